Background: an optimization exercise with open tools, aiming at small area, a short achievable clock period and few clock cycles per item. Do not read the settings as production practice.
RTL that was checked went through simulation tests only; none was proved equivalent to the original.
Runs are listed by start time; runs that overlapped did not see each other's results, and the first one shown may already differ from the original design.
Some runs may be left out. An edit can pass the tests and still lose a function that they never use.
Function not checked in runs 2, 5, 7, 8 and 11 to 14: the RTL went through the layout flow alone.
Power and IR drop assume default switching activity.

==> flow/design.v <==
`timescale 1ns / 1ps
module PE_v2 #(
    parameter DATA_WIDTH = 16,
    parameter FRAC_WIDTH = 8
)(
    input wire clk,
    input wire rst_n,
    input wire enable,
    input wire clear,
    input wire signed [DATA_WIDTH-1:0] a_in,
    input wire signed [DATA_WIDTH-1:0] b_in,
    output reg signed [DATA_WIDTH-1:0] a_out,
    output reg signed [DATA_WIDTH-1:0] b_out,
    output wire signed [DATA_WIDTH-1:0] c_out
);
    reg signed [2*DATA_WIDTH-1:0] accumulator;
    wire signed [2*DATA_WIDTH-1:0] product;
    assign product = a_in * b_in;
    assign c_out = accumulator[DATA_WIDTH+FRAC_WIDTH-1:FRAC_WIDTH];
    always @(posedge clk or negedge rst_n) begin
        if (!rst_n) begin
            a_out <= 0;
            b_out <= 0;
            accumulator <= 0;
        end else begin
            if (clear) begin
                accumulator <= 0;
            end 
            if (enable) begin
                a_out <= a_in;
                b_out <= b_in;
                accumulator <= accumulator + product;
            end
        end
    end
endmodule
module systolic_matrix_mult #(
    parameter DATA_WIDTH = 16,
    parameter FRAC_WIDTH = 8,
    parameter M = 4,
    parameter N = 4,
    parameter K = 4
)(
    input wire clk,
    input wire rst_n,
    input wire start,
    input wire signed [DATA_WIDTH-1:0] a_data,
    input wire [$clog2(M)-1:0] a_row,
    input wire [$clog2(K)-1:0] a_col,
    input wire a_valid,
    input wire signed [DATA_WIDTH-1:0] b_data,
    input wire [$clog2(K)-1:0] b_row,
    input wire [$clog2(N)-1:0] b_col,
    input wire b_valid,
    output reg signed [DATA_WIDTH-1:0] c_data,
    output reg [$clog2(M)-1:0] c_row,
    output reg [$clog2(N)-1:0] c_col,
    output reg c_valid,
    output reg done
);
    reg signed [DATA_WIDTH-1:0] mat_a [0:M-1][0:K-1];
    reg signed [DATA_WIDTH-1:0] mat_b [0:K-1][0:N-1];
    wire signed [DATA_WIDTH-1:0] a_h [0:M-1][0:N];
    wire signed [DATA_WIDTH-1:0] b_v [0:M][0:N-1];
    wire signed [DATA_WIDTH-1:0] c_results [0:M-1][0:N-1];
    reg compute_enable;
    reg clear_accumulators;
    reg [7:0] cycle_count;
    genvar i, j;
    generate
        for (i = 0; i < M; i = i + 1) begin : row
            for (j = 0; j < N; j = j + 1) begin : col
                PE_v2 #(.DATA_WIDTH(DATA_WIDTH), .FRAC_WIDTH(FRAC_WIDTH)) pe (
                    .clk(clk),
                    .rst_n(rst_n),
                    .enable(compute_enable),
                    .clear(clear_accumulators),
                    .a_in(a_h[i][j]),
                    .a_out(a_h[i][j+1]),
                    .b_in(b_v[i][j]),
                    .b_out(b_v[i+1][j]),
                    .c_out(c_results[i][j])
                );
            end
        end
    endgenerate
    reg signed [DATA_WIDTH-1:0] a_feed [0:M-1];
    reg signed [DATA_WIDTH-1:0] b_feed [0:N-1];
    integer idx;
    always @(*) begin
        for (idx = 0; idx < M; idx = idx + 1) begin
            if (compute_enable && cycle_count >= idx && cycle_count - idx < K) begin
                a_feed[idx] = mat_a[idx][cycle_count - idx];
            end else begin
                a_feed[idx] = 0;
            end
        end
        for (idx = 0; idx < N; idx = idx + 1) begin
            if (compute_enable && cycle_count >= idx && cycle_count - idx < K) begin
                b_feed[idx] = mat_b[cycle_count - idx][idx];
            end else begin
                b_feed[idx] = 0;
            end
        end
    end
    generate
        for (i = 0; i < M; i = i + 1) begin : a_connect
            assign a_h[i][0] = a_feed[i];
        end
        for (j = 0; j < N; j = j + 1) begin : b_connect
            assign b_v[0][j] = b_feed[j];
        end
    endgenerate
    localparam IDLE = 2'b00;
    localparam LOAD = 2'b01;
    localparam COMPUTE = 2'b10;
    localparam OUTPUT = 2'b11;
    reg [1:0] state, next_state;
    reg [$clog2(M*K):0] a_load_count;
    reg [$clog2(K*N):0] b_load_count;
    always @(posedge clk or negedge rst_n) begin
        if (!rst_n) begin
            state <= IDLE;
        end else begin
            state <= next_state;
        end
    end
    always @(*) begin
        next_state = state;
        case (state)
            IDLE: if (start) next_state = LOAD;
            LOAD: if (a_load_count == M*K && b_load_count == K*N) next_state = COMPUTE;
            COMPUTE: if (cycle_count == M + N + K - 1) next_state = OUTPUT;
            OUTPUT: if (out_row == M-1 && out_col == N-1) next_state = IDLE;
        endcase
    end
    always @(posedge clk or negedge rst_n) begin
        if (!rst_n) begin
            a_load_count <= 0;
            b_load_count <= 0;
        end else if (state == IDLE) begin
            a_load_count <= 0;
            b_load_count <= 0;
        end else if (state == LOAD) begin
            if (a_valid && a_load_count < M*K) begin
                mat_a[a_row][a_col] <= a_data;
                a_load_count <= a_load_count + 1;
            end
            if (b_valid && b_load_count < K*N) begin
                mat_b[b_row][b_col] <= b_data;
                b_load_count <= b_load_count + 1;
            end
        end
    end
    always @(posedge clk or negedge rst_n) begin
        if (!rst_n) begin
            cycle_count <= 0;
            compute_enable <= 0;
            clear_accumulators <= 0;
        end else begin
            clear_accumulators <= 0;
            case (state)
                IDLE, LOAD: begin
                    cycle_count <= 0;
                    compute_enable <= 0;
                    if (state == LOAD && next_state == COMPUTE) begin
                        clear_accumulators <= 1;
                    end
                end
                COMPUTE: begin
                    compute_enable <= 1;
                    if (cycle_count < M + N + K - 1 && compute_enable) begin
                        cycle_count <= cycle_count + 1;
                    end
                end
                default: begin
                    compute_enable <= 0;
                end
            endcase
        end
    end
    reg [$clog2(M)-1:0] out_row;
    reg [$clog2(N)-1:0] out_col;
    always @(posedge clk or negedge rst_n) begin
        if (!rst_n) begin
            out_row <= 0;
            out_col <= 0;
            c_data <= 0;
            c_row <= 0;
            c_col <= 0;
            c_valid <= 0;
            done <= 0;
        end else begin
            c_valid <= 0;
            done <= 0;
            if (state == OUTPUT) begin
                c_data <= c_results[out_row][out_col];
                c_row <= out_row;
                c_col <= out_col;
                c_valid <= 1;
                if (out_col == N-1) begin
                    out_col <= 0;
                    if (out_row == M-1) begin
                        out_row <= 0;
                        done <= 1;
                    end else begin
                        out_row <= out_row + 1;
                    end
                end else begin
                    out_col <= out_col + 1;
                end
            end else if (state == IDLE) begin
                out_row <= 0;
                out_col <= 0;
            end
        end
    end
endmodule
==> flow/run.sh <==
#!/bin/bash
# synth_recipe.tcl (not shown) runs the flow's synth.tcl, then flattens the netlist and writes it again
# the make line also repeats each setting of config.mk as NAME=value (left out here)
make -C /OpenROAD-flow-scripts/flow DESIGN_CONFIG=/design/flow/config.mk WORK_HOME=/design/flow/orfs CLKGATE_MAP_FILE= SYNTH_SCRIPT=/design/flow/synth_recipe.tcl finish
==> flow/config.mk <==
export PLATFORM = sky130hd
export DESIGN_NAME = systolic_matrix_mult
export DESIGN_NICKNAME = systolic_matrix_mult
export VERILOG_FILES = /design/flow/design.v
export SDC_FILE = /design/flow/constraint.sdc
export NUM_CORES = 4
export LEC_CHECK = 0
export CAP_MARGIN = 20
export CORE_MARGIN = 2
export CORE_UTILIZATION = 30
export SLEW_MARGIN = 20
==> flow/constraint.sdc <==
create_clock -name core_clock -period 10.0 [get_ports {clk}]
set_input_delay 2.0000 -clock core_clock [delete_from_list [all_inputs] [get_ports {clk}]]
set_output_delay 2.0000 -clock core_clock [all_outputs]
set_load 0.01 [all_outputs]
==> reports/metrics.cfg, run 1 <==
[sta]
drv_slew = 0
timing.final.crit_share_pct = 95.83
worstMarginPinSlew_ps = 1216
max_slew_margin_pct = 18.92
setup_viol = 0
hold_viol_final = 0
setup_tns_ps = 0
rsz0062_at_grt = no
fmaxAchievable_ghz = 0.1043
finClkSkew_ps = 87.30
period_minus_slack_ps = 9583

[detailed_routing]
ant_nets = 0
drc = 0
wirelength_um = 624400
via_per_inst = 4.972
wl_per_cell_um = 22.94
first_pass_iters = 10
drt_iter0_drc = 12670
num_vias = 135300

[setup_path]
endpoint_kind = flop
worst_ep_required_time_ps = 10800
arrival_ps = 10390
startpoint_type = flop
slowest_stage = fa_1
max_stage_delay_ps = 550
startpoint = cycle_count[1]$_DFFE_PN0P_
r2r-start = cycle_count[1]$_DFFE_PN0P_
cp_max_fo = 17
criticalPathCategory = flop to flop

[clock_tree]
cts_root_buf = clkbuf_16
ctsHtreeMaxLevel = 4
clock_sinks = 1328
cts_tree = done
numCtsBuffers = 170
postCtsHoldBufs = 0
clock_path_buffers = 4
clock_latency_ps = 930
clk_pin_slew_ps = 60

[synthesis]
synth.net_count = 23720
syn_area_sq_um = 186400
yosysWarnings = 10
synth_most_common_cell = inv_1
avgSynthCellArea_sq_um = 9.806
ys_top_cells_by_area = fa_1, dfrtp_1, ha_1
synth_top_cell_by_area = fa_1
synth-edff-count = 512
ys_types = 104
async_reset_ff_share_pct = 61.45
synthTopCellsByCount = inv_1, fa_1, nand2_1, and2_1, ha_1
seq_area_frac_synth_pct = 19.20
syn-instance-count = 19010
synth_flop_cell = dfrtp_1
synth_seq_cells = 1328
synth_top_area_share_pct = 35.91

[flow_run]
max_cap_viol_count = 0

[final_layout]
fill_cells = 63410
areaGrowthSynthToFinish_pct = 9.256
fin_cells = 27220
nets = 23500
multi_input_area_sq_um = 132500
post_route_cells_drive_above_1_share_pct = 6.344
register_area_sq_um = 35810

[global_route]
grt_first_pass_wirelength_um = 945500
gr-total-overflow = 0
grt_use_total_pct = 19.93
grt_pass1_vias = 143200
antenna_found_initial = 53
grt_max_degree = 140

[min_path]
hp-class = flop to flop
holdCritStartpoint = row[1].col[0].pe.a_out[10]$_DFFE_PN0P_

[floorplan]
placementRows = 289
die_w_um = 792.3
start_util_pct = 30.11
die_y_um = 792.3
dieArea_sq_um = 627700
core_sq_um = 619100
ios = 67

[place]
portBuffers = 66
dp_cells = 26900
dp.final_hpwl_um = 496100
gp_congestion = 0.9816

[outcome]
status = timing/DRC/antenna clean

layer usage:
metal | vias up | GRT usage (%) | share of wire [%]
li1 | 58340 | - | -
met1 | 70070 | 26.77 | 42
met2 | 5698 | 30.66 | 44
met3 | 1219 | 4.376 | 8.9
met4 | 20 | 9.347 | 5.8
met5 | - | 0 | 0.020
flip-flops by register name, summed over array words and instances, names as in the netlist, 5 cells and up:
register / count
a_load_count: 5
b_load_count: 5
c_data: 16
cycle_count: 8
mat_a: 256
mat_b: 256
row.col.pe.a_out: 192
row.col.pe.accumulator: 384
row.col.pe.b_out: 192
cell families after synthesis:
| family | count (synthesis) | share of synthesized area (%) |
|---|---|---|
| adders and majority gates | 4669 | 44.81 |
| DFF | 1328 | 19.20 |
| muxes | 352 | 2.149 |
| and+or+nand+nor | 4986 | 12.72 |
| xor gates and xnor gates | 706 | 3.382 |
| AOI/OAI and AO/OA | 2065 | 7.758 |
| buffers and inverters | 4903 | 9.985 |
cell usage in the layout, fill, tap and decap left out, drive strengths merged, types with 20 or more instances in the layout:
| cell | count |
|---|---|
| nor2b | 41 |
| a221oi | 55 |
| nand3 | 143 |
| nand2b | 117 |
| a222oi | 79 |
| a31oi | 89 |
| a211oi | 34 |
| buf | 451 |
| clkinv | 57 |
| dfrtp | 816 |
| o22ai | 55 |
| and3 | 63 |
| o21a | 31 |
| or2 | 23 |
| a22oi | 333 |
| a21oi | 344 |
| o211ai | 20 |
| nor2 | 428 |
| o21ai | 385 |
| ha | 1325 |
| xnor2 | 488 |
| nand4 | 47 |
| mux2i | 56 |
| bufinv | 20 |
| nor3 | 97 |
| xor2 | 213 |
| edfxtp | 512 |
| clkdlybuf4s50 | 62 |
| and2 | 1450 |
| clkbuf | 194 |
| a22o | 181 |
| o21bai | 40 |
| a21o | 235 |
| nand2 | 2501 |
| fa | 3344 |
| inv | 4011 |
| mux2 | 286 |
what timing repair did:
item                       CTS  global route
buffers inserted             0             0
setup endpoints to repair    0             1
gates resized for setup      0             1
metrics by stage:
step / utilization, % / hold slack (ps) / worst slack [ps] / instance area [sq um]
floorplan: - / 456.3 / 870.6 / 186400
global placement: 31.97 / 463.6 / 472.3 / 197900
detailed placement: 31.97 / 470.2 / 505.5 / 197900
CTS: 32.89 / 483.1 / 449.5 / 203600
global route: 32.89 / 490.5 / 1.925 / 203600
finish: 32.90 / 482.1 / 416.5 / 203700
path summary, 6_finish.rpt:
check	slack, ps	end	cells past startpoint
max in group asynchronous	6170	row[0].col[3].pe.accumulator[7]$_DFFE_PN0P_	5
worst max-delay path	420	row[1].col[0].pe.accumulator[23]$_DFFE_PN0P_	33
worst min-delay path	480	row[1].col[0].pe.a_out[10]$_DFFE_PN0P_	1
worst min register to register	480	row[1].col[0].pe.a_out[10]$_DFFE_PN0P_	1
worst max register to register	420	row[1].col[0].pe.accumulator[23]$_DFFE_PN0P_	33
min in group asynchronous	1360	b_load_count[4]$_DFFE_PN0P_	2
final cells by class:
cell class / instances / area share, %
multi-input combinational: 12780 / 65.07
tap: 8293 / 5.095
timing repair buffer: 513 / 2.075
clock buffer: 194 / 2.173
clock inverter: 109 / 0.6273
sequential: 1328 / 17.58
antenna: 13 / 0.01597
inverter: 3993 / 7.363
worst max-delay path, delay by kind of cell, from the launching register on:
kind,cells,cell delay (ps)
AO/OA/AOI/OAI,11,3120
flip-flops,1,490
adder cells (fa/ha/maj),8,3700
AND/OR/NAND/NOR,4,560
XOR/XNOR,2,470
buffers and inverters,8,1130
Testbench counts, summed over its fixed seeds: cycles 75,208, items 1,600.
Power of run 1 is not shown: the default activity estimate is doubtful for this run.
==> run 2: changes to the inputs <==
==> flow/design.v (replaced) <==
`timescale 1ns / 1ps
module systolic_matrix_mult #(
    parameter DATA_WIDTH = 16,
    parameter FRAC_WIDTH = 8,
    parameter M = 4,
    parameter N = 4,
    parameter K = 4
)(
    input wire clk,
    input wire rst_n,
    input wire start,
    input wire signed [DATA_WIDTH-1:0] a_data,
    input wire [$clog2(M)-1:0] a_row,
    input wire [$clog2(K)-1:0] a_col,
    input wire a_valid,
    input wire signed [DATA_WIDTH-1:0] b_data,
    input wire [$clog2(K)-1:0] b_row,
    input wire [$clog2(N)-1:0] b_col,
    input wire b_valid,
    output reg signed [DATA_WIDTH-1:0] c_data,
    output reg [$clog2(M)-1:0] c_row,
    output reg [$clog2(N)-1:0] c_col,
    output reg c_valid,
    output reg done
);
    localparam MB = $clog2(M);
    localparam NB = $clog2(N);
    localparam KB = $clog2(K);
    reg signed [DATA_WIDTH-1:0] mat_a [0:M*K-1];
    reg signed [DATA_WIDTH-1:0] mat_b [0:K*N-1];
    always @(posedge clk) begin
        if (a_valid) mat_a[{a_row, a_col}] <= a_data;
        if (b_valid) mat_b[{b_row, b_col}] <= b_data;
    end
    reg [KB:0] a_cnt [0:M-1];
    reg [KB:0] b_cnt [0:N-1];
    reg [M*N-1:0] issued;
    reg [M-1:0] a_full;
    reg [N-1:0] b_full;
    reg [M*N-1:0] cand;
    reg [M*N-1:0] pick;
    reg pick_v;
    reg [MB-1:0] pick_i;
    reg [NB-1:0] pick_j;
    integer x, y;
    always @(*) begin
        for (x = 0; x < M; x = x + 1)
            a_full[x] = (a_cnt[x] == K) || (a_cnt[x] == K-1 && a_valid && a_row == x);
        for (y = 0; y < N; y = y + 1)
            b_full[y] = (b_cnt[y] == K) || (b_cnt[y] == K-1 && b_valid && b_col == y);
        for (x = 0; x < M; x = x + 1)
            for (y = 0; y < N; y = y + 1)
                cand[x*N+y] = a_full[x] & b_full[y] & ~issued[x*N+y];
        pick = cand & (~cand + 1'b1);
        pick_v = |cand;
        pick_i = 0;
        pick_j = 0;
        for (x = 0; x < M; x = x + 1)
            for (y = 0; y < N; y = y + 1)
                if (pick[x*N+y]) begin
                    pick_i = pick_i | x;
                    pick_j = pick_j | y;
                end
    end
    reg s_v, s_last;
    reg [MB-1:0] s_i;
    reg [NB-1:0] s_j;
    always @(posedge clk or negedge rst_n) begin
        if (!rst_n) begin
            for (x = 0; x < M; x = x + 1) a_cnt[x] <= 0;
            for (y = 0; y < N; y = y + 1) b_cnt[y] <= 0;
            issued <= 0;
            s_v <= 1'b0;
            s_last <= 1'b0;
            s_i <= 0;
            s_j <= 0;
        end else begin
            s_v <= pick_v;
            s_last <= pick_v && ((issued | pick) == {M*N{1'b1}});
            s_i <= pick_i;
            s_j <= pick_j;
            if (start) begin
                for (x = 0; x < M; x = x + 1) a_cnt[x] <= 0;
                for (y = 0; y < N; y = y + 1) b_cnt[y] <= 0;
                issued <= 0;
            end else begin
                for (x = 0; x < M; x = x + 1)
                    if (a_valid && a_row == x) a_cnt[x] <= a_cnt[x] + 1'b1;
                for (y = 0; y < N; y = y + 1)
                    if (b_valid && b_col == y) b_cnt[y] <= b_cnt[y] + 1'b1;
                issued <= issued | pick;
            end
        end
    end
    reg signed [2*DATA_WIDTH-1:0] acc;
    integer k;
    always @(*) begin
        acc = 0;
        for (k = 0; k < K; k = k + 1)
            acc = acc + mat_a[s_i*K + k] * mat_b[k*N + s_j];
    end
    always @(posedge clk or negedge rst_n) begin
        if (!rst_n) begin
            c_data <= 0;
            c_row <= 0;
            c_col <= 0;
            c_valid <= 1'b0;
            done <= 1'b0;
        end else begin
            c_valid <= s_v;
            done <= s_last;
            if (s_v) begin
                c_data <= acc[DATA_WIDTH+FRAC_WIDTH-1:FRAC_WIDTH];
                c_row <= s_i;
                c_col <= s_j;
            end
        end
    end
endmodule
==> run 2 against run 1 <==
Final cell count shrank 74%. Area after synthesis decreased by 72%. Highest routed layer unchanged. Wire length shrank 75%. Sequential share of layout area increased by 11 points. Synthesized cell count is 76% lower. Clock-buffer cell count down 116. Clock skew fell by 32 ps. First-iteration DRC count fell by 76%. Register-to-register slack worse by 210 ps. Global-route usage shrank 2.4 points.
==> reports/metrics.cfg, run 2 <==
[outcome]
status = timing/DRC/antenna clean

[sta]
setup_viol = 0
whs_ps = 351.8
max_slew_margin_pct = 27.35
drv_slew = 0
hold_viol_final = 0
finClkSkew_ps = 55.00
period_minus_slack_ps = 9792
timing.final.crit_share_pct = 97.91
fmaxAchievable_ghz = 0.1021
worstMarginPinSlew_ps = 1086
setup_tns_ps = 0

[final_layout]
areaGrowthSynthToFinish_pct = 12.76
post_route_cells_drive_above_1_share_pct = 10.17
nets = 5901
fin_cells = 7129
layout_commonest_cell = inv_1
layout_common_cells = inv_1, fa_1, edfxtp_1, nand2_1, nor2_1
reg_top3 = mat_a x256, mat_b x256

[clock_tree]
clk_pin_slew_ps = 70
clock_path_buffers = 3
cts_tree = done
cts_root_buf = clkbuf_16
clock_latency_ps = 670
ctsHtreeMaxLevel = 3
numCtsBuffers = 66
clock_sinks = 580

[setup_path]
worst_ep_required_time_ps = 10520
endpoint_kind = flop
criticalPathCategory = flop to flop
cp_max_fo = 14
r2r-start = s_j[0]$_DFF_PN0_
startpoint = s_j[0]$_DFF_PN0_
max_stage_delay_ps = 600
cp_common_cell = fa_1
arrival_ps = 10310
startpoint_type = flop
slowest_stage = fa_1

[detailed_routing]
wirelength_um = 155600
ant_nets = 0
drc = 0
drt_iter0_drc = 2987
wl_per_cell_um = 21.83
via_per_inst = 4.676
num_vias = 33330
first_pass_iters = 6

[floorplan]
dieArea_sq_um = 179900
core_sq_um = 175700
placementRows = 154
ios = 67
start_util_pct = 30.13
die_y_um = 424.1
die_w_um = 424.1

[synthesis]
yosys-mux-area-fraction_pct = 7.040
yosysWarnings = 3
ys_types = 72
yosys.area_share.adder_pct = 38.76
seq_area_frac_synth_pct = 32.25
synth-edff-count = 512
ys_top_cells_by_area = fa_1, edfxtp_1, inv_1
synthTopCellsByCount = inv_1, fa_1, edfxtp_1, nand2_1, nor2_1
avgSynthCellArea_sq_um = 11.61
synth_flop_cell = edfxtp_1
synthSimpleGateAreaFrac_pct = 9.426
synth_top_cell_by_area = fa_1
synth_top_area_share_pct = 32.86
syn-instance-count = 4559
synth_compound_area_share_pct = 2.290
synth_top_family_by_area = adder cells
synth.net_count = 5723
syn_area_sq_um = 52950
async_reset_ff_share_pct = 11.72
synth_seq_cells = 580
synth-xor-area-share_pct = 2.098
synth_most_common_cell = inv_1

[place]
dp.final_hpwl_um = 128400
gp_congestion = 0.9685
portBuffers = 66
dp_cells = 7003

[global_route]
grt_pass1_vias = 35670
grt_max_degree = 46
grt_use_total_pct = 17.52
antenna_found_initial = 8
grt_first_pass_wirelength_um = 231100
gr-total-overflow = 0

[flow_run]
max_cap_viol_count = 0

[min_path]
holdCritStartpoint = s_last$_DFF_PN0_
hp-class = flop to flop

run 2: cell count changes after synthesis, sizes merged, moves of 302 or more:
cell,delta
a21oi,-306
a22oi,-328
and2,-1333
clkbuf,-651
dfrtp,-748
fa,-2475
ha,-1075
inv,-3006
nand2,-2010
o21ai,-302
xnor2,-386
run 2: worst paths after layout:
kind / end / slack (ps) / cells past startpoint
max in group asynchronous: c_data[15]$_DFFE_PN0P_ / 7530 / 2
min in group asynchronous: issued[6]$_DFF_PN0_ / 1340 / 1
worst min register to register: done$_DFF_PN0_ / 350 / 0
worst min-delay path: done$_DFF_PN0_ / 350 / 0
worst max register to register: c_data[15]$_DFFE_PN0P_ / 210 / 33
worst max-delay path: c_data[15]$_DFFE_PN0P_ / 210 / 33
run 2: final cells by class:
type | instances | area [sq um]
inverters | 984 | 3694
clock buffers | 78 | 1748
multi-input cells | 2860 | 31640
well taps | 2340 | 2928
flip-flops and latches | 580 | 17090
fillers | 17560 | 116000
clock inverters | 41 | 473.0
repair buffers | 245 | 2125
diodes | 1 | 2.502
run 2: repair_timing:
item                       in CTS  in global routing
pin swaps                       0                  0
resized for setup               1                  6
hold endpoints to repair        0                  0
setup endpoints to repair       1                  1
buffers inserted                1                  5
hold buffers                    0                  0
run 2: kinds of logic after synthesis:
| logic type | after synthesis |
|---|---|
| fa+ha+maj | 1119 |
| flops | 580 |
| compound gates | 198 |
| buf+inv | 1119 |
| xor+xnor | 122 |
| mux | 261 |
| simple gates | 1160 |
run 2: layer usage:
layer / GRT usage, % / vias to the layer above / part of all wire [%]
met1: 22.30 / 17530 / 40
met2: 30.59 / 1079 / 51
li1: - / 14520 / -
met5: 0 / - / 0.016
met3: 2.538 / 207 / 6.4
met4: 5.522 / 4 / 3.3
run 2: critical path: cells and delay by family, from the launching register on:
kind | cells | cell delay, ps
multiplexers | 2 | 620
XOR/XNOR | 8 | 1870
adder cells (fa/ha/maj) | 10 | 5020
AO/OA/AOI/OAI | 1 | 320
AND/OR/NAND/NOR | 1 | 120
flip-flops | 1 | 560
buffers and inverters | 11 | 1150
run 2: metrics by stage:
stage | utilization [%] | setup slack, ps | cell area [sq um]
after floorplan | - | 327.6 | 52950
after global placement | 32.63 | 33.66 | 57340
after detailed placement | 32.63 | 27.01 | 57340
after CTS | 33.91 | 102.2 | 59600
after global routing | 33.98 | -47.84 | 59700
final | 33.98 | 208.5 | 59700
Power of run 2 is not shown: default switching activity piles up to over one toggle a cycle in this logic, so the estimate is an artifact.
--- run 3: outline of the changes from run 2 ---
flow/design.v: 119 -> 1985 lines; modules unchanged: 0
  systolic_matrix_mult: edited, 118 -> 1984 lines, shown in part
==> module systolic_matrix_mult, changes in run 3, first 55 of 2034 lines <==
@@ -24,7 +24,4 @@
 );
-    localparam MB = $clog2(M);
-    localparam NB = $clog2(N);
-    localparam KB = $clog2(K);
-    reg signed [DATA_WIDTH-1:0] mat_a [0:M*K-1];
-    reg signed [DATA_WIDTH-1:0] mat_b [0:K*N-1];
+    reg [15:0] mat_a [0:15];
+    reg [15:0] mat_b [0:15];
     always @(posedge clk) begin
@@ -33,68 +30,1940 @@
     end
-    reg [KB:0] a_cnt [0:M-1];
-    reg [KB:0] b_cnt [0:N-1];
-    reg [M*N-1:0] issued;
-    reg [M-1:0] a_full;
-    reg [N-1:0] b_full;
-    reg [M*N-1:0] cand;
-    reg [M*N-1:0] pick;
+    reg [2:0] a_cnt [0:3];
+    reg [2:0] b_cnt [0:3];
+    reg [15:0] issued;
+    reg [3:0] a_full, b_full;
+    reg [15:0] cand;
+    reg [3:0] row_ok;
+    reg [3:0] row_cand;
     reg pick_v;
-    reg [MB-1:0] pick_i;
-    reg [NB-1:0] pick_j;
+    reg [1:0] pick_i, pick_j;
+    reg [15:0] pick;
     integer x, y;
     always @(*) begin
-        for (x = 0; x < M; x = x + 1)
-            a_full[x] = (a_cnt[x] == K) || (a_cnt[x] == K-1 && a_valid && a_row == x);
-        for (y = 0; y < N; y = y + 1)
-            b_full[y] = (b_cnt[y] == K) || (b_cnt[y] == K-1 && b_valid && b_col == y);
-        for (x = 0; x < M; x = x + 1)
-            for (y = 0; y < N; y = y + 1)
-                cand[x*N+y] = a_full[x] & b_full[y] & ~issued[x*N+y];
-        pick = cand & (~cand + 1'b1);
-        pick_v = |cand;
-        pick_i = 0;
-        pick_j = 0;
-        for (x = 0; x < M; x = x + 1)
-            for (y = 0; y < N; y = y + 1)
-                if (pick[x*N+y]) begin
-                    pick_i = pick_i | x;
-                    pick_j = pick_j | y;
-                end
-    end
-    reg s_v, s_last;
-    reg [MB-1:0] s_i;
-    reg [NB-1:0] s_j;
+        for (x = 0; x < 4; x = x + 1) a_full[x] = a_cnt[x][2];
--- a/flow/config.mk
+++ b/flow/config.mk
@@ -10,2 +10,3 @@
 export CORE_UTILIZATION = 30
+export SETUP_SLACK_MARGIN = 5
 export SLEW_MARGIN = 20
==> run 3 against run 2 <==
Largest cell class unchanged. Register-to-register slack better by 5300 ps. Highest routed layer unchanged. Final cell count down 9.7%. Global-route usage down 0.94 points. Clock-buffer cell count increased by 61. First-iteration DRC count rose by 7.5%. Still clean on timing, DRC and antenna. Cell area decreased by 7.0%. Synthesized cell count down 6.5%. Critical endpoint is now p1_last$_DFF_PN0_. Setup slack improved by 5300 ps.
==> reports/metrics.cfg, run 3 <==
[outcome]
status = timing/DRC/antenna clean

[clock_tree]
postCtsHoldBufs = 0
cts_resized = 0
cts_tree = done
clock_latency_ps = 680
numCtsBuffers = 95
ctsHtreeMaxLevel = 3
post_cts_buffers = 0
clock_path_buffers = 3
clk_pin_slew_ps = 60
clock_sinks = 889
cts_root_buf = clkbuf_16

[final_layout]
nets = 4688
layout_commonest_cell = edfxtp_1
fin_cells = 6441
diodes = 0
areaGrowthSynthToFinish_pct = 12.06
layout_common_cells = edfxtp_1, inv_1, a22oi_1, fa_1, dfxtp_1
fill_cells = 16300
reg_top3 = mat_a x256, mat_b x256
post_route_cells_drive_above_1_share_pct = 8.255

[setup_path]
arrival_ps = 5100
startpoint_type = flop
path_cells = nor2b_1 -> o41a_2 -> buf_4 -> o21a_1 -> o221ai_1 -> nand2_4 -> nor3_4 -> buf_4 -> o211ai_1 -> a2111oi_2 -> and4_1
cp_max_fo = 68
slowest_stage = buf_4
crit_end = p1_last$_DFF_PN0_
cp_common_cell = buf_4
r2r_cells = 11
startpoint = b_cnt[0][2]$_DFFE_PN0P_
criticalPathCategory = flop to flop
r2r-start = b_cnt[0][2]$_DFFE_PN0P_
endpoint_kind = flop
max_stage_delay_ps = 520
rr_endpoint = p1_last$_DFF_PN0_
worst_ep_required_time_ps = 10620
rrSetupSlack_ps = 5520

[sta]
drv_slew = 0
max_slew_margin_pct = 21.24
period_minus_slack_ps = 4480
setup_tns_ps = 0
setup_viol = 0
timing.final.crit_share_pct = 44.80
rsz0062_at_grt = no
hold_viol_final = 0
worstMarginPinSlew_ps = 1180
fmaxAchievable_ghz = 0.2232
finClkSkew_ps = 20.77

[pwr]
power_density_nw_per_um2 = 259.3
leakage_nw = 21.59
ir_drop_uv = 477.9

[floorplan]
placementRows = 149
die_w_um = 410.4
core_sq_um = 164400
dieArea_sq_um = 168400
start_util_pct = 30.14
die_y_um = 410.4
ios = 67

[synthesis]
seq_area_frac_synth_pct = 46.72
ys_types = 57
synth-edff-count = 512
avgSynthCellArea_sq_um = 11.63
synthTopCellsByCount = edfxtp_1, inv_1, a22oi_1, fa_1, dfxtp_1
async_reset_ff_share_pct = 5.174
synth_top_cell_by_area = edfxtp_1
synth_most_common_cell = edfxtp_1
synth_flop_cell = edfxtp_1
yosysWarnings = 3
ys_top_cells_by_area = edfxtp_1, fa_1, dfxtp_1
synth_seq_cells = 889
syn-instance-count = 4261
synth_top_area_share_pct = 31.03
synth.net_count = 4779
syn_area_sq_um = 49550

[place]
gp_congestion = 0.9193
dp.final_hpwl_um = 100000
dp_cells = 6262
portBuffers = 66

[flow_run]
max_cap_viol_count = 0

[global_route]
antenna_found_initial = 2
grt_pass1_vias = 32530
gr-total-overflow = 0
grt_first_pass_wirelength_um = 211300
grt_use_total_pct = 16.58
grt_max_degree = 115

[detailed_routing]
first_pass_iters = 6
drt_iter0_drc = 3211
drc = 0
via_per_inst = 4.914
wirelength_um = 139400
num_vias = 31650
wl_per_cell_um = 21.64
ant_nets = 0

[min_path]
hp-class = flop to flop

-- run 3: worst min-delay path by stage --
stage | start | end | cells past startpoint
final | p2_i[1]$_DFF_P_ | c_row[1]$_DFF_P_ | 0
after global routing | p1_i[0]$_DFF_P_ | p2_i[0]$_DFF_P_ | 0
after CTS | p1_i[0]$_DFF_P_ | p2_i[0]$_DFF_P_ | 0
after detailed placement | p1_i[0]$_DFF_P_ | p2_i[0]$_DFF_P_ | 0
after global placement | p2_j[1]$_DFF_P_ | c_col[1]$_DFF_P_ | 0
after floorplan | p2_j[0]$_DFF_P_ | c_col[0]$_DFF_P_ | 0
-- run 3: worst max-delay path: cells and delay by family, from the launching register on --
kind,cells,cell delay (ps)
compound gates,5,1690
simple gates,4,1440
buf+inv,2,850
flops,1,440
-- run 3: power breakdown --
| group | leakage (nW) | switching, mW | internal [mW] |
|---|---|---|---|
| clock | 1.54 | 1.46 | 2.04 |
| combinational | 12.0 | 3.60 | 2.82 |
| sequential | 8.05 | 0.162 | 4.32 |
-- run 3: cell families (layout without fill, tap and decap cells) --
group	Yosys count	count (layout)	share of synthesized area [%]
simple gates	621	621	5.381
mux	52	52	1.081
flops	889	889	46.72
buf+inv	867	858	6.658
fa+ha+maj	473	473	18.26
xor+xnor	564	564	9.968
compound gates	795	795	11.93
-- run 3: per-stage QoR --
step	hold slack (ps)	worst slack (ps)	utilization (%)	cell area [sq um]	total power [mW]
floorplan	309.6	5805	-	49550	9.105
finish	326.9	5520	33.77	55530	14.40
global placement	312.3	5469	31.83	52340	10.95
CTS	326.4	5419	33.76	55510	14.62
global route	332.7	5102	33.77	55530	15.57
detailed placement	313.5	5446	31.84	52360	11.07
-- run 3: metal layers --
metal | up-vias | global-route usage, % | wire, um
li1 | 14080 | - | -
met1 | 15860 | 22.40 | 59160
met2 | 1369 | 26.14 | 63470
met3 | 343 | 2.567 | 9590
met4 | 2 | 7.543 | 7180
met5 | - | 0 | 1
-- run 3: final cells by class --
type	instances	area [sq um]	share of cell area, %
sequential	889	23150	41.70
timing repair buffer	153	1315	2.368
multi-input combinational	2505	23190	41.77
tap	2189	2739	4.932
clock buffer	139	2764	4.977
inverter	526	1974	3.556
clock inverter	40	391.6	0.7053
Testbench counts for the RTL of run 3, summed over its fixed seeds: cycles 49,921, items 1,600.
==> run 4: changes to the inputs <==
--- a/flow/config.mk
+++ b/flow/config.mk
@@ -7,2 +7,3 @@
 export LEC_CHECK = 0
+export ABC_CLOCK_PERIOD_IN_PS = 3000
 export CAP_MARGIN = 20
==> run 4 against run 3 <==
Largest cell class unchanged. Clock power is essentially flat. Sequential power about the same. Still clean. Setup slack unchanged.
==> reports/metrics.cfg, run 4 <==
[setup_path]
startpoint_type = flop
cp_max_fo = 68
endpoint_kind = flop
worst_ep_required_time_ps = 10620
criticalPathCategory = flop to flop
arrival_ps = 5100

[clock_tree]
post_cts_buffers = 0
clk_pin_slew_ps = 60
clock_sinks = 889
cts_root_buf = clkbuf_16
cts_resized = 0
clock_path_buffers = 3
postCtsHoldBufs = 0
numCtsBuffers = 95
ctsHtreeMaxLevel = 3
clock_latency_ps = 680
cts_tree = done

[place]
gp_congestion = 0.9193
dp_cells = 6262
portBuffers = 66
dp.final_hpwl_um = 100000
post-place-ws_ps = 5446

[final_layout]
areaGrowthSynthToFinish_pct = 12.06
reg_top3 = mat_a x256, mat_b x256
layout_common_cells = edfxtp_1, inv_1, a22oi_1, fa_1, dfxtp_1
diodes = 0
fill_cells = 16300
post_route_cells_drive_above_1_share_pct = 8.255
nets = 4688
layout_commonest_cell = edfxtp_1
fin_util_pct = 33.77
fin_cells = 6441

[floorplan]
dieArea_sq_um = 168400
core_sq_um = 164400
ios = 67
start_util_pct = 30.14
placementRows = 149
die_y_um = 410.4
die_w_um = 410.4

[detailed_routing]
num_vias = 31650
drc = 0
wl_per_cell_um = 21.64
via_per_inst = 4.914
first_pass_iters = 6
ant_nets = 0
drt_iter0_drc = 3211
wirelength_um = 139400

[synthesis]
ys_top_cells_by_area = edfxtp_1, fa_1, dfxtp_1
synth_top_area_share_pct = 31.03
syn-instance-count = 4261
avgSynthCellArea_sq_um = 11.63
synth-edff-count = 512
synth.net_count = 4779
synthTopCellsByCount = edfxtp_1, inv_1, a22oi_1, fa_1, dfxtp_1
async_reset_ff_share_pct = 5.174
syn_area_sq_um = 49550
seq_area_frac_synth_pct = 46.72
synth_seq_cells = 889
ys_types = 57
synth_most_common_cell = edfxtp_1
yosysWarnings = 3
synth_flop_cell = edfxtp_1
synth_top_cell_by_area = edfxtp_1

[global_route]
grt_max_degree = 115
grt_use_total_pct = 16.58
grtUsageMet3_pct = 2.567
antenna_found_initial = 2
met2_usage_pct = 26.14
grt_first_pass_wirelength_um = 211300
grt_pass1_vias = 32530
top_usage_layer = met2
met1_usage_pct = 22.40
gr-total-overflow = 0

[flow_run]
max_cap_viol_count = 0

[min_path]
hp-class = flop to flop

[sta]
fmaxAchievable_ghz = 0.2232
period_minus_slack_ps = 4480
max_slew_margin_pct = 21.24
finClkSkew_ps = 20.77
hold_viol_final = 0
setup_tns_ps = 0
setup_ws_ps = 5520
timing.final.crit_share_pct = 44.80
setup_viol = 0
worstMarginPinSlew_ps = 1180
drv_slew = 0
rsz0062_at_grt = no

[outcome]
status = timing/DRC/antenna clean

[pwr]
ir_drop_uv = 477.9
leakage_nw = 21.59
finalPower_mw = 14.40
power_density_nw_per_um2 = 259.3

run 4: cell counts after synthesis:
Identical to the previous run, type by type.
run 4: cells by family after synthesis:
family                     Yosys count  share of synthesized area (%)
buffers and inverters              867                          6.658
DFF                                889                          46.72
xor gates and xnor gates           564                          9.968
and+or+nand+nor                    621                          5.381
adders and majority gates          473                          18.26
muxes                               52                          1.081
AOI/OAI and AO/OA                  795                          11.93
run 4: critical path, cell delays in order, from the launching register on:
cell and delay (ps):
dfrtp_1 440, nor2b_1 220, o41a_2 500, buf_4 330, o21a_1 280, o221ai_1 460, nand2_4 500, nor3_4 500
buf_4 520, o211ai_1 170, a2111oi_2 280, and4_1 220
run 4: layout make-up:
type                            instances  area (sq um)  area share [%]
Tap cell                             2189          2739           4.932
Inverter                              526          1974           3.556
Sequential cell                       889         23150           41.70
Clock buffer                          139          2764           4.977
Clock inverter                         40         391.6          0.7053
Timing Repair Buffer                  153          1315           2.368
Multi-Input combinational cell       2505         23190           41.77
run 4: power by group:
group / switching [mW] / internal, mW / leakage [nW]
sequential: 0.162 / 4.32 / 8.05
clock: 1.46 / 2.04 / 1.54
combinational: 3.60 / 2.82 / 12.0
run 4: final timing paths:
check                                         from                 endpoint  slack (ps)  depth (start not counted)
setup / recovery           b_cnt[0][2]$_DFFE_PN0P_        p1_last$_DFF_PN0_        5520                         11
hold / removal                     p2_i[1]$_DFF_P_         c_row[1]$_DFF_P_         330                          0
setup reg to reg           b_cnt[0][2]$_DFFE_PN0P_        p1_last$_DFF_PN0_        5520                         11
hold reg to reg                    p2_i[1]$_DFF_P_         c_row[1]$_DFF_P_         330                          0
max in group asynchronous                    rst_n      issued[1]$_DFF_PN0_        8270                          1
min in group asynchronous                    rst_n  a_cnt[3][1]$_DFFE_PN0P_        1330                          1
run 4: metrics by stage:
step | hold slack (ps) | area [sq um]
after floorplan | 309.6 | 49550
after global placement | 312.3 | 52340
after detailed placement | 313.5 | 52360
after CTS | 326.4 | 55510
after global routing | 332.7 | 55530
final | 326.9 | 55530
run 4: routing by layer:
layer	up-vias	part of all wire (%)
met5	-	0.00072
met4	2	5.2
met3	343	6.9
met2	1369	46
met1	15860	42
li1	14080	-
==> run 5: changes to the inputs <==
--- a/flow/design.v
+++ b/flow/design.v
@@ -55,3 +55,4 @@
     end
-    wire pick_last = pick_v && ((issued | pick) == 16'hffff);
+    reg [3:0] n_issued;      
+    wire pick_last = pick_v && (n_issued == 4'd15);
     always @(posedge clk or negedge rst_n) begin
@@ -61,2 +62,3 @@
             issued <= 16'd0;
+            n_issued <= 4'd0;
         end else if (start) begin
@@ -65,2 +67,3 @@
             issued <= 16'd0;
+            n_issued <= 4'd0;
         end else begin
@@ -71,2 +74,3 @@
             issued <= issued | pick;
+            if (pick_v) n_issued <= n_issued + 1'b1;
         end
==> flow/flow/run.sh (new file) <==
#!/bin/bash
set -euo pipefail
margin=$(cat flow/margin.txt)
bash standard.sh SETUP_SLACK_MARGIN="$margin" finish > standard_flow.log 2>&1
==> flow/flow/margin.txt (new file) <==
6.5
==> flow/standard.sh (new file) <==
#!/bin/bash
# synth_recipe.tcl (not shown) runs the flow's synth.tcl, then flattens the netlist and writes it again
# the make line also repeats each setting of config.mk as NAME=value (left out here)
make -C /OpenROAD-flow-scripts/flow DESIGN_CONFIG=/design/flow/config.mk WORK_HOME=/design/flow/orfs CLKGATE_MAP_FILE= SYNTH_SCRIPT=/design/flow/synth_recipe.tcl "${@:-finish}"
--- a/flow/config.mk
+++ b/flow/config.mk
@@ -7,7 +7,5 @@
 export LEC_CHECK = 0
-export ABC_CLOCK_PERIOD_IN_PS = 3000
 export CAP_MARGIN = 20
 export CORE_MARGIN = 2
-export CORE_UTILIZATION = 30
-export SETUP_SLACK_MARGIN = 5
+export CORE_UTILIZATION = 60
 export SLEW_MARGIN = 20
removed: flow/run.sh
==> run 5 against run 4 <==
Total power increased by 17%. Hold slack about the same. Non-clock buffer count increased by 112. Largest cell class unchanged. Critical path depth increased by 4. Still clean on timing, DRC and antenna. Cell area increased by 2.5%. Critical endpoint is now c_data[10]$_DFF_P_.
==> reports/metrics.cfg, run 5 <==
[place]
portBuffers = 66
post-place-ws_ps = 5383
gp_congestion = 1.000
dp.final_hpwl_um = 101800
dp_cells = 5086

[final_layout]
multi_input_area_sq_um = 24210
fill_cells = 5780
reg_top3 = mat_a x256, mat_b x256
layout_common_cells = edfxtp_1, inv_1, a22oi_1, fa_1, xnor2_1
layout_commonest_cell = edfxtp_1
diodes = 0
post_route_cells_drive_above_1_share_pct = 15.15
register_area_sq_um = 23470
fin_cells = 5366
nets = 4735
areaGrowthSynthToFinish_pct = 14.78
fin_util_pct = 69.46

[detailed_routing]
num_vias = 34320
drc = 0
ant_nets = 0
via_per_inst = 6.396
wirelength_um = 153600
first_pass_iters = 8
drt_iter0_drc = 3830
wl_per_cell_um = 28.62

[synthesis]
synth_top_area_share_pct = 30.99
synth_compound_area_share_pct = 13.01
synth_top_cell_by_area = edfxtp_1
avgSynthCellArea_sq_um = 11.79
ys_types = 63
synth_seq_cells = 893
ys_top_cells_by_area = edfxtp_1, fa_1, dfxtp_1
synthTopCellsByCount = edfxtp_1, inv_1, a22oi_1, fa_1, dfxtp_1
syn-instance-count = 4207
yosys.area_share.adder_pct = 18.27
async_reset_ff_share_pct = 5.599
synth.net_count = 4726
syn_area_sq_um = 49610
synthSimpleGateAreaFrac_pct = 4.222
yosysWarnings = 3
synth_top_family_by_area = adder cells
synth-edff-count = 512
yosys-mux-area-fraction_pct = 1.064
synth-xor-area-share_pct = 10.06
seq_area_frac_synth_pct = 46.87
synth_most_common_cell = edfxtp_1
synth_flop_cell = edfxtp_1

[floorplan]
ios = 67
start_util_pct = 60.51
core_sq_um = 81980
dieArea_sq_um = 85000
die_w_um = 291.5
placementRows = 105
die_y_um = 291.5

[min_path]
whs_endpoint = p2_j[1]$_DFF_P_
holdCritStartpoint = p1_j[1]$_DFF_P_
whs_path_depth = 0
hp-class = flop to flop

[setup_path]
worst_ep_required_time_ps = 10600
endpoint_kind = flop
criticalPathCategory = flop to flop
startpoint = q2_c646$_DFF_P_
arrival_ps = 4440
rr_endpoint = c_data[10]$_DFF_P_
rrSetupSlack_ps = 6160
r2r-start = q2_c646$_DFF_P_
r2r_cells = 15
cp_max_fo = 3
startpoint_type = flop

[sta]
timing.final.crit_share_pct = 38.42
max_slew_margin_pct = 33.33
setup_tns_ps = 0
period_minus_slack_ps = 3842
rsz0062_at_grt = yes
finClkSkew_ps = 40.02
setup_viol = 0
setup_ws_ps = 6158
worstMarginPinSlew_ps = 998.6
hold_viol_final = 0
drv_slew = 0
whs_ps = 327.0
fmaxAchievable_ghz = 0.2603

[pwr]
ir_drop_uv = 866.1
leakage_nw = 22.25
power_density_nw_per_um2 = 295.1

[global_route]
grt_use_total_pct = 36.37
grt_pass1_vias = 35820
grt_first_pass_wirelength_um = 227800
grt_max_degree = 98
gr-total-overflow = 0
antenna_found_initial = 2

[clock_tree]
numCtsBuffers = 92
ctsHtreeMaxLevel = 3
cts_root_buf = clkbuf_16
cts_tree = done
clock_latency_ps = 670
clock_path_buffers = 3
clk_pin_slew_ps = 60
clock_sinks = 893

[flow_run]
max_cap_viol_count = 0

[outcome]
status = timing/DRC/antenna clean

[run 5: cell count changes in the layout (fill, tap and decap cells not counted), sizes merged, moves of 31 or more]
cell,before,now
a22oi,464,433
o211ai,1,42
nor2,112,221
nand3,73,8
a21oi,32,113
nor3,51,13
buf,88,185
nand2,326,161
a22o,33,0
a31oi,3,69
o21ai,170,33
o221ai,1,64
[run 5: power by group]
part           leakage, nW  total (mW)  internal, mW  switching, mW
clock network         1.53        3.51          2.03           1.49
logic                 12.6        8.80          4.12           4.68
registers             8.12        4.49          4.34          0.151
total                 22.3        16.8          10.5           6.31
[run 5: worst max-delay path, stage by stage, from the launching register on]
cell and delay, ps:
dfxtp_1 310, inv_1 50, fa_1 530, inv_1 50, fa_1 460, fa_1 560
ha_4 220, a21oi_4 130, o21ai_2 90, nor4b_4 280, buf_6 180, o21bai_4 90
a2111oi_4 390, o31ai_4 140, a21oi_2 150, xnor2_1 120
[run 5: layout make-up]
class / instances / share of cell area (%)
tap: 1070 / 2.351
timing repair buffer: 265 / 5.069
sequential: 893 / 41.21
multi-input combinational: 2463 / 42.52
inverter: 501 / 3.303
clock inverter: 41 / 0.8108
clock buffer: 133 / 4.733
[run 5: worst max-delay path by stage]
| stage | to | cells past startpoint |
|---|---|---|
| 6_report | c_data[10]$_DFF_P_ | 15 |
| 5_1_grt | c_data[10]$_DFF_P_ | 15 |
| 4_1_cts | c_data[10]$_DFF_P_ | 15 |
| 3_5_place_dp | c_data[10]$_DFF_P_ | 14 |
| 3_3_place_gp | bt2_7$_DFF_P_ | 10 |
| 2_1_floorplan | mat_b[4][0]$_DFFE_PP_ | 3 |
[run 5: cell families (layout without fill, tap and decap cells)]
kind of cell,count (synthesis),in the layout
AO/OA/AOI/OAI,886,886
XOR/XNOR,570,570
adder cells (fa/ha/maj),474,474
buffers and inverters,852,940
flip-flops,893,893
multiplexers,49,49
AND/OR/NAND/NOR,483,484
[run 5: repair_timing]
item,4_1_cts,5_1_grt
endpoints found under the setup margin,244,96
gates resized for setup,306,132
gates cloned,13,0
hold buffers,0,0
setup buffers,60,33
pin swaps,49,67
[run 5: per-layer routing]
layer  wire [um]  global-route usage, %  vias up
li1            -                      -    14380
met1       57170                  47.07    17210
met2       71730                  58.00     2162
met3       15710                  7.832      555
met4        8918                  19.02        4
met5          27                      0        -
[run 5: per-stage QoR]
stage	instance area, sq um	total power, mW
global route	56940	17.81
global placement	51100	10.99
detailed placement	51130	11.29
CTS	56160	16.15
finish	56940	16.80
floorplan	49790	9.254
==> run 6: changes to the inputs <==
--- a/flow/design.v
+++ b/flow/design.v
@@ -55,4 +55,3 @@
     end
-    reg [3:0] n_issued;      
-    wire pick_last = pick_v && (n_issued == 4'd15);
+    wire pick_last = pick_v && ((issued | pick) == 16'hffff);
     always @(posedge clk or negedge rst_n) begin
@@ -62,3 +61,2 @@
             issued <= 16'd0;
-            n_issued <= 4'd0;
         end else if (start) begin
@@ -67,3 +65,2 @@
             issued <= 16'd0;
-            n_issued <= 4'd0;
         end else begin
@@ -74,3 +71,2 @@
             issued <= issued | pick;
-            if (pick_v) n_issued <= n_issued + 1'b1;
         end
--- a/flow/config.mk
+++ b/flow/config.mk
@@ -9,3 +9,3 @@
 export CORE_MARGIN = 2
-export CORE_UTILIZATION = 60
+export CORE_UTILIZATION = 30
 export SLEW_MARGIN = 20
==> run 6 against run 5 <==
Total power fell by 2.3%. Highest routed layer is now met4. Die area rose by 98%. Critical path type unchanged. Cell area rose by 1.9%. Setup slack improved by 65 ps. Wire length fell by 4.2%. First-iteration DRC count rose by 2.4%. Final cell count rose by 22%. Register-to-register slack improved by 60 ps. Still clean on timing, DRC and antenna. Clock-buffer cell count fell by 3. Hold slack got worse by 3.3 ps. Sequential power barely moved. Non-clock buffer count rose by 19.
==> reports/metrics.cfg, run 6 <==
[synthesis]
ys_types = 57
yosysWarnings = 3
synth_seq_cells = 889
syn_area_sq_um = 49550
synth_top_cell_by_area = edfxtp_1
synth.net_count = 4779
seq_area_frac_synth_pct = 46.72
synth-edff-count = 512
synth_most_common_cell = edfxtp_1
synth_flop_cell = edfxtp_1
syn-instance-count = 4261
synth_top_area_share_pct = 31.03
async_reset_ff_share_pct = 5.174
avgSynthCellArea_sq_um = 11.63
ys_top_cells_by_area = edfxtp_1, fa_1, dfxtp_1
synthTopCellsByCount = edfxtp_1, inv_1, a22oi_1, fa_1, dfxtp_1

[clock_tree]
clock_path_buffers = 3
cts_tree = done
numCtsBuffers = 92
postCtsHoldBufs = 0
clock_latency_ps = 680
cts_root_buf = clkbuf_16
clk_pin_slew_ps = 60
clock_sinks = 889
ctsHtreeMaxLevel = 3

[sta]
hold_viol_final = 0
period_minus_slack_ps = 3777
max_slew_margin_pct = 26.32
worstMarginPinSlew_ps = 1102
drv_slew = 0
fmaxAchievable_ghz = 0.2647
setup_tns_ps = 0
setup_viol = 0
timing.final.crit_share_pct = 37.77
rsz0062_at_grt = yes
finClkSkew_ps = 34.95
whs_ps = 323.6

[final_layout]
reg_top3 = mat_a x256, mat_b x256
diodes = 0
post_route_cells_drive_above_1_share_pct = 16.74
layout_common_cells = edfxtp_1, inv_1, a22oi_1, fa_1, nand2_1
fill_cells = 16170
areaGrowthSynthToFinish_pct = 17.04
multi_input_area_sq_um = 24030
nets = 4819
fin_util_pct = 35.27
layout_commonest_cell = edfxtp_1
register_area_sq_um = 23400

[setup_path]
r2r_cells = 15
arrival_ps = 4330
cp_max_fo = 4
startpoint_type = flop
slowest_stage = fa_2
rr_endpoint = c_data[14]$_DFF_P_
r2r-start = q2_c674$_DFF_P_
criticalPathCategory = flop to flop
worst_ep_required_time_ps = 10550
rrSetupSlack_ps = 6220
path_cells = inv_2 -> fa_1 -> inv_2 -> fa_2 -> fa_2 -> ha_4 -> nand4_1 -> buf_4 -> a21o_1 -> nand3_4 -> a31oi_4 -> o21ai_4 -> o21a_1 -> nor2_1 -> xnor2_1
startpoint = q2_c674$_DFF_P_
endpoint_kind = flop
max_stage_delay_ps = 570
crit_end = c_data[14]$_DFF_P_

[floorplan]
start_util_pct = 30.14
die_w_um = 410.4
dieArea_sq_um = 168400
die_y_um = 410.4
placementRows = 149
ios = 67
core_sq_um = 164400

[detailed_routing]
wirelength_um = 147200
via_per_inst = 5.013
drt_iter0_drc = 3921
drc = 0
num_vias = 32930
ant_nets = 0
first_pass_iters = 7
wl_per_cell_um = 22.40

[place]
portBuffers = 66
gp_congestion = 0.9346
dp.final_hpwl_um = 100800

[global_route]
gr-total-overflow = 0
grt_first_pass_wirelength_um = 217000
grt_pass1_vias = 33440
grt_use_total_pct = 17.08
grt_max_degree = 112
antenna_found_initial = 1

[pwr]
ir_drop_uv = 558.8
leakage_nw = 22.49
power_density_nw_per_um2 = 283.0

[flow_run]
max_cap_viol_count = 0

[min_path]
hp-class = flop to flop

[outcome]
status = timing/DRC/antenna clean

run 6: worst min path at each step:
stage	start	to	slack, ps	cells after the start
after CTS	p2_i[1]$_DFF_P_	c_row[1]$_DFF_P_	330	0
after global placement	p2_i[1]$_DFF_P_	c_row[1]$_DFF_P_	310	0
after floorplan	p2_j[0]$_DFF_P_	c_col[0]$_DFF_P_	310	0
after global routing	p1_i[1]$_DFF_P_	p2_i[1]$_DFF_P_	330	0
final	p1_i[1]$_DFF_P_	p2_i[1]$_DFF_P_	320	0
after detailed placement	p2_i[1]$_DFF_P_	c_row[1]$_DFF_P_	310	0
run 6: cell type report:
type / instances / area share [%]
Clock buffer: 130 / 4.513
Clock inverter: 43 / 0.7141
Inverter: 526 / 3.404
Multi-Input combinational cell: 2508 / 41.42
Sequential cell: 889 / 40.35
Tap cell: 2189 / 4.722
Timing Repair Buffer: 284 / 4.873
run 6: cells by family after synthesis:
kind of cell | Yosys count | synth area share [%]
flops | 889 | 46.72
mux | 52 | 1.081
buf+inv | 867 | 6.658
simple gates | 621 | 5.381
xor+xnor | 564 | 9.968
fa+ha+maj | 473 | 18.26
compound gates | 795 | 11.93
run 6: layer usage:
| layer | GRT usage (%) | share of wire (%) | up-vias |
|---|---|---|---|
| met2 | 26.60 | 45 | 1705 |
| met3 | 3.134 | 9.0 | 363 |
| li1 | - | - | 14350 |
| met1 | 23.23 | 41 | 16510 |
| met4 | 7.296 | 4.3 | 0 |
| met5 | 0 | 0 | - |
run 6: worst max-delay path, delay by kind of cell, from the launching register on:
family          cells  cell delay, ps
compound gates      4             790
buf+inv             3             230
xor+xnor            1             120
simple gates        3             320
flops               1             320
fa+ha+maj           4            1850
run 6: report_power, final:
part	total [mW]	switching [mW]	internal [mW]
Combinational	8.53	4.37	4.15
Clock	3.41	1.47	1.95
Sequential	4.48	0.160	4.32
run 6: timing repair:
item / CTS / global route
gates resized for setup: 258 / 157
pin swaps: 55 / 68
gates cloned: 4 / 6
endpoints found under the setup margin: 367 / 199
buffers inserted: 57 / 65
run 6: stage by stage:
step	std cells	cell area (sq um)	power [mW]	worst slack, ps
2_1_floorplan	4261	49820	9.547	6210
3_3_place_gp	6263	52490	11.46	5427
3_5_place_dp	6264	52500	11.61	5465
4_1_cts	6498	56710	16.34	6228
5_1_grt	6569	58000	17.72	6042
6_report	6569	58000	16.41	6223
Testbench counts for the RTL of run 6, summed over its fixed seeds: cycles 49,921, items 1,600.
==> run 7: changes to the inputs <==
--- a/flow/design.v
+++ b/flow/design.v
@@ -55,3 +55,4 @@
     end
-    wire pick_last = pick_v && ((issued | pick) == 16'hffff);
+    reg [3:0] n_issued;      
+    wire pick_last = pick_v && (n_issued == 4'd15);
     always @(posedge clk or negedge rst_n) begin
@@ -61,2 +62,3 @@
             issued <= 16'd0;
+            n_issued <= 4'd0;
         end else if (start) begin
@@ -65,2 +67,3 @@
             issued <= 16'd0;
+            n_issued <= 4'd0;
         end else begin
@@ -71,2 +74,3 @@
             issued <= issued | pick;
+            if (pick_v) n_issued <= n_issued + 1'b1;
         end
--- a/flow/config.mk
+++ b/flow/config.mk
@@ -9,3 +9,5 @@
 export CORE_MARGIN = 2
-export CORE_UTILIZATION = 30
+export CORE_UTILIZATION = 40
+export CTS_BUF_LIST = sky130_fd_sc_hd__clkbuf_8
+export CTS_CLUSTER_SIZE = 30
 export SLEW_MARGIN = 20
==> run 7 against run 6 <==
Still clean on timing, DRC and antenna. Clock skew rose by 14 ps. Fmax down 1.7%. Critical path depth did not move. Clock power down 6%. Synthesized cell count decreased by 1.3%. Combinational power shrank 2%. Cell area fell by 1.1%. Sequential power about the same. Die area decreased by 25%. Largest cell class unchanged.
==> reports/metrics.cfg, run 7 <==
[synthesis]
synth_compound_area_share_pct = 13.01
async_reset_ff_share_pct = 5.599
synth_top_cell_by_area = edfxtp_1
synth_flop_cell = edfxtp_1
synthSimpleGateAreaFrac_pct = 4.222
synth-edff-count = 512
ys_types = 63
synth_seq_cells = 893
yosys.area_share.adder_pct = 18.27
synthTopCellsByCount = edfxtp_1, inv_1, a22oi_1, fa_1, dfxtp_1
ys_top_cells_by_area = edfxtp_1, fa_1, dfxtp_1
yosysWarnings = 3
synth-xor-area-share_pct = 10.06
synth_most_common_cell = edfxtp_1
yosys-mux-area-fraction_pct = 1.064
synth.net_count = 4726
synth_top_area_share_pct = 30.99
synth_top_family_by_area = adder cells
seq_area_frac_synth_pct = 46.87
syn_area_sq_um = 49610
avgSynthCellArea_sq_um = 11.79
syn-instance-count = 4207

[detailed_routing]
ant_nets = 0
wl_per_cell_um = 24.96
first_pass_iters = 6
drt_iter0_drc = 3646
wl_met2_um = 68710
via_per_inst = 5.566
highest_layer = met5
wl_met1_um = 60510
num_vias = 33720
wirelength_um = 151200
drc = 0
route.met3.wl_um = 14080

[setup_path]
worst_ep_required_time_ps = 10710
path_cells = fa_1 -> inv_1 -> fa_1 -> inv_1 -> fa_1 -> ha_4 -> a21oi_4 -> a211oi_2 -> nor4b_2 -> buf_4 -> o21bai_4 -> a2111oi_4 -> o31ai_4 -> a21oi_2 -> xnor2_1
cp_max_fo = 3
slowest_stage = fa_1
cp_common_cell = fa_1
arrival_ps = 4550
path_buf_inv = 3
startpoint_type = flop
endpoint_kind = flop
cp_top_family = adder cells
criticalPathCategory = flop to flop
max_stage_delay_ps = 540

[clock_tree]
numCtsBuffers = 147
clk_pin_slew_ps = 60
clock_path_buffers = 3
ctsHtreeMaxLevel = 4
cts_root_buf = clkbuf_8
clock_latency_ps = 850
cts_tree = done
clock_sinks = 893

[sta]
setup_tns_ps = 0
setup_ws_ps = 6157
timing.final.crit_share_pct = 38.43
max_slew_margin_pct = 27.60
period_minus_slack_ps = 3843
hold_viol_final = 0
drv_slew = 0
setup_viol = 0
worstMarginPinSlew_ps = 1084
finClkSkew_ps = 49.12
rsz0062_at_grt = yes
fmaxAchievable_ghz = 0.2602

[place]
gp_congestion = 0.9511
dp.final_hpwl_um = 100600
portBuffers = 66
post-place-ws_ps = 5329

[global_route]
grt_max_degree = 76
antenna_found_initial = 5
grt_use_total_pct = 23.72
grt_pass1_vias = 34710
gr-total-overflow = 0
grt_first_pass_wirelength_um = 223200

[final_layout]
fill_cells = 11160
nets = 4814
multi_input_area_sq_um = 24100
post_route_cells_drive_above_1_share_pct = 17.05
layout_commonest_cell = inv_1
layout_common_cells = inv_1, edfxtp_1, a22oi_1, fa_1, xnor2_1
areaGrowthSynthToFinish_pct = 15.60
register_area_sq_um = 23490
reg_top3 = mat_a x256, mat_b x256

[floorplan]
ios = 67
start_util_pct = 40.23
core_sq_um = 123300
placementRows = 129
dieArea_sq_um = 126900
die_y_um = 356.2
die_w_um = 356.2

[pwr]
power.internal_mw = 9.925
leakage_nw = 22.47
p_clk_share_pct = 20.1
power.switching_mw = 6.128
power_frac_comb_pct = 52.0
p_seq_share_pct = 27.9
switching_share_pct = 38.17
power_density_nw_per_um2 = 279.9
ir_drop_uv = 487.6

[outcome]
status = timing/DRC/antenna clean

[flow_run]
max_cap_viol_count = 0

[min_path]
hp-class = flop to flop

run 7: path summary, 6_finish.rpt:
| path | from | endpoint | slack [ps] | cells after the start |
|---|---|---|---|---|
| setup / recovery | q2_s469$_DFF_P_ | c_data[10]$_DFF_P_ | 6160 | 15 |
| hold / removal | p1_i[0]$_DFF_P_ | p2_i[0]$_DFF_P_ | 320 | 0 |
| setup reg to reg | q2_s469$_DFF_P_ | c_data[10]$_DFF_P_ | 6160 | 15 |
| hold reg to reg | p1_i[0]$_DFF_P_ | p2_i[0]$_DFF_P_ | 320 | 0 |
| max in group asynchronous | rst_n | done$_DFF_PN0_ | 8260 | 2 |
| min in group asynchronous | rst_n | b_cnt[1][2]$_DFFE_PN0P_ | 1290 | 2 |
run 7: kinds of logic after synthesis:
group,Yosys count
DFF,893
xor gates and xnor gates,570
and+or+nand+nor,483
AOI/OAI and AO/OA,886
adders and majority gates,474
muxes,49
buffers and inverters,852
run 7: stage by stage:
step,cells,total power [mW],area (sq um),util [%],hold slack [ps]
floorplan,4207,9.254,49790,-,309.6
global placement,5656,11.15,51830,42.03,314.6
detailed placement,5656,11.22,51850,42.05,313.2
CTS,6013,15.32,56330,45.68,326.6
global route,6059,17.40,57350,46.51,327.9
finish,6059,16.05,57350,46.51,324.8
run 7: repair_timing:
item	in CTS	in global routing
pin swaps	34	71
setup endpoints to repair	194	107
cloned	6	5
hold buffers	0	0
resized for setup	271	158
buffers inserted	76	40
run 7: layout make-up:
cell class	instances	area share, %
inverter	501	3.279
timing repair buffer	290	4.924
multi-input combinational	2462	42.03
tap	1637	3.571
clock buffer	170	4.080
sequential	893	40.96
clock inverter	105	1.150
antenna	1	0.004363
run 7: layer usage:
metal  GRT usage [%]  vias up
li1                -    14570
met1           31.60    16780
met2           36.78     1939
met3           4.808      433
met4           12.09        2
met5          0.1111        -
run 7: power by group through the flow:
| stage | Sequential [mW] | Combinational [mW] | Clock, mW |
|---|---|---|---|
| 6_report | 4.48 | 8.35 | 3.22 |
| 5_1_grt | 4.51 | 9.42 | 3.47 |
| 4_1_cts | 4.48 | 7.55 | 3.29 |
| 3_5_place_dp | 4.57 | 6.65 | 0 |
| 3_3_place_gp | 4.56 | 6.58 | 0 |
| 2_1_floorplan | 4.51 | 4.75 | 0 |
==> run 8: too many edits to list; what changed since run 7 <==
flow/design.v: 1989 -> 2439 lines; modules unchanged: 0
  systolic_matrix_mult: edited, 1988 -> 2438 lines, shown in part
==> module systolic_matrix_mult as of run 8, first 52 of 2438 lines <==
module systolic_matrix_mult #(
    parameter DATA_WIDTH = 16,
    parameter FRAC_WIDTH = 8,
    parameter M = 4,
    parameter N = 4,
    parameter K = 4
)(
    input wire clk,
    input wire rst_n,
    input wire start,
    input wire signed [DATA_WIDTH-1:0] a_data,
    input wire [$clog2(M)-1:0] a_row,
    input wire [$clog2(K)-1:0] a_col,
    input wire a_valid,
    input wire signed [DATA_WIDTH-1:0] b_data,
    input wire [$clog2(K)-1:0] b_row,
    input wire [$clog2(N)-1:0] b_col,
    input wire b_valid,
    output reg signed [DATA_WIDTH-1:0] c_data,
    output reg [$clog2(M)-1:0] c_row,
    output reg [$clog2(N)-1:0] c_col,
    output reg c_valid,
    output reg done
);
    reg [15:0] mat_a [0:15];
    reg [15:0] mat_b [0:15];
    always @(posedge clk) begin
        if (a_valid) mat_a[{a_row, a_col}] <= a_data;
        if (b_valid) mat_b[{b_row, b_col}] <= b_data;
    end
    reg [2:0] a_cnt [0:3];
    reg [2:0] b_cnt [0:3];
    reg [15:0] issued;
    reg [3:0] a_full, b_full;
    reg [15:0] cand;
    reg [3:0] row_ok;
    reg [3:0] row_cand;
    reg pick_v;
    reg [1:0] pick_i, pick_j;
    reg [15:0] pick;
    integer x, y;
    always @(*) begin
        for (x = 0; x < 4; x = x + 1) a_full[x] = a_cnt[x][2];
        for (y = 0; y < 4; y = y + 1) b_full[y] = b_cnt[y][2];
        for (x = 0; x < 4; x = x + 1)
            for (y = 0; y < 4; y = y + 1)
                cand[x*4+y] = a_full[x] & b_full[y] & ~issued[x*4+y];
        for (x = 0; x < 4; x = x + 1) row_ok[x] = |cand[x*4 +: 4];
        pick_v = |row_ok;
        pick_i = row_ok[0] ? 2'd0 : row_ok[1] ? 2'd1 : row_ok[2] ? 2'd2 : 2'd3;
        row_cand = cand[pick_i*4 +: 4];
        pick_j = row_cand[0] ? 2'd0 : row_cand[1] ? 2'd1 : row_cand[2] ? 2'd2 : 2'd3;
--- a/flow/config.mk
+++ b/flow/config.mk
@@ -9,5 +9,3 @@
 export CORE_MARGIN = 2
-export CORE_UTILIZATION = 40
-export CTS_BUF_LIST = sky130_fd_sc_hd__clkbuf_8
-export CTS_CLUSTER_SIZE = 30
+export CORE_UTILIZATION = 30
 export SLEW_MARGIN = 20
==> run 8 against run 7 <==
Still clean on timing, DRC and antenna. Combinational power fell by 11%. Wire length shrank 8.2%. Global-route usage is 7.2 points lower. Clock-buffer cell count is 38 lower. Sequential power increased by 2%. Setup slack got worse by 93 ps. First-iteration DRC count down 14%. Final cell count increased by 3.4%.
==> reports/metrics.cfg, run 8 <==
[sta]
max_slew_margin_pct = 36.26
drv_slew = 0
timing.final.crit_share_pct = 39.36
rsz0062_at_grt = yes
period_minus_slack_ps = 3936
fmaxAchievable_ghz = 0.2541
hold_viol_final = 0
worstMarginPinSlew_ps = 954.7
finClkSkew_ps = 46.19
whs_ps = 325.1
setup_viol = 0
setup_tns_ps = 0

[setup_path]
r2r-start = q2_c1035$_DFF_P_
rr_endpoint = c_data[15]$_DFF_P_
r2r_cells = 14
rrSetupSlack_ps = 6060
cp_top_family = adder cells
path_buf_inv = 3
worst_ep_required_time_ps = 10560
startpoint_type = flop
cp_max_fo = 3
startpoint = q2_c1035$_DFF_P_
slowest_stage = fa_1
arrival_ps = 4500
criticalPathCategory = flop to flop
path_cells = fa_1 -> inv_1 -> fa_1 -> fa_1 -> inv_2 -> ha_4 -> and3_4 -> a221o_1 -> or3_4 -> o211ai_1 -> buf_4 -> a31oi_4 -> a21oi_2 -> xnor2_1
endpoint_kind = flop
max_stage_delay_ps = 570
cp_common_cell = fa_1

[synthesis]
yosys.area_share.adder_pct = 18.50
seq_area_frac_synth_pct = 47.48
syn_area_sq_um = 48980
synthTopCellsByCount = edfxtp_1, a22oi_1, fa_1, xor2_1, inv_1
synth_top_cell_by_area = edfxtp_1
async_reset_ff_share_pct = 5.599
synth_most_common_cell = edfxtp_1
synth.net_count = 4562
synth-edff-count = 512
yosys-mux-area-fraction_pct = 1.076
synth_seq_cells = 893
ys_types = 61
synth_flop_cell = edfxtp_1
avgSynthCellArea_sq_um = 12.11
synth-xor-area-share_pct = 10.18
synthSimpleGateAreaFrac_pct = 4.974
synth_top_area_share_pct = 31.39
syn-instance-count = 4043
synth_compound_area_share_pct = 12.01
yosysWarnings = 3
synth_top_family_by_area = adder cells
ys_top_cells_by_area = edfxtp_1, fa_1, dfxtp_1

[final_layout]
layout_common_cells = edfxtp_1, a22oi_1, xor2_1, fa_1, inv_1
nets = 4528
layout_commonest_cell = edfxtp_1
fin_util_pct = 34.72
areaGrowthSynthToFinish_pct = 15.14
post_route_cells_drive_above_1_share_pct = 13.96
fill_cells = 15800
reg_top3 = mat_a x256, mat_b x256
diodes = 0

[detailed_routing]
drc = 0
wirelength_um = 138800
drt_iter0_drc = 3132
wl_per_cell_um = 22.16
num_vias = 31340
first_pass_iters = 6
ant_nets = 0
via_per_inst = 5.003

[min_path]
holdCritStartpoint = p1_i[0]$_DFF_P_
hp-class = flop to flop
whs_path_depth = 0
whs_endpoint = p2_i[0]$_DFF_P_

[global_route]
antenna_found_initial = 2
grt_use_total_pct = 16.53
grt_pass1_vias = 32250
grt_first_pass_wirelength_um = 210200
gr-total-overflow = 0
grt_max_degree = 94

[pwr]
leakage_nw = 21.19
power_density_nw_per_um2 = 274.9
ir_drop_uv = 606.0

[place]
dp.final_hpwl_um = 98210
portBuffers = 66
gp_congestion = 0.9141

[floorplan]
die_y_um = 408.0
start_util_pct = 30.16
ios = 67
dieArea_sq_um = 166500
die_w_um = 408.0
core_sq_um = 162400
placementRows = 148

[clock_tree]
ctsHtreeMaxLevel = 3
clock_sinks = 893
clk_pin_slew_ps = 60
clock_latency_ps = 690
numCtsBuffers = 93
cts_root_buf = clkbuf_16
clock_path_buffers = 3
cts_tree = done

[flow_run]
max_cap_viol_count = 0

[outcome]
status = timing/DRC/antenna clean

[run 8: changes by cell type after synthesis, sizes merged, moves of 24 or more]
cell	previous run	this run
inv	501	381
xnor2	286	167
xor2	284	402
nand2b	6	59
a21oi	113	61
a221oi	52	0
nor2	221	175
a211oi	9	54
o211ai	42	4
nand2	161	190
mux2i	19	47
nor3	13	41
mux2	30	5
a221o	7	31
[run 8: per-stage QoR]
| stage | instances | total power [mW] | setup WS (ps) | cell area (sq um) |
|---|---|---|---|---|
| 3_5_place_dp | 6011 | 11.36 | 5414 | 51720 |
| 6_report | 6264 | 15.50 | 6064 | 56390 |
| 2_1_floorplan | 4043 | 9.425 | 6211 | 49250 |
| 5_1_grt | 6264 | 16.81 | 5873 | 56390 |
| 4_1_cts | 6243 | 15.50 | 5976 | 55920 |
| 3_3_place_gp | 6011 | 11.19 | 5432 | 51710 |
[run 8: worst max path at each step]
stage	cells after the start	endpoint	slack, ps
after floorplan	3	mat_b[8][0]$_DFFE_PP_	6210
after global placement	16	c_data[15]$_DFF_P_	5430
after detailed placement	16	c_data[15]$_DFF_P_	5410
after CTS	13	c_data[15]$_DFF_P_	5980
after global routing	14	c_data[15]$_DFF_P_	5870
final	14	c_data[15]$_DFF_P_	6060
[run 8: per-layer routing]
layer | wire length, um | up-vias | track usage, %
met1 | 56920 | 15930 | 21.78
met2 | 66230 | 1334 | 27.08
li1 | - | 13770 | -
met3 | 8896 | 300 | 2.273
met5 | 30 | - | 0
met4 | 6714 | 4 | 7.286
[run 8: what timing repair did]
action | 4_1_cts | 5_1_grt
pin swaps | 46 | 62
gates cloned | 2 | 0
hold buffers | 0 | 0
endpoints found under the setup margin | 287 | 104
resized for setup | 247 | 80
setup buffers | 55 | 21
[run 8: kinds of logic after synthesis]
family,count (synthesis)
AOI/OAI and AO/OA,781
xor gates and xnor gates,569
adders and majority gates,474
buffers and inverters,731
DFF,893
muxes,52
and+or+nand+nor,543
[run 8: power by group]
| part | switching, mW | total [mW] | internal [mW] |
|---|---|---|---|
| clock network | 1.47 | 3.52 | 2.05 |
| logic | 3.95 | 7.44 | 3.49 |
| registers | 0.213 | 4.55 | 4.33 |
| total | 5.63 | 15.5 | 9.87 |
[run 8: worst reg2reg max path, delay by kind of cell (launching register included)]
kind / cells / cell delay, ps
compound gates: 4 / 830
flops: 1 / 320
fa+ha+maj: 4 / 1780
simple gates: 2 / 540
xor+xnor: 1 / 80
buf+inv: 3 / 270
[run 8: cell type report]
cell class,instances,area [sq um],area share [%]
flip-flops and latches,893,23520,41.71
clock inverters,43,489.2,0.8676
clock buffers,132,2676,4.746
repair buffers,220,2001,3.548
well taps,2175,2721,4.826
inverters,381,1430,2.536
multi-input cells,2420,23550,41.76
==> run 9: changes to the inputs <==
--- a/flow/design.v
+++ b/flow/design.v
@@ -2333,73 +2333,217 @@
     wire s1329 = t1331 ^ s1255;
-    wire s1332 = q2_s928 ^ s1124;
-    wire c1333 = q2_s928 & s1124;
-    wire t1336 = s1127 ^ c1262;
-    wire s1334 = t1336 ^ s1263;
-    wire c1335 = (s1127 & c1262) | (t1336 & s1263);
-    wire t1339 = s1133 ^ c1264;
-    wire s1337 = t1339 ^ s1266;
-    wire c1338 = (s1133 & c1264) | (t1339 & s1266);
-    wire t1342 = s1138 ^ c1267;
-    wire s1340 = t1342 ^ s1269;
-    wire c1341 = (s1138 & c1267) | (t1342 & s1269);
-    wire t1345 = s1144 ^ c1270;
-    wire s1343 = t1345 ^ s1272;
-    wire c1344 = (s1144 & c1270) | (t1345 & s1272);
-    wire t1348 = s1150 ^ c1273;
-    wire s1346 = t1348 ^ s1275;
-    wire c1347 = (s1150 & c1273) | (t1348 & s1275);
-    wire t1351 = s1156 ^ c1276;
-    wire s1349 = t1351 ^ s1278;
-    wire c1350 = (s1156 & c1276) | (t1351 & s1278);
-    wire t1354 = s1162 ^ c1279;
-    wire s1352 = t1354 ^ s1281;
-    wire c1353 = (s1162 & c1279) | (t1354 & s1281);
-    wire t1357 = s1168 ^ c1282;
-    wire s1355 = t1357 ^ s1284;
-    wire c1356 = (s1168 & c1282) | (t1357 & s1284);
-    wire t1360 = s1174 ^ c1285;
-    wire s1358 = t1360 ^ s1287;
-    wire c1359 = (s1174 & c1285) | (t1360 & s1287);
-    wire t1363 = s1180 ^ c1288;
-    wire s1361 = t1363 ^ s1290;
-    wire c1362 = (s1180 & c1288) | (t1363 & s1290);
-    wire t1366 = s1186 ^ c1291;
-    wire s1364 = t1366 ^ s1293;
-    wire c1365 = (s1186 & c1291) | (t1366 & s1293);
-    wire t1369 = s1192 ^ c1294;
-    wire s1367 = t1369 ^ s1296;
-    wire c1368 = (s1192 & c1294) | (t1369 & s1296);
-    wire t1372 = s1198 ^ c1297;
-    wire s1370 = t1372 ^ s1299;
-    wire c1371 = (s1198 & c1297) | (t1372 & s1299);
-    wire t1375 = s1204 ^ c1300;
-    wire s1373 = t1375 ^ s1302;
-    wire c1374 = (s1204 & c1300) | (t1375 & s1302);
-    wire t1378 = s1210 ^ c1303;
-    wire s1376 = t1378 ^ s1305;
-    wire c1377 = (s1210 & c1303) | (t1378 & s1305);
-    wire t1381 = s1216 ^ c1306;
-    wire s1379 = t1381 ^ s1308;
-    wire c1380 = (s1216 & c1306) | (t1381 & s1308);
-    wire t1384 = s1222 ^ c1309;
-    wire s1382 = t1384 ^ s1311;
-    wire c1383 = (s1222 & c1309) | (t1384 & s1311);
-    wire t1387 = s1228 ^ c1312;
-    wire s1385 = t1387 ^ s1314;
-    wire c1386 = (s1228 & c1312) | (t1387 & s1314);
-    wire t1390 = s1234 ^ c1315;
-    wire s1388 = t1390 ^ s1317;
-    wire c1389 = (s1234 & c1315) | (t1390 & s1317);
-    wire t1393 = s1240 ^ c1318;
-    wire s1391 = t1393 ^ s1320;
-    wire c1392 = (s1240 & c1318) | (t1393 & s1320);
-    wire t1396 = s1246 ^ c1321;
-    wire s1394 = t1396 ^ s1323;
-    wire c1395 = (s1246 & c1321) | (t1396 & s1323);
-    wire t1399 = s1252 ^ c1324;
-    wire s1397 = t1399 ^ s1326;
-    wire c1398 = (s1252 & c1324) | (t1399 & s1326);
-    wire t1402 = s1258 ^ c1327;
-    wire s1400 = t1402 ^ s1329;
-    wire [23:0] sum_a = {c1398, c1395, c1392, c1389, c1386, c1383, c1380, c1377, c1374, c1371, c1368, c1365, c1362, c1359, c1356, c1353, c1350, c1347, c1344, c1341, c1338, c1335, c1333, s1261};
+    reg q3_q2_s928;
+    always @(posedge clk) q3_q2_s928 <= q2_s928;
+    reg q3_s1124;
+    always @(posedge clk) q3_s1124 <= s1124;
+    reg q3_s1261;
+    always @(posedge clk) q3_s1261 <= s1261;
+    reg q3_s1127;
+    always @(posedge clk) q3_s1127 <= s1127;
+    reg q3_c1262;
+    always @(posedge clk) q3_c1262 <= c1262;
+    reg q3_s1263;
+    always @(posedge clk) q3_s1263 <= s1263;
+    reg q3_s1133;
+    always @(posedge clk) q3_s1133 <= s1133;
+    reg q3_c1264;
+    always @(posedge clk) q3_c1264 <= c1264;
+    reg q3_s1266;
+    always @(posedge clk) q3_s1266 <= s1266;
+    reg q3_s1138;
+    always @(posedge clk) q3_s1138 <= s1138;
+    reg q3_c1267;
+    always @(posedge clk) q3_c1267 <= c1267;
+    reg q3_s1269;
+    always @(posedge clk) q3_s1269 <= s1269;
+    reg q3_s1144;
+    always @(posedge clk) q3_s1144 <= s1144;
+    reg q3_c1270;
+    always @(posedge clk) q3_c1270 <= c1270;
+    reg q3_s1272;
+    always @(posedge clk) q3_s1272 <= s1272;
+    reg q3_s1150;
+    always @(posedge clk) q3_s1150 <= s1150;
+    reg q3_c1273;
+    always @(posedge clk) q3_c1273 <= c1273;
+    reg q3_s1275;
+    always @(posedge clk) q3_s1275 <= s1275;
+    reg q3_s1156;
+    always @(posedge clk) q3_s1156 <= s1156;
+    reg q3_c1276;
+    always @(posedge clk) q3_c1276 <= c1276;
+    reg q3_s1278;
+    always @(posedge clk) q3_s1278 <= s1278;
+    reg q3_s1162;
+    always @(posedge clk) q3_s1162 <= s1162;
+    reg q3_c1279;
+    always @(posedge clk) q3_c1279 <= c1279;
+    reg q3_s1281;
+    always @(posedge clk) q3_s1281 <= s1281;
+    reg q3_s1168;
+    always @(posedge clk) q3_s1168 <= s1168;
+    reg q3_c1282;
+    always @(posedge clk) q3_c1282 <= c1282;
+    reg q3_s1284;
+    always @(posedge clk) q3_s1284 <= s1284;
+    reg q3_s1174;
+    always @(posedge clk) q3_s1174 <= s1174;
+    reg q3_c1285;
+    always @(posedge clk) q3_c1285 <= c1285;
+    reg q3_s1287;
+    always @(posedge clk) q3_s1287 <= s1287;
+    reg q3_s1180;
+    always @(posedge clk) q3_s1180 <= s1180;
+    reg q3_c1288;
+    always @(posedge clk) q3_c1288 <= c1288;
+    reg q3_s1290;
+    always @(posedge clk) q3_s1290 <= s1290;
+    reg q3_s1186;
+    always @(posedge clk) q3_s1186 <= s1186;
+    reg q3_c1291;
+    always @(posedge clk) q3_c1291 <= c1291;
+    reg q3_s1293;
+    always @(posedge clk) q3_s1293 <= s1293;
+    reg q3_s1192;
+    always @(posedge clk) q3_s1192 <= s1192;
+    reg q3_c1294;
+    always @(posedge clk) q3_c1294 <= c1294;
+    reg q3_s1296;
+    always @(posedge clk) q3_s1296 <= s1296;
+    reg q3_s1198;
+    always @(posedge clk) q3_s1198 <= s1198;
+    reg q3_c1297;
+    always @(posedge clk) q3_c1297 <= c1297;
+    reg q3_s1299;
+    always @(posedge clk) q3_s1299 <= s1299;
+    reg q3_s1204;
+    always @(posedge clk) q3_s1204 <= s1204;
+    reg q3_c1300;
+    always @(posedge clk) q3_c1300 <= c1300;
+    reg q3_s1302;
+    always @(posedge clk) q3_s1302 <= s1302;
+    reg q3_s1210;
+    always @(posedge clk) q3_s1210 <= s1210;
+    reg q3_c1303;
+    always @(posedge clk) q3_c1303 <= c1303;
+    reg q3_s1305;
+    always @(posedge clk) q3_s1305 <= s1305;
+    reg q3_s1216;
+    always @(posedge clk) q3_s1216 <= s1216;
+    reg q3_c1306;
+    always @(posedge clk) q3_c1306 <= c1306;
+    reg q3_s1308;
+    always @(posedge clk) q3_s1308 <= s1308;
+    reg q3_s1222;
+    always @(posedge clk) q3_s1222 <= s1222;
+    reg q3_c1309;
+    always @(posedge clk) q3_c1309 <= c1309;
+    reg q3_s1311;
+    always @(posedge clk) q3_s1311 <= s1311;
+    reg q3_s1228;
+    always @(posedge clk) q3_s1228 <= s1228;
+    reg q3_c1312;
+    always @(posedge clk) q3_c1312 <= c1312;
+    reg q3_s1314;
+    always @(posedge clk) q3_s1314 <= s1314;
+    reg q3_s1234;
+    always @(posedge clk) q3_s1234 <= s1234;
+    reg q3_c1315;
+    always @(posedge clk) q3_c1315 <= c1315;
+    reg q3_s1317;
+    always @(posedge clk) q3_s1317 <= s1317;
+    reg q3_s1240;
+    always @(posedge clk) q3_s1240 <= s1240;
+    reg q3_c1318;
+    always @(posedge clk) q3_c1318 <= c1318;
+    reg q3_s1320;
+    always @(posedge clk) q3_s1320 <= s1320;
+    reg q3_s1246;
+    always @(posedge clk) q3_s1246 <= s1246;
+    reg q3_c1321;
+    always @(posedge clk) q3_c1321 <= c1321;
+    reg q3_s1323;
+    always @(posedge clk) q3_s1323 <= s1323;
+    reg q3_s1252;
+    always @(posedge clk) q3_s1252 <= s1252;
+    reg q3_c1324;
+    always @(posedge clk) q3_c1324 <= c1324;
+    reg q3_s1326;
+    always @(posedge clk) q3_s1326 <= s1326;
+    reg q3_s1258;
+    always @(posedge clk) q3_s1258 <= s1258;
+    reg q3_c1327;
+    always @(posedge clk) q3_c1327 <= c1327;
+    reg q3_s1329;
+    always @(posedge clk) q3_s1329 <= s1329;
+    wire s1332 = q3_q2_s928 ^ q3_s1124;
+    wire c1333 = q3_q2_s928 & q3_s1124;
+    wire t1336 = q3_s1127 ^ q3_c1262;
+    wire s1334 = t1336 ^ q3_s1263;
+    wire c1335 = (q3_s1127 & q3_c1262) | (t1336 & q3_s1263);
+    wire t1339 = q3_s1133 ^ q3_c1264;
+    wire s1337 = t1339 ^ q3_s1266;
+    wire c1338 = (q3_s1133 & q3_c1264) | (t1339 & q3_s1266);
+    wire t1342 = q3_s1138 ^ q3_c1267;
+    wire s1340 = t1342 ^ q3_s1269;
+    wire c1341 = (q3_s1138 & q3_c1267) | (t1342 & q3_s1269);
+    wire t1345 = q3_s1144 ^ q3_c1270;
+    wire s1343 = t1345 ^ q3_s1272;
+    wire c1344 = (q3_s1144 & q3_c1270) | (t1345 & q3_s1272);
+    wire t1348 = q3_s1150 ^ q3_c1273;
+    wire s1346 = t1348 ^ q3_s1275;
+    wire c1347 = (q3_s1150 & q3_c1273) | (t1348 & q3_s1275);
+    wire t1351 = q3_s1156 ^ q3_c1276;
+    wire s1349 = t1351 ^ q3_s1278;
+    wire c1350 = (q3_s1156 & q3_c1276) | (t1351 & q3_s1278);
+    wire t1354 = q3_s1162 ^ q3_c1279;
+    wire s1352 = t1354 ^ q3_s1281;
+    wire c1353 = (q3_s1162 & q3_c1279) | (t1354 & q3_s1281);
+    wire t1357 = q3_s1168 ^ q3_c1282;
+    wire s1355 = t1357 ^ q3_s1284;
+    wire c1356 = (q3_s1168 & q3_c1282) | (t1357 & q3_s1284);
+    wire t1360 = q3_s1174 ^ q3_c1285;
+    wire s1358 = t1360 ^ q3_s1287;
+    wire c1359 = (q3_s1174 & q3_c1285) | (t1360 & q3_s1287);
+    wire t1363 = q3_s1180 ^ q3_c1288;
+    wire s1361 = t1363 ^ q3_s1290;
+    wire c1362 = (q3_s1180 & q3_c1288) | (t1363 & q3_s1290);
+    wire t1366 = q3_s1186 ^ q3_c1291;
+    wire s1364 = t1366 ^ q3_s1293;
+    wire c1365 = (q3_s1186 & q3_c1291) | (t1366 & q3_s1293);
+    wire t1369 = q3_s1192 ^ q3_c1294;
+    wire s1367 = t1369 ^ q3_s1296;
+    wire c1368 = (q3_s1192 & q3_c1294) | (t1369 & q3_s1296);
+    wire t1372 = q3_s1198 ^ q3_c1297;
+    wire s1370 = t1372 ^ q3_s1299;
+    wire c1371 = (q3_s1198 & q3_c1297) | (t1372 & q3_s1299);
+    wire t1375 = q3_s1204 ^ q3_c1300;
+    wire s1373 = t1375 ^ q3_s1302;
+    wire c1374 = (q3_s1204 & q3_c1300) | (t1375 & q3_s1302);
+    wire t1378 = q3_s1210 ^ q3_c1303;
+    wire s1376 = t1378 ^ q3_s1305;
+    wire c1377 = (q3_s1210 & q3_c1303) | (t1378 & q3_s1305);
+    wire t1381 = q3_s1216 ^ q3_c1306;
+    wire s1379 = t1381 ^ q3_s1308;
+    wire c1380 = (q3_s1216 & q3_c1306) | (t1381 & q3_s1308);
+    wire t1384 = q3_s1222 ^ q3_c1309;
+    wire s1382 = t1384 ^ q3_s1311;
+    wire c1383 = (q3_s1222 & q3_c1309) | (t1384 & q3_s1311);
+    wire t1387 = q3_s1228 ^ q3_c1312;
+    wire s1385 = t1387 ^ q3_s1314;
+    wire c1386 = (q3_s1228 & q3_c1312) | (t1387 & q3_s1314);
+    wire t1390 = q3_s1234 ^ q3_c1315;
+    wire s1388 = t1390 ^ q3_s1317;
+    wire c1389 = (q3_s1234 & q3_c1315) | (t1390 & q3_s1317);
+    wire t1393 = q3_s1240 ^ q3_c1318;
+    wire s1391 = t1393 ^ q3_s1320;
+    wire c1392 = (q3_s1240 & q3_c1318) | (t1393 & q3_s1320);
+    wire t1396 = q3_s1246 ^ q3_c1321;
+    wire s1394 = t1396 ^ q3_s1323;
+    wire c1395 = (q3_s1246 & q3_c1321) | (t1396 & q3_s1323);
+    wire t1399 = q3_s1252 ^ q3_c1324;
+    wire s1397 = t1399 ^ q3_s1326;
+    wire c1398 = (q3_s1252 & q3_c1324) | (t1399 & q3_s1326);
+    wire t1402 = q3_s1258 ^ q3_c1327;
+    wire s1400 = t1402 ^ q3_s1329;
+    wire [23:0] sum_a = {c1398, c1395, c1392, c1389, c1386, c1383, c1380, c1377, c1374, c1371, c1368, c1365, c1362, c1359, c1356, c1353, c1350, c1347, c1344, c1341, c1338, c1335, c1333, q3_s1261};
     wire [23:0] sum_b = {s1400, s1397, s1394, s1391, s1388, s1385, s1382, s1379, s1376, s1373, s1370, s1367, s1364, s1361, s1358, s1355, s1352, s1349, s1346, s1343, s1340, s1337, s1334, s1332};
@@ -2424,2 +2568,11 @@
     end
+    reg p3_v, p3_last;
+    reg [1:0] p3_i, p3_j;
+    always @(posedge clk or negedge rst_n) begin
+        if (!rst_n) begin p3_v <= 1'b0; p3_last <= 1'b0; end
+        else begin p3_v <= p2_v; p3_last <= p2_last; end
+    end
+    always @(posedge clk) begin
+        p3_i <= p2_i; p3_j <= p2_j;
+    end
     always @(posedge clk or negedge rst_n) begin
@@ -2429,4 +2582,4 @@
         end else begin
-            c_valid <= p2_v;
-            done <= p2_last;
+            c_valid <= p3_v;
+            done <= p3_last;
         end
@@ -2435,4 +2588,4 @@
         c_data <= dot[DATA_WIDTH+FRAC_WIDTH-1:FRAC_WIDTH];
-        c_row <= p2_i;
-        c_col <= p2_j;
+        c_row <= p3_i;
+        c_col <= p3_j;
     end
==> flow/flow/margin.txt (replaced) <==
6.6
--- a/flow/config.mk
+++ b/flow/config.mk
@@ -9,3 +9,4 @@
 export CORE_MARGIN = 2
-export CORE_UTILIZATION = 30
+export CORE_UTILIZATION = 45
+export CTS_BUF_LIST = sky130_fd_sc_hd__clkbuf_4
 export SLEW_MARGIN = 20
==> run 9 against run 8 <==
Still clean on timing, DRC and antenna. Combinational power decreased by 52%. Utilization up 17 points. Total power decreased by 22%. Synthesized cell count up 5.6%. Hold slack gained 1.7 ps. Global-route usage rose by 8.9 points. Highest routed layer unchanged.
==> reports/metrics.cfg, run 9 <==
[setup_path]
rr_endpoint = q2_s1067$_DFF_P_
r2r_cells = 10
crit_end = done
cp_top_family = flip-flops
criticalPathCategory = flop to output port
rrSetupSlack_ps = 6410
endpoint_kind = output port
startpoint = done$_DFF_PN0_
worst_ep_required_time_ps = 8000
arrival_ps = 1600
slowest_stage = dfrtp_1
path_cells = buf_2
cp_max_fo = 1
r2r-start = bt1_1$_DFF_P_
path_buf_inv = 1
path_depth = 1
max_stage_delay_ps = 360
startpoint_type = flop

[pwr]
p_seq_share_pct = 41.1
power_frac_comb_pct = 29.6
switching_share_pct = 31.85
p_clk_share_pct = 29.3
power_density_nw_per_um2 = 207.3
power.switching_mw = 3.835
leakage_nw = 22.92
power.internal_mw = 8.208
ir_drop_uv = 125.2

[final_layout]
post_route_cells_drive_above_1_share_pct = 20.21
layout_commonest_cell = edfxtp_1
fin_util_pct = 51.65
nets = 4956
reg_top3 = mat_a x256, mat_b x256
areaGrowthSynthToFinish_pct = 13.83
layout_common_cells = edfxtp_1, inv_1, clkbuf_4, xor2_1, a22oi_1

[synthesis]
synth_top_cell_by_area = edfxtp_1
synth_top_area_share_pct = 30.12
syn_area_sq_um = 51040
seq_area_frac_synth_pct = 48.63
synthTopCellsByCount = edfxtp_1, inv_1, a22oi_1, fa_1, dfxtp_1
synthSimpleGateAreaFrac_pct = 5.592
avgSynthCellArea_sq_um = 11.95
synth-xor-area-share_pct = 9.626
synth_seq_cells = 971
synth-edff-count = 512
yosys-mux-area-fraction_pct = 1.723
synth_most_common_cell = edfxtp_1
synth_compound_area_share_pct = 10.69
yosys.area_share.adder_pct = 17.75
ys_top_cells_by_area = edfxtp_1, fa_1, dfxtp_1
ys_types = 64
synth.net_count = 4790
synth_top_family_by_area = adder cells
yosysWarnings = 3
async_reset_ff_share_pct = 5.355
synth_flop_cell = edfxtp_1
syn-instance-count = 4271

[sta]
hold_viol_final = 0
timing.final.crit_share_pct = 36.05
whs_ps = 326.8
worstMarginPinSlew_ps = 1105
fmaxAchievable_ghz = 0.2774
drv_slew = 0
setup_tns_ps = 0
rsz0062_at_grt = yes
max_slew_margin_pct = 26.12
finClkSkew_ps = 139.7
period_minus_slack_ps = 3605
setup_viol = 0

[clock_tree]
numCtsBuffers = 276
clock_path_buffers = 4
postCtsHoldBufs = 0
clock_latency_ps = 1180
clock_sinks = 971
cts_tree = done
cts_root_buf = clkbuf_4
ctsHtreeMaxLevel = 5
clk_pin_slew_ps = 60

[detailed_routing]
num_vias = 33650
first_pass_iters = 6
drc = 0
drt_iter0_drc = 3230
wirelength_um = 146500
via_per_inst = 5.488
ant_nets = 0
wl_per_cell_um = 23.90

[floorplan]
core_sq_um = 112500
die_w_um = 340.8
die_y_um = 340.8
start_util_pct = 45.37
dieArea_sq_um = 116100
ios = 67
placementRows = 123

[place]
dp.final_hpwl_um = 98470
gp_congestion = 0.9227
portBuffers = 66

[min_path]
hp-class = flop to flop

[global_route]
grt_max_degree = 129
antenna_found_initial = 6
gr-total-overflow = 0
grt_first_pass_wirelength_um = 219000
grt_pass1_vias = 34860
grt_use_total_pct = 25.42

[flow_run]
max_cap_viol_count = 0

[outcome]
status = timing/DRC/antenna clean

## run 9: power groups by stage
stage	clock (mW)	combinational, mW	sequential, mW
after floorplan	0	2.40	4.97
after CTS	3.65	3.58	4.96
after global placement	0	3.48	5.04
after global routing	3.85	4.15	4.99
final	3.53	3.56	4.95
after detailed placement	0	3.53	5.05
## run 9: routing by layer
layer  wire [um]  track usage (%)  vias to the layer above  share of wire, %
met5          13                0                        -            0.0089
met4        8239            14.46                        2               5.6
met3       13080            6.005                      468               8.9
met2       65540            38.46                     1772                45
met1       59630            33.64                    16560                41
li1            -                -                    14840                 -
## run 9: cell families after synthesis
kind of cell	Yosys count
DFF	971
and+or+nand+nor	626
AOI/OAI and AO/OA	764
muxes	86
buffers and inverters	789
xor gates and xnor gates	561
adders and majority gates	474
## run 9: worst min path at each step
stage	slack (ps)	endpoint	from	cells after the start
6_report	330	p2_j[1]$_DFF_P_	p1_j[1]$_DFF_P_	0
5_1_grt	320	p3_i[0]$_DFF_P_	p2_i[0]$_DFF_P_	0
4_1_cts	320	p3_i[0]$_DFF_P_	p2_i[0]$_DFF_P_	0
3_5_place_dp	310	c_col[0]$_DFF_P_	p3_j[0]$_DFF_P_	0
3_3_place_gp	310	p3_j[0]$_DFF_P_	p2_j[0]$_DFF_P_	0
2_1_floorplan	310	c_col[0]$_DFF_P_	p3_j[0]$_DFF_P_	0
## run 9: what timing repair did
action	CTS	global route
buffers inserted	55	11
endpoints found under the setup margin	208	117
cloned	2	3
gates resized for setup	337	110
pin swaps	47	57
## run 9: through the flow
stage	area, sq um	setup WS, ps	instances	total power, mW
3_3_place_gp	53100	5347	5587	8.519
4_1_cts	57550	6268	6112	12.18
6_report	58100	6395	6131	12.04
3_5_place_dp	53120	5344	5588	8.582
5_1_grt	58100	6302	6130	12.99
2_1_floorplan	51550	6357	4271	7.370
## run 9: cell type report
type / count / area, sq um
diodes: 5 / 12.51
clock buffers: 404 / 3033
clock inverters: 63 / 355.3
fillers: 9825 / 54400
inverters: 447 / 1694
multi-input cells: 2511 / 23830
flip-flops and latches: 971 / 25070
well taps: 1500 / 1877
repair buffers: 230 / 2226
Testbench counts for the RTL of run 9, summed over its fixed seeds: cycles 51,521, items 1,600.
==> run 10: changes to the inputs <==
--- a/flow/config.mk
+++ b/flow/config.mk
@@ -10,3 +10,2 @@
 export CORE_UTILIZATION = 45
-export CTS_BUF_LIST = sky130_fd_sc_hd__clkbuf_4
 export SLEW_MARGIN = 20
==> run 10 against run 9 <==
Flip-flop and latch count did not move. Via count fell by 3.3%. Critical path depth rose by 7. Non-clock buffer count rose by 13. Setup slack improved by 69 ps. Largest cell class unchanged. Sequential share of layout area fell by 0.22 points. Clock power rose by 8.5%. Final cell count fell by 4.4%. Largest power group unchanged. Global-route usage fell by 0.49 points. Fmax rose by 1.9%. Still clean.
==> reports/metrics.cfg, run 10 <==
[clock_tree]
cts_root_buf = clkbuf_16
clk_pin_slew_ps = 60
cts_tree = done
clock_sinks = 971
ctsHtreeMaxLevel = 3
clock_latency_ps = 720
numCtsBuffers = 101
clock_path_buffers = 3

[final_layout]
reg_top3 = mat_a x256, mat_b x256
post_route_cells_drive_above_1_share_pct = 14.77
fin_util_pct = 51.86
layout_common_cells = edfxtp_1, inv_1, xor2_1, fa_1, a22oi_1
diodes = 0
fin_cells = 5861
layout_commonest_cell = edfxtp_1
areaGrowthSynthToFinish_pct = 14.31
nets = 4794

[synthesis]
async_reset_ff_share_pct = 5.355
ys_top_cells_by_area = edfxtp_1, fa_1, dfxtp_1
synth_seq_cells = 971
syn_area_sq_um = 51040
avgSynthCellArea_sq_um = 11.95
seq_area_frac_synth_pct = 48.63
syn-instance-count = 4271
synth_flop_cell = edfxtp_1
synth_top_area_share_pct = 30.12
synth_top_cell_by_area = edfxtp_1
synth_most_common_cell = edfxtp_1
yosysWarnings = 3
ys_types = 64
synth-edff-count = 512
synthTopCellsByCount = edfxtp_1, inv_1, a22oi_1, fa_1, dfxtp_1
synth.net_count = 4790

[detailed_routing]
wl_per_cell_um = 24.67
via_per_inst = 5.548
first_pass_iters = 6
drc = 0
ant_nets = 0
wirelength_um = 144600
drt_iter0_drc = 3362
num_vias = 32520

[sta]
whs_ps = 322.5
setup_viol = 0
worstMarginPinSlew_ps = 1089
drv_slew = 0
fmaxAchievable_ghz = 0.2828
setup_tns_ps = 0
max_slew_margin_pct = 27.39
finClkSkew_ps = 65.42
setup_ws_ps = 6464
rsz0062_at_grt = yes
period_minus_slack_ps = 3536
hold_viol_final = 0
timing.final.crit_share_pct = 35.36

[pwr]
power_frac_comb_pct = 28.8
p_clk_share_pct = 31.1
power.switching_mw = 3.821
power.internal_mw = 8.498
leakage_nw = 22.67
ir_drop_uv = 148.8
power_density_nw_per_um2 = 211.1
p_seq_share_pct = 40.2
switching_share_pct = 31.02

[setup_path]
cp_top_family = adder cells
path_buf_inv = 1
cp_max_fo = 15
arrival_ps = 4080
slowest_stage = fa_1
criticalPathCategory = flop to flop
startpoint_type = flop
cp_common_cell = fa_1
worst_ep_required_time_ps = 10550
endpoint_kind = flop
path_cells = a22oi_2 -> xor2_1 -> fa_1 -> fa_2 -> fa_1 -> fa_1 -> inv_2 -> fa_1
max_stage_delay_ps = 540

[place]
gp_congestion = 0.9227
portBuffers = 66
dp.final_hpwl_um = 98470
post-place-ws_ps = 5344
dp_cells = 5588

[floorplan]
ios = 67
placementRows = 123
die_w_um = 340.8
dieArea_sq_um = 116100
core_sq_um = 112500
start_util_pct = 45.37
die_y_um = 340.8

[global_route]
grt_pass1_vias = 33210
grt_max_degree = 129
gr-total-overflow = 0
antenna_found_initial = 2
grt_first_pass_wirelength_um = 215300
grt_use_total_pct = 24.93

[flow_run]
max_cap_viol_count = 0

[min_path]
hp-class = flop to flop

[outcome]
status = timing/DRC/antenna clean

## run 10: metal layers
layer / vias up / global-route usage, % / wire, um
li1: 14330 / - / -
met1: 16190 / 34.08 / 59790
met2: 1608 / 38.18 / 64700
met3: 386 / 4.947 / 12680
met4: 0 / 12.03 / 7396
met5: - / 0 / 0
## run 10: cells by family after synthesis
| kind of cell | synth area share [%] |
|---|---|
| mux | 1.723 |
| buf+inv | 5.979 |
| fa+ha+maj | 17.75 |
| simple gates | 5.591 |
| flops | 48.63 |
| compound gates | 10.69 |
| xor+xnor | 9.626 |
## run 10: worst paths after layout
path,startpoint,endpoint,slack [ps],cells after the start
min in group asynchronous,rst_n,issued[3]$_DFF_PN0_,1410,2
max in group asynchronous,rst_n,b_cnt[0][2]$_DFFE_PN0P_,8110,2
hold / removal,p3_j[0]$_DFF_P_,c_col[0]$_DFF_P_,320,0
setup reg to reg,bt0_4$_DFF_P_,q2_s1058$_DFF_P_,6460,8
hold reg to reg,p3_j[0]$_DFF_P_,c_col[0]$_DFF_P_,320,0
setup / recovery,bt0_4$_DFF_P_,q2_s1058$_DFF_P_,6460,8
## run 10: metrics by stage
stage	power [mW]	area [sq um]
3_5_place_dp	8.582	53120
4_1_cts	12.45	57590
2_1_floorplan	7.370	51550
5_1_grt	13.19	58340
6_report	12.32	58340
3_3_place_gp	8.519	53100
## run 10: power by group through the flow
stage	clock network (mW)	registers, mW	logic (mW)
after floorplan	0	4.97	2.40
after global placement	0	5.04	3.48
after detailed placement	0	5.05	3.53
after CTS	3.91	4.96	3.59
after global routing	4.07	4.99	4.13
final	3.83	4.95	3.54
## run 10: area by class of cell
cell class / count / area [sq um]
Inverter: 447 / 1694
Clock inverter: 50 / 565.5
Sequential cell: 971 / 25050
Fill cell: 9608 / 54150
Multi-Input combinational cell: 2511 / 23830
Tap cell: 1500 / 1877
Clock buffer: 139 / 2893
Timing Repair Buffer: 243 / 2434
## run 10: timing repair
action                                  4_1_cts  5_1_grt
endpoints found under the setup margin      347      268
resized for setup                           246      101
cloned                                        1        2
pin swaps                                    42       75
hold buffers                                  0        0
setup buffers                                51       30
--- run 11: outline of the changes from run 10 ---
flow/design.v: 2592 -> 2408 lines; modules unchanged: 0
  systolic_matrix_mult: edited, 2591 -> 2407 lines, shown in part
==> module systolic_matrix_mult as of run 11, first 52 of 2407 lines <==
module systolic_matrix_mult #(
    parameter DATA_WIDTH = 16,
    parameter FRAC_WIDTH = 8,
    parameter M = 4,
    parameter N = 4,
    parameter K = 4
)(
    input wire clk,
    input wire rst_n,
    input wire start,
    input wire signed [DATA_WIDTH-1:0] a_data,
    input wire [$clog2(M)-1:0] a_row,
    input wire [$clog2(K)-1:0] a_col,
    input wire a_valid,
    input wire signed [DATA_WIDTH-1:0] b_data,
    input wire [$clog2(K)-1:0] b_row,
    input wire [$clog2(N)-1:0] b_col,
    input wire b_valid,
    output reg signed [DATA_WIDTH-1:0] c_data,
    output reg [$clog2(M)-1:0] c_row,
    output reg [$clog2(N)-1:0] c_col,
    output reg c_valid,
    output reg done
);
    reg [15:0] mat_a [0:15];
    reg [15:0] mat_b [0:15];
    always @(posedge clk) begin
        if (a_valid) mat_a[{a_row, a_col}] <= a_data;
        if (b_valid) mat_b[{b_row, b_col}] <= b_data;
    end
    reg [2:0] a_cnt [0:3];
    reg [2:0] b_cnt [0:3];
    reg [15:0] issued;
    reg [3:0] a_full, b_full;
    reg [15:0] cand;
    reg [3:0] row_ok;
    reg [3:0] row_cand;
    reg pick_v;
    reg [1:0] pick_i, pick_j;
    reg [15:0] pick;
    integer x, y;
    always @(*) begin
        for (x = 0; x < 4; x = x + 1) a_full[x] = a_cnt[x][2];
        for (y = 0; y < 4; y = y + 1) b_full[y] = b_cnt[y][2];
        for (x = 0; x < 4; x = x + 1)
            for (y = 0; y < 4; y = y + 1)
                cand[x*4+y] = a_full[x] & b_full[y] & ~issued[x*4+y];
        for (x = 0; x < 4; x = x + 1) row_ok[x] = |cand[x*4 +: 4];
        pick_v = |row_ok;
        pick_i = row_ok[0] ? 2'd0 : row_ok[1] ? 2'd1 : row_ok[2] ? 2'd2 : 2'd3;
        row_cand = cand[pick_i*4 +: 4];
        pick_j = row_cand[0] ? 2'd0 : row_cand[1] ? 2'd1 : row_cand[2] ? 2'd2 : 2'd3;
--- a/flow/config.mk
+++ b/flow/config.mk
@@ -9,3 +9,3 @@
 export CORE_MARGIN = 2
-export CORE_UTILIZATION = 45
+export CORE_UTILIZATION = 30
 export SLEW_MARGIN = 20
==> run 11 against run 10 <==
Highest routed layer is now met5. First-iteration DRC count is 14% higher. Register-to-register slack worse by 170 ps. Area after synthesis is 5.1% lower. Sequential share of layout area is 4.5 points lower. Total power is 7.5% lower. Synthesized cell count is 7.0% lower. Combinational power is 3% lower.
==> reports/metrics.cfg, run 11 <==
[synthesis]
avgSynthCellArea_sq_um = 12.20
synth_flop_cell = edfxtp_1
synth_top_family_by_area = adder cells
synth.net_count = 4467
seq_area_frac_synth_pct = 47.59
yosysWarnings = 3
async_reset_ff_share_pct = 5.896
synth_top_cell_by_area = edfxtp_1
synth_top_area_share_pct = 31.76
yosys.area_share.adder_pct = 18.05
synthSimpleGateAreaFrac_pct = 4.698
synth_most_common_cell = edfxtp_1
synthTopCellsByCount = edfxtp_1, a22oi_1, xor2_1, fa_1, dfxtp_1
ys_types = 71
syn-instance-count = 3970
ys_top_cells_by_area = edfxtp_1, fa_1, dfxtp_1
syn_area_sq_um = 48420
synth_seq_cells = 882
synth-edff-count = 512
synth_compound_area_share_pct = 12.94
yosys-mux-area-fraction_pct = 1.535
synth-xor-area-share_pct = 10.17

[final_layout]
post_route_cells_drive_above_1_share_pct = 29.96
fin_util_pct = 38.02
layout_commonest_cell = edfxtp_1
register_area_sq_um = 23460
reg_top3 = mat_a x256, mat_b x256
multi_input_area_sq_um = 25350
nets = 4675
areaGrowthSynthToFinish_pct = 25.95
layout_common_cells = edfxtp_1, xor2_1, nand2_1, inv_1, a22oi_2
fill_cells = 15210
finalInstanceArea_sq_um = 60980

[floorplan]
dieArea_sq_um = 164600
placementRows = 147
die_y_um = 405.7
die_w_um = 405.7
start_util_pct = 30.19
core_sq_um = 160400
ios = 67

[clock_tree]
postCtsHoldBufs = 0
numCtsBuffers = 91
clock_latency_ps = 710
cts_tree = done
ctsHtreeMaxLevel = 3
cts_root_buf = clkbuf_16
clock_path_buffers = 3
clk_pin_slew_ps = 60
clock_sinks = 882

[sta]
rsz0062_at_grt = yes
timing.final.crit_share_pct = 37.04
period_minus_slack_ps = 3704
max_slew_margin_pct = 22.31
finClkSkew_ps = 51.62
drv_slew = 0
setup_ws_ps = 6296
setup_tns_ps = 0
setup_viol = 0
hold_viol_final = 0
worstMarginPinSlew_ps = 1162
fmaxAchievable_ghz = 0.2700

[global_route]
gr-total-overflow = 0
grt_use_total_pct = 19.25
grt_max_degree = 103
grt_pass1_vias = 33620
antenna_found_initial = 5
grt_first_pass_wirelength_um = 231400

[setup_path]
endpoint_kind = flop
path_cells = buf_12 -> a22oi_2 -> xor2_1 -> fa_1 -> fa_2 -> fa_1 -> inv_1 -> fa_2 -> xnor2_2 -> xnor2_2 -> xnor2_2 -> xnor2_2 -> xnor2_1
max_stage_delay_ps = 520
criticalPathCategory = flop to flop
cp_top_family = adder cells
cp_common_cell = xnor2_2
path_buf_inv = 2
startpoint_type = flop
worst_ep_required_time_ps = 10620
arrival_ps = 4330
slowest_stage = fa_1
cp_max_fo = 7

[pwr]
ir_drop_uv = 153.7
leakage_nw = 22.29
power_density_nw_per_um2 = 186.9

[detailed_routing]
num_vias = 33370
ant_nets = 0
via_per_inst = 5.203
drt_iter0_drc = 3823
wl_per_cell_um = 25.32
first_pass_iters = 9
wirelength_um = 162400
drc = 0

[place]
portBuffers = 66
dp.final_hpwl_um = 98820
gp_congestion = 0.9500
post-place-ws_ps = 5446
placedInstanceArea_sq_um = 51650

[flow_run]
max_cap_viol_count = 0

[outcome]
status = timing/DRC/antenna clean

[min_path]
hp-class = flop to flop

## run 11: final timing paths
kind	start	endpoint	slack, ps	cells past startpoint
worst min register to register	p2_j[0]$_DFF_P_	p3_j[0]$_DFF_P_	320	0
worst max register to register	ra1[5]$_DFF_P_	q2_s1249$_DFF_P_	6300	13
min in group asynchronous	rst_n	c_valid$_DFF_PN0_	1420	2
max in group asynchronous	rst_n	b_cnt[2][2]$_DFFE_PN0P_	8120	2
worst max-delay path	ra1[5]$_DFF_P_	q2_s1249$_DFF_P_	6300	13
worst min-delay path	p2_j[0]$_DFF_P_	p3_j[0]$_DFF_P_	320	0
## run 11: layout make-up
cell class | count | share of cell area [%]
multi-input combinational | 2470 | 41.57
sequential | 882 | 38.47
timing repair buffer | 450 | 8.644
tap | 2160 | 4.432
clock buffer | 114 | 4.161
inverter | 283 | 1.742
clock inverter | 54 | 0.9828
antenna | 1 | 0.004104
## run 11: cells by family after synthesis
family	Yosys count
flip-flops	882
AND/OR/NAND/NOR	523
multiplexers	74
AO/OA/AOI/OAI	856
buffers and inverters	621
adder cells (fa/ha/maj)	452
XOR/XNOR	562
## run 11: metal layers
| layer | part of all wire, % | GRT usage (%) | up-vias |
|---|---|---|---|
| met5 | 0.012 | 0 | - |
| met4 | 6.8 | 11.19 | 2 |
| met3 | 11 | 4.978 | 549 |
| met2 | 43 | 28.42 | 2063 |
| met1 | 40 | 25.46 | 16730 |
| li1 | - | - | 14030 |
## run 11: stage by stage
stage	hold slack, ps	instances	total power, mW
6_report	323.9	6414	11.40
5_1_grt	327.3	6413	12.15
4_1_cts	325.9	6346	11.46
3_5_place_dp	312.1	5924	7.793
3_3_place_gp	310.8	5923	7.720
2_1_floorplan	309.6	3970	6.631
## run 11: repair_timing
item | CTS | global route
gates cloned | 12 | 4
hold endpoints to repair | 0 | 0
endpoints found under the setup margin | 477 | 333
pin swaps | 230 | 135
setup buffers | 242 | 63
gates resized for setup | 656 | 185
## run 11: power by group
| part | switching, mW | leakage [nW] | internal (mW) | total (mW) |
|---|---|---|---|---|
| logic | 1.90 | 12.7 | 1.53 | 3.43 |
| registers | 0.187 | 8.06 | 4.27 | 4.45 |
| clock network | 1.47 | 1.53 | 2.04 | 3.51 |
==> run 12: changes to the inputs <==
==> flow/flow/margin.txt (replaced) <==
6.8
==> run 12 against run 11 <==
Largest cell class unchanged. Area after synthesis unchanged. Synthesized cell count stayed put. Sequential power hardly changed. Hold slack better by 1.9 ps. Non-clock buffer count is 63 lower. Global-route usage down 0.96 points. Utilization decreased by 0.73 points. Critical path type unchanged. Final cell count decreased by 0.89%. Setup slack worse by 15 ps. Register-to-register slack about the same. Critical endpoint unchanged. Wire length down 2.0%.
==> reports/metrics.cfg, run 12 <==
[detailed_routing]
num_vias = 32940
drt_iter0_drc = 3734
ant_nets = 0
first_pass_iters = 6
drc = 0
wl_per_cell_um = 25.05
wirelength_um = 159200
via_per_inst = 5.182

[synthesis]
ys_types = 71
synth_most_common_cell = edfxtp_1
async_reset_ff_share_pct = 5.896
yosysWarnings = 3
avgSynthCellArea_sq_um = 12.20
ys_top_cells_by_area = edfxtp_1, fa_1, dfxtp_1
seq_area_frac_synth_pct = 47.59
synth-edff-count = 512
syn-instance-count = 3970
synth_top_cell_by_area = edfxtp_1
synth_seq_cells = 882
synth.net_count = 4467
syn_area_sq_um = 48420
synthTopCellsByCount = edfxtp_1, a22oi_1, xor2_1, fa_1, dfxtp_1
synth_flop_cell = edfxtp_1
synth_top_area_share_pct = 31.76

[clock_tree]
cts_tree = done
cts_root_buf = clkbuf_16
ctsHtreeMaxLevel = 3
numCtsBuffers = 92
clock_sinks = 882
clock_latency_ps = 740
clock_path_buffers = 3
clk_pin_slew_ps = 70

[setup_path]
path_cells = buf_12 -> a22oi_2 -> xor2_1 -> fa_1 -> fa_2 -> fa_1 -> inv_1 -> fa_2 -> xnor2_2 -> xnor2_1 -> xnor2_1 -> xnor2_1 -> xnor2_1
criticalPathCategory = flop to flop
endpoint_kind = flop
cp_max_fo = 6
rrSetupSlack_ps = 6280
max_stage_delay_ps = 510
r2r_cells = 13
cp_top_family = adder cells
arrival_ps = 4350
cp_common_cell = xnor2_1
startpoint_type = flop
r2r-start = bo1_3$_DFF_P_
path_buf_inv = 2
rr_endpoint = q2_s1249$_DFF_P_
worst_ep_required_time_ps = 10630
slowest_stage = fa_1

[outcome]
status = timing/DRC/antenna clean

[flow_run]
max_cap_viol_count = 0

[final_layout]
layout_commonest_cell = edfxtp_1
layout_common_cells = edfxtp_1, xor2_1, a22oi_1, nand2_1, fa_1
reg_top3 = mat_a x256, mat_b x256
register_area_sq_um = 23470
fill_cells = 15290
multi_input_area_sq_um = 24920
fin_util_pct = 37.29
post_route_cells_drive_above_1_share_pct = 26.25
nets = 4613
areaGrowthSynthToFinish_pct = 23.52

[sta]
period_minus_slack_ps = 3719
setup_tns_ps = 0
fmaxAchievable_ghz = 0.2689
drv_slew = 0
max_slew_margin_pct = 25.99
setup_viol = 0
rsz0062_at_grt = yes
hold_viol_final = 0
worstMarginPinSlew_ps = 1107
timing.final.crit_share_pct = 37.19
finClkSkew_ps = 87.83

[place]
dp.final_hpwl_um = 98640
portBuffers = 66
gp_congestion = 0.9290

[min_path]
whs_path_depth = 0
hp-class = flop to flop
whs_endpoint = c_col[0]$_DFF_P_
holdCritStartpoint = p3_j[0]$_DFF_P_

[pwr]
ir_drop_uv = 140.9
finalPower_mw = 11.39
power_density_nw_per_um2 = 190.4
leakage_nw = 21.93

[global_route]
grt_max_degree = 121
grt_first_pass_wirelength_um = 222500
grt_use_total_pct = 18.29
gr-total-overflow = 0
grt_pass1_vias = 32500
antenna_found_initial = 4

[floorplan]
dieArea_sq_um = 164600
die_w_um = 405.7
placementRows = 147
die_y_um = 405.7
core_sq_um = 160400
start_util_pct = 30.19
ios = 67

run 12: logic make-up after synthesis:
family | Yosys count | synth area share, %
DFF | 882 | 47.59
AOI/OAI and AO/OA | 856 | 12.94
buffers and inverters | 621 | 5.013
xor gates and xnor gates | 562 | 10.17
and+or+nand+nor | 523 | 4.698
adders and majority gates | 452 | 18.05
muxes | 74 | 1.535
run 12: worst max path at each step:
stage / start / endpoint / slack (ps) / cells past startpoint
final: bo1_3$_DFF_P_ / q2_s1249$_DFF_P_ / 6280 / 13
after global routing: ra0[7]$_DFF_P_ / q2_s1249$_DFF_P_ / 6170 / 13
after CTS: ra0[7]$_DFF_P_ / q2_s1183$_DFF_P_ / 6380 / 9
after detailed placement: b_cnt[0][2]$_DFFE_PN0P_ / bt0_3$_DFF_P_ / 5450 / 10
after global placement: b_cnt[0][2]$_DFFE_PN0P_ / bt0_6$_DFF_P_ / 5530 / 11
after floorplan: bo2_4$_DFF_P_ / q2_s1249$_DFF_P_ / 6500 / 14
run 12: where the power goes:
group	total (mW)	switching, mW	leakage (nW)	internal, mW
clock network	3.52	1.51	1.54	2.01
registers	4.47	0.201	8.06	4.27
logic	3.40	1.90	12.3	1.50
run 12: timing repair:
| action | CTS | global route |
|---|---|---|
| cloned | 9 | 8 |
| resized for setup | 480 | 250 |
| pin swaps | 59 | 96 |
| buffers inserted | 126 | 120 |
| hold buffers | 0 | 0 |
| hold endpoints to repair | 0 | 0 |
| setup endpoints to repair | 543 | 424 |
run 12: final cells by class:
class	instances	area share, %
sequential	882	39.24
multi-input combinational	2470	41.67
timing repair buffer	387	7.479
inverter	283	1.776
antenna	2	0.008368
clock buffer	138	4.525
tap	2160	4.519
clock inverter	35	0.7908
run 12: per-layer routing:
metal / wire length, um / share of wire (%) / track usage (%)
met1: 64190 / 40 / 24.75
met2: 70880 / 45 / 28.23
met3: 15370 / 9.7 / 3.612
met4: 8785 / 5.5 / 8.368
met5: 0 / 0 / 0
run 12: through the flow:
stage          std cells  setup WS [ps]  instance area (sq um)  hold WS, ps
2_1_floorplan       3970           6496                  50270        309.6
3_3_place_gp        5919           5531                  51640        312.2
3_5_place_dp        5919           5454                  51640        312.8
4_1_cts             6227           6380                  57510        326.0
5_1_grt             6355           6167                  59800        327.4
6_report            6357           6281                  59810        325.9
==> run 13: changes to the inputs <==
--- a/flow/design.v
+++ b/flow/design.v
@@ -1207,1046 +1207,1049 @@
     wire c473 = (pp3_3_16 & pp3_4_14) | (t474 & pp3_5_12);
-    wire t477 = pp0_4_15 ^ pp0_5_13;
-    wire s475 = t477 ^ pp0_6_11;
-    wire t480 = pp0_7_9 ^ pp1_4_15;
-    wire s478 = t480 ^ pp1_5_13;
-    wire t483 = pp1_6_11 ^ pp1_7_9;
-    wire s481 = t483 ^ pp2_4_15;
-    wire t486 = pp2_5_13 ^ pp2_6_11;
-    wire s484 = t486 ^ pp2_7_9;
-    wire t489 = pp3_4_15 ^ pp3_5_13;
-    wire s487 = t489 ^ pp3_6_11;
-    wire t492 = pp3_0_0 ^ bn3_0;
-    wire s490 = t492 ^ s1;
-    wire c491 = (pp3_0_0 & bn3_0) | (t492 & s1);
-    wire t495 = pp3_0_1 ^ c2;
-    wire s493 = t495 ^ c5;
-    wire c494 = (pp3_0_1 & c2) | (t495 & c5);
-    wire t498 = c8 ^ s10;
-    wire s496 = t498 ^ s13;
-    wire c497 = (c8 & s10) | (t498 & s13);
-    wire t501 = pp3_0_3 ^ pp3_1_1;
-    wire s499 = t501 ^ c11;
-    wire c500 = (pp3_0_3 & pp3_1_1) | (t501 & c11);
-    wire t504 = c14 ^ c17;
-    wire s502 = t504 ^ c20;
-    wire c503 = (c14 & c17) | (t504 & c20);
-    wire t507 = bn3_2 ^ c23;
-    wire s505 = t507 ^ c26;
-    wire c506 = (bn3_2 & c23) | (t507 & c26);
-    wire t510 = s28 ^ s31;
-    wire s508 = t510 ^ s34;
-    wire c509 = (s28 & s31) | (t510 & s34);
-    wire t513 = c29 ^ c32;
-    wire s511 = t513 ^ c35;
-    wire c512 = (c29 & c32) | (t513 & c35);
-    wire t516 = c38 ^ c41;
-    wire s514 = t516 ^ s43;
-    wire c515 = (c38 & c41) | (t516 & s43);
-    wire t519 = s46 ^ s49;
-    wire s517 = t519 ^ s52;
-    wire c518 = (s46 & s49) | (t519 & s52);
-    wire t522 = pp3_3_0 ^ bn3_3;
-    wire s520 = t522 ^ c44;
-    wire c521 = (pp3_3_0 & bn3_3) | (t522 & c44);
-    wire t525 = c47 ^ c50;
-    wire s523 = t525 ^ c53;
-    wire c524 = (c47 & c50) | (t525 & c53);
-    wire t528 = s55 ^ s58;
-    wire s526 = t528 ^ s61;
-    wire c527 = (s55 & s58) | (t528 & s61);
-    wire t531 = s64 ^ s67;
-    wire s529 = t531 ^ s70;
-    wire c530 = (s64 & s67) | (t531 & s70);
-    wire t534 = pp3_3_1 ^ c56;
-    wire s532 = t534 ^ c59;
-    wire c533 = (pp3_3_1 & c56) | (t534 & c59);
-    wire t537 = c62 ^ c65;
-    wire s535 = t537 ^ c68;
-    wire c536 = (c62 & c65) | (t537 & c68);
-    wire t540 = c71 ^ s73;
-    wire s538 = t540 ^ s76;
-    wire c539 = (c71 & s73) | (t540 & s76);
-    wire t543 = s79 ^ s82;
-    wire s541 = t543 ^ s85;
-    wire c542 = (s79 & s82) | (t543 & s85);
-    wire t546 = c74 ^ c77;
-    wire s544 = t546 ^ c80;
-    wire c545 = (c74 & c77) | (t546 & c80);
-    wire t549 = c83 ^ c86;
-    wire s547 = t549 ^ s88;
-    wire c548 = (c83 & c86) | (t549 & s88);
-    wire t552 = s91 ^ s94;
-    wire s550 = t552 ^ s97;
-    wire c551 = (s91 & s94) | (t552 & s97);
-    wire t555 = s100 ^ s103;
-    wire s553 = t555 ^ s106;
-    wire c554 = (s100 & s103) | (t555 & s106);
-    wire t558 = pp3_3_3 ^ pp3_4_1;
-    wire s556 = t558 ^ c89;
-    wire c557 = (pp3_3_3 & pp3_4_1) | (t558 & c89);
-    wire t561 = c92 ^ c95;
-    wire s559 = t561 ^ c98;
-    wire c560 = (c92 & c95) | (t561 & c98);
-    wire t564 = c101 ^ c104;
-    wire s562 = t564 ^ c107;
-    wire c563 = (c101 & c104) | (t564 & c107);
-    wire t567 = c110 ^ s112;
-    wire s565 = t567 ^ s115;
-    wire c566 = (c110 & s112) | (t567 & s115);
-    wire t570 = s118 ^ s121;
-    wire s568 = t570 ^ s124;
-    wire c569 = (s118 & s121) | (t570 & s124);
-    wire t573 = bn3_5 ^ c113;
-    wire s571 = t573 ^ c116;
-    wire c572 = (bn3_5 & c113) | (t573 & c116);
-    wire t576 = c119 ^ c122;
-    wire s574 = t576 ^ c125;
-    wire c575 = (c119 & c122) | (t576 & c125);
-    wire t579 = c128 ^ s130;
-    wire s577 = t579 ^ s133;
-    wire c578 = (c128 & s130) | (t579 & s133);
-    wire t582 = s136 ^ s139;
-    wire s580 = t582 ^ s142;
-    wire c581 = (s136 & s139) | (t582 & s142);
-    wire t585 = s145 ^ s148;
-    wire s583 = t585 ^ s151;
-    wire c584 = (s145 & s148) | (t585 & s151);
-    wire t588 = c131 ^ c134;
-    wire s586 = t588 ^ c137;
-    wire c587 = (c131 & c134) | (t588 & c137);
-    wire t591 = c140 ^ c143;
-    wire s589 = t591 ^ c146;
-    wire c590 = (c140 & c143) | (t591 & c146);
-    wire t594 = c149 ^ c152;
-    wire s592 = t594 ^ c155;
-    wire c593 = (c149 & c152) | (t594 & c155);
-    wire t597 = s157 ^ s160;
-    wire s595 = t597 ^ s163;
-    wire c596 = (s157 & s160) | (t597 & s163);
-    wire t600 = s166 ^ s169;
-    wire s598 = t600 ^ s172;
-    wire c599 = (s166 & s169) | (t600 & s172);
-    wire t603 = pp3_6_0 ^ bn3_6;
-    wire s601 = t603 ^ c158;
-    wire c602 = (pp3_6_0 & bn3_6) | (t603 & c158);
-    wire t606 = c161 ^ c164;
-    wire s604 = t606 ^ c167;
-    wire c605 = (c161 & c164) | (t606 & c167);
-    wire t609 = c170 ^ c173;
-    wire s607 = t609 ^ c176;
-    wire c608 = (c170 & c173) | (t609 & c176);
-    wire t612 = c179 ^ s181;
-    wire s610 = t612 ^ s184;
-    wire c611 = (c179 & s181) | (t612 & s184);
-    wire t615 = s187 ^ s190;
-    wire s613 = t615 ^ s193;
-    wire c614 = (s187 & s190) | (t615 & s193);
-    wire t618 = s196 ^ s199;
-    wire s616 = t618 ^ s202;
-    wire c617 = (s196 & s199) | (t618 & s202);
-    wire t621 = pp3_6_1 ^ c182;
-    wire s619 = t621 ^ c185;
-    wire c620 = (pp3_6_1 & c182) | (t621 & c185);
-    wire t624 = c188 ^ c191;
-    wire s622 = t624 ^ c194;
-    wire c623 = (c188 & c191) | (t624 & c194);
-    wire t627 = c197 ^ c200;
-    wire s625 = t627 ^ c203;
-    wire c626 = (c197 & c200) | (t627 & c203);
-    wire t630 = c206 ^ c209;
-    wire s628 = t630 ^ s211;
-    wire c629 = (c206 & c209) | (t630 & s211);
-    wire t633 = s214 ^ s217;
-    wire s631 = t633 ^ s220;
-    wire c632 = (s214 & s217) | (t633 & s220);
-    wire t636 = s223 ^ s226;
-    wire s634 = t636 ^ s229;
-    wire c635 = (s223 & s226) | (t636 & s229);
-    wire t639 = c212 ^ c215;
-    wire s637 = t639 ^ c218;
-    wire c638 = (c212 & c215) | (t639 & c218);
-    wire t642 = c221 ^ c224;
-    wire s640 = t642 ^ c227;
-    wire c641 = (c221 & c224) | (t642 & c227);
-    wire t645 = c230 ^ c233;
-    wire s643 = t645 ^ c236;
-    wire c644 = (c230 & c233) | (t645 & c236);
-    wire t648 = s238 ^ s241;
-    wire s646 = t648 ^ s244;
-    wire c647 = (s238 & s241) | (t648 & s244);
-    wire t651 = s247 ^ s250;
-    wire s649 = t651 ^ s253;
-    wire c650 = (s247 & s250) | (t651 & s253);
-    wire t654 = s256 ^ s259;
-    wire s652 = t654 ^ s262;
-    wire c653 = (s256 & s259) | (t654 & s262);
-    wire t657 = s265 ^ s268;
-    wire s655 = t657 ^ s271;
-    wire c656 = (s265 & s268) | (t657 & s271);
-    wire t660 = pp3_6_3 ^ pp3_7_1;
-    wire s658 = t660 ^ c239;
-    wire c659 = (pp3_6_3 & pp3_7_1) | (t660 & c239);
-    wire t663 = c242 ^ c245;
-    wire s661 = t663 ^ c248;
-    wire c662 = (c242 & c245) | (t663 & c248);
-    wire t666 = c251 ^ c254;
-    wire s664 = t666 ^ c257;
-    wire c665 = (c251 & c254) | (t666 & c257);
-    wire t669 = c260 ^ c263;
-    wire s667 = t669 ^ c266;
-    wire c668 = (c260 & c263) | (t669 & c266);
-    wire t672 = c269 ^ c272;
-    wire s670 = t672 ^ s274;
-    wire c671 = (c269 & c272) | (t672 & s274);
-    wire t675 = s277 ^ s280;
-    wire s673 = t675 ^ s283;
-    wire c674 = (s277 & s280) | (t675 & s283);
-    wire t678 = s286 ^ s289;
-    wire s676 = t678 ^ s292;
-    wire c677 = (s286 & s289) | (t678 & s292);
-    wire t681 = s295 ^ s298;
-    wire s679 = t681 ^ s301;
-    wire c680 = (s295 & s298) | (t681 & s301);
-    wire t684 = pp3_6_4 ^ pp3_7_2;
-    wire s682 = t684 ^ c275;
-    wire c683 = (pp3_6_4 & pp3_7_2) | (t684 & c275);
-    wire t687 = c278 ^ c281;
-    wire s685 = t687 ^ c284;
-    wire c686 = (c278 & c281) | (t687 & c284);
-    wire t690 = c287 ^ c290;
-    wire s688 = t690 ^ c293;
-    wire c689 = (c287 & c290) | (t690 & c293);
-    wire t693 = c296 ^ c299;
-    wire s691 = t693 ^ c302;
-    wire c692 = (c296 & c299) | (t693 & c302);
-    wire t696 = s304 ^ s307;
-    wire s694 = t696 ^ s310;
-    wire c695 = (s304 & s307) | (t696 & s310);
-    wire t699 = s313 ^ s316;
-    wire s697 = t699 ^ s319;
-    wire c698 = (s313 & s316) | (t699 & s319);
-    wire t702 = s322 ^ s325;
-    wire s700 = t702 ^ s328;
-    wire c701 = (s322 & s325) | (t702 & s328);
-    wire t705 = pp3_7_3 ^ c305;
-    wire s703 = t705 ^ c308;
-    wire c704 = (pp3_7_3 & c305) | (t705 & c308);
-    wire t708 = c311 ^ c314;
-    wire s706 = t708 ^ c317;
-    wire c707 = (c311 & c314) | (t708 & c317);
-    wire t711 = c320 ^ c323;
-    wire s709 = t711 ^ c326;
-    wire c710 = (c320 & c323) | (t711 & c326);
-    wire t714 = c329 ^ c332;
-    wire s712 = t714 ^ s334;
-    wire c713 = (c329 & c332) | (t714 & s334);
-    wire t717 = s337 ^ s340;
-    wire s715 = t717 ^ s343;
-    wire c716 = (s337 & s340) | (t717 & s343);
-    wire t720 = s346 ^ s349;
-    wire s718 = t720 ^ s352;
-    wire c719 = (s346 & s349) | (t720 & s352);
-    wire t723 = pp3_7_4 ^ 1'b1;
-    wire s721 = t723 ^ c335;
-    wire c722 = (pp3_7_4 & 1'b1) | (t723 & c335);
-    wire t726 = c338 ^ c341;
-    wire s724 = t726 ^ c344;
-    wire c725 = (c338 & c341) | (t726 & c344);
-    wire t729 = c347 ^ c350;
-    wire s727 = t729 ^ c353;
-    wire c728 = (c347 & c350) | (t729 & c353);
-    wire t732 = c356 ^ c359;
-    wire s730 = t732 ^ s361;
-    wire c731 = (c356 & c359) | (t732 & s361);
-    wire t735 = s364 ^ s367;
-    wire s733 = t735 ^ s370;
-    wire c734 = (s364 & s367) | (t735 & s370);
-    wire t738 = s373 ^ s376;
-    wire s736 = t738 ^ s379;
-    wire c737 = (s373 & s376) | (t738 & s379);
-    wire t741 = 1'b1 ^ c362;
-    wire s739 = t741 ^ c365;
-    wire c740 = (1'b1 & c362) | (t741 & c365);
-    wire t744 = c368 ^ c371;
-    wire s742 = t744 ^ c374;
-    wire c743 = (c368 & c371) | (t744 & c374);
-    wire t747 = c377 ^ c380;
-    wire s745 = t747 ^ c383;
-    wire c746 = (c377 & c380) | (t747 & c383);
-    wire t750 = c386 ^ s388;
-    wire s748 = t750 ^ s391;
-    wire c749 = (c386 & s388) | (t750 & s391);
-    wire t753 = s394 ^ s397;
-    wire s751 = t753 ^ s400;
-    wire c752 = (s394 & s397) | (t753 & s400);
-    wire t756 = s403 ^ s406;
-    wire s754 = t756 ^ s409;
-    wire c755 = (s403 & s406) | (t756 & s409);
-    wire t759 = c389 ^ c392;
-    wire s757 = t759 ^ c395;
-    wire c758 = (c389 & c392) | (t759 & c395);
-    wire t762 = c398 ^ c401;
-    wire s760 = t762 ^ c404;
-    wire c761 = (c398 & c401) | (t762 & c404);
-    wire t765 = c407 ^ c410;
-    wire s763 = t765 ^ s412;
-    wire c764 = (c407 & c410) | (t765 & s412);
-    wire t768 = s415 ^ s418;
-    wire s766 = t768 ^ s421;
-    wire c767 = (s415 & s418) | (t768 & s421);
-    wire t771 = s424 ^ s427;
-    wire s769 = t771 ^ s430;
-    wire c770 = (s424 & s427) | (t771 & s430);
-    wire t774 = c413 ^ c416;
-    wire s772 = t774 ^ c419;
-    wire c773 = (c413 & c416) | (t774 & c419);
-    wire t777 = c422 ^ c425;
-    wire s775 = t777 ^ c428;
-    wire c776 = (c422 & c425) | (t777 & c428);
-    wire t780 = c431 ^ c434;
-    wire s778 = t780 ^ s436;
-    wire c779 = (c431 & c434) | (t780 & s436);
-    wire t783 = s439 ^ s442;
-    wire s781 = t783 ^ s445;
-    wire c782 = (s439 & s442) | (t783 & s445);
-    wire t786 = s448 ^ s451;
-    wire s784 = t786 ^ s454;
-    wire c785 = (s448 & s451) | (t786 & s454);
-    wire t789 = pp3_6_10 ^ pp3_7_8;
-    wire s787 = t789 ^ c437;
-    wire c788 = (pp3_6_10 & pp3_7_8) | (t789 & c437);
-    wire t792 = c440 ^ c443;
-    wire s790 = t792 ^ c446;
-    wire c791 = (c440 & c443) | (t792 & c446);
-    wire t795 = c449 ^ c452;
-    wire s793 = t795 ^ c455;
-    wire c794 = (c449 & c452) | (t795 & c455);
-    wire t798 = s457 ^ s460;
-    wire s796 = t798 ^ s463;
-    wire c797 = (s457 & s460) | (t798 & s463);
-    wire t801 = s466 ^ s469;
-    wire s799 = t801 ^ s472;
-    wire c800 = (s466 & s469) | (t801 & s472);
-    wire t804 = pp3_7_9 ^ 1'b1;
-    wire s802 = t804 ^ c458;
-    wire t807 = c461 ^ c464;
-    wire s805 = t807 ^ c467;
-    wire t810 = c470 ^ c473;
-    wire s808 = t810 ^ s475;
-    wire t813 = s478 ^ s481;
-    wire s811 = t813 ^ s484;
-    wire t816 = s7 ^ c491;
-    wire s814 = t816 ^ s493;
-    wire c815 = (s7 & c491) | (t816 & s493);
-    wire t819 = s16 ^ s19;
-    wire s817 = t819 ^ c494;
-    wire c818 = (s16 & s19) | (t819 & c494);
-    wire t822 = s22 ^ s25;
-    wire s820 = t822 ^ c497;
-    wire c821 = (s22 & s25) | (t822 & c497);
-    wire t825 = s37 ^ s40;
-    wire s823 = t825 ^ c500;
-    wire c824 = (s37 & s40) | (t825 & c500);
-    wire t828 = c503 ^ s505;
-    wire s826 = t828 ^ s508;
-    wire c827 = (c503 & s505) | (t828 & s508);
-    wire t831 = c506 ^ c509;
-    wire s829 = t831 ^ s511;
-    wire c830 = (c506 & c509) | (t831 & s511);
-    wire t834 = c512 ^ c515;
-    wire s832 = t834 ^ c518;
-    wire c833 = (c512 & c515) | (t834 & c518);
-    wire t837 = s520 ^ s523;
-    wire s835 = t837 ^ s526;
-    wire c836 = (s520 & s523) | (t837 & s526);
-    wire t840 = c521 ^ c524;
-    wire s838 = t840 ^ c527;
-    wire c839 = (c521 & c524) | (t840 & c527);
-    wire t843 = c530 ^ s532;
-    wire s841 = t843 ^ s535;
-    wire c842 = (c530 & s532) | (t843 & s535);
-    wire t846 = s109 ^ c533;
-    wire s844 = t846 ^ c536;
-    wire c845 = (s109 & c533) | (t846 & c536);
-    wire t849 = c539 ^ c542;
-    wire s847 = t849 ^ s544;
-    wire c848 = (c539 & c542) | (t849 & s544);
-    wire t852 = s547 ^ s550;
-    wire s850 = t852 ^ s553;
-    wire c851 = (s547 & s550) | (t852 & s553);
-    wire t855 = s127 ^ c545;
-    wire s853 = t855 ^ c548;
-    wire c854 = (s127 & c545) | (t855 & c548);
-    wire t858 = c551 ^ c554;
-    wire s856 = t858 ^ s556;
-    wire c857 = (c551 & c554) | (t858 & s556);
-    wire t861 = s559 ^ s562;
-    wire s859 = t861 ^ s565;
-    wire c860 = (s559 & s562) | (t861 & s565);
-    wire t864 = s154 ^ c557;
-    wire s862 = t864 ^ c560;
-    wire c863 = (s154 & c557) | (t864 & c560);
-    wire t867 = c563 ^ c566;
-    wire s865 = t867 ^ c569;
-    wire c866 = (c563 & c566) | (t867 & c569);
-    wire t870 = s571 ^ s574;
-    wire s868 = t870 ^ s577;
-    wire c869 = (s571 & s574) | (t870 & s577);
-    wire t873 = s175 ^ s178;
-    wire s871 = t873 ^ c572;
-    wire c872 = (s175 & s178) | (t873 & c572);
-    wire t876 = c575 ^ c578;
-    wire s874 = t876 ^ c581;
-    wire c875 = (c575 & c578) | (t876 & c581);
-    wire t879 = c584 ^ s586;
-    wire s877 = t879 ^ s589;
-    wire c878 = (c584 & s586) | (t879 & s589);
-    wire t882 = s592 ^ s595;
-    wire s880 = t882 ^ s598;
-    wire c881 = (s592 & s595) | (t882 & s598);
-    wire t885 = s205 ^ s208;
-    wire s883 = t885 ^ c587;
-    wire c884 = (s205 & s208) | (t885 & c587);
-    wire t888 = c590 ^ c593;
-    wire s886 = t888 ^ c596;
-    wire c887 = (c590 & c593) | (t888 & c596);
-    wire t891 = c599 ^ s601;
-    wire s889 = t891 ^ s604;
-    wire c890 = (c599 & s601) | (t891 & s604);
-    wire t894 = s607 ^ s610;
-    wire s892 = t894 ^ s613;
-    wire c893 = (s607 & s610) | (t894 & s613);
-    wire t897 = s232 ^ s235;
-    wire s895 = t897 ^ c602;
-    wire c896 = (s232 & s235) | (t897 & c602);
-    wire t900 = c605 ^ c608;
-    wire s898 = t900 ^ c611;
-    wire c899 = (c605 & c608) | (t900 & c611);
-    wire t903 = c614 ^ c617;
-    wire s901 = t903 ^ s619;
-    wire c902 = (c614 & c617) | (t903 & s619);
-    wire t906 = s622 ^ s625;
-    wire s904 = t906 ^ s628;
-    wire c905 = (s622 & s625) | (t906 & s628);
-    wire t909 = c620 ^ c623;
-    wire s907 = t909 ^ c626;
-    wire c908 = (c620 & c623) | (t909 & c626);
-    wire t912 = c629 ^ c632;
-    wire s910 = t912 ^ c635;
-    wire c911 = (c629 & c632) | (t912 & c635);
-    wire t915 = s637 ^ s640;
-    wire s913 = t915 ^ s643;
-    wire c914 = (s637 & s640) | (t915 & s643);
-    wire t918 = s646 ^ s649;
-    wire s916 = t918 ^ s652;
-    wire c917 = (s646 & s649) | (t918 & s652);
-    wire t921 = c638 ^ c641;
-    wire s919 = t921 ^ c644;
-    wire c920 = (c638 & c641) | (t921 & c644);
-    wire t924 = c647 ^ c650;
-    wire s922 = t924 ^ c653;
-    wire c923 = (c647 & c650) | (t924 & c653);
-    wire t927 = c656 ^ s658;
-    wire s925 = t927 ^ s661;
-    wire c926 = (c656 & s658) | (t927 & s661);
-    wire t930 = s664 ^ s667;
-    wire s928 = t930 ^ s670;
-    wire c929 = (s664 & s667) | (t930 & s670);
-    wire t933 = s673 ^ s676;
-    wire s931 = t933 ^ s679;
-    wire c932 = (s673 & s676) | (t933 & s679);
-    wire t936 = s331 ^ c659;
-    wire s934 = t936 ^ c662;
-    wire c935 = (s331 & c659) | (t936 & c662);
-    wire t939 = c665 ^ c668;
-    wire s937 = t939 ^ c671;
-    wire c938 = (c665 & c668) | (t939 & c671);
-    wire t942 = c674 ^ c677;
-    wire s940 = t942 ^ c680;
-    wire c941 = (c674 & c677) | (t942 & c680);
-    wire t945 = s682 ^ s685;
-    wire s943 = t945 ^ s688;
-    wire c944 = (s682 & s685) | (t945 & s688);
-    wire t948 = s691 ^ s694;
-    wire s946 = t948 ^ s697;
-    wire c947 = (s691 & s694) | (t948 & s697);
-    wire t951 = s355 ^ s358;
-    wire s949 = t951 ^ c683;
-    wire c950 = (s355 & s358) | (t951 & c683);
-    wire t954 = c686 ^ c689;
-    wire s952 = t954 ^ c692;
-    wire c953 = (c686 & c689) | (t954 & c692);
-    wire t957 = c695 ^ c698;
-    wire s955 = t957 ^ c701;
-    wire c956 = (c695 & c698) | (t957 & c701);
-    wire t960 = s703 ^ s706;
-    wire s958 = t960 ^ s709;
-    wire c959 = (s703 & s706) | (t960 & s709);
-    wire t963 = s712 ^ s715;
-    wire s961 = t963 ^ s718;
-    wire c962 = (s712 & s715) | (t963 & s718);
-    wire t966 = s382 ^ s385;
-    wire s964 = t966 ^ c704;
-    wire c965 = (s382 & s385) | (t966 & c704);
-    wire t969 = c707 ^ c710;
-    wire s967 = t969 ^ c713;
-    wire c968 = (c707 & c710) | (t969 & c713);
-    wire t972 = c716 ^ c719;
-    wire s970 = t972 ^ s721;
-    wire c971 = (c716 & c719) | (t972 & s721);
-    wire t975 = s724 ^ s727;
-    wire s973 = t975 ^ s730;
-    wire c974 = (s724 & s727) | (t975 & s730);
-    wire t978 = c722 ^ c725;
-    wire s976 = t978 ^ c728;
-    wire c977 = (c722 & c725) | (t978 & c728);
-    wire t981 = c731 ^ c734;
-    wire s979 = t981 ^ c737;
-    wire c980 = (c731 & c734) | (t981 & c737);
-    wire t984 = s739 ^ s742;
-    wire s982 = t984 ^ s745;
-    wire c983 = (s739 & s742) | (t984 & s745);
-    wire t987 = s748 ^ s751;
-    wire s985 = t987 ^ s754;
-    wire c986 = (s748 & s751) | (t987 & s754);
-    wire t990 = s433 ^ c740;
-    wire s988 = t990 ^ c743;
-    wire c989 = (s433 & c740) | (t990 & c743);
-    wire t993 = c746 ^ c749;
-    wire s991 = t993 ^ c752;
-    wire c992 = (c746 & c749) | (t993 & c752);
-    wire t996 = c755 ^ s757;
-    wire s994 = t996 ^ s760;
-    wire c995 = (c755 & s757) | (t996 & s760);
-    wire t999 = s763 ^ s766;
-    wire s997 = t999 ^ s769;
-    wire c998 = (s763 & s766) | (t999 & s769);
-    wire t1002 = c758 ^ c761;
-    wire s1000 = t1002 ^ c764;
-    wire c1001 = (c758 & c761) | (t1002 & c764);
-    wire t1005 = c767 ^ c770;
-    wire s1003 = t1005 ^ s772;
-    wire c1004 = (c767 & c770) | (t1005 & s772);
-    wire t1008 = s775 ^ s778;
-    wire s1006 = t1008 ^ s781;
-    wire c1007 = (s775 & s778) | (t1008 & s781);
-    wire t1011 = c773 ^ c776;
-    wire s1009 = t1011 ^ c779;
-    wire c1010 = (c773 & c776) | (t1011 & c779);
-    wire t1014 = c782 ^ c785;
-    wire s1012 = t1014 ^ s787;
-    wire c1013 = (c782 & c785) | (t1014 & s787);
-    wire t1017 = s790 ^ s793;
-    wire s1015 = t1017 ^ s796;
-    wire c1016 = (s790 & s793) | (t1017 & s796);
-    wire t1020 = s487 ^ c788;
-    wire s1018 = t1020 ^ c791;
-    wire t1023 = c794 ^ c797;
-    wire s1021 = t1023 ^ c800;
-    wire t1026 = s802 ^ s805;
-    wire s1024 = t1026 ^ s808;
-    wire t1029 = s496 ^ c815;
-    wire s1027 = t1029 ^ s817;
-    wire c1028 = (s496 & c815) | (t1029 & s817);
-    wire t1032 = s499 ^ s502;
-    wire s1030 = t1032 ^ c818;
-    wire c1031 = (s499 & s502) | (t1032 & c818);
-    wire t1035 = c821 ^ s823;
-    wire s1033 = t1035 ^ s826;
-    wire c1034 = (c821 & s823) | (t1035 & s826);
-    wire t1038 = s514 ^ s517;
-    wire s1036 = t1038 ^ c824;
-    wire c1037 = (s514 & s517) | (t1038 & c824);
-    wire t1041 = s529 ^ c830;
-    wire s1039 = t1041 ^ s832;
-    wire c1040 = (s529 & c830) | (t1041 & s832);
-    wire t1044 = s538 ^ s541;
-    wire s1042 = t1044 ^ c833;
-    wire c1043 = (s538 & s541) | (t1044 & c833);
-    wire t1047 = c836 ^ s838;
-    wire s1045 = t1047 ^ s841;
-    wire c1046 = (c836 & s838) | (t1047 & s841);
-    wire t1050 = c839 ^ c842;
-    wire s1048 = t1050 ^ s844;
-    wire c1049 = (c839 & c842) | (t1050 & s844);
-    wire t1053 = s568 ^ c845;
-    wire s1051 = t1053 ^ c848;
-    wire c1052 = (s568 & c845) | (t1053 & c848);
-    wire t1056 = c851 ^ s853;
-    wire s1054 = t1056 ^ s856;
-    wire c1055 = (c851 & s853) | (t1056 & s856);
-    wire t1059 = s580 ^ s583;
-    wire s1057 = t1059 ^ c854;
-    wire c1058 = (s580 & s583) | (t1059 & c854);
-    wire t1062 = c857 ^ c860;
-    wire s1060 = t1062 ^ s862;
-    wire c1061 = (c857 & c860) | (t1062 & s862);
-    wire t1065 = c863 ^ c866;
-    wire s1063 = t1065 ^ c869;
-    wire c1064 = (c863 & c866) | (t1065 & c869);
-    wire t1068 = s871 ^ s874;
-    wire s1066 = t1068 ^ s877;
-    wire c1067 = (s871 & s874) | (t1068 & s877);
-    wire t1071 = s616 ^ c872;
-    wire s1069 = t1071 ^ c875;
-    wire c1070 = (s616 & c872) | (t1071 & c875);
-    wire t1074 = c878 ^ c881;
-    wire s1072 = t1074 ^ s883;
-    wire c1073 = (c878 & c881) | (t1074 & s883);
-    wire t1077 = s886 ^ s889;
-    wire s1075 = t1077 ^ s892;
-    wire c1076 = (s886 & s889) | (t1077 & s892);
-    wire t1080 = s631 ^ s634;
-    wire s1078 = t1080 ^ c884;
-    wire c1079 = (s631 & s634) | (t1080 & c884);
-    wire t1083 = c887 ^ c890;
-    wire s1081 = t1083 ^ c893;
-    wire c1082 = (c887 & c890) | (t1083 & c893);
-    wire t1086 = s895 ^ s898;
-    wire s1084 = t1086 ^ s901;
-    wire c1085 = (s895 & s898) | (t1086 & s901);
-    wire t1089 = s655 ^ c896;
-    wire s1087 = t1089 ^ c899;
-    wire c1088 = (s655 & c896) | (t1089 & c899);
-    wire t1092 = c902 ^ c905;
-    wire s1090 = t1092 ^ s907;
-    wire c1091 = (c902 & c905) | (t1092 & s907);
-    wire t1095 = s910 ^ s913;
-    wire s1093 = t1095 ^ s916;
-    wire c1094 = (s910 & s913) | (t1095 & s916);
-    wire t1098 = c908 ^ c911;
-    wire s1096 = t1098 ^ c914;
-    wire c1097 = (c908 & c911) | (t1098 & c914);
-    wire t1101 = c917 ^ s919;
-    wire s1099 = t1101 ^ s922;
-    wire c1100 = (c917 & s919) | (t1101 & s922);
-    wire t1104 = s925 ^ s928;
-    wire s1102 = t1104 ^ s931;
-    wire c1103 = (s925 & s928) | (t1104 & s931);
-    wire t1107 = s700 ^ c920;
-    wire s1105 = t1107 ^ c923;
-    wire c1106 = (s700 & c920) | (t1107 & c923);
-    wire t1110 = c926 ^ c929;
-    wire s1108 = t1110 ^ c932;
-    wire c1109 = (c926 & c929) | (t1110 & c932);
-    wire t1113 = s934 ^ s937;
-    wire s1111 = t1113 ^ s940;
-    wire c1112 = (s934 & s937) | (t1113 & s940);
-    wire t1116 = c935 ^ c938;
-    wire s1114 = t1116 ^ c941;
-    wire c1115 = (c935 & c938) | (t1116 & c941);
-    wire t1119 = c944 ^ c947;
-    wire s1117 = t1119 ^ s949;
-    wire c1118 = (c944 & c947) | (t1119 & s949);
-    wire t1122 = s952 ^ s955;
-    wire s1120 = t1122 ^ s958;
-    wire c1121 = (s952 & s955) | (t1122 & s958);
-    wire t1125 = s733 ^ s736;
-    wire s1123 = t1125 ^ c950;
-    wire c1124 = (s733 & s736) | (t1125 & c950);
-    wire t1128 = c953 ^ c956;
-    wire s1126 = t1128 ^ c959;
-    wire c1127 = (c953 & c956) | (t1128 & c959);
-    wire t1131 = c962 ^ s964;
-    wire s1129 = t1131 ^ s967;
-    wire c1130 = (c962 & s964) | (t1131 & s967);
-    wire t1134 = c965 ^ c968;
-    wire s1132 = t1134 ^ c971;
-    wire c1133 = (c965 & c968) | (t1134 & c971);
-    wire t1137 = c974 ^ s976;
-    wire s1135 = t1137 ^ s979;
-    wire c1136 = (c974 & s976) | (t1137 & s979);
-    wire t1140 = c977 ^ c980;
-    wire s1138 = t1140 ^ c983;
-    wire c1139 = (c977 & c980) | (t1140 & c983);
-    wire t1143 = c986 ^ s988;
-    wire s1141 = t1143 ^ s991;
-    wire c1142 = (c986 & s988) | (t1143 & s991);
-    wire t1146 = s784 ^ c989;
-    wire s1144 = t1146 ^ c992;
-    wire c1145 = (s784 & c989) | (t1146 & c992);
-    wire t1149 = c995 ^ c998;
-    wire s1147 = t1149 ^ s1000;
-    wire c1148 = (c995 & c998) | (t1149 & s1000);
-    wire t1152 = s799 ^ c1001;
-    wire s1150 = t1152 ^ c1004;
-    wire c1151 = (s799 & c1001) | (t1152 & c1004);
-    wire t1155 = c1007 ^ s1009;
-    wire s1153 = t1155 ^ s1012;
-    wire c1154 = (c1007 & s1009) | (t1155 & s1012);
-    wire t1158 = s811 ^ c1010;
-    wire s1156 = t1158 ^ c1013;
-    wire t1161 = c1016 ^ s1018;
-    wire s1159 = t1161 ^ s1021;
-    wire t1164 = s820 ^ c1028;
-    wire s1162 = t1164 ^ s1030;
-    wire c1163 = (s820 & c1028) | (t1164 & s1030);
-    wire t1167 = c827 ^ s829;
-    wire s1165 = t1167 ^ c1034;
-    wire c1166 = (c827 & s829) | (t1167 & c1034);
-    wire t1170 = s835 ^ c1037;
-    wire s1168 = t1170 ^ s1039;
-    wire c1169 = (s835 & c1037) | (t1170 & s1039);
-    wire t1173 = c1040 ^ s1042;
-    wire s1171 = t1173 ^ s1045;
-    wire c1172 = (c1040 & s1042) | (t1173 & s1045);
-    wire t1176 = s847 ^ s850;
-    wire s1174 = t1176 ^ c1043;
-    wire c1175 = (s847 & s850) | (t1176 & c1043);
-    wire t1179 = s859 ^ c1049;
-    wire s1177 = t1179 ^ s1051;
-    wire c1178 = (s859 & c1049) | (t1179 & s1051);
-    wire t1182 = s865 ^ s868;
-    wire s1180 = t1182 ^ c1052;
-    wire c1181 = (s865 & s868) | (t1182 & c1052);
-    wire t1185 = c1055 ^ s1057;
-    wire s1183 = t1185 ^ s1060;
-    wire c1184 = (c1055 & s1057) | (t1185 & s1060);
-    wire t1188 = s880 ^ c1058;
-    wire s1186 = t1188 ^ c1061;
-    wire c1187 = (s880 & c1058) | (t1188 & c1061);
-    wire t1191 = c1064 ^ c1067;
-    wire s1189 = t1191 ^ s1069;
-    wire c1190 = (c1064 & c1067) | (t1191 & s1069);
-    wire t1194 = s904 ^ c1070;
-    wire s1192 = t1194 ^ c1073;
-    wire c1193 = (s904 & c1070) | (t1194 & c1073);
-    wire t1197 = c1076 ^ s1078;
-    wire s1195 = t1197 ^ s1081;
-    wire c1196 = (c1076 & s1078) | (t1197 & s1081);
-    wire t1200 = c1079 ^ c1082;
-    wire s1198 = t1200 ^ c1085;
-    wire c1199 = (c1079 & c1082) | (t1200 & c1085);
-    wire t1203 = s1087 ^ s1090;
-    wire s1201 = t1203 ^ s1093;
-    wire c1202 = (s1087 & s1090) | (t1203 & s1093);
-    wire t1206 = c1088 ^ c1091;
-    wire s1204 = t1206 ^ c1094;
-    wire c1205 = (c1088 & c1091) | (t1206 & c1094);
-    wire t1209 = s1096 ^ s1099;
-    wire s1207 = t1209 ^ s1102;
-    wire c1208 = (s1096 & s1099) | (t1209 & s1102);
-    wire t1212 = s943 ^ s946;
-    wire s1210 = t1212 ^ c1097;
-    wire c1211 = (s943 & s946) | (t1212 & c1097);
-    wire t1215 = c1100 ^ c1103;
-    wire s1213 = t1215 ^ s1105;
-    wire c1214 = (c1100 & c1103) | (t1215 & s1105);
-    wire t1218 = s961 ^ c1106;
-    wire s1216 = t1218 ^ c1109;
-    wire c1217 = (s961 & c1106) | (t1218 & c1109);
-    wire t1221 = c1112 ^ s1114;
-    wire s1219 = t1221 ^ s1117;
-    wire c1220 = (c1112 & s1114) | (t1221 & s1117);
-    wire t1224 = s970 ^ s973;
-    wire s1222 = t1224 ^ c1115;
-    wire c1223 = (s970 & s973) | (t1224 & c1115);
-    wire t1227 = c1118 ^ c1121;
-    wire s1225 = t1227 ^ s1123;
-    wire c1226 = (c1118 & c1121) | (t1227 & s1123);
-    wire t1230 = s982 ^ s985;
-    wire s1228 = t1230 ^ c1124;
-    wire c1229 = (s982 & s985) | (t1230 & c1124);
-    wire t1233 = c1127 ^ c1130;
-    wire s1231 = t1233 ^ s1132;
-    wire c1232 = (c1127 & c1130) | (t1233 & s1132);
-    wire t1236 = s994 ^ s997;
-    wire s1234 = t1236 ^ c1133;
-    wire c1235 = (s994 & s997) | (t1236 & c1133);
-    wire t1239 = c1136 ^ s1138;
-    wire s1237 = t1239 ^ s1141;
-    wire c1238 = (c1136 & s1138) | (t1239 & s1141);
-    wire t1242 = s1003 ^ s1006;
-    wire s1240 = t1242 ^ c1139;
-    wire c1241 = (s1003 & s1006) | (t1242 & c1139);
-    wire t1245 = c1142 ^ s1144;
-    wire s1243 = t1245 ^ s1147;
-    wire c1244 = (c1142 & s1144) | (t1245 & s1147);
-    wire t1248 = s1015 ^ c1145;
-    wire s1246 = t1248 ^ c1148;
-    wire c1247 = (s1015 & c1145) | (t1248 & c1148);
-    wire t1251 = s1024 ^ c1151;
-    wire s1249 = t1251 ^ c1154;
+    wire t477 = pp3_0_0 ^ bn3_0;
+    wire s475 = t477 ^ s1;
+    wire c476 = (pp3_0_0 & bn3_0) | (t477 & s1);
+    wire t480 = pp3_0_1 ^ c2;
+    wire s478 = t480 ^ c5;
+    wire c479 = (pp3_0_1 & c2) | (t480 & c5);
+    wire t483 = c8 ^ s10;
+    wire s481 = t483 ^ s13;
+    wire c482 = (c8 & s10) | (t483 & s13);
+    wire t486 = pp3_0_3 ^ pp3_1_1;
+    wire s484 = t486 ^ c11;
+    wire c485 = (pp3_0_3 & pp3_1_1) | (t486 & c11);
+    wire t489 = c14 ^ c17;
+    wire s487 = t489 ^ c20;
+    wire c488 = (c14 & c17) | (t489 & c20);
+    wire t492 = bn3_2 ^ c23;
+    wire s490 = t492 ^ c26;
+    wire c491 = (bn3_2 & c23) | (t492 & c26);
+    wire t495 = s28 ^ s31;
+    wire s493 = t495 ^ s34;
+    wire c494 = (s28 & s31) | (t495 & s34);
+    wire t498 = c29 ^ c32;
+    wire s496 = t498 ^ c35;
+    wire c497 = (c29 & c32) | (t498 & c35);
+    wire t501 = c38 ^ c41;
+    wire s499 = t501 ^ s43;
+    wire c500 = (c38 & c41) | (t501 & s43);
+    wire t504 = s46 ^ s49;
+    wire s502 = t504 ^ s52;
+    wire c503 = (s46 & s49) | (t504 & s52);
+    wire t507 = pp3_3_0 ^ bn3_3;
+    wire s505 = t507 ^ c44;
+    wire c506 = (pp3_3_0 & bn3_3) | (t507 & c44);
+    wire t510 = c47 ^ c50;
+    wire s508 = t510 ^ c53;
+    wire c509 = (c47 & c50) | (t510 & c53);
+    wire t513 = s55 ^ s58;
+    wire s511 = t513 ^ s61;
+    wire c512 = (s55 & s58) | (t513 & s61);
+    wire t516 = s64 ^ s67;
+    wire s514 = t516 ^ s70;
+    wire c515 = (s64 & s67) | (t516 & s70);
+    wire t519 = pp3_3_1 ^ c56;
+    wire s517 = t519 ^ c59;
+    wire c518 = (pp3_3_1 & c56) | (t519 & c59);
+    wire t522 = c62 ^ c65;
+    wire s520 = t522 ^ c68;
+    wire c521 = (c62 & c65) | (t522 & c68);
+    wire t525 = c71 ^ s73;
+    wire s523 = t525 ^ s76;
+    wire c524 = (c71 & s73) | (t525 & s76);
+    wire t528 = s79 ^ s82;
+    wire s526 = t528 ^ s85;
+    wire c527 = (s79 & s82) | (t528 & s85);
+    wire t531 = c74 ^ c77;
+    wire s529 = t531 ^ c80;
+    wire c530 = (c74 & c77) | (t531 & c80);
+    wire t534 = c83 ^ c86;
+    wire s532 = t534 ^ s88;
+    wire c533 = (c83 & c86) | (t534 & s88);
+    wire t537 = s91 ^ s94;
+    wire s535 = t537 ^ s97;
+    wire c536 = (s91 & s94) | (t537 & s97);
+    wire t540 = s100 ^ s103;
+    wire s538 = t540 ^ s106;
+    wire c539 = (s100 & s103) | (t540 & s106);
+    wire t543 = pp3_3_3 ^ pp3_4_1;
+    wire s541 = t543 ^ c89;
+    wire c542 = (pp3_3_3 & pp3_4_1) | (t543 & c89);
+    wire t546 = c92 ^ c95;
+    wire s544 = t546 ^ c98;
+    wire c545 = (c92 & c95) | (t546 & c98);
+    wire t549 = c101 ^ c104;
+    wire s547 = t549 ^ c107;
+    wire c548 = (c101 & c104) | (t549 & c107);
+    wire t552 = c110 ^ s112;
+    wire s550 = t552 ^ s115;
+    wire c551 = (c110 & s112) | (t552 & s115);
+    wire t555 = s118 ^ s121;
+    wire s553 = t555 ^ s124;
+    wire c554 = (s118 & s121) | (t555 & s124);
+    wire t558 = bn3_5 ^ c113;
+    wire s556 = t558 ^ c116;
+    wire c557 = (bn3_5 & c113) | (t558 & c116);
+    wire t561 = c119 ^ c122;
+    wire s559 = t561 ^ c125;
+    wire c560 = (c119 & c122) | (t561 & c125);
+    wire t564 = c128 ^ s130;
+    wire s562 = t564 ^ s133;
+    wire c563 = (c128 & s130) | (t564 & s133);
+    wire t567 = s136 ^ s139;
+    wire s565 = t567 ^ s142;
+    wire c566 = (s136 & s139) | (t567 & s142);
+    wire t570 = s145 ^ s148;
+    wire s568 = t570 ^ s151;
+    wire c569 = (s145 & s148) | (t570 & s151);
+    wire t573 = c131 ^ c134;
+    wire s571 = t573 ^ c137;
+    wire c572 = (c131 & c134) | (t573 & c137);
+    wire t576 = c140 ^ c143;
+    wire s574 = t576 ^ c146;
+    wire c575 = (c140 & c143) | (t576 & c146);
+    wire t579 = c149 ^ c152;
+    wire s577 = t579 ^ c155;
+    wire c578 = (c149 & c152) | (t579 & c155);
+    wire t582 = s157 ^ s160;
+    wire s580 = t582 ^ s163;
+    wire c581 = (s157 & s160) | (t582 & s163);
+    wire t585 = s166 ^ s169;
+    wire s583 = t585 ^ s172;
+    wire c584 = (s166 & s169) | (t585 & s172);
+    wire t588 = pp3_6_0 ^ bn3_6;
+    wire s586 = t588 ^ c158;
+    wire c587 = (pp3_6_0 & bn3_6) | (t588 & c158);
+    wire t591 = c161 ^ c164;
+    wire s589 = t591 ^ c167;
+    wire c590 = (c161 & c164) | (t591 & c167);
+    wire t594 = c170 ^ c173;
+    wire s592 = t594 ^ c176;
+    wire c593 = (c170 & c173) | (t594 & c176);
+    wire t597 = c179 ^ s181;
+    wire s595 = t597 ^ s184;
+    wire c596 = (c179 & s181) | (t597 & s184);
+    wire t600 = s187 ^ s190;
+    wire s598 = t600 ^ s193;
+    wire c599 = (s187 & s190) | (t600 & s193);
+    wire t603 = s196 ^ s199;
+    wire s601 = t603 ^ s202;
+    wire c602 = (s196 & s199) | (t603 & s202);
+    wire t606 = pp3_6_1 ^ c182;
+    wire s604 = t606 ^ c185;
+    wire c605 = (pp3_6_1 & c182) | (t606 & c185);
+    wire t609 = c188 ^ c191;
+    wire s607 = t609 ^ c194;
+    wire c608 = (c188 & c191) | (t609 & c194);
+    wire t612 = c197 ^ c200;
+    wire s610 = t612 ^ c203;
+    wire c611 = (c197 & c200) | (t612 & c203);
+    wire t615 = c206 ^ c209;
+    wire s613 = t615 ^ s211;
+    wire c614 = (c206 & c209) | (t615 & s211);
+    wire t618 = s214 ^ s217;
+    wire s616 = t618 ^ s220;
+    wire c617 = (s214 & s217) | (t618 & s220);
+    wire t621 = s223 ^ s226;
+    wire s619 = t621 ^ s229;
+    wire c620 = (s223 & s226) | (t621 & s229);
+    wire t624 = c212 ^ c215;
+    wire s622 = t624 ^ c218;
+    wire c623 = (c212 & c215) | (t624 & c218);
+    wire t627 = c221 ^ c224;
+    wire s625 = t627 ^ c227;
+    wire c626 = (c221 & c224) | (t627 & c227);
+    wire t630 = c230 ^ c233;
+    wire s628 = t630 ^ c236;
+    wire c629 = (c230 & c233) | (t630 & c236);
+    wire t633 = s238 ^ s241;
+    wire s631 = t633 ^ s244;
+    wire c632 = (s238 & s241) | (t633 & s244);
+    wire t636 = s247 ^ s250;
+    wire s634 = t636 ^ s253;
+    wire c635 = (s247 & s250) | (t636 & s253);
+    wire t639 = s256 ^ s259;
+    wire s637 = t639 ^ s262;
+    wire c638 = (s256 & s259) | (t639 & s262);
+    wire t642 = s265 ^ s268;
+    wire s640 = t642 ^ s271;
+    wire c641 = (s265 & s268) | (t642 & s271);
+    wire t645 = pp3_6_3 ^ pp3_7_1;
+    wire s643 = t645 ^ c239;
+    wire c644 = (pp3_6_3 & pp3_7_1) | (t645 & c239);
+    wire t648 = c242 ^ c245;
+    wire s646 = t648 ^ c248;
+    wire c647 = (c242 & c245) | (t648 & c248);
+    wire t651 = c251 ^ c254;
+    wire s649 = t651 ^ c257;
+    wire c650 = (c251 & c254) | (t651 & c257);
+    wire t654 = c260 ^ c263;
+    wire s652 = t654 ^ c266;
+    wire c653 = (c260 & c263) | (t654 & c266);
+    wire t657 = c269 ^ c272;
+    wire s655 = t657 ^ s274;
+    wire c656 = (c269 & c272) | (t657 & s274);
+    wire t660 = s277 ^ s280;
+    wire s658 = t660 ^ s283;
+    wire c659 = (s277 & s280) | (t660 & s283);
+    wire t663 = s286 ^ s289;
+    wire s661 = t663 ^ s292;
+    wire c662 = (s286 & s289) | (t663 & s292);
+    wire t666 = s295 ^ s298;
+    wire s664 = t666 ^ s301;
+    wire c665 = (s295 & s298) | (t666 & s301);
+    wire t669 = pp3_6_4 ^ pp3_7_2;
+    wire s667 = t669 ^ c275;
+    wire c668 = (pp3_6_4 & pp3_7_2) | (t669 & c275);
+    wire t672 = c278 ^ c281;
+    wire s670 = t672 ^ c284;
+    wire c671 = (c278 & c281) | (t672 & c284);
+    wire t675 = c287 ^ c290;
+    wire s673 = t675 ^ c293;
+    wire c674 = (c287 & c290) | (t675 & c293);
+    wire t678 = c296 ^ c299;
+    wire s676 = t678 ^ c302;
+    wire c677 = (c296 & c299) | (t678 & c302);
+    wire t681 = s304 ^ s307;
+    wire s679 = t681 ^ s310;
+    wire c680 = (s304 & s307) | (t681 & s310);
+    wire t684 = s313 ^ s316;
+    wire s682 = t684 ^ s319;
+    wire c683 = (s313 & s316) | (t684 & s319);
+    wire t687 = s322 ^ s325;
+    wire s685 = t687 ^ s328;
+    wire c686 = (s322 & s325) | (t687 & s328);
+    wire t690 = pp3_7_3 ^ c305;
+    wire s688 = t690 ^ c308;
+    wire c689 = (pp3_7_3 & c305) | (t690 & c308);
+    wire t693 = c311 ^ c314;
+    wire s691 = t693 ^ c317;
+    wire c692 = (c311 & c314) | (t693 & c317);
+    wire t696 = c320 ^ c323;
+    wire s694 = t696 ^ c326;
+    wire c695 = (c320 & c323) | (t696 & c326);
+    wire t699 = c329 ^ c332;
+    wire s697 = t699 ^ s334;
+    wire c698 = (c329 & c332) | (t699 & s334);
+    wire t702 = s337 ^ s340;
+    wire s700 = t702 ^ s343;
+    wire c701 = (s337 & s340) | (t702 & s343);
+    wire t705 = s346 ^ s349;
+    wire s703 = t705 ^ s352;
+    wire c704 = (s346 & s349) | (t705 & s352);
+    wire t708 = pp3_7_4 ^ 1'b1;
+    wire s706 = t708 ^ c335;
+    wire c707 = (pp3_7_4 & 1'b1) | (t708 & c335);
+    wire t711 = c338 ^ c341;
+    wire s709 = t711 ^ c344;
+    wire c710 = (c338 & c341) | (t711 & c344);
+    wire t714 = c347 ^ c350;
+    wire s712 = t714 ^ c353;
+    wire c713 = (c347 & c350) | (t714 & c353);
+    wire t717 = c356 ^ c359;
+    wire s715 = t717 ^ s361;
+    wire c716 = (c356 & c359) | (t717 & s361);
+    wire t720 = s364 ^ s367;
+    wire s718 = t720 ^ s370;
+    wire c719 = (s364 & s367) | (t720 & s370);
+    wire t723 = s373 ^ s376;
+    wire s721 = t723 ^ s379;
+    wire c722 = (s373 & s376) | (t723 & s379);
+    wire t726 = 1'b1 ^ c362;
+    wire s724 = t726 ^ c365;
+    wire c725 = (1'b1 & c362) | (t726 & c365);
+    wire t729 = c368 ^ c371;
+    wire s727 = t729 ^ c374;
+    wire c728 = (c368 & c371) | (t729 & c374);
+    wire t732 = c377 ^ c380;
+    wire s730 = t732 ^ c383;
+    wire c731 = (c377 & c380) | (t732 & c383);
+    wire t735 = c386 ^ s388;
+    wire s733 = t735 ^ s391;
+    wire c734 = (c386 & s388) | (t735 & s391);
+    wire t738 = s394 ^ s397;
+    wire s736 = t738 ^ s400;
+    wire c737 = (s394 & s397) | (t738 & s400);
+    wire t741 = s403 ^ s406;
+    wire s739 = t741 ^ s409;
+    wire c740 = (s403 & s406) | (t741 & s409);
+    wire t744 = c389 ^ c392;
+    wire s742 = t744 ^ c395;
+    wire c743 = (c389 & c392) | (t744 & c395);
+    wire t747 = c398 ^ c401;
+    wire s745 = t747 ^ c404;
+    wire c746 = (c398 & c401) | (t747 & c404);
+    wire t750 = c407 ^ c410;
+    wire s748 = t750 ^ s412;
+    wire c749 = (c407 & c410) | (t750 & s412);
+    wire t753 = s415 ^ s418;
+    wire s751 = t753 ^ s421;
+    wire c752 = (s415 & s418) | (t753 & s421);
+    wire t756 = s424 ^ s427;
+    wire s754 = t756 ^ s430;
+    wire c755 = (s424 & s427) | (t756 & s430);
+    wire t759 = c413 ^ c416;
+    wire s757 = t759 ^ c419;
+    wire c758 = (c413 & c416) | (t759 & c419);
+    wire t762 = c422 ^ c425;
+    wire s760 = t762 ^ c428;
+    wire c761 = (c422 & c425) | (t762 & c428);
+    wire t765 = c431 ^ c434;
+    wire s763 = t765 ^ s436;
+    wire c764 = (c431 & c434) | (t765 & s436);
+    wire t768 = s439 ^ s442;
+    wire s766 = t768 ^ s445;
+    wire c767 = (s439 & s442) | (t768 & s445);
+    wire t771 = s448 ^ s451;
+    wire s769 = t771 ^ s454;
+    wire c770 = (s448 & s451) | (t771 & s454);
+    wire t774 = pp3_6_10 ^ pp3_7_8;
+    wire s772 = t774 ^ c437;
+    wire c773 = (pp3_6_10 & pp3_7_8) | (t774 & c437);
+    wire t777 = c440 ^ c443;
+    wire s775 = t777 ^ c446;
+    wire c776 = (c440 & c443) | (t777 & c446);
+    wire t780 = c449 ^ c452;
+    wire s778 = t780 ^ c455;
+    wire c779 = (c449 & c452) | (t780 & c455);
+    wire t783 = s457 ^ s460;
+    wire s781 = t783 ^ s463;
+    wire c782 = (s457 & s460) | (t783 & s463);
+    wire t786 = s466 ^ s469;
+    wire s784 = t786 ^ s472;
+    wire c785 = (s466 & s469) | (t786 & s472);
+    wire t789 = pp0_4_15 ^ pp0_5_13;
+    wire s787 = t789 ^ pp0_6_11;
+    wire t792 = pp0_7_9 ^ pp1_4_15;
+    wire s790 = t792 ^ pp1_5_13;
+    wire t795 = pp1_6_11 ^ pp1_7_9;
+    wire s793 = t795 ^ pp2_4_15;
+    wire t798 = pp2_5_13 ^ pp2_6_11;
+    wire s796 = t798 ^ pp2_7_9;
+    wire s799 = pp3_4_15 ^ pp3_5_13;
+    wire t803 = s7 ^ c476;
+    wire s801 = t803 ^ s478;
+    wire c802 = (s7 & c476) | (t803 & s478);
+    wire t806 = s16 ^ s19;
+    wire s804 = t806 ^ c479;
+    wire c805 = (s16 & s19) | (t806 & c479);
+    wire t809 = s22 ^ s25;
+    wire s807 = t809 ^ c482;
+    wire c808 = (s22 & s25) | (t809 & c482);
+    wire t812 = s37 ^ s40;
+    wire s810 = t812 ^ c485;
+    wire c811 = (s37 & s40) | (t812 & c485);
+    wire t815 = c488 ^ s490;
+    wire s813 = t815 ^ s493;
+    wire c814 = (c488 & s490) | (t815 & s493);
+    wire t818 = c491 ^ c494;
+    wire s816 = t818 ^ s496;
+    wire c817 = (c491 & c494) | (t818 & s496);
+    wire t821 = c497 ^ c500;
+    wire s819 = t821 ^ c503;
+    wire c820 = (c497 & c500) | (t821 & c503);
+    wire t824 = s505 ^ s508;
+    wire s822 = t824 ^ s511;
+    wire c823 = (s505 & s508) | (t824 & s511);
+    wire t827 = c506 ^ c509;
+    wire s825 = t827 ^ c512;
+    wire c826 = (c506 & c509) | (t827 & c512);
+    wire t830 = c515 ^ s517;
+    wire s828 = t830 ^ s520;
+    wire c829 = (c515 & s517) | (t830 & s520);
+    wire t833 = s109 ^ c518;
+    wire s831 = t833 ^ c521;
+    wire c832 = (s109 & c518) | (t833 & c521);
+    wire t836 = c524 ^ c527;
+    wire s834 = t836 ^ s529;
+    wire c835 = (c524 & c527) | (t836 & s529);
+    wire t839 = s532 ^ s535;
+    wire s837 = t839 ^ s538;
+    wire c838 = (s532 & s535) | (t839 & s538);
+    wire t842 = s127 ^ c530;
+    wire s840 = t842 ^ c533;
+    wire c841 = (s127 & c530) | (t842 & c533);
+    wire t845 = c536 ^ c539;
+    wire s843 = t845 ^ s541;
+    wire c844 = (c536 & c539) | (t845 & s541);
+    wire t848 = s544 ^ s547;
+    wire s846 = t848 ^ s550;
+    wire c847 = (s544 & s547) | (t848 & s550);
+    wire t851 = s154 ^ c542;
+    wire s849 = t851 ^ c545;
+    wire c850 = (s154 & c542) | (t851 & c545);
+    wire t854 = c548 ^ c551;
+    wire s852 = t854 ^ c554;
+    wire c853 = (c548 & c551) | (t854 & c554);
+    wire t857 = s556 ^ s559;
+    wire s855 = t857 ^ s562;
+    wire c856 = (s556 & s559) | (t857 & s562);
+    wire t860 = s175 ^ s178;
+    wire s858 = t860 ^ c557;
+    wire c859 = (s175 & s178) | (t860 & c557);
+    wire t863 = c560 ^ c563;
+    wire s861 = t863 ^ c566;
+    wire c862 = (c560 & c563) | (t863 & c566);
+    wire t866 = c569 ^ s571;
+    wire s864 = t866 ^ s574;
+    wire c865 = (c569 & s571) | (t866 & s574);
+    wire t869 = s577 ^ s580;
+    wire s867 = t869 ^ s583;
+    wire c868 = (s577 & s580) | (t869 & s583);
+    wire t872 = s205 ^ s208;
+    wire s870 = t872 ^ c572;
+    wire c871 = (s205 & s208) | (t872 & c572);
+    wire t875 = c575 ^ c578;
+    wire s873 = t875 ^ c581;
+    wire c874 = (c575 & c578) | (t875 & c581);
+    wire t878 = c584 ^ s586;
+    wire s876 = t878 ^ s589;
+    wire c877 = (c584 & s586) | (t878 & s589);
+    wire t881 = s592 ^ s595;
+    wire s879 = t881 ^ s598;
+    wire c880 = (s592 & s595) | (t881 & s598);
+    wire t884 = s232 ^ s235;
+    wire s882 = t884 ^ c587;
+    wire c883 = (s232 & s235) | (t884 & c587);
+    wire t887 = c590 ^ c593;
+    wire s885 = t887 ^ c596;
+    wire c886 = (c590 & c593) | (t887 & c596);
+    wire t890 = c599 ^ c602;
+    wire s888 = t890 ^ s604;
+    wire c889 = (c599 & c602) | (t890 & s604);
+    wire t893 = s607 ^ s610;
+    wire s891 = t893 ^ s613;
+    wire c892 = (s607 & s610) | (t893 & s613);
+    wire t896 = c605 ^ c608;
+    wire s894 = t896 ^ c611;
+    wire c895 = (c605 & c608) | (t896 & c611);
+    wire t899 = c614 ^ c617;
+    wire s897 = t899 ^ c620;
+    wire c898 = (c614 & c617) | (t899 & c620);
+    wire t902 = s622 ^ s625;
+    wire s900 = t902 ^ s628;
+    wire c901 = (s622 & s625) | (t902 & s628);
+    wire t905 = s631 ^ s634;
+    wire s903 = t905 ^ s637;
+    wire c904 = (s631 & s634) | (t905 & s637);
+    wire t908 = c623 ^ c626;
+    wire s906 = t908 ^ c629;
+    wire c907 = (c623 & c626) | (t908 & c629);
+    wire t911 = c632 ^ c635;
+    wire s909 = t911 ^ c638;
+    wire c910 = (c632 & c635) | (t911 & c638);
+    wire t914 = c641 ^ s643;
+    wire s912 = t914 ^ s646;
+    wire c913 = (c641 & s643) | (t914 & s646);
+    wire t917 = s649 ^ s652;
+    wire s915 = t917 ^ s655;
+    wire c916 = (s649 & s652) | (t917 & s655);
+    wire t920 = s658 ^ s661;
+    wire s918 = t920 ^ s664;
+    wire c919 = (s658 & s661) | (t920 & s664);
+    wire t923 = s331 ^ c644;
+    wire s921 = t923 ^ c647;
+    wire c922 = (s331 & c644) | (t923 & c647);
+    wire t926 = c650 ^ c653;
+    wire s924 = t926 ^ c656;
+    wire c925 = (c650 & c653) | (t926 & c656);
+    wire t929 = c659 ^ c662;
+    wire s927 = t929 ^ c665;
+    wire c928 = (c659 & c662) | (t929 & c665);
+    wire t932 = s667 ^ s670;
+    wire s930 = t932 ^ s673;
+    wire c931 = (s667 & s670) | (t932 & s673);
+    wire t935 = s676 ^ s679;
+    wire s933 = t935 ^ s682;
+    wire c934 = (s676 & s679) | (t935 & s682);
+    wire t938 = s355 ^ s358;
+    wire s936 = t938 ^ c668;
+    wire c937 = (s355 & s358) | (t938 & c668);
+    wire t941 = c671 ^ c674;
+    wire s939 = t941 ^ c677;
+    wire c940 = (c671 & c674) | (t941 & c677);
+    wire t944 = c680 ^ c683;
+    wire s942 = t944 ^ c686;
+    wire c943 = (c680 & c683) | (t944 & c686);
+    wire t947 = s688 ^ s691;
+    wire s945 = t947 ^ s694;
+    wire c946 = (s688 & s691) | (t947 & s694);
+    wire t950 = s697 ^ s700;
+    wire s948 = t950 ^ s703;
+    wire c949 = (s697 & s700) | (t950 & s703);
+    wire t953 = s382 ^ s385;
+    wire s951 = t953 ^ c689;
+    wire c952 = (s382 & s385) | (t953 & c689);
+    wire t956 = c692 ^ c695;
+    wire s954 = t956 ^ c698;
+    wire c955 = (c692 & c695) | (t956 & c698);
+    wire t959 = c701 ^ c704;
+    wire s957 = t959 ^ s706;
+    wire c958 = (c701 & c704) | (t959 & s706);
+    wire t962 = s709 ^ s712;
+    wire s960 = t962 ^ s715;
+    wire c961 = (s709 & s712) | (t962 & s715);
+    wire t965 = c707 ^ c710;
+    wire s963 = t965 ^ c713;
+    wire c964 = (c707 & c710) | (t965 & c713);
+    wire t968 = c716 ^ c719;
+    wire s966 = t968 ^ c722;
+    wire c967 = (c716 & c719) | (t968 & c722);
+    wire t971 = s724 ^ s727;
+    wire s969 = t971 ^ s730;
+    wire c970 = (s724 & s727) | (t971 & s730);
+    wire t974 = s733 ^ s736;
+    wire s972 = t974 ^ s739;
+    wire c973 = (s733 & s736) | (t974 & s739);
+    wire t977 = s433 ^ c725;
+    wire s975 = t977 ^ c728;
+    wire c976 = (s433 & c725) | (t977 & c728);
+    wire t980 = c731 ^ c734;
+    wire s978 = t980 ^ c737;
+    wire c979 = (c731 & c734) | (t980 & c737);
+    wire t983 = c740 ^ s742;
+    wire s981 = t983 ^ s745;
+    wire c982 = (c740 & s742) | (t983 & s745);
+    wire t986 = s748 ^ s751;
+    wire s984 = t986 ^ s754;
+    wire c985 = (s748 & s751) | (t986 & s754);
+    wire t989 = c743 ^ c746;
+    wire s987 = t989 ^ c749;
+    wire c988 = (c743 & c746) | (t989 & c749);
+    wire t992 = c752 ^ c755;
+    wire s990 = t992 ^ s757;
+    wire c991 = (c752 & c755) | (t992 & s757);
+    wire t995 = s760 ^ s763;
+    wire s993 = t995 ^ s766;
+    wire c994 = (s760 & s763) | (t995 & s766);
+    wire t998 = c758 ^ c761;
+    wire s996 = t998 ^ c764;
+    wire c997 = (c758 & c761) | (t998 & c764);
+    wire t1001 = c767 ^ c770;
+    wire s999 = t1001 ^ s772;
+    wire c1000 = (c767 & c770) | (t1001 & s772);
+    wire t1004 = s775 ^ s778;
+    wire s1002 = t1004 ^ s781;
+    wire c1003 = (s775 & s778) | (t1004 & s781);
+    wire t1007 = pp3_6_11 ^ pp3_7_9;
+    wire s1005 = t1007 ^ 1'b1;
+    wire t1010 = c458 ^ c461;
+    wire s1008 = t1010 ^ c464;
+    wire t1013 = c467 ^ c470;
+    wire s1011 = t1013 ^ c473;
+    wire t1016 = c773 ^ c776;
+    wire s1014 = t1016 ^ c779;
+    wire s1017 = c782 ^ c785;
+    wire t1021 = s481 ^ c802;
+    wire s1019 = t1021 ^ s804;
+    wire c1020 = (s481 & c802) | (t1021 & s804);
+    wire t1024 = s484 ^ s487;
+    wire s1022 = t1024 ^ c805;
+    wire c1023 = (s484 & s487) | (t1024 & c805);
+    wire t1027 = c808 ^ s810;
+    wire s1025 = t1027 ^ s813;
+    wire c1026 = (c808 & s810) | (t1027 & s813);
+    wire t1030 = s499 ^ s502;
+    wire s1028 = t1030 ^ c811;
+    wire c1029 = (s499 & s502) | (t1030 & c811);
+    wire t1033 = s514 ^ c817;
+    wire s1031 = t1033 ^ s819;
+    wire c1032 = (s514 & c817) | (t1033 & s819);
+    wire t1036 = s523 ^ s526;
+    wire s1034 = t1036 ^ c820;
+    wire c1035 = (s523 & s526) | (t1036 & c820);
+    wire t1039 = c823 ^ s825;
+    wire s1037 = t1039 ^ s828;
+    wire c1038 = (c823 & s825) | (t1039 & s828);
+    wire t1042 = c826 ^ c829;
+    wire s1040 = t1042 ^ s831;
+    wire c1041 = (c826 & c829) | (t1042 & s831);
+    wire t1045 = s553 ^ c832;
+    wire s1043 = t1045 ^ c835;
+    wire c1044 = (s553 & c832) | (t1045 & c835);
+    wire t1048 = c838 ^ s840;
+    wire s1046 = t1048 ^ s843;
+    wire c1047 = (c838 & s840) | (t1048 & s843);
+    wire t1051 = s565 ^ s568;
+    wire s1049 = t1051 ^ c841;
+    wire c1050 = (s565 & s568) | (t1051 & c841);
+    wire t1054 = c844 ^ c847;
+    wire s1052 = t1054 ^ s849;
+    wire c1053 = (c844 & c847) | (t1054 & s849);
+    wire t1057 = c850 ^ c853;
+    wire s1055 = t1057 ^ c856;
+    wire c1056 = (c850 & c853) | (t1057 & c856);
+    wire t1060 = s858 ^ s861;
+    wire s1058 = t1060 ^ s864;
+    wire c1059 = (s858 & s861) | (t1060 & s864);
+    wire t1063 = s601 ^ c859;
+    wire s1061 = t1063 ^ c862;
+    wire c1062 = (s601 & c859) | (t1063 & c862);
+    wire t1066 = c865 ^ c868;
+    wire s1064 = t1066 ^ s870;
+    wire c1065 = (c865 & c868) | (t1066 & s870);
+    wire t1069 = s873 ^ s876;
+    wire s1067 = t1069 ^ s879;
+    wire c1068 = (s873 & s876) | (t1069 & s879);
+    wire t1072 = s616 ^ s619;
+    wire s1070 = t1072 ^ c871;
+    wire c1071 = (s616 & s619) | (t1072 & c871);
+    wire t1075 = c874 ^ c877;
+    wire s1073 = t1075 ^ c880;
+    wire c1074 = (c874 & c877) | (t1075 & c880);
+    wire t1078 = s882 ^ s885;
+    wire s1076 = t1078 ^ s888;
+    wire c1077 = (s882 & s885) | (t1078 & s888);
+    wire t1081 = s640 ^ c883;
+    wire s1079 = t1081 ^ c886;
+    wire c1080 = (s640 & c883) | (t1081 & c886);
+    wire t1084 = c889 ^ c892;
+    wire s1082 = t1084 ^ s894;
+    wire c1083 = (c889 & c892) | (t1084 & s894);
+    wire t1087 = s897 ^ s900;
+    wire s1085 = t1087 ^ s903;
+    wire c1086 = (s897 & s900) | (t1087 & s903);
+    wire t1090 = c895 ^ c898;
+    wire s1088 = t1090 ^ c901;
+    wire c1089 = (c895 & c898) | (t1090 & c901);
+    wire t1093 = c904 ^ s906;
+    wire s1091 = t1093 ^ s909;
+    wire c1092 = (c904 & s906) | (t1093 & s909);
+    wire t1096 = s912 ^ s915;
+    wire s1094 = t1096 ^ s918;
+    wire c1095 = (s912 & s915) | (t1096 & s918);
+    wire t1099 = s685 ^ c907;
+    wire s1097 = t1099 ^ c910;
+    wire c1098 = (s685 & c907) | (t1099 & c910);
+    wire t1102 = c913 ^ c916;
+    wire s1100 = t1102 ^ c919;
+    wire c1101 = (c913 & c916) | (t1102 & c919);
+    wire t1105 = s921 ^ s924;
+    wire s1103 = t1105 ^ s927;
+    wire c1104 = (s921 & s924) | (t1105 & s927);
+    wire t1108 = c922 ^ c925;
+    wire s1106 = t1108 ^ c928;
+    wire c1107 = (c922 & c925) | (t1108 & c928);
+    wire t1111 = c931 ^ c934;
+    wire s1109 = t1111 ^ s936;
+    wire c1110 = (c931 & c934) | (t1111 & s936);
+    wire t1114 = s939 ^ s942;
+    wire s1112 = t1114 ^ s945;
+    wire c1113 = (s939 & s942) | (t1114 & s945);
+    wire t1117 = s718 ^ s721;
+    wire s1115 = t1117 ^ c937;
+    wire c1116 = (s718 & s721) | (t1117 & c937);
+    wire t1120 = c940 ^ c943;
+    wire s1118 = t1120 ^ c946;
+    wire c1119 = (c940 & c943) | (t1120 & c946);
+    wire t1123 = c949 ^ s951;
+    wire s1121 = t1123 ^ s954;
+    wire c1122 = (c949 & s951) | (t1123 & s954);
+    wire t1126 = c952 ^ c955;
+    wire s1124 = t1126 ^ c958;
+    wire c1125 = (c952 & c955) | (t1126 & c958);
+    wire t1129 = c961 ^ s963;
+    wire s1127 = t1129 ^ s966;
+    wire c1128 = (c961 & s963) | (t1129 & s966);
+    wire t1132 = c964 ^ c967;
+    wire s1130 = t1132 ^ c970;
+    wire c1131 = (c964 & c967) | (t1132 & c970);
+    wire t1135 = c973 ^ s975;
+    wire s1133 = t1135 ^ s978;
+    wire c1134 = (c973 & s975) | (t1135 & s978);
+    wire t1138 = s769 ^ c976;
+    wire s1136 = t1138 ^ c979;
+    wire c1137 = (s769 & c976) | (t1138 & c979);
+    wire t1141 = c982 ^ c985;
+    wire s1139 = t1141 ^ s987;
+    wire c1140 = (c982 & c985) | (t1141 & s987);
+    wire t1144 = s784 ^ c988;
+    wire s1142 = t1144 ^ c991;
+    wire c1143 = (s784 & c988) | (t1144 & c991);
+    wire t1147 = c994 ^ s996;
+    wire s1145 = t1147 ^ s999;
+    wire c1146 = (c994 & s996) | (t1147 & s999);
+    wire t1150 = s787 ^ s790;
+    wire s1148 = t1150 ^ s793;
+    wire t1153 = s796 ^ s799;
+    wire s1151 = t1153 ^ c997;
+    wire t1156 = c1000 ^ c1003;
+    wire s1154 = t1156 ^ s1005;
+    wire t1159 = s807 ^ c1020;
+    wire s1157 = t1159 ^ s1022;
+    wire c1158 = (s807 & c1020) | (t1159 & s1022);
+    wire t1162 = c814 ^ s816;
+    wire s1160 = t1162 ^ c1026;
+    wire c1161 = (c814 & s816) | (t1162 & c1026);
+    wire t1165 = s822 ^ c1029;
+    wire s1163 = t1165 ^ s1031;
+    wire c1164 = (s822 & c1029) | (t1165 & s1031);
+    wire t1168 = c1032 ^ s1034;
+    wire s1166 = t1168 ^ s1037;
+    wire c1167 = (c1032 & s1034) | (t1168 & s1037);
+    wire t1171 = s834 ^ s837;
+    wire s1169 = t1171 ^ c1035;
+    wire c1170 = (s834 & s837) | (t1171 & c1035);
+    wire t1174 = s846 ^ c1041;
+    wire s1172 = t1174 ^ s1043;
+    wire c1173 = (s846 & c1041) | (t1174 & s1043);
+    wire t1177 = s852 ^ s855;
+    wire s1175 = t1177 ^ c1044;
+    wire c1176 = (s852 & s855) | (t1177 & c1044);
+    wire t1180 = c1047 ^ s1049;
+    wire s1178 = t1180 ^ s1052;
+    wire c1179 = (c1047 & s1049) | (t1180 & s1052);
+    wire t1183 = s867 ^ c1050;
+    wire s1181 = t1183 ^ c1053;
+    wire c1182 = (s867 & c1050) | (t1183 & c1053);
+    wire t1186 = c1056 ^ c1059;
+    wire s1184 = t1186 ^ s1061;
+    wire c1185 = (c1056 & c1059) | (t1186 & s1061);
+    wire t1189 = s891 ^ c1062;
+    wire s1187 = t1189 ^ c1065;
+    wire c1188 = (s891 & c1062) | (t1189 & c1065);
+    wire t1192 = c1068 ^ s1070;
+    wire s1190 = t1192 ^ s1073;
+    wire c1191 = (c1068 & s1070) | (t1192 & s1073);
+    wire t1195 = c1071 ^ c1074;
+    wire s1193 = t1195 ^ c1077;
+    wire c1194 = (c1071 & c1074) | (t1195 & c1077);
+    wire t1198 = s1079 ^ s1082;
+    wire s1196 = t1198 ^ s1085;
+    wire c1197 = (s1079 & s1082) | (t1198 & s1085);
+    wire t1201 = c1080 ^ c1083;
+    wire s1199 = t1201 ^ c1086;
+    wire c1200 = (c1080 & c1083) | (t1201 & c1086);
+    wire t1204 = s1088 ^ s1091;
+    wire s1202 = t1204 ^ s1094;
+    wire c1203 = (s1088 & s1091) | (t1204 & s1094);
+    wire t1207 = s930 ^ s933;
+    wire s1205 = t1207 ^ c1089;
+    wire c1206 = (s930 & s933) | (t1207 & c1089);
+    wire t1210 = c1092 ^ c1095;
+    wire s1208 = t1210 ^ s1097;
+    wire c1209 = (c1092 & c1095) | (t1210 & s1097);
+    wire t1213 = s948 ^ c1098;
+    wire s1211 = t1213 ^ c1101;
+    wire c1212 = (s948 & c1098) | (t1213 & c1101);
+    wire t1216 = c1104 ^ s1106;
+    wire s1214 = t1216 ^ s1109;
+    wire c1215 = (c1104 & s1106) | (t1216 & s1109);
+    wire t1219 = s957 ^ s960;
+    wire s1217 = t1219 ^ c1107;
+    wire c1218 = (s957 & s960) | (t1219 & c1107);
+    wire t1222 = c1110 ^ c1113;
+    wire s1220 = t1222 ^ s1115;
+    wire c1221 = (c1110 & c1113) | (t1222 & s1115);
+    wire t1225 = s969 ^ s972;
+    wire s1223 = t1225 ^ c1116;
+    wire c1224 = (s969 & s972) | (t1225 & c1116);
+    wire t1228 = c1119 ^ c1122;
+    wire s1226 = t1228 ^ s1124;
+    wire c1227 = (c1119 & c1122) | (t1228 & s1124);
+    wire t1231 = s981 ^ s984;
+    wire s1229 = t1231 ^ c1125;
+    wire c1230 = (s981 & s984) | (t1231 & c1125);
+    wire t1234 = c1128 ^ s1130;
+    wire s1232 = t1234 ^ s1133;
+    wire c1233 = (c1128 & s1130) | (t1234 & s1133);
+    wire t1237 = s990 ^ s993;
+    wire s1235 = t1237 ^ c1131;
+    wire c1236 = (s990 & s993) | (t1237 & c1131);
+    wire t1240 = c1134 ^ s1136;
+    wire s1238 = t1240 ^ s1139;
+    wire c1239 = (c1134 & s1136) | (t1240 & s1139);
+    wire t1243 = s1002 ^ c1137;
+    wire s1241 = t1243 ^ c1140;
+    wire c1242 = (s1002 & c1137) | (t1243 & c1140);
+    wire t1246 = s1008 ^ s1011;
+    wire s1244 = t1246 ^ s1014;
+    wire t1249 = s1017 ^ c1143;
+    wire s1247 = t1249 ^ c1146;
     reg q2_s4;
     always @(posedge clk) q2_s4 <= s4;
-    reg q2_s490;
-    always @(posedge clk) q2_s490 <= s490;
-    reg q2_s814;
-    always @(posedge clk) q2_s814 <= s814;
-    reg q2_s1027;
-    always @(posedge clk) q2_s1027 <= s1027;
-    reg q2_s1162;
-    always @(posedge clk) q2_s1162 <= s1162;
-    reg q2_c1031;
-    always @(posedge clk) q2_c1031 <= c1031;
-    reg q2_s1033;
-    always @(posedge clk) q2_s1033 <= s1033;
-    reg q2_c1163;
-    always @(posedge clk) q2_c1163 <= c1163;
-    reg q2_s1036;
-    always @(posedge clk) q2_s1036 <= s1036;
-    reg q2_s1165;
-    always @(posedge clk) q2_s1165 <= s1165;
-    reg q2_c1166;
-    always @(posedge clk) q2_c1166 <= c1166;
-    reg q2_s1168;
-    always @(posedge clk) q2_s1168 <= s1168;
-    reg q2_c1169;
-    always @(posedge clk) q2_c1169 <= c1169;
-    reg q2_s1171;
-    always @(posedge clk) q2_s1171 <= s1171;
-    reg q2_c1046;
-    always @(posedge clk) q2_c1046 <= c1046;
-    reg q2_s1048;
-    always @(posedge clk) q2_s1048 <= s1048;
-    reg q2_c1172;
-    always @(posedge clk) q2_c1172 <= c1172;
-    reg q2_s1174;
-    always @(posedge clk) q2_s1174 <= s1174;
-    reg q2_s1054;
-    always @(posedge clk) q2_s1054 <= s1054;
-    reg q2_c1175;
-    always @(posedge clk) q2_c1175 <= c1175;
-    reg q2_s1177;
-    always @(posedge clk) q2_s1177 <= s1177;
-    reg q2_c1178;
-    always @(posedge clk) q2_c1178 <= c1178;
-    reg q2_s1180;
-    always @(posedge clk) q2_s1180 <= s1180;
-    reg q2_s1183;
-    always @(posedge clk) q2_s1183 <= s1183;
-    reg q2_s1063;
-    always @(posedge clk) q2_s1063 <= s1063;
-    reg q2_s1066;
-    always @(posedge clk) q2_s1066 <= s1066;
-    reg q2_c1181;
-    always @(posedge clk) q2_c1181 <= c1181;
-    reg q2_c1184;
-    always @(posedge clk) q2_c1184 <= c1184;
-    reg q2_s1186;
-    always @(posedge clk) q2_s1186 <= s1186;
-    reg q2_s1072;
-    always @(posedge clk) q2_s1072 <= s1072;
-    reg q2_s1075;
-    always @(posedge clk) q2_s1075 <= s1075;
-    reg q2_c1187;
-    always @(posedge clk) q2_c1187 <= c1187;
-    reg q2_s1189;
-    always @(posedge clk) q2_s1189 <= s1189;
-    reg q2_s1084;
-    always @(posedge clk) q2_s1084 <= s1084;
-    reg q2_c1190;
-    always @(posedge clk) q2_c1190 <= c1190;
-    reg q2_s1192;
-    always @(posedge clk) q2_s1192 <= s1192;
-    reg q2_s1195;
-    always @(posedge clk) q2_s1195 <= s1195;
-    reg q2_c1193;
-    always @(posedge clk) q2_c1193 <= c1193;
-    reg q2_c1196;
-    always @(posedge clk) q2_c1196 <= c1196;
-    reg q2_s1198;
-    always @(posedge clk) q2_s1198 <= s1198;
-    reg q2_s1201;
-    always @(posedge clk) q2_s1201 <= s1201;
-    reg q2_c1199;
-    always @(posedge clk) q2_c1199 <= c1199;
-    reg q2_c1202;
-    always @(posedge clk) q2_c1202 <= c1202;
-    reg q2_s1204;
-    always @(posedge clk) q2_s1204 <= s1204;
-    reg q2_s1207;
-    always @(posedge clk) q2_s1207 <= s1207;
-    reg q2_s1108;
-    always @(posedge clk) q2_s1108 <= s1108;
-    reg q2_s1111;
-    always @(posedge clk) q2_s1111 <= s1111;
-    reg q2_c1205;
-    always @(posedge clk) q2_c1205 <= c1205;
-    reg q2_c1208;
-    always @(posedge clk) q2_c1208 <= c1208;
-    reg q2_s1210;
-    always @(posedge clk) q2_s1210 <= s1210;
-    reg q2_s1213;
-    always @(posedge clk) q2_s1213 <= s1213;
-    reg q2_s1120;
-    always @(posedge clk) q2_s1120 <= s1120;
-    reg q2_c1211;
-    always @(posedge clk) q2_c1211 <= c1211;
-    reg q2_c1214;
-    always @(posedge clk) q2_c1214 <= c1214;
-    reg q2_s1216;
-    always @(posedge clk) q2_s1216 <= s1216;
-    reg q2_s1219;
-    always @(posedge clk) q2_s1219 <= s1219;
-    reg q2_s1126;
-    always @(posedge clk) q2_s1126 <= s1126;
-    reg q2_s1129;
-    always @(posedge clk) q2_s1129 <= s1129;
-    reg q2_c1217;
-    always @(posedge clk) q2_c1217 <= c1217;
-    reg q2_c1220;
-    always @(posedge clk) q2_c1220 <= c1220;
-    reg q2_s1222;
-    always @(posedge clk) q2_s1222 <= s1222;
-    reg q2_s1225;
-    always @(posedge clk) q2_s1225 <= s1225;
-    reg q2_s1135;
-    always @(posedge clk) q2_s1135 <= s1135;
-    reg q2_c1223;
-    always @(posedge clk) q2_c1223 <= c1223;
-    reg q2_c1226;
-    always @(posedge clk) q2_c1226 <= c1226;
-    reg q2_s1228;
-    always @(posedge clk) q2_s1228 <= s1228;
-    reg q2_s1231;
-    always @(posedge clk) q2_s1231 <= s1231;
-    reg q2_c1229;
-    always @(posedge clk) q2_c1229 <= c1229;
-    reg q2_c1232;
-    always @(posedge clk) q2_c1232 <= c1232;
-    reg q2_s1234;
-    always @(posedge clk) q2_s1234 <= s1234;
-    reg q2_s1237;
-    always @(posedge clk) q2_s1237 <= s1237;
-    reg q2_c1235;
-    always @(posedge clk) q2_c1235 <= c1235;
-    reg q2_c1238;
-    always @(posedge clk) q2_c1238 <= c1238;
-    reg q2_s1240;
-    always @(posedge clk) q2_s1240 <= s1240;
-    reg q2_s1243;
-    always @(posedge clk) q2_s1243 <= s1243;
-    reg q2_s1150;
-    always @(posedge clk) q2_s1150 <= s1150;
-    reg q2_s1153;
-    always @(posedge clk) q2_s1153 <= s1153;
-    reg q2_c1241;
-    always @(posedge clk) q2_c1241 <= c1241;
-    reg q2_c1244;
-    always @(posedge clk) q2_c1244 <= c1244;
-    reg q2_s1246;
-    always @(posedge clk) q2_s1246 <= s1246;
-    reg q2_s1156;
-    always @(posedge clk) q2_s1156 <= s1156;
-    reg q2_s1159;
-    always @(posedge clk) q2_s1159 <= s1159;
-    reg q2_c1247;
-    always @(posedge clk) q2_c1247 <= c1247;
-    reg q2_s1249;
-    always @(posedge clk) q2_s1249 <= s1249;
-    wire t1254 = q2_c1031 ^ q2_s1033;
-    wire s1252 = t1254 ^ q2_c1163;
-    wire c1253 = (q2_c1031 & q2_s1033) | (t1254 & q2_c1163);
-    wire t1257 = q2_c1046 ^ q2_s1048;
-    wire s1255 = t1257 ^ q2_c1172;
-    wire c1256 = (q2_c1046 & q2_s1048) | (t1257 & q2_c1172);
-    wire t1260 = q2_s1054 ^ q2_c1175;
-    wire s1258 = t1260 ^ q2_s1177;
-    wire c1259 = (q2_s1054 & q2_c1175) | (t1260 & q2_s1177);
-    wire t1263 = q2_c1178 ^ q2_s1180;
-    wire s1261 = t1263 ^ q2_s1183;
-    wire c1262 = (q2_c1178 & q2_s1180) | (t1263 & q2_s1183);
-    wire t1266 = q2_s1063 ^ q2_s1066;
-    wire s1264 = t1266 ^ q2_c1181;
-    wire c1265 = (q2_s1063 & q2_s1066) | (t1266 & q2_c1181);
-    wire t1269 = q2_s1072 ^ q2_s1075;
-    wire s1267 = t1269 ^ q2_c1187;
-    wire c1268 = (q2_s1072 & q2_s1075) | (t1269 & q2_c1187);
-    wire t1272 = q2_s1084 ^ q2_c1190;
-    wire s1270 = t1272 ^ q2_s1192;
-    wire c1271 = (q2_s1084 & q2_c1190) | (t1272 & q2_s1192);
-    wire t1275 = q2_c1193 ^ q2_c1196;
-    wire s1273 = t1275 ^ q2_s1198;
-    wire c1274 = (q2_c1193 & q2_c1196) | (t1275 & q2_s1198);
-    wire t1278 = q2_c1199 ^ q2_c1202;
-    wire s1276 = t1278 ^ q2_s1204;
-    wire c1277 = (q2_c1199 & q2_c1202) | (t1278 & q2_s1204);
-    wire t1281 = q2_s1108 ^ q2_s1111;
-    wire s1279 = t1281 ^ q2_c1205;
-    wire c1280 = (q2_s1108 & q2_s1111) | (t1281 & q2_c1205);
-    wire t1284 = q2_c1208 ^ q2_s1210;
-    wire s1282 = t1284 ^ q2_s1213;
-    wire c1283 = (q2_c1208 & q2_s1210) | (t1284 & q2_s1213);
-    wire t1287 = q2_s1120 ^ q2_c1211;
-    wire s1285 = t1287 ^ q2_c1214;
-    wire c1286 = (q2_s1120 & q2_c1211) | (t1287 & q2_c1214);
-    wire s1288 = q2_s1216 ^ q2_s1219;
-    wire c1289 = q2_s1216 & q2_s1219;
-    wire t1292 = q2_s1126 ^ q2_s1129;
-    wire s1290 = t1292 ^ q2_c1217;
-    wire c1291 = (q2_s1126 & q2_s1129) | (t1292 & q2_c1217);
-    wire t1295 = q2_c1220 ^ q2_s1222;
-    wire s1293 = t1295 ^ q2_s1225;
-    wire c1294 = (q2_c1220 & q2_s1222) | (t1295 & q2_s1225);
-    wire t1298 = q2_s1135 ^ q2_c1223;
-    wire s1296 = t1298 ^ q2_c1226;
-    wire c1297 = (q2_s1135 & q2_c1223) | (t1298 & q2_c1226);
-    wire s1299 = q2_s1228 ^ q2_s1231;
-    wire c1300 = q2_s1228 & q2_s1231;
-    wire t1303 = q2_c1229 ^ q2_c1232;
-    wire s1301 = t1303 ^ q2_s1234;
-    wire c1302 = (q2_c1229 & q2_c1232) | (t1303 & q2_s1234);
-    wire t1306 = q2_c1235 ^ q2_c1238;
-    wire s1304 = t1306 ^ q2_s1240;
-    wire c1305 = (q2_c1235 & q2_c1238) | (t1306 & q2_s1240);
-    wire t1309 = q2_s1150 ^ q2_s1153;
-    wire s1307 = t1309 ^ q2_c1241;
-    wire c1308 = (q2_s1150 & q2_s1153) | (t1309 & q2_c1241);
-    wire t1312 = q2_s1156 ^ q2_s1159;
-    wire s1310 = t1312 ^ q2_c1247;
-    wire t1315 = q2_s1036 ^ q2_s1165;
-    wire s1313 = t1315 ^ c1253;
-    wire c1314 = (q2_s1036 & q2_s1165) | (t1315 & c1253);
-    wire t1318 = q2_c1184 ^ q2_s1186;
-    wire s1316 = t1318 ^ c1262;
-    wire c1317 = (q2_c1184 & q2_s1186) | (t1318 & c1262);
-    wire t1321 = q2_s1189 ^ c1265;
-    wire s1319 = t1321 ^ s1267;
-    wire c1320 = (q2_s1189 & c1265) | (t1321 & s1267);
-    wire t1324 = q2_s1195 ^ c1268;
-    wire s1322 = t1324 ^ s1270;
-    wire c1323 = (q2_s1195 & c1268) | (t1324 & s1270);
-    wire t1327 = q2_s1201 ^ c1271;
-    wire s1325 = t1327 ^ s1273;
-    wire c1326 = (q2_s1201 & c1271) | (t1327 & s1273);
-    wire t1330 = q2_s1207 ^ c1274;
-    wire s1328 = t1330 ^ s1276;
-    wire c1329 = (q2_s1207 & c1274) | (t1330 & s1276);
-    wire t1333 = c1277 ^ s1279;
-    wire s1331 = t1333 ^ s1282;
-    wire c1332 = (c1277 & s1279) | (t1333 & s1282);
-    wire t1336 = c1280 ^ c1283;
-    wire s1334 = t1336 ^ s1285;
-    wire c1335 = (c1280 & c1283) | (t1336 & s1285);
-    wire t1339 = c1286 ^ c1289;
-    wire s1337 = t1339 ^ s1290;
-    wire c1338 = (c1286 & c1289) | (t1339 & s1290);
-    wire t1342 = c1291 ^ c1294;
-    wire s1340 = t1342 ^ s1296;
-    wire c1341 = (c1291 & c1294) | (t1342 & s1296);
-    wire t1345 = q2_s1237 ^ c1297;
-    wire s1343 = t1345 ^ c1300;
-    wire c1344 = (q2_s1237 & c1297) | (t1345 & c1300);
-    wire t1348 = q2_s1243 ^ c1302;
-    wire s1346 = t1348 ^ s1304;
-    wire c1347 = (q2_s1243 & c1302) | (t1348 & s1304);
-    wire t1351 = q2_c1244 ^ q2_s1246;
-    wire s1349 = t1351 ^ c1305;
-    wire c1350 = (q2_c1244 & q2_s1246) | (t1351 & c1305);
-    wire t1354 = q2_s1249 ^ c1308;
-    wire s1352 = t1354 ^ s1310;
-    wire t1357 = q2_c1166 ^ q2_s1168;
+    reg q2_s475;
+    always @(posedge clk) q2_s475 <= s475;
+    reg q2_s801;
+    always @(posedge clk) q2_s801 <= s801;
+    reg q2_s1019;
+    always @(posedge clk) q2_s1019 <= s1019;
+    reg q2_s1157;
+    always @(posedge clk) q2_s1157 <= s1157;
+    reg q2_c1023;
+    always @(posedge clk) q2_c1023 <= c1023;
+    reg q2_s1025;
+    always @(posedge clk) q2_s1025 <= s1025;
+    reg q2_c1158;
+    always @(posedge clk) q2_c1158 <= c1158;
+    reg q2_s1028;
+    always @(posedge clk) q2_s1028 <= s1028;
+    reg q2_s1160;
+    always @(posedge clk) q2_s1160 <= s1160;
+    reg q2_c1161;
+    always @(posedge clk) q2_c1161 <= c1161;
+    reg q2_s1163;
+    always @(posedge clk) q2_s1163 <= s1163;
+    reg q2_c1164;
+    always @(posedge clk) q2_c1164 <= c1164;
+    reg q2_s1166;
+    always @(posedge clk) q2_s1166 <= s1166;
+    reg q2_c1038;
+    always @(posedge clk) q2_c1038 <= c1038;
+    reg q2_s1040;
+    always @(posedge clk) q2_s1040 <= s1040;
+    reg q2_c1167;
+    always @(posedge clk) q2_c1167 <= c1167;
+    reg q2_s1169;
+    always @(posedge clk) q2_s1169 <= s1169;
+    reg q2_s1046;
+    always @(posedge clk) q2_s1046 <= s1046;
+    reg q2_c1170;
+    always @(posedge clk) q2_c1170 <= c1170;
+    reg q2_s1172;
+    always @(posedge clk) q2_s1172 <= s1172;
+    reg q2_c1173;
+    always @(posedge clk) q2_c1173 <= c1173;
+    reg q2_s1175;
+    always @(posedge clk) q2_s1175 <= s1175;
+    reg q2_s1178;
+    always @(posedge clk) q2_s1178 <= s1178;
+    reg q2_s1055;
+    always @(posedge clk) q2_s1055 <= s1055;
+    reg q2_s1058;
+    always @(posedge clk) q2_s1058 <= s1058;
+    reg q2_c1176;
+    always @(posedge clk) q2_c1176 <= c1176;
+    reg q2_c1179;
+    always @(posedge clk) q2_c1179 <= c1179;
+    reg q2_s1181;
+    always @(posedge clk) q2_s1181 <= s1181;
+    reg q2_s1064;
+    always @(posedge clk) q2_s1064 <= s1064;
+    reg q2_s1067;
+    always @(posedge clk) q2_s1067 <= s1067;
+    reg q2_c1182;
+    always @(posedge clk) q2_c1182 <= c1182;
+    reg q2_s1184;
+    always @(posedge clk) q2_s1184 <= s1184;
+    reg q2_s1076;
+    always @(posedge clk) q2_s1076 <= s1076;
+    reg q2_c1185;
+    always @(posedge clk) q2_c1185 <= c1185;
+    reg q2_s1187;
+    always @(posedge clk) q2_s1187 <= s1187;
+    reg q2_s1190;
+    always @(posedge clk) q2_s1190 <= s1190;
+    reg q2_c1188;
+    always @(posedge clk) q2_c1188 <= c1188;
+    reg q2_c1191;
+    always @(posedge clk) q2_c1191 <= c1191;
+    reg q2_s1193;
+    always @(posedge clk) q2_s1193 <= s1193;
+    reg q2_s1196;
+    always @(posedge clk) q2_s1196 <= s1196;
+    reg q2_c1194;
+    always @(posedge clk) q2_c1194 <= c1194;
+    reg q2_c1197;
+    always @(posedge clk) q2_c1197 <= c1197;
+    reg q2_s1199;
+    always @(posedge clk) q2_s1199 <= s1199;
+    reg q2_s1202;
+    always @(posedge clk) q2_s1202 <= s1202;
+    reg q2_s1100;
+    always @(posedge clk) q2_s1100 <= s1100;
+    reg q2_s1103;
+    always @(posedge clk) q2_s1103 <= s1103;
+    reg q2_c1200;
+    always @(posedge clk) q2_c1200 <= c1200;
+    reg q2_c1203;
+    always @(posedge clk) q2_c1203 <= c1203;
+    reg q2_s1205;
+    always @(posedge clk) q2_s1205 <= s1205;
+    reg q2_s1208;
+    always @(posedge clk) q2_s1208 <= s1208;
+    reg q2_s1112;
+    always @(posedge clk) q2_s1112 <= s1112;
+    reg q2_c1206;
+    always @(posedge clk) q2_c1206 <= c1206;
+    reg q2_c1209;
+    always @(posedge clk) q2_c1209 <= c1209;
+    reg q2_s1211;
+    always @(posedge clk) q2_s1211 <= s1211;
+    reg q2_s1214;
+    always @(posedge clk) q2_s1214 <= s1214;
+    reg q2_s1118;
+    always @(posedge clk) q2_s1118 <= s1118;
+    reg q2_s1121;
+    always @(posedge clk) q2_s1121 <= s1121;
+    reg q2_c1212;
+    always @(posedge clk) q2_c1212 <= c1212;
+    reg q2_c1215;
+    always @(posedge clk) q2_c1215 <= c1215;
+    reg q2_s1217;
+    always @(posedge clk) q2_s1217 <= s1217;
+    reg q2_s1220;
+    always @(posedge clk) q2_s1220 <= s1220;
+    reg q2_s1127;
+    always @(posedge clk) q2_s1127 <= s1127;
+    reg q2_c1218;
+    always @(posedge clk) q2_c1218 <= c1218;
+    reg q2_c1221;
+    always @(posedge clk) q2_c1221 <= c1221;
+    reg q2_s1223;
+    always @(posedge clk) q2_s1223 <= s1223;
+    reg q2_s1226;
+    always @(posedge clk) q2_s1226 <= s1226;
+    reg q2_c1224;
+    always @(posedge clk) q2_c1224 <= c1224;
+    reg q2_c1227;
+    always @(posedge clk) q2_c1227 <= c1227;
+    reg q2_s1229;
+    always @(posedge clk) q2_s1229 <= s1229;
+    reg q2_s1232;
+    always @(posedge clk) q2_s1232 <= s1232;
+    reg q2_c1230;
+    always @(posedge clk) q2_c1230 <= c1230;
+    reg q2_c1233;
+    always @(posedge clk) q2_c1233 <= c1233;
+    reg q2_s1235;
+    always @(posedge clk) q2_s1235 <= s1235;
+    reg q2_s1238;
+    always @(posedge clk) q2_s1238 <= s1238;
+    reg q2_s1142;
+    always @(posedge clk) q2_s1142 <= s1142;
+    reg q2_s1145;
+    always @(posedge clk) q2_s1145 <= s1145;
+    reg q2_c1236;
+    always @(posedge clk) q2_c1236 <= c1236;
+    reg q2_c1239;
+    always @(posedge clk) q2_c1239 <= c1239;
+    reg q2_s1241;
+    always @(posedge clk) q2_s1241 <= s1241;
+    reg q2_s1148;
+    always @(posedge clk) q2_s1148 <= s1148;
+    reg q2_s1151;
+    always @(posedge clk) q2_s1151 <= s1151;
+    reg q2_s1154;
+    always @(posedge clk) q2_s1154 <= s1154;
+    reg q2_c1242;
+    always @(posedge clk) q2_c1242 <= c1242;
+    reg q2_s1244;
+    always @(posedge clk) q2_s1244 <= s1244;
+    reg q2_s1247;
+    always @(posedge clk) q2_s1247 <= s1247;
+    wire t1252 = q2_c1023 ^ q2_s1025;
+    wire s1250 = t1252 ^ q2_c1158;
+    wire c1251 = (q2_c1023 & q2_s1025) | (t1252 & q2_c1158);
+    wire t1255 = q2_c1038 ^ q2_s1040;
+    wire s1253 = t1255 ^ q2_c1167;
+    wire c1254 = (q2_c1038 & q2_s1040) | (t1255 & q2_c1167);
+    wire t1258 = q2_s1046 ^ q2_c1170;
+    wire s1256 = t1258 ^ q2_s1172;
+    wire c1257 = (q2_s1046 & q2_c1170) | (t1258 & q2_s1172);
+    wire t1261 = q2_c1173 ^ q2_s1175;
+    wire s1259 = t1261 ^ q2_s1178;
+    wire c1260 = (q2_c1173 & q2_s1175) | (t1261 & q2_s1178);
+    wire t1264 = q2_s1055 ^ q2_s1058;
+    wire s1262 = t1264 ^ q2_c1176;
+    wire c1263 = (q2_s1055 & q2_s1058) | (t1264 & q2_c1176);
+    wire t1267 = q2_s1064 ^ q2_s1067;
+    wire s1265 = t1267 ^ q2_c1182;
+    wire c1266 = (q2_s1064 & q2_s1067) | (t1267 & q2_c1182);
+    wire t1270 = q2_s1076 ^ q2_c1185;
+    wire s1268 = t1270 ^ q2_s1187;
+    wire c1269 = (q2_s1076 & q2_c1185) | (t1270 & q2_s1187);
+    wire t1273 = q2_c1188 ^ q2_c1191;
+    wire s1271 = t1273 ^ q2_s1193;
+    wire c1272 = (q2_c1188 & q2_c1191) | (t1273 & q2_s1193);
+    wire t1276 = q2_c1194 ^ q2_c1197;
+    wire s1274 = t1276 ^ q2_s1199;
+    wire c1275 = (q2_c1194 & q2_c1197) | (t1276 & q2_s1199);
+    wire t1279 = q2_s1100 ^ q2_s1103;
+    wire s1277 = t1279 ^ q2_c1200;
+    wire c1278 = (q2_s1100 & q2_s1103) | (t1279 & q2_c1200);
+    wire t1282 = q2_c1203 ^ q2_s1205;
+    wire s1280 = t1282 ^ q2_s1208;
+    wire c1281 = (q2_c1203 & q2_s1205) | (t1282 & q2_s1208);
+    wire t1285 = q2_s1112 ^ q2_c1206;
+    wire s1283 = t1285 ^ q2_c1209;
+    wire c1284 = (q2_s1112 & q2_c1206) | (t1285 & q2_c1209);
+    wire s1286 = q2_s1211 ^ q2_s1214;
+    wire c1287 = q2_s1211 & q2_s1214;
+    wire t1290 = q2_s1118 ^ q2_s1121;
+    wire s1288 = t1290 ^ q2_c1212;
+    wire c1289 = (q2_s1118 & q2_s1121) | (t1290 & q2_c1212);
+    wire t1293 = q2_c1215 ^ q2_s1217;
+    wire s1291 = t1293 ^ q2_s1220;
+    wire c1292 = (q2_c1215 & q2_s1217) | (t1293 & q2_s1220);
+    wire t1296 = q2_s1127 ^ q2_c1218;
+    wire s1294 = t1296 ^ q2_c1221;
+    wire c1295 = (q2_s1127 & q2_c1218) | (t1296 & q2_c1221);
+    wire s1297 = q2_s1223 ^ q2_s1226;
+    wire c1298 = q2_s1223 & q2_s1226;
+    wire t1301 = q2_c1224 ^ q2_c1227;
+    wire s1299 = t1301 ^ q2_s1229;
+    wire c1300 = (q2_c1224 & q2_c1227) | (t1301 & q2_s1229);
+    wire t1304 = q2_c1230 ^ q2_c1233;
+    wire s1302 = t1304 ^ q2_s1235;
+    wire c1303 = (q2_c1230 & q2_c1233) | (t1304 & q2_s1235);
+    wire t1307 = q2_s1142 ^ q2_s1145;
+    wire s1305 = t1307 ^ q2_c1236;
+    wire c1306 = (q2_s1142 & q2_s1145) | (t1307 & q2_c1236);
+    wire t1310 = q2_s1148 ^ q2_s1151;
+    wire s1308 = t1310 ^ q2_s1154;
+    wire s1311 = q2_c1242 ^ q2_s1244;
+    wire t1315 = q2_s1028 ^ q2_s1160;
+    wire s1313 = t1315 ^ c1251;
+    wire c1314 = (q2_s1028 & q2_s1160) | (t1315 & c1251);
+    wire t1318 = q2_c1179 ^ q2_s1181;
+    wire s1316 = t1318 ^ c1260;
+    wire c1317 = (q2_c1179 & q2_s1181) | (t1318 & c1260);
+    wire t1321 = q2_s1184 ^ c1263;
+    wire s1319 = t1321 ^ s1265;
+    wire c1320 = (q2_s1184 & c1263) | (t1321 & s1265);
+    wire t1324 = q2_s1190 ^ c1266;
+    wire s1322 = t1324 ^ s1268;
+    wire c1323 = (q2_s1190 & c1266) | (t1324 & s1268);
+    wire t1327 = q2_s1196 ^ c1269;
+    wire s1325 = t1327 ^ s1271;
+    wire c1326 = (q2_s1196 & c1269) | (t1327 & s1271);
+    wire t1330 = q2_s1202 ^ c1272;
+    wire s1328 = t1330 ^ s1274;
+    wire c1329 = (q2_s1202 & c1272) | (t1330 & s1274);
+    wire t1333 = c1275 ^ s1277;
+    wire s1331 = t1333 ^ s1280;
+    wire c1332 = (c1275 & s1277) | (t1333 & s1280);
+    wire t1336 = c1278 ^ c1281;
+    wire s1334 = t1336 ^ s1283;
+    wire c1335 = (c1278 & c1281) | (t1336 & s1283);
+    wire t1339 = c1284 ^ c1287;
+    wire s1337 = t1339 ^ s1288;
+    wire c1338 = (c1284 & c1287) | (t1339 & s1288);
+    wire t1342 = c1289 ^ c1292;
+    wire s1340 = t1342 ^ s1294;
+    wire c1341 = (c1289 & c1292) | (t1342 & s1294);
+    wire t1345 = q2_s1232 ^ c1295;
+    wire s1343 = t1345 ^ c1298;
+    wire c1344 = (q2_s1232 & c1295) | (t1345 & c1298);
+    wire t1348 = q2_s1238 ^ c1300;
+    wire s1346 = t1348 ^ s1302;
+    wire c1347 = (q2_s1238 & c1300) | (t1348 & s1302);
+    wire t1351 = q2_c1239 ^ q2_s1241;
+    wire s1349 = t1351 ^ c1303;
+    wire c1350 = (q2_c1239 & q2_s1241) | (t1351 & c1303);
+    wire t1354 = q2_s1247 ^ c1306;
+    wire s1352 = t1354 ^ s1308;
+    wire t1357 = q2_c1161 ^ q2_s1163;
     wire s1355 = t1357 ^ c1314;
-    wire c1356 = (q2_c1166 & q2_s1168) | (t1357 & c1314);
-    wire s1358 = q2_c1169 ^ q2_s1171;
-    wire c1359 = q2_c1169 & q2_s1171;
-    wire s1360 = q2_s1174 ^ s1255;
-    wire c1361 = q2_s1174 & s1255;
-    wire s1362 = c1256 ^ s1258;
-    wire c1363 = c1256 & s1258;
-    wire s1364 = c1259 ^ s1261;
-    wire c1365 = c1259 & s1261;
-    wire s1366 = s1264 ^ s1316;
-    wire c1367 = s1264 & s1316;
+    wire c1356 = (q2_c1161 & q2_s1163) | (t1357 & c1314);
+    wire s1358 = q2_c1164 ^ q2_s1166;
+    wire c1359 = q2_c1164 & q2_s1166;
+    wire s1360 = q2_s1169 ^ s1253;
+    wire c1361 = q2_s1169 & s1253;
+    wire s1362 = c1254 ^ s1256;
+    wire c1363 = c1254 & s1256;
+    wire s1364 = c1257 ^ s1259;
+    wire c1365 = c1257 & s1259;
+    wire s1366 = s1262 ^ s1316;
+    wire c1367 = s1262 & s1316;
     wire s1368 = c1317 ^ s1319;
@@ -2261,32 +2264,33 @@
     wire c1377 = c1329 & s1331;
-    wire t1380 = s1288 ^ c1332;
+    wire t1380 = s1286 ^ c1332;
     wire s1378 = t1380 ^ s1334;
-    wire c1379 = (s1288 & c1332) | (t1380 & s1334);
-    wire t1383 = s1293 ^ c1335;
+    wire c1379 = (s1286 & c1332) | (t1380 & s1334);
+    wire t1383 = s1291 ^ c1335;
     wire s1381 = t1383 ^ s1337;
-    wire c1382 = (s1293 & c1335) | (t1383 & s1337);
-    wire t1386 = s1299 ^ c1338;
+    wire c1382 = (s1291 & c1335) | (t1383 & s1337);
+    wire t1386 = s1297 ^ c1338;
     wire s1384 = t1386 ^ s1340;
-    wire c1385 = (s1299 & c1338) | (t1386 & s1340);
-    wire t1389 = s1301 ^ c1341;
+    wire c1385 = (s1297 & c1338) | (t1386 & s1340);
+    wire t1389 = s1299 ^ c1341;
     wire s1387 = t1389 ^ s1343;
-    wire c1388 = (s1301 & c1341) | (t1389 & s1343);
+    wire c1388 = (s1299 & c1341) | (t1389 & s1343);
     wire s1390 = c1344 ^ s1346;
     wire c1391 = c1344 & s1346;
-    wire t1394 = s1307 ^ c1347;
+    wire t1394 = s1305 ^ c1347;
     wire s1392 = t1394 ^ s1349;
-    wire c1393 = (s1307 & c1347) | (t1394 & s1349);
-    wire s1395 = c1350 ^ s1352;
+    wire c1393 = (s1305 & c1347) | (t1394 & s1349);
+    wire t1397 = s1311 ^ c1350;
+    wire s1395 = t1397 ^ s1352;
     reg q3_q2_s4;
     always @(posedge clk) q3_q2_s4 <= q2_s4;
-    reg q3_q2_s490;
-    always @(posedge clk) q3_q2_s490 <= q2_s490;
-    reg q3_q2_s814;
-    always @(posedge clk) q3_q2_s814 <= q2_s814;
-    reg q3_q2_s1027;
-    always @(posedge clk) q3_q2_s1027 <= q2_s1027;
-    reg q3_q2_s1162;
-    always @(posedge clk) q3_q2_s1162 <= q2_s1162;
-    reg q3_s1252;
-    always @(posedge clk) q3_s1252 <= s1252;
+    reg q3_q2_s475;
+    always @(posedge clk) q3_q2_s475 <= q2_s475;
+    reg q3_q2_s801;
+    always @(posedge clk) q3_q2_s801 <= q2_s801;
+    reg q3_q2_s1019;
+    always @(posedge clk) q3_q2_s1019 <= q2_s1019;
+    reg q3_q2_s1157;
+    always @(posedge clk) q3_q2_s1157 <= q2_s1157;
+    reg q3_s1250;
+    always @(posedge clk) q3_s1250 <= s1250;
     reg q3_s1313;
@@ -2363,4 +2367,4 @@
     always @(posedge clk) q3_s1395 <= s1395;
-    wire [23:0] sum_a = {q3_c1393, q3_c1391, q3_c1388, q3_c1385, q3_c1382, q3_c1379, q3_c1377, q3_c1375, q3_c1373, q3_c1371, q3_c1369, q3_c1367, q3_c1365, q3_c1363, q3_c1361, q3_c1359, q3_c1356, q3_s1355, q3_s1313, q3_s1252, q3_q2_s1162, q3_q2_s1027, q3_q2_s814, q3_q2_s4};
-    wire [23:0] sum_b = {q3_s1395, q3_s1392, q3_s1390, q3_s1387, q3_s1384, q3_s1381, q3_s1378, q3_s1376, q3_s1374, q3_s1372, q3_s1370, q3_s1368, q3_s1366, q3_s1364, q3_s1362, q3_s1360, q3_s1358, 1'b0, 1'b0, 1'b0, 1'b0, 1'b0, 1'b0, q3_q2_s490};
+    wire [23:0] sum_a = {q3_c1393, q3_c1391, q3_c1388, q3_c1385, q3_c1382, q3_c1379, q3_c1377, q3_c1375, q3_c1373, q3_c1371, q3_c1369, q3_c1367, q3_c1365, q3_c1363, q3_c1361, q3_c1359, q3_c1356, q3_s1355, q3_s1313, q3_s1250, q3_q2_s1157, q3_q2_s1019, q3_q2_s801, q3_q2_s4};
+    wire [23:0] sum_b = {q3_s1395, q3_s1392, q3_s1390, q3_s1387, q3_s1384, q3_s1381, q3_s1378, q3_s1376, q3_s1374, q3_s1372, q3_s1370, q3_s1368, q3_s1366, q3_s1364, q3_s1362, q3_s1360, q3_s1358, 1'b0, 1'b0, 1'b0, 1'b0, 1'b0, 1'b0, q3_q2_s475};
     wire [23:0] dot = sum_a + sum_b;
==> flow/flow/margin.txt (replaced) <==
6.6
==> run 13 against run 12 <==
Cell area is 0.19% lower. Largest power group unchanged. Still clean. Highest routed layer is now met5. Sequential power hardly changed. Non-clock buffer count is 12 higher. Via count is 1.1% lower. Final cell count is 0.25% higher. Clock-buffer cell count is 11 lower. Critical path depth is 4 lower. Hold slack worse by 21 ps. Combinational power is 3% lower.
==> reports/metrics.cfg, run 13 <==
[final_layout]
layout_common_cells = edfxtp_1, xor2_1, nand2_1, a22oi_1, fa_1
post_route_cells_drive_above_1_share_pct = 26.90
areaGrowthSynthToFinish_pct = 23.19
fin_util_pct = 37.18
nets = 4631
reg_top3 = mat_a x256, mat_b x256
layout_commonest_cell = edfxtp_1
fill_cells = 15280
fin_cells = 6373

[synthesis]
syn-instance-count = 3988
synth_top_area_share_pct = 31.73
synth_seq_cells = 884
synth-edff-count = 512
avgSynthCellArea_sq_um = 12.15
ys_types = 65
synth_most_common_cell = edfxtp_1
async_reset_ff_share_pct = 5.882
yosysWarnings = 3
seq_area_frac_synth_pct = 47.63
ys_top_cells_by_area = edfxtp_1, fa_1, dfxtp_1
synth.net_count = 4485
syn_area_sq_um = 48460
synthTopCellsByCount = edfxtp_1, xor2_1, a22oi_1, fa_1, dfxtp_1
synth_top_cell_by_area = edfxtp_1
synth_flop_cell = edfxtp_1

[sta]
timing.final.crit_share_pct = 36.60
whs_ps = 304.4
setup_tns_ps = 0
setup_viol = 0
rsz0062_at_grt = yes
period_minus_slack_ps = 3660
max_slew_margin_pct = 31.39
worstMarginPinSlew_ps = 1026
drv_slew = 0
hold_viol_final = 0
fmaxAchievable_ghz = 0.2732
finClkSkew_ps = 48.04

[setup_path]
path_buf_inv = 2
cp_max_fo = 6
criticalPathCategory = flop to flop
max_stage_delay_ps = 620
slowest_stage = fa_2
endpoint_kind = flop
path_cells = buf_12 -> a22oi_2 -> xor2_2 -> fa_2 -> fa_2 -> fa_1 -> fa_2 -> inv_1 -> fa_1
arrival_ps = 4200
startpoint_type = flop
cp_top_family = adder cells
worst_ep_required_time_ps = 10540
cp_common_cell = fa_2

[global_route]
grt_use_total_pct = 17.55
grt_pass1_vias = 33270
gr-total-overflow = 0
grt_max_degree = 114
grt_first_pass_wirelength_um = 216000
antenna_found_initial = 3

[clock_tree]
ctsHtreeMaxLevel = 3
clk_pin_slew_ps = 60
clock_path_buffers = 3
clock_sinks = 884
cts_tree = done
cts_root_buf = clkbuf_16
numCtsBuffers = 91
clock_latency_ps = 710

[detailed_routing]
drc = 0
num_vias = 32570
wirelength_um = 147700
drt_iter0_drc = 3430
via_per_inst = 5.111
wl_per_cell_um = 23.18
first_pass_iters = 6
ant_nets = 0

[pwr]
ir_drop_uv = 146.6
power_density_nw_per_um2 = 188.3
leakage_nw = 22.28

[floorplan]
start_util_pct = 30.18
die_y_um = 405.9
dieArea_sq_um = 164800
placementRows = 147
die_w_um = 405.9
core_sq_um = 160600
ios = 67

[flow_run]
max_cap_viol_count = 0

[place]
gp_congestion = 0.9155
dp_cells = 5911
portBuffers = 66
dp.final_hpwl_um = 97500

[min_path]
hp-class = flop to flop

[outcome]
status = timing/DRC/antenna clean

[run 13: cell count changes after synthesis, sizes merged, moves of 21 or more]
cell / change
nor2: -31
o21ai: +38
o211a: +32
inv: -34
o22ai: +21
a221oi: +34
xor2: +24
o221ai: -39
a22oi: -36
o31ai: +31
a211oi: -22
[run 13: cell type report]
class,count,area [sq um],area share (%)
Tap cell,2160,2703,4.527
Antenna cell,1,2.502,0.004192
Sequential cell,884,23570,39.49
Clock inverter,44,475.5,0.7965
Inverter,250,938.4,1.572
Timing Repair Buffer,399,4338,7.267
Clock buffer,127,2584,4.328
Multi-Input combinational cell,2508,25080,42.02
[run 13: through the flow]
step	power, mW	cell area [sq um]	worst slack [ps]
4_1_cts	11.38	57990	6334
3_3_place_gp	7.724	51450	5538
6_report	11.24	59690	6340
2_1_floorplan	6.632	50190	6357
5_1_grt	12.04	59690	6270
3_5_place_dp	7.803	51460	5481
[run 13: final timing paths]
kind | start | slack [ps] | cells after the start | to
worst max-delay path | bo0_1$_DFF_P_ | 6340 | 9 | q2_s1196$_DFF_P_
worst min-delay path | q2_s475$_DFF_P_ | 300 | 0 | q3_q2_s475$_DFF_P_
worst max register to register | bo0_1$_DFF_P_ | 6340 | 9 | q2_s1196$_DFF_P_
worst min register to register | q2_s475$_DFF_P_ | 300 | 0 | q3_q2_s475$_DFF_P_
max in group asynchronous | rst_n | 8100 | 2 | b_cnt[0][2]$_DFFE_PN0P_
min in group asynchronous | rst_n | 1420 | 2 | b_cnt[3][1]$_DFFE_PN0P_
[run 13: cells by family (layout without fill, tap and decap cells)]
group	count (synthesis)	after routing	share of synthesized area, %
other	0	1	0
buffers and inverters	599	820	4.857
multiplexers	86	86	1.779
adder cells (fa/ha/maj)	452	452	18.04
flip-flops	884	884	47.63
XOR/XNOR	568	568	10.27
AO/OA/AOI/OAI	904	904	12.92
AND/OR/NAND/NOR	495	498	4.503
[run 13: power by group]
group / switching, mW / internal [mW]
logic: 1.82 / 1.49
clock network: 1.49 / 1.96
registers: 0.204 / 4.28
total: 3.51 / 7.73
[run 13: what timing repair did]
item	CTS	global route
cloned	6	4
setup endpoints to repair	456	325
buffers inserted	192	88
hold buffers	0	0
resized for setup	592	153
pin swaps	182	135
[run 13: layer usage]
metal,vias up,GRT usage [%],wire length [um]
met3,378,2.967,11720
li1,14060,-,-
met5,-,0,16
met4,2,8.863,9160
met2,1594,28.48,69010
met1,16540,22.56,57830
==> run 14: too many edits to list; what changed since run 13 <==
flow/design.v: 2412 -> 2544 lines; modules unchanged: 0
  systolic_matrix_mult: edited, 2411 -> 2543 lines, shown in part
==> module systolic_matrix_mult as of run 14, first 52 of 2543 lines <==
module systolic_matrix_mult #(
    parameter DATA_WIDTH = 16,
    parameter FRAC_WIDTH = 8,
    parameter M = 4,
    parameter N = 4,
    parameter K = 4
)(
    input wire clk,
    input wire rst_n,
    input wire start,
    input wire signed [DATA_WIDTH-1:0] a_data,
    input wire [$clog2(M)-1:0] a_row,
    input wire [$clog2(K)-1:0] a_col,
    input wire a_valid,
    input wire signed [DATA_WIDTH-1:0] b_data,
    input wire [$clog2(K)-1:0] b_row,
    input wire [$clog2(N)-1:0] b_col,
    input wire b_valid,
    output reg signed [DATA_WIDTH-1:0] c_data,
    output reg [$clog2(M)-1:0] c_row,
    output reg [$clog2(N)-1:0] c_col,
    output reg c_valid,
    output reg done
);
    reg [15:0] mat_a [0:15];
    reg [15:0] mat_b [0:15];
    always @(posedge clk) begin
        if (a_valid) mat_a[{a_row, a_col}] <= a_data;
        if (b_valid) mat_b[{b_row, b_col}] <= b_data;
    end
    reg [2:0] a_cnt [0:3];
    reg [2:0] b_cnt [0:3];
    reg [15:0] issued;
    reg [3:0] a_full, b_full;
    reg [15:0] cand;
    reg [3:0] row_ok;
    reg [3:0] row_cand;
    reg pick_v;
    reg [1:0] pick_i, pick_j;
    reg [15:0] pick;
    integer x, y;
    always @(*) begin
        for (x = 0; x < 4; x = x + 1) a_full[x] = a_cnt[x][2];
        for (y = 0; y < 4; y = y + 1) b_full[y] = b_cnt[y][2];
        for (x = 0; x < 4; x = x + 1)
            for (y = 0; y < 4; y = y + 1)
                cand[x*4+y] = a_full[x] & b_full[y] & ~issued[x*4+y];
        for (x = 0; x < 4; x = x + 1) row_ok[x] = |cand[x*4 +: 4];
        pick_v = |row_ok;
        pick_i = row_ok[0] ? 2'd0 : row_ok[1] ? 2'd1 : row_ok[2] ? 2'd2 : 2'd3;
        row_cand = cand[pick_i*4 +: 4];
        pick_j = row_cand[0] ? 2'd0 : row_cand[1] ? 2'd1 : row_cand[2] ? 2'd2 : 2'd3;
==> run 14 against run 13 <==
Still clean on timing, DRC and antenna. Fmax up 4.7%. Register-to-register slack gained 160 ps. Flip-flop and latch count up 63. Area after synthesis rose by 4.5%. Die area is 4.4% higher. Total power increased by 6.0%. Wire length rose by 2.1%. Cell area shrank 1.5%. Clock power increased by 5%. Combinational power grew 4%. Critical endpoint is now q2_s1067$_DFF_P_. Largest power group unchanged.
==> reports/metrics.cfg, run 14 <==
[final_layout]
layout_common_cells = edfxtp_1, a22oi_1, inv_1, xor2_1, fa_1
areaGrowthSynthToFinish_pct = 16.20
fill_cells = 16430
nets = 4780
post_route_cells_drive_above_1_share_pct = 15.17
layout_commonest_cell = edfxtp_1
reg_top3 = mat_a x256, mat_b x256

[global_route]
gr-total-overflow = 0
grt_first_pass_wirelength_um = 223500
grt_use_total_pct = 17.24
grt_max_degree = 129
grt_pass1_vias = 33940
antenna_found_initial = 2

[synthesis]
synth_most_common_cell = edfxtp_1
synth.net_count = 4756
async_reset_ff_share_pct = 5.491
ys_types = 78
synth_flop_cell = edfxtp_1
synth_top_area_share_pct = 30.37
synth_top_cell_by_area = edfxtp_1
yosysWarnings = 3
synth-edff-count = 512
ys_top_cells_by_area = edfxtp_1, fa_1, dfxtp_1
synthTopCellsByCount = edfxtp_1, a22oi_1, fa_1, inv_1, xor2_1
seq_area_frac_synth_pct = 48.08
syn-instance-count = 4237
syn_area_sq_um = 50630
synth_seq_cells = 947
avgSynthCellArea_sq_um = 11.95

[detailed_routing]
drt_iter0_drc = 3600
via_per_inst = 5.087
ant_nets = 0
wirelength_um = 150900
wl_per_cell_um = 23.04
num_vias = 33320
first_pass_iters = 6
drc = 0

[sta]
fmaxAchievable_ghz = 0.2860
whs_ps = 324.6
rsz0062_at_grt = yes
setup_viol = 0
finClkSkew_ps = 67.90
timing.final.crit_share_pct = 34.97
drv_slew = 0
max_slew_margin_pct = 26.19
period_minus_slack_ps = 3497
setup_ws_ps = 6503
worstMarginPinSlew_ps = 1104
setup_tns_ps = 0
hold_viol_final = 0

[pwr]
ir_drop_uv = 140.8
power.switching_mw = 3.760
finalPower_mw = 11.92
p_seq_share_pct = 40.6
leakage_nw = 22.28
power_frac_comb_pct = 29.0
power.internal_mw = 8.156
switching_share_pct = 31.56
p_clk_share_pct = 30.5
power_density_nw_per_um2 = 202.6

[floorplan]
die_y_um = 414.8
ios = 67
start_util_pct = 30.24
dieArea_sq_um = 172100
placementRows = 150
core_sq_um = 167400
die_w_um = 414.8

[outcome]
status = timing/DRC/antenna clean

[place]
gp_congestion = 0.9470
post-place-ws_ps = 5623
portBuffers = 66
dp.final_hpwl_um = 103400

[clock_tree]
cts_root_buf = clkbuf_16
cts_tree = done
numCtsBuffers = 97
ctsHtreeMaxLevel = 3
clock_sinks = 947
clock_latency_ps = 750
clk_pin_slew_ps = 60
clock_path_buffers = 3

[setup_path]
endpoint_kind = flop
max_stage_delay_ps = 570
slowest_stage = fa_2
worst_ep_required_time_ps = 10630
cp_max_fo = 7
startpoint_type = flop
criticalPathCategory = flop to flop
path_buf_inv = 2
cp_common_cell = fa_2
cp_top_family = adder cells
path_cells = buf_12 -> a22oi_2 -> xor2_1 -> fa_2 -> fa_2 -> fa_1 -> fa_2 -> inv_2 -> fa_2
arrival_ps = 4130

[flow_run]
max_cap_viol_count = 0

[min_path]
hp-class = flop to flop

[run 14: per-stage QoR]
step           util [%]  cell area [sq um]  std cells
6_report          35.14              58830       6550
5_1_grt           35.14              58820       6548
4_1_cts           34.70              58090       6511
3_3_place_gp      32.03              53630       6257
3_5_place_dp      32.04              53630       6257
2_1_floorplan         -              51120       4237
[run 14: power groups by stage]
stage	Clock [mW]	Sequential, mW	Combinational (mW)
2_1_floorplan	0	4.85	2.37
3_5_place_dp	0	4.93	3.52
4_1_cts	3.72	4.84	3.55
3_3_place_gp	0	4.92	3.45
6_report	3.63	4.83	3.45
5_1_grt	3.87	4.88	4.11
[run 14: worst reg2reg max path: cells and delay by family, from the launching register on]
family	cells	cell delay, ps
xor+xnor	1	220
fa+ha+maj	5	2490
flops	1	320
buf+inv	2	180
compound gates	1	190
[run 14: cells by family after synthesis]
logic type,share of synthesized area (%)
compound gates,11.87
xor+xnor,9.809
fa+ha+maj,17.90
buf+inv,5.778
flops,48.08
mux,1.394
simple gates,5.173
[run 14: worst paths after layout]
path	start	endpoint	slack (ps)	cells after the start
worst max-delay path	bt0_1$_DFF_P_	q2_s1067$_DFF_P_	6500	9
worst min-delay path	p3_j[1]$_DFF_P_	c_col[1]$_DFF_P_	320	0
worst max register to register	bt0_1$_DFF_P_	q2_s1067$_DFF_P_	6500	9
worst min register to register	p3_j[1]$_DFF_P_	c_col[1]$_DFF_P_	320	0
max in group asynchronous	rst_n	b_cnt[0][2]$_DFFE_PN0P_	8170	2
min in group asynchronous	rst_n	a_cnt[3][1]$_DFFE_PN0P_	1380	2
[run 14: metal layers]
layer,up-vias,global-route usage [%],share of wire (%)
met2,1712,26.63,45
met5,-,0,0
li1,14470,-,-
met1,16770,23.10,41
met3,365,3.677,9.0
met4,0,7.936,4.9
[run 14: final cells by class]
class                           count  area (sq um)  area share (%)
Sequential cell                   947         24560           41.74
Multi-Input combinational cell   2530         24050           40.88
Clock buffer                      136          2764           4.698
Tap cell                         2204          2758           4.688
Timing Repair Buffer              275          2674           4.545
Inverter                          410          1548           2.631
Clock inverter                     46         474.2          0.8061
Antenna cell                        2         5.005        0.008507
[run 14: timing repair]
item / CTS / global route
buffers inserted: 71 / 35
endpoints found under the hold margin: 0 / 0
pin swaps: 66 / 49
gates cloned: 1 / 2
hold buffers: 0 / 0
resized for setup: 260 / 84
setup endpoints to repair: 376 / 233
--- run 15: outline of the changes from run 14 ---
flow/design.v: 2544 -> 2478 lines; modules unchanged: 0
  systolic_matrix_mult: edited, 2543 -> 2477 lines, shown in part
==> module systolic_matrix_mult as of run 15, first 52 of 2477 lines <==
module systolic_matrix_mult #(
    parameter DATA_WIDTH = 16,
    parameter FRAC_WIDTH = 8,
    parameter M = 4,
    parameter N = 4,
    parameter K = 4
)(
    input wire clk,
    input wire rst_n,
    input wire start,
    input wire signed [DATA_WIDTH-1:0] a_data,
    input wire [$clog2(M)-1:0] a_row,
    input wire [$clog2(K)-1:0] a_col,
    input wire a_valid,
    input wire signed [DATA_WIDTH-1:0] b_data,
    input wire [$clog2(K)-1:0] b_row,
    input wire [$clog2(N)-1:0] b_col,
    input wire b_valid,
    output reg signed [DATA_WIDTH-1:0] c_data,
    output reg [$clog2(M)-1:0] c_row,
    output reg [$clog2(N)-1:0] c_col,
    output reg c_valid,
    output reg done
);
    reg [15:0] mat_a [0:15];
    reg [15:0] mat_b [0:15];
    always @(posedge clk) begin
        if (a_valid) mat_a[{a_row, a_col}] <= a_data;
        if (b_valid) mat_b[{b_row, b_col}] <= b_data;
    end
    reg [2:0] a_cnt [0:3];
    reg [2:0] b_cnt [0:3];
    reg [15:0] issued;
    reg [3:0] a_full, b_full;
    reg [15:0] cand;
    reg [3:0] row_ok;
    reg [3:0] row_cand;
    reg pick_v;
    reg [1:0] pick_i, pick_j;
    reg [15:0] pick;
    integer x, y;
    always @(*) begin
        for (x = 0; x < 4; x = x + 1) a_full[x] = a_cnt[x][2];
        for (y = 0; y < 4; y = y + 1) b_full[y] = b_cnt[y][2];
        for (x = 0; x < 4; x = x + 1)
            for (y = 0; y < 4; y = y + 1)
                cand[x*4+y] = a_full[x] & b_full[y] & ~issued[x*4+y];
        for (x = 0; x < 4; x = x + 1) row_ok[x] = |cand[x*4 +: 4];
        pick_v = |row_ok;
        pick_i = row_ok[0] ? 2'd0 : row_ok[1] ? 2'd1 : row_ok[2] ? 2'd2 : 2'd3;
        row_cand = cand[pick_i*4 +: 4];
        pick_j = row_cand[0] ? 2'd0 : row_cand[1] ? 2'd1 : row_cand[2] ? 2'd2 : 2'd3;
==> run 15 against run 14 <==
Still clean. Register-to-register slack better by 120 ps. Total power is 0.83% lower. Sequential power is 2% lower. Critical path depth is 6 lower. Fmax is 0.32% lower. Clock power is 4% lower. Final cell count is 5.4% lower. Global-route usage is 0.76 points lower. Critical path type is now primary input to flop. Largest cell class unchanged. Highest routed layer unchanged.
==> reports/metrics.cfg, run 15 <==
[sta]
setup_tns_ps = 0
rsz0062_at_grt = yes
setup_ws_ps = 6492
drv_slew = 0
timing.final.crit_share_pct = 35.08
worstMarginPinSlew_ps = 1093
max_slew_margin_pct = 27.15
finClkSkew_ps = 56.15
period_minus_slack_ps = 3508
setup_viol = 0
hold_viol_final = 0
fmaxAchievable_ghz = 0.2850

[floorplan]
core_sq_um = 163100
die_w_um = 409.7
start_util_pct = 30.27
placementRows = 148
die_y_um = 409.7
dieArea_sq_um = 167900
ios = 67

[synthesis]
synth_most_common_cell = edfxtp_1
async_reset_ff_share_pct = 5.671
synth.net_count = 4536
seq_area_frac_synth_pct = 48.08
synth-edff-count = 512
synth_flop_cell = edfxtp_1
synth_top_cell_by_area = edfxtp_1
ys_types = 63
avgSynthCellArea_sq_um = 12.23
synthTopCellsByCount = edfxtp_1, a22oi_1, xor2_1, fa_1, dfxtp_1
synth_seq_cells = 917
syn_area_sq_um = 49380
yosysWarnings = 3
synth_top_area_share_pct = 31.14
ys_top_cells_by_area = edfxtp_1, fa_1, dfxtp_1
syn-instance-count = 4039

[setup_path]
path_cells = clkdlybuf4s50_1 -> nand3b_1 -> nor2_2
rrSetupSlack_ps = 6620
worst_ep_required_time_ps = 10300
slowest_stage = nor2_2
endpoint_kind = flop
arrival_ps = 3810
max_stage_delay_ps = 840
cp_max_fo = 16
startpoint_type = primary input
criticalPathCategory = primary input to flop

[final_layout]
diodes = 0
register_area_sq_um = 24020
layout_common_cells = edfxtp_1, a22oi_1, xor2_1, fa_1, inv_1
post_route_cells_drive_above_1_share_pct = 10.09
reg_top3 = mat_a x256, mat_b x256
fill_cells = 15770
finalInstanceArea_sq_um = 56110
multi_input_area_sq_um = 23530
nets = 4441
areaGrowthSynthToFinish_pct = 13.62
layout_commonest_cell = edfxtp_1

[clock_tree]
ctsHtreeMaxLevel = 3
cts_tree = done
clock_sinks = 917
postCtsHoldBufs = 0
cts_root_buf = clkbuf_16
clk_pin_slew_ps = 60
numCtsBuffers = 93
clock_latency_ps = 700
clock_path_buffers = 3

[place]
portBuffers = 66
post-place-ws_ps = 5483
placedInstanceArea_sq_um = 52010
gp_congestion = 0.9514
dp.final_hpwl_um = 97670

[global_route]
grt_first_pass_wirelength_um = 208600
antenna_found_initial = 0
grt_pass1_vias = 31860
gr-total-overflow = 0
grt_max_degree = 121
grt_use_total_pct = 16.48

[pwr]
power_density_nw_per_um2 = 210.6
finalPower_mw = 11.82
leakage_nw = 21.34
ir_drop_uv = 153.1

[detailed_routing]
drt_iter0_drc = 3341
wl_per_cell_um = 22.53
drc = 0
ant_nets = 0
num_vias = 30930
wirelength_um = 139700
via_per_inst = 4.990
first_pass_iters = 7

[flow_run]
max_cap_viol_count = 0

[min_path]
hp-class = flop to flop

[outcome]
status = timing/DRC/antenna clean

## run 15: cell count changes in the layout (fill, tap and decap cells not counted), moves of 32 or more
cell,change
nor2_1,+151
a22oi_1,+32
dfxtp_1,-52
o211ai_1,-44
nand3_1,-73
a22oi_2,-39
a21oi_1,+95
xor2_1,+42
nand2_1,-185
buf_4,-93
o21ai_0,-42
inv_1,-54
fa_2,-37
mux2i_1,+134
## run 15: kinds of logic (layout without fill, tap and decap cells)
family / Yosys count / after routing / share of synthesized area [%]
DFF: 917 / 917 / 48.08
AOI/OAI and AO/OA: 774 / 775 / 10.90
buffers and inverters: 678 / 660 / 5.326
xor gates and xnor gates: 566 / 566 / 10.04
and+or+nand+nor: 465 / 467 / 4.153
adders and majority gates: 452 / 452 / 17.70
muxes: 187 / 187 / 3.801
## run 15: final timing paths
| path | end | cells past startpoint | startpoint |
|---|---|---|---|
| min reg2reg | p3_j[1]$_DFF_P_ | 0 | p2_j[1]$_DFF_P_ |
| max in group asynchronous | b_cnt[0][2]$_DFFE_PN0P_ | 2 | rst_n |
| max reg2reg | q2_s1094$_DFF_P_ | 7 | bo1_7$_DFF_P_ |
| min in group asynchronous | p1_last$_DFF_PN0_ | 2 | rst_n |
| min | p3_j[1]$_DFF_P_ | 0 | p2_j[1]$_DFF_P_ |
| max | mat_b[6][3]$_DFFE_PP_ | 3 | b_col[0] |
## run 15: metal layers
metal	routed length (um)	part of all wire [%]	global-route usage (%)	up-vias
met2	63020	45	25.77	1490
li1	-	-	-	13520
met1	58580	42	21.94	15550
met4	7288	5.2	7.866	0
met3	10790	7.7	3.126	367
met5	0	0	0	-
## run 15: report_power, final
group / internal (mW) / leakage (nW) / switching (mW) / total, mW
clock network: 2.03 / 1.51 / 1.47 / 3.50
registers: 4.50 / 8.34 / 0.254 / 4.75
logic: 1.56 / 11.5 / 2.00 / 3.56
total: 8.09 / 21.3 / 3.72 / 11.8
## run 15: stage by stage
stage | hold slack, ps | cells | utilization (%)
floorplan | 309.6 | 4039 | -
global placement | 313.3 | 6007 | 31.88
detailed placement | 312.1 | 6007 | 31.88
CTS | 314.8 | 6191 | 34.19
global route | 321.7 | 6199 | 34.39
finish | 311.1 | 6199 | 34.39
## run 15: area by class of cell
cell class,instances,share of cell area (%)
multi-input cells,2447,41.94
inverters,339,2.268
repair buffers,146,2.576
clock buffers,129,4.540
flip-flops and latches,917,42.81
clock inverters,46,1.010
well taps,2175,4.850
## run 15: critical path, delay by kind of cell
| kind | cells | cell delay (ps) |
|---|---|---|
| and+or+nand+nor | 2 | 1330 |
| buffers and inverters | 1 | 470 |
## run 15: repair_timing
| action | in CTS | in global routing |
|---|---|---|
| resized for setup | 182 | 77 |
| cloned | 4 | 1 |
| setup endpoints to repair | 385 | 254 |
| setup buffers | 5 | 7 |
| pin swaps | 4 | 5 |
Testbench counts for the RTL of run 15, summed over its fixed seeds: cycles 51,521, items 1,600.
==> run 16: changes to the inputs <==
==> flow/design.v: back to that of run 9 <==
==> run 16 against run 15 <==
Sequential share of layout area decreased by 0.43 points. Hold slack improved by 13 ps. Largest power group unchanged. Die area increased by 3.3%. Non-clock buffer count increased by 101. Clock-buffer cell count increased by 28. Highest routed layer unchanged. Fmax increased by 1.8%. Synthesized cell count increased by 5.7%. Critical path type is now flop to flop. Wire length increased by 6.3%. Combinational power about the same. Clock power increased by 8.9%. Cell area increased by 5.4%. Flip-flop and latch count increased by 54. Largest cell class unchanged.
==> reports/metrics.cfg, run 16 <==
[outcome]
status = timing/DRC/antenna clean

[final_layout]
post_route_cells_drive_above_1_share_pct = 14.24
nets = 4799
register_area_sq_um = 25060
fill_cells = 16580
layout_commonest_cell = edfxtp_1
finalInstanceArea_sq_um = 59130
diodes = 0
reg_top3 = mat_a x256, mat_b x256
areaGrowthSynthToFinish_pct = 15.85
layout_common_cells = edfxtp_1, inv_1, xor2_1, a22oi_1, fa_1
multi_input_area_sq_um = 23740

[floorplan]
dieArea_sq_um = 173500
start_util_pct = 30.15
core_sq_um = 169300
die_y_um = 416.5
die_w_um = 416.5
placementRows = 151
ios = 67

[global_route]
grt_max_degree = 115
gr-total-overflow = 0
antenna_found_initial = 2
grt_pass1_vias = 33850
grt_use_total_pct = 16.92
grt_first_pass_wirelength_um = 220500

[place]
portBuffers = 66
gp_congestion = 0.9150
dp.final_hpwl_um = 102100
post-place-ws_ps = 5325
placedInstanceArea_sq_um = 54070

[sta]
setup_tns_ps = 0
finClkSkew_ps = 62.65
max_slew_margin_pct = 32.69
whs_ps = 324.4
setup_ws_ps = 6553
period_minus_slack_ps = 3447
worstMarginPinSlew_ps = 1007
timing.final.crit_share_pct = 34.47
drv_slew = 0
setup_viol = 0
rsz0062_at_grt = yes
fmaxAchievable_ghz = 0.2901
hold_viol_final = 0

[pwr]
p_clk_share_pct = 30.9
ir_drop_uv = 158.7
switching_share_pct = 31.54
power.switching_mw = 3.898
power.internal_mw = 8.461
power_density_nw_per_um2 = 209.0
p_seq_share_pct = 40.2
power_frac_comb_pct = 28.9
leakage_nw = 22.62

[synthesis]
synth_seq_cells = 971
synth-edff-count = 512
synth_top_cell_by_area = edfxtp_1
synthSimpleGateAreaFrac_pct = 5.592
synth_flop_cell = edfxtp_1
synthTopCellsByCount = edfxtp_1, inv_1, a22oi_1, fa_1, dfxtp_1
yosysWarnings = 3
synth_most_common_cell = edfxtp_1
synth_top_area_share_pct = 30.12
syn_area_sq_um = 51040
syn-instance-count = 4271
synth.net_count = 4790
seq_area_frac_synth_pct = 48.63
async_reset_ff_share_pct = 5.355
avgSynthCellArea_sq_um = 11.95
synth_top_family_by_area = adder cells
ys_types = 64
synth_compound_area_share_pct = 10.69
ys_top_cells_by_area = edfxtp_1, fa_1, dfxtp_1
yosys-mux-area-fraction_pct = 1.723
synth-xor-area-share_pct = 9.626
yosys.area_share.adder_pct = 17.75

[setup_path]
startpoint_type = flop
cp_max_fo = 5
criticalPathCategory = flop to flop
rr_endpoint = q2_s1049$_DFF_P_
arrival_ps = 4120
worst_ep_required_time_ps = 10670
r2r-start = ra0[9]$_DFF_P_
endpoint_kind = flop
rrSetupSlack_ps = 6550
r2r_cells = 11

[clock_tree]
clk_pin_slew_ps = 60
cts_tree = done
clock_path_buffers = 3
clock_latency_ps = 750
postCtsHoldBufs = 0
numCtsBuffers = 102
ctsHtreeMaxLevel = 3
clock_sinks = 971
cts_root_buf = clkbuf_16

[min_path]
whs_endpoint = c_col[0]$_DFF_P_
whs_path_depth = 0
hp-class = flop to flop
holdCritStartpoint = p3_j[0]$_DFF_P_

[detailed_routing]
drt_iter0_drc = 3443
wl_per_cell_um = 22.53
first_pass_iters = 6
num_vias = 32880
wirelength_um = 148400
via_per_inst = 4.992
drc = 0
ant_nets = 0

[flow_run]
max_cap_viol_count = 0

## run 16: changes by cell type in the layout (fill, tap and decap cells not counted), sizes merged, moves of 28 or more
cell	delta
nand3	+69
a21oi	-95
clkbuf	+29
buf	+102
nor3	+35
mux2i	-112
a211oi	+36
nand2	+133
o21ai	+63
inv	+109
dfxtp	+54
nor2	-93
a221oi	-28
## run 16: cell families after synthesis
kind of cell | Yosys count
multiplexers | 86
buffers and inverters | 789
AND/OR/NAND/NOR | 626
adder cells (fa/ha/maj) | 474
AO/OA/AOI/OAI | 764
flip-flops | 971
XOR/XNOR | 561
## run 16: worst max-delay path by stage
stage	start	end	slack, ps	cells after the start
after floorplan	a_row[1]	mat_a[1][0]$_DFFE_PP_	6360	3
after global placement	b_col[1]	mat_b[1][5]$_DFFE_PP_	5480	3
after detailed placement	b_cnt[0][2]$_DFFE_PN0P_	bo0_2$_DFF_P_	5330	11
after CTS	b_col[1]	mat_b[9][9]$_DFFE_PP_	6350	3
after global routing	bo0_2$_DFF_P_	q2_s1058$_DFF_P_	6480	9
final	ra0[9]$_DFF_P_	q2_s1049$_DFF_P_	6550	11
## run 16: layer usage
metal,vias to the layer above,wire length [um],track usage [%]
li1,14350,-,-
met1,16500,60320,21.99
met2,1614,66980,26.59
met3,422,12900,3.617
met4,0,8228,8.628
met5,-,0,0
## run 16: worst max-delay path, cell delays in order, from the launching register on
cell     delay [ps]
dfxtp_4         380
buf_6           120
a22oi_2         170
xor2_1          100
fa_1            510
inv_2            70
fa_1            530
inv_2            50
fa_2            380
inv_2            60
fa_1            440
fa_2            590
## run 16: repair_timing
| item | CTS | global route |
|---|---|---|
| cloned | 0 | 1 |
| setup endpoints to repair | 333 | 189 |
| hold endpoints to repair | 0 | 0 |
| pin swaps | 42 | 39 |
| buffers inserted | 60 | 21 |
| resized for setup | 268 | 78 |
## run 16: metrics by stage
| step | util (%) | power (mW) | instances |
|---|---|---|---|
| after floorplan | - | 7.370 | 4271 |
| after global placement | 31.93 | 8.562 | 6312 |
| after detailed placement | 31.94 | 8.648 | 6312 |
| after CTS | 34.63 | 12.52 | 6565 |
| after global routing | 34.93 | 13.24 | 6587 |
| final | 34.93 | 12.36 | 6587 |
## run 16: power groups by stage
stage | logic [mW] | clock network, mW | registers [mW]
final | 3.57 | 3.81 | 4.97
after CTS | 3.63 | 3.90 | 4.98
after global placement | 3.50 | 0 | 5.06
after global routing | 4.17 | 4.05 | 5.02
after detailed placement | 3.58 | 0 | 5.07
after floorplan | 2.40 | 0 | 4.97
## run 16: final cells by class
class                   count  area share, %
flip-flops and latches    971          42.39
multi-input cells        2511          40.15
clock buffers             157          4.985
well taps                2218          4.693
repair buffers            247          4.107
inverters                 447          2.865
clock inverters            36         0.8147
Testbench counts for the RTL of run 16, summed over its fixed seeds: cycles 51,521, items 1,600.
==> run 17: changes to the inputs <==
==> flow/design.v: back to that of run 15 <==
==> flow/flow/margin.txt (replaced) <==
7.0
==> run 17 against run 16 <==
Flip-flop and latch count decreased by 54. Setup slack better by 150 ps. Fmax rose by 4.5%. Sequential power decreased by 4.8%. Largest power group unchanged.
==> reports/metrics.cfg, run 17 <==
[synthesis]
yosysWarnings = 3
ys_types = 63
seq_area_frac_synth_pct = 48.08
synth_seq_cells = 917
synthTopCellsByCount = edfxtp_1, a22oi_1, xor2_1, fa_1, dfxtp_1
avgSynthCellArea_sq_um = 12.23
synth.net_count = 4536
syn-instance-count = 4039
syn_area_sq_um = 49380
synth_top_cell_by_area = edfxtp_1
async_reset_ff_share_pct = 5.671
synth_flop_cell = edfxtp_1
synth-edff-count = 512
synth_top_area_share_pct = 31.14
synth_most_common_cell = edfxtp_1
ys_top_cells_by_area = edfxtp_1, fa_1, dfxtp_1

[place]
placedInstanceArea_sq_um = 52430
dp_cells = 5996
dp.final_hpwl_um = 99200
portBuffers = 66
gp_congestion = 0.9235

[clock_tree]
clock_latency_ps = 750
cts_tree = done
clock_path_buffers = 3
cts_root_buf = clkbuf_16
ctsHtreeMaxLevel = 3
postCtsHoldBufs = 0
clock_sinks = 917
clk_pin_slew_ps = 60
numCtsBuffers = 96

[floorplan]
dieArea_sq_um = 167900
placementRows = 148
core_sq_um = 163100
die_y_um = 409.7
die_w_um = 409.7
ios = 67
start_util_pct = 30.27

[detailed_routing]
first_pass_iters = 6
ant_nets = 0
wl_per_cell_um = 24.01
wirelength_um = 157900
num_vias = 33240
drt_iter0_drc = 3648
drc = 0
via_per_inst = 5.057

[setup_path]
criticalPathCategory = flop to flop
cp_max_fo = 17
endpoint_kind = flop
r2r_cells = 9
worst_ep_required_time_ps = 10610
arrival_ps = 3900
startpoint_type = flop
rrSetupSlack_ps = 6700
startpoint = bn0_0$_DFF_P_
rr_endpoint = q2_s1085$_DFF_P_
r2r-start = bn0_0$_DFF_P_

[global_route]
grt_pass1_vias = 34160
gr-total-overflow = 0
grt_use_total_pct = 18.28
grt_first_pass_wirelength_um = 228100
grt_max_degree = 90
antenna_found_initial = 1

[final_layout]
fill_cells = 15130
reg_top3 = mat_a x256, mat_b x256
areaGrowthSynthToFinish_pct = 27.38
multi_input_area_sq_um = 25640
layout_commonest_cell = edfxtp_1
register_area_sq_um = 24200
nets = 4812
finalInstanceArea_sq_um = 62900
post_route_cells_drive_above_1_share_pct = 29.95
layout_common_cells = edfxtp_1, xor2_1, inv_1, fa_1, a22oi_1
fin_cells = 6574
fin_util_pct = 38.55

[pwr]
leakage_nw = 23.90
ir_drop_uv = 188.4
power_density_nw_per_um2 = 195.3

[min_path]
hp-class = flop to flop
whs_path_depth = 0
whs_endpoint = c_row[0]$_DFF_P_
holdCritStartpoint = p3_i[0]$_DFF_P_

[sta]
setup_viol = 0
whs_ps = 313.1
worstMarginPinSlew_ps = 1150
drv_slew = 0
timing.final.crit_share_pct = 32.99
hold_viol_final = 0
setup_tns_ps = 0
fmaxAchievable_ghz = 0.3031
period_minus_slack_ps = 3299
rsz0062_at_grt = yes
finClkSkew_ps = 94.64
max_slew_margin_pct = 23.09

[flow_run]
max_cap_viol_count = 0

[outcome]
status = timing/DRC/antenna clean

-- run 17: through the flow --
step	total power, mW	setup slack [ps]
2_1_floorplan	7.244	6585
3_3_place_gp	8.554	5449
3_5_place_dp	8.646	5422
4_1_cts	12.40	6723
5_1_grt	13.16	6675
6_report	12.29	6701
-- run 17: how the worst max path moves through the flow --
stage	end
after floorplan	mat_a[0][0]$_DFFE_PP_
after global placement	mat_b[2][11]$_DFFE_PP_
after detailed placement	mat_b[2][13]$_DFFE_PP_
after CTS	c_valid
after global routing	q2_s1085$_DFF_P_
final	q2_s1085$_DFF_P_
-- run 17: layer usage --
layer	track usage [%]	vias to the layer above	wire length, um
li1	-	14300	-
met1	23.89	16750	64200
met3	4.113	440	14100
met5	0	-	0
met4	9.337	0	8472
met2	28.36	1746	71100
-- run 17: kinds of logic (layout without fill, tap and decap cells) --
family	Yosys count	in the layout	share of synthesized area (%)
flops	917	917	48.08
other cells	0	2	0
xor+xnor	566	566	10.04
buf+inv	678	1030	5.326
compound gates	774	779	10.90
simple gates	465	466	4.153
fa+ha+maj	452	452	17.70
mux	187	187	3.801
-- run 17: power breakdown --
part	internal [mW]	switching, mW	leakage (nW)
Combinational	1.75	2.19	14.0
Clock	2.07	1.55	1.57
Sequential	4.50	0.233	8.36
-- run 17: layout make-up --
class                      instances  share of cell area, %
multi-input combinational       2450                  40.76
sequential                       917                  38.47
timing repair buffer             511                  9.270
clock buffer                     135                  4.372
tap                             2175                  4.327
inverter                         339                  2.027
clock inverter                    45                 0.7679
antenna                            2               0.007957
-- run 17: worst max-delay path, cell delays in order (launching register included) --
cell and delay [ps]:
dfxtp_1 330, buf_6 250, xor2_1 150, fa_2 600, inv_2 50, fa_2 570
inv_2 60, fa_2 580, inv_2 50, fa_2 520
-- run 17: what timing repair did --
action                     CTS  global route
resized for setup          778           255
pin swaps                  236           170
buffers inserted           292            81
gates cloned                17             6
setup endpoints to repair  792           281
Testbench counts for the RTL of run 17, summed over its fixed seeds: cycles 51,521, items 1,600.
==> run 18: changes to the inputs <==
==> flow/flow/margin.txt (replaced) <==
6.8
==> run 18 against run 17 <==
Sequential power barely moved. Hold slack better by 12 ps. Setup slack improved by 47 ps. Flip-flop and latch count unchanged. Largest power group unchanged. Critical path depth shrank 1. Cell area is 6.3% lower. Total power shrank 1.8%. Clock skew decreased by 37 ps. Area after synthesis did not move. Final cell count is 3.5% lower.
==> reports/metrics.cfg, run 18 <==
[outcome]
status = timing/DRC/antenna clean

[clock_tree]
cts_root_buf = clkbuf_16
cts_tree = done
clk_pin_slew_ps = 60
clock_latency_ps = 740
clock_path_buffers = 3
postCtsHoldBufs = 0
ctsHtreeMaxLevel = 3
numCtsBuffers = 94
clock_sinks = 917

[detailed_routing]
wl_per_cell_um = 23.63
drt_iter0_drc = 3488
num_vias = 31890
wirelength_um = 149900
ant_nets = 0
via_per_inst = 5.024
drc = 0
first_pass_iters = 9

[place]
dp.final_hpwl_um = 98780
gp_congestion = 0.9351
portBuffers = 66
placedInstanceArea_sq_um = 52050
dp_cells = 5996
post-place-ws_ps = 5501

[pwr]
switching_share_pct = 31.49
power.switching_mw = 3.799
power.internal_mw = 8.267
p_clk_share_pct = 30.4
p_seq_share_pct = 39.4
ir_drop_uv = 174.3
leakage_nw = 22.53
power_density_nw_per_um2 = 204.7
power_frac_comb_pct = 30.1
finalPower_mw = 12.07

[setup_path]
slowest_stage = fa_1
startpoint_type = flop
worst_ep_required_time_ps = 10600
max_stage_delay_ps = 580
arrival_ps = 3850
path_cells = buf_6 -> a22oi_1 -> xor2_1 -> fa_1 -> fa_1 -> fa_2 -> fa_1 -> inv_1
endpoint_kind = flop
cp_max_fo = 9
criticalPathCategory = flop to flop
cp_common_cell = fa_1

[synthesis]
synth_top_cell_by_area = edfxtp_1
avgSynthCellArea_sq_um = 12.23
synth_flop_cell = edfxtp_1
synthTopCellsByCount = edfxtp_1, a22oi_1, xor2_1, fa_1, dfxtp_1
synth-edff-count = 512
yosysWarnings = 3
syn-instance-count = 4039
async_reset_ff_share_pct = 5.671
syn_area_sq_um = 49380
synth_top_area_share_pct = 31.14
ys_top_cells_by_area = edfxtp_1, fa_1, dfxtp_1
synth.net_count = 4536
synth_most_common_cell = edfxtp_1
seq_area_frac_synth_pct = 48.08
synth_seq_cells = 917
ys_types = 63

[sta]
max_slew_margin_pct = 26.00
period_minus_slack_ps = 3252
whs_ps = 325.2
rsz0062_at_grt = yes
setup_viol = 0
setup_tns_ps = 0
fmaxAchievable_ghz = 0.3075
setup_ws_ps = 6748
hold_viol_final = 0
timing.final.crit_share_pct = 32.52
finClkSkew_ps = 57.18
worstMarginPinSlew_ps = 1107
drv_slew = 0

[final_layout]
nets = 4590
register_area_sq_um = 24190
fill_cells = 15560
layout_commonest_cell = edfxtp_1
fin_util_pct = 36.13
diodes = 0
areaGrowthSynthToFinish_pct = 19.36
reg_top3 = mat_a x256, mat_b x256
fin_cells = 6346
finalInstanceArea_sq_um = 58940
layout_common_cells = edfxtp_1, xor2_1, fa_1, a22oi_1, inv_1
multi_input_area_sq_um = 24090
post_route_cells_drive_above_1_share_pct = 17.43

[min_path]
hp-class = flop to flop

[global_route]
grt_use_total_pct = 17.18
antenna_found_initial = 0
grt_max_degree = 118
grt_first_pass_wirelength_um = 215900
grt_pass1_vias = 32440
gr-total-overflow = 0

[floorplan]
dieArea_sq_um = 167900
ios = 67
die_w_um = 409.7
core_sq_um = 163100
placementRows = 148
die_y_um = 409.7
start_util_pct = 30.27

[flow_run]
max_cap_viol_count = 0

## run 18: cell count changes in the layout (fill, tap and decap cells not counted), moves of 38 or more
| cell | change |
|---|---|
| fa_1 | +126 |
| a22oi_1 | +136 |
| buf_6 | -45 |
| buf_4 | -120 |
| inv_2 | -38 |
| inv_1 | +39 |
| fa_2 | -126 |
| a22oi_2 | -136 |
## run 18: layout make-up
class / count / area share (%)
Timing Repair Buffer: 294 / 5.757
Inverter: 339 / 2.159
Tap cell: 2175 / 4.617
Clock buffer: 125 / 4.528
Multi-Input combinational cell: 2447 / 40.87
Clock inverter: 49 / 1.036
Sequential cell: 917 / 41.03
## run 18: power groups by stage
stage	registers [mW]	logic, mW	clock network [mW]
after floorplan	4.74	2.48	0
after global placement	4.84	3.59	0
after detailed placement	4.85	3.68	0
after CTS	4.77	3.72	3.75
after global routing	4.80	4.31	3.90
final	4.76	3.64	3.67
## run 18: timing repair
| action | 4_1_cts | 5_1_grt |
|---|---|---|
| setup endpoints to repair | 640 | 273 |
| resized for setup | 424 | 157 |
| pin swaps | 44 | 63 |
| buffers inserted | 72 | 93 |
| gates cloned | 7 | 4 |
## run 18: worst max-delay path, delay by kind of cell (launching register included)
kind	cells	cell delay, ps
XOR/XNOR	1	170
flip-flops	1	490
AO/OA/AOI/OAI	1	120
buffers and inverters	2	260
adder cells (fa/ha/maj)	4	2070
## run 18: per-layer routing
metal | up-vias | global-route usage [%] | routed length (um)
met5 | - | 0 | 0
met4 | 0 | 8.297 | 8165
met3 | 447 | 3.552 | 13150
met2 | 1613 | 26.56 | 67140
met1 | 16000 | 22.91 | 61470
li1 | 13830 | - | -
## run 18: cell families (layout without fill, tap and decap cells)
logic type	Yosys count	in the layout	share of synthesized area [%]
buffers and inverters	678	807	5.326
AOI/OAI and AO/OA	774	775	10.90
adders and majority gates	452	452	17.70
and+or+nand+nor	465	467	4.153
muxes	187	187	3.801
DFF	917	917	48.08
xor gates and xnor gates	566	566	10.04
## run 18: final timing paths
check / startpoint / end / slack, ps / depth (start not counted)
worst min register to register: p1_j[1]$_DFF_P_ / p2_j[1]$_DFF_P_ / 330 / 0
worst min-delay path: p1_j[1]$_DFF_P_ / p2_j[1]$_DFF_P_ / 330 / 0
max in group asynchronous: rst_n / b_cnt[0][2]$_DFFE_PN0P_ / 8090 / 2
worst max register to register: bo0_2$_DFF_P_ / q2_s1031$_DFF_P_ / 6750 / 8
min in group asynchronous: rst_n / b_cnt[2][1]$_DFFE_PN0P_ / 1410 / 2
worst max-delay path: bo0_2$_DFF_P_ / q2_s1031$_DFF_P_ / 6750 / 8
==> run 19: changes to the inputs <==
--- a/flow/config.mk
+++ b/flow/config.mk
@@ -9,3 +9,3 @@
 export CORE_MARGIN = 2
-export CORE_UTILIZATION = 30
+export CORE_UTILIZATION = 40
 export SLEW_MARGIN = 20
==> run 19 against run 18 <==
Clock-buffer cell count rose by 6. Critical endpoint is now q2_s1094$_DFF_P_. Area after synthesis unchanged. Utilization grew 12 points. Largest cell class is now multi-input combinational cells. Global-route usage rose by 5.3 points.
==> reports/metrics.cfg, run 19 <==
[outcome]
status = timing/DRC/antenna clean

[detailed_routing]
via_per_inst = 5.500
num_vias = 31910
first_pass_iters = 6
drt_iter0_drc = 3560
ant_nets = 0
drc = 0
wirelength_um = 148700
wl_per_cell_um = 25.63

[clock_tree]
cts_root_buf = clkbuf_16
numCtsBuffers = 96
clk_pin_slew_ps = 60
cts_tree = done
clock_latency_ps = 700
clock_sinks = 917
postCtsHoldBufs = 0
clock_path_buffers = 3
ctsHtreeMaxLevel = 3

[global_route]
grt_first_pass_wirelength_um = 211700
grt_use_total_pct = 22.49
grt_max_degree = 133
antenna_found_initial = 2
grt_pass1_vias = 32170
gr-total-overflow = 0

[sta]
setup_viol = 0
period_minus_slack_ps = 3237
drv_slew = 0
fmaxAchievable_ghz = 0.3089
timing.final.crit_share_pct = 32.37
finClkSkew_ps = 42.08
rsz0062_at_grt = yes
worstMarginPinSlew_ps = 945.0
setup_tns_ps = 0
hold_viol_final = 0
max_slew_margin_pct = 36.80
setup_ws_ps = 6763

[pwr]
power_density_nw_per_um2 = 203.4
ir_drop_uv = 164.5
leakage_nw = 22.47
finalPower_mw = 11.84

[synthesis]
ys_types = 63
synth_top_area_share_pct = 31.14
synthTopCellsByCount = edfxtp_1, a22oi_1, xor2_1, fa_1, dfxtp_1
syn_area_sq_um = 49380
seq_area_frac_synth_pct = 48.08
yosys.area_share.adder_pct = 17.70
synth_compound_area_share_pct = 10.90
yosysWarnings = 3
avgSynthCellArea_sq_um = 12.23
synthSimpleGateAreaFrac_pct = 4.153
syn-instance-count = 4039
yosys-mux-area-fraction_pct = 3.801
synth_top_cell_by_area = edfxtp_1
ys_top_cells_by_area = edfxtp_1, fa_1, dfxtp_1
synth-edff-count = 512
synth_seq_cells = 917
async_reset_ff_share_pct = 5.671
synth_top_family_by_area = adder cells
synth.net_count = 4536
synth-xor-area-share_pct = 10.04
synth_most_common_cell = edfxtp_1
synth_flop_cell = edfxtp_1

[final_layout]
areaGrowthSynthToFinish_pct = 17.90
layout_common_cells = edfxtp_1, xor2_1, a22oi_1, fa_1, inv_1
fin_util_pct = 47.64
nets = 4591
fill_cells = 10750
reg_top3 = mat_a x256, mat_b x256
layout_commonest_cell = edfxtp_1
post_route_cells_drive_above_1_share_pct = 17.92

[setup_path]
cp_max_fo = 16
criticalPathCategory = flop to flop
endpoint_kind = flop
arrival_ps = 3760
startpoint_type = flop
worst_ep_required_time_ps = 10530

[flow_run]
max_cap_viol_count = 0

[floorplan]
die_w_um = 355.4
dieArea_sq_um = 126300
core_sq_um = 122200
start_util_pct = 40.41
die_y_um = 355.4
ios = 67
placementRows = 128

[place]
dp.final_hpwl_um = 96440
gp_congestion = 0.9585
post-place-ws_ps = 5629
portBuffers = 66

[min_path]
hp-class = flop to flop

## run 19: cell families after synthesis
kind of cell               after synthesis
DFF                                    917
AOI/OAI and AO/OA                      774
buffers and inverters                  678
xor gates and xnor gates               566
and+or+nand+nor                        465
adders and majority gates              452
muxes                                  187
## run 19: path summary, 6_finish.rpt
check                                startpoint                 endpoint  slack [ps]  cells after the start
max in group asynchronous                 rst_n  b_cnt[1][2]$_DFFE_PN0P_        8090                      2
min in group asynchronous                 rst_n  a_cnt[3][1]$_DFFE_PN0P_        1410                      2
worst max-delay path             ra1[7]$_DFF_P_         q2_s1094$_DFF_P_        6760                      7
worst min-delay path            p3_j[0]$_DFF_P_         c_col[0]$_DFF_P_         330                      0
worst min register to register  p3_j[0]$_DFF_P_         c_col[0]$_DFF_P_         330                      0
worst max register to register   ra1[7]$_DFF_P_         q2_s1094$_DFF_P_        6760                      7
## run 19: report_power, final
| group | internal, mW | total, mW | leakage (nW) | switching [mW] |
|---|---|---|---|---|
| clock network | 2.01 | 3.55 | 1.54 | 1.54 |
| registers | 4.49 | 4.72 | 8.35 | 0.229 |
| logic | 1.58 | 3.57 | 12.6 | 1.99 |
## run 19: through the flow
stage	area (sq um)	instances	hold WS, ps
finish	58220	5801	326.6
floorplan	49710	4039	309.6
global route	58210	5799	330.7
global placement	51440	5458	311.5
detailed placement	51440	5458	314.3
CTS	56670	5719	328.7
## run 19: critical path, stage by stage, from the launching register on
cell and delay [ps]:
dfxtp_4 530, a22oi_1 160, xor2_1 180, fa_1 600
fa_1 460, fa_1 520, inv_1 50, fa_1 520
## run 19: what timing repair did
action / in CTS / in global routing
buffers inserted: 76 / 74
setup endpoints to repair: 593 / 387
gates cloned: 7 / 6
hold endpoints to repair: 0 / 0
gates resized for setup: 438 / 159
pin swaps: 61 / 100
## run 19: area by class of cell
type	count	area (sq um)	share of cell area (%)
diodes	2	5.005	0.008597
clock buffers	131	2769	4.756
inverters	339	1272	2.186
repair buffers	292	3304	5.676
clock inverters	47	427.9	0.7350
flip-flops and latches	917	24140	41.46
well taps	1625	2033	3.492
multi-input cells	2448	24270	41.69
## run 19: per-layer routing
layer | track usage, % | vias up | wire length (um)
met5 | 0 | - | 13
met4 | 11.40 | 2 | 9633
met3 | 4.190 | 472 | 13270
met2 | 34.27 | 1662 | 65250
met1 | 30.73 | 15940 | 60520
li1 | - | 13840 | -
==> run 20: changes to the inputs <==
==> flow/flow/margin.txt (replaced) <==
6.7
--- a/flow/config.mk
+++ b/flow/config.mk
@@ -9,3 +9,3 @@
 export CORE_MARGIN = 2
-export CORE_UTILIZATION = 40
+export CORE_UTILIZATION = 50
 export SLEW_MARGIN = 20
==> run 20 against run 19 <==
Still clean. Area after synthesis did not move. Via count shrank 2.3%. Global-route usage grew 4.7 points. Non-clock buffer count is 51 lower. Highest routed layer is now met4.
==> reports/metrics.cfg, run 20 <==
[outcome]
status = timing/DRC/antenna clean

[synthesis]
yosysWarnings = 3
async_reset_ff_share_pct = 5.671
seq_area_frac_synth_pct = 48.08
syn_area_sq_um = 49380
ys_top_cells_by_area = edfxtp_1, fa_1, dfxtp_1
synth-edff-count = 512
synth.net_count = 4536
ys_types = 63
synth_seq_cells = 917
synth_most_common_cell = edfxtp_1
syn-instance-count = 4039
avgSynthCellArea_sq_um = 12.23
synth_top_cell_by_area = edfxtp_1
synthTopCellsByCount = edfxtp_1, a22oi_1, xor2_1, fa_1, dfxtp_1
synth_flop_cell = edfxtp_1
synth_top_area_share_pct = 31.14

[global_route]
grt_max_degree = 116
antenna_found_initial = 0
met2_usage_pct = 41.82
met1_usage_pct = 38.13
gr-total-overflow = 0
top_usage_layer = met2
grt_first_pass_wirelength_um = 204800
grt_pass1_vias = 31300
grt_use_total_pct = 27.18
grtUsageMet3_pct = 5.533

[sta]
setup_tns_ps = 0
rsz0062_at_grt = yes
drv_slew = 0
setup_viol = 0
fmaxAchievable_ghz = 0.3004
setup_ws_ps = 6671
period_minus_slack_ps = 3329
timing.final.crit_share_pct = 33.29
max_slew_margin_pct = 30.54
worstMarginPinSlew_ps = 1039
finClkSkew_ps = 28.16
hold_viol_final = 0

[floorplan]
die_w_um = 318.3
core_sq_um = 98130
placementRows = 115
start_util_pct = 50.32
ios = 67
die_y_um = 318.3
dieArea_sq_um = 101300

[clock_tree]
cts_root_buf = clkbuf_16
clock_path_buffers = 3
clk_pin_slew_ps = 60
ctsHtreeMaxLevel = 3
numCtsBuffers = 93
clock_sinks = 917
clock_latency_ps = 680
cts_tree = done

[detailed_routing]
first_pass_iters = 6
via_per_inst = 5.764
wirelength_um = 139500
drc = 0
wl_per_cell_um = 25.79
ant_nets = 0
num_vias = 31170
drt_iter0_drc = 3494

[place]
post-place-ws_ps = 5639
portBuffers = 66
gp_congestion = 0.9517
dp.final_hpwl_um = 95920

[pwr]
ir_drop_uv = 140.8
leakage_nw = 21.96
power_density_nw_per_um2 = 209.3

[final_layout]
areaGrowthSynthToFinish_pct = 14.07
nets = 4539
multi_input_area_sq_um = 23830
reg_top3 = mat_a x256, mat_b x256
register_area_sq_um = 24100
layout_common_cells = edfxtp_1, xor2_1, a22oi_1, fa_1, inv_1
post_route_cells_drive_above_1_share_pct = 14.47
fill_cells = 8095
layout_commonest_cell = edfxtp_1

[setup_path]
worst_ep_required_time_ps = 10340
criticalPathCategory = primary input to flop
slowest_stage = clkdlybuf4s50_1
arrival_ps = 3670
max_stage_delay_ps = 750
rrSetupSlack_ps = 6680
endpoint_kind = flop
cp_max_fo = 16
path_cells = clkdlybuf4s50_1 -> nand2_1 -> nor2_1 -> buf_4
startpoint_type = primary input

[min_path]
hp-class = flop to flop

[flow_run]
max_cap_viol_count = 0

[run 20: changes by cell type in the layout (fill, tap and decap cells not counted), sizes merged, moves of 2 or more]
cell and change:
clkbuf -8, bufinv +6, clkdlybuf4s50 +3, clkinv +10
clkinvlp -10, buf -68, nor2 +2, inv -3
bufbuf -2, dlygate4sd2 +19, dlymetal6s2s -3
[run 20: report_power, final]
group | switching, mW | internal, mW | total (mW)
Clock | 1.46 | 2.02 | 3.48
Sequential | 0.231 | 4.49 | 4.72
Combinational | 2.00 | 1.59 | 3.59
Total | 3.69 | 8.10 | 11.8
[run 20: cell families (layout without fill, tap and decap cells)]
logic type,Yosys count,in the layout,synth area share (%)
adder cells (fa/ha/maj),452,452,17.70
buffers and inverters,678,753,5.326
multiplexers,187,187,3.801
AO/OA/AOI/OAI,774,776,10.90
other,0,1,0
flip-flops,917,917,48.08
XOR/XNOR,566,566,10.04
AND/OR/NAND/NOR,465,469,4.153
[run 20: worst max-delay path, delay by kind of cell]
family / cells / cell delay (ps)
buffers and inverters: 2 / 1050
and+or+nand+nor: 2 / 610
[run 20: path summary, 6_finish.rpt]
path,startpoint,end,cells after the start
min,p1_i[0]$_DFF_P_,p2_i[0]$_DFF_P_,0
max in group asynchronous,rst_n,b_cnt[2][2]$_DFFE_PN0P_,2
min in group asynchronous,rst_n,n_issued[1]$_DFFE_PN0P_,2
max,b_row[0],mat_b[12][6]$_DFFE_PP_,4
min reg2reg,p1_i[0]$_DFF_P_,p2_i[0]$_DFF_P_,0
max reg2reg,bt0_2$_DFF_P_,q2_s1085$_DFF_P_,10
[run 20: metal layers]
layer	share of wire (%)	wire, um
met5	0	0
met4	4.1	5754
met3	8.4	11680
met2	45	62670
met1	43	59370
[run 20: timing repair]
item,in CTS,in global routing
hold buffers,0,0
cloned,7,3
pin swaps,16,52
resized for setup,233,179
endpoints found under the setup margin,490,284
setup buffers,31,75
[run 20: per-stage QoR]
| step | power, mW | util, % | hold WS [ps] | instances | area [sq um] |
|---|---|---|---|---|---|
| floorplan | 7.214 | - | 309.6 | 4039 | 49540 |
| global placement | 8.399 | 51.89 | 311.4 | 5118 | 50920 |
| detailed placement | 8.471 | 51.89 | 312.1 | 5118 | 50920 |
| CTS | 11.93 | 56.03 | 325.8 | 5329 | 54990 |
| global route | 12.71 | 57.40 | 328.9 | 5407 | 56320 |
| finish | 11.79 | 57.40 | 319.0 | 5408 | 56330 |
[run 20: layout make-up]
class / count / share of cell area, %
timing repair buffer: 241 / 4.296
multi-input combinational: 2450 / 42.31
sequential: 917 / 42.79
tap: 1287 / 2.859
clock inverter: 50 / 0.9241
inverter: 339 / 2.259
clock buffer: 123 / 4.554
antenna: 1 / 0.004443
==> run 21: changes to the inputs <==
==> flow/flow/margin.txt (replaced) <==
6.6
--- a/flow/config.mk
+++ b/flow/config.mk
@@ -9,3 +9,3 @@
 export CORE_MARGIN = 2
-export CORE_UTILIZATION = 50
+export CORE_UTILIZATION = 40
 export SLEW_MARGIN = 20
==> run 21 against run 20 <==
Still clean on timing, DRC and antenna. Combinational power shrank 3%. Final cell count grew 4.9%. Area after synthesis is the same. Synthesized cell count is the same. Global-route usage shrank 5.0 points. Wire length grew 0.42%. Total power grew 0.44%. Sequential power is essentially flat. Die area grew 25%. Via count shrank 0.36%. Clock skew grew 22 ps. Critical path type is now flop to flop. Largest power group unchanged. Highest routed layer unchanged.
==> reports/metrics.cfg, run 21 <==
[outcome]
status = timing/DRC/antenna clean

[final_layout]
layout_common_cells = edfxtp_1, a22oi_1, xor2_1, fa_1, inv_1
reg_top3 = mat_a x256, mat_b x256
nets = 4466
fill_cells = 10880
layout_commonest_cell = edfxtp_1
diodes = 0
fin_cells = 5674
finalInstanceArea_sq_um = 55740
areaGrowthSynthToFinish_pct = 12.87
fin_util_pct = 45.61
post_route_cells_drive_above_1_share_pct = 10.79

[detailed_routing]
num_vias = 31060
wl_per_cell_um = 24.68
via_per_inst = 5.474
first_pass_iters = 9
wirelength_um = 140100
drt_iter0_drc = 3492
ant_nets = 0
drc = 0

[pwr]
power.switching_mw = 3.687
switching_share_pct = 31.15
p_seq_share_pct = 40.0
power.internal_mw = 8.152
power_frac_comb_pct = 29.6
finalPower_mw = 11.84
power_density_nw_per_um2 = 212.4
ir_drop_uv = 152.6
p_clk_share_pct = 30.5
leakage_nw = 21.52

[synthesis]
async_reset_ff_share_pct = 5.671
ys_top_cells_by_area = edfxtp_1, fa_1, dfxtp_1
seq_area_frac_synth_pct = 48.08
synth_flop_cell = edfxtp_1
synth_most_common_cell = edfxtp_1
synth_seq_cells = 917
syn-instance-count = 4039
synth-edff-count = 512
synthTopCellsByCount = edfxtp_1, a22oi_1, xor2_1, fa_1, dfxtp_1
avgSynthCellArea_sq_um = 12.23
syn_area_sq_um = 49380
synth_top_cell_by_area = edfxtp_1
synth_top_area_share_pct = 31.14
ys_types = 63
yosysWarnings = 3
synth.net_count = 4536

[sta]
drv_slew = 0
timing.final.crit_share_pct = 33.35
rsz0062_at_grt = no
max_slew_margin_pct = 32.49
hold_viol_final = 0
period_minus_slack_ps = 3335
setup_tns_ps = 0
worstMarginPinSlew_ps = 1010
setup_viol = 0
whs_ps = 323.8
finClkSkew_ps = 50.32
setup_ws_ps = 6665
fmaxAchievable_ghz = 0.2998

[place]
dp_cells = 5467
dp.final_hpwl_um = 95780
gp_congestion = 0.9449
post-place-ws_ps = 5601
placedInstanceArea_sq_um = 51400
portBuffers = 66

[floorplan]
ios = 67
start_util_pct = 40.41
dieArea_sq_um = 126300
die_y_um = 355.4
core_sq_um = 122200
placementRows = 128
die_w_um = 355.4

[setup_path]
r2r-start = ra0[4]$_DFF_P_
path_cells = a22oi_1 -> xor2_1 -> fa_1 -> inv_1 -> fa_1 -> inv_1 -> fa_1 -> inv_1 -> fa_1
criticalPathCategory = flop to flop
slowest_stage = fa_1
r2r_cells = 9
rr_endpoint = q2_s1085$_DFF_P_
cp_max_fo = 16
worst_ep_required_time_ps = 10520
endpoint_kind = flop
arrival_ps = 3850
max_stage_delay_ps = 570
cp_common_cell = fa_1
startpoint_type = flop
rrSetupSlack_ps = 6660

[clock_tree]
ctsHtreeMaxLevel = 3
clk_pin_slew_ps = 60
clock_path_buffers = 3
numCtsBuffers = 95
clock_sinks = 917
clock_latency_ps = 700
cts_tree = done
postCtsHoldBufs = 0
cts_root_buf = clkbuf_16

[global_route]
grt_pass1_vias = 31470
grt_use_total_pct = 22.19
antenna_found_initial = 0
gr-total-overflow = 0
grt_max_degree = 111
grt_first_pass_wirelength_um = 208400

[min_path]
holdCritStartpoint = q2_s4$_DFF_P_
hp-class = flop to flop
whs_path_depth = 0
whs_endpoint = q3_q2_s4$_DFF_P_

[flow_run]
max_cap_viol_count = 0

## run 21: worst max-delay path, delay by kind of cell (launching register included)
family | cells | cell delay [ps]
adder cells (fa/ha/maj) | 4 | 2090
buffers and inverters | 3 | 180
XOR/XNOR | 1 | 180
AO/OA/AOI/OAI | 1 | 170
flip-flops | 1 | 530
## run 21: per-layer routing
layer	global-route usage (%)	up-vias	wire [um]
met4	10.05	0	7038
met5	0	-	0
li1	-	13570	-
met1	30.71	15590	59390
met3	4.051	363	11100
met2	33.95	1543	62530
## run 21: worst max path at each step
| stage | cells past startpoint | to | slack [ps] | startpoint |
|---|---|---|---|---|
| 6_report | 9 | q2_s1085$_DFF_P_ | 6660 | ra0[4]$_DFF_P_ |
| 3_5_place_dp | 3 | mat_b[10][11]$_DFFE_PP_ | 5600 | b_col[0] |
| 4_1_cts | 3 | mat_b[10][6]$_DFFE_PP_ | 6320 | b_col[0] |
| 3_3_place_gp | 3 | mat_a[1][0]$_DFFE_PP_ | 5530 | a_valid |
| 2_1_floorplan | 3 | mat_a[1][0]$_DFFE_PP_ | 6360 | a_row[1] |
| 5_1_grt | 11 | bt0_6$_DFF_P_ | 6590 | b_cnt[3][2]$_DFFE_PN0P_ |
## run 21: area by class of cell
type	instances	area, sq um	share of cell area [%]
multi-input combinational	2445	23520	42.20
timing repair buffer	171	1660	2.979
tap	1625	2033	3.648
sequential	917	24040	43.13
inverter	339	1272	2.283
clock buffer	128	2619	4.698
clock inverter	49	589.3	1.057
## run 21: repair_timing
action | 4_1_cts | 5_1_grt
endpoints found under the setup margin | 370 | 267
buffers inserted | 5 | 19
gates cloned | 3 | 2
pin swaps | 5 | 10
resized for setup | 180 | 96
## run 21: logic make-up (layout without fill, tap and decap cells)
logic type	after synthesis	in the layout	synth area share, %
flip-flops	917	917	48.08
AND/OR/NAND/NOR	465	465	4.153
multiplexers	187	187	3.801
XOR/XNOR	566	566	10.04
AO/OA/AOI/OAI	774	775	10.90
adder cells (fa/ha/maj)	452	452	17.70
buffers and inverters	678	687	5.326
## run 21: power groups by stage
stage / Clock, mW / Sequential [mW] / Combinational [mW]
5_1_grt: 3.83 / 4.77 / 4.21
3_3_place_gp: 0 / 4.82 / 3.57
2_1_floorplan: 0 / 4.74 / 2.47
6_report: 3.61 / 4.73 / 3.50
4_1_cts: 3.69 / 4.75 / 3.64
3_5_place_dp: 0 / 4.83 / 3.63
## Run 22: large edit since run 21, in outline
flow/design.v: 2478 -> 2478 lines; modules unchanged: 0
  systolic_matrix_mult: edited, 2477 -> 2477 lines, shown in part
==> module systolic_matrix_mult as of run 22, first 52 of 2477 lines <==
module systolic_matrix_mult #(
    parameter DATA_WIDTH = 16,
    parameter FRAC_WIDTH = 8,
    parameter M = 4,
    parameter N = 4,
    parameter K = 4
)(
    input wire clk,
    input wire rst_n,
    input wire start,
    input wire signed [DATA_WIDTH-1:0] a_data,
    input wire [$clog2(M)-1:0] a_row,
    input wire [$clog2(K)-1:0] a_col,
    input wire a_valid,
    input wire signed [DATA_WIDTH-1:0] b_data,
    input wire [$clog2(K)-1:0] b_row,
    input wire [$clog2(N)-1:0] b_col,
    input wire b_valid,
    output reg signed [DATA_WIDTH-1:0] c_data,
    output reg [$clog2(M)-1:0] c_row,
    output reg [$clog2(N)-1:0] c_col,
    output reg c_valid,
    output reg done
);
    reg [15:0] mat_a [0:15];
    reg [15:0] mat_b [0:15];
    always @(posedge clk) begin
        if (a_valid) mat_a[{a_row, a_col}] <= a_data;
        if (b_valid) mat_b[{b_row, b_col}] <= b_data;
    end
    reg [2:0] a_cnt [0:3];
    reg [2:0] b_cnt [0:3];
    reg [15:0] issued;
    reg [3:0] a_full, b_full;
    reg [15:0] cand;
    reg [3:0] row_ok;
    reg [3:0] row_cand;
    reg pick_v;
    reg [1:0] pick_i, pick_j;
    reg [15:0] pick;
    integer x, y;
    always @(*) begin
        for (x = 0; x < 4; x = x + 1) a_full[x] = a_cnt[x][2];
        for (y = 0; y < 4; y = y + 1) b_full[y] = b_cnt[y][2];
        for (x = 0; x < 4; x = x + 1)
            for (y = 0; y < 4; y = y + 1)
                cand[x*4+y] = a_full[x] & b_full[y] & ~issued[x*4+y];
        for (x = 0; x < 4; x = x + 1) row_ok[x] = |cand[x*4 +: 4];
        pick_v = |row_ok;
        pick_i = row_ok[0] ? 2'd0 : row_ok[1] ? 2'd1 : row_ok[2] ? 2'd2 : 2'd3;
        row_cand = cand[pick_i*4 +: 4];
        pick_j = row_cand[0] ? 2'd0 : row_cand[1] ? 2'd1 : row_cand[2] ? 2'd2 : 2'd3;
--- a/flow/config.mk
+++ b/flow/config.mk
@@ -10,2 +10,4 @@
 export CORE_UTILIZATION = 40
+export CTS_CLUSTER_DIAMETER = 120
+export CTS_CLUSTER_SIZE = 28
 export SLEW_MARGIN = 20
==> run 22 against run 21 <==
Die area is 0.77% lower. Clock skew is 18 ps lower. Setup slack worse by 75 ps. Global-route usage is 0.45 points higher. Fmax is 2.2% lower. Sequential share of layout area is 1.8 points higher. Combinational power is 4% lower. Clock power is 43% lower. Utilization is 1.8 points lower. Critical endpoint is now q2_s1094$_DFF_P_. Largest cell class unchanged.
==> reports/metrics.cfg, run 22 <==
[synthesis]
avgSynthCellArea_sq_um = 12.23
synth_seq_cells = 917
yosysWarnings = 3
synth_top_cell_by_area = edfxtp_1
ys_top_cells_by_area = edfxtp_1, fa_1, dfxtp_1
yosys-mux-area-fraction_pct = 1.376
ys_types = 61
seq_area_frac_synth_pct = 48.46
synthSimpleGateAreaFrac_pct = 5.644
synth_most_common_cell = edfxtp_1
async_reset_ff_share_pct = 5.671
syn_area_sq_um = 48990
yosys.area_share.adder_pct = 17.84
synth_compound_area_share_pct = 12.36
synth-xor-area-share_pct = 10.10
synthTopCellsByCount = edfxtp_1, xnor2_1, a22oi_1, fa_1, dfxtp_1
synth_top_area_share_pct = 31.38
synth-edff-count = 512
synth_top_family_by_area = adder cells
synth_flop_cell = edfxtp_1
syn-instance-count = 4005
synth.net_count = 4502

[floorplan]
die_w_um = 354.0
dieArea_sq_um = 125300
die_y_um = 354.0
start_util_pct = 40.25
core_sq_um = 121700
ios = 67
placementRows = 128

[detailed_routing]
via_per_inst = 5.772
drc = 0
drt_iter0_drc = 4301
ant_nets = 0
first_pass_iters = 6
wirelength_um = 144500
wl_per_cell_um = 26.13
num_vias = 31930

[global_route]
grt_first_pass_wirelength_um = 212500
antenna_found_initial = 0
grt_max_degree = 132
grt_use_total_pct = 22.64
gr-total-overflow = 0
grt_pass1_vias = 32100

[final_layout]
layout_commonest_cell = edfxtp_1
layout_common_cells = edfxtp_1, xnor2_1, a22oi_1, fa_1, nand2_1
areaGrowthSynthToFinish_pct = 8.739
post_route_cells_drive_above_1_share_pct = 9.601
nets = 4371
reg_top3 = mat_a x256, mat_b x256
diodes = 0

[setup_path]
cp_max_fo = 16
startpoint_type = flop
max_stage_delay_ps = 690
endpoint_kind = flop
path_cells = a22oi_1 -> xnor2_1 -> fa_1 -> inv_1 -> fa_1 -> fa_1 -> fa_1
r2r-start = ra0[5]$_DFF_P_
rrSetupSlack_ps = 6590
slowest_stage = dfxtp_2
worst_ep_required_time_ps = 10500
arrival_ps = 3910
startpoint = ra0[5]$_DFF_P_
criticalPathCategory = flop to flop
cp_common_cell = fa_1

[outcome]
status = timing/DRC/antenna clean

[clock_tree]
ctsHtreeMaxLevel = 2
clock_sinks = 917
clock_path_buffers = 3
cts_tree = done
clk_pin_slew_ps = 110
numCtsBuffers = 41
clock_latency_ps = 640
cts_root_buf = clkbuf_16

[pwr]
p_seq_share_pct = 46.5
power_frac_comb_pct = 33.1
switching_share_pct = 32.34
power_density_nw_per_um2 = 189.7
leakage_nw = 19.32
p_clk_share_pct = 20.4
power.internal_mw = 6.838
ir_drop_uv = 157.0
power.switching_mw = 3.268

[place]
portBuffers = 66
gp_congestion = 0.9510
dp.final_hpwl_um = 99830

[sta]
worstMarginPinSlew_ps = 1051
setup_viol = 0
timing.final.crit_share_pct = 34.10
hold_viol_final = 0
max_slew_margin_pct = 29.74
drv_slew = 0
finClkSkew_ps = 32.21
whs_ps = 324.0
period_minus_slack_ps = 3410
setup_tns_ps = 0
rsz0062_at_grt = yes
fmaxAchievable_ghz = 0.2932

[flow_run]
max_cap_viol_count = 0

[min_path]
hp-class = flop to flop
holdCritStartpoint = q2_s801$_DFF_P_

[run 22: cell types whose count changed in the layout (fill, tap and decap cells not counted), moves of 45 or more]
cell	change
nand3_1	+90
xor2_1	-313
mux2i_1	-163
o21ai_0	+45
clkbuf_16	-57
xnor2_1	+313
nor2_1	-126
nand2_1	+178
inv_1	-139
a21oi_1	-93
[run 22: repair_timing]
action                                  4_1_cts  5_1_grt
endpoints found under the setup margin      461      197
buffers inserted                             13       19
cloned                                        4        2
resized for setup                           154       78
hold buffers                                  0        0
pin swaps                                    10        8
[run 22: metrics by stage]
| stage | power [mW] | util [%] | setup slack [ps] | std cells | area (sq um) |
|---|---|---|---|---|---|
| 6_report | 10.11 | 43.77 | 6590 | 5531 | 53280 |
| 5_1_grt | 10.92 | 43.77 | 6566 | 5531 | 53280 |
| 4_1_cts | 10.30 | 43.36 | 6376 | 5510 | 52770 |
| 3_5_place_dp | 8.284 | 41.86 | 5227 | 5418 | 50950 |
| 3_3_place_gp | 8.223 | 41.86 | 5325 | 5418 | 50950 |
| 2_1_floorplan | 6.987 | - | 6357 | 4005 | 49100 |
[run 22: cell families (layout without fill, tap and decap cells)]
| group | count (synthesis) | count (layout) |
|---|---|---|
| adders and majority gates | 452 | 452 |
| DFF | 917 | 917 |
| xor gates and xnor gates | 565 | 565 |
| AOI/OAI and AO/OA | 849 | 849 |
| and+or+nand+nor | 617 | 617 |
| muxes | 62 | 62 |
| buffers and inverters | 543 | 444 |
[run 22: layer usage]
metal,vias to the layer above,track usage [%],share of wire [%],routed length [um]
li1,13680,-,-,-
met1,16060,31.43,42,60190
met2,1807,34.94,44,64060
met3,374,3.866,8.9,12900
met4,0,9.941,5.1,7370
met5,-,0,0,0
[run 22: path summary, 6_finish.rpt]
path	end	depth (start not counted)
min in group asynchronous	a_cnt[2][1]$_DFFE_PN0P_	2
worst max-delay path	q2_s1094$_DFF_P_	7
worst min register to register	q3_q2_s801$_DFF_P_	0
worst min-delay path	q3_q2_s801$_DFF_P_	0
max in group asynchronous	b_cnt[1][2]$_DFFE_PN0P_	2
worst max register to register	q2_s1094$_DFF_P_	7
[run 22: power by group through the flow]
| stage | logic, mW | registers (mW) | clock network (mW) |
|---|---|---|---|
| 3_3_place_gp | 3.44 | 4.78 | 0 |
| 6_report | 3.35 | 4.70 | 2.06 |
| 2_1_floorplan | 2.29 | 4.70 | 0 |
| 5_1_grt | 3.95 | 4.74 | 2.24 |
| 3_5_place_dp | 3.49 | 4.79 | 0 |
| 4_1_cts | 3.49 | 4.70 | 2.11 |
[run 22: area by class of cell]
type                       count  area [sq um]
fill                       11210         68440
sequential                   917         23930
multi-input combinational   2545         23550
tap                         1625          2033
timing repair buffer         166          1700
clock buffer                  65          1137
inverter                     203         784.5
clock inverter                10         143.9
[run 22: worst max-delay path, delay by kind of cell (launching register included)]
family          cells  cell delay (ps)
compound gates      1              200
xor+xnor            1              180
fa+ha+maj           4             2110
buf+inv             1               70
flops               1              690
Testbench counts for the RTL of run 22, summed over its fixed seeds: cycles 51,521, items 1,600.
==> run 23: changes to the inputs <==
==> flow/flow/margin.txt (replaced) <==
6.8
==> run 23 against run 22 <==
Register-to-register slack better by 60 ps. Cell area up 3.4%. Die area unchanged. First-iteration DRC count down 7.0%. Sequential share of layout area down 1.2 points. Wire length up 2.9%. Clock power up 3%. Critical path type unchanged. Largest cell class unchanged. Largest power group unchanged.
==> reports/metrics.cfg, run 23 <==
[setup_path]
rrSetupSlack_ps = 6650
r2r_cells = 13
rr_endpoint = bt0_2$_DFF_P_
cp_max_fo = 5
r2r-start = b_cnt[2][2]$_DFFE_PN0P_
worst_ep_required_time_ps = 10560
endpoint_kind = flop
criticalPathCategory = flop to flop
arrival_ps = 3910
startpoint_type = flop

[sta]
fmaxAchievable_ghz = 0.2988
timing.final.crit_share_pct = 33.47
setup_viol = 0
drv_slew = 0
rsz0062_at_grt = yes
whs_ps = 335.5
period_minus_slack_ps = 3347
worstMarginPinSlew_ps = 1036
finClkSkew_ps = 62.79
hold_viol_final = 0
setup_tns_ps = 0
max_slew_margin_pct = 30.69
setup_ws_ps = 6653

[detailed_routing]
via_per_inst = 5.760
num_vias = 32370
drt_iter0_drc = 4000
first_pass_iters = 6
wl_per_cell_um = 26.47
drc = 0
wirelength_um = 148800
ant_nets = 0

[floorplan]
placementRows = 128
core_sq_um = 121700
die_w_um = 354.0
ios = 67
dieArea_sq_um = 125300
die_y_um = 354.0
start_util_pct = 40.25

[min_path]
whs_path_depth = 0
whs_endpoint = p3_j[0]$_DFF_P_
hp-class = flop to flop
holdCritStartpoint = p2_j[0]$_DFF_P_

[clock_tree]
clock_latency_ps = 690
clk_pin_slew_ps = 120
cts_root_buf = clkbuf_16
postCtsHoldBufs = 0
clock_path_buffers = 3
clock_sinks = 917
numCtsBuffers = 42
ctsHtreeMaxLevel = 2
cts_tree = done

[synthesis]
syn_area_sq_um = 48990
ys_types = 61
avgSynthCellArea_sq_um = 12.23
async_reset_ff_share_pct = 5.671
synth_seq_cells = 917
synthTopCellsByCount = edfxtp_1, xnor2_1, a22oi_1, fa_1, dfxtp_1
synth_top_cell_by_area = edfxtp_1
synth-edff-count = 512
synth_top_area_share_pct = 31.38
ys_top_cells_by_area = edfxtp_1, fa_1, dfxtp_1
synth_most_common_cell = edfxtp_1
seq_area_frac_synth_pct = 48.46
synth.net_count = 4502
yosysWarnings = 3
syn-instance-count = 4005
synth_flop_cell = edfxtp_1

[pwr]
power_density_nw_per_um2 = 185.0
finalPower_mw = 10.19
ir_drop_uv = 129.9
leakage_nw = 20.06

[final_layout]
areaGrowthSynthToFinish_pct = 12.47
nets = 4458
layout_common_cells = edfxtp_1, xnor2_1, a22oi_1, fa_1, nand2_1
reg_top3 = mat_a x256, mat_b x256
post_route_cells_drive_above_1_share_pct = 14.12
layout_commonest_cell = edfxtp_1
fin_cells = 5620

[place]
portBuffers = 66
post-place-ws_ps = 5193
dp.final_hpwl_um = 99330
dp_cells = 5413
gp_congestion = 0.9383

[global_route]
grt_max_degree = 120
antenna_found_initial = 2
grt_first_pass_wirelength_um = 218600
grt_pass1_vias = 32010
gr-total-overflow = 0
grt_use_total_pct = 23.47

[flow_run]
max_cap_viol_count = 0

[outcome]
status = timing/DRC/antenna clean

[run 23: cell counts after synthesis]
Identical to the previous run, type by type.
[run 23: layer usage]
metal	routed length, um	GRT usage, %	up-vias
li1	-	-	13860
met1	60580	32.54	16300
met2	67040	36.83	1834
met3	13850	4.046	378
met4	7279	8.983	0
met5	0	0	-
[run 23: worst max path at each step]
stage | start | endpoint | slack (ps) | cells after the start
6_report | b_cnt[2][2]$_DFFE_PN0P_ | bt0_2$_DFF_P_ | 6650 | 13
5_1_grt | b_cnt[2][2]$_DFFE_PN0P_ | bt0_2$_DFF_P_ | 6560 | 13
4_1_cts | a_row[0] | mat_a[15][11]$_DFFE_PP_ | 6470 | 3
3_5_place_dp | b_cnt[2][2]$_DFFE_PN0P_ | bt0_2$_DFF_P_ | 5190 | 10
3_3_place_gp | b_cnt[2][2]$_DFFE_PN0P_ | bt3_3$_DFF_P_ | 5330 | 10
2_1_floorplan | a_row[0] | mat_a[10][0]$_DFFE_PP_ | 6560 | 2
[run 23: cells by family after synthesis]
family	synth area share [%]
flops	48.46
compound gates	12.36
simple gates	5.644
xor+xnor	10.10
buf+inv	4.216
fa+ha+maj	17.84
mux	1.376
[run 23: final cells by class]
type                       instances  area [sq um]
clock inverter                    10         195.2
fill                           10960         66610
timing repair buffer             248          2863
multi-input combinational       2549         23970
tap                             1625          2033
inverter                         203         774.5
antenna                            1         2.502
sequential                       917         24090
clock buffer                      67          1176
[run 23: critical path: stages, from the launching register on]
cell and delay [ps]:
dfrtp_2 450, buf_6 120, nor2b_4 120, o41ai_4 430, clkbuf_16 210, nand4b_1 140
o211a_4 290, buf_12 130, o2111a_2 170, buf_12 150, buf_12 140, a221o_1 370
o211a_1 220, mux2_2 250
[run 23: power by group]
group	leakage, nW	switching [mW]	internal [mW]
Clock	0.650	1.26	0.863
Combinational	11.1	1.86	1.53
Sequential	8.34	0.201	4.48
[run 23: metrics by stage]
step | cell area (sq um) | util, %
after floorplan | 49230 | -
after global placement | 51010 | 41.91
after detailed placement | 51020 | 41.92
after CTS | 54310 | 44.62
after global routing | 55100 | 45.27
final | 55100 | 45.27
[run 23: repair_timing]
| action | 4_1_cts | 5_1_grt |
|---|---|---|
| pin swaps | 38 | 48 |
| endpoints found under the setup margin | 694 | 367 |
| setup buffers | 79 | 35 |
| resized for setup | 360 | 108 |
| cloned | 13 | 2 |
| endpoints found under the hold margin | 0 | 0 |
==> run 24: changes to the inputs <==
==> flow/flow/margin.txt (replaced) <==
6.5
==> run 24 against run 23 <==
Via count decreased by 1.9%. Die area unchanged. Clock power decreased by 6%. Combinational power decreased by 2%. Critical path depth decreased by 9. Final cell count decreased by 1.7%. Sequential share of layout area increased by 1.4 points. Global-route usage decreased by 0.59 points. First-iteration DRC count decreased by 2.4%. Area after synthesis unchanged. Largest cell class unchanged.
==> reports/metrics.cfg, run 24 <==
[global_route]
grt_pass1_vias = 32060
gr-total-overflow = 0
grt_first_pass_wirelength_um = 214200
antenna_found_initial = 0
grt_max_degree = 92
grt_use_total_pct = 22.87

[final_layout]
finalInstanceArea_sq_um = 52990
layout_common_cells = edfxtp_1, xnor2_1, a22oi_1, fa_1, nand2_1
nets = 4367
areaGrowthSynthToFinish_pct = 8.159
layout_commonest_cell = edfxtp_1
fill_cells = 11240
post_route_cells_drive_above_1_share_pct = 8.741
reg_top3 = mat_a x256, mat_b x256
diodes = 0
multi_input_area_sq_um = 23470
register_area_sq_um = 23900

[detailed_routing]
ant_nets = 0
drt_iter0_drc = 3903
wirelength_um = 145000
via_per_inst = 5.746
wl_per_cell_um = 26.23
first_pass_iters = 6
drc = 0
num_vias = 31750

[sta]
drv_slew = 0
setup_tns_ps = 0
fmaxAchievable_ghz = 0.2879
period_minus_slack_ps = 3474
timing.final.crit_share_pct = 34.74
rsz0062_at_grt = no
max_slew_margin_pct = 27.62
worstMarginPinSlew_ps = 1082
hold_viol_final = 0
setup_viol = 0
finClkSkew_ps = 58.93

[setup_path]
endpoint_kind = flop
criticalPathCategory = primary input to flop
startpoint_type = primary input
worst_ep_required_time_ps = 10350
cp_max_fo = 16
arrival_ps = 3820

[clock_tree]
clock_sinks = 917
clk_pin_slew_ps = 110
cts_root_buf = clkbuf_16
ctsHtreeMaxLevel = 2
clock_latency_ps = 690
postCtsHoldBufs = 0
cts_tree = done
numCtsBuffers = 40
clock_path_buffers = 3

[place]
placedInstanceArea_sq_um = 51020
gp_congestion = 0.9552
dp.final_hpwl_um = 101300
portBuffers = 66

[synthesis]
synthTopCellsByCount = edfxtp_1, xnor2_1, a22oi_1, fa_1, dfxtp_1
syn-instance-count = 4005
synth_top_area_share_pct = 31.38
synth.net_count = 4502
async_reset_ff_share_pct = 5.671
synth_top_cell_by_area = edfxtp_1
ys_types = 61
avgSynthCellArea_sq_um = 12.23
syn_area_sq_um = 48990
synth_most_common_cell = edfxtp_1
yosysWarnings = 3
seq_area_frac_synth_pct = 48.46
synth_flop_cell = edfxtp_1
synth-edff-count = 512
ys_top_cells_by_area = edfxtp_1, fa_1, dfxtp_1
synth_seq_cells = 917

[floorplan]
die_y_um = 354.0
ios = 67
dieArea_sq_um = 125300
start_util_pct = 40.25
placementRows = 128
core_sq_um = 121700
die_w_um = 354.0

[flow_run]
max_cap_viol_count = 0

[min_path]
hp-class = flop to flop

[outcome]
status = timing/DRC/antenna clean

[pwr]
power_density_nw_per_um2 = 188.8
leakage_nw = 19.27
ir_drop_uv = 163.3

==> run 24: cell counts after synthesis <==
Identical to the previous run, type by type.
==> run 24: layer usage <==
metal | part of all wire (%) | vias to the layer above | routed length [um] | GRT usage [%]
met5 | 0 | - | 0 | 0
met4 | 4.6 | 0 | 6702 | 9.407
met3 | 8.5 | 321 | 12320 | 4.062
met2 | 45 | 1686 | 65700 | 36.04
met1 | 42 | 16090 | 60230 | 31.27
li1 | - | 13660 | - | -
==> run 24: metrics by stage <==
step | hold slack, ps | worst slack [ps] | power [mW] | std cells | util (%)
4_1_cts | 336.5 | 6500 | 10.22 | 5513 | 43.23
6_report | 334.8 | 6526 | 10.01 | 5526 | 43.54
2_1_floorplan | 309.6 | 6210 | 6.985 | 4005 | -
5_1_grt | 339.6 | 6457 | 10.87 | 5526 | 43.54
3_3_place_gp | 312.3 | 5506 | 8.203 | 5430 | 41.91
3_5_place_dp | 312.1 | 5419 | 8.251 | 5430 | 41.92
==> run 24: cells by family (layout without fill, tap and decap cells) <==
kind of cell	after synthesis	after routing	share of synthesized area, %
compound gates	849	850	12.36
xor+xnor	565	565	10.10
fa+ha+maj	452	452	17.84
buf+inv	543	438	4.216
flops	917	917	48.46
mux	62	62	1.376
simple gates	617	617	5.644
==> run 24: power by group <==
group,internal [mW],total (mW),switching [mW]
clock network,0.791,2.00,1.21
logic,1.50,3.31,1.81
registers,4.50,4.70,0.200
total,6.79,10.0,3.22
==> run 24: final cells by class <==
cell class,instances,share of cell area (%)
clock buffers,64,2.059
clock inverters,9,0.2574
inverters,203,1.473
multi-input cells,2546,44.29
well taps,1625,3.837
repair buffers,162,2.994
flip-flops and latches,917,45.09
==> run 24: worst max-delay path, stage by stage <==
cell and delay (ps):
clkdlybuf4s50_1 540, or3b_2 630, nor2_1 290, buf_4 350
==> run 24: timing repair <==
item,4_1_cts,5_1_grt
gates cloned,4,2
endpoints found under the setup margin,251,120
pin swaps,3,6
gates resized for setup,114,76
buffers inserted,6,11
==> run 24: worst paths after layout <==
check                                         from                       to  slack [ps]  cells after the start
max                                        b_valid   mat_b[12][6]$_DFFE_PP_        6530                      4
min                                q2_s801$_DFF_P_       q3_q2_s801$_DFF_P_         330                      0
max reg2reg                b_cnt[0][2]$_DFFE_PN0P_            bt1_2$_DFF_P_        6570                     11
min reg2reg                        q2_s801$_DFF_P_       q3_q2_s801$_DFF_P_         330                      0
max in group asynchronous                    rst_n  b_cnt[2][2]$_DFFE_PN0P_        8110                      2
min in group asynchronous                    rst_n           done$_DFF_PN0_        1390                      2
==> run 25: changes to the inputs <==
==> flow/flow/margin.txt (replaced) <==
6.6
--- a/flow/config.mk
+++ b/flow/config.mk
@@ -9,3 +9,3 @@
 export CORE_MARGIN = 2
-export CORE_UTILIZATION = 40
+export CORE_UTILIZATION = 50
 export CTS_CLUSTER_DIAMETER = 120
==> run 25 against run 24 <==
Global-route usage rose by 6.6 points. Utilization is 11 points higher. Wire length increased by 0.96%. Register-to-register slack better by 70 ps. Critical path type is now flop to flop. Largest cell class unchanged. Largest power group unchanged.
==> reports/metrics.cfg, run 25 <==
[final_layout]
register_area_sq_um = 23940
reg_top3 = mat_a x256, mat_b x256
layout_commonest_cell = edfxtp_1
layout_common_cells = edfxtp_1, xnor2_1, a22oi_1, fa_1, nand2_1
diodes = 0
areaGrowthSynthToFinish_pct = 7.733
post_route_cells_drive_above_1_share_pct = 9.696
fin_cells = 5185
finalInstanceArea_sq_um = 52780
fin_util_pct = 54.50
multi_input_area_sq_um = 23580
nets = 4377
fill_cells = 8135

[global_route]
grt_pass1_vias = 31470
gr-total-overflow = 0
grt_first_pass_wirelength_um = 216100
grt_max_degree = 105
grt_use_total_pct = 29.50
antenna_found_initial = 0

[pwr]
ir_drop_uv = 157.3
power_density_nw_per_um2 = 189.6
leakage_nw = 19.28

[min_path]
hp-class = flop to flop

[detailed_routing]
via_per_inst = 6.131
drc = 0
drt_iter0_drc = 3774
wirelength_um = 146300
num_vias = 31790
wl_per_cell_um = 28.23
first_pass_iters = 10
ant_nets = 0

[synthesis]
synth_top_area_share_pct = 31.38
synth_top_cell_by_area = edfxtp_1
synth.net_count = 4502
syn-instance-count = 4005
synth_most_common_cell = edfxtp_1
ys_top_cells_by_area = edfxtp_1, fa_1, dfxtp_1
seq_area_frac_synth_pct = 48.46
yosysWarnings = 3
synth_flop_cell = edfxtp_1
syn_area_sq_um = 48990
synthTopCellsByCount = edfxtp_1, xnor2_1, a22oi_1, fa_1, dfxtp_1
synth-edff-count = 512
avgSynthCellArea_sq_um = 12.23
async_reset_ff_share_pct = 5.671
ys_types = 61
synth_seq_cells = 917

[clock_tree]
clock_path_buffers = 3
clk_pin_slew_ps = 110
clock_latency_ps = 660
cts_root_buf = clkbuf_16
ctsHtreeMaxLevel = 2
clock_sinks = 917
postCtsHoldBufs = 0
numCtsBuffers = 40
cts_tree = done

[setup_path]
cp_max_fo = 16
endpoint_kind = flop
worst_ep_required_time_ps = 10500
arrival_ps = 3850
criticalPathCategory = flop to flop
startpoint_type = flop

[floorplan]
die_w_um = 317.0
core_sq_um = 96850
placementRows = 114
ios = 67
die_y_um = 317.0
start_util_pct = 50.59
dieArea_sq_um = 100500

[place]
gp_congestion = 0.9565
placedInstanceArea_sq_um = 50540
portBuffers = 66
dp.final_hpwl_um = 100100
dp_cells = 5072

[sta]
setup_tns_ps = 0
rsz0062_at_grt = yes
timing.final.crit_share_pct = 33.55
finClkSkew_ps = 50.24
hold_viol_final = 0
drv_slew = 0
period_minus_slack_ps = 3355
worstMarginPinSlew_ps = 1064
setup_viol = 0
max_slew_margin_pct = 28.84
fmaxAchievable_ghz = 0.2980

[flow_run]
max_cap_viol_count = 0

[outcome]
status = timing/DRC/antenna clean

==> run 25: cell counts after synthesis <==
Identical to the previous run, type by type.
==> run 25: cell type report <==
type,instances,share of cell area (%)
Sequential cell,917,45.36
Multi-Input combinational cell,2549,44.67
Timing Repair Buffer,169,3.148
Tap cell,1276,3.025
Clock buffer,65,2.093
Inverter,203,1.472
Clock inverter,6,0.2299
==> run 25: through the flow <==
stage	power, mW	setup WS (ps)	hold slack [ps]
global route	10.77	6581	342.1
CTS	10.15	6376	337.9
floorplan	6.987	6357	309.6
detailed placement	8.194	4850	312.8
global placement	8.132	5044	312.9
finish	10.01	6645	334.7
==> run 25: report_power, final <==
part / switching (mW) / internal (mW) / leakage (nW)
registers: 0.207 / 4.49 / 8.33
clock network: 1.20 / 0.793 / 0.579
logic: 1.81 / 1.50 / 10.4
==> run 25: cells by family after synthesis <==
logic type	synth area share, %
AO/OA/AOI/OAI	12.36
XOR/XNOR	10.10
adder cells (fa/ha/maj)	17.84
buffers and inverters	4.216
flip-flops	48.46
multiplexers	1.376
AND/OR/NAND/NOR	5.644
==> run 25: worst max-delay path, stage by stage, from the launching register on <==
cell and delay (ps):
dfxtp_2 650, a22oi_1 150, xor2_1 190, fa_1 550, inv_1 80, fa_1 510
fa_1 600, fa_1 450
==> run 25: path summary, 6_finish.rpt <==
check,slack [ps],depth (start not counted),startpoint,end
setup reg to reg,6640,7,ra0[2]$_DFF_P_,q2_s1103$_DFF_P_
hold / removal,330,0,q2_s1019$_DFF_P_,q3_q2_s1019$_DFF_P_
min in group asynchronous,1440,2,rst_n,done$_DFF_PN0_
max in group asynchronous,8080,2,rst_n,b_cnt[1][2]$_DFFE_PN0P_
setup / recovery,6640,7,ra0[2]$_DFF_P_,q2_s1103$_DFF_P_
hold reg to reg,330,0,q2_s1019$_DFF_P_,q3_q2_s1019$_DFF_P_
==> run 25: metal layers <==
layer	wire length, um	track usage, %	up-vias
met5	0	0	-
met4	5430	9.873	0
met3	13700	5.680	314
met2	65860	45.83	1650
met1	61360	41.82	16150
li1	-	-	13680
==> run 25: timing repair <==
| item | CTS | global route |
|---|---|---|
| buffers inserted | 23 | 11 |
| cloned | 8 | 0 |
| endpoints found under the setup margin | 410 | 187 |
| pin swaps | 12 | 8 |
| gates resized for setup | 171 | 65 |
==> run 26: changes to the inputs <==
--- a/flow/config.mk
+++ b/flow/config.mk
@@ -9,3 +9,3 @@
 export CORE_MARGIN = 2
-export CORE_UTILIZATION = 50
+export CORE_UTILIZATION = 60
 export CTS_CLUSTER_DIAMETER = 120
==> run 26 against run 25 <==
Still clean on timing, DRC and antenna. Area after synthesis is the same. Wire length grew 5.4%. Register-to-register slack lost 98 ps. Fmax shrank 2.8%. Final cell count shrank 3.5%. Die area shrank 16%. Utilization grew 12 points. Synthesized cell count is the same. Cell area grew 1.1%. Sequential power is essentially flat. Clock skew shrank 14 ps. Clock-buffer cell count shrank 1. Critical path type unchanged. Largest cell class unchanged. Largest power group unchanged. Highest routed layer is now met5.
==> reports/metrics.cfg, run 26 <==
[sta]
setup_viol = 0
hold_viol_final = 0
setup_tns_ps = 0
timing.final.crit_share_pct = 34.53
max_slew_margin_pct = 25.42
period_minus_slack_ps = 3453
worstMarginPinSlew_ps = 1119
finClkSkew_ps = 35.75
drv_slew = 0
fmaxAchievable_ghz = 0.2896
rsz0062_at_grt = yes

[global_route]
gr-total-overflow = 0
antenna_found_initial = 5
grt_pass1_vias = 33140
grt_use_total_pct = 36.19
grt_first_pass_wirelength_um = 220100
grt_max_degree = 132

[setup_path]
rr_endpoint = bt0_6$_DFF_P_
worst_ep_required_time_ps = 10530
cp_max_fo = 12
arrival_ps = 3990
rrSetupSlack_ps = 6550
r2r_cells = 12
r2r-start = b_cnt[0][2]$_DFFE_PN0P_
endpoint_kind = flop
criticalPathCategory = flop to flop
startpoint_type = flop

[detailed_routing]
first_pass_iters = 6
ant_nets = 0
drc = 0
wirelength_um = 154200
via_per_inst = 6.655
drt_iter0_drc = 4533
wl_per_cell_um = 30.82
num_vias = 33310

[synthesis]
synth_top_area_share_pct = 31.38
synth-edff-count = 512
syn-instance-count = 4005
avgSynthCellArea_sq_um = 12.23
ys_types = 61
synth_top_cell_by_area = edfxtp_1
synth_seq_cells = 917
synth_flop_cell = edfxtp_1
ys_top_cells_by_area = edfxtp_1, fa_1, dfxtp_1
synth.net_count = 4502
syn_area_sq_um = 48990
synth_most_common_cell = edfxtp_1
yosysWarnings = 3
synthTopCellsByCount = edfxtp_1, xnor2_1, a22oi_1, fa_1, dfxtp_1
async_reset_ff_share_pct = 5.671
seq_area_frac_synth_pct = 48.46

[final_layout]
reg_top3 = mat_a x256, mat_b x256
register_area_sq_um = 23940
fin_cells = 5005
fill_cells = 6001
nets = 4412
layout_commonest_cell = edfxtp_1
post_route_cells_drive_above_1_share_pct = 11.01
layout_common_cells = edfxtp_1, xnor2_1, a22oi_1, fa_1, nand2_1
areaGrowthSynthToFinish_pct = 8.933
finalInstanceArea_sq_um = 53370
multi_input_area_sq_um = 23760

[floorplan]
die_y_um = 289.8
die_w_um = 289.8
start_util_pct = 60.73
core_sq_um = 80680
placementRows = 104
ios = 67
dieArea_sq_um = 83960

[min_path]
whs_path_depth = 0
whs_endpoint = p2_j[0]$_DFF_P_
hp-class = flop to flop
holdCritStartpoint = p1_j[0]$_DFF_P_

[clock_tree]
ctsHtreeMaxLevel = 2
numCtsBuffers = 40
clock_latency_ps = 640
cts_root_buf = clkbuf_16
clock_sinks = 917
postCtsHoldBufs = 0
cts_tree = done
clk_pin_slew_ps = 110
clock_path_buffers = 3

[outcome]
status = timing/DRC/antenna clean

[place]
portBuffers = 66
dp.final_hpwl_um = 103100
gp_congestion = 0.9868
dp_cells = 4851
placedInstanceArea_sq_um = 50250

[pwr]
power_density_nw_per_um2 = 190.2
ir_drop_uv = 192.6
leakage_nw = 19.65

[flow_run]
max_cap_viol_count = 0

## run 26: cell counts after synthesis
No cell type changed its count.
## run 26: logic make-up after synthesis
kind of cell / Yosys count / synth area share, %
adder cells (fa/ha/maj): 452 / 17.84
flip-flops: 917 / 48.46
buffers and inverters: 543 / 4.216
AO/OA/AOI/OAI: 849 / 12.36
multiplexers: 62 / 1.376
XOR/XNOR: 565 / 10.10
AND/OR/NAND/NOR: 617 / 5.644
## run 26: where the power goes
part	switching (mW)	total, mW	internal, mW	leakage (nW)
logic	1.91	3.46	1.55	10.8
registers	0.222	4.72	4.50	8.33
clock network	1.19	1.97	0.784	0.570
total	3.32	10.2	6.83	19.7
## run 26: how the worst max path moves through the flow
stage | from | end | depth (start not counted)
3_5_place_dp | b_cnt[2][2]$_DFFE_PN0P_ | bt0_6$_DFF_P_ | 12
5_1_grt | b_cnt[0][2]$_DFFE_PN0P_ | bt2_2$_DFF_P_ | 11
4_1_cts | b_col[0] | mat_b[2][0]$_DFFE_PP_ | 4
2_1_floorplan | a_row[1] | mat_a[1][0]$_DFFE_PP_ | 3
3_3_place_gp | b_cnt[2][2]$_DFFE_PN0P_ | bt0_2$_DFF_P_ | 12
6_report | b_cnt[0][2]$_DFFE_PN0P_ | bt0_6$_DFF_P_ | 12
## run 26: what timing repair did
| action | CTS | global route |
|---|---|---|
| endpoints found under the hold margin | 0 | 0 |
| endpoints found under the setup margin | 443 | 204 |
| pin swaps | 13 | 34 |
| gates resized for setup | 171 | 109 |
| gates cloned | 6 | 11 |
| setup buffers | 24 | 41 |
## run 26: layout make-up
| class | instances | share of cell area [%] |
|---|---|---|
| sequential | 917 | 44.85 |
| antenna | 3 | 0.01407 |
| tap | 1060 | 2.485 |
| clock buffer | 64 | 2.044 |
| multi-input combinational | 2545 | 44.51 |
| inverter | 203 | 1.456 |
| timing repair buffer | 208 | 4.403 |
| clock inverter | 5 | 0.2297 |
## run 26: metrics by stage
step / utilization, % / hold WS, ps / power, mW / setup slack, ps
after floorplan: - / 309.6 / 6.987 / 6357
after global placement: 62.26 / 311.1 / 8.221 / 5169
after detailed placement: 62.29 / 312.8 / 8.350 / 5029
after CTS: 64.79 / 337.9 / 10.27 / 6566
after global routing: 66.14 / 342.4 / 10.86 / 6481
final: 66.15 / 335.3 / 10.15 / 6547
## run 26: metal layers
layer | vias to the layer above | wire [um] | GRT usage, %
li1 | 13750 | - | -
met1 | 16690 | 57410 | 47.72
met2 | 2297 | 69310 | 55.76
met3 | 568 | 17820 | 8.948
met4 | 4 | 9600 | 19.01
met5 | - | 94 | 0.7386
## run 26: critical path, cell delays in order (launching register included)
cell	delay [ps]
dfrtp_2	420
buf_4	170
nor2b_2	180
o41ai_4	480
a311oi_2	210
or2_4	320
buf_16	170
o2111a_2	280
clkbuf_16	250
buf_12	130
a221oi_2	340
a221oi_2	90
mux2_2	290
==> run 27: changes to the inputs <==
--- a/flow/config.mk
+++ b/flow/config.mk
@@ -9,5 +9,5 @@
 export CORE_MARGIN = 2
-export CORE_UTILIZATION = 60
-export CTS_CLUSTER_DIAMETER = 120
-export CTS_CLUSTER_SIZE = 28
+export CORE_UTILIZATION = 50
+export CTS_CLUSTER_DIAMETER = 100
+export CTS_CLUSTER_SIZE = 24
 export SLEW_MARGIN = 20
==> run 27 against run 26 <==
Critical endpoint is now q2_s1094$_DFF_P_. Critical path depth fell by 5. Highest routed layer is now met4. Sequential power hardly changed. Hold slack lost 6.2 ps. Final cell count up 3.8%. Clock power up about 10%. Wire length fell by 5.2%.
==> reports/metrics.cfg, run 27 <==
[outcome]
status = timing/DRC/antenna clean

[sta]
period_minus_slack_ps = 3417
rsz0062_at_grt = yes
finClkSkew_ps = 48.48
fmaxAchievable_ghz = 0.2927
whs_ps = 329.1
worstMarginPinSlew_ps = 1062
drv_slew = 0
setup_tns_ps = 0
hold_viol_final = 0
timing.final.crit_share_pct = 34.17
setup_viol = 0
max_slew_margin_pct = 29.00

[floorplan]
die_w_um = 317.0
dieArea_sq_um = 100500
die_y_um = 317.0
core_sq_um = 96850
start_util_pct = 50.59
placementRows = 114
ios = 67

[global_route]
grt_use_total_pct = 29.43
grt_pass1_vias = 31600
grt_first_pass_wirelength_um = 215800
grt_max_degree = 105
antenna_found_initial = 1
gr-total-overflow = 0

[clock_tree]
clock_latency_ps = 670
cts_root_buf = clkbuf_16
numCtsBuffers = 46
clk_pin_slew_ps = 100
clock_path_buffers = 3
clock_sinks = 917
cts_tree = done
postCtsHoldBufs = 0
ctsHtreeMaxLevel = 2

[pwr]
finalPower_mw = 10.18
leakage_nw = 19.39
ir_drop_uv = 144.1
power_density_nw_per_um2 = 192.0

[synthesis]
ys_top_cells_by_area = edfxtp_1, fa_1, dfxtp_1
synth.net_count = 4502
synth_seq_cells = 917
synth_top_area_share_pct = 31.38
synth_top_cell_by_area = edfxtp_1
syn-instance-count = 4005
synth_most_common_cell = edfxtp_1
yosysWarnings = 3
ys_types = 61
synth-edff-count = 512
synthTopCellsByCount = edfxtp_1, xnor2_1, a22oi_1, fa_1, dfxtp_1
avgSynthCellArea_sq_um = 12.23
synth_flop_cell = edfxtp_1
seq_area_frac_synth_pct = 48.46
syn_area_sq_um = 48990
async_reset_ff_share_pct = 5.671

[place]
dp.final_hpwl_um = 100100
gp_congestion = 0.9565
portBuffers = 66
dp_cells = 5072

[setup_path]
arrival_ps = 3950
cp_max_fo = 16
endpoint_kind = flop
worst_ep_required_time_ps = 10540
criticalPathCategory = flop to flop
startpoint_type = flop

[final_layout]
layout_commonest_cell = edfxtp_1
fin_util_pct = 54.74
post_route_cells_drive_above_1_share_pct = 9.903
nets = 4379
fin_cells = 5196
layout_common_cells = edfxtp_1, xnor2_1, a22oi_1, fa_1, nand2_1
reg_top3 = mat_a x256, mat_b x256
areaGrowthSynthToFinish_pct = 8.210

[detailed_routing]
drt_iter0_drc = 3852
wl_per_cell_um = 28.15
first_pass_iters = 6
wirelength_um = 146300
via_per_inst = 6.110
ant_nets = 0
drc = 0
num_vias = 31750

[flow_run]
max_cap_viol_count = 0

[min_path]
hp-class = flop to flop

==> run 27: cell counts after synthesis <==
Identical to the previous run, type by type.
==> run 27: repair_timing <==
| action | in CTS | in global routing |
|---|---|---|
| gates resized for setup | 166 | 72 |
| pin swaps | 11 | 9 |
| endpoints found under the setup margin | 393 | 170 |
| gates cloned | 7 | 0 |
| setup buffers | 19 | 12 |
==> run 27: worst paths after layout <==
path	cells after the start	endpoint	slack (ps)	from
min	0	q3_q2_s1019$_DFF_P_	330	q2_s1019$_DFF_P_
min in group asynchronous	2	b_cnt[2][1]$_DFFE_PN0P_	1430	rst_n
max reg2reg	7	q2_s1094$_DFF_P_	6580	ra0[3]$_DFF_P_
min reg2reg	0	q3_q2_s1019$_DFF_P_	330	q2_s1019$_DFF_P_
max in group asynchronous	2	b_cnt[0][2]$_DFFE_PN0P_	8110	rst_n
max	7	q2_s1094$_DFF_P_	6580	ra0[3]$_DFF_P_
==> run 27: worst max-delay path, stage by stage (launching register included) <==
cell	delay, ps
dfxtp_2	670
a22oi_1	190
xor2_1	200
fa_1	550
inv_1	80
fa_1	580
fa_1	590
fa_1	400
==> run 27: cell type report <==
cell class	instances	area, sq um
timing repair buffer	165	1615
sequential	917	23930
tap	1276	1597
antenna	2	5.005
multi-input combinational	2549	23610
clock buffer	75	1291
inverter	203	795.8
fill	8074	43830
clock inverter	9	166.4
==> run 27: logic make-up after synthesis <==
kind of cell,Yosys count,synth area share [%]
flops,917,48.46
buf+inv,543,4.216
mux,62,1.376
compound gates,849,12.36
fa+ha+maj,452,17.84
simple gates,617,5.644
xor+xnor,565,10.10
==> run 27: power by group <==
part | switching (mW) | total (mW) | internal [mW]
Combinational | 1.80 | 3.30 | 1.50
Sequential | 0.207 | 4.70 | 4.50
Clock | 1.22 | 2.17 | 0.954
Total | 3.23 | 10.2 | 6.95
==> run 27: stage by stage <==
step	setup WS (ps)	cell area, sq um
after floorplan	6357	49100
after global placement	5044	50540
after detailed placement	4850	50540
after CTS	6399	52610
after global routing	6530	53010
final	6583	53020
==> run 27: metal layers <==
metal	share of wire [%]	wire (um)	track usage, %
met1	42	61920	41.76
met5	0	0	0
met2	45	66180	45.77
met4	3.5	5120	10.02
met3	8.9	13040	5.439

==> port drivers added, routing unchanged <==
The flow's constraints put no driver on any port. The routed layouts listed below were extracted and timed again, unchanged, in two steps. Step 1, drivers: a clkbuf_16 drives clk and a buf_2 each remaining input, both assumed. Step 2 moves the port delays by t, midway between the first and last clock arrival at a register: inputs arrive t later, outputs are due t later. That takes back most of the time a late clock gives input paths. a / b / c = no drivers / after step 1 / after step 2; a / b = the first two.
run	t (ns)	setup slack, ns	worst data-port slew with drivers (ns)
run 1	0.999	0.417 / 0.417 / 0.417	0.23
run 2	0.715	0.208 / 0.208 / 0.208	0.10
run 3	0.740	5.520 / 5.520 / 5.520	0.07
run 4	0.740	5.520 / 5.520 / 5.520	0.07
run 5	0.722	6.158 / 6.158 / 5.923	0.06
run 6	0.742	6.223 / 6.223 / 5.850	0.07
run 7	0.893	6.157 / 6.157 / 5.718	0.07
run 8	0.740	6.064 / 6.064 / 5.866	0.10
run 9	1.183	6.395 / 6.326 / 5.632	0.06
run 10	0.756	6.464 / 6.464 / 5.958	0.06
run 11	0.764	6.296 / 6.296 / 5.862	0.07
run 12	0.777	6.281 / 6.281 / 6.062	0.05
run 13	0.758	6.340 / 6.340 / 5.958	0.09
run 14	0.788	6.503 / 6.503 / 5.916	0.04
run 15	0.740	6.492 / 6.532 / 5.792	0.08
run 16	0.785	6.553 / 6.553 / 5.905	0.08
run 17	0.781	6.701 / 6.691 / 6.267	0.06
run 18	0.770	6.748 / 6.747 / 6.109	0.04
run 19	0.752	6.763 / 6.726 / 6.071	0.05
run 20	0.740	6.671 / 6.681 / 5.969	0.05
run 21	0.738	6.665 / 6.636 / 5.980	0.04
run 22	0.697	6.590 / 6.590 / 5.944	0.04
run 23	0.734	6.653 / 6.653 / 6.120	0.05
run 24	0.738	6.526 / 6.548 / 5.832	0.05
run 25	0.711	6.645 / 6.610 / 6.028	0.04
run 26	0.696	6.547 / 6.547 / 5.979	0.08
run 27	0.727	6.583 / 6.583 / 5.994	0.04
After both steps setup and hold are still met in every run listed. For run 9, which loses most, drivers alone change the setup slack by -0.069 ns; drivers and shift together by -0.763 ns.
